Context: an optimization exercise on an open-source flow, tuned for small area and a short achievable clock period. The choices shown serve that exercise and are no tape-out recipe.
Where RTL was checked, it was by simulation tests only, not by an equivalence proof against the original.
Order is by start time. A run may have started before the one above it ended, and the first run may already hold edits.
Not every run is shown, and edits may drop behaviour that the tests do not exercise.
For runs 6, 7, 10, 19, 20, 23 to 27, 48, 49, 52 and 55, only the layout was checked, not whether the RTL still works.
The clock input has no modelled driver; a real chip could not lean on it and would need a root buffer or a full tree.
Power figures rest on the tool's default switching activity, not on a simulated workload.

==> flow/design.v <==
module memory_unit(
    input CLK, RESET,  
    input [3:0] ADDR,  
    input [7:0] DATA_IN,  
    input READ, WRITE,  
    input [7:0] SEARCH_KEY,  
    output reg [7:0] DATA_OUT,  
    output reg [7:0] SEARCH_RESULT  
);
reg [7:0] cam_memory [7:0];  
reg [7:0] cam_data [7:0];  
reg [7:0] dasd_memory [31:0];  
always @(posedge CLK) begin
    if (!RESET && !READ && WRITE) begin
        dasd_memory[{1'b0, ADDR}] <= DATA_IN;  
        if (ADDR < 4'd8) begin
            cam_memory[ADDR[2:0]] <= DATA_IN;
            cam_data[ADDR[2:0]] <= SEARCH_KEY;
        end
    end
end
integer i;
always @(posedge CLK or posedge RESET) begin
    if (RESET) begin
        DATA_OUT <= 8'b00000000;  
        SEARCH_RESULT <= 8'b00000000;  
    end else if (READ) begin
        DATA_OUT <= dasd_memory[{1'b0, ADDR}];  
        SEARCH_RESULT <= 8'b00000000;  
        for (i = 0; i < 8; i = i + 1) begin
            if (cam_data[i] == SEARCH_KEY) begin
                SEARCH_RESULT <= cam_memory[i];  
            end
        end
    end
end
endmodule
==> flow/run.sh <==
#!/bin/bash
# synth_recipe.tcl (not shown) runs the flow's synth.tcl, then flattens the netlist and writes it again
# the make line also repeats each setting of config.mk as NAME=value (left out here)
make -C /OpenROAD-flow-scripts/flow DESIGN_CONFIG=/design/flow/config.mk WORK_HOME=/design/flow/orfs CLKGATE_MAP_FILE= SYNTH_SCRIPT=/design/flow/synth_recipe.tcl finish
==> flow/config.mk <==
export PLATFORM = sky130hd
export DESIGN_NAME = memory_unit
export DESIGN_NICKNAME = memory_unit
export VERILOG_FILES = /design/flow/design.v
export SDC_FILE = /design/flow/constraint.sdc
export NUM_CORES = 4
export LEC_CHECK = 0
export CAP_MARGIN = 20
export CORE_MARGIN = 2
export CORE_UTILIZATION = 40
export SLEW_MARGIN = 20
==> flow/constraint.sdc <==
create_clock -name core_clock -period 4.0 [get_ports {CLK}]
set_input_delay 0.8000 -clock core_clock [delete_from_list [all_inputs] [get_ports {CLK}]]
set_output_delay 0.8000 -clock core_clock [all_outputs]
set_load 0.01 [all_outputs]
==> results of run 1 <==
==> power groups by stage <==
stage / clock network, mW / logic (mW) / registers [mW]
3_3_place_gp: 0 / 0.297 / 3.22
6_report: 2.72 / 0.299 / 3.16
5_1_grt: 2.88 / 0.323 / 3.16
4_1_cts: 2.76 / 0.305 / 3.16
3_5_place_dp: 0 / 0.304 / 3.22
2_1_floorplan: 0 / 0.157 / 3.22
==> stage by stage <==
| stage | power [mW] | hold WS (ns) | utilization [%] | instance area, sq um |
|---|---|---|---|---|
| after floorplan | 3.380 | 0.5519 | - | 10900 |
| after CTS | 6.232 | 0.5262 | 47.69 | 12820 |
| final | 6.179 | 0.5241 | 47.69 | 12820 |
| after global routing | 6.367 | 0.5445 | 47.69 | 12820 |
| after detailed placement | 3.526 | 0.5023 | 44.02 | 11830 |
| after global placement | 3.517 | 0.4950 | 44.02 | 11830 |
==> cell families after synthesis <==
group           synth area share (%)
mux                            11.20
simple gates                   4.904
flops                          74.23
buf+inv                        1.676
xor+xnor                       5.145
compound gates                 2.848
==> flip-flops by register name, indices dropped and copies added (netlist names) <==
register       count
DATA_OUT           8
cam_memory        64
dasd_memory      128
SEARCH_RESULT      8
cam_data          64
==> worst max-delay path by stage <==
stage             startpoint               end  cells past startpoint
2_1_floorplan        ADDR[1]    cam_data[3][0]                      4
3_3_place_gp   SEARCH_KEY[3]  SEARCH_RESULT[7]                      7
3_5_place_dp   SEARCH_KEY[1]  SEARCH_RESULT[2]                      7
4_1_cts        SEARCH_KEY[3]  SEARCH_RESULT[2]                      7
5_1_grt        SEARCH_KEY[3]  SEARCH_RESULT[2]                      7
6_report       SEARCH_KEY[6]  SEARCH_RESULT[2]                      8
==> layer usage <==
layer / vias up / track usage, % / part of all wire [%]
met5: - / 0 / 0
met4: 0 / 4.682 / 2.9
met3: 49 / 2.455 / 5.0
met2: 183 / 27.32 / 49
met1: 2814 / 21.90 / 43
li1: 2438 / - / -
==> cell type report <==
cell class	instances	area, sq um	share of cell area [%]
Multi-Input combinational cell	262	2645	20.64
Timing Repair Buffer	76	663.1	5.174
Clock inverter	14	177.7	1.386
Clock buffer	38	809.5	6.316
Tap cell	341	426.7	3.329
Inverter	2	7.507	0.05857
Sequential cell	272	8088	63.10
==> placed cells by master, fill, tap and decap left out, types with 16 or more instances in the layout <==
cell type        instances
xnor2_1                 16
nor3_1                  20
buf_4                   37
mux4_1                  29
dfrtp_1                 16
nor2_1                  27
edfxtp_1               256
clkbuf_16               29
clkdlybuf4s50_1         38
o21ai_0                 16
xor2_1                  48
==> critical path: stages <==
cell and delay [ns]:
clkdlybuf4s50_1 0.86, buf_4 0.27, xnor2_1 0.13, nand4_1 0.12, o211ai_1 0.70, o22a_1 0.26, o21ai_0 0.18, a2bb2oi_1 0.24
==> results.yml, run 1 <==
power_and_ir_drop:
  clkPwrFrac_pct: 44.0
  p_switching_mw: 1.223
  peakVddDrop_uv: 324.9
  p_leak_nw: 4.342
  p_int_mw: 4.956
  power.share.switching_pct: 19.79
  powerDensity_nw_per_um2: 482.1
  pwr-share-seq_pct: 51.2
  pwr-share-comb_pct: 4.8
global_routing:
  first_global_vias: 5588
  grtUsageTotal_pct: 16.16
  antenna_found_initial: 0
  grt_overflow: 0
  grt_max_degree: 37
  grt_first_pass_wirelength_um: 34570
synth:
  yosys_warnings: 1
  synth_seq_cells: 272
  synth_fp_nets: 587
  netlist_area_sq_um: 10900
  synthTopCellsByCount: "edfxtp_1, xor2_1, mux4_1"
  synthFlopType: "edfxtp_1"
  synth_area_per_cell_sq_um: 19.35
  synth_edf_count: 256
  ys_seq_area_share_pct: 74.23
  synthTopCellsByArea: "edfxtp_1, mux4_1, xor2_1"
  synth_top_area_share_pct: 70.56
  ys_async_sr_fraction_pct: 5.882
  yosysTopAreaCell: "edfxtp_1"
  syn_inst: 563
  yosysMostFrequentCell: "edfxtp_1"
  yosysUniqueCellTypes: 33
sta:
  rsz0062_at_grt: "false"
  setup_violations: 0
  fin_crit_sh_pct: 78.30
  fin_skew_ns: 0.007719
  finalCriticalPeriod_ns: 3.132
  report.final.slew_viol_count: 0
  clock.fmax_mhz: 319.3
  fin_setup_tns_ns: 0
  slew_headroom_pct: 32.15
  worstMarginPinSlew_ns: 1.018
  setup_ws_ns: 0.8680
  finalHoldViolations: 0
worst_setup_path:
  rr_endpoint: "SEARCH_RESULT[2]"
  end_kind: "register"
  required_ns: 4.44
  rrSetupSlack_ns: 1.65
  r2r_start: "cam_data[5][0]"
  crit_arrival_ns: 3.57
  reg2regPathDepth: 6
  crit_type: "input port to register"
  path_max_fanout: 10
  cp-start-kind: "input port"
placed_design:
  port_buffers: 39
  dp_hpwl_um: 14320
  dp_slack_ns: 0.4058
  dp_cells: 953
  gp_congestion: 0.7561
clock_tree:
  cts_tree: "done"
  clkTransAtPathRegs_ns: 0.06
  post_cts_buffers: 0
  clock_path_buffers: 3
  clk_latency_ns: 0.53
  cts.sink_count: 272
  cts-buffers-inserted: 28
  post_cts_resized: 0
  cts.htree.levels: 1
  cts-root-buf: "clkbuf_16"
  cts.hold.buffers_added: 0
detailed_routing:
  ant_nets: 0
  via_count: 5484
  wirelength_um: 22900
  dr.pass1.iters: 5
  detail_route.wl_per_cell_um: 22.79
  route.detailed.drc: 0
  drt-vias-per-instance: 5.457
  drt_iter0_markers: 528
final_layout:
  synthToLayoutAreaGrowth_pct: 17.64
  diodes: 0
  final_cell_count_no_fill: 1005
  final_nets: 666
  final_layout_size_suffix_gt1_share_pct: 17.17
  fillers: 2236
die:
  start_util_pct: 40.54
  coreArea_sq_um: 26880
  die_area_sq_um: 28570
  dieHeight_um: 169.0
  rows: 60
  die_w_um: 169.0
  pin_count: 40
hold_path:
  min_path_cells: 1
  worstHoldStart: "DATA_OUT[5]"
  hold_end: "DATA_OUT[5]"
  hp-class: "register to register"
outcome:
  outcome: "timing/DRC/antenna clean"
run:
  max_cap_violations: 0
==> run 2, diff against run 1 <==
==> flow/design.v (replaced) <==
module memory_unit(
    input CLK, RESET,  
    input [3:0] ADDR,  
    input [7:0] DATA_IN,  
    input READ, WRITE,  
    input [7:0] SEARCH_KEY,  
    output reg [7:0] DATA_OUT,  
    output reg [7:0] SEARCH_RESULT  
);
reg [7:0] dasd_memory [0:15];  
reg [7:0] cam_key [0:7];       
wire we = !RESET && !READ && WRITE;
always @(posedge CLK) begin
    if (we) begin
        dasd_memory[ADDR] <= DATA_IN;
        if (!ADDR[3])
            cam_key[ADDR[2:0]] <= SEARCH_KEY;
    end
end
reg [7:0] search;
integer i;
always @(*) begin
    search = 8'd0;
    for (i = 0; i < 8; i = i + 1)
        if (cam_key[i] == SEARCH_KEY)
            search = dasd_memory[i];
end
always @(posedge CLK or posedge RESET) begin
    if (RESET) begin
        DATA_OUT <= 8'd0;
        SEARCH_RESULT <= 8'd0;
    end else if (READ) begin
        DATA_OUT <= dasd_memory[ADDR];
        SEARCH_RESULT <= search;
    end
end
endmodule
==> run 2 against run 1 <==
Wire length shrank 15%; cell area is 18% lower; cell count down 14%; sequential power decreased by 23%; worst hold slack got worse by 0.0050 ns; synthesized area is 18% lower; highest routed layer unchanged; global-route usage up 0.41 points; setup slack improved by 0.021 ns; critical path type unchanged; register-to-register slack better by 0.09 ns; first-iteration DRC count fell by 29%; critical path depth stayed put; sequential cell count decreased by 64.
==> results.yml, run 2 <==
sta:
  worstMarginPinSlew_ns: 1.107
  fin_crit_sh_pct: 77.76
  slew_headroom_pct: 26.23
  finalHoldViolations: 0
  rsz0062_at_grt: "false"
  fin_skew_ns: 0.01002
  setup_violations: 0
  fin_setup_tns_ns: 0
  clock.fmax_mhz: 321.5
  report.final.slew_viol_count: 0
  finalCriticalPeriod_ns: 3.111
worst_setup_path:
  rrSetupSlack_ns: 1.74
  crit_arrival_ns: 3.53
  required_ns: 4.42
  end_kind: "register"
  cp-start-kind: "input port"
  rr_endpoint: "SEARCH_RESULT[6]"
  crit_type: "input port to register"
  path_max_fanout: 11
  cp-startpoint: "SEARCH_KEY[4]"
  reg2regPathDepth: 6
  r2r_start: "cam_key[6][1]"
die:
  start_util_pct: 40.99
  rows: 54
  die_w_um: 153.8
  coreArea_sq_um: 21890
  die_area_sq_um: 23650
  dieHeight_um: 153.8
  pin_count: 40
placed_design:
  dp_hpwl_um: 13540
  port_buffers: 39
  gp_congestion: 0.7961
final_layout:
  register_area_sq_um: 6166
  largest_register: "dasd_memory"
  final_cell_mix: "edfxtp_1, xor2_1, clkdlybuf4s50_1, buf_4, mux4_1"
  diodes: 0
  fillers: 1823
  largest_reg_flops: 128
  synthToLayoutAreaGrowth_pct: 17.61
  final_nets: 597
  multi_input_area_sq_um: 2628
  final_common_cell: "edfxtp_1"
  final_layout_size_suffix_gt1_share_pct: 17.06
  post-route-util_pct: 48.21
clock_tree:
  cts-root-buf: "clkbuf_16"
  cts_tree: "done"
  post_cts_resized: 0
  cts.htree.levels: 1
  clock_path_buffers: 3
  cts.sink_count: 208
  clkTransAtPathRegs_ns: 0.06
  cts.hold.buffers_added: 0
  cts-buffers-inserted: 22
  clk_latency_ns: 0.50
  post_cts_buffers: 0
detailed_routing:
  route.detailed.drc: 0
  ant_nets: 0
  drt_iter0_markers: 375
  detail_route.wl_per_cell_um: 22.43
  dr.pass1.iters: 4
  wirelength_um: 19420
  drt-vias-per-instance: 5.529
  via_count: 4788
synth:
  synth_top_area_share_pct: 64.26
  yosys_warnings: 1
  synth_seq_cells: 208
  netlist_area_sq_um: 8972
  synthTopCellsByCount: "edfxtp_1, xor2_1, mux4_1"
  syn_inst: 499
  yosysMostFrequentCell: "edfxtp_1"
  synth_fp_nets: 523
  yosysTopAreaCell: "edfxtp_1"
  synth_edf_count: 192
  yosysUniqueCellTypes: 35
  ys_async_sr_fraction_pct: 7.692
  ys_seq_area_share_pct: 68.72
  synthTopCellsByArea: "edfxtp_1, mux4_1, xor2_1"
  synthFlopType: "edfxtp_1"
  synth_area_per_cell_sq_um: 17.98
hold_path:
  hold_end: "DATA_OUT[1]"
  worstHoldStart: "DATA_OUT[1]"
  hp-class: "register to register"
  min_path_cells: 1
power_and_ir_drop:
  powerDensity_nw_per_um2: 450.2
  peakVddDrop_uv: 305.9
  p_leak_nw: 3.635
outcome:
  outcome: "timing/DRC/antenna clean"
global_routing:
  first_global_vias: 4919
  grt_overflow: 0
  antenna_found_initial: 0
  grt_first_pass_wirelength_um: 30230
  grt_max_degree: 36
  grtUsageTotal_pct: 16.57
run:
  max_cap_violations: 0
## run 2: worst max-delay path by stage
stage	to	slack [ns]	cells after the start
3_3_place_gp	SEARCH_RESULT[0]	0.47	8
3_5_place_dp	SEARCH_RESULT[6]	0.39	8
5_1_grt	SEARCH_RESULT[6]	0.67	8
2_1_floorplan	cam_key[1][0]	1.41	5
4_1_cts	SEARCH_RESULT[6]	0.90	8
6_report	SEARCH_RESULT[6]	0.89	8
## run 2: cell families (layout without fill, tap and decap cells)
family / after synthesis / count (layout) / synth area share, %
DFF: 208 / 208 / 68.72
and+or+nand+nor: 99 / 99 / 5.955
xor gates and xnor gates: 64 / 64 / 6.247
muxes: 56 / 56 / 13.55
AOI/OAI and AO/OA: 43 / 43 / 3.458
buffers and inverters: 29 / 116 / 2.064
## run 2: layer usage
layer,wire length (um),track usage [%],up-vias
met3,1041,3.298,23
met1,8656,23.04,2478
li1,-,-,2158
met5,0,0,-
met2,9463,27.20,129
met4,263,3.844,0
## run 2: metrics by stage
step                      cells  hold slack (ns)  power (mW)  worst slack [ns]  area [sq um]
after floorplan             499           0.5520       2.623             1.407          8972
after global placement      829           0.5026       2.752            0.4703          9816
after detailed placement    829           0.5022       2.757            0.3881          9816
after CTS                   866           0.5213       4.796            0.9015         10550
after global routing        866           0.5304       4.908            0.6750         10550
final                       866           0.5191       4.751            0.8894         10550
## run 2: area by class of cell
cell class                 instances  share of cell area [%]
clock inverter                     9                   1.209
inverter                           2                 0.07114
multi-input combinational        262                   24.90
tap                              280                   3.320
sequential                       208                   58.43
timing repair buffer              77                   6.355
clock buffer                      28                   5.715
## run 2: power breakdown
part | internal [mW] | total, mW | switching [mW] | leakage (nW)
sequential | 2.40 | 2.42 | 0.0140 | 1.93
clock | 1.25 | 2.04 | 0.788 | 0.358
combinational | 0.141 | 0.292 | 0.151 | 1.34
total | 3.80 | 4.75 | 0.953 | 3.64
## run 2: worst max-delay path, cell delays in order
cell             delay [ns]
clkdlybuf4s50_1        0.85
buf_4                  0.25
xor2_1                 0.15
nor4_1                 0.09
a21oi_1                0.60
o21ai_0                0.24
nor3_1                 0.36
a2bb2oi_1              0.18
==> run 3, diff against run 2 <==
--- a/flow/config.mk
+++ b/flow/config.mk
@@ -8,4 +8,5 @@
 export CAP_MARGIN = 20
 export CORE_MARGIN = 2
 export CORE_UTILIZATION = 40
+export SETUP_SLACK_MARGIN = 2.2
 export SLEW_MARGIN = 20
==> run 3 against run 2 <==
Sequential power about the same; utilization rose by 4.6 points; first-iteration DRC count rose by 4.0%; setup slack gained 1.1 ns; highest routed layer unchanged; still clean; synthesized area stayed put; critical path depth down 3.
==> results.yml, run 3 <==
sta:
  setup_ws_ns: 2.023
  finalCriticalPeriod_ns: 1.977
  worstMarginPinSlew_ns: 0.7453
  finalHoldViolations: 0
  slew_headroom_pct: 50.16
  fin_setup_tns_ns: 0
  rsz0062_at_grt: "true"
  fin_crit_sh_pct: 49.43
  clock.fmax_mhz: 505.8
  fin_skew_ns: 0.01794
  setup_violations: 0
  report.final.slew_viol_count: 0
clock_tree:
  cts_tree: "done"
  cts-buffers-inserted: 23
  clk_latency_ns: 0.51
  clkTransAtPathRegs_ns: 0.06
  cts-root-buf: "clkbuf_16"
  cts.sink_count: 208
  cts.htree.levels: 1
  cts.hold.buffers_added: 0
  clock_path_buffers: 3
placed_design:
  dp_hpwl_um: 13670
  dp_slack_ns: 0.4163
  gp_congestion: 0.8020
  placed_area_sq_um: 9819
  port_buffers: 39
global_routing:
  grtUsageTotal_pct: 18.76
  grt_overflow: 0
  antenna_found_initial: 0
  first_global_vias: 5150
  grt_first_pass_wirelength_um: 33100
  grt_max_degree: 36
synth:
  synth_seq_cells: 208
  synthFlopType: "edfxtp_1"
  ys_seq_area_share_pct: 68.72
  synth_edf_count: 192
  ys_async_sr_fraction_pct: 7.692
  synthTopCellsByArea: "edfxtp_1, mux4_1, xor2_1"
  synth_top_area_share_pct: 64.26
  yosysMostFrequentCell: "edfxtp_1"
  synth_fp_nets: 523
  netlist_area_sq_um: 8972
  synthTopCellsByCount: "edfxtp_1, xor2_1, mux4_1"
  yosysUniqueCellTypes: 35
  yosys_warnings: 1
  syn_inst: 499
  yosysTopAreaCell: "edfxtp_1"
  synth_area_per_cell_sq_um: 17.98
die:
  start_util_pct: 40.99
  die_w_um: 153.8
  rows: 54
  dieHeight_um: 153.8
  coreArea_sq_um: 21890
  die_area_sq_um: 23650
  pin_count: 40
worst_setup_path:
  crit_chain: "buf_16 -> buf_12 -> mux4_2 -> mux4_2 -> mux2_4"
  worst_path_most_repeated_cell: "mux4_2"
  reg2regPathDepth: 3
  cp-start-kind: "input port"
  r2r_start: "dasd_memory[5][4]"
  rrSetupSlack_ns: 2.15
  path_max_fanout: 5
  cpPeakStageDelay_ns: 0.56
  crit_arrival_ns: 2.38
  end_kind: "register"
  crit_type: "input port to register"
  critPathSlowestCell: "mux4_2"
  rr_endpoint: "DATA_OUT[4]"
  required_ns: 4.40
  critPathTopFamily: "multiplexers"
  path_buf_inv: 2
final_layout:
  diodes: 0
  final_cell_mix: "edfxtp_1, xor2_1, buf_4"
  synthToLayoutAreaGrowth_pct: 28.77
  final_common_cell: "edfxtp_1"
  largest_register: "dasd_memory"
  final_nets: 633
  fin_area_sq_um: 11550
  post-route-util_pct: 52.78
  fillers: 1769
  largest_reg_flops: 128
  final_layout_size_suffix_gt1_share_pct: 41.85
detailed_routing:
  drt_iter0_markers: 390
  dr.pass1.iters: 4
  wirelength_um: 21860
  drt-vias-per-instance: 5.491
  ant_nets: 0
  via_count: 4975
  route.detailed.drc: 0
  detail_route.wl_per_cell_um: 24.13
power_and_ir_drop:
  p_leak_nw: 4.018
  powerDensity_nw_per_um2: 432.3
  total_power_mw: 4.994
  peakVddDrop_uv: 253.8
outcome:
  outcome: "timing/DRC/antenna clean"
hold_path:
  hp-class: "input port to async pin"
run:
  max_cap_violations: 0
[run 3: cell counts after synthesis]
No cell type changed its count.
[run 3: worst min-delay path: cells and delay by family]
family | cells | cell delay, ns
buf+inv | 3 | 0.48
[run 3: routing by layer]
layer  track usage (%)  vias up  part of all wire, %
met5                 0        -                    0
met4             5.068        0                  2.2
met3             2.311       32                  7.4
met2             30.73      178                   48
met1             26.79     2549                   42
li1                  -     2216                    -
[run 3: metrics by stage]
step	std cells	hold slack, ns
CTS	900	0.5245
global route	906	0.4148
detailed placement	810	0.4972
global placement	810	0.5003
floorplan	499	0.5519
finish	906	0.3929
[run 3: final cells by class]
cell class | instances | area [sq um] | area share, %
sequential | 208 | 6166 | 53.37
multi-input combinational | 263 | 3033 | 26.25
timing repair buffer | 111 | 1194 | 10.33
clock buffer | 32 | 669.4 | 5.794
tap | 280 | 350.3 | 3.032
clock inverter | 10 | 130.1 | 1.126
inverter | 2 | 11.26 | 0.09747
[run 3: power by group]
group          total (mW)  internal [mW]  switching [mW]
Sequential           2.42           2.40          0.0132
Clock                2.20           1.36           0.837
Combinational       0.381          0.187           0.194
[run 3: cells by family after synthesis]
logic type	Yosys count	share of synthesized area (%)
xor gates and xnor gates	64	6.247
buffers and inverters	29	2.064
muxes	56	13.55
and+or+nand+nor	99	5.955
AOI/OAI and AO/OA	43	3.458
DFF	208	68.72
[run 3: how the worst max path moves through the flow]
stage	start	endpoint	cells past startpoint	slack, ns
floorplan	ADDR[0]	DATA_OUT[7]	5	1.63
global placement	SEARCH_KEY[4]	SEARCH_RESULT[3]	7	0.49
detailed placement	SEARCH_KEY[2]	SEARCH_RESULT[5]	7	0.42
CTS	ADDR[0]	DATA_OUT[3]	5	2.04
global route	ADDR[0]	DATA_OUT[7]	5	2.02
finish	ADDR[0]	DATA_OUT[7]	5	2.02
[run 3: what timing repair did]
action                     CTS  global route
gates cloned                 5             0
pin swaps                   34             9
resized for setup          225             6
buffers inserted            43             6
setup endpoints to repair  224           133
==> run 4, diff against run 3 <==
--- a/flow/config.mk
+++ b/flow/config.mk
@@ -8,5 +8,5 @@
 export CAP_MARGIN = 20
 export CORE_MARGIN = 2
 export CORE_UTILIZATION = 40
-export SETUP_SLACK_MARGIN = 2.2
+export SETUP_SLACK_MARGIN = 1.5
 export SLEW_MARGIN = 20
==> run 4 against run 3 <==
Sequential cell count unchanged; via count is 1.7% lower; first-iteration DRC count up 63%; cell count decreased by 3.2%; count of clock-buffer cells in the layout shrank 1; sequential share of layout area grew 4.1 points; utilization shrank 3.8 points; largest cell class unchanged; critical endpoint is now dasd_memory[14][1]; still clean on timing, DRC and antenna; worst hold slack improved by 0.12 ns; sequential power is essentially flat.
==> results.yml, run 4 <==
sta:
  finalHoldViolations: 0
  clock.fmax_mhz: 398.7
  worstMarginPinSlew_ns: 0.7686
  report.final.slew_viol_count: 0
  fin_setup_tns_ns: 0
  finalCriticalPeriod_ns: 2.508
  setup_violations: 0
  fin_skew_ns: 0.01849
  setup_ws_ns: 1.492
  fin_crit_sh_pct: 62.70
  slew_headroom_pct: 48.60
  rsz0062_at_grt: "true"
global_routing:
  grt_overflow: 0
  grt_first_pass_wirelength_um: 31310
  first_global_vias: 4964
  grtUsageTotal_pct: 17.39
  antenna_found_initial: 0
  grt_max_degree: 36
final_layout:
  largest_register: "dasd_memory"
  largest_reg_flops: 128
  synthToLayoutAreaGrowth_pct: 19.58
  fillers: 1833
  final_layout_size_suffix_gt1_share_pct: 23.28
  diodes: 0
  final_nets: 604
  final_cell_mix: "edfxtp_1, xor2_1, buf_4"
  post-route-util_pct: 49.01
  fin_area_sq_um: 10730
  final_common_cell: "edfxtp_1"
detailed_routing:
  route.detailed.drc: 0
  ant_nets: 0
  drt-vias-per-instance: 5.576
  wirelength_um: 20480
  via_count: 4890
  drt_iter0_markers: 634
  dr.pass1.iters: 5
  detail_route.wl_per_cell_um: 23.35
worst_setup_path:
  crit_chain: "clkdlybuf4s50_1 -> nor2_1 -> nand4_1 -> nor2_2"
  rrSetupSlack_ns: 2.01
  required_ns: 4.14
  critPathTopFamily: "simple AND/OR/NAND/NOR gates"
  r2r_start: "cam_key[6][1]"
  crit_type: "input port to register"
  cp-startpoint: "READ"
  path_max_fanout: 8
  reg2regPathDepth: 7
  crit_arrival_ns: 2.65
  path_buf_inv: 1
  end_kind: "register"
  path_depth: 4
  critPathSlowestCell: "nor2_2"
  crit_end: "dasd_memory[14][1]"
  rr_endpoint: "SEARCH_RESULT[1]"
  cpPeakStageDelay_ns: 0.63
  cp-start-kind: "input port"
synth:
  synth_edf_count: 192
  synth_top_area_share_pct: 64.26
  yosys_warnings: 1
  synthTopCellsByCount: "edfxtp_1, xor2_1, mux4_1"
  ys_async_sr_fraction_pct: 7.692
  netlist_area_sq_um: 8972
  syn_inst: 499
  yosysUniqueCellTypes: 35
  synthTopCellsByArea: "edfxtp_1, mux4_1, xor2_1"
  yosysTopAreaCell: "edfxtp_1"
  synth_fp_nets: 523
  synth_seq_cells: 208
  ys_seq_area_share_pct: 68.72
  synthFlopType: "edfxtp_1"
  yosysMostFrequentCell: "edfxtp_1"
  synth_area_per_cell_sq_um: 17.98
outcome:
  outcome: "timing/DRC/antenna clean"
clock_tree:
  clock_path_buffers: 3
  cts.sink_count: 208
  cts.htree.levels: 1
  cts-buffers-inserted: 23
  cts_tree: "done"
  cts-root-buf: "clkbuf_16"
  clkTransAtPathRegs_ns: 0.06
  clk_latency_ns: 0.50
placed_design:
  dp_hpwl_um: 13770
  dp_slack_ns: 0.3722
  gp_congestion: 0.8365
  placed_area_sq_um: 9811
  port_buffers: 39
run:
  max_cap_violations: 0
hold_path:
  hp-class: "register to register"
die:
  dieHeight_um: 153.8
  die_area_sq_um: 23650
  coreArea_sq_um: 21890
  rows: 54
  start_util_pct: 40.99
  pin_count: 40
  die_w_um: 153.8
power_and_ir_drop:
  peakVddDrop_uv: 268.2
  total_power_mw: 4.796
  powerDensity_nw_per_um2: 447.0
  p_leak_nw: 3.700
run 4: cell counts after synthesis:
Identical to the previous run, type by type.
run 4: through the flow:
stage,cells,hold WS (ns)
6_report,877,0.5114
4_1_cts,871,0.5184
3_3_place_gp,827,0.4977
2_1_floorplan,499,0.5520
5_1_grt,877,0.5398
3_5_place_dp,827,0.5000
run 4: cell type report:
cell class,count,area (sq um),area share [%]
flip-flops and latches,208,6166,57.47
multi-input cells,263,2736,25.50
repair buffers,82,714.4,6.659
clock buffers,31,645.6,6.018
well taps,280,350.3,3.265
clock inverters,11,108.9,1.015
inverters,2,7.507,0.06997
run 4: power breakdown:
part,switching (mW),internal (mW),total [mW]
Combinational,0.165,0.142,0.308
Sequential,0.0137,2.40,2.42
Clock,0.810,1.26,2.07
run 4: how the worst min path moves through the flow:
stage / startpoint / end / slack, ns / depth (start not counted)
2_1_floorplan: DATA_OUT[0] / DATA_OUT[0] / 0.55 / 1
3_3_place_gp: DATA_OUT[5] / DATA_OUT[5] / 0.50 / 1
3_5_place_dp: DATA_OUT[0] / DATA_OUT[0] / 0.50 / 1
4_1_cts: DATA_OUT[5] / DATA_OUT[5] / 0.52 / 1
5_1_grt: DATA_OUT[6] / DATA_OUT[6] / 0.54 / 1
6_report: DATA_OUT[5] / DATA_OUT[5] / 0.51 / 1
run 4: worst reg2reg max path, delay by kind of cell, from the launching register on:
family / cells / cell delay [ns]
buf+inv: 1 / 0.22
compound gates: 2 / 0.27
xor+xnor: 1 / 0.20
flops: 1 / 0.38
simple gates: 3 / 0.81
run 4: logic make-up (layout without fill, tap and decap cells):
group | count (synthesis) | in the layout | synth area share [%]
simple gates | 99 | 100 | 5.955
flops | 208 | 208 | 68.72
compound gates | 43 | 43 | 3.458
mux | 56 | 56 | 13.55
buf+inv | 29 | 126 | 2.064
xor+xnor | 64 | 64 | 6.247
run 4: per-layer routing:
metal	vias up	routed length, um	GRT usage (%)
li1	2180	-	-
met1	2505	9132	25.43
met2	173	9814	27.94
met3	32	1149	2.227
met4	0	384	4.325
met5	-	0	0
run 4: timing repair:
item | 4_1_cts | 5_1_grt
gates resized for setup | 32 | 23
pin swaps | 3 | 4
hold buffers | 0 | 0
buffers inserted | 2 | 5
endpoints found under the setup margin | 122 | 42
gates cloned | 0 | 1
==> run 5, diff against run 4 <==
--- a/flow/config.mk
+++ b/flow/config.mk
@@ -8,5 +8,5 @@
 export CAP_MARGIN = 20
 export CORE_MARGIN = 2
 export CORE_UTILIZATION = 40
-export SETUP_SLACK_MARGIN = 1.5
+export SETUP_SLACK_MARGIN = 2.6
 export SLEW_MARGIN = 20
==> run 5 against run 4 <==
Wire length grew 12%; cell count grew 5.4%; largest cell class unchanged; combinational power grew 35%; critical path depth grew 1; still clean on timing, DRC and antenna; utilization grew 5.6 points; global-route usage grew 2.3 points; via count grew 5.8%; critical path type unchanged; fmax grew 27%; register-to-register slack gained 0.09 ns.
==> results.yml, run 5 <==
sta:
  worstMarginPinSlew_ns: 0.7844
  rsz0062_at_grt: "true"
  setup_violations: 0
  report.final.slew_viol_count: 0
  fin_setup_tns_ns: 0
  clock.fmax_mhz: 505.7
  finalCriticalPeriod_ns: 1.977
  fin_crit_sh_pct: 49.43
  slew_headroom_pct: 47.70
  finalHoldViolations: 0
  setup_ws_ns: 2.023
  fin_skew_ns: 0.01816
synth:
  synth_seq_cells: 208
  yosys_warnings: 1
  yosysTopAreaCell: "edfxtp_1"
  yosysUniqueCellTypes: 35
  synth_top_area_share_pct: 64.26
  synthTopCellsByCount: "edfxtp_1, xor2_1, mux4_1"
  netlist_area_sq_um: 8972
  synthTopCellsByArea: "edfxtp_1, mux4_1, xor2_1"
  ys_seq_area_share_pct: 68.72
  synthFlopType: "edfxtp_1"
  synth_area_per_cell_sq_um: 17.98
  ys_async_sr_fraction_pct: 7.692
  synth_fp_nets: 523
  synth_edf_count: 192
  yosysMostFrequentCell: "edfxtp_1"
  syn_inst: 499
detailed_routing:
  ant_nets: 0
  dr.pass1.iters: 5
  wirelength_um: 22980
  drt_iter0_markers: 401
  detail_route.wl_per_cell_um: 24.87
  drt-vias-per-instance: 5.600
  via_count: 5174
  route.detailed.drc: 0
final_layout:
  final_cell_mix: "edfxtp_1, xor2_1, buf_4"
  diodes: 0
  fillers: 1712
  final_common_cell: "edfxtp_1"
  register_area_sq_um: 6166
  synthToLayoutAreaGrowth_pct: 33.24
  final_nets: 651
  largest_reg_flops: 128
  final_layout_size_suffix_gt1_share_pct: 44.41
  largest_register: "dasd_memory"
  multi_input_area_sq_um: 3082
die:
  dieHeight_um: 153.8
  die_area_sq_um: 23650
  start_util_pct: 40.99
  pin_count: 40
  rows: 54
  coreArea_sq_um: 21890
  die_w_um: 153.8
worst_setup_path:
  required_ns: 4.39
  end_kind: "register"
  crit_arrival_ns: 2.37
  critPathSlowestCell: "mux4_2"
  crit_type: "input port to register"
  cpPeakStageDelay_ns: 0.57
  r2r_start: "cam_key[5][0]"
  rr_endpoint: "SEARCH_RESULT[2]"
  worst_path_most_repeated_cell: "mux4_2"
  reg2regPathDepth: 8
  cp-start-kind: "input port"
  cp-startpoint: "ADDR[0]"
  crit_chain: "buf_16 -> buf_8 -> mux4_2 -> mux4_2 -> mux2_4"
  rrSetupSlack_ns: 2.10
  path_max_fanout: 5
  crit_end: "DATA_OUT[3]"
power_and_ir_drop:
  powerDensity_nw_per_um2: 420.3
  clkPwrFrac_pct: 43.6
  peakVddDrop_uv: 249.4
  pwr-share-seq_pct: 48.1
  p_leak_nw: 4.201
  p_int_mw: 3.973
  power.share.switching_pct: 20.93
  p_switching_mw: 1.052
  pwr-share-comb_pct: 8.3
global_routing:
  first_global_vias: 5302
  grt_overflow: 0
  antenna_found_initial: 0
  grt_first_pass_wirelength_um: 34700
  grt_max_degree: 18
  grtUsageTotal_pct: 19.73
clock_tree:
  clk_latency_ns: 0.51
  cts_tree: "done"
  cts-buffers-inserted: 23
  clock_path_buffers: 3
  cts.htree.levels: 1
  cts.sink_count: 208
  cts-root-buf: "clkbuf_16"
  clkTransAtPathRegs_ns: 0.06
outcome:
  outcome: "timing/DRC/antenna clean"
hold_path:
  hp-class: "input port to async pin"
placed_design:
  dp_hpwl_um: 13670
  port_buffers: 39
  dp_slack_ns: 0.4163
  gp_congestion: 0.8020
run:
  max_cap_violations: 0
==> run 5: how the worst min path moves through the flow <==
stage / endpoint / slack [ns] / cells past startpoint
after detailed placement: DATA_OUT[0] / 0.50 / 1
after CTS: DATA_OUT[7] / 0.38 / 3
after floorplan: DATA_OUT[0] / 0.55 / 1
after global placement: DATA_OUT[7] / 0.50 / 1
after global routing: DATA_OUT[0] / 0.40 / 3
final: DATA_OUT[0] / 0.38 / 3
==> run 5: per-layer routing <==
metal	GRT usage [%]	routed length, um	part of all wire, %
met1	27.88	9813	43
met4	6.946	798	3.5
met2	31.43	10920	48
met5	0	0	0
met3	3.016	1450	6.3
==> run 5: area by class of cell <==
| class | count | area share (%) |
|---|---|---|
| sequential | 208 | 51.58 |
| clock buffer | 32 | 5.599 |
| clock inverter | 10 | 1.088 |
| multi-input combinational | 263 | 25.78 |
| tap | 280 | 2.930 |
| timing repair buffer | 129 | 12.94 |
| inverter | 2 | 0.09419 |
==> run 5: cell families (layout without fill, tap and decap cells) <==
kind of cell           count (synthesis)  after routing  share of synthesized area (%)
flip-flops                           208            208                          68.72
multiplexers                          56             56                          13.55
XOR/XNOR                              64             64                          6.247
AO/OA/AOI/OAI                         43             43                          3.458
AND/OR/NAND/NOR                       99            100                          5.955
buffers and inverters                 29            173                          2.064
==> run 5: critical path: cells and delay by family <==
| kind | cells | cell delay (ns) |
|---|---|---|
| buf+inv | 2 | 0.23 |
| mux | 3 | 1.33 |
==> run 5: stage by stage <==
stage                     total power, mW  std cells  utilization, %  area (sq um)  hold slack (ns)
after floorplan                     2.657        499               -          9273           0.5519
after global placement              2.776        810           44.86          9819           0.5003
after detailed placement            2.782        810           44.86          9819           0.4972
after CTS                           5.045        915           53.98         11820           0.3783
after global routing                5.184        924           54.61         11960           0.4006
final                               5.025        924           54.61         11960           0.3834
==> run 5: what timing repair did <==
action	CTS	global route
buffers inserted	55	9
hold buffers	0	0
endpoints found under the setup margin	413	224
pin swaps	42	19
cloned	8	0
gates resized for setup	269	12
==> run 5: power by group through the flow <==
stage | registers (mW) | clock network [mW] | logic, mW
floorplan | 2.47 | 0 | 0.190
global placement | 2.46 | 0 | 0.313
CTS | 2.42 | 2.23 | 0.401
detailed placement | 2.46 | 0 | 0.318
finish | 2.42 | 2.19 | 0.415
global route | 2.42 | 2.33 | 0.439
==> run 6, diff against run 5 <==
==> flow/design.v (replaced) <==
module memory_unit(
    input CLK, RESET,  
    input [3:0] ADDR,  
    input [7:0] DATA_IN,  
    input READ, WRITE,  
    input [7:0] SEARCH_KEY,  
    output reg [7:0] DATA_OUT,  
    output reg [7:0] SEARCH_RESULT  
);
wire we = !RESET && !READ && WRITE;
reg [7:0] dasd_memory [0:15];
reg [7:0] cam_key [0:7];
wire [15:0] rsel;    
wire [7:0]  match;   
wire [7:0]  ssel;    
wire [7:0]  dout_t [0:16];
wire [7:0]  sres_t [0:8];
assign dout_t[0] = READ ? 8'd0 : DATA_OUT;
assign sres_t[0] = READ ? 8'd0 : SEARCH_RESULT;
genvar g;
generate
    for (g = 0; g < 16; g = g + 1) begin : word
        always @(posedge CLK)
            if (we && ADDR == g)
                dasd_memory[g] <= DATA_IN;
        assign rsel[g] = READ && ADDR == g;
        assign dout_t[g + 1] = dout_t[g] | ({8{rsel[g]}} & dasd_memory[g]);
    end
    for (g = 0; g < 8; g = g + 1) begin : entry
        always @(posedge CLK)
            if (we && ADDR == g)
                cam_key[g] <= SEARCH_KEY;
        assign match[g] = cam_key[g] == SEARCH_KEY;
        if (g == 7) begin : top
            assign ssel[g] = READ && match[g];
        end else begin : below
            assign ssel[g] = READ && match[g] && match[7:g + 1] == 0;
        end
        assign sres_t[g + 1] = sres_t[g] | ({8{ssel[g]}} & dasd_memory[g]);
    end
endgenerate
always @(posedge CLK or posedge RESET) begin
    if (RESET) begin
        DATA_OUT <= 8'd0;
        SEARCH_RESULT <= 8'd0;
    end else begin
        DATA_OUT <= dout_t[16];
        SEARCH_RESULT <= sres_t[8];
    end
end
endmodule
--- a/flow/config.mk
+++ b/flow/config.mk
@@ -8,5 +8,5 @@
 export CAP_MARGIN = 20
 export CORE_MARGIN = 2
 export CORE_UTILIZATION = 40
-export SETUP_SLACK_MARGIN = 2.6
+export SETUP_SLACK_MARGIN = 2.2
 export SLEW_MARGIN = 20
==> run 6 against run 5 <==
Global-route usage rose by 2.2 points; cell area fell by 0.70%; utilization rose by 1.7 points; setup slack got worse by 0.13 ns; non-clock buffer count rose by 26; synthesized cell count rose by 11%; register-to-register slack got worse by 0.18 ns; critical path depth rose by 5; cell count rose by 8.7%; sequential power barely moved; synthesized area fell by 3.9%; critical path type unchanged; largest cell class unchanged.
==> results.yml, run 6 <==
outcome:
  outcome: "timing/DRC/antenna clean"
synth:
  synth_edf_count: 192
  synthTopCellsByArea: "edfxtp_1, dfrtp_1, xnor2_1"
  ys_async_sr_fraction_pct: 7.692
  netlist_area_sq_um: 8621
  yosys_warnings: 3
  synth_top_area_share_pct: 66.88
  synth_area_per_cell_sq_um: 15.56
  yosysUniqueCellTypes: 47
  ys_seq_area_share_pct: 71.52
  synthTopCellsByCount: "edfxtp_1, xnor2_1, nor2_1"
  synth_fp_nets: 578
  synthFlopType: "edfxtp_1"
  synth_seq_cells: 208
  yosysTopAreaCell: "edfxtp_1"
  yosysMostFrequentCell: "edfxtp_1"
  syn_inst: 554
sta:
  fin_setup_tns_ns: 0
  worstMarginPinSlew_ns: 0.6094
  slew_headroom_pct: 59.25
  clock.fmax_mhz: 473.5
  fin_crit_sh_pct: 52.80
  rsz0062_at_grt: "true"
  setup_violations: 0
  finalHoldViolations: 0
  report.final.slew_viol_count: 0
  fin_skew_ns: 0.02612
  finalCriticalPeriod_ns: 2.112
detailed_routing:
  drt-vias-per-instance: 5.906
  wl_met1_um: 10200
  wl_met2_um: 11930
  drt_iter0_markers: 603
  via_count: 5930
  ant_nets: 0
  top_layer_used: "met4"
  detail_route.wl_per_cell_um: 24.99
  wirelength_um: 25090
  wl_met3_um: 2004
  dr.pass1.iters: 5
  route.detailed.drc: 0
clock_tree:
  cts.sink_count: 208
  cts.hold.buffers_added: 0
  clock_path_buffers: 3
  cts-buffers-inserted: 21
  clkTransAtPathRegs_ns: 0.06
  cts.htree.levels: 1
  clk_latency_ns: 0.51
  cts-root-buf: "clkbuf_16"
  cts_tree: "done"
final_layout:
  fin_area_sq_um: 11870
  final_cell_count_no_fill: 1004
  largest_register: "dasd_memory"
  largest_reg_flops: 128
  synthToLayoutAreaGrowth_pct: 37.71
  final_cell_mix: "edfxtp_1, buf_4, xnor2_1"
  post-route-util_pct: 56.30
  final_nets: 738
  final_common_cell: "edfxtp_1"
  final_layout_size_suffix_gt1_share_pct: 41.02
  diodes: 0
power_and_ir_drop:
  peakVddDrop_uv: 258.6
  p_leak_nw: 4.021
  powerDensity_nw_per_um2: 402.1
worst_setup_path:
  reg2regPathDepth: 8
  crit_arrival_ns: 2.49
  required_ns: 4.38
  r2r_start: "cam_key[6][0]"
  crit_type: "input port to register"
  end_kind: "register"
  rrSetupSlack_ns: 1.92
  rr_endpoint: "SEARCH_RESULT[5]"
  path_max_fanout: 8
  cp-start-kind: "input port"
  cp-startpoint: "SEARCH_KEY[0]"
placed_design:
  dp_hpwl_um: 15190
  gp_congestion: 0.9140
  placed_area_sq_um: 9739
  port_buffers: 39
  dp_cells: 871
global_routing:
  grt_max_degree: 18
  grt_first_pass_wirelength_um: 36490
  grtUsageTotal_pct: 21.94
  antenna_found_initial: 0
  first_global_vias: 5873
  grt_overflow: 0
  top_usage_layer: "met2"
  grt_use_met2_pct: 34.70
  grt.met3_usage_pct: 3.494
  use_met1_pct: 30.46
die:
  rows: 53
  start_util_pct: 40.88
  dieHeight_um: 150.8
  die_w_um: 150.8
  pin_count: 40
  coreArea_sq_um: 21090
  die_area_sq_um: 22740
run:
  max_cap_violations: 0
hold_path:
  hp-class: "input port to async pin"
[run 6: what timing repair did]
item / CTS / global route
pin swaps: 58 / 31
endpoints found under the setup margin: 224 / 94
buffers inserted: 77 / 14
cloned: 3 / 1
resized for setup: 232 / 30
[run 6: stage by stage]
stage / total power, mW / hold slack, ns / worst slack (ns)
after floorplan: 2.647 / 0.4273 / 1.711
after global placement: 2.768 / 0.4535 / 0.5996
after detailed placement: 2.772 / 0.4617 / 0.5253
after CTS: 4.752 / 0.4822 / 1.904
after global routing: 4.907 / 0.4757 / 1.851
final: 4.773 / 0.4464 / 1.888
[run 6: critical path, stage by stage]
cell and delay, ns:
buf_12 0.11, buf_12 0.13, xor2_4 0.15, nor4_4 0.26, buf_4 0.18, a21oi_4 0.08, nor4b_4 0.15, buf_6 0.15
o2bb2ai_2 0.11, a2111o_1 0.35
[run 6: worst max path at each step]
stage                       endpoint  slack (ns)  cells past startpoint
floorplan           SEARCH_RESULT[4]        1.71                      9
global placement    SEARCH_RESULT[6]        0.60                      8
detailed placement  SEARCH_RESULT[5]        0.53                      8
CTS                 SEARCH_RESULT[2]        1.90                      9
global route        SEARCH_RESULT[2]        1.85                      9
finish              SEARCH_RESULT[5]        1.89                     10
[run 6: area by class of cell]
type | count | area (sq um)
Fill cell | 1586 | 9216
Sequential cell | 208 | 6166
Multi-Input combinational cell | 319 | 3075
Timing Repair Buffer | 155 | 1563
Clock buffer | 24 | 536.8
Tap cell | 275 | 344.1
Clock inverter | 14 | 148.9
Inverter | 9 | 37.54
[run 6: kinds of logic (layout without fill, tap and decap cells)]
group	after synthesis	count (layout)	synth area share (%)
DFF	208	208	71.52
buffers and inverters	29	202	2.496
and+or+nand+nor	146	148	9.071
muxes	1	1	0.1161
xor gates and xnor gates	64	64	6.763
AOI/OAI and AO/OA	106	106	10.03
[run 6: where the power goes]
| part | switching (mW) | internal, mW | total [mW] | leakage (nW) |
|---|---|---|---|---|
| sequential | 0.0208 | 2.41 | 2.43 | 1.93 |
| combinational | 0.204 | 0.183 | 0.387 | 1.76 |
| clock | 0.797 | 1.16 | 1.96 | 0.333 |
==> run 7, diff against run 6 <==
--- a/flow/config.mk
+++ b/flow/config.mk
@@ -8,5 +8,6 @@
 export CAP_MARGIN = 20
 export CORE_MARGIN = 2
 export CORE_UTILIZATION = 40
+export CTS_BUF_LIST = sky130_fd_sc_hd__clkbuf_4 sky130_fd_sc_hd__clkbuf_8
 export SETUP_SLACK_MARGIN = 2.2
 export SLEW_MARGIN = 20
==> run 7 against run 6 <==
Total power decreased by 5.0%; still clean; combinational power decreased by 5%; global-route usage about the same; register-to-register slack got worse by 0.04 ns; worst hold slack improved by 0.0085 ns; fmax decreased by 2.8%; sequential cell count unchanged; die area unchanged; highest routed layer unchanged; wire length decreased by 1.3%; count of clock-buffer cells in the layout increased by 21; critical path type unchanged.
==> results.yml, run 7 <==
synth:
  synth_fa_ha_area_share_pct: 0
  synth_seq_cells: 208
  yosysMostFrequentCell: "edfxtp_1"
  ys_async_sr_fraction_pct: 7.692
  synthFlopType: "edfxtp_1"
  ys_seq_area_share_pct: 71.52
  synth_fp_nets: 578
  synth_xor_area_share_pct: 6.763
  synth_edf_count: 192
  yosysTopAreaCell: "edfxtp_1"
  synth_top_area_share_pct: 66.88
  netlist_area_sq_um: 8621
  synth_compound_area_share_pct: 10.03
  synth_top_family_by_area: "compound AO/OA/AOI/OAI gates"
  synthTopCellsByArea: "edfxtp_1, dfrtp_1, xnor2_1"
  yosysUniqueCellTypes: 47
  yosys_warnings: 3
  synthMuxAreaShare_pct: 0.1161
  synth_area_per_cell_sq_um: 15.56
  synthTopCellsByCount: "edfxtp_1, xnor2_1, nor2_1"
  synth-simple-area-share_pct: 9.071
  syn_inst: 554
clock_tree:
  cts.htree.levels: 1
  cts-buffers-inserted: 31
  cts.hold.buffers_added: 0
  clkTransAtPathRegs_ns: 0.07
  cts_tree: "done"
  clk_latency_ns: 0.56
  clock_path_buffers: 3
  cts.sink_count: 208
  cts-root-buf: "clkbuf_8"
die:
  die_area_sq_um: 22740
  coreArea_sq_um: 21090
  die_w_um: 150.8
  start_util_pct: 40.88
  pin_count: 40
  rows: 53
  dieHeight_um: 150.8
sta:
  report.final.slew_viol_count: 0
  fin_crit_sh_pct: 54.29
  whs_ns: 0.4549
  rsz0062_at_grt: "true"
  finalCriticalPeriod_ns: 2.172
  fin_skew_ns: 0.01377
  fin_setup_tns_ns: 0
  worstMarginPinSlew_ns: 0.6319
  setup_violations: 0
  clock.fmax_mhz: 460.5
  finalHoldViolations: 0
  slew_headroom_pct: 57.74
power_and_ir_drop:
  total_power_mw: 4.533
  powerDensity_nw_per_um2: 391.4
  p_leak_nw: 3.913
  peakVddDrop_uv: 237.8
global_routing:
  grt_max_degree: 18
  antenna_found_initial: 0
  grt_overflow: 0
  grtUsageTotal_pct: 21.98
  grt_first_pass_wirelength_um: 36470
  first_global_vias: 5880
detailed_routing:
  wirelength_um: 24770
  route.detailed.drc: 0
  dr.pass1.iters: 5
  drt_iter0_markers: 616
  ant_nets: 0
  via_count: 5883
  drt-vias-per-instance: 5.831
  detail_route.wl_per_cell_um: 24.55
final_layout:
  diodes: 0
  final_layout_size_suffix_gt1_share_pct: 39.92
  largest_register: "dasd_memory"
  final_common_cell: "edfxtp_1"
  largest_reg_flops: 128
  fin_area_sq_um: 11580
  post-route-util_pct: 54.91
  final_nets: 734
  synthToLayoutAreaGrowth_pct: 34.33
  final_cell_mix: "edfxtp_1, buf_4, xnor2_1"
worst_setup_path:
  r2r_start: "cam_key[6][1]"
  crit_chain: "buf_6 -> buf_8 -> xor2_4 -> nor4_4 -> buf_4 -> a21oi_4 -> nor4b_4 -> buf_6 -> o2bb2ai_2 -> a2111o_1"
  crit_arrival_ns: 2.59
  cpPeakStageDelay_ns: 0.41
  required_ns: 4.42
  end_kind: "register"
  crit_type: "input port to register"
  cp-startpoint: "SEARCH_KEY[1]"
  reg2regPathDepth: 8
  critPathSlowestCell: "a2111o_1"
  cp-start-kind: "input port"
  rr_endpoint: "SEARCH_RESULT[7]"
  rrSetupSlack_ns: 1.88
  path_max_fanout: 8
  worst_path_most_repeated_cell: "buf_6"
hold_path:
  worstHoldStart: "SEARCH_KEY[0]"
  min_path_cells: 1
  hold_end: "cam_key[0][0]"
  hp-class: "input port to register"
run:
  max_cap_violations: 0
placed_design:
  port_buffers: 39
  gp_congestion: 0.9140
  placed_area_sq_um: 9739
  dp_hpwl_um: 15190
outcome:
  outcome: "timing/DRC/antenna clean"
run 7: cell count changes in the layout (fill, tap and decap cells not counted), sizes merged:
cell           change
buf               -15
bufinv             -2
clkbuf            +21
clkdlybuf4s15      -1
clkinv             +1
dlygate4sd2        +2
inv                -1
run 7: how the worst max path moves through the flow:
stage / to / slack, ns
floorplan: SEARCH_RESULT[4] / 1.71
global placement: SEARCH_RESULT[6] / 0.60
detailed placement: SEARCH_RESULT[5] / 0.53
CTS: SEARCH_RESULT[2] / 1.94
global route: SEARCH_RESULT[7] / 1.84
finish: SEARCH_RESULT[7] / 1.83
run 7: kinds of logic after synthesis:
family,after synthesis
simple gates,146
buf+inv,29
compound gates,106
flops,208
mux,1
xor+xnor,64
run 7: through the flow:
step	instances	worst slack [ns]
5_1_grt	1009	1.838
2_1_floorplan	554	1.711
3_3_place_gp	871	0.5996
6_report	1009	1.828
4_1_cts	998	1.944
3_5_place_dp	871	0.5253
run 7: layout make-up:
class / instances / area (sq um)
Clock inverter: 12 / 78.83
Clock buffer: 45 / 556.8
Tap cell: 275 / 344.1
Fill cell: 1666 / 9508
Inverter: 9 / 37.54
Multi-Input combinational cell: 319 / 3014
Timing Repair Buffer: 141 / 1383
Sequential cell: 208 / 6166
run 7: power breakdown:
| part | internal, mW | switching, mW | leakage, nW |
|---|---|---|---|
| Sequential | 2.41 | 0.0204 | 1.93 |
| Clock | 0.955 | 0.780 | 0.335 |
| Combinational | 0.171 | 0.197 | 1.65 |
run 7: repair_timing:
item / 4_1_cts / 5_1_grt
endpoints found under the hold margin: 0 / 0
setup endpoints to repair: 224 / 49
pin swaps: 49 / 29
gates cloned: 3 / 1
resized for setup: 201 / 41
buffers inserted: 67 / 10
run 7: per-layer routing:
metal | part of all wire (%) | global-route usage (%) | wire length, um
met3 | 7.9 | 4.157 | 1954
met1 | 42 | 30.34 | 10280
met2 | 46 | 34.64 | 11500
met4 | 4.2 | 8.785 | 1029
met5 | 0 | 0 | 0
run 7: worst max-delay path: cells and delay by family:
family	cells	cell delay, ns
and+or+nand+nor	2	0.41
AOI/OAI and AO/OA	3	0.60
buffers and inverters	4	0.58
xor gates and xnor gates	1	0.18
==> run 8, diff against run 7 <==
==> flow/design.v (replaced) <==
module memory_unit(
    input CLK, RESET,  
    input [3:0] ADDR,  
    input [7:0] DATA_IN,  
    input READ, WRITE,  
    input [7:0] SEARCH_KEY,  
    output reg [7:0] DATA_OUT,  
    output reg [7:0] SEARCH_RESULT  
);
reg [7:0] dasd_memory [0:15];  
reg [7:0] cam_key [0:7];       
wire we = !RESET && !READ && WRITE;
always @(posedge CLK) begin
    if (we) begin
        dasd_memory[ADDR] <= DATA_IN;
        if (!ADDR[3])
            cam_key[ADDR[2:0]] <= SEARCH_KEY;
    end
end
reg [7:0] search;
integer i;
always @(*) begin
    search = 8'd0;
    for (i = 0; i < 8; i = i + 1)
        if (cam_key[i] == SEARCH_KEY)
            search = dasd_memory[i];
end
always @(posedge CLK or posedge RESET) begin
    if (RESET) begin
        DATA_OUT <= 8'd0;
        SEARCH_RESULT <= 8'd0;
    end else if (READ) begin
        DATA_OUT <= dasd_memory[ADDR];
        SEARCH_RESULT <= search;
    end
end
endmodule
==> flow/flow/run.sh (new file) <==
#!/bin/bash
# Own layout flow: the standard synthesis, then the standard ORFS steps with
# extra make variables (flow/make_args.txt, one NAME=VALUE per line).
set -uo pipefail
here=$(cd "$(dirname "$0")" && pwd)
mapfile -t args < <(grep -v '^\s*#' "$here/make_args.txt" | grep -v '^\s*$')
printf '%s\n' "${args[@]}" > make_args_used.log
bash standard.sh synth > synth.log 2>&1 || exit 1
bash standard.sh "${args[@]}" finish > layout.log 2>&1
==> flow/flow/make_args.txt (new file) <==
MATCH_CELL_FOOTPRINT=0
BUFFER_PORTS_ARGS=-buffer_cell sky130_fd_sc_hd__buf_2
CTS_ARGS=-sink_clustering_enable -repair_clock_nets -dont_use_dummy_load
==> flow/standard.sh (new file) <==
#!/bin/bash
# synth_recipe.tcl (not shown) runs the flow's synth.tcl, then flattens the netlist and writes it again
# the make line also repeats each setting of config.mk as NAME=value (left out here)
make -C /OpenROAD-flow-scripts/flow DESIGN_CONFIG=/design/flow/config.mk WORK_HOME=/design/flow/orfs CLKGATE_MAP_FILE= SYNTH_SCRIPT=/design/flow/synth_recipe.tcl "${@:-finish}"
--- a/flow/config.mk
+++ b/flow/config.mk
@@ -8,6 +8,5 @@
 export CAP_MARGIN = 20
 export CORE_MARGIN = 2
 export CORE_UTILIZATION = 40
-export CTS_BUF_LIST = sky130_fd_sc_hd__clkbuf_4 sky130_fd_sc_hd__clkbuf_8
 export SETUP_SLACK_MARGIN = 2.2
 export SLEW_MARGIN = 20
removed: flow/run.sh
==> run 8 against run 7 <==
Wire length fell by 4.6%; largest power group unchanged; cell count decreased by 12%; register-to-register slack improved by 0.30 ns; cell area down 2.4%; total power down 1.0%.
==> results.yml, run 8 <==
outcome:
  outcome: "timing/DRC/antenna clean"
final_layout:
  final_layout_size_suffix_gt1_share_pct: 42.29
  diodes: 0
  final_cell_mix: "edfxtp_1, xor2_1, buf_4"
  final_nets: 629
  final_cell_count_no_fill: 883
  fin_area_sq_um: 11300
  fillers: 1736
  synthToLayoutAreaGrowth_pct: 25.92
  final_common_cell: "edfxtp_1"
  post-route-util_pct: 51.61
  largest_reg_flops: 128
  largest_register: "dasd_memory"
synth:
  synth_edf_count: 192
  yosysUniqueCellTypes: 35
  ys_async_sr_fraction_pct: 7.692
  synth_top_area_share_pct: 64.26
  syn_inst: 499
  yosysTopAreaCell: "edfxtp_1"
  ys_seq_area_share_pct: 68.72
  synth_area_per_cell_sq_um: 17.98
  yosysMostFrequentCell: "edfxtp_1"
  synthTopCellsByArea: "edfxtp_1, mux4_1, xor2_1"
  netlist_area_sq_um: 8972
  synthTopCellsByCount: "edfxtp_1, xor2_1, mux4_1"
  yosys_warnings: 1
  synth_seq_cells: 208
  synthFlopType: "edfxtp_1"
  synth_fp_nets: 523
sta:
  setup_ws_ns: 2.091
  rsz0062_at_grt: "true"
  finalHoldViolations: 0
  fin_skew_ns: 0.02042
  fin_setup_tns_ns: 0
  clock.fmax_mhz: 523.8
  whs_ns: 0.4315
  fin_crit_sh_pct: 47.73
  setup_violations: 0
  slew_headroom_pct: 73.10
  worstMarginPinSlew_ns: 0.4025
  finalCriticalPeriod_ns: 1.909
  report.final.slew_viol_count: 0
placed_design:
  dp_slack_ns: 0.9052
  dp_hpwl_um: 13510
  port_buffers: 39
  gp_congestion: 0.7862
  dp_cells: 806
  placed_area_sq_um: 9598
global_routing:
  grt_max_degree: 18
  grtUsageTotal_pct: 20.39
  first_global_vias: 5351
  grt_first_pass_wirelength_um: 35130
  grt_overflow: 0
  antenna_found_initial: 0
clock_tree:
  clkTransAtPathRegs_ns: 0.06
  cts.htree.levels: 1
  clk_latency_ns: 0.50
  cts-root-buf: "clkbuf_16"
  cts.sink_count: 208
  cts-buffers-inserted: 22
  cts_tree: "done"
  clock_path_buffers: 3
run:
  max_cap_violations: 0
die:
  start_util_pct: 40.99
  coreArea_sq_um: 21890
  dieHeight_um: 153.8
  die_area_sq_um: 23650
  die_w_um: 153.8
  pin_count: 40
  rows: 54
worst_setup_path:
  critPathSlowestCell: "dfrtp_1"
  end_kind: "output port"
  path_max_fanout: 2
  crit_type: "register to output port"
  cpPeakStageDelay_ns: 0.43
  r2r_start: "cam_key[6][4]"
  crit_chain: "buf_2"
  required_ns: 3.20
  cp-start-kind: "register"
  path_buf_inv: 1
  cp-startpoint: "SEARCH_RESULT[6]"
  crit_arrival_ns: 1.11
  critPathTopFamily: "flip-flops"
power_and_ir_drop:
  power.share.switching_pct: 20.80
  p_switching_uw: 933.1
  peakVddDrop_uv: 231.7
  clkPwrFrac_pct: 37.8
  total_power_mw: 4.487
  p_int_mw: 3.554
  pwr-share-seq_pct: 54.0
  powerDensity_nw_per_um2: 397.1
  p_leak_nw: 3.877
  pwr-share-comb_pct: 8.3
detailed_routing:
  via_count: 5172
  dr.pass1.iters: 5
  drt_iter0_markers: 556
  ant_nets: 0
  wirelength_um: 23640
  route.detailed.drc: 0
  drt-vias-per-instance: 5.857
  detail_route.wl_per_cell_um: 26.77
hold_path:
  hp-class: "input port to async pin"
[run 8: what timing repair did]
action	4_1_cts	5_1_grt
pin swaps	36	22
setup endpoints to repair	224	80
buffers inserted	46	3
hold buffers	0	0
gates resized for setup	108	31
cloned	6	0
[run 8: power by group through the flow]
stage,Combinational [mW],Sequential (mW),Clock (mW)
3_5_place_dp,0.276,2.47,0
4_1_cts,0.360,2.42,1.72
2_1_floorplan,0.189,2.47,0
3_3_place_gp,0.270,2.46,0
5_1_grt,0.395,2.42,1.80
6_report,0.370,2.42,1.69
[run 8: final timing paths]
kind | end | slack, ns | depth (start not counted)
min in group core_clock | cam_key[5][6] | 0.52 | 1
setup reg to reg | SEARCH_RESULT[7] | 2.18 | 8
hold reg to reg | DATA_OUT[5] | 0.59 | 2
setup / recovery | SEARCH_RESULT[6] | 2.09 | 1
max in group asynchronous | DATA_OUT[7] | 3.31 | 3
hold / removal | SEARCH_RESULT[4] | 0.43 | 3
[run 8: area by class of cell]
type	instances	area, sq um	share of cell area (%)
clock buffer	22	550.5	4.873
multi-input combinational	262	2997	26.52
sequential	208	6167	54.58
inverter	2	15.01	0.1329
tap	280	350.3	3.101
timing repair buffer	109	1219	10.79
[run 8: per-layer routing]
metal	part of all wire (%)	global-route usage [%]	vias up
li1	-	-	2193
met1	39	27.69	2677
met2	49	33.08	255
met3	9.2	4.228	47
met4	2.8	6.815	0
met5	0	0	-
[run 8: cell families (layout without fill, tap and decap cells)]
logic type | after synthesis | count (layout) | synth area share, %
AOI/OAI and AO/OA | 43 | 43 | 3.458
DFF | 208 | 208 | 68.72
buffers and inverters | 29 | 133 | 2.064
and+or+nand+nor | 99 | 99 | 5.955
xor gates and xnor gates | 64 | 64 | 6.247
muxes | 56 | 56 | 13.55
==> run 9, diff against run 8 <==
--- a/flow/config.mk
+++ b/flow/config.mk
@@ -8,5 +8,5 @@
 export CAP_MARGIN = 20
 export CORE_MARGIN = 2
 export CORE_UTILIZATION = 40
-export SETUP_SLACK_MARGIN = 2.2
+export SETUP_SLACK_MARGIN = 2.4
 export SLEW_MARGIN = 20
==> run 9 against run 8 <==
Still clean; fmax shrank 0.59%; critical path depth increased by 8; die area unchanged; clock skew up 0.0052 ns; synthesized cell count stayed put; count of clock-buffer cells in the layout unchanged; critical path type is now input port to register; wire length is 1.7% higher; clock power is essentially flat; total power is essentially flat; synthesized area unchanged.
==> results.yml, run 9 <==
detailed_routing:
  drt-vias-per-instance: 5.846
  ant_nets: 0
  detail_route.wl_per_cell_um: 26.97
  route.detailed.drc: 0
  dr.pass1.iters: 4
  via_count: 5209
  drt_iter0_markers: 569
  wirelength_um: 24030
clock_tree:
  cts.hold.buffers_added: 0
  cts.sink_count: 208
  cts_tree: "done"
  clk_latency_ns: 0.51
  clkTransAtPathRegs_ns: 0.06
  cts.htree.levels: 1
  cts-buffers-inserted: 22
  clock_path_buffers: 3
  cts-root-buf: "clkbuf_16"
final_layout:
  diodes: 0
  final_layout_size_suffix_gt1_share_pct: 42.55
  final_common_cell: "edfxtp_1"
  largest_reg_flops: 128
  largest_register: "dasd_memory"
  final_cell_mix: "edfxtp_1, xor2_1, mux4_2"
  synthToLayoutAreaGrowth_pct: 27.68
  final_nets: 637
power_and_ir_drop:
  p_switching_uw: 932.9
  pwr-share-seq_pct: 53.9
  clkPwrFrac_pct: 37.7
  power_leader: "sequential cells"
  pwr-share-comb_pct: 8.4
  p_leak_nw: 3.938
  power.share.switching_pct: 20.78
  p_int_mw: 3.557
  peakVddDrop_uv: 234.3
  powerSeq_mw: 2.42
  comb-power_uw: 376
  pg_clk_mw: 1.69
  powerDensity_nw_per_um2: 391.9
  total_power_mw: 4.490
worst_setup_path:
  cp-startpoint: "SEARCH_KEY[6]"
  end_kind: "register"
  crit_type: "input port to register"
  path_max_fanout: 8
  r2r_start: "cam_key[6][4]"
  reg2regPathDepth: 8
  critPathSlowestCell: "and3_4"
  worst_path_most_repeated_cell: "buf_4"
  rrSetupSlack_ns: 2.16
  crit_arrival_ns: 2.34
  cp-start-kind: "input port"
  cpPeakStageDelay_ns: 0.38
  crit_end: "SEARCH_RESULT[7]"
  crit_chain: "buf_12 -> buf_4 -> buf_4 -> xor2_2 -> nor4_2 -> and3_4 -> a22o_1 -> nor2_1 -> a2bb2oi_2"
  rr_endpoint: "SEARCH_RESULT[1]"
  required_ns: 4.42
run:
  max_cap_violations: 0
synth:
  syn_inst: 499
  yosysTopAreaCell: "edfxtp_1"
  synth_fp_nets: 523
  ys_seq_area_share_pct: 68.72
  yosys_warnings: 1
  yosysMostFrequentCell: "edfxtp_1"
  synthFlopType: "edfxtp_1"
  synth_top_area_share_pct: 64.26
  synthTopCellsByArea: "edfxtp_1, mux4_1, xor2_1"
  synthTopCellsByCount: "edfxtp_1, xor2_1, mux4_1"
  synth_edf_count: 192
  ys_async_sr_fraction_pct: 7.692
  yosysUniqueCellTypes: 35
  synth_area_per_cell_sq_um: 17.98
  synth_seq_cells: 208
  netlist_area_sq_um: 8972
global_routing:
  first_global_vias: 5440
  antenna_found_initial: 0
  grt_overflow: 0
  grtUsageTotal_pct: 20.60
  grt_first_pass_wirelength_um: 35520
  grt_max_degree: 18
sta:
  worstMarginPinSlew_ns: 0.3688
  fin_skew_ns: 0.02557
  finalHoldViolations: 0
  fin_setup_tns_ns: 0
  rsz0062_at_grt: "true"
  clock.fmax_mhz: 520.8
  setup_violations: 0
  report.final.slew_viol_count: 0
  fin_crit_sh_pct: 48.01
  finalCriticalPeriod_ns: 1.920
  slew_headroom_pct: 75.35
die:
  pin_count: 40
  start_util_pct: 40.99
  dieHeight_um: 153.8
  rows: 54
  die_w_um: 153.8
  coreArea_sq_um: 21890
  die_area_sq_um: 23650
placed_design:
  port_buffers: 39
  gp_congestion: 0.7862
  dp_hpwl_um: 13510
outcome:
  outcome: "timing/DRC/antenna clean"
hold_path:
  hp-class: "input port to async pin"
run 9: cell counts after synthesis:
Identical to the previous run, type by type.
run 9: cell type report:
class	instances	area, sq um
sequential	208	6167
multi-input combinational	262	2999
tap	280	350.3
inverter	2	15.01
clock buffer	22	550.5
timing repair buffer	117	1374
fill	1723	10440
run 9: critical path: cells and delay by family:
kind | cells | cell delay [ns]
simple gates | 3 | 0.65
compound gates | 2 | 0.31
buf+inv | 3 | 0.39
xor+xnor | 1 | 0.17
run 9: through the flow:
step	cell area (sq um)	utilization [%]	cells	setup slack (ns)	hold WS, ns
2_1_floorplan	9253	-	499	1.630	0.5519
3_3_place_gp	9595	43.83	806	0.7275	0.4957
3_5_place_dp	9598	43.84	806	0.9052	0.5115
4_1_cts	11300	51.63	887	2.055	0.4287
5_1_grt	11460	52.33	891	2.028	0.4492
6_report	11460	52.33	891	2.080	0.4409
run 9: worst min-delay path by stage:
stage | slack (ns) | depth (start not counted) | end | startpoint
floorplan | 0.55 | 1 | DATA_OUT[0] | DATA_OUT[0]
global placement | 0.50 | 1 | DATA_OUT[6] | DATA_OUT[6]
detailed placement | 0.51 | 1 | DATA_OUT[6] | DATA_OUT[6]
CTS | 0.43 | 3 | SEARCH_RESULT[4] | RESET
global route | 0.45 | 3 | SEARCH_RESULT[1] | RESET
finish | 0.44 | 3 | SEARCH_RESULT[4] | RESET
run 9: logic make-up (layout without fill, tap and decap cells):
kind of cell / Yosys count / after routing / share of synthesized area [%]
AOI/OAI and AO/OA: 43 / 43 / 3.458
xor gates and xnor gates: 64 / 64 / 6.247
buffers and inverters: 29 / 141 / 2.064
DFF: 208 / 208 / 68.72
muxes: 56 / 56 / 13.55
and+or+nand+nor: 99 / 99 / 5.955
run 9: routing by layer:
layer	vias to the layer above	GRT usage (%)	routed length, um
li1	2209	-	-
met1	2696	27.73	9404
met2	255	33.40	11840
met3	49	4.425	2015
met4	0	7.296	766
met5	-	0	0
run 9: timing repair:
action / 4_1_cts / 5_1_grt
pin swaps: 39 / 28
endpoints found under the setup margin: 224 / 207
buffers inserted: 53 / 4
cloned: 6 / 0
resized for setup: 124 / 23
hold endpoints to repair: 0 / 0
==> run 10, diff against run 9 <==
==> flow/design.v (replaced) <==
module memory_unit(
    input CLK, RESET,  
    input [3:0] ADDR,  
    input [7:0] DATA_IN,  
    input READ, WRITE,  
    input [7:0] SEARCH_KEY,  
    output reg [7:0] DATA_OUT,  
    output reg [7:0] SEARCH_RESULT  
);
wire we = !RESET && !READ && WRITE;
reg [7:0] dasd_memory [0:15];
reg [7:0] cam_key [0:7];
wire [15:0] rsel;    
wire [7:0]  match;   
wire [7:0]  ssel;    
wire [7:0]  dout_t [0:16];
wire [7:0]  sres_t [0:8];
assign dout_t[0] = READ ? 8'd0 : DATA_OUT;
assign sres_t[0] = READ ? 8'd0 : SEARCH_RESULT;
genvar g;
generate
    for (g = 0; g < 16; g = g + 1) begin : word
        always @(posedge CLK)
            if (we && ADDR == g)
                dasd_memory[g] <= DATA_IN;
        assign rsel[g] = READ && ADDR == g;
        assign dout_t[g + 1] = dout_t[g] | ({8{rsel[g]}} & dasd_memory[g]);
    end
    for (g = 0; g < 8; g = g + 1) begin : entry
        always @(posedge CLK)
            if (we && ADDR == g)
                cam_key[g] <= SEARCH_KEY;
        assign match[g] = cam_key[g] == SEARCH_KEY;
        if (g == 7) begin : top
            assign ssel[g] = READ && match[g];
        end else begin : below
            assign ssel[g] = READ && match[g] && match[7:g + 1] == 0;
        end
        assign sres_t[g + 1] = sres_t[g] | ({8{ssel[g]}} & dasd_memory[g]);
    end
endgenerate
always @(posedge CLK or posedge RESET) begin
    if (RESET) begin
        DATA_OUT <= 8'd0;
        SEARCH_RESULT <= 8'd0;
    end else begin
        DATA_OUT <= dout_t[16];
        SEARCH_RESULT <= sres_t[8];
    end
end
endmodule
--- a/flow/config.mk
+++ b/flow/config.mk
@@ -8,5 +8,5 @@
 export CAP_MARGIN = 20
 export CORE_MARGIN = 2
 export CORE_UTILIZATION = 40
-export SETUP_SLACK_MARGIN = 2.4
+export SETUP_SLACK_MARGIN = 2.2
 export SLEW_MARGIN = 20
==> run 10 against run 9 <==
Total power decreased by 1.7%; synthesized area decreased by 3.9%; largest power group unchanged; via count increased by 7.7%; sequential share of layout area increased by 2.0 points; critical path depth decreased by 1; clock skew increased by 0.0036 ns; non-clock buffer count decreased by 10.
==> results.yml, run 10 <==
clock_tree:
  cts.htree.levels: 1
  cts_tree: "done"
  cts.sink_count: 208
  clkTransAtPathRegs_ns: 0.06
  clock_path_buffers: 3
  cts-root-buf: "clkbuf_16"
  cts-buffers-inserted: 21
  clk_latency_ns: 0.50
global_routing:
  grt_first_pass_wirelength_um: 35590
  grt_max_degree: 19
  antenna_found_initial: 0
  grt_overflow: 0
  first_global_vias: 5630
  grtUsageTotal_pct: 21.45
die:
  die_w_um: 150.8
  dieHeight_um: 150.8
  pin_count: 40
  rows: 53
  die_area_sq_um: 22740
  start_util_pct: 40.88
  coreArea_sq_um: 21090
worst_setup_path:
  r2r_start: "cam_key[7][5]"
  end_kind: "register"
  cp-startpoint: "SEARCH_KEY[0]"
  crit_arrival_ns: 2.45
  critPathSlowestCell: "nor4_4"
  critPathTopFamily: "compound AO/OA/AOI/OAI gates"
  cp-start-kind: "input port"
  path_buf_inv: 2
  crit_chain: "buf_12 -> xor2_2 -> nor4_4 -> a21oi_2 -> nor4b_4 -> buf_4 -> o2bb2ai_1 -> a2111o_1"
  path_depth: 8
  cpPeakStageDelay_ns: 0.40
  crit_end: "SEARCH_RESULT[6]"
  rrSetupSlack_ns: 1.95
  reg2regPathDepth: 9
  crit_type: "input port to register"
  required_ns: 4.36
  rr_endpoint: "SEARCH_RESULT[1]"
  path_max_fanout: 16
synth:
  yosysMostFrequentCell: "edfxtp_1"
  ys_async_sr_fraction_pct: 7.692
  synth_top_area_share_pct: 66.88
  yosys_warnings: 3
  synthTopCellsByCount: "edfxtp_1, xnor2_1, nor2_1"
  syn_inst: 554
  netlist_area_sq_um: 8621
  synthTopCellsByArea: "edfxtp_1, dfrtp_1, xnor2_1"
  synthFlopType: "edfxtp_1"
  ys_seq_area_share_pct: 71.52
  synth_seq_cells: 208
  synth_area_per_cell_sq_um: 15.56
  yosysUniqueCellTypes: 47
  synth_fp_nets: 578
  synth_edf_count: 192
  yosysTopAreaCell: "edfxtp_1"
detailed_routing:
  top_layer_used: "met4"
  route.detailed.drc: 0
  wl_met2_um: 11400
  drt-vias-per-instance: 5.989
  ant_nets: 0
  wirelength_um: 24120
  drt_iter0_markers: 757
  detail_route.wl_per_cell_um: 25.75
  via_count: 5612
  dr.pass1.iters: 6
  wl_met1_um: 9500
  wl_met3_um: 2256
sta:
  fin_setup_tns_ns: 0
  report.final.slew_viol_count: 0
  slew_headroom_pct: 64.39
  finalCriticalPeriod_ns: 2.088
  rsz0062_at_grt: "true"
  worstMarginPinSlew_ns: 0.5324
  fin_crit_sh_pct: 52.19
  whs_ns: 0.4062
  setup_violations: 0
  clock.fmax_mhz: 479.0
  fin_skew_ns: 0.02921
  finalHoldViolations: 0
placed_design:
  port_buffers: 39
  placed_area_sq_um: 9380
  dp_hpwl_um: 15160
  gp_congestion: 0.9842
final_layout:
  largest_reg_flops: 128
  fin_area_sq_um: 11040
  post-route-util_pct: 52.34
  final_common_cell: "edfxtp_1"
  final_nets: 688
  register_area_sq_um: 6166
  fillers: 1708
  final_cell_mix: "edfxtp_1, buf_4, xnor2_1"
  diodes: 0
  largest_register: "dasd_memory"
  multi_input_area_sq_um: 2897
  synthToLayoutAreaGrowth_pct: 28.04
  final_layout_size_suffix_gt1_share_pct: 35.05
power_and_ir_drop:
  p_leak_nw: 3.644
  peakVddDrop_uv: 239.1
  powerDensity_nw_per_um2: 399.8
run:
  max_cap_violations: 0
hold_path:
  hp-class: "input port to async pin"
outcome:
  outcome: "timing/DRC/antenna clean"
run 10: kinds of logic after synthesis:
family | count (synthesis) | synth area share [%]
compound gates | 106 | 10.03
mux | 1 | 0.1161
flops | 208 | 71.52
xor+xnor | 64 | 6.763
simple gates | 146 | 9.071
buf+inv | 29 | 2.496
run 10: worst reg2reg max path: cells and delay by family, from the launching register on:
kind                      cells  cell delay (ns)
buffers and inverters         3             0.44
DFF                           1             0.40
and+or+nand+nor               5             1.00
xor gates and xnor gates      1             0.15
run 10: final cells by class:
type | instances | area share (%)
well taps | 275 | 3.117
repair buffers | 107 | 9.612
flip-flops and latches | 208 | 55.86
multi-input cells | 317 | 26.24
clock buffers | 21 | 4.761
inverters | 9 | 0.4081
run 10: metrics by stage:
step,instances,power [mW],worst slack [ns]
after floorplan,554,2.646,1.711
after CTS,919,4.416,1.883
after global routing,937,4.552,1.840
after detailed placement,850,2.733,0.8511
final,937,4.413,1.912
after global placement,850,2.729,0.8960
run 10: what timing repair did:
| action | in CTS | in global routing |
|---|---|---|
| hold buffers | 0 | 0 |
| buffers inserted | 48 | 18 |
| resized for setup | 95 | 28 |
| endpoints found under the hold margin | 0 | 0 |
| endpoints found under the setup margin | 224 | 50 |
| pin swaps | 43 | 22 |
run 10: routing by layer:
metal  GRT usage, %  vias up
met5              0        -
met4          8.458        0
met3          4.036       70
met2          34.07      366
met1          29.44     2779
li1               -     2397
run 10: worst min-delay path by stage:
stage | start | endpoint | depth (start not counted)
2_1_floorplan | dasd_memory[8][4] | DATA_OUT[4] | 2
3_3_place_gp | dasd_memory[8][4] | DATA_OUT[4] | 2
3_5_place_dp | dasd_memory[8][4] | DATA_OUT[4] | 2
4_1_cts | RESET | DATA_OUT[0] | 3
5_1_grt | RESET | DATA_OUT[0] | 3
6_report | RESET | DATA_OUT[0] | 3
run 10: where the power goes:
group	switching, mW	internal (mW)
clock	0.723	0.920
sequential	0.0235	2.41
combinational	0.191	0.147
total	0.937	3.48
==> run 11, diff against run 10 <==
==> flow/design.v (replaced) <==
module memory_unit(
    input CLK, RESET,  
    input [3:0] ADDR,  
    input [7:0] DATA_IN,  
    input READ, WRITE,  
    input [7:0] SEARCH_KEY,  
    output reg [7:0] DATA_OUT,  
    output reg [7:0] SEARCH_RESULT  
);
reg [7:0] dasd_memory [0:15];  
reg [7:0] cam_key [0:7];       
wire we = !RESET && !READ && WRITE;
always @(posedge CLK) begin
    if (we) begin
        dasd_memory[ADDR] <= DATA_IN;
        if (!ADDR[3])
            cam_key[ADDR[2:0]] <= SEARCH_KEY;
    end
end
reg [7:0] search;
integer i;
always @(*) begin
    search = 8'd0;
    for (i = 0; i < 8; i = i + 1)
        if (cam_key[i] == SEARCH_KEY)
            search = dasd_memory[i];
end
always @(posedge CLK or posedge RESET) begin
    if (RESET) begin
        DATA_OUT <= 8'd0;
        SEARCH_RESULT <= 8'd0;
    end else if (READ) begin
        DATA_OUT <= dasd_memory[ADDR];
        SEARCH_RESULT <= search;
    end
end
endmodule
==> flow/flow/make_args.txt (replaced) <==
MATCH_CELL_FOOTPRINT=0
BUFFER_PORTS_ARGS=-buffer_cell sky130_fd_sc_hd__buf_2
CTS_ARGS=-sink_clustering_enable -repair_clock_nets -dont_use_dummy_load -buf_list sky130_fd_sc_hd__clkbuf_16 -sink_clustering_size 30 -sink_clustering_max_diameter 100
==> run 11 against run 10 <==
Still clean on timing, DRC and antenna; count of clock-buffer cells in the layout is 11 lower; cell count fell by 7.5%; setup slack improved by 0.14 ns; sequential power hardly changed.
==> results.yml, run 11 <==
outcome:
  outcome: "timing/DRC/antenna clean"
sta:
  worstMarginPinSlew_ns: 0.4132
  fin_setup_tns_ns: 0
  slew_headroom_pct: 72.46
  fin_skew_ns: 0.03353
  setup_violations: 0
  clock.fmax_mhz: 512.4
  rsz0062_at_grt: "true"
  fin_crit_sh_pct: 48.79
  setup_ws_ns: 2.048
  finalHoldViolations: 0
  report.final.slew_viol_count: 0
  finalCriticalPeriod_ns: 1.952
worst_setup_path:
  cp-start-kind: "input port"
  rr_endpoint: "SEARCH_RESULT[7]"
  crit_arrival_ns: 2.34
  critPathTopFamily: "simple AND/OR/NAND/NOR gates"
  r2r_start: "cam_key[6][4]"
  crit_type: "input port to register"
  end_kind: "register"
  rrSetupSlack_ns: 2.06
  reg2regPathDepth: 8
  cpPeakStageDelay_ns: 0.32
  path_buf_inv: 3
  path_max_fanout: 16
  worst_path_most_repeated_cell: "buf_12"
  critPathSlowestCell: "nor4_4"
  crit_chain: "buf_12 -> xor2_2 -> nor4_4 -> nand2_2 -> buf_12 -> o211ai_1 -> buf_6 -> nor2_1 -> a2bb2oi_2"
  required_ns: 4.39
die:
  pin_count: 40
  die_w_um: 153.8
  start_util_pct: 40.99
  rows: 54
  dieHeight_um: 153.8
  coreArea_sq_um: 21890
  die_area_sq_um: 23650
global_routing:
  grt.met3_usage_pct: 3.185
  use_met1_pct: 27.19
  grt_use_met2_pct: 33.40
  grt_max_degree: 31
  grtUsageTotal_pct: 20.02
  first_global_vias: 5237
  antenna_found_initial: 0
  grt_overflow: 0
  top_usage_layer: "met2"
  grt_first_pass_wirelength_um: 34470
final_layout:
  final_common_cell: "edfxtp_1"
  diodes: 0
  final_layout_size_suffix_gt1_share_pct: 41.23
  final_nets: 613
  largest_register: "dasd_memory"
  synthToLayoutAreaGrowth_pct: 22.91
  largest_reg_flops: 128
  final_cell_mix: "edfxtp_1, xor2_1, mux4_2"
hold_path:
  hp-class: "input port to async pin"
detailed_routing:
  detail_route.wl_per_cell_um: 26.82
  ant_nets: 0
  drt-vias-per-instance: 5.840
  wl_met3_um: 1920
  wl_met1_um: 9073
  top_layer_used: "met4"
  via_count: 5063
  dr.pass1.iters: 5
  wirelength_um: 23260
  wl_met2_um: 11470
  route.detailed.drc: 0
  drt_iter0_markers: 480
clock_tree:
  cts-root-buf: "clkbuf_16"
  clock_path_buffers: 3
  cts.htree.levels: 1
  cts-buffers-inserted: 10
  clk_latency_ns: 0.48
  clkTransAtPathRegs_ns: 0.12
  cts.sink_count: 208
  cts_tree: "done"
placed_design:
  gp_congestion: 0.7862
  dp_slack_ns: 0.9052
  port_buffers: 39
  dp_hpwl_um: 13510
synth:
  syn_inst: 499
  synth_area_per_cell_sq_um: 17.98
  yosysUniqueCellTypes: 35
  ys_async_sr_fraction_pct: 7.692
  ys_seq_area_share_pct: 68.72
  synth_fp_nets: 523
  yosysTopAreaCell: "edfxtp_1"
  synthTopCellsByCount: "edfxtp_1, xor2_1, mux4_1"
  synth_seq_cells: 208
  yosys_warnings: 1
  yosysMostFrequentCell: "edfxtp_1"
  synthTopCellsByArea: "edfxtp_1, mux4_1, xor2_1"
  netlist_area_sq_um: 8972
  synthFlopType: "edfxtp_1"
  synth_top_area_share_pct: 64.26
  synth_edf_count: 192
run:
  max_cap_violations: 0
power_and_ir_drop:
  powerDensity_nw_per_um2: 350.5
  p_leak_nw: 3.711
  peakVddDrop_uv: 218.9
[run 11: cell types whose count changed in the layout (fill, tap and decap cells not counted), moves of 13 or more]
cell      change
xnor2_1      -24
nand4_1      -13
a22oi_1      -31
buf_4        -15
nand2_1      -25
a221oi_2     -13
mux4_2       +38
xor2_1       +35
[run 11: final cells by class]
class                   count  area [sq um]
multi-input cells         262          3054
fillers                  1763         10860
repair buffers            105          1191
well taps                 280         350.3
clock buffers              10         250.2
flip-flops and latches    208          6167
inverters                   2         15.01
[run 11: worst max path at each step]
stage	start	endpoint	depth (start not counted)
finish	SEARCH_KEY[4]	SEARCH_RESULT[7]	9
detailed placement	SEARCH_KEY[2]	SEARCH_RESULT[1]	7
CTS	SEARCH_KEY[6]	SEARCH_RESULT[0]	9
global route	cam_key[6][7]	SEARCH_RESULT[6]	8
floorplan	ADDR[0]	DATA_OUT[7]	5
global placement	ADDR[0]	DATA_OUT[7]	4
[run 11: metrics by stage]
step / cell area (sq um) / hold WS [ns] / util (%) / instances / power [mW]
2_1_floorplan: 9253 / 0.5519 / - / 499 / 2.655
3_5_place_dp: 9598 / 0.5115 / 43.84 / 806 / 2.742
6_report: 11030 / 0.4445 / 50.38 / 867 / 3.865
3_3_place_gp: 9595 / 0.4957 / 43.83 / 806 / 2.735
5_1_grt: 11030 / 0.4462 / 50.38 / 867 / 3.984
4_1_cts: 10860 / 0.4396 / 49.62 / 864 / 3.882
[run 11: worst register-to-register path, delay by kind of cell, from the launching register on]
family | cells | cell delay [ns]
AND/OR/NAND/NOR | 3 | 0.59
XOR/XNOR | 1 | 0.21
AO/OA/AOI/OAI | 2 | 0.23
buffers and inverters | 2 | 0.43
flip-flops | 1 | 0.43
[run 11: power by group]
part           switching (mW)  leakage (nW)  total, mW  internal (mW)
clock                   0.621         0.123       1.08          0.454
combinational           0.186          1.66      0.372          0.186
sequential             0.0173          1.93       2.42           2.40
[run 11: cells by family after synthesis]
kind of cell           share of synthesized area [%]
flip-flops                                     68.72
AO/OA/AOI/OAI                                  3.458
multiplexers                                   13.55
XOR/XNOR                                       6.247
buffers and inverters                          2.064
AND/OR/NAND/NOR                                5.955
[run 11: timing repair]
item	CTS	global route
cloned	6	1
hold buffers	0	0
pin swaps	38	11
gates resized for setup	118	25
endpoints found under the setup margin	224	73
setup buffers	42	2
==> run 12, diff against run 11 <==
==> flow/flow/make_args.txt (replaced) <==
MATCH_CELL_FOOTPRINT=0
BUFFER_PORTS_ARGS=-buffer_cell sky130_fd_sc_hd__buf_2
CTS_ARGS=-sink_clustering_enable -repair_clock_nets -dont_use_dummy_load -buf_list sky130_fd_sc_hd__clkbuf_8 -sink_clustering_size 16 -sink_clustering_max_diameter 50
==> run 12 against run 11 <==
Synthesized cell count unchanged; critical endpoint is now SEARCH_RESULT[6]; non-clock buffer count is 5 higher; highest routed layer unchanged; count of clock-buffer cells in the layout rose by 12; first-iteration DRC count fell by 1.5%; fmax rose by 0.16%; clock skew increased by 0.031 ns; critical path depth down 8; sequential power about the same; largest power group unchanged; die area is the same.
==> results.yml, run 12 <==
synth:
  synthFlopType: "edfxtp_1"
  synth_top_area_share_pct: 64.26
  yosysMostFrequentCell: "edfxtp_1"
  synth_seq_cells: 208
  yosys_warnings: 1
  syn_inst: 499
  synth_edf_count: 192
  synth_fp_nets: 523
  netlist_area_sq_um: 8972
  synthTopCellsByCount: "edfxtp_1, xor2_1, mux4_1"
  synth_area_per_cell_sq_um: 17.98
  yosysTopAreaCell: "edfxtp_1"
  ys_async_sr_fraction_pct: 7.692
  yosysUniqueCellTypes: 35
  ys_seq_area_share_pct: 68.72
  synthTopCellsByArea: "edfxtp_1, mux4_1, xor2_1"
worst_setup_path:
  critPathTopFamily: "flip-flops"
  rrSetupSlack_ns: 2.18
  cp-start-kind: "register"
  rr_endpoint: "SEARCH_RESULT[5]"
  crit_arrival_ns: 1.15
  path_max_fanout: 2
  cpPeakStageDelay_ns: 0.43
  crit_type: "register to output port"
  required_ns: 3.20
  reg2regPathDepth: 7
  path_buf_inv: 1
  end_kind: "output port"
  crit_chain: "buf_2"
  critPathSlowestCell: "dfrtp_1"
  r2r_start: "cam_key[6][7]"
global_routing:
  antenna_found_initial: 0
  grtUsageTotal_pct: 19.94
  grt_use_met2_pct: 33.04
  use_met1_pct: 27.01
  grt_overflow: 0
  top_usage_layer: "met2"
  grt_max_degree: 21
  first_global_vias: 5362
  grt.met3_usage_pct: 3.326
  grt_first_pass_wirelength_um: 34620
detailed_routing:
  dr.pass1.iters: 5
  route.detailed.drc: 0
  drt_iter0_markers: 473
  wirelength_um: 23330
  ant_nets: 0
  via_count: 5143
  detail_route.wl_per_cell_um: 26.39
  drt-vias-per-instance: 5.818
final_layout:
  fin_area_sq_um: 10960
  largest_reg_flops: 128
  final_nets: 630
  largest_register: "dasd_memory"
  synthToLayoutAreaGrowth_pct: 22.16
  final_cell_count_no_fill: 884
  diodes: 0
  final_cell_mix: "edfxtp_1, buf_4, xor2_1"
  final_layout_size_suffix_gt1_share_pct: 41.89
  fillers: 1784
  final_common_cell: "edfxtp_1"
  post-route-util_pct: 50.07
power_and_ir_drop:
  clkPwrFrac_pct: 29.5
  pwr-share-seq_pct: 61.3
  pwr-share-comb_pct: 9.2
  power.share.switching_pct: 22.17
  p_int_mw: 3.068
  p_leak_nw: 3.717
  total_power_mw: 3.942
  powerDensity_nw_per_um2: 359.6
  peakVddDrop_uv: 168.6
  p_switching_uw: 873.7
sta:
  slew_headroom_pct: 73.44
  whs_ns: 0.3860
  worstMarginPinSlew_ns: 0.3984
  fin_setup_tns_ns: 0
  fin_crit_sh_pct: 48.71
  rsz0062_at_grt: "true"
  fin_skew_ns: 0.06433
  finalCriticalPeriod_ns: 1.948
  setup_ws_ns: 2.052
  clock.fmax_mhz: 513.3
  finalHoldViolations: 0
  report.final.slew_viol_count: 0
  setup_violations: 0
clock_tree:
  cts-buffers-inserted: 22
  cts.htree.levels: 1
  cts.sink_count: 208
  clock_path_buffers: 3
  cts-root-buf: "clkbuf_8"
  clk_latency_ns: 0.56
  cts.hold.buffers_added: 0
  cts_tree: "done"
  clkTransAtPathRegs_ns: 0.08
placed_design:
  dp_slack_ns: 0.9052
  placed_area_sq_um: 9598
  port_buffers: 39
  dp_cells: 806
  gp_congestion: 0.7862
  dp_hpwl_um: 13510
die:
  pin_count: 40
  die_w_um: 153.8
  dieHeight_um: 153.8
  coreArea_sq_um: 21890
  rows: 54
  start_util_pct: 40.99
  die_area_sq_um: 23650
hold_path:
  hp-class: "input port to async pin"
outcome:
  outcome: "timing/DRC/antenna clean"
run:
  max_cap_violations: 0
-- run 12: area by class of cell --
class | instances | area [sq um] | share of cell area (%)
repair buffers | 110 | 1146 | 10.46
multi-input cells | 262 | 2979 | 27.18
well taps | 280 | 350.3 | 3.196
inverters | 2 | 15.01 | 0.1370
clock buffers | 22 | 302.8 | 2.763
flip-flops and latches | 208 | 6167 | 56.27
-- run 12: what timing repair did --
action | in CTS | in global routing
resized for setup | 100 | 22
buffers inserted | 49 | 2
endpoints found under the setup margin | 224 | 81
gates cloned | 3 | 2
pin swaps | 39 | 14
-- run 12: cell families after synthesis --
kind of cell | share of synthesized area, %
AO/OA/AOI/OAI | 3.458
buffers and inverters | 2.064
multiplexers | 13.55
flip-flops | 68.72
AND/OR/NAND/NOR | 5.955
XOR/XNOR | 6.247
-- run 12: power groups by stage --
stage                     logic [mW]  clock network, mW  registers (mW)
final                          0.361               1.16            2.42
after global routing           0.385               1.26            2.42
after CTS                      0.348               1.19            2.42
after detailed placement       0.276                  0            2.47
after global placement         0.270                  0            2.46
after floorplan                0.189                  0            2.47
-- run 12: how the worst max path moves through the flow --
| stage | startpoint | end | slack [ns] | depth (start not counted) |
|---|---|---|---|---|
| final | SEARCH_RESULT[6] | SEARCH_RESULT[6] | 2.05 | 1 |
| after global routing | SEARCH_RESULT[6] | SEARCH_RESULT[6] | 2.01 | 1 |
| after floorplan | ADDR[0] | DATA_OUT[7] | 1.63 | 5 |
| after CTS | SEARCH_RESULT[6] | SEARCH_RESULT[6] | 2.02 | 1 |
| after global placement | ADDR[0] | DATA_OUT[7] | 0.73 | 4 |
| after detailed placement | SEARCH_KEY[2] | SEARCH_RESULT[1] | 0.91 | 7 |
-- run 12: worst reg2reg max path: stages, from the launching register on --
cell	delay, ns
edfxtp_1	0.38
xor2_1	0.18
nor4_2	0.37
and2_4	0.31
buf_4	0.15
nor3_1	0.04
nor3_1	0.19
a2bb2oi_1	0.17
-- run 12: metal layers --
layer,up-vias,share of wire (%)
li1,2178,-
met1,2681,40
met2,230,49
met3,54,7.9
met4,0,3.1
met5,-,0
==> run 13, diff against run 12 <==
==> flow/flow/run.sh (replaced) <==
#!/bin/bash
# Own layout flow: the standard synthesis, then the standard ORFS steps with
# extra make variables (flow/make_args.txt, one NAME=VALUE per line; @FLOW@ is
# replaced by this folder's absolute path, for hook scripts).
set -uo pipefail
here=$(cd "$(dirname "$0")" && pwd)
mapfile -t args < <(grep -v '^\s*#' "$here/make_args.txt" | grep -v '^\s*$' | sed "s#@FLOW@#$here#g")
printf '%s\n' "${args[@]}" > make_args_used.log
bash standard.sh synth > synth.log 2>&1 || exit 1
bash standard.sh "${args[@]}" finish > layout.log 2>&1
==> flow/flow/make_args.txt (replaced) <==
MATCH_CELL_FOOTPRINT=0
BUFFER_PORTS_ARGS=-buffer_cell sky130_fd_sc_hd__buf_2
CTS_ARGS=-sink_clustering_enable -repair_clock_nets -dont_use_dummy_load -buf_list sky130_fd_sc_hd__clkbuf_8 -sink_clustering_size 16 -sink_clustering_max_diameter 50
PRE_CTS_TCL=@FLOW@/pre_cts.tcl
RECOVER_POWER=100
==> flow/flow/pre_cts.tcl (new file) <==
# Upsize the output registers and the output port buffers: the paths from the
# output registers to the ports are the slowest in the design.
foreach inst [get_cells -filter "ref_name == sky130_fd_sc_hd__dfrtp_1"] {
  replace_cell $inst sky130_fd_sc_hd__dfrtp_4
}
foreach port [get_ports {DATA_OUT* SEARCH_RESULT*}] {
  foreach pin [get_pins -of_objects [get_nets -of_objects $port] -filter "direction == output"] {
    replace_cell [get_cells -of_objects $pin] sky130_fd_sc_hd__buf_4
  }
}
==> run 13 against run 12 <==
The flow now stops in clock tree synthesis (4_1_cts); synthesized area unchanged; synthesized cell count is the same.
==> results.yml, run 13 <==
outcome:
  outcome: "aborted with a tool error"
  failed_stage: "clock tree synthesis (4_1_cts)"
  tool.error: "[ERROR STA-0100] unsupported object type Port."
synth:
  netlist_area_sq_um: 8972
  ys_seq_area_share_pct: 68.72
  yosysTopAreaCell: "edfxtp_1"
  synth_seq_cells: 208
  synth_edf_count: 192
  synthTopCellsByArea: "edfxtp_1, mux4_1, xor2_1"
  ys_async_sr_fraction_pct: 7.692
  synthFlopType: "edfxtp_1"
  yosys_warnings: 1
  yosysUniqueCellTypes: 35
  synth_top_area_share_pct: 64.26
  syn_inst: 499
  yosysMostFrequentCell: "edfxtp_1"
  synth_area_per_cell_sq_um: 17.98
  synth_fp_nets: 523
  synthTopCellsByCount: "edfxtp_1, xor2_1, mux4_1"
die:
  rows: 54
  pin_count: 40
  die_w_um: 153.8
  start_util_pct: 40.99
  dieHeight_um: 153.8
placed_design:
  port_buffers: 39
  dp_cells: 806
  placed_area_sq_um: 9598
  dp_slack_ns: 0.9052
  gp_congestion: 0.7862
  dp_hpwl_um: 13510
run 13: cell counts after synthesis:
Identical to the previous run, type by type.
run 13: cell families after synthesis:
| family | after synthesis | synth area share (%) |
|---|---|---|
| xor+xnor | 64 | 6.247 |
| mux | 56 | 13.55 |
| compound gates | 43 | 3.458 |
| flops | 208 | 68.72 |
| buf+inv | 29 | 2.064 |
| simple gates | 99 | 5.955 |
run 13: metrics by stage:
step           power [mW]  hold slack, ns
2_1_floorplan       2.655          0.5519
3_3_place_gp        2.735          0.4957
3_5_place_dp        2.742          0.5115
run 13: how the worst max path moves through the flow:
stage,startpoint,endpoint,slack (ns),depth (start not counted)
2_1_floorplan,ADDR[0],DATA_OUT[7],1.63,5
3_5_place_dp,SEARCH_KEY[2],SEARCH_RESULT[1],0.91,7
3_3_place_gp,ADDR[0],DATA_OUT[7],0.73,4
run 13: power groups by stage:
stage | combinational, mW | clock [mW] | sequential (mW)
after floorplan | 0.189 | 0 | 2.47
after global placement | 0.270 | 0 | 2.46
after detailed placement | 0.276 | 0 | 2.47
==> run 14, diff against run 13 <==
==> flow/flow/make_args.txt (replaced) <==
MATCH_CELL_FOOTPRINT=0
BUFFER_PORTS_ARGS=-buffer_cell sky130_fd_sc_hd__buf_2
CTS_ARGS=-sink_clustering_enable -repair_clock_nets -dont_use_dummy_load -buf_list sky130_fd_sc_hd__clkbuf_8 -sink_clustering_size 16 -sink_clustering_max_diameter 50
PRE_CTS_TCL=@FLOW@/pre_cts.tcl
==> run 14 against run 13 <==
The run again fails in clock tree synthesis (4_1_cts); synthesized cell count stayed put; synthesized area stayed put.
==> results.yml, run 14 <==
die:
  dieHeight_um: 153.8
  die_w_um: 153.8
  start_util_pct: 40.99
  pin_count: 40
  rows: 54
outcome:
  tool.error: "[ERROR STA-0100] unsupported object type Port."
  outcome: "aborted with a tool error"
  failed_stage: "clock tree synthesis (4_1_cts)"
placed_design:
  dp_cells: 806
  dp_hpwl_um: 13510
  dp_slack_ns: 0.9052
  gp_congestion: 0.7862
  port_buffers: 39
synth:
  synth_xor_area_share_pct: 6.247
  yosysTopAreaCell: "edfxtp_1"
  synthTopCellsByCount: "edfxtp_1, xor2_1, mux4_1"
  synth_area_per_cell_sq_um: 17.98
  ys_seq_area_share_pct: 68.72
  yosysUniqueCellTypes: 35
  synth_seq_cells: 208
  synth_compound_area_share_pct: 3.458
  synthFlopType: "edfxtp_1"
  synth-simple-area-share_pct: 5.955
  ys_async_sr_fraction_pct: 7.692
  synth_top_family_by_area: "multiplexers"
  yosysMostFrequentCell: "edfxtp_1"
  synthTopCellsByArea: "edfxtp_1, mux4_1, xor2_1"
  synth_edf_count: 192
  synth_fp_nets: 523
  syn_inst: 499
  synth_fa_ha_area_share_pct: 0
  netlist_area_sq_um: 8972
  yosys_warnings: 1
  synthMuxAreaShare_pct: 13.55
  synth_top_area_share_pct: 64.26
run 14: power by group through the flow:
stage                     Combinational [mW]  Clock, mW  Sequential, mW
after floorplan                        0.189          0            2.47
after global placement                 0.270          0            2.46
after detailed placement               0.276          0            2.47
run 14: cells by family after synthesis:
kind of cell           after synthesis
flip-flops                         208
AND/OR/NAND/NOR                     99
XOR/XNOR                            64
multiplexers                        56
AO/OA/AOI/OAI                       43
buffers and inverters               29
run 14: worst max path at each step:
| stage | startpoint | to | slack (ns) |
|---|---|---|---|
| detailed placement | SEARCH_KEY[2] | SEARCH_RESULT[1] | 0.91 |
| floorplan | ADDR[0] | DATA_OUT[7] | 1.63 |
| global placement | ADDR[0] | DATA_OUT[7] | 0.73 |
run 14: through the flow:
step	power (mW)	area, sq um	hold slack [ns]
after global placement	2.735	9595	0.4957
after detailed placement	2.742	9598	0.5115
after floorplan	2.655	9253	0.5519
==> run 15, diff against run 14 <==
==> flow/flow/pre_cts.tcl (replaced) <==
# Upsize the output registers and the output port buffers: the paths from the
# output registers to the ports are the slowest in the design.
set block [ord::get_db_block]
set master_ff [[ord::get_db] findMaster sky130_fd_sc_hd__dfrtp_4]
set master_buf [[ord::get_db] findMaster sky130_fd_sc_hd__buf_4]
foreach inst [$block getInsts] {
  if {[[$inst getMaster] getName] eq "sky130_fd_sc_hd__dfrtp_1"} {
    $inst swapMaster $master_ff
  }
}
foreach bterm [$block getBTerms] {
  if {[$bterm getIoType] ne "OUTPUT"} { continue }
  foreach iterm [[$bterm getNet] getITerms] {
    if {[$iterm isOutputSignal]} { [$iterm getInst] swapMaster $master_buf }
  }
}
==> run 15 against run 14 <==
Now clean on timing, DRC and antenna; synthesized cell count is the same; synthesized area is the same.
==> results.yml, run 15 <==
sta:
  rsz0062_at_grt: "true"
  clock.fmax_mhz: 500.1
  fin_skew_ns: 0.05750
  setup_violations: 0
  fin_crit_sh_pct: 49.99
  report.final.slew_viol_count: 0
  finalCriticalPeriod_ns: 2.000
  fin_setup_tns_ns: 0
  worstMarginPinSlew_ns: 0.3951
  slew_headroom_pct: 73.57
  finalHoldViolations: 0
hold_path:
  hp-class: "input port to async pin"
detailed_routing:
  ant_nets: 0
  drt-vias-per-instance: 5.790
  dr.pass1.iters: 5
  wirelength_um: 23490
  detail_route.wl_per_cell_um: 26.39
  route.detailed.drc: 0
  drt_iter0_markers: 435
  via_count: 5153
placed_design:
  dp_cells: 806
  gp_congestion: 0.7862
  dp_hpwl_um: 13510
  port_buffers: 39
power_and_ir_drop:
  pwr-share-comb_pct: 9.5
  pwr-share-seq_pct: 61.2
  p_int_mw: 3.092
  clkPwrFrac_pct: 29.3
  power.share.switching_pct: 22.08
  powerDensity_nw_per_um2: 353.6
  p_switching_uw: 876.2
  peakVddDrop_uv: 170.1
  p_leak_nw: 3.779
final_layout:
  diodes: 0
  final_common_cell: "edfxtp_1"
  synthToLayoutAreaGrowth_pct: 25.07
  largest_reg_flops: 128
  final_nets: 636
  final_cell_mix: "edfxtp_1, buf_4, xor2_1"
  final_cell_count_no_fill: 890
  largest_register: "dasd_memory"
  final_layout_size_suffix_gt1_share_pct: 45.90
  post-route-util_pct: 51.26
global_routing:
  first_global_vias: 5365
  grt_max_degree: 18
  grt_use_met2_pct: 33.02
  use_met1_pct: 27.28
  antenna_found_initial: 0
  top_usage_layer: "met2"
  grt.met3_usage_pct: 3.805
  grt_overflow: 0
  grt_first_pass_wirelength_um: 35020
  grtUsageTotal_pct: 20.23
clock_tree:
  cts.sink_count: 208
  clkTransAtPathRegs_ns: 0.07
  clk_latency_ns: 0.56
  cts-buffers-inserted: 22
  cts_tree: "done"
  cts.hold.buffers_added: 0
synth:
  synth_edf_count: 192
  yosysTopAreaCell: "edfxtp_1"
  yosys_warnings: 1
  yosysMostFrequentCell: "edfxtp_1"
  synth_fp_nets: 523
  syn_inst: 499
  synthFlopType: "edfxtp_1"
  synth_seq_cells: 208
  yosysUniqueCellTypes: 35
  synthTopCellsByCount: "edfxtp_1, xor2_1, mux4_1"
  ys_async_sr_fraction_pct: 7.692
  synth_top_area_share_pct: 64.26
  ys_seq_area_share_pct: 68.72
  synth_area_per_cell_sq_um: 17.98
  synthTopCellsByArea: "edfxtp_1, mux4_1, xor2_1"
  netlist_area_sq_um: 8972
outcome:
  outcome: "timing/DRC/antenna clean"
worst_setup_path:
  cp-start-kind: "register"
  required_ns: 3.20
  path_buf_inv: 1
  cpPeakStageDelay_ns: 0.51
  crit_arrival_ns: 1.20
  crit_type: "register to output port"
  crit_chain: "buf_6"
  critPathSlowestCell: "dfrtp_4"
  path_max_fanout: 2
  critPathTopFamily: "flip-flops"
  end_kind: "output port"
die:
  pin_count: 40
  start_util_pct: 40.99
  die_w_um: 153.8
  rows: 54
  coreArea_sq_um: 21890
  die_area_sq_um: 23650
  dieHeight_um: 153.8
run:
  max_cap_violations: 0
-- run 15: cell counts after synthesis --
No cell type changed its count.
-- run 15: layout make-up --
cell class | instances | area [sq um]
timing repair buffer | 116 | 1321
clock buffer | 22 | 302.8
tap | 280 | 350.3
sequential | 208 | 6226
fill | 1744 | 10670
multi-input combinational | 262 | 3007
inverter | 2 | 15.01
-- run 15: through the flow --
stage	power, mW	hold WS [ns]	setup slack [ns]	cell area [sq um]
after floorplan	2.655	0.5519	1.630	9253
after global placement	2.735	0.4957	0.7275	9595
after detailed placement	2.742	0.5115	0.9052	9598
after CTS	3.979	0.3714	1.978	10980
after global routing	4.097	0.3895	1.969	11220
final	3.968	0.3788	2.000	11220
-- run 15: what timing repair did --
| action | 4_1_cts | 5_1_grt |
|---|---|---|
| endpoints found under the setup margin | 224 | 70 |
| pin swaps | 42 | 19 |
| resized for setup | 108 | 31 |
| gates cloned | 5 | 1 |
| buffers inserted | 46 | 10 |
-- run 15: cell families (layout without fill, tap and decap cells) --
| kind of cell | after synthesis | after routing | synth area share, % |
|---|---|---|---|
| DFF | 208 | 208 | 68.72 |
| xor gates and xnor gates | 64 | 64 | 6.247 |
| muxes | 56 | 56 | 13.55 |
| and+or+nand+nor | 99 | 99 | 5.955 |
| AOI/OAI and AO/OA | 43 | 43 | 3.458 |
| buffers and inverters | 29 | 140 | 2.064 |
-- run 15: power by group through the flow --
stage	combinational, mW	clock [mW]	sequential [mW]
3_3_place_gp	0.270	0	2.46
2_1_floorplan	0.189	0	2.47
4_1_cts	0.362	1.19	2.43
6_report	0.376	1.16	2.43
3_5_place_dp	0.276	0	2.47
5_1_grt	0.400	1.27	2.43
-- run 15: routing by layer --
layer  part of all wire (%)  vias up
met5                      0        -
met4                    3.1        0
met3                    7.3       50
met2                     49      220
met1                     40     2688
li1                       -     2195
-- run 15: worst paths after layout --
path                                from  cells after the start  slack (ns)          endpoint
max in group asynchronous          RESET                      3        3.30       DATA_OUT[7]
hold reg to reg              DATA_OUT[1]                      1        0.62       DATA_OUT[1]
setup reg to reg           cam_key[6][7]                      8        2.18  SEARCH_RESULT[2]
hold / removal                     RESET                      3        0.38  SEARCH_RESULT[4]
setup / recovery             DATA_OUT[4]                      1        2.00       DATA_OUT[4]
min in group core_clock    SEARCH_KEY[6]                      1        0.49     cam_key[5][6]
==> run 16, diff against run 15 <==
==> flow/flow/make_args.txt (replaced) <==
MATCH_CELL_FOOTPRINT=0
BUFFER_PORTS_ARGS=-buffer_cell sky130_fd_sc_hd__buf_2
CTS_ARGS=-sink_clustering_enable -repair_clock_nets -dont_use_dummy_load -buf_list sky130_fd_sc_hd__clkbuf_8 -sink_clustering_size 16 -sink_clustering_max_diameter 50
PRE_CTS_TCL=@FLOW@/pre_cts.tcl
RECOVER_POWER=100
==> run 16 against run 15 <==
Still clean on timing, DRC and antenna; total power down 1.5%; critical path depth up 5; register-to-register slack worse by 0.19 ns; sequential cell count unchanged; non-clock buffer count unchanged; clock power about the same; critical endpoint is now dasd_memory[1][7]; largest cell class unchanged.
==> results.yml, run 16 <==
sta:
  report.final.slew_viol_count: 0
  clock.fmax_mhz: 347.0
  rsz0062_at_grt: "true"
  slew_headroom_pct: 17.30
  worstMarginPinSlew_ns: 1.240
  finalCriticalPeriod_ns: 2.882
  fin_skew_ns: 0.06074
  setup_ws_ns: 1.118
  fin_setup_tns_ns: 0
  finalHoldViolations: 0
  whs_ns: 0.6034
  fin_crit_sh_pct: 72.04
  setup_violations: 0
die:
  coreArea_sq_um: 21890
  pin_count: 40
  die_area_sq_um: 23650
  die_w_um: 153.8
  start_util_pct: 40.99
  rows: 54
  dieHeight_um: 153.8
synth:
  ys_seq_area_share_pct: 68.72
  yosys_warnings: 1
  synthTopCellsByArea: "edfxtp_1, mux4_1, xor2_1"
  synth_top_area_share_pct: 64.26
  synth_fp_nets: 523
  yosysMostFrequentCell: "edfxtp_1"
  netlist_area_sq_um: 8972
  ys_async_sr_fraction_pct: 7.692
  syn_inst: 499
  yosysTopAreaCell: "edfxtp_1"
  synth_seq_cells: 208
  synthFlopType: "edfxtp_1"
  yosysUniqueCellTypes: 35
  synthTopCellsByCount: "edfxtp_1, xor2_1, mux4_1"
  synth_area_per_cell_sq_um: 17.98
  synth_edf_count: 192
final_layout:
  synthToLayoutAreaGrowth_pct: 17.10
  diodes: 0
  multi_input_area_sq_um: 2781
  largest_register: "dasd_memory"
  final_nets: 636
  final_cell_count_no_fill: 890
  fillers: 1877
  final_layout_size_suffix_gt1_share_pct: 29.51
  register_area_sq_um: 6226
  largest_reg_flops: 128
  fin_area_sq_um: 10510
  final_cell_mix: "edfxtp_1, clkbuf_1, xor2_1"
  final_common_cell: "edfxtp_1"
global_routing:
  antenna_found_initial: 0
  grtUsageTotal_pct: 20.23
  grt_max_degree: 18
  grt_overflow: 0
  first_global_vias: 5365
  grt_first_pass_wirelength_um: 35020
detailed_routing:
  drt_iter0_markers: 422
  dr.pass1.iters: 5
  route.detailed.drc: 0
  wirelength_um: 23710
  via_count: 5149
  detail_route.wl_per_cell_um: 26.64
  ant_nets: 0
  drt-vias-per-instance: 5.785
placed_design:
  dp_cells: 806
  gp_congestion: 0.7862
  placed_area_sq_um: 9598
  port_buffers: 39
  dp_hpwl_um: 13510
  dp_slack_ns: 0.9052
power_and_ir_drop:
  pwr-share-seq_pct: 62.1
  clkPwrFrac_pct: 29.8
  pwr-share-comb_pct: 8.1
  power.share.switching_pct: 22.12
  p_switching_uw: 864.3
  powerDensity_nw_per_um2: 371.8
  p_leak_nw: 3.371
  p_int_mw: 3.042
  peakVddDrop_uv: 169.1
clock_tree:
  cts.hold.buffers_added: 0
  cts.sink_count: 208
  clkTransAtPathRegs_ns: 0.07
  cts_tree: "done"
  clk_latency_ns: 0.55
  cts-buffers-inserted: 22
worst_setup_path:
  required_ns: 4.16
  cp-start-kind: "input port"
  crit_type: "input port to register"
  end_kind: "register"
  path_max_fanout: 12
  crit_arrival_ns: 3.04
outcome:
  outcome: "timing/DRC/antenna clean"
hold_path:
  hp-class: "register to register"
run:
  max_cap_violations: 0
[run 16: cell counts after synthesis]
No cell type changed its count.
[run 16: what timing repair did]
action / in CTS / in global routing
pin swaps: 42 / 19
gates cloned: 5 / 1
buffers inserted: 46 / 10
endpoints found under the hold margin: 0 / 0
gates resized for setup: 108 / 31
endpoints found under the setup margin: 224 / 70
[run 16: kinds of logic after synthesis]
logic type	share of synthesized area (%)
mux	13.55
flops	68.72
buf+inv	2.064
compound gates	3.458
simple gates	5.955
xor+xnor	6.247
[run 16: final timing paths]
path                               startpoint                end  slack, ns  depth (start not counted)
worst max-delay path                     READ  dasd_memory[1][7]       1.12                          6
worst min-delay path              DATA_OUT[1]        DATA_OUT[1]       0.60                          1
worst max register to register  cam_key[6][2]   SEARCH_RESULT[1]       1.99                          7
worst min register to register    DATA_OUT[1]        DATA_OUT[1]       0.60                          1
max in group asynchronous               RESET        DATA_OUT[7]       2.23                          3
min in group asynchronous               RESET   SEARCH_RESULT[4]       0.82                          3
[run 16: through the flow]
step / util [%] / power, mW
after floorplan: - / 2.655
after global routing: 47.99 / 4.033
after global placement: 43.83 / 2.735
after CTS: 50.16 / 3.979
after detailed placement: 43.84 / 2.742
final: 47.99 / 3.907
[run 16: final cells by class]
| class | count | area share (%) |
|---|---|---|
| clock buffer | 22 | 2.882 |
| inverter | 2 | 0.1429 |
| multi-input combinational | 262 | 26.47 |
| sequential | 208 | 59.26 |
| tap | 280 | 3.335 |
| timing repair buffer | 116 | 7.908 |
[run 16: critical path: stages]
cell and delay [ns]:
clkbuf_1 0.44, clkinvlp_4 0.24, clkbuf_1 0.41, nand3_1 0.31
nor3_1 0.32, clkdlybuf4s25_1 0.53
[run 16: routing by layer]
layer,vias up,wire length [um],GRT usage [%]
met2,226,11630,33.02
met1,2687,9755,27.28
li1,2191,-,-
met3,45,1664,3.805
met5,-,0,0
met4,0,655,7.383
[run 16: power groups by stage]
stage          Clock [mW]  Sequential [mW]  Combinational, mW
2_1_floorplan           0             2.47              0.189
3_3_place_gp            0             2.46              0.270
3_5_place_dp            0             2.47              0.276
4_1_cts              1.19             2.43              0.362
5_1_grt              1.27             2.43              0.338
6_report             1.16             2.43              0.316
==> run 17, diff against run 16 <==
==> flow/flow/make_args.txt (replaced) <==
MATCH_CELL_FOOTPRINT=0
BUFFER_PORTS_ARGS=-buffer_cell sky130_fd_sc_hd__buf_2
CTS_ARGS=-sink_clustering_enable -repair_clock_nets -dont_use_dummy_load -buf_list sky130_fd_sc_hd__clkbuf_16 -sink_clustering_size 24 -sink_clustering_max_diameter 80
POST_CTS_TCL=@FLOW@/post_cts.tcl
SKIP_CTS_REPAIR_TIMING=1
==> flow/flow/post_cts.tcl (new file) <==
# Flatten the clock tree to two levels: the root buffer (the only cell the CLK
# port drives) drives the leaf buffers directly, which drive the registers. The
# branching buffers between them are removed, and the root is a clkbuf_16. All
# registers keep the same number of buffers on their clock path.
set block [ord::get_db_block]
proc out_net {inst} {
  foreach it [$inst getITerms] { if {[$it isOutputSignal]} { return [$it getNet] } }
  return ""
}
proc is_clkbuf {inst} { string match sky130_fd_sc_hd__clkbuf_* [[$inst getMaster] getName] }
set clk [$block findNet CLK]
set root ""
foreach it [$clk getITerms] { set root [$it getInst] }
set n0 [out_net $root]
set changed 1
while {$changed} {
  set changed 0
  foreach it [$n0 getITerms] {
    if {![$it isInputSignal]} { continue }
    set b [$it getInst]
    if {![is_clkbuf $b]} { continue }
    set n1 [out_net $b]
    # collapse b only if everything it drives is a clock buffer
    set all_bufs 1
    foreach l [$n1 getITerms] {
      if {[$l isInputSignal] && ![is_clkbuf [$l getInst]]} { set all_bufs 0 }
    }
    if {!$all_bufs} { continue }
    foreach l [$n1 getITerms] {
      if {[$l isInputSignal]} { $l disconnect; $l connect $n0 }
    }
    foreach bt [$b getITerms] { $bt disconnect }
    odb::dbInst_destroy $b
    odb::dbNet_destroy $n1
    set changed 1
    break
  }
}
$root swapMaster [[ord::get_db] findMaster sky130_fd_sc_hd__clkbuf_16]
puts "post_cts: root [$root getName] drives [expr {[llength [$n0 getITerms]] - 1}] clock buffers"
detailed_placement
check_placement -verbose
==> flow/flow/pre_cts.tcl (replaced) <==
# Upsize the output port buffers.
set block [ord::get_db_block]
set master_buf [[ord::get_db] findMaster sky130_fd_sc_hd__buf_4]
foreach bterm [$block getBTerms] {
  if {[$bterm getIoType] ne "OUTPUT"} { continue }
  foreach iterm [[$bterm getNet] getITerms] {
    if {[$iterm isOutputSignal]} { [$iterm getInst] swapMaster $master_buf }
  }
}
==> run 17 against run 16 <==
Still clean on timing, DRC and antenna; setup slack improved by 0.88 ns; synthesized area did not move; count of clock-buffer cells in the layout fell by 11; die area did not move; utilization rose by 2.2 points; sequential cell count did not move; cell area rose by 4.7%; total power fell by 0.19%; wire length fell by 2.1%; critical path depth rose by 3; clock power barely moved; synthesized cell count did not move; largest power group unchanged.
==> results.yml, run 17 <==
outcome:
  outcome: "timing/DRC/antenna clean"
die:
  coreArea_sq_um: 21890
  die_w_um: 153.8
  die_area_sq_um: 23650
  start_util_pct: 40.99
  dieHeight_um: 153.8
  rows: 54
  pin_count: 40
synth:
  synth-simple-area-share_pct: 5.955
  synthTopCellsByCount: "edfxtp_1, xor2_1, mux4_1"
  synth_fa_ha_area_share_pct: 0
  synthTopCellsByArea: "edfxtp_1, mux4_1, xor2_1"
  ys_async_sr_fraction_pct: 7.692
  yosysTopAreaCell: "edfxtp_1"
  synth_xor_area_share_pct: 6.247
  synth_top_area_share_pct: 64.26
  synth_top_family_by_area: "multiplexers"
  syn_inst: 499
  synth_compound_area_share_pct: 3.458
  yosysUniqueCellTypes: 35
  synth_area_per_cell_sq_um: 17.98
  synthMuxAreaShare_pct: 13.55
  synth_seq_cells: 208
  yosysMostFrequentCell: "edfxtp_1"
  ys_seq_area_share_pct: 68.72
  yosys_warnings: 1
  synth_fp_nets: 523
  synthFlopType: "edfxtp_1"
  synth_edf_count: 192
  netlist_area_sq_um: 8972
sta:
  whs_ns: 0.5097
  setup_ws_ns: 1.995
  finalCriticalPeriod_ns: 2.005
  fin_skew_ns: 0.05598
  worstMarginPinSlew_ns: 0.3786
  fin_setup_tns_ns: 0
  slew_headroom_pct: 74.76
  report.final.slew_viol_count: 0
  finalHoldViolations: 0
  rsz0062_at_grt: "true"
  fin_crit_sh_pct: 50.13
  setup_violations: 0
  clock.fmax_mhz: 498.8
global_routing:
  first_global_vias: 4933
  grt_first_pass_wirelength_um: 32480
  antenna_found_initial: 0
  grtUsageTotal_pct: 19.23
  grt_max_degree: 34
  grt_overflow: 0
detailed_routing:
  wirelength_um: 23210
  drt_iter0_markers: 532
  via_count: 5053
  detail_route.wl_per_cell_um: 26.68
  route.detailed.drc: 0
  dr.pass1.iters: 5
  drt-vias-per-instance: 5.808
  ant_nets: 0
final_layout:
  post-route-util_pct: 50.23
  largest_register: "dasd_memory"
  final_common_cell: "edfxtp_1"
  final_layout_size_suffix_gt1_share_pct: 40.17
  largest_reg_flops: 128
  final_nets: 616
  diodes: 0
  synthToLayoutAreaGrowth_pct: 22.55
  final_cell_mix: "edfxtp_1, xor2_1, mux4_2"
power_and_ir_drop:
  p_switching_uw: 837.4
  power.share.switching_pct: 21.48
  pwr-share-comb_pct: 9.1
  clkPwrFrac_pct: 29.0
  p_leak_nw: 3.720
  p_int_mw: 3.062
  peakVddDrop_uv: 233.1
  powerDensity_nw_per_um2: 354.6
  pwr-share-seq_pct: 62.0
worst_setup_path:
  path_max_fanout: 17
  required_ns: 4.33
  crit_type: "input port to register"
  cp-start-kind: "input port"
  crit_arrival_ns: 2.34
  end_kind: "register"
run:
  max_cap_violations: 0
placed_design:
  dp_slack_ns: 0.9052
  dp_hpwl_um: 13510
  port_buffers: 39
  gp_congestion: 0.7862
clock_tree:
  clkTransAtPathRegs_ns: 0.09
  clk_latency_ns: 0.41
  cts.sink_count: 208
hold_path:
  hp-class: "input port to async pin"
==> run 17: power groups by stage <==
stage | sequential (mW) | clock, mW | combinational [mW]
2_1_floorplan | 2.47 | 0 | 0.189
3_3_place_gp | 2.46 | 0 | 0.270
3_5_place_dp | 2.47 | 0 | 0.276
5_1_grt | 2.42 | 1.21 | 0.376
6_report | 2.42 | 1.13 | 0.353
==> run 17: path summary, 6_finish.rpt <==
path | from | endpoint | slack (ns) | cells after the start
max in group asynchronous | RESET | DATA_OUT[4] | 3.24 | 3
setup reg to reg | cam_key[6][0] | SEARCH_RESULT[2] | 2.13 | 8
setup / recovery | SEARCH_KEY[0] | SEARCH_RESULT[2] | 1.99 | 9
hold reg to reg | DATA_OUT[6] | DATA_OUT[6] | 0.52 | 1
hold / removal | RESET | SEARCH_RESULT[4] | 0.51 | 3
min in group core_clock | DATA_OUT[6] | DATA_OUT[6] | 0.52 | 1
==> run 17: critical path, stage by stage <==
cell and delay, ns:
buf_6 0.14, xor2_1 0.16, nor4_2 0.37, nand2_2 0.10
buf_8 0.17, o211ai_1 0.13, buf_6 0.22, nor2_1 0.06
a2bb2oi_1 0.17
==> run 17: kinds of logic after synthesis <==
logic type | count (synthesis)
AND/OR/NAND/NOR | 99
multiplexers | 56
XOR/XNOR | 64
buffers and inverters | 29
flip-flops | 208
AO/OA/AOI/OAI | 43
==> run 17: stage by stage <==
stage | cell area [sq um] | cells | power [mW]
after detailed placement | 9598 | 806 | 2.742
after global routing | 11000 | 870 | 4.010
after global placement | 9595 | 806 | 2.735
final | 11000 | 870 | 3.899
after floorplan | 9253 | 499 | 2.655
==> run 17: final cells by class <==
type,instances,area (sq um)
clock buffers,11,275.3
fillers,1765,10900
inverters,2,15.01
multi-input cells,262,2953
flip-flops and latches,208,6167
well taps,280,350.3
repair buffers,107,1235
==> run 17: layer usage <==
metal  wire, um  share of wire [%]  vias up  track usage [%]
met2      11470                 49      224            31.03
met3       1948                8.4       36            4.030
met5          0                  0        -                0
li1           -                  -     2161                -
met4        635                2.7        0            7.296
met1       9155                 39     2632            25.86
==> run 18, diff against run 17 <==
==> flow/flow/make_args.txt (replaced) <==
MATCH_CELL_FOOTPRINT=0
BUFFER_PORTS_ARGS=-buffer_cell sky130_fd_sc_hd__buf_2
CTS_ARGS=-sink_clustering_enable -repair_clock_nets -dont_use_dummy_load -buf_list sky130_fd_sc_hd__clkbuf_8 -sink_clustering_size 16 -sink_clustering_max_diameter 50
POST_CTS_TCL=@FLOW@/post_cts.tcl
SKIP_CTS_REPAIR_TIMING=1
==> run 18 against run 17 <==
Sequential cell count did not move; count of clock-buffer cells in the layout rose by 9; global-route usage rose by 0.43 points; worst hold slack barely moved; cell area rose by 2.0%; first-iteration DRC count rose by 1.9%; total power rose by 0.16%; die area did not move; register-to-register slack got worse by 0.09 ns; cell count rose by 1.5%; still clean; largest power group unchanged; sequential power barely moved.
==> results.yml, run 18 <==
detailed_routing:
  via_count: 5198
  dr.pass1.iters: 5
  detail_route.wl_per_cell_um: 27.15
  drt_iter0_markers: 542
  route.detailed.drc: 0
  drt-vias-per-instance: 5.887
  wirelength_um: 23970
  ant_nets: 0
sta:
  finalCriticalPeriod_ns: 2.012
  setup_ws_ns: 1.988
  slew_headroom_pct: 73.26
  finalHoldViolations: 0
  report.final.slew_viol_count: 0
  worstMarginPinSlew_ns: 0.3999
  whs_ns: 0.5094
  fin_skew_ns: 0.02147
  fin_setup_tns_ns: 0
  fin_crit_sh_pct: 50.30
  rsz0062_at_grt: "true"
  clock.fmax_mhz: 497.0
  setup_violations: 0
synth:
  synth_area_per_cell_sq_um: 17.98
  yosys_warnings: 1
  ys_seq_area_share_pct: 68.72
  ys_async_sr_fraction_pct: 7.692
  yosysTopAreaCell: "edfxtp_1"
  synth_fp_nets: 523
  synth_edf_count: 192
  yosysMostFrequentCell: "edfxtp_1"
  syn_inst: 499
  yosysUniqueCellTypes: 35
  synthTopCellsByArea: "edfxtp_1, mux4_1, xor2_1"
  synth_seq_cells: 208
  netlist_area_sq_um: 8972
  synthTopCellsByCount: "edfxtp_1, xor2_1, mux4_1"
  synth_top_area_share_pct: 64.26
  synthFlopType: "edfxtp_1"
die:
  rows: 54
  start_util_pct: 40.99
  coreArea_sq_um: 21890
  dieHeight_um: 153.8
  pin_count: 40
  die_area_sq_um: 23650
  die_w_um: 153.8
final_layout:
  diodes: 0
  register_area_sq_um: 6168
  final_layout_size_suffix_gt1_share_pct: 43.45
  largest_reg_flops: 128
  final_nets: 629
  final_cell_mix: "edfxtp_1, xor2_1, mux4_2"
  fillers: 1746
  final_cell_count_no_fill: 883
  synthToLayoutAreaGrowth_pct: 25.00
  final_common_cell: "edfxtp_1"
  post-route-util_pct: 51.23
  multi_input_area_sq_um: 3073
  largest_register: "dasd_memory"
  fin_area_sq_um: 11220
placed_design:
  dp_hpwl_um: 13510
  dp_cells: 806
  gp_congestion: 0.7862
  placed_area_sq_um: 9598
  port_buffers: 39
  dp_slack_ns: 0.9052
worst_setup_path:
  path_max_fanout: 8
  critPathSlowestCell: "nor4_4"
  required_ns: 4.34
  crit_arrival_ns: 2.35
  cp-start-kind: "input port"
  crit_type: "input port to register"
  end_kind: "register"
  cpPeakStageDelay_ns: 0.32
  rrSetupSlack_ns: 2.04
  crit_chain: "buf_16 -> xor2_4 -> nor4_4 -> nand2_2 -> buf_12 -> buf_6 -> and4b_1 -> nor3_2 -> a2bb2oi_1"
power_and_ir_drop:
  powerDensity_nw_per_um2: 348.2
  clkPwrFrac_pct: 28.6
  power.share.switching_pct: 21.93
  total_power_mw: 3.906
  pwr-share-seq_pct: 61.9
  pwr-share-comb_pct: 9.5
  p_leak_nw: 3.811
  p_int_mw: 3.049
  peakVddDrop_uv: 212.5
  p_switching_uw: 856.5
outcome:
  outcome: "timing/DRC/antenna clean"
global_routing:
  grt_overflow: 0
  antenna_found_initial: 0
  grt_max_degree: 34
  grtUsageTotal_pct: 19.66
  first_global_vias: 4999
  grt_first_pass_wirelength_um: 32780
clock_tree:
  clk_latency_ns: 0.42
  clkTransAtPathRegs_ns: 0.08
  cts.sink_count: 208
hold_path:
  hp-class: "input port to async pin"
run:
  max_cap_violations: 0
-- run 18: cell count changes in the layout (fill, tap and decap cells not counted), moves of 2 or more --
cell and change:
buf_16 +2, nor4_2 -3, buf_8 +2, xor2_2 +5
nor4_4 +3, clkbuf_8 +19, buf_6 -4, o21ai_1 +3
clkbuf_16 -9, xor2_1 -6, o21ai_0 -3, buf_4 +2
-- run 18: final cells by class --
| class | instances | share of cell area, % |
|---|---|---|
| clock buffers | 20 | 2.555 |
| inverters | 2 | 0.1339 |
| repair buffers | 111 | 11.79 |
| flip-flops and latches | 208 | 55.00 |
| multi-input cells | 262 | 27.40 |
| well taps | 280 | 3.124 |
-- run 18: power groups by stage --
stage | logic, mW | clock network, mW | registers [mW]
after floorplan | 0.189 | 0 | 2.47
final | 0.372 | 1.12 | 2.42
after detailed placement | 0.276 | 0 | 2.47
after global placement | 0.270 | 0 | 2.46
after global routing | 0.395 | 1.22 | 2.42
-- run 18: final timing paths --
| check | startpoint | endpoint | cells after the start |
|---|---|---|---|
| worst max-delay path | SEARCH_KEY[0] | SEARCH_RESULT[7] | 9 |
| worst min-delay path | RESET | SEARCH_RESULT[4] | 3 |
| worst max register to register | cam_key[6][0] | SEARCH_RESULT[7] | 8 |
| worst min register to register | DATA_OUT[6] | DATA_OUT[6] | 1 |
| max in group asynchronous | RESET | DATA_OUT[7] | 3 |
| min in group core_clock | DATA_OUT[6] | DATA_OUT[6] | 1 |
-- run 18: kinds of logic after synthesis --
| family | Yosys count | synth area share (%) |
|---|---|---|
| AO/OA/AOI/OAI | 43 | 3.458 |
| buffers and inverters | 29 | 2.064 |
| AND/OR/NAND/NOR | 99 | 5.955 |
| flip-flops | 208 | 68.72 |
| XOR/XNOR | 64 | 6.247 |
| multiplexers | 56 | 13.55 |
-- run 18: per-layer routing --
layer / GRT usage (%) / wire length (um) / vias up
met5: 0 / 0 / -
met4: 8.432 / 703 / 0
met3: 4.820 / 1963 / 44
met2: 31.26 / 11840 / 247
met1: 25.96 / 9462 / 2722
li1: - / - / 2185
-- run 18: worst max-delay path: cells and delay by family --
kind,cells,cell delay (ns)
buffers and inverters,3,0.41
xor gates and xnor gates,1,0.18
and+or+nand+nor,4,0.77
AOI/OAI and AO/OA,1,0.19
==> run 19, diff against run 18 <==
--- a/flow/design.v
+++ b/flow/design.v
@@ -17,21 +17,63 @@
             cam_key[ADDR[2:0]] <= SEARCH_KEY;
     end
 end
-reg [7:0] search;
-integer i;
-always @(*) begin
-    search = 8'd0;
-    for (i = 0; i < 8; i = i + 1)
-        if (cam_key[i] == SEARCH_KEY)
-            search = dasd_memory[i];
-end
+wire [7:0] lo_ne, hi_ne;  
+wire [7:0] ssel;          
+genvar g, b;
+generate
+    for (g = 0; g < 8; g = g + 1) begin : cmp
+        mu_ne4 lo (.a(cam_key[g][3:0]), .b(SEARCH_KEY[3:0]), .y(lo_ne[g]));
+        mu_ne4 hi (.a(cam_key[g][7:4]), .b(SEARCH_KEY[7:4]), .y(hi_ne[g]));
+    end
+endgenerate
+mu_prio prio (.lo_ne(lo_ne), .hi_ne(hi_ne), .rd(READ), .sel(ssel));
+wire [15:0] rsel;
+mu_dec dec (.a(ADDR), .rd(READ), .sel(rsel));
+wire [7:0] dout_d, sres_d;
+generate
+    for (b = 0; b < 8; b = b + 1) begin : bits
+        wire [15:0] col;
+        for (g = 0; g < 16; g = g + 1) begin : w
+            assign col[g] = dasd_memory[g][b];
+        end
+        mu_sel16 sd (.s(rsel), .v(col), .rd(READ), .q(DATA_OUT[b]), .y(dout_d[b]));
+        mu_sel8 ss (.s(ssel), .v(col[7:0]), .rd(READ), .q(SEARCH_RESULT[b]), .y(sres_d[b]));
+    end
+endgenerate
 always @(posedge CLK or posedge RESET) begin
     if (RESET) begin
         DATA_OUT <= 8'd0;
         SEARCH_RESULT <= 8'd0;
-    end else if (READ) begin
-        DATA_OUT <= dasd_memory[ADDR];
-        SEARCH_RESULT <= search;
+    end else begin
+        DATA_OUT <= dout_d;
+        SEARCH_RESULT <= sres_d;
     end
 end
 endmodule
+module mu_ne4(input [3:0] a, input [3:0] b, output y);
+    assign y = ~&(a ~^ b);
+endmodule
+module mu_prio(input [7:0] lo_ne, input [7:0] hi_ne, input rd, output [7:0] sel);
+    wire [7:0] m = ~(lo_ne | hi_ne);
+    assign sel[7] = rd & m[7];
+    genvar i;
+    generate
+        for (i = 0; i < 7; i = i + 1) begin : p
+            assign sel[i] = rd & m[i] & ~|m[7:i + 1];
+        end
+    endgenerate
+endmodule
+module mu_dec(input [3:0] a, input rd, output [15:0] sel);
+    genvar i;
+    generate
+        for (i = 0; i < 16; i = i + 1) begin : d
+            assign sel[i] = rd & (a == i);
+        end
+    endgenerate
+endmodule
+module mu_sel16(input [15:0] s, input [15:0] v, input rd, input q, output y);
+    assign y = |(s & v) | (~rd & q);
+endmodule
+module mu_sel8(input [7:0] s, input [7:0] v, input rd, input q, output y);
+    assign y = |(s & v) | (~rd & q);
+endmodule
==> flow/flow/make_args.txt (replaced) <==
MATCH_CELL_FOOTPRINT=0
BUFFER_PORTS_ARGS=-buffer_cell sky130_fd_sc_hd__buf_2
CTS_ARGS=-sink_clustering_enable -repair_clock_nets -dont_use_dummy_load -buf_list sky130_fd_sc_hd__clkbuf_16 -sink_clustering_size 24 -sink_clustering_max_diameter 80
POST_CTS_TCL=@FLOW@/post_cts.tcl
SKIP_CTS_REPAIR_TIMING=1
--- a/flow/config.mk
+++ b/flow/config.mk
@@ -10,3 +10,4 @@
 export CORE_UTILIZATION = 40
 export SETUP_SLACK_MARGIN = 2.2
 export SLEW_MARGIN = 20
+export SYNTH_HIERARCHICAL = 1
==> run 19 against run 18 <==
Still clean on timing, DRC and antenna; clock power fell by 4%; wire length down 12%; critical path depth unchanged; via count shrank 0.42%; first-iteration DRC count grew 25%; count of clock-buffer cells in the layout shrank 10; worst hold slack worse by 0.0047 ns; synthesized area is 6.2% lower; synthesized cell count is 2.6% higher; critical endpoint is now SEARCH_RESULT[2]; largest power group unchanged; highest routed layer unchanged.
==> results.yml, run 19 <==
sta:
  fin_skew_ns: 0.02761
  slew_headroom_pct: 50.76
  clock.fmax_mhz: 441.4
  setup_violations: 0
  whs_ns: 0.5047
  finalCriticalPeriod_ns: 2.265
  fin_setup_tns_ns: 0
  rsz0062_at_grt: "true"
  worstMarginPinSlew_ns: 0.7378
  fin_crit_sh_pct: 56.63
  report.final.slew_viol_count: 0
  setup_ws_ns: 1.735
  finalHoldViolations: 0
detailed_routing:
  route.detailed.drc: 0
  drt_iter0_markers: 675
  detail_route.wl_per_cell_um: 23.65
  drt-vias-per-instance: 5.783
  via_count: 5176
  dr.pass1.iters: 6
  wirelength_um: 21170
  ant_nets: 0
die:
  dieHeight_um: 149.1
  start_util_pct: 40.43
  rows: 53
  coreArea_sq_um: 20820
  die_area_sq_um: 22220
  die_w_um: 149.1
  pin_count: 40
synth:
  ys_async_sr_fraction_pct: 7.692
  synthFlopType: "edfxtp_1"
  synth_area_per_cell_sq_um: 16.44
  synth_top_area_share_pct: 68.48
  synthTopCellsByArea: "edfxtp_1, xnor2_1, dfrtp_1"
  syn_inst: 512
  netlist_area_sq_um: 8419
  synth_seq_cells: 208
  synthTopCellsByCount: "edfxtp_1, xnor2_1, a22oi_1"
  ys_seq_area_share_pct: 73.24
  yosys_warnings: 7
  yosysMostFrequentCell: "edfxtp_1"
  yosysUniqueCellTypes: 32
  synth_edf_count: 192
  synth_fp_nets: 536
  yosysTopAreaCell: "edfxtp_1"
power_and_ir_drop:
  peakVddDrop_uv: 209.4
  p_leak_nw: 3.481
  powerDensity_nw_per_um2: 356.9
placed_design:
  placed_area_sq_um: 9320
  dp_cells: 826
  gp_congestion: 0.9742
  port_buffers: 39
  dp_slack_ns: 0.8375
  dp_hpwl_um: 14130
final_layout:
  multi_input_area_sq_um: 2773
  synthToLayoutAreaGrowth_pct: 26.53
  fillers: 1708
  diodes: 0
  largest_register: "dasd_memory"
  fin_area_sq_um: 10650
  largest_reg_flops: 128
  final_layout_size_suffix_gt1_share_pct: 31.94
  final_common_cell: "edfxtp_1"
  final_cell_count_no_fill: 895
  final_nets: 646
  register_area_sq_um: 6166
  final_cell_mix: "edfxtp_1, xnor2_1, buf_4"
worst_setup_path:
  required_ns: 4.34
  critPathTopFamily: "simple AND/OR/NAND/NOR gates"
  end_kind: "register"
  crit_chain: "buf_16 -> xnor2_4 -> nand4_1 -> o22ai_2 -> or4_4 -> nor4_4 -> buf_6 -> a222oi_1 -> nand3_1"
  cpPeakStageDelay_ns: 0.58
  crit_type: "input port to register"
  crit_arrival_ns: 2.61
  path_buf_inv: 2
  critPathSlowestCell: "or4_4"
  path_max_fanout: 8
  cp-start-kind: "input port"
global_routing:
  grt_first_pass_wirelength_um: 30260
  grt_overflow: 0
  first_global_vias: 4903
  grt_max_degree: 25
  grtUsageTotal_pct: 18.61
  antenna_found_initial: 0
outcome:
  outcome: "timing/DRC/antenna clean"
clock_tree:
  clk_latency_ns: 0.41
  cts.sink_count: 208
  clkTransAtPathRegs_ns: 0.09
run:
  max_cap_violations: 0
hold_path:
  hp-class: "register to register"
-- run 19: metal layers --
layer	global-route usage [%]	wire (um)
met1	26.53	9084
met2	28.18	10210
met4	6.333	345
met3	4.465	1531
met5	0	0
-- run 19: modules after synthesis, one instance, submodules excluded --
module / copies in the design / cell area [sq um]
mu_dec: 1 / 117.6
mu_sel8: 8 / 50.05
mu_prio: 1 / 113.9
mu_ne4: 16 / 41.29
memory_unit: 1 / 6396
mu_sel16: 8 / 91.34
-- run 19: final timing paths --
path,cells after the start,slack (ns),startpoint,to
hold reg to reg,2,0.50,dasd_memory[15][1],DATA_OUT[1]
setup / recovery,9,1.73,SEARCH_KEY[4],SEARCH_RESULT[2]
max in group asynchronous,2,2.97,RESET,DATA_OUT[2]
setup reg to reg,8,1.78,cam_key[4][1],SEARCH_RESULT[2]
min in group asynchronous,2,0.55,RESET,SEARCH_RESULT[0]
hold / removal,2,0.50,dasd_memory[15][1],DATA_OUT[1]
-- run 19: final cells by class --
class,count,share of cell area (%)
Timing Repair Buffer,103,10.19
Inverter,9,0.3171
Sequential cell,208,57.88
Tap cell,275,3.230
Multi-Input combinational cell,290,26.03
Clock buffer,10,2.349
-- run 19: metrics by stage --
step	total power [mW]	utilization (%)
6_report	3.802	51.16
5_1_grt	3.912	51.16
3_5_place_dp	2.705	44.76
3_3_place_gp	2.698	44.76
2_1_floorplan	2.597	-
-- run 19: worst reg2reg max path: stages (launching register included) --
cell	delay, ns
edfxtp_1	0.48
xnor2_4	0.16
nand4_1	0.16
o22ai_2	0.11
or4_4	0.58
nor4_4	0.28
buf_6	0.17
a222oi_1	0.12
nand3_1	0.10
-- run 19: power breakdown --
group | internal [mW] | switching [mW]
Clock | 0.449 | 0.627
Sequential | 2.40 | 0.0140
Combinational | 0.130 | 0.181
Total | 2.98 | 0.823
-- run 19: cell families after synthesis --
| kind of cell | share of synthesized area, % |
|---|---|
| flops | 73.24 |
| compound gates | 10.36 |
| buf+inv | 0.7726 |
| simple gates | 8.976 |
| xor+xnor | 6.658 |
==> run 20, diff against run 19 <==
==> flow/design.v (replaced) <==
module memory_unit(
    input CLK, RESET,  
    input [3:0] ADDR,  
    input [7:0] DATA_IN,  
    input READ, WRITE,  
    input [7:0] SEARCH_KEY,  
    output reg [7:0] DATA_OUT,  
    output reg [7:0] SEARCH_RESULT  
);
wire we = !RESET && !READ && WRITE;
reg [7:0] dasd_memory [0:15];  
reg [7:0] cam_key [0:7];       
wire [15:0] rsel;    
wire [7:0]  dout_t [0:16];
wire [7:0]  sres_t [0:8];
assign dout_t[0] = READ ? 8'd0 : DATA_OUT;
assign sres_t[0] = 8'd0;
genvar g;
generate
    for (g = 0; g < 16; g = g + 1) begin : word
        always @(posedge CLK)
            if (we && ADDR == g)
                dasd_memory[g] <= DATA_IN;
        assign rsel[g] = READ && ADDR == g;
        assign dout_t[g + 1] = dout_t[g] | ({8{rsel[g]}} & dasd_memory[g]);
    end
    for (g = 0; g < 8; g = g + 1) begin : entry
        always @(posedge CLK)
            if (we && ADDR == g)
                cam_key[g] <= SEARCH_KEY;
        assign sres_t[g + 1] = cam_key[g] == SEARCH_KEY ? dasd_memory[g] : sres_t[g];
    end
endgenerate
always @(posedge CLK or posedge RESET) begin
    if (RESET) begin
        DATA_OUT <= 8'd0;
        SEARCH_RESULT <= 8'd0;
    end else begin
        DATA_OUT <= dout_t[16];
        if (READ)
            SEARCH_RESULT <= sres_t[8];
    end
end
endmodule
--- a/flow/config.mk
+++ b/flow/config.mk
@@ -10,4 +10,3 @@
 export CORE_UTILIZATION = 40
 export SETUP_SLACK_MARGIN = 2.2
 export SLEW_MARGIN = 20
-export SYNTH_HIERARCHICAL = 1
==> run 20 against run 19 <==
Fmax is 12% higher; count of clock-buffer cells in the layout rose by 1; setup slack better by 0.24 ns; register-to-register slack improved by 0.29 ns; combinational power rose by 4%; wire length is 15% higher; global-route usage rose by 2.9 points; worst hold slack lost 0.033 ns; sequential power is essentially flat; critical path type unchanged; largest cell class unchanged; highest routed layer unchanged.
==> results.yml, run 20 <==
sta:
  finalCriticalPeriod_ns: 2.029
  worstMarginPinSlew_ns: 0.9818
  whs_ns: 0.4720
  clock.fmax_mhz: 492.8
  slew_headroom_pct: 34.47
  fin_crit_sh_pct: 50.73
  finalHoldViolations: 0
  fin_setup_tns_ns: 0
  rsz0062_at_grt: "true"
  setup_violations: 0
  fin_skew_ns: 0.02353
  report.final.slew_viol_count: 0
placed_design:
  placed_area_sq_um: 9443
  port_buffers: 39
  gp_congestion: 0.8668
  dp_hpwl_um: 15300
final_layout:
  diodes: 0
  final_common_cell: "edfxtp_1"
  final_nets: 697
  largest_reg_flops: 128
  synthToLayoutAreaGrowth_pct: 28.30
  final_layout_size_suffix_gt1_share_pct: 38.60
  post-route-util_pct: 52.61
  final_cell_mix: "edfxtp_1, buf_4, xor2_1, a22oi_1, buf_2"
  fin_area_sq_um: 11130
  largest_register: "dasd_memory"
synth:
  synth_area_per_cell_sq_um: 15.77
  synthTopCellsByArea: "edfxtp_1, dfrtp_1, xor2_1"
  synth_edf_count: 192
  synth_top_area_share_pct: 66.46
  synth_seq_cells: 208
  ys_seq_area_share_pct: 71.08
  yosysMostFrequentCell: "edfxtp_1"
  yosysTopAreaCell: "edfxtp_1"
  syn_inst: 550
  yosysUniqueCellTypes: 47
  yosys_warnings: 3
  synthTopCellsByCount: "edfxtp_1, xor2_1, a22oi_1"
  synthFlopType: "edfxtp_1"
  ys_async_sr_fraction_pct: 7.692
  netlist_area_sq_um: 8675
  synth_fp_nets: 574
die:
  start_util_pct: 41.01
  coreArea_sq_um: 21150
  rows: 53
  die_area_sq_um: 22880
  die_w_um: 151.3
  dieHeight_um: 151.3
  pin_count: 40
power_and_ir_drop:
  powerDensity_nw_per_um2: 347.1
  peakVddDrop_uv: 198.4
  clkPwrFrac_pct: 29.1
  pwr-share-seq_pct: 62.5
  p_int_mw: 3.029
  p_leak_nw: 3.697
  pg_clk_mw: 1.12
  powerSeq_mw: 2.42
  power_leader: "sequential cells"
  power.share.switching_pct: 21.59
  pwr-share-comb_pct: 8.4
  p_switching_uw: 833.8
  comb-power_uw: 324
worst_setup_path:
  cpPeakStageDelay_ns: 0.35
  critPathSlowestCell: "o311a_2"
  required_ns: 4.27
  path_max_fanout: 17
  crit_type: "input port to register"
  crit_chain: "buf_6 -> xor2_1 -> nor4_2 -> nand2_2 -> buf_12 -> o311a_2 -> a21oi_2 -> a21oi_1"
  cp-start-kind: "input port"
  critPathTopFamily: "compound AO/OA/AOI/OAI gates"
  path_buf_inv: 2
  end_kind: "register"
  crit_arrival_ns: 2.30
clock_tree:
  clkTransAtPathRegs_ns: 0.09
  clk_latency_ns: 0.41
  cts.sink_count: 208
outcome:
  outcome: "timing/DRC/antenna clean"
global_routing:
  grt_overflow: 0
  grt_first_pass_wirelength_um: 34600
  grt_max_degree: 25
  antenna_found_initial: 0
  first_global_vias: 5450
  grtUsageTotal_pct: 21.55
detailed_routing:
  drt_iter0_markers: 648
  ant_nets: 0
  drt-vias-per-instance: 6.036
  detail_route.wl_per_cell_um: 25.79
  wirelength_um: 24390
  via_count: 5710
  dr.pass1.iters: 5
  route.detailed.drc: 0
run:
  max_cap_violations: 0
hold_path:
  hp-class: "register to register"
run 20: cell types whose count changed after synthesis, moves of 8 or more:
| cell | change |
|---|---|
| a221oi_2 | -16 |
| a22oi_1 | +12 |
| nand2_1 | +12 |
| a21oi_1 | +15 |
| nand3_1 | -24 |
| nor2_1 | +10 |
| o221ai_1 | +8 |
| xnor2_1 | -48 |
| a222oi_1 | -13 |
| nand4b_1 | +8 |
| xor2_1 | +45 |
| nor3_1 | -9 |
run 20: layer usage:
metal / vias to the layer above / track usage, % / part of all wire [%]
met5: - / 0 / 0
met4: 0 / 10.14 / 3.7
met3: 64 / 4.518 / 7.9
met2: 321 / 33.03 / 48
met1: 2892 / 29.49 / 41
li1: 2433 / - / -
run 20: final cells by class:
type | instances | area (sq um)
fillers | 1676 | 10020
flip-flops and latches | 208 | 6166
multi-input cells | 324 | 3093
repair buffers | 126 | 1244
well taps | 275 | 344.1
clock buffers | 11 | 275.3
inverters | 2 | 7.507
run 20: path summary, 6_finish.rpt:
| kind | from | end | slack, ns | depth (start not counted) |
|---|---|---|---|---|
| setup reg to reg | cam_key[1][0] | SEARCH_RESULT[7] | 2.07 | 7 |
| max in group asynchronous | RESET | SEARCH_RESULT[4] | 2.73 | 2 |
| hold / removal | dasd_memory[14][6] | DATA_OUT[6] | 0.47 | 2 |
| setup / recovery | SEARCH_KEY[5] | SEARCH_RESULT[7] | 1.97 | 8 |
| min in group asynchronous | RESET | DATA_OUT[3] | 0.64 | 2 |
| hold reg to reg | dasd_memory[14][6] | DATA_OUT[6] | 0.47 | 2 |
run 20: stage by stage:
step | power (mW) | setup WS [ns] | instances
global placement | 2.694 | 0.5380 | 859
finish | 3.863 | 1.971 | 946
global route | 3.968 | 1.961 | 946
floorplan | 2.611 | 1.709 | 550
detailed placement | 2.700 | 0.4690 | 859
run 20: logic make-up (layout without fill, tap and decap cells):
group                  after synthesis  count (layout)  share of synthesized area [%]
AO/OA/AOI/OAI                      107             107                          9.707
AND/OR/NAND/NOR                    145             145                          9.823
XOR/XNOR                            64              64                          6.721
multiplexers                         8               8                          1.039
buffers and inverters               18             139                          1.630
flip-flops                         208             208                          71.08
run 20: tightest hold or removal path: cells and delay by family (launching register included):
| kind | cells | cell delay (ns) |
|---|---|---|
| flip-flops | 1 | 0.33 |
| AND/OR/NAND/NOR | 2 | 0.11 |
==> run 21, diff against run 20 <==
==> flow/design.v (replaced) <==
module memory_unit(
    input CLK, RESET,  
    input [3:0] ADDR,  
    input [7:0] DATA_IN,  
    input READ, WRITE,  
    input [7:0] SEARCH_KEY,  
    output reg [7:0] DATA_OUT,  
    output reg [7:0] SEARCH_RESULT  
);
reg [7:0] dasd_memory [0:15];  
reg [7:0] cam_key [0:7];       
wire we = !RESET && !READ && WRITE;
always @(posedge CLK) begin
    if (we) begin
        dasd_memory[ADDR] <= DATA_IN;
        if (!ADDR[3])
            cam_key[ADDR[2:0]] <= SEARCH_KEY;
    end
end
reg [7:0] search;
integer i;
always @(*) begin
    search = 8'd0;
    for (i = 0; i < 8; i = i + 1)
        if (cam_key[i] == SEARCH_KEY)
            search = dasd_memory[i];
end
always @(posedge CLK or posedge RESET) begin
    if (RESET) begin
        DATA_OUT <= 8'd0;
        SEARCH_RESULT <= 8'd0;
    end else if (READ) begin
        DATA_OUT <= dasd_memory[ADDR];
        SEARCH_RESULT <= search;
    end
end
endmodule
==> flow/flow/run.sh (replaced) <==
#!/bin/bash
# Own layout flow: the standard synthesis, then the standard ORFS steps with
# extra make variables (flow/make_args.txt, one NAME=VALUE per line).
set -uo pipefail
here=$(cd "$(dirname "$0")" && pwd)
mapfile -t args < <(grep -v '^\s*#' "$here/make_args.txt" | grep -v '^\s*$')
printf '%s\n' "${args[@]}" > make_args_used.log
bash standard.sh synth > synth.log 2>&1 || exit 1
bash standard.sh "${args[@]}" finish > layout.log 2>&1
==> flow/flow/make_args.txt (replaced) <==
MATCH_CELL_FOOTPRINT=0
BUFFER_PORTS_ARGS=-buffer_cell sky130_fd_sc_hd__buf_2
CTS_ARGS=-sink_clustering_enable -repair_clock_nets -dont_use_dummy_load -buf_list sky130_fd_sc_hd__clkbuf_8 -sink_clustering_size 16 -sink_clustering_max_diameter 50
--- a/flow/config.mk
+++ b/flow/config.mk
@@ -7,6 +7,7 @@
 export LEC_CHECK = 0
 export CAP_MARGIN = 20
 export CORE_MARGIN = 2
-export CORE_UTILIZATION = 40
+export CORE_UTILIZATION = 70
+export PLACE_DENSITY = 0.8
 export SETUP_SLACK_MARGIN = 2.2
 export SLEW_MARGIN = 20
removed: flow/flow/post_cts.tcl
removed: flow/flow/pre_cts.tcl
==> run 21 against run 20 <==
Still clean on timing, DRC and antenna; clock skew rose by 0.021 ns; worst hold slack got worse by 0.079 ns; critical path depth did not move; setup slack got worse by 0.0082 ns; critical endpoint is now SEARCH_RESULT[5]; sequential power barely moved; largest power group unchanged; synthesized area rose by 3.4%; total power fell by 0.16%; cell area fell by 3.1%.
==> results.yml, run 21 <==
worst_setup_path:
  path_buf_inv: 2
  critPathTopFamily: "simple AND/OR/NAND/NOR gates"
  r2r_start: "cam_key[6][1]"
  cp-startpoint: "SEARCH_KEY[3]"
  crit_type: "input port to register"
  crit_arrival_ns: 2.41
  required_ns: 4.38
  critPathSlowestCell: "nor4_2"
  cpPeakStageDelay_ns: 0.34
  path_max_fanout: 16
  end_kind: "register"
  cp-start-kind: "input port"
  crit_chain: "buf_6 -> xor2_1 -> nor4_2 -> nand2_2 -> buf_12 -> mux2_2 -> o21ai_1 -> a2bb2oi_2"
synth:
  syn_inst: 499
  synthFlopType: "edfxtp_1"
  ys_seq_area_share_pct: 68.72
  ys_async_sr_fraction_pct: 7.692
  synthTopCellsByArea: "edfxtp_1, mux4_1, xor2_1"
  synth_fp_nets: 523
  synth_edf_count: 192
  yosys_warnings: 1
  synth_top_area_share_pct: 64.26
  netlist_area_sq_um: 8972
  synth_seq_cells: 208
  yosysMostFrequentCell: "edfxtp_1"
  synthTopCellsByCount: "edfxtp_1, xor2_1, mux4_1"
  yosysTopAreaCell: "edfxtp_1"
  synth_area_per_cell_sq_um: 17.98
  yosysUniqueCellTypes: 35
detailed_routing:
  wirelength_um: 23260
  ant_nets: 0
  via_count: 5456
  route.detailed.drc: 0
  dr.pass1.iters: 5
  drt_iter0_markers: 728
  detail_route.wl_per_cell_um: 30.16
  drt-vias-per-instance: 7.077
global_routing:
  first_global_vias: 5400
  grt_max_degree: 36
  antenna_found_initial: 0
  grt_overflow: 0
  grtUsageTotal_pct: 33.55
  grt_first_pass_wirelength_um: 32770
power_and_ir_drop:
  peakVddDrop_uv: 341.6
  pwr-share-comb_pct: 9.7
  p_leak_nw: 3.714
  powerDensity_nw_per_um2: 357.6
  p_int_mw: 2.979
  pwr-share-seq_pct: 62.7
  p_switching_uw: 877.9
  power.share.switching_pct: 22.76
  clkPwrFrac_pct: 27.6
final_layout:
  final_layout_size_suffix_gt1_share_pct: 41.74
  diodes: 0
  final_nets: 625
  final_cell_mix: "edfxtp_1, buf_4, xor2_1"
  final_cell_count_no_fill: 771
  largest_register: "dasd_memory"
  synthToLayoutAreaGrowth_pct: 20.19
  largest_reg_flops: 128
  post-route-util_pct: 85.80
  fin_area_sq_um: 10780
  final_common_cell: "edfxtp_1"
  fillers: 520
die:
  rows: 41
  dieHeight_um: 117.2
  coreArea_sq_um: 12570
  die_area_sq_um: 13740
  start_util_pct: 71.39
  die_w_um: 117.2
  pin_count: 40
clock_tree:
  cts.htree.levels: 1
  clkTransAtPathRegs_ns: 0.12
  cts_tree: "done"
  cts.sink_count: 208
  clock_path_buffers: 3
  clk_latency_ns: 0.52
  cts-buffers-inserted: 18
  cts-root-buf: "clkbuf_8"
sta:
  rsz0062_at_grt: "true"
  finalCriticalPeriod_ns: 2.037
  report.final.slew_viol_count: 0
  slew_headroom_pct: 69.58
  finalHoldViolations: 0
  setup_violations: 0
  clock.fmax_mhz: 490.8
  fin_setup_tns_ns: 0
  whs_ns: 0.3930
  fin_crit_sh_pct: 50.94
  fin_skew_ns: 0.04416
  worstMarginPinSlew_ns: 0.4562
placed_design:
  port_buffers: 39
  gp_congestion: 0.8770
  placed_area_sq_um: 9435
  dp_hpwl_um: 12960
  dp_cells: 693
hold_path:
  hp-class: "input port to async pin"
outcome:
  outcome: "timing/DRC/antenna clean"
run:
  max_cap_violations: 0
run 21: metal layers:
metal	GRT usage, %	up-vias	wire length (um)
met5	0	-	0
met4	12.24	0	879
met3	9.114	95	2857
met2	51.07	450	11190
met1	47.77	2735	8328
li1	-	2176	-
run 21: kinds of logic after synthesis:
kind of cell    count (synthesis)  synth area share [%]
mux                            56                 13.55
xor+xnor                       64                 6.247
buf+inv                        29                 2.064
compound gates                 43                 3.458
flops                         208                 68.72
simple gates                   99                 5.955
run 21: final timing paths:
check / depth (start not counted) / endpoint / slack (ns)
worst min-delay path: 3 / DATA_OUT[5] / 0.39
max in group asynchronous: 3 / DATA_OUT[6] / 3.35
worst max-delay path: 8 / SEARCH_RESULT[5] / 1.96
worst min register to register: 1 / DATA_OUT[0] / 0.52
min in group core_clock: 1 / DATA_OUT[0] / 0.52
worst max register to register: 7 / SEARCH_RESULT[2] / 2.00
run 21: area by class of cell:
class	instances	area [sq um]	share of cell area (%)
Multi-Input combinational cell	264	3059	28.37
Tap cell	172	215.2	1.996
Clock buffer	18	247.7	2.297
Inverter	2	15.01	0.1392
Timing Repair Buffer	107	1081	10.02
Sequential cell	208	6166	57.18
run 21: worst register-to-register path, stage by stage (launching register included):
cell and delay (ns):
edfxtp_1 0.46, xor2_4 0.19, nor4_4 0.31, buf_4 0.19, nand2_2 0.17, o21ai_0 0.33
nor3_2 0.10, a2bb2oi_1 0.14
run 21: through the flow:
| step | total power [mW] | worst slack [ns] |
|---|---|---|
| after global placement | 2.731 | 0.9692 |
| final | 3.857 | 1.963 |
| after floorplan | 2.655 | 1.630 |
| after detailed placement | 2.740 | 0.8718 |
| after global routing | 3.941 | 1.952 |
| after CTS | 3.797 | 2.041 |
run 21: power groups by stage:
| stage | sequential, mW | combinational, mW | clock, mW |
|---|---|---|---|
| after floorplan | 2.47 | 0.189 | 0 |
| after global placement | 2.46 | 0.268 | 0 |
| after detailed placement | 2.46 | 0.276 | 0 |
| after CTS | 2.41 | 0.335 | 1.05 |
| after global routing | 2.42 | 0.389 | 1.13 |
| final | 2.42 | 0.373 | 1.07 |
run 21: what timing repair did:
item | in CTS | in global routing
setup buffers | 36 | 19
cloned | 5 | 0
gates resized for setup | 93 | 34
hold buffers | 0 | 0
setup endpoints to repair | 224 | 157
pin swaps | 28 | 23
==> run 22, diff against run 21 <==
--- a/flow/config.mk
+++ b/flow/config.mk
@@ -7,7 +7,6 @@
 export LEC_CHECK = 0
 export CAP_MARGIN = 20
 export CORE_MARGIN = 2
-export CORE_UTILIZATION = 70
-export PLACE_DENSITY = 0.8
+export CORE_UTILIZATION = 60
 export SETUP_SLACK_MARGIN = 2.2
 export SLEW_MARGIN = 20
==> run 22 against run 21 <==
Worst hold slack better by 0.075 ns; count of clock-buffer cells in the layout is 3 higher; sequential cell count unchanged; via count is 4.1% lower; clock skew fell by 0.0089 ns; global-route usage is 4.7 points lower; synthesized cell count is the same; die area up 16%; fmax increased by 0.30%; largest power group unchanged.
==> results.yml, run 22 <==
outcome:
  outcome: "timing/DRC/antenna clean"
synth:
  synthTopCellsByArea: "edfxtp_1, mux4_1, xor2_1"
  synth_seq_cells: 208
  ys_seq_area_share_pct: 68.72
  synth_top_area_share_pct: 64.26
  synth_edf_count: 192
  synth_area_per_cell_sq_um: 17.98
  syn_inst: 499
  ys_async_sr_fraction_pct: 7.692
  synthTopCellsByCount: "edfxtp_1, xor2_1, mux4_1"
  yosysUniqueCellTypes: 35
  yosysMostFrequentCell: "edfxtp_1"
  synthFlopType: "edfxtp_1"
  synth_fp_nets: 523
  netlist_area_sq_um: 8972
  yosysTopAreaCell: "edfxtp_1"
  yosys_warnings: 1
global_routing:
  grt_first_pass_wirelength_um: 33400
  grt_use_met2_pct: 45.60
  first_global_vias: 5285
  antenna_found_initial: 0
  use_met1_pct: 40.65
  grt.met3_usage_pct: 5.862
  grt_max_degree: 36
  grt_overflow: 0
  top_usage_layer: "met2"
  grtUsageTotal_pct: 28.87
die:
  start_util_pct: 61.50
  rows: 44
  coreArea_sq_um: 14590
  dieHeight_um: 126.3
  die_w_um: 126.3
  pin_count: 40
  die_area_sq_um: 15950
detailed_routing:
  top_layer_used: "met4"
  drt_iter0_markers: 685
  detail_route.wl_per_cell_um: 29.17
  dr.pass1.iters: 5
  wirelength_um: 23130
  wl_met1_um: 9220
  ant_nets: 0
  route.detailed.drc: 0
  drt-vias-per-instance: 6.595
  wl_met3_um: 1928
  wl_met2_um: 11200
  via_count: 5230
final_layout:
  final_nets: 635
  fillers: 889
  final_cell_mix: "edfxtp_1, buf_4, xor2_1"
  largest_register: "dasd_memory"
  synthToLayoutAreaGrowth_pct: 21.20
  register_area_sq_um: 6166
  multi_input_area_sq_um: 3038
  diodes: 0
  final_common_cell: "edfxtp_1"
  largest_reg_flops: 128
  final_cell_count_no_fill: 793
  final_layout_size_suffix_gt1_share_pct: 44.83
sta:
  finalHoldViolations: 0
  worstMarginPinSlew_ns: 0.4727
  fin_setup_tns_ns: 0
  fin_crit_sh_pct: 50.78
  setup_violations: 0
  rsz0062_at_grt: "true"
  slew_headroom_pct: 68.49
  report.final.slew_viol_count: 0
  clock.fmax_mhz: 492.3
  fin_skew_ns: 0.03526
  finalCriticalPeriod_ns: 2.031
clock_tree:
  clkTransAtPathRegs_ns: 0.10
  cts_tree: "done"
  cts-buffers-inserted: 21
  clock_path_buffers: 3
  cts.sink_count: 208
  clk_latency_ns: 0.52
  cts.htree.levels: 1
  cts-root-buf: "clkbuf_8"
worst_setup_path:
  critPathTopFamily: "simple AND/OR/NAND/NOR gates"
  path_max_fanout: 9
  path_buf_inv: 1
  crit_arrival_ns: 2.46
  crit_type: "input port to register"
  critPathSlowestCell: "nor4_2"
  cp-start-kind: "input port"
  required_ns: 4.43
  end_kind: "register"
  crit_chain: "buf_16 -> xor2_2 -> nor4_2 -> nand2_2 -> and4b_1 -> nor3_2 -> a2bb2oi_2"
  cpPeakStageDelay_ns: 0.34
power_and_ir_drop:
  total_power_mw: 3.896
  p_leak_nw: 3.756
  powerDensity_nw_per_um2: 358.3
  peakVddDrop_uv: 308.6
run:
  max_cap_violations: 0
placed_design:
  dp_hpwl_um: 12980
  dp_cells: 707
  port_buffers: 39
  gp_congestion: 0.8819
hold_path:
  hp-class: "input port to async pin"
==> run 22: cell types whose count changed in the layout (fill, tap and decap cells not counted), moves of 5 or more <==
cell,previous run,this run
buf_4,50,56
buf_6,16,22
buf_12,13,8
o21ai_1,7,2
==> run 22: power breakdown <==
group          switching [mW]  internal, mW  leakage [nW]
clock                   0.645         0.469         0.151
sequential             0.0186          2.40          1.93
combinational           0.188         0.176          1.67
==> run 22: per-stage QoR <==
| step | setup slack (ns) | util, % | area (sq um) | hold WS [ns] |
|---|---|---|---|---|
| finish | 1.969 | 74.54 | 10870 | 0.4675 |
| detailed placement | 0.8117 | 64.88 | 9465 | 0.5032 |
| CTS | 2.069 | 71.94 | 10500 | 0.4320 |
| global placement | 0.8443 | 64.88 | 9465 | 0.5097 |
| global route | 1.923 | 74.54 | 10870 | 0.4598 |
| floorplan | 1.630 | - | 9253 | 0.5519 |
==> run 22: final timing paths <==
check | cells past startpoint | slack, ns | startpoint | to
min in group core_clock | 1 | 0.53 | SEARCH_KEY[6] | cam_key[1][6]
setup / recovery | 7 | 1.97 | SEARCH_KEY[7] | SEARCH_RESULT[4]
setup reg to reg | 6 | 2.00 | cam_key[5][7] | SEARCH_RESULT[4]
hold / removal | 3 | 0.47 | RESET | SEARCH_RESULT[0]
hold reg to reg | 1 | 0.58 | DATA_OUT[4] | DATA_OUT[4]
max in group asynchronous | 3 | 3.25 | RESET | DATA_OUT[2]
==> run 22: kinds of logic after synthesis <==
kind of cell	Yosys count	share of synthesized area, %
compound gates	43	3.458
xor+xnor	64	6.247
buf+inv	29	2.064
flops	208	68.72
simple gates	99	5.955
mux	56	13.55
==> run 22: what timing repair did <==
action                                 4_1_cts  5_1_grt
pin swaps                                   32       22
endpoints found under the hold margin        0        0
cloned                                       5        1
hold buffers                                 0        0
setup buffers                               41       18
gates resized for setup                     92       47
setup endpoints to repair                  224      117
==> run 22: cell type report <==
| type | instances | share of cell area [%] |
|---|---|---|
| Tap cell | 184 | 2.117 |
| Inverter | 2 | 0.1381 |
| Clock buffer | 21 | 2.658 |
| Multi-Input combinational cell | 262 | 27.94 |
| Sequential cell | 208 | 56.70 |
| Timing Repair Buffer | 116 | 10.45 |
==> run 23, diff against run 22 <==
==> flow/design.v (replaced) <==
module memory_unit(
    input CLK, RESET,  
    input [3:0] ADDR,  
    input [7:0] DATA_IN,  
    input READ, WRITE,  
    input [7:0] SEARCH_KEY,  
    output reg [7:0] DATA_OUT,  
    output reg [7:0] SEARCH_RESULT  
);
reg [7:0] dasd_memory [0:15];  
reg [7:0] cam_key [0:7];       
wire we = !RESET && !READ && WRITE;
always @(posedge CLK) begin
    if (we) begin
        dasd_memory[ADDR] <= DATA_IN;
        if (!ADDR[3])
            cam_key[ADDR[2:0]] <= SEARCH_KEY;
    end
end
wire nrd;
g_inv u_nrd (.a(READ), .y(nrd));
wire [7:0] nlo, nhi, m, mr;
genvar g, b;
generate
    for (g = 0; g < 8; g = g + 1) begin : cmp
        wire [7:0] eq;
        for (b = 0; b < 8; b = b + 1) begin : bit_eq
            g_xnor2 u_eq (.a(cam_key[g][b]), .b(SEARCH_KEY[b]), .y(eq[b]));
        end
        g_nand4 u_lo (.a(eq[0]), .b(eq[1]), .c(eq[2]), .d(eq[3]), .y(nlo[g]));
        g_nand4 u_hi (.a(eq[4]), .b(eq[5]), .c(eq[6]), .d(eq[7]), .y(nhi[g]));
        g_nor2 u_m (.a(nlo[g]), .b(nhi[g]), .y(m[g]));
        g_nor3 u_mr (.a(nlo[g]), .b(nhi[g]), .c(nrd), .y(mr[g]));
    end
endgenerate
wire [7:0] nh, ssel;
wire z47, n23, n13;
g_or2  u_nh6 (.a(nlo[7]), .b(nhi[7]), .y(nh[6]));
g_nor2 u_nh5 (.a(m[6]), .b(m[7]), .y(nh[5]));
g_nor3 u_nh4 (.a(m[5]), .b(m[6]), .c(m[7]), .y(nh[4]));
g_nor4 u_z47 (.a(m[4]), .b(m[5]), .c(m[6]), .d(m[7]), .y(z47));
assign nh[3] = z47;
g_or2  u_n3  (.a(nlo[3]), .b(nhi[3]), .y(n13));
g_and2 u_nh2 (.a(z47), .b(n13), .y(nh[2]));
g_nor2 u_n23 (.a(m[2]), .b(m[3]), .y(n23));
g_and2 u_nh1 (.a(z47), .b(n23), .y(nh[1]));
wire n123;
g_nor3 u_n123 (.a(m[1]), .b(m[2]), .c(m[3]), .y(n123));
g_and2 u_nh0 (.a(z47), .b(n123), .y(nh[0]));
assign nh[7] = 1'b1;
assign ssel[7] = mr[7];
generate
    for (g = 0; g < 7; g = g + 1) begin : sel
        g_and2 u_s (.a(mr[g]), .b(nh[g]), .y(ssel[g]));
    end
endgenerate
wire [15:0] rsel;
mu_dec u_dec (.a(ADDR), .rd(READ), .sel(rsel));
wire [7:0] dout_d, sres_d;
generate
    for (b = 0; b < 8; b = b + 1) begin : bits
        wire [15:0] v;
        for (g = 0; g < 16; g = g + 1) begin : w
            assign v[g] = dasd_memory[g][b];
        end
        wire s0, s1, s2;
        g_a222oi u_s0 (.a1(ssel[0]), .a2(v[0]), .b1(ssel[1]), .b2(v[1]), .c1(ssel[2]), .c2(v[2]), .y(s0));
        g_a222oi u_s1 (.a1(ssel[3]), .a2(v[3]), .b1(ssel[4]), .b2(v[4]), .c1(ssel[5]), .c2(v[5]), .y(s1));
        g_a222oi u_s2 (.a1(ssel[6]), .a2(v[6]), .b1(ssel[7]), .b2(v[7]), .c1(nrd), .c2(SEARCH_RESULT[b]), .y(s2));
        g_nand3 u_sy (.a(s0), .b(s1), .c(s2), .y(sres_d[b]));
        wire d0, d1, d2, d3, d4, d5, e0, e1;
        g_a222oi u_d0 (.a1(rsel[0]), .a2(v[0]), .b1(rsel[1]), .b2(v[1]), .c1(rsel[2]), .c2(v[2]), .y(d0));
        g_a222oi u_d1 (.a1(rsel[3]), .a2(v[3]), .b1(rsel[4]), .b2(v[4]), .c1(rsel[5]), .c2(v[5]), .y(d1));
        g_a222oi u_d2 (.a1(rsel[6]), .a2(v[6]), .b1(rsel[7]), .b2(v[7]), .c1(rsel[8]), .c2(v[8]), .y(d2));
        g_a222oi u_d3 (.a1(rsel[9]), .a2(v[9]), .b1(rsel[10]), .b2(v[10]), .c1(rsel[11]), .c2(v[11]), .y(d3));
        g_a222oi u_d4 (.a1(rsel[12]), .a2(v[12]), .b1(rsel[13]), .b2(v[13]), .c1(rsel[14]), .c2(v[14]), .y(d4));
        g_a22oi  u_d5 (.a1(rsel[15]), .a2(v[15]), .b1(nrd), .b2(DATA_OUT[b]), .y(d5));
        g_nand3 u_e0 (.a(d0), .b(d1), .c(d2), .y(e0));
        g_nand3 u_e1 (.a(d3), .b(d4), .c(d5), .y(e1));
        g_or2 u_dy (.a(e0), .b(e1), .y(dout_d[b]));
    end
endgenerate
always @(posedge CLK or posedge RESET) begin
    if (RESET) begin
        DATA_OUT <= 8'd0;
        SEARCH_RESULT <= 8'd0;
    end else begin
        DATA_OUT <= dout_d;
        SEARCH_RESULT <= sres_d;
    end
end
endmodule
module mu_dec(input [3:0] a, input rd, output [15:0] sel);
    genvar i;
    generate
        for (i = 0; i < 16; i = i + 1) begin : d
            assign sel[i] = rd & (a == i);
        end
    endgenerate
endmodule
module g_inv(input a, output y);
    assign y = ~a;
endmodule
module g_xnor2(input a, input b, output y);
    assign y = ~(a ^ b);
endmodule
module g_nand3(input a, input b, input c, output y);
    assign y = ~(a & b & c);
endmodule
module g_nand4(input a, input b, input c, input d, output y);
    assign y = ~(a & b & c & d);
endmodule
module g_nor2(input a, input b, output y);
    assign y = ~(a | b);
endmodule
module g_nor3(input a, input b, input c, output y);
    assign y = ~(a | b | c);
endmodule
module g_nor4(input a, input b, input c, input d, output y);
    assign y = ~(a | b | c | d);
endmodule
module g_or2(input a, input b, output y);
    assign y = a | b;
endmodule
module g_and2(input a, input b, output y);
    assign y = a & b;
endmodule
module g_a22oi(input a1, input a2, input b1, input b2, output y);
    assign y = ~(a1 & a2 | b1 & b2);
endmodule
module g_a222oi(input a1, input a2, input b1, input b2, input c1, input c2, output y);
    assign y = ~(a1 & a2 | b1 & b2 | c1 & c2);
endmodule
==> flow/flow/run.sh (replaced) <==
#!/bin/bash
# Own layout flow: the standard synthesis, then the standard ORFS steps with
# extra make variables (flow/make_args.txt, one NAME=VALUE per line; @FLOW@ is
# replaced by this folder's absolute path, for hook scripts).
set -uo pipefail
here=$(cd "$(dirname "$0")" && pwd)
mapfile -t args < <(grep -v '^\s*#' "$here/make_args.txt" | grep -v '^\s*$' | sed "s#@FLOW@#$here#g")
printf '%s\n' "${args[@]}" > make_args_used.log
bash standard.sh synth > synth.log 2>&1 || exit 1
bash standard.sh "${args[@]}" finish > layout.log 2>&1
==> flow/flow/make_args.txt (replaced) <==
MATCH_CELL_FOOTPRINT=0
BUFFER_PORTS_ARGS=-buffer_cell sky130_fd_sc_hd__buf_2
CTS_ARGS=-sink_clustering_enable -repair_clock_nets -dont_use_dummy_load -buf_list sky130_fd_sc_hd__clkbuf_16 -sink_clustering_size 24 -sink_clustering_max_diameter 80
POST_CTS_TCL=@FLOW@/post_cts.tcl
SKIP_CTS_REPAIR_TIMING=1
==> flow/flow/post_cts.tcl (new file) <==
# Flatten the clock tree to two levels: the root buffer (the only cell the CLK
# port drives) drives the leaf buffers directly, which drive the registers. The
# branching buffers between them are removed, and the root is a clkbuf_16. All
# registers keep the same number of buffers on their clock path.
set block [ord::get_db_block]
proc out_net {inst} {
  foreach it [$inst getITerms] { if {[$it isOutputSignal]} { return [$it getNet] } }
  return ""
}
proc is_clkbuf {inst} { string match sky130_fd_sc_hd__clkbuf_* [[$inst getMaster] getName] }
set clk [$block findNet CLK]
set root ""
foreach it [$clk getITerms] { set root [$it getInst] }
set n0 [out_net $root]
set changed 1
while {$changed} {
  set changed 0
  foreach it [$n0 getITerms] {
    if {![$it isInputSignal]} { continue }
    set b [$it getInst]
    if {![is_clkbuf $b]} { continue }
    set n1 [out_net $b]
    # collapse b only if everything it drives is a clock buffer
    set all_bufs 1
    foreach l [$n1 getITerms] {
      if {[$l isInputSignal] && ![is_clkbuf [$l getInst]]} { set all_bufs 0 }
    }
    if {!$all_bufs} { continue }
    foreach l [$n1 getITerms] {
      if {[$l isInputSignal]} { $l disconnect; $l connect $n0 }
    }
    foreach bt [$b getITerms] { $bt disconnect }
    odb::dbInst_destroy $b
    odb::dbNet_destroy $n1
    set changed 1
    break
  }
}
$root swapMaster [[ord::get_db] findMaster sky130_fd_sc_hd__clkbuf_16]
puts "post_cts: root [$root getName] drives [expr {[llength [$n0 getITerms]] - 1}] clock buffers"
detailed_placement
check_placement -verbose
==> flow/flow/pre_cts.tcl (new file) <==
# Upsize the output port buffers.
set block [ord::get_db_block]
set master_buf [[ord::get_db] findMaster sky130_fd_sc_hd__buf_4]
foreach bterm [$block getBTerms] {
  if {[$bterm getIoType] ne "OUTPUT"} { continue }
  foreach iterm [[$bterm getNet] getITerms] {
    if {[$iterm isOutputSignal]} { [$iterm getInst] swapMaster $master_buf }
  }
}
--- a/flow/config.mk
+++ b/flow/config.mk
@@ -7,6 +7,7 @@
 export LEC_CHECK = 0
 export CAP_MARGIN = 20
 export CORE_MARGIN = 2
-export CORE_UTILIZATION = 60
+export CORE_UTILIZATION = 40
 export SETUP_SLACK_MARGIN = 2.2
 export SLEW_MARGIN = 20
+export SYNTH_HIERARCHICAL = 1
==> run 23 against run 22 <==
Largest power group unchanged; still clean; critical endpoint is now SEARCH_RESULT[1]; die area rose by 38%; setup slack got worse by 0.25 ns; global-route usage fell by 10 points.
==> results.yml, run 23 <==
global_routing:
  grt_first_pass_wirelength_um: 29330
  antenna_found_initial: 0
  grt_max_degree: 25
  grt_overflow: 0
  grtUsageTotal_pct: 18.59
  first_global_vias: 4820
worst_setup_path:
  cpPeakStageDelay_ns: 0.45
  cp-startpoint: "SEARCH_KEY[6]"
  crit_arrival_ns: 2.54
  required_ns: 4.26
  r2r_start: "cam_key[7][4]"
  rrSetupSlack_ns: 1.78
  critPathTopFamily: "simple AND/OR/NAND/NOR gates"
  critPathSlowestCell: "a222oi_1"
  crit_chain: "buf_16 -> xnor2_2 -> nand4_1 -> nor2_4 -> nor4_4 -> and2_1 -> and2_4 -> a222oi_1 -> nand3_1"
  crit_type: "input port to register"
  path_max_fanout: 15
  reg2regPathDepth: 8
  rr_endpoint: "SEARCH_RESULT[1]"
  end_kind: "register"
  cp-start-kind: "input port"
  crit_end: "SEARCH_RESULT[1]"
  path_depth: 9
  path_buf_inv: 1
sta:
  fin_skew_ns: 0.01625
  slew_headroom_pct: 40.44
  fin_setup_tns_ns: 0
  clock.fmax_mhz: 438.6
  rsz0062_at_grt: "true"
  fin_crit_sh_pct: 56.99
  report.final.slew_viol_count: 0
  worstMarginPinSlew_ns: 0.8924
  setup_violations: 0
  finalCriticalPeriod_ns: 2.280
  whs_ns: 0.5214
  finalHoldViolations: 0
power_and_ir_drop:
  p_leak_nw: 3.526
  clkPwrFrac_pct: 27.7
  power.share.switching_pct: 21.21
  peakVddDrop_uv: 256.5
  pwr-share-seq_pct: 63.4
  p_int_mw: 3.008
  pwr-share-comb_pct: 8.9
  p_switching_uw: 809.5
  total_power_mw: 3.817
  powerDensity_nw_per_um2: 358.0
outcome:
  outcome: "timing/DRC/antenna clean"
final_layout:
  fillers: 1656
  final_nets: 625
  final_cell_count_no_fill: 869
  final_common_cell: "edfxtp_1"
  final_layout_size_suffix_gt1_share_pct: 36.06
  final_cell_mix: "edfxtp_1, a222oi_1, buf_4"
  fin_area_sq_um: 10660
  largest_reg_flops: 128
  diodes: 0
  synthToLayoutAreaGrowth_pct: 28.30
  largest_register: "dasd_memory"
synth:
  synthTopCellsByArea: "edfxtp_1, a222oi_1, xnor2_1"
  synthTopCellsByCount: "edfxtp_1, a222oi_1, xnor2_1"
  synth_fp_nets: 512
  ys_async_sr_fraction_pct: 7.692
  synthMuxAreaShare_pct: 0
  synth_xor_area_share_pct: 6.745
  synthFlopType: "edfxtp_1"
  synth-simple-area-share_pct: 9.681
  synth_compound_area_share_pct: 8.913
  syn_inst: 488
  synth_seq_cells: 208
  synth_edf_count: 192
  yosys_warnings: 7
  netlist_area_sq_um: 8310
  yosysTopAreaCell: "edfxtp_1"
  yosysMostFrequentCell: "edfxtp_1"
  synth_top_family_by_area: "simple AND/OR/NAND/NOR gates"
  synth_top_area_share_pct: 69.38
  ys_seq_area_share_pct: 74.19
  synth_fa_ha_area_share_pct: 0
  synth_area_per_cell_sq_um: 17.03
  yosysUniqueCellTypes: 25
clock_tree:
  clkTransAtPathRegs_ns: 0.09
  clk_latency_ns: 0.39
  cts.sink_count: 208
die:
  start_util_pct: 40.94
  coreArea_sq_um: 20300
  pin_count: 40
  die_area_sq_um: 21950
  die_w_um: 148.1
  rows: 52
  dieHeight_um: 148.1
detailed_routing:
  ant_nets: 0
  drt-vias-per-instance: 5.894
  detail_route.wl_per_cell_um: 25.25
  via_count: 5122
  drt_iter0_markers: 565
  route.detailed.drc: 0
  wirelength_um: 21940
  dr.pass1.iters: 6
hold_path:
  min_path_cells: 2
  worstHoldStart: "dasd_memory[1][6]"
  hp-class: "register to register"
  hold_end: "SEARCH_RESULT[6]"
placed_design:
  placed_area_sq_um: 9231
  gp_congestion: 0.7982
  dp_cells: 793
  port_buffers: 39
  dp_hpwl_um: 13020
run:
  max_cap_violations: 0
==> run 23: cell count changes after synthesis, moves of 10 or more <==
cell      before  now
xor2_1        48    0
nand4_1        6   16
nor3_2         0   13
mux4_1        28    0
nor3_1        24   13
o21ai_0       16    0
xnor2_1       16   64
mux4_2        12    0
a222oi_1       0   64
or2_1          0   10
nand3_1        1   26
==> run 23: power groups by stage <==
stage          clock network (mW)  registers, mW  logic, mW
5_1_grt                      1.15           2.42      0.362
2_1_floorplan                   0           2.47      0.129
3_3_place_gp                    0           2.47      0.235
3_5_place_dp                    0           2.47      0.241
6_report                     1.06           2.42      0.340
==> run 23: modules after synthesis, one instance, submodules excluded <==
| module | cell area (sq um) | cells | copies in the design | flops+latches |
|---|---|---|---|---|
| g_nor3 | 10.01 | 1 | 10 | 0 |
| g_nor4 | 12.51 | 1 | 1 | 0 |
| g_a22oi | 12.51 | 1 | 8 | 0 |
| g_and2 | 6.256 | 1 | 10 | 0 |
| g_inv | 3.754 | 1 | 1 | 0 |
| memory_unit | 6396 | 248 | 1 | 208 |
| g_or2 | 6.256 | 1 | 10 | 0 |
| mu_dec | 117.6 | 23 | 1 | 0 |
| g_nand3 | 5.005 | 1 | 24 | 0 |
| g_nor2 | 3.754 | 1 | 9 | 0 |
| g_nand4 | 6.256 | 1 | 16 | 0 |
| g_a222oi | 10.01 | 1 | 64 | 0 |
| g_xnor2 | 8.758 | 1 | 64 | 0 |
==> run 23: per-layer routing <==
layer | track usage, % | vias up | part of all wire (%)
met1 | 22.78 | 2597 | 38
met5 | 0 | - | 0
met3 | 4.969 | 38 | 7.1
li1 | - | 2268 | -
met4 | 6.095 | 0 | 2.1
met2 | 32.13 | 219 | 53
==> run 23: final cells by class <==
cell class	count	area [sq um]	share of cell area (%)
multi-input cells	273	2690	25.23
well taps	270	337.8	3.168
clock buffers	10	250.2	2.347
repair inverters	1	7.507	0.07041
inverters	2	11.26	0.1056
repair buffers	105	1199	11.24
flip-flops and latches	208	6167	57.84
==> run 23: stage by stage <==
stage	setup WS, ns	utilization [%]
after global placement	0.9182	45.48
after detailed placement	0.8288	45.48
final	1.720	52.53
after floorplan	1.826	-
after global routing	1.707	52.53
==> run 24, diff against run 23 <==
==> flow/flow/run.sh (replaced) <==
#!/bin/bash
# Own layout flow: the standard synthesis, then the standard ORFS steps with
# extra make variables (flow/make_args.txt, one NAME=VALUE per line).
set -uo pipefail
here=$(cd "$(dirname "$0")" && pwd)
mapfile -t args < <(grep -v '^\s*#' "$here/make_args.txt" | grep -v '^\s*$')
printf '%s\n' "${args[@]}" > make_args_used.log
bash standard.sh synth > synth.log 2>&1 || exit 1
bash standard.sh "${args[@]}" finish > layout.log 2>&1
==> flow/flow/make_args.txt (replaced) <==
MATCH_CELL_FOOTPRINT=0
BUFFER_PORTS_ARGS=-buffer_cell sky130_fd_sc_hd__buf_2
CTS_ARGS=-sink_clustering_enable -repair_clock_nets -dont_use_dummy_load -buf_list sky130_fd_sc_hd__clkbuf_8 -sink_clustering_size 16 -sink_clustering_max_diameter 50
removed: flow/flow/post_cts.tcl
removed: flow/flow/pre_cts.tcl
==> run 24 against run 23 <==
Synthesized cell count is the same; count of clock-buffer cells in the layout grew 11; clock skew grew 0.033 ns; still clean on timing, DRC and antenna; cell count grew 2.2%; cell area shrank 1.5%; critical path depth is the same; non-clock buffer count grew 8.
==> results.yml, run 24 <==
outcome:
  outcome: "timing/DRC/antenna clean"
sta:
  fin_crit_sh_pct: 52.89
  whs_ns: 0.4839
  fin_setup_tns_ns: 0
  setup_violations: 0
  clock.fmax_mhz: 472.7
  fin_skew_ns: 0.04933
  finalCriticalPeriod_ns: 2.116
  finalHoldViolations: 0
  report.final.slew_viol_count: 0
  worstMarginPinSlew_ns: 0.8725
  slew_headroom_pct: 41.77
  setup_ws_ns: 1.884
  rsz0062_at_grt: "true"
synth:
  synth_fp_nets: 512
  yosys_warnings: 7
  synthFlopType: "edfxtp_1"
  synthMuxAreaShare_pct: 0
  synth_top_family_by_area: "simple AND/OR/NAND/NOR gates"
  syn_inst: 488
  netlist_area_sq_um: 8310
  synthTopCellsByCount: "edfxtp_1, a222oi_1, xnor2_1"
  synth_compound_area_share_pct: 8.913
  synth_area_per_cell_sq_um: 17.03
  yosysMostFrequentCell: "edfxtp_1"
  synth_xor_area_share_pct: 6.745
  ys_async_sr_fraction_pct: 7.692
  synth_seq_cells: 208
  synth_fa_ha_area_share_pct: 0
  yosysUniqueCellTypes: 25
  ys_seq_area_share_pct: 74.19
  synthTopCellsByArea: "edfxtp_1, a222oi_1, xnor2_1"
  synth-simple-area-share_pct: 9.681
  synth_edf_count: 192
  synth_top_area_share_pct: 69.38
  yosysTopAreaCell: "edfxtp_1"
final_layout:
  largest_register: "dasd_memory"
  register_area_sq_um: 6166
  final_nets: 644
  diodes: 0
  fin_area_sq_um: 10500
  synthToLayoutAreaGrowth_pct: 26.38
  largest_reg_flops: 128
  final_layout_size_suffix_gt1_share_pct: 37.38
  fillers: 1674
  final_common_cell: "edfxtp_1"
  final_cell_mix: "edfxtp_1, buf_4, a222oi_1"
  multi_input_area_sq_um: 2671
  post-route-util_pct: 51.74
detailed_routing:
  ant_nets: 0
  route.detailed.drc: 0
  dr.pass1.iters: 7
  via_count: 5150
  detail_route.wl_per_cell_um: 23.90
  drt_iter0_markers: 615
  drt-vias-per-instance: 5.800
  wirelength_um: 21220
global_routing:
  top_usage_layer: "met2"
  grtUsageTotal_pct: 19.10
  grt_first_pass_wirelength_um: 31040
  use_met1_pct: 23.48
  grt_max_degree: 25
  grt_overflow: 0
  grt_use_met2_pct: 33.73
  antenna_found_initial: 0
  first_global_vias: 5223
  grt.met3_usage_pct: 3.313
worst_setup_path:
  cp-start-kind: "input port"
  path_max_fanout: 16
  required_ns: 4.39
  cpPeakStageDelay_ns: 0.43
  crit_arrival_ns: 2.50
  critPathSlowestCell: "a222oi_1"
  crit_chain: "buf_8 -> xnor2_2 -> nand4_1 -> nor2_4 -> nor4_4 -> and2_1 -> and2_4 -> a222oi_1 -> nand3_1"
  end_kind: "register"
  crit_type: "input port to register"
placed_design:
  dp_slack_ns: 0.8288
  dp_hpwl_um: 13020
  placed_area_sq_um: 9231
  gp_congestion: 0.7982
  port_buffers: 39
clock_tree:
  cts.sink_count: 208
  cts-buffers-inserted: 21
  clk_latency_ns: 0.53
  clock_path_buffers: 3
  cts-root-buf: "clkbuf_8"
  clkTransAtPathRegs_ns: 0.10
  cts.hold.buffers_added: 0
  cts_tree: "done"
  cts.htree.levels: 1
hold_path:
  hp-class: "input port to async pin"
die:
  coreArea_sq_um: 20300
  start_util_pct: 40.94
  die_w_um: 148.1
  pin_count: 40
  rows: 52
  die_area_sq_um: 21950
  dieHeight_um: 148.1
run:
  max_cap_violations: 0
power_and_ir_drop:
  p_leak_nw: 3.479
  peakVddDrop_uv: 259.5
  powerDensity_nw_per_um2: 367.6
run 24: cell counts after synthesis:
No cell type changed its count.
run 24: final timing paths:
kind	start	end	slack, ns	depth (start not counted)
setup reg to reg	cam_key[6][1]	SEARCH_RESULT[1]	1.90	8
setup / recovery	SEARCH_KEY[1]	SEARCH_RESULT[1]	1.88	9
max in group asynchronous	RESET	DATA_OUT[2]	2.95	2
hold / removal	RESET	SEARCH_RESULT[5]	0.48	2
min in group core_clock	dasd_memory[1][6]	SEARCH_RESULT[6]	0.48	2
hold reg to reg	dasd_memory[1][6]	SEARCH_RESULT[6]	0.48	2
run 24: Yosys stat by module, one instance, submodules excluded, a selection:
| module | flip-flops and latches | copies in the design |
|---|---|---|
| g_and2 | 0 | 10 |
| g_a222oi | 0 | 64 |
| g_nand4 | 0 | 16 |
| g_a22oi | 0 | 8 |
| g_nor2 | 0 | 9 |
| g_inv | 0 | 1 |
| g_nand3 | 0 | 24 |
| g_nor4 | 0 | 1 |
| g_nor3 | 0 | 10 |
| mu_dec | 0 | 1 |
| g_or2 | 0 | 10 |
| g_xnor2 | 0 | 64 |
run 24: critical path: cells and delay by family:
family / cells / cell delay, ns
AND/OR/NAND/NOR: 6 / 0.96
AO/OA/AOI/OAI: 1 / 0.43
XOR/XNOR: 1 / 0.16
buffers and inverters: 1 / 0.14
run 24: layout make-up:
type,instances,share of cell area [%]
Sequential cell,208,58.71
Inverter,2,0.1072
Multi-Input combinational cell,273,25.43
Tap cell,270,3.217
Timing Repair inverter,1,0.07148
Timing Repair Buffer,113,9.709
Clock buffer,21,2.752
run 24: per-stage QoR:
step                power [mW]  cells
floorplan                2.599    488
global placement         2.706    793
detailed placement       2.713    793
CTS                      3.852    861
global route             3.990    888
finish                   3.861    888
run 24: where the power goes:
part / switching (mW) / internal (mW) / total [mW]
logic: 0.181 / 0.144 / 0.325
registers: 0.0184 / 2.40 / 2.42
clock network: 0.648 / 0.468 / 1.12
total: 0.848 / 3.01 / 3.86
run 24: timing repair:
item / 4_1_cts / 5_1_grt
resized for setup: 77 / 27
pin swaps: 30 / 22
setup endpoints to repair: 224 / 44
cloned: 2 / 1
setup buffers: 45 / 26
run 24: per-layer routing:
metal  vias up  wire length (um)
met5         -                 0
met4         0               804
met3        64              1680
met2       233             10880
met1      2552              7849
li1       2301                 -
==> run 25, diff against run 24 <==
==> flow/flow/run.sh (replaced) <==
#!/bin/bash
# Own layout flow: the standard synthesis, then the standard ORFS steps with
# extra make variables (flow/make_args.txt, one NAME=VALUE per line; @FLOW@ is
# replaced by this folder's absolute path, for hook scripts).
set -uo pipefail
here=$(cd "$(dirname "$0")" && pwd)
mapfile -t args < <(grep -v '^\s*#' "$here/make_args.txt" | grep -v '^\s*$' | sed "s#@FLOW@#$here#g")
printf '%s\n' "${args[@]}" > make_args_used.log
bash standard.sh synth > synth.log 2>&1 || exit 1
bash standard.sh "${args[@]}" finish > layout.log 2>&1
==> flow/flow/make_args.txt (replaced) <==
MATCH_CELL_FOOTPRINT=0
BUFFER_PORTS_ARGS=-buffer_cell sky130_fd_sc_hd__buf_2
CTS_ARGS=-sink_clustering_enable -repair_clock_nets -dont_use_dummy_load -buf_list sky130_fd_sc_hd__clkbuf_16 -sink_clustering_size 24 -sink_clustering_max_diameter 80
POST_CTS_TCL=@FLOW@/post_cts.tcl
SKIP_CTS_REPAIR_TIMING=1
==> flow/flow/post_cts.tcl (new file) <==
# Flatten the clock tree to two levels: the root buffer (the only cell the CLK
# port drives) drives the leaf buffers directly, which drive the registers. The
# branching buffers between them are removed, and the root is a clkbuf_16. All
# registers keep the same number of buffers on their clock path.
set block [ord::get_db_block]
proc out_net {inst} {
  foreach it [$inst getITerms] { if {[$it isOutputSignal]} { return [$it getNet] } }
  return ""
}
proc is_clkbuf {inst} { string match sky130_fd_sc_hd__clkbuf_* [[$inst getMaster] getName] }
set clk [$block findNet CLK]
set root ""
foreach it [$clk getITerms] { set root [$it getInst] }
set n0 [out_net $root]
set changed 1
while {$changed} {
  set changed 0
  foreach it [$n0 getITerms] {
    if {![$it isInputSignal]} { continue }
    set b [$it getInst]
    if {![is_clkbuf $b]} { continue }
    set n1 [out_net $b]
    # collapse b only if everything it drives is a clock buffer
    set all_bufs 1
    foreach l [$n1 getITerms] {
      if {[$l isInputSignal] && ![is_clkbuf [$l getInst]]} { set all_bufs 0 }
    }
    if {!$all_bufs} { continue }
    foreach l [$n1 getITerms] {
      if {[$l isInputSignal]} { $l disconnect; $l connect $n0 }
    }
    foreach bt [$b getITerms] { $bt disconnect }
    odb::dbInst_destroy $b
    odb::dbNet_destroy $n1
    set changed 1
    break
  }
}
$root swapMaster [[ord::get_db] findMaster sky130_fd_sc_hd__clkbuf_16]
puts "post_cts: root [$root getName] drives [expr {[llength [$n0 getITerms]] - 1}] clock buffers"
detailed_placement
check_placement -verbose
==> flow/flow/pre_cts.tcl (new file) <==
# Upsize the output port buffers.
set block [ord::get_db_block]
set master_buf [[ord::get_db] findMaster sky130_fd_sc_hd__buf_4]
foreach bterm [$block getBTerms] {
  if {[$bterm getIoType] ne "OUTPUT"} { continue }
  foreach iterm [[$bterm getNet] getITerms] {
    if {[$iterm isOutputSignal]} { [$iterm getInst] swapMaster $master_buf }
  }
}
--- a/flow/config.mk
+++ b/flow/config.mk
@@ -8,6 +8,6 @@
 export CAP_MARGIN = 20
 export CORE_MARGIN = 2
 export CORE_UTILIZATION = 40
-export SETUP_SLACK_MARGIN = 2.2
+export SETUP_SLACK_MARGIN = 1.9
 export SLEW_MARGIN = 20
 export SYNTH_HIERARCHICAL = 1
==> run 25 against run 24 <==
Still clean; register-to-register slack worse by 0.07 ns; critical path depth is 1 lower; utilization is 0.81 points lower; count of clock-buffer cells in the layout is 10 lower; setup slack worse by 0.13 ns; synthesized area stayed put; sequential cell count stayed put; synthesized cell count stayed put; sequential share of layout area is 0.93 points higher; critical endpoint is now SEARCH_RESULT[2]; largest cell class unchanged; largest power group unchanged.
==> results.yml, run 25 <==
sta:
  whs_ns: 0.5073
  finalCriticalPeriod_ns: 2.243
  setup_violations: 0
  fin_crit_sh_pct: 56.08
  rsz0062_at_grt: "true"
  report.final.slew_viol_count: 0
  fin_skew_ns: 0.03039
  setup_ws_ns: 1.757
  clock.fmax_mhz: 445.8
  fin_setup_tns_ns: 0
  finalHoldViolations: 0
  worstMarginPinSlew_ns: 0.7394
  slew_headroom_pct: 50.65
outcome:
  outcome: "timing/DRC/antenna clean"
synth:
  ys_async_sr_fraction_pct: 7.692
  yosys_warnings: 7
  ys_seq_area_share_pct: 74.19
  synth_top_area_share_pct: 69.38
  synthFlopType: "edfxtp_1"
  syn_inst: 488
  synthTopCellsByCount: "edfxtp_1, a222oi_1, xnor2_1"
  yosysUniqueCellTypes: 25
  netlist_area_sq_um: 8310
  synth_fp_nets: 512
  synth_edf_count: 192
  synthTopCellsByArea: "edfxtp_1, a222oi_1, xnor2_1"
  yosysTopAreaCell: "edfxtp_1"
  synth_seq_cells: 208
  synth_area_per_cell_sq_um: 17.03
  yosysMostFrequentCell: "edfxtp_1"
die:
  start_util_pct: 40.94
  pin_count: 40
  dieHeight_um: 148.1
  rows: 52
  coreArea_sq_um: 20300
  die_area_sq_um: 21950
  die_w_um: 148.1
worst_setup_path:
  critPathSlowestCell: "a222oi_1"
  reg2regPathDepth: 7
  cp-startpoint: "SEARCH_KEY[0]"
  crit_end: "SEARCH_RESULT[2]"
  cpPeakStageDelay_ns: 0.56
  crit_chain: "buf_16 -> xnor2_4 -> nand4_1 -> nor2_2 -> nor4_4 -> and2_4 -> a222oi_1 -> nand3_1"
  crit_arrival_ns: 2.49
  cp-start-kind: "input port"
  required_ns: 4.25
  crit_type: "input port to register"
  path_depth: 8
  r2r_start: "cam_key[5][2]"
  end_kind: "register"
  path_buf_inv: 1
  rrSetupSlack_ns: 1.83
  critPathTopFamily: "simple AND/OR/NAND/NOR gates"
  rr_endpoint: "SEARCH_RESULT[2]"
  path_max_fanout: 9
placed_design:
  dp_slack_ns: 0.9921
  dp_hpwl_um: 13140
  dp_cells: 802
  gp_congestion: 0.8347
  port_buffers: 39
detailed_routing:
  drt-vias-per-instance: 5.968
  ant_nets: 0
  via_count: 5037
  wirelength_um: 20390
  dr.pass1.iters: 9
  drt_iter0_markers: 745
  route.detailed.drc: 0
  detail_route.wl_per_cell_um: 24.16
clock_tree:
  clk_latency_ns: 0.40
  clkTransAtPathRegs_ns: 0.09
  cts.sink_count: 208
power_and_ir_drop:
  peakVddDrop_uv: 233.6
  p_switching_uw: 810.6
  p_leak_nw: 3.405
  power.share.switching_pct: 21.16
  pwr-share-seq_pct: 63.2
  p_int_mw: 3.020
  powerDensity_nw_per_um2: 370.5
  clkPwrFrac_pct: 29.0
  pwr-share-comb_pct: 7.8
final_layout:
  synthToLayoutAreaGrowth_pct: 24.41
  final_common_cell: "edfxtp_1"
  largest_register: "dasd_memory"
  final_cell_count_no_fill: 844
  fillers: 1699
  final_cell_mix: "edfxtp_1, a222oi_1, xnor2_2"
  final_layout_size_suffix_gt1_share_pct: 34.84
  largest_reg_flops: 128
  final_nets: 600
  post-route-util_pct: 50.93
  diodes: 0
run:
  max_cap_violations: 0
global_routing:
  first_global_vias: 4782
  grtUsageTotal_pct: 18.41
  grt_max_degree: 25
  antenna_found_initial: 0
  grt_overflow: 0
  grt_first_pass_wirelength_um: 29560
hold_path:
  hp-class: "register to register"
  worstHoldStart: "dasd_memory[4][0]"
-- run 25: per-layer routing --
metal  GRT usage (%)  vias to the layer above  part of all wire (%)
li1                -                     2221                     -
met1           25.93                     2558                    42
met2           28.80                      235                    49
met3           3.804                       23                   7.6
met4           6.190                        0                   2.0
met5               0                        -                     0
-- run 25: kinds of logic (layout without fill, tap and decap cells) --
group                  Yosys count  after routing  share of synthesized area [%]
AO/OA/AOI/OAI                   72             72                          8.913
flip-flops                     208            208                          74.19
XOR/XNOR                        64             64                          6.745
buffers and inverters            8             94                         0.4666
AND/OR/NAND/NOR                136            136                          9.681
-- run 25: final cells by class --
type                       count  area (sq um)  share of cell area, %
timing repair buffer          81         794.5                  7.685
sequential                   208          6166                  59.64
inverter                       2         11.26                 0.1089
multi-input combinational    272          2754                  26.64
clock buffer                  11         275.3                  2.662
tap                          270         337.8                  3.268
-- run 25: stage by stage --
stage	instance area (sq um)	power, mW
2_1_floorplan	8541	2.581
3_3_place_gp	9125	2.695
3_5_place_dp	9125	2.701
5_1_grt	10340	3.959
6_report	10340	3.831
-- run 25: power by group through the flow --
stage / registers [mW] / logic, mW / clock network [mW]
2_1_floorplan: 2.47 / 0.111 / 0
3_3_place_gp: 2.47 / 0.227 / 0
3_5_place_dp: 2.47 / 0.232 / 0
5_1_grt: 2.42 / 0.318 / 1.22
6_report: 2.42 / 0.299 / 1.11
-- run 25: worst min path at each step --
stage | to | slack (ns) | cells after the start
finish | SEARCH_RESULT[0] | 0.51 | 2
global route | SEARCH_RESULT[4] | 0.55 | 2
detailed placement | SEARCH_RESULT[2] | 0.50 | 2
global placement | SEARCH_RESULT[2] | 0.49 | 2
floorplan | SEARCH_RESULT[0] | 0.47 | 2
-- run 25: Yosys stat by module, one instance, submodules excluded, a selection --
module	cells inside	flip-flops and latches	copies in the design
g_xnor2	1	0	64
g_a222oi	1	0	64
g_nand3	1	0	24
g_a22oi	1	0	8
g_and2	1	0	10
g_or2	1	0	10
g_inv	1	0	1
g_nand4	1	0	16
g_nor2	1	0	9
-- run 25: worst reg2reg max path, stage by stage (launching register included) --
cell and delay, ns:
edfxtp_1 0.44, xnor2_2 0.18, nand4_1 0.25, nor2_4 0.21, nor4_4 0.06, and2_4 0.17
a222oi_1 0.56, nand3_1 0.15
==> run 26, diff against run 25 <==
--- a/flow/design.v
+++ b/flow/design.v
@@ -33,27 +33,23 @@
         g_nor3 u_mr (.a(nlo[g]), .b(nhi[g]), .c(nrd), .y(mr[g]));
     end
 endgenerate
-wire [7:0] nh, ssel;
-wire z47, n23, n13;
-g_or2  u_nh6 (.a(nlo[7]), .b(nhi[7]), .y(nh[6]));
-g_nor2 u_nh5 (.a(m[6]), .b(m[7]), .y(nh[5]));
-g_nor3 u_nh4 (.a(m[5]), .b(m[6]), .c(m[7]), .y(nh[4]));
-g_nor4 u_z47 (.a(m[4]), .b(m[5]), .c(m[6]), .d(m[7]), .y(z47));
-assign nh[3] = z47;
-g_or2  u_n3  (.a(nlo[3]), .b(nhi[3]), .y(n13));
-g_and2 u_nh2 (.a(z47), .b(n13), .y(nh[2]));
-g_nor2 u_n23 (.a(m[2]), .b(m[3]), .y(n23));
-g_and2 u_nh1 (.a(z47), .b(n23), .y(nh[1]));
-wire n123;
+wire [7:0] ssel;
+wire nm7, nm6, nh4, z47, n13, n23, n123;
+g_or2  u_nm7  (.a(nlo[7]), .b(nhi[7]), .y(nm7));
+g_nor4 u_z47  (.a(m[4]), .b(m[5]), .c(m[6]), .d(m[7]), .y(z47));
+g_or2  u_n13  (.a(nlo[3]), .b(nhi[3]), .y(n13));
+g_nor2 u_n23  (.a(m[2]), .b(m[3]), .y(n23));
 g_nor3 u_n123 (.a(m[1]), .b(m[2]), .c(m[3]), .y(n123));
-g_and2 u_nh0 (.a(z47), .b(n123), .y(nh[0]));
-assign nh[7] = 1'b1;
 assign ssel[7] = mr[7];
-generate
-    for (g = 0; g < 7; g = g + 1) begin : sel
-        g_and2 u_s (.a(mr[g]), .b(nh[g]), .y(ssel[g]));
-    end
-endgenerate
+g_and2 u_s6 (.a(mr[6]), .b(nm7), .y(ssel[6]));
+g_and3 u_s5b (.a(mr[5]), .b(nm7), .c(nm6), .y(ssel[5]));
+g_or2  u_nm6  (.a(nlo[6]), .b(nhi[6]), .y(nm6));
+g_nor3 u_nh4 (.a(m[5]), .b(m[6]), .c(m[7]), .y(nh4));
+g_and2 u_s4  (.a(mr[4]), .b(nh4), .y(ssel[4]));
+g_and2 u_s3 (.a(mr[3]), .b(z47), .y(ssel[3]));
+g_and3 u_s2 (.a(mr[2]), .b(z47), .c(n13), .y(ssel[2]));
+g_and3 u_s1 (.a(mr[1]), .b(z47), .c(n23), .y(ssel[1]));
+g_and3 u_s0 (.a(mr[0]), .b(z47), .c(n123), .y(ssel[0]));
 wire [15:0] rsel;
 mu_dec u_dec (.a(ADDR), .rd(READ), .sel(rsel));
 wire [7:0] dout_d, sres_d;
@@ -63,11 +59,14 @@
         for (g = 0; g < 16; g = g + 1) begin : w
             assign v[g] = dasd_memory[g][b];
         end
-        wire s0, s1, s2;
-        g_a222oi u_s0 (.a1(ssel[0]), .a2(v[0]), .b1(ssel[1]), .b2(v[1]), .c1(ssel[2]), .c2(v[2]), .y(s0));
-        g_a222oi u_s1 (.a1(ssel[3]), .a2(v[3]), .b1(ssel[4]), .b2(v[4]), .c1(ssel[5]), .c2(v[5]), .y(s1));
-        g_a222oi u_s2 (.a1(ssel[6]), .a2(v[6]), .b1(ssel[7]), .b2(v[7]), .c1(nrd), .c2(SEARCH_RESULT[b]), .y(s2));
-        g_nand3 u_sy (.a(s0), .b(s1), .c(s2), .y(sres_d[b]));
+        wire s0, s1, s2, s3, sh, sx;
+        g_a22oi u_s0 (.a1(ssel[0]), .a2(v[0]), .b1(ssel[1]), .b2(v[1]), .y(s0));
+        g_a22oi u_s1 (.a1(ssel[2]), .a2(v[2]), .b1(ssel[3]), .b2(v[3]), .y(s1));
+        g_a22oi u_s2 (.a1(ssel[4]), .a2(v[4]), .b1(ssel[5]), .b2(v[5]), .y(s2));
+        g_a22oi u_s3 (.a1(ssel[6]), .a2(v[6]), .b1(ssel[7]), .b2(v[7]), .y(s3));
+        g_nand2 u_sh (.a(nrd), .b(SEARCH_RESULT[b]), .y(sh));
+        g_and2 u_sx (.a(s3), .b(sh), .y(sx));
+        g_nand4 u_sy (.a(s0), .b(s1), .c(s2), .d(sx), .y(sres_d[b]));
         wire d0, d1, d2, d3, d4, d5, e0, e1;
         g_a222oi u_d0 (.a1(rsel[0]), .a2(v[0]), .b1(rsel[1]), .b2(v[1]), .c1(rsel[2]), .c2(v[2]), .y(d0));
         g_a222oi u_d1 (.a1(rsel[3]), .a2(v[3]), .b1(rsel[4]), .b2(v[4]), .c1(rsel[5]), .c2(v[5]), .y(d1));
@@ -104,6 +103,12 @@
 module g_xnor2(input a, input b, output y);
     assign y = ~(a ^ b);
 endmodule
+module g_nand2(input a, input b, output y);
+    assign y = ~(a & b);
+endmodule
+module g_and3(input a, input b, input c, output y);
+    assign y = a & b & c;
+endmodule
 module g_nand3(input a, input b, input c, output y);
     assign y = ~(a & b & c);
 endmodule
--- a/flow/config.mk
+++ b/flow/config.mk
@@ -8,6 +8,6 @@
 export CAP_MARGIN = 20
 export CORE_MARGIN = 2
 export CORE_UTILIZATION = 40
-export SETUP_SLACK_MARGIN = 1.9
+export SETUP_SLACK_MARGIN = 2.2
 export SLEW_MARGIN = 20
 export SYNTH_HIERARCHICAL = 1
==> run 26 against run 25 <==
Total power up 1.4%; combinational power up 14%; still clean on timing, DRC and antenna; first-iteration DRC count down 33%; synthesized area up 2.8%; setup slack better by 0.21 ns; sequential share of layout area down 3.5 points; fmax up 10%; synthesized cell count up 4.3%; count of clock-buffer cells in the layout unchanged.
==> results.yml, run 26 <==
sta:
  setup_violations: 0
  whs_ns: 0.4828
  rsz0062_at_grt: "true"
  fin_skew_ns: 0.04208
  fin_setup_tns_ns: 0
  setup_ws_ns: 1.965
  finalCriticalPeriod_ns: 2.035
  worstMarginPinSlew_ns: 0.8372
  clock.fmax_mhz: 491.3
  fin_crit_sh_pct: 50.89
  slew_headroom_pct: 44.12
  finalHoldViolations: 0
  report.final.slew_viol_count: 0
detailed_routing:
  route.detailed.drc: 0
  wirelength_um: 21520
  dr.pass1.iters: 8
  ant_nets: 0
  via_count: 5229
  detail_route.wl_per_cell_um: 23.99
  drt_iter0_markers: 499
  drt-vias-per-instance: 5.829
final_layout:
  synthToLayoutAreaGrowth_pct: 28.48
  final_common_cell: "edfxtp_1"
  final_cell_mix: "edfxtp_1, xnor2_1, a222oi_1, a22oi_2, buf_4"
  final_cell_count_no_fill: 897
  final_layout_size_suffix_gt1_share_pct: 39.23
  multi_input_area_sq_um: 2902
  post-route-util_pct: 52.22
  register_area_sq_um: 6167
  largest_reg_flops: 128
  fin_area_sq_um: 10980
  diodes: 0
  final_nets: 648
  largest_register: "dasd_memory"
  fillers: 1650
power_and_ir_drop:
  total_power_mw: 3.884
  p_leak_nw: 3.527
  powerDensity_nw_per_um2: 353.8
  peakVddDrop_uv: 279.7
placed_design:
  placed_area_sq_um: 9429
  dp_slack_ns: 0.8638
  gp_congestion: 0.8084
  dp_hpwl_um: 13260
  dp_cells: 820
  port_buffers: 39
die:
  coreArea_sq_um: 21020
  dieHeight_um: 150.2
  die_w_um: 150.2
  rows: 53
  start_util_pct: 40.65
  die_area_sq_um: 22550
  pin_count: 40
run:
  max_cap_violations: 0
global_routing:
  grtUsageTotal_pct: 18.80
  grt_max_degree: 25
  first_global_vias: 4975
  grt_overflow: 0
  antenna_found_initial: 0
  grt_first_pass_wirelength_um: 30250
synth:
  ys_async_sr_fraction_pct: 7.692
  synth_edf_count: 192
  synthFlopType: "edfxtp_1"
  synthTopCellsByArea: "edfxtp_1, xnor2_1, a22oi_2"
  yosysMostFrequentCell: "edfxtp_1"
  synth_seq_cells: 208
  yosysUniqueCellTypes: 26
  synth_fp_nets: 533
  syn_inst: 509
  synth_area_per_cell_sq_um: 16.79
  ys_seq_area_share_pct: 72.16
  synth_top_area_share_pct: 67.48
  yosys_warnings: 7
  yosysTopAreaCell: "edfxtp_1"
  synthTopCellsByCount: "edfxtp_1, xnor2_1, a222oi_1, a22oi_2, nor2_1"
  netlist_area_sq_um: 8544
hold_path:
  hp-class: "register to register"
worst_setup_path:
  cpPeakStageDelay_ns: 0.40
  critPathTopFamily: "simple AND/OR/NAND/NOR gates"
  worst_path_most_repeated_cell: "nand4_1"
  critPathSlowestCell: "and3_4"
  rr_endpoint: "SEARCH_RESULT[1]"
  cp-startpoint: "SEARCH_KEY[0]"
  rrSetupSlack_ns: 2.07
  crit_arrival_ns: 2.38
  required_ns: 4.35
  reg2regPathDepth: 7
  crit_chain: "buf_8 -> xnor2_2 -> nand4_1 -> buf_6 -> nor2_4 -> nor4_4 -> and3_4 -> a22oi_2 -> nand4_1"
  path_max_fanout: 16
  path_buf_inv: 2
  cp-start-kind: "input port"
  r2r_start: "cam_key[6][4]"
  crit_type: "input port to register"
  path_depth: 9
  crit_end: "SEARCH_RESULT[1]"
  end_kind: "register"
clock_tree:
  clkTransAtPathRegs_ns: 0.09
  cts.sink_count: 208
  clk_latency_ns: 0.41
outcome:
  outcome: "timing/DRC/antenna clean"
[run 26: cell count changes in the layout (fill, tap and decap cells not counted), sizes merged, moves of 8 or more]
cell,before,now
a22oi,8,40
nand2,2,10
nand4,16,24
nand3,26,18
a222oi,64,40
buf,76,103
[run 26: per-module statistics from Yosys (local to each module, per instance), a selection]
| module | cells | times used | flops+latches | cell area, sq um |
|---|---|---|---|---|
| g_nand2 | 1 | 8 | 0 | 3.754 |
| g_and2 | 1 | 11 | 0 | 6.256 |
| g_nor3 | 1 | 10 | 0 | 10.01 |
| g_a222oi | 1 | 40 | 0 | 10.01 |
| g_inv | 1 | 1 | 0 | 3.754 |
| g_nor4 | 1 | 1 | 0 | 12.51 |
| g_and3 | 1 | 4 | 0 | 6.256 |
| g_nor2 | 1 | 8 | 0 | 3.754 |
[run 26: layer usage]
layer | vias to the layer above | part of all wire, % | routed length (um) | global-route usage, %
li1 | 2314 | - | - | -
met1 | 2638 | 39 | 8378 | 24.03
met2 | 231 | 50 | 10850 | 30.80
met3 | 46 | 7.2 | 1552 | 4.333
met4 | 0 | 3.4 | 737 | 8.302
met5 | - | 0 | 0 | 0
[run 26: worst min-delay path by stage]
| stage | cells past startpoint | end | from |
|---|---|---|---|
| after floorplan | 2 | SEARCH_RESULT[0] | dasd_memory[3][0] |
| after global placement | 2 | SEARCH_RESULT[6] | dasd_memory[3][6] |
| after detailed placement | 2 | SEARCH_RESULT[6] | dasd_memory[3][6] |
| after global routing | 2 | SEARCH_RESULT[4] | dasd_memory[3][4] |
| final | 2 | SEARCH_RESULT[4] | dasd_memory[1][4] |
[run 26: layout make-up]
class | count | area share [%]
sequential | 208 | 56.18
multi-input combinational | 293 | 26.43
timing repair buffer | 107 | 11.58
tap | 275 | 3.134
clock buffer | 11 | 2.507
inverter | 2 | 0.1026
timing repair inverter | 1 | 0.06838
[run 26: cells by family after synthesis]
logic type	Yosys count	synth area share, %
flip-flops	208	72.16
buffers and inverters	8	0.4539
AO/OA/AOI/OAI	80	10.54
AND/OR/NAND/NOR	149	10.28
XOR/XNOR	64	6.560
[run 26: report_power, final]
part           leakage (nW)  switching (mW)  total [mW]  internal (mW)
Clock                 0.136           0.630        1.12          0.490
Sequential             1.94          0.0211        2.42           2.40
Combinational          1.46           0.181       0.341          0.161
==> run 27, diff against run 26 <==
==> flow/flow/run.sh (replaced) <==
#!/bin/bash
# Own layout flow: the standard synthesis, then the standard ORFS steps with
# extra make variables (flow/make_args.txt, one NAME=VALUE per line).
set -uo pipefail
here=$(cd "$(dirname "$0")" && pwd)
mapfile -t args < <(grep -v '^\s*#' "$here/make_args.txt" | grep -v '^\s*$')
printf '%s\n' "${args[@]}" > make_args_used.log
bash standard.sh synth > synth.log 2>&1 || exit 1
bash standard.sh "${args[@]}" finish > layout.log 2>&1
==> flow/flow/make_args.txt (replaced) <==
MATCH_CELL_FOOTPRINT=0
BUFFER_PORTS_ARGS=-buffer_cell sky130_fd_sc_hd__buf_2
CTS_ARGS=-sink_clustering_enable -repair_clock_nets -dont_use_dummy_load -buf_list sky130_fd_sc_hd__clkbuf_8 -sink_clustering_size 16 -sink_clustering_max_diameter 50
removed: flow/flow/post_cts.tcl
removed: flow/flow/pre_cts.tcl
==> run 27 against run 26 <==
Register-to-register slack gained 0.03 ns; sequential power about the same; clock power about the same; synthesized area is the same; via count down 1.5%; highest routed layer unchanged.
==> results.yml, run 27 <==
final_layout:
  final_layout_size_suffix_gt1_share_pct: 37.48
  largest_register: "dasd_memory"
  post-route-util_pct: 50.61
  synthToLayoutAreaGrowth_pct: 24.51
  final_common_cell: "edfxtp_1"
  fillers: 1698
  final_nets: 645
  diodes: 0
  fin_area_sq_um: 10640
  final_cell_count_no_fill: 894
  largest_reg_flops: 128
  final_cell_mix: "edfxtp_1, xnor2_1, a222oi_1, a22oi_2, buf_4"
worst_setup_path:
  crit_arrival_ns: 2.37
  reg2regPathDepth: 7
  path_max_fanout: 16
  end_kind: "register"
  cp-start-kind: "input port"
  required_ns: 4.42
  crit_type: "input port to register"
sta:
  fin_skew_ns: 0.04706
  finalCriticalPeriod_ns: 1.950
  fin_crit_sh_pct: 48.74
  whs_ns: 0.4345
  setup_ws_ns: 2.050
  worstMarginPinSlew_ns: 0.8213
  clock.fmax_mhz: 512.9
  report.final.slew_viol_count: 0
  rsz0062_at_grt: "true"
  setup_violations: 0
  fin_setup_tns_ns: 0
  finalHoldViolations: 0
  slew_headroom_pct: 45.18
clock_tree:
  cts-buffers-inserted: 22
  cts-root-buf: "clkbuf_8"
  clk_latency_ns: 0.54
  cts.htree.levels: 1
  clkTransAtPathRegs_ns: 0.09
  clock_path_buffers: 3
  cts.sink_count: 208
  cts_tree: "done"
  cts.hold.buffers_added: 0
die:
  coreArea_sq_um: 21020
  dieHeight_um: 150.2
  die_w_um: 150.2
  start_util_pct: 40.65
  die_area_sq_um: 22550
  rows: 53
  pin_count: 40
placed_design:
  dp_cells: 820
  placed_area_sq_um: 9429
  dp_hpwl_um: 13260
  port_buffers: 39
  dp_slack_ns: 0.8638
  gp_congestion: 0.8084
global_routing:
  first_global_vias: 5276
  antenna_found_initial: 0
  grt_first_pass_wirelength_um: 31400
  grt_max_degree: 25
  grt_overflow: 0
  grtUsageTotal_pct: 18.91
synth:
  ys_async_sr_fraction_pct: 7.692
  synthFlopType: "edfxtp_1"
  ys_seq_area_share_pct: 72.16
  netlist_area_sq_um: 8544
  yosysTopAreaCell: "edfxtp_1"
  synth_fp_nets: 533
  synth_top_area_share_pct: 67.48
  synth_edf_count: 192
  synth_seq_cells: 208
  synthTopCellsByCount: "edfxtp_1, xnor2_1, a222oi_1, a22oi_2, nor2_1"
  synthTopCellsByArea: "edfxtp_1, xnor2_1, a22oi_2"
  yosys_warnings: 7
  synth_area_per_cell_sq_um: 16.79
  syn_inst: 509
  yosysMostFrequentCell: "edfxtp_1"
  yosysUniqueCellTypes: 26
power_and_ir_drop:
  power.share.switching_pct: 22.04
  p_leak_nw: 3.380
  pwr-share-seq_pct: 62.3
  clkPwrFrac_pct: 29.6
  powerDensity_nw_per_um2: 365.4
  peakVddDrop_uv: 286.9
  p_int_mw: 3.031
  p_switching_uw: 856.7
  total_power_mw: 3.887
  pwr-share-comb_pct: 8.1
detailed_routing:
  wirelength_um: 21110
  dr.pass1.iters: 9
  ant_nets: 0
  detail_route.wl_per_cell_um: 23.62
  route.detailed.drc: 0
  drt_iter0_markers: 554
  via_count: 5149
  drt-vias-per-instance: 5.760
run:
  max_cap_violations: 0
outcome:
  outcome: "timing/DRC/antenna clean"
hold_path:
  hp-class: "input port to async pin"
-- run 27: area by class of cell --
cell class	instances	area, sq um	share of cell area [%]
Sequential cell	208	6166	57.96
Multi-Input combinational cell	293	2810	26.41
Timing Repair Buffer	93	997.2	9.373
Tap cell	275	344.1	3.234
Clock buffer	22	302.8	2.846
Inverter	2	11.26	0.1058
Timing Repair inverter	1	7.507	0.07056
-- run 27: metal layers --
layer  wire length, um  global-route usage (%)  vias up
met3              1400                   3.364       52
met5                 0                       0        -
met4               708                   7.028        0
met2             10730                   32.42      225
met1              8270                   24.10     2566
li1                  -                       -     2306
-- run 27: worst paths after layout --
path,start,endpoint,slack [ns]
max in group asynchronous,RESET,SEARCH_RESULT[1],3.00
setup / recovery,SEARCH_KEY[7],SEARCH_RESULT[1],2.05
hold reg to reg,dasd_memory[3][0],SEARCH_RESULT[0],0.49
setup reg to reg,cam_key[5][7],SEARCH_RESULT[1],2.10
hold / removal,RESET,DATA_OUT[6],0.43
min in group core_clock,dasd_memory[3][0],SEARCH_RESULT[0],0.49
-- run 27: kinds of logic after synthesis --
logic type / count (synthesis) / synth area share, %
AO/OA/AOI/OAI: 80 / 10.54
buffers and inverters: 8 / 0.4539
flip-flops: 208 / 72.16
XOR/XNOR: 64 / 6.560
AND/OR/NAND/NOR: 149 / 10.28
-- run 27: what timing repair did --
action	4_1_cts	5_1_grt
buffers inserted	34	15
endpoints found under the setup margin	224	65
gates resized for setup	75	20
hold endpoints to repair	0	0
pin swaps	34	20
cloned	2	1
-- run 27: power by group through the flow --
stage,Combinational (mW),Clock (mW),Sequential (mW)
2_1_floorplan,0.127,0,2.47
3_3_place_gp,0.232,0,2.47
3_5_place_dp,0.239,0,2.47
4_1_cts,0.294,1.17,2.42
5_1_grt,0.339,1.25,2.42
6_report,0.316,1.15,2.42
-- run 27: critical path, stage by stage --
cell	delay, ns
buf_6	0.15
xnor2_1	0.14
nand4_1	0.17
nor2_2	0.09
nor4_4	0.37
and3_4	0.40
a22oi_2	0.11
nand4_1	0.13
==> run 28, diff against run 27 <==
==> flow/design.v (replaced) <==
module memory_unit(
    input CLK, RESET,  
    input [3:0] ADDR,  
    input [7:0] DATA_IN,  
    input READ, WRITE,  
    input [7:0] SEARCH_KEY,  
    output reg [7:0] DATA_OUT,  
    output reg [7:0] SEARCH_RESULT  
);
reg [7:0] dasd_memory [0:15];  
reg [7:0] cam_key [0:7];       
wire we = !RESET && !READ && WRITE;
always @(posedge CLK) begin
    if (we) begin
        dasd_memory[ADDR] <= DATA_IN;
        if (!ADDR[3])
            cam_key[ADDR[2:0]] <= SEARCH_KEY;
    end
end
reg [7:0] search;
integer i;
always @(*) begin
    search = 8'd0;
    for (i = 0; i < 8; i = i + 1)
        if (cam_key[i] == SEARCH_KEY)
            search = dasd_memory[i];
end
wire nrd;
g_inv u_nrd (.a(READ), .y(nrd));
wire [15:0] rsel;
mu_dec u_dec (.a(ADDR), .rd(READ), .sel(rsel));
wire [7:0] dout_d;
genvar g, b;
generate
    for (b = 0; b < 8; b = b + 1) begin : bits
        wire [15:0] v;
        for (g = 0; g < 16; g = g + 1) begin : w
            assign v[g] = dasd_memory[g][b];
        end
        wire d0, d1, d2, d3, d4, d5, e0, e1;
        g_a222oi u_d0 (.a1(rsel[0]), .a2(v[0]), .b1(rsel[1]), .b2(v[1]), .c1(rsel[2]), .c2(v[2]), .y(d0));
        g_a222oi u_d1 (.a1(rsel[3]), .a2(v[3]), .b1(rsel[4]), .b2(v[4]), .c1(rsel[5]), .c2(v[5]), .y(d1));
        g_a222oi u_d2 (.a1(rsel[6]), .a2(v[6]), .b1(rsel[7]), .b2(v[7]), .c1(rsel[8]), .c2(v[8]), .y(d2));
        g_a222oi u_d3 (.a1(rsel[9]), .a2(v[9]), .b1(rsel[10]), .b2(v[10]), .c1(rsel[11]), .c2(v[11]), .y(d3));
        g_a222oi u_d4 (.a1(rsel[12]), .a2(v[12]), .b1(rsel[13]), .b2(v[13]), .c1(rsel[14]), .c2(v[14]), .y(d4));
        g_a22oi  u_d5 (.a1(rsel[15]), .a2(v[15]), .b1(nrd), .b2(DATA_OUT[b]), .y(d5));
        g_nand3 u_e0 (.a(d0), .b(d1), .c(d2), .y(e0));
        g_nand3 u_e1 (.a(d3), .b(d4), .c(d5), .y(e1));
        g_or2 u_dy (.a(e0), .b(e1), .y(dout_d[b]));
    end
endgenerate
always @(posedge CLK or posedge RESET) begin
    if (RESET) begin
        DATA_OUT <= 8'd0;
        SEARCH_RESULT <= 8'd0;
    end else begin
        DATA_OUT <= dout_d;
        if (READ)
            SEARCH_RESULT <= search;
    end
end
endmodule
module mu_dec(input [3:0] a, input rd, output [15:0] sel);
    genvar i;
    generate
        for (i = 0; i < 16; i = i + 1) begin : d
            assign sel[i] = rd & (a == i);
        end
    endgenerate
endmodule
module g_inv(input a, output y);
    assign y = ~a;
endmodule
module g_nand3(input a, input b, input c, output y);
    assign y = ~(a & b & c);
endmodule
module g_or2(input a, input b, output y);
    assign y = a | b;
endmodule
module g_a22oi(input a1, input a2, input b1, input b2, output y);
    assign y = ~(a1 & a2 | b1 & b2);
endmodule
module g_a222oi(input a1, input a2, input b1, input b2, input c1, input c2, output y);
    assign y = ~(a1 & a2 | b1 & b2 | c1 & c2);
endmodule
--- a/flow/config.mk
+++ b/flow/config.mk
@@ -5,9 +5,9 @@
 export SDC_FILE = /design/flow/constraint.sdc
 export NUM_CORES = 4
 export LEC_CHECK = 0
-export CAP_MARGIN = 20
+export CAP_MARGIN = 5
 export CORE_MARGIN = 2
 export CORE_UTILIZATION = 40
 export SETUP_SLACK_MARGIN = 2.2
-export SLEW_MARGIN = 20
+export SLEW_MARGIN = 5
 export SYNTH_HIERARCHICAL = 1
==> run 28 against run 27 <==
Register-to-register slack gained 0.07 ns; worst hold slack lost 0.12 ns; largest power group unchanged; die area grew 0.75%.
==> results.yml, run 28 <==
outcome:
  outcome: "timing/DRC/antenna clean"
synth:
  synth_area_per_cell_sq_um: 16.06
  yosysMostFrequentCell: "edfxtp_1"
  yosys_warnings: 7
  synth_edf_count: 192
  syn_inst: 536
  netlist_area_sq_um: 8611
  ys_async_sr_fraction_pct: 7.692
  synthFlopType: "edfxtp_1"
  ys_seq_area_share_pct: 71.61
  synthTopCellsByCount: "edfxtp_1, xor2_1, a222oi_1"
  synth_fp_nets: 560
  yosysTopAreaCell: "edfxtp_1"
  yosysUniqueCellTypes: 44
  synth_seq_cells: 208
  synth_top_area_share_pct: 66.96
  synthTopCellsByArea: "edfxtp_1, a222oi_1, dfrtp_1"
detailed_routing:
  drt-vias-per-instance: 5.883
  detail_route.wl_per_cell_um: 23.53
  dr.pass1.iters: 6
  wirelength_um: 21670
  route.detailed.drc: 0
  wl_met1_um: 8794
  drt_iter0_markers: 637
  ant_nets: 0
  top_layer_used: "met4"
  wl_met2_um: 10570
  via_count: 5418
  wl_met3_um: 1674
worst_setup_path:
  path_buf_inv: 1
  path_max_fanout: 2
  crit_arrival_ns: 1.14
  cp-start-kind: "register"
  cpPeakStageDelay_ns: 0.42
  critPathTopFamily: "flip-flops"
  required_ns: 3.20
  end_kind: "output port"
  crit_type: "register to output port"
  crit_chain: "buf_2"
  critPathSlowestCell: "dfrtp_1"
hold_path:
  hp-class: "input port to async pin"
clock_tree:
  cts-root-buf: "clkbuf_8"
  clk_latency_ns: 0.57
  post_cts_resized: 111
  clkTransAtPathRegs_ns: 0.10
  cts-buffers-inserted: 23
  clock_path_buffers: 3
  cts_tree: "done"
  post_cts_buffers: 36
  cts.hold.buffers_added: 0
  cts.sink_count: 208
  cts.htree.levels: 1
sta:
  setup_violations: 0
  clock.fmax_mhz: 514.4
  fin_skew_ns: 0.09769
  report.final.slew_viol_count: 0
  finalCriticalPeriod_ns: 1.944
  finalHoldViolations: 0
  worstMarginPinSlew_ns: 0.8239
  fin_setup_tns_ns: 0
  rsz0062_at_grt: "true"
  setup_ws_ns: 2.056
  fin_crit_sh_pct: 48.60
  slew_headroom_pct: 45.08
global_routing:
  grtUsageTotal_pct: 19.22
  antenna_found_initial: 0
  first_global_vias: 5335
  grt_overflow: 0
  grt_first_pass_wirelength_um: 32330
  grt_max_degree: 17
die:
  coreArea_sq_um: 21090
  dieHeight_um: 150.7
  rows: 53
  start_util_pct: 40.83
  die_area_sq_um: 22720
  die_w_um: 150.7
  pin_count: 40
power_and_ir_drop:
  pwr-share-comb_pct: 8.3
  powerDensity_nw_per_um2: 370.6
  p_switching_uw: 883.7
  power.share.switching_pct: 22.44
  clkPwrFrac_pct: 30.2
  total_power_mw: 3.938
  p_leak_nw: 3.554
  p_int_mw: 3.054
  peakVddDrop_uv: 331.6
  pwr-share-seq_pct: 61.4
placed_design:
  dp_slack_ns: 0.9545
  placed_area_sq_um: 9245
  port_buffers: 39
  gp_congestion: 0.9354
  dp_hpwl_um: 14330
final_layout:
  final_nets: 672
  final_common_cell: "edfxtp_1"
  fin_area_sq_um: 10630
  post-route-util_pct: 50.39
  largest_register: "dasd_memory"
  synthToLayoutAreaGrowth_pct: 23.39
  final_layout_size_suffix_gt1_share_pct: 35.45
  largest_reg_flops: 128
  final_cell_mix: "edfxtp_1, buf_4, a222oi_1"
  fillers: 1753
  diodes: 0
run:
  max_cap_violations: 0
-- run 28: changes by cell type after synthesis, moves of 10 or more --
cell     previous run  this run
xor2_1              0        44
nor3_2             13         1
and2_1             11         1
nand4_1            24         6
nor2_1             28        39
a22oi_2            40         8
xnor2_1            64        16
a21oi_1             0        11
-- run 28: cells by family after synthesis --
kind of cell	Yosys count	synth area share, %
AOI/OAI and AO/OA	96	9.837
xor gates and xnor gates	64	6.858
buffers and inverters	19	1.584
DFF	208	71.61
muxes	8	1.046
and+or+nand+nor	141	9.067
-- run 28: final timing paths --
check | to | from | slack (ns) | cells after the start
min | DATA_OUT[7] | RESET | 0.32 | 3
max in group asynchronous | DATA_OUT[0] | RESET | 3.42 | 3
min in group core_clock | cam_key[3][7] | SEARCH_KEY[7] | 0.53 | 1
max reg2reg | SEARCH_RESULT[5] | cam_key[1][4] | 2.17 | 6
min reg2reg | DATA_OUT[1] | dasd_memory[9][1] | 0.55 | 3
max | DATA_OUT[1] | DATA_OUT[1] | 2.06 | 1
-- run 28: metal layers --
metal,global-route usage (%),up-vias
met5,0,-
met1,26.43,2728
met4,7.009,0
met2,30.77,261
met3,3.455,46
li1,-,2383
-- run 28: layout make-up --
type                            count  area, sq um  area share (%)
Sequential cell                   208         6166           58.03
Multi-Input combinational cell    309         2867           26.98
Timing Repair Buffer              103        917.1           8.632
Clock buffer                       23        316.6           2.979
Tap cell                          275        344.1           3.238
Inverter                            3        15.01          0.1413
-- run 28: per-module statistics from Yosys (local to each module, per instance) --
module,times used,cells
memory_unit,1,440
mu_dec,1,23
g_a22oi,8,1
g_a222oi,40,1
g_or2,8,1
g_nand3,16,1
g_inv,1,1
-- run 28: per-stage QoR --
| step | std cells | hold WS (ns) |
|---|---|---|
| 3_5_place_dp | 840 | 0.5549 |
| 4_1_cts | 900 | 0.3015 |
| 3_3_place_gp | 840 | 0.5526 |
| 6_report | 921 | 0.3164 |
| 2_1_floorplan | 536 | 0.5239 |
| 5_1_grt | 921 | 0.3243 |
-- run 28: power by group through the flow --
stage          clock [mW]  combinational, mW  sequential [mW]
2_1_floorplan           0              0.130             2.47
3_3_place_gp            0              0.229             2.47
3_5_place_dp            0              0.234             2.47
4_1_cts              1.20              0.295             2.42
5_1_grt              1.29              0.351             2.42
6_report             1.19              0.328             2.42
==> run 29, diff against run 28 <==
--- a/flow/config.mk
+++ b/flow/config.mk
@@ -5,9 +5,10 @@
 export SDC_FILE = /design/flow/constraint.sdc
 export NUM_CORES = 4
 export LEC_CHECK = 0
-export CAP_MARGIN = 5
+export CAP_MARGIN = 20
 export CORE_MARGIN = 2
 export CORE_UTILIZATION = 40
 export SETUP_SLACK_MARGIN = 2.2
-export SLEW_MARGIN = 5
+export SLEW_MARGIN = 20
 export SYNTH_HIERARCHICAL = 1
+export TNS_END_PERCENT = 10
==> run 29 against run 28 <==
Critical path type is now input port to register; largest power group unchanged; setup slack lost 0.047 ns; highest routed layer unchanged; combinational power shrank 7.3%; wire length grew 2.7%; sequential cell count is the same; global-route usage grew 0.60 points; via count shrank 2.0%; synthesized cell count is the same; cell count shrank 0.87%; total power shrank 3.9%.
==> results.yml, run 29 <==
final_layout:
  seq-cell-share_pct: 58.62
  clock_buffers: 19
  final_common_cell: "edfxtp_1"
  clk_share_pct: 2.486
  multi_input_gates: 310
  area_dominant_class: "flip-flops and latches"
  largest_register: "dasd_memory"
  register_area_sq_um: 6166
  n_all_buffers: 98
  num-nonclk-inverters: 3
  buffer_area_share_pct: 8.433
  post-route-util_pct: 49.88
  final_cell_mix: "edfxtp_1, buf_4, a222oi_1"
  multi_input_area_share_pct: 27.05
  multi_input_area_sq_um: 2845
  final_nets: 664
  fillers: 1764
  seq_cells: 208
  largest_reg_flops: 128
  final_layout_size_suffix_gt1_share_pct: 34.48
  synthToLayoutAreaGrowth_pct: 22.16
  diodes: 0
worst_setup_path:
  crit_chain: "buf_16 -> nand3b_1 -> nor2_2 -> a222oi_1 -> nand3_1 -> or2_1"
  critPathSlowestCell: "a222oi_1"
  r2r_start: "cam_key[1][7]"
  crit_type: "input port to register"
  crit_arrival_ns: 2.39
  cp-start-kind: "input port"
  rrSetupSlack_ns: 2.07
  path_buf_inv: 1
  end_kind: "register"
  critPathTopFamily: "simple AND/OR/NAND/NOR gates"
  cpPeakStageDelay_ns: 0.55
  path_max_fanout: 8
  rr_endpoint: "SEARCH_RESULT[6]"
  path_depth: 6
  reg2regPathDepth: 7
  required_ns: 4.40
sta:
  finalCriticalPeriod_ns: 1.991
  rsz0062_at_grt: "true"
  fin_setup_tns_ns: 0
  slew_headroom_pct: 52.95
  finalHoldViolations: 0
  setup_violations: 0
  fin_crit_sh_pct: 49.79
  clock.fmax_mhz: 502.1
  report.final.slew_viol_count: 0
  worstMarginPinSlew_ns: 0.7057
  fin_skew_ns: 0.05333
detailed_routing:
  route.detailed.drc: 0
  drt-vias-per-instance: 5.815
  drt_iter0_markers: 593
  wl_met1_um: 9184
  wl_met3_um: 1430
  ant_nets: 0
  wl_met2_um: 10980
  wirelength_um: 22270
  detail_route.wl_per_cell_um: 24.39
  via_count: 5309
  dr.pass1.iters: 7
  top_layer_used: "met4"
power_and_ir_drop:
  peakVddDrop_uv: 309.3
  p_leak_nw: 3.502
  powerDensity_nw_per_um2: 359.8
  total_power_mw: 3.785
placed_design:
  gp_congestion: 0.8611
  port_buffers: 39
  dp_hpwl_um: 14450
global_routing:
  first_global_vias: 5469
  top_usage_layer: "met2"
  grt_max_degree: 17
  antenna_found_initial: 0
  grt_first_pass_wirelength_um: 33440
  grt_overflow: 0
  grtUsageTotal_pct: 19.83
  grt.met3_usage_pct: 3.030
  grt_use_met2_pct: 33.18
  use_met1_pct: 26.64
synth:
  synth_top_area_share_pct: 66.96
  synthTopCellsByCount: "edfxtp_1, xor2_1, a222oi_1"
  yosysMostFrequentCell: "edfxtp_1"
  netlist_area_sq_um: 8611
  yosysUniqueCellTypes: 44
  syn_inst: 536
  ys_seq_area_share_pct: 71.61
  synthFlopType: "edfxtp_1"
  synthTopCellsByArea: "edfxtp_1, a222oi_1, dfrtp_1"
  synth_area_per_cell_sq_um: 16.06
  ys_async_sr_fraction_pct: 7.692
  yosys_warnings: 7
  yosysTopAreaCell: "edfxtp_1"
  synth_fp_nets: 560
  synth_seq_cells: 208
  synth_edf_count: 192
die:
  start_util_pct: 40.83
  dieHeight_um: 150.7
  pin_count: 40
  die_area_sq_um: 22720
  rows: 53
  taps: 275
  coreArea_sq_um: 21090
  die_w_um: 150.7
clock_tree:
  clock_path_buffers: 3
  clk_latency_ns: 0.52
  cts.htree.levels: 1
  clkTransAtPathRegs_ns: 0.10
  cts-buffers-inserted: 19
  cts.hold.buffers_added: 0
  cts_tree: "done"
  cts.sink_count: 208
  cts-root-buf: "clkbuf_8"
run:
  max_cap_violations: 0
hold_path:
  hp-class: "input port to async pin"
outcome:
  outcome: "timing/DRC/antenna clean"
## run 29: cell counts after synthesis
Identical to the previous run, type by type.
## run 29: report_power, final
group / internal (mW) / total, mW / switching (mW) / leakage [nW]
logic: 0.122 / 0.304 / 0.183 / 1.43
registers: 2.40 / 2.42 / 0.0189 / 1.94
clock network: 0.426 / 1.06 / 0.635 / 0.137
## run 29: how the worst max path moves through the flow
| stage | startpoint | to | slack [ns] |
|---|---|---|---|
| floorplan | ADDR[1] | cam_key[1][0] | 1.77 |
| global placement | RESET | dasd_memory[6][5] | 1.0 |
| detailed placement | ADDR[1] | dasd_memory[1][6] | 0.83 |
| CTS | SEARCH_KEY[5] | SEARCH_RESULT[7] | 1.98 |
| global route | SEARCH_KEY[2] | SEARCH_RESULT[4] | 1.98 |
| finish | ADDR[3] | DATA_OUT[7] | 2.01 |
## run 29: kinds of logic (layout without fill, tap and decap cells)
logic type | Yosys count | in the layout | synth area share, %
multiplexers | 8 | 8 | 1.046
AND/OR/NAND/NOR | 141 | 142 | 9.067
XOR/XNOR | 64 | 64 | 6.858
AO/OA/AOI/OAI | 96 | 96 | 9.837
buffers and inverters | 19 | 120 | 1.584
flip-flops | 208 | 208 | 71.61
## run 29: timing repair
| item | in CTS | in global routing |
|---|---|---|
| endpoints found under the setup margin | 212 | 160 |
| buffers inserted | 42 | 7 |
| pin swaps | 26 | 20 |
| cloned | 2 | 1 |
| gates resized for setup | 113 | 52 |
## run 29: metrics by stage
stage | worst slack (ns) | cells | hold WS, ns | area, sq um
after floorplan | 1.767 | 536 | 0.5239 | 8721
after global placement | 0.9998 | 842 | 0.5562 | 9171
after detailed placement | 0.8336 | 842 | 0.5581 | 9171
after CTS | 1.980 | 905 | 0.3434 | 10220
after global routing | 1.980 | 913 | 0.3607 | 10520
final | 2.009 | 913 | 0.3432 | 10520
## run 29: Yosys stat by module, one instance, submodules excluded
module | cell area (sq um) | flip-flops and latches | cells inside | times used
g_nand3 | 5.005 | 0 | 1 | 16
mu_dec | 117.6 | 0 | 23 | 1
memory_unit | 7859 | 208 | 440 | 1
g_a222oi | 10.01 | 0 | 1 | 40
g_inv | 3.754 | 0 | 1 | 1
g_a22oi | 12.51 | 0 | 1 | 8
g_or2 | 6.256 | 0 | 1 | 8
==> run 30, diff against run 29 <==
--- a/flow/config.mk
+++ b/flow/config.mk
@@ -11,4 +11,3 @@
 export SETUP_SLACK_MARGIN = 2.2
 export SLEW_MARGIN = 20
 export SYNTH_HIERARCHICAL = 1
-export TNS_END_PERCENT = 10
==> run 30 against run 29 <==
Still clean; critical path depth is 5 lower; setup slack gained 0.047 ns; die area unchanged; utilization is 0.50 points higher; largest cell class unchanged.
==> results.yml, run 30 <==
outcome:
  outcome: "timing/DRC/antenna clean"
detailed_routing:
  route.detailed.drc: 0
  wl_met2_um: 10570
  wl_met1_um: 8794
  detail_route.wl_per_cell_um: 23.53
  drt-vias-per-instance: 5.883
  wirelength_um: 21670
  dr.pass1.iters: 6
  via_count: 5418
  top_layer_used: "met4"
  ant_nets: 0
  drt_iter0_markers: 637
  wl_met3_um: 1674
synth:
  netlist_area_sq_um: 8611
  synthTopCellsByCount: "edfxtp_1, xor2_1, a222oi_1"
  yosys_warnings: 7
  synth_top_family_by_area: "compound AO/OA/AOI/OAI gates"
  synthMuxAreaShare_pct: 1.046
  synth_fp_nets: 560
  synthTopCellsByArea: "edfxtp_1, a222oi_1, dfrtp_1"
  synthFlopType: "edfxtp_1"
  ys_seq_area_share_pct: 71.61
  synth_area_per_cell_sq_um: 16.06
  yosysMostFrequentCell: "edfxtp_1"
  synth_top_area_share_pct: 66.96
  synth_seq_cells: 208
  yosysTopAreaCell: "edfxtp_1"
  synth-simple-area-share_pct: 9.067
  synth_compound_area_share_pct: 9.837
  yosysUniqueCellTypes: 44
  ys_async_sr_fraction_pct: 7.692
  synth_edf_count: 192
  syn_inst: 536
  synth_fa_ha_area_share_pct: 0
  synth_xor_area_share_pct: 6.858
die:
  coreArea_sq_um: 21090
  rows: 53
  start_util_pct: 40.83
  dieHeight_um: 150.7
  die_area_sq_um: 22720
  die_w_um: 150.7
  pin_count: 40
power_and_ir_drop:
  peakVddDrop_uv: 331.6
  total_power_mw: 3.938
  p_leak_nw: 3.554
  powerDensity_nw_per_um2: 370.6
worst_setup_path:
  path_buf_inv: 1
  r2r_start: "cam_key[1][4]"
  crit_chain: "buf_2"
  crit_end: "DATA_OUT[1]"
  required_ns: 3.20
  crit_type: "register to output port"
  end_kind: "output port"
  cpPeakStageDelay_ns: 0.42
  critPathSlowestCell: "dfrtp_1"
  crit_arrival_ns: 1.14
  reg2regPathDepth: 6
  cp-startpoint: "DATA_OUT[1]"
  rrSetupSlack_ns: 2.17
  path_max_fanout: 2
  cp-start-kind: "register"
  critPathTopFamily: "flip-flops"
  rr_endpoint: "SEARCH_RESULT[5]"
  path_depth: 1
final_layout:
  multi_input_area_sq_um: 2867
  final_cell_mix: "edfxtp_1, buf_4, a222oi_1"
  diodes: 0
  synthToLayoutAreaGrowth_pct: 23.39
  largest_reg_flops: 128
  final_common_cell: "edfxtp_1"
  register_area_sq_um: 6166
  fin_area_sq_um: 10630
  fillers: 1753
  final_nets: 672
  final_layout_size_suffix_gt1_share_pct: 35.45
  largest_register: "dasd_memory"
global_routing:
  antenna_found_initial: 0
  first_global_vias: 5335
  grt_overflow: 0
  grt_first_pass_wirelength_um: 32330
  grt_max_degree: 17
  grtUsageTotal_pct: 19.22
sta:
  finalHoldViolations: 0
  setup_ws_ns: 2.056
  worstMarginPinSlew_ns: 0.8239
  setup_violations: 0
  finalCriticalPeriod_ns: 1.944
  fin_crit_sh_pct: 48.60
  fin_skew_ns: 0.09769
  slew_headroom_pct: 45.08
  rsz0062_at_grt: "true"
  fin_setup_tns_ns: 0
  report.final.slew_viol_count: 0
  clock.fmax_mhz: 514.4
clock_tree:
  cts_tree: "done"
  cts.sink_count: 208
  cts-buffers-inserted: 23
  clk_latency_ns: 0.57
  cts.htree.levels: 1
  clkTransAtPathRegs_ns: 0.10
  cts.hold.buffers_added: 0
  cts-root-buf: "clkbuf_8"
  clock_path_buffers: 3
placed_design:
  placed_area_sq_um: 9245
  port_buffers: 39
  dp_hpwl_um: 14330
  gp_congestion: 0.9354
  dp_slack_ns: 0.9545
run:
  max_cap_violations: 0
hold_path:
  hp-class: "input port to async pin"
## run 30: cell counts after synthesis
No cell type changed its count.
## run 30: worst min-delay path by stage
| stage | from | to | slack, ns | depth (start not counted) |
|---|---|---|---|---|
| after floorplan | dasd_memory[13][0] | DATA_OUT[0] | 0.52 | 3 |
| after global placement | dasd_memory[13][3] | DATA_OUT[3] | 0.55 | 3 |
| after detailed placement | dasd_memory[13][3] | DATA_OUT[3] | 0.55 | 3 |
| after CTS | RESET | DATA_OUT[7] | 0.30 | 3 |
| after global routing | RESET | DATA_OUT[7] | 0.32 | 3 |
| final | RESET | DATA_OUT[7] | 0.32 | 3 |
## run 30: what timing repair did
action,in CTS,in global routing
pin swaps,35,34
cloned,1,1
setup buffers,36,20
setup endpoints to repair,186,88
resized for setup,111,38
## run 30: where the power goes
part | switching, mW | leakage [nW] | internal (mW) | total, mW
clock network | 0.681 | 0.165 | 0.510 | 1.19
logic | 0.186 | 1.45 | 0.142 | 0.328
registers | 0.0170 | 1.94 | 2.40 | 2.42
total | 0.884 | 3.55 | 3.05 | 3.94
## run 30: per-stage QoR
step / util (%) / instances / hold slack, ns
after detailed placement: 43.84 / 840 / 0.5549
after CTS: 48.65 / 900 / 0.3015
final: 50.39 / 921 / 0.3164
after global routing: 50.39 / 921 / 0.3243
after global placement: 43.84 / 840 / 0.5526
after floorplan: - / 536 / 0.5239
## run 30: per-module statistics from Yosys (local to each module, per instance)
module,cell area (sq um),copies in the design
g_or2,6.256,8
g_a22oi,12.51,8
g_a222oi,10.01,40
mu_dec,117.6,1
g_inv,3.754,1
memory_unit,7859,1
g_nand3,5.005,16
## run 30: cell type report
class	instances	share of cell area, %
Clock buffer	23	2.979
Inverter	3	0.1413
Multi-Input combinational cell	309	26.98
Sequential cell	208	58.03
Tap cell	275	3.238
Timing Repair Buffer	103	8.632
## run 30: routing by layer
layer | GRT usage, % | vias to the layer above
li1 | - | 2383
met1 | 26.43 | 2728
met5 | 0 | -
met4 | 7.009 | 0
met2 | 30.77 | 261
met3 | 3.455 | 46
## run 30: worst register-to-register path, cell delays in order (launching register included)
cell,delay (ns)
edfxtp_1,0.41
xor2_2,0.19
nor4_2,0.32
nand2_2,0.27
mux2_4,0.38
o21ai_4,0.16
a21oi_1,0.09
==> run 31, diff against run 30 <==
--- a/flow/config.mk
+++ b/flow/config.mk
@@ -8,6 +8,6 @@
 export CAP_MARGIN = 20
 export CORE_MARGIN = 2
 export CORE_UTILIZATION = 40
-export SETUP_SLACK_MARGIN = 2.2
+export SETUP_SLACK_MARGIN = 2.05
 export SLEW_MARGIN = 20
 export SYNTH_HIERARCHICAL = 1
==> run 31 against run 30 <==
Utilization is 0.48 points lower; sequential cell count stayed put; sequential share of layout area is 0.56 points higher; critical path type is now input port to register; clock power is 8% lower; cell count is 1.2% lower; critical path depth is 5 higher; synthesized cell count stayed put; critical endpoint is now DATA_OUT[1]; cell area is 0.95% lower.
==> results.yml, run 31 <==
outcome:
  outcome: "timing/DRC/antenna clean"
clock_tree:
  cts_tree: "done"
  clkTransAtPathRegs_ns: 0.11
  clock_path_buffers: 3
  cts.htree.levels: 1
  cts-buffers-inserted: 19
  cts.hold.buffers_added: 0
  cts-root-buf: "clkbuf_8"
  cts.sink_count: 208
  clk_latency_ns: 0.55
synth:
  yosys_warnings: 7
  synth_seq_cells: 208
  synthTopCellsByCount: "edfxtp_1, xor2_1, a222oi_1"
  yosysUniqueCellTypes: 44
  synthFlopType: "edfxtp_1"
  synth_fp_nets: 560
  yosysMostFrequentCell: "edfxtp_1"
  synth_area_per_cell_sq_um: 16.06
  ys_seq_area_share_pct: 71.61
  synth_top_area_share_pct: 66.96
  netlist_area_sq_um: 8611
  ys_async_sr_fraction_pct: 7.692
  yosysTopAreaCell: "edfxtp_1"
  syn_inst: 536
  synthTopCellsByArea: "edfxtp_1, a222oi_1, dfrtp_1"
  synth_edf_count: 192
die:
  pin_count: 40
  die_w_um: 150.7
  dieHeight_um: 150.7
  die_area_sq_um: 22720
  coreArea_sq_um: 21090
  rows: 53
  start_util_pct: 40.83
detailed_routing:
  ant_nets: 0
  route.detailed.drc: 0
  via_count: 5425
  drt_iter0_markers: 833
  detail_route.wl_per_cell_um: 24.56
  wirelength_um: 22350
  dr.pass1.iters: 10
  drt-vias-per-instance: 5.962
sta:
  setup_ws_ns: 2.003
  slew_headroom_pct: 50.21
  clock.fmax_mhz: 500.6
  rsz0062_at_grt: "true"
  finalHoldViolations: 0
  fin_setup_tns_ns: 0
  worstMarginPinSlew_ns: 0.7469
  finalCriticalPeriod_ns: 1.997
  whs_ns: 0.2778
  setup_violations: 0
  report.final.slew_viol_count: 0
  fin_crit_sh_pct: 49.94
  fin_skew_ns: 0.06451
global_routing:
  first_global_vias: 5298
  grt_overflow: 0
  grt_max_degree: 18
  antenna_found_initial: 0
  grtUsageTotal_pct: 19.19
  grt_first_pass_wirelength_um: 32520
power_and_ir_drop:
  pwr-share-comb_pct: 8.0
  p_int_mw: 2.950
  peakVddDrop_uv: 297.1
  comb-power_uw: 305
  clkPwrFrac_pct: 28.6
  p_switching_uw: 862.9
  total_power_mw: 3.813
  power.share.switching_pct: 22.63
  pwr-share-seq_pct: 63.4
  powerSeq_mw: 2.42
  pg_clk_mw: 1.09
  powerDensity_nw_per_um2: 362.3
  power_leader: "sequential cells"
  p_leak_nw: 3.476
worst_setup_path:
  reg2regPathDepth: 7
  cp-startpoint: "ADDR[1]"
  crit_arrival_ns: 2.42
  required_ns: 4.43
  crit_type: "input port to register"
  rr_endpoint: "SEARCH_RESULT[0]"
  path_max_fanout: 10
  r2r_start: "cam_key[5][0]"
  rrSetupSlack_ns: 2.13
  cp-start-kind: "input port"
  end_kind: "register"
  crit_end: "DATA_OUT[1]"
final_layout:
  post-route-util_pct: 49.91
  final_cell_mix: "edfxtp_1, buf_4, a222oi_1"
  final_cell_count_no_fill: 910
  final_common_cell: "edfxtp_1"
  final_layout_size_suffix_gt1_share_pct: 34.49
  synthToLayoutAreaGrowth_pct: 22.22
  fin_area_sq_um: 10520
  diodes: 0
  largest_register: "dasd_memory"
  largest_reg_flops: 128
  final_nets: 661
run:
  max_cap_violations: 0
placed_design:
  port_buffers: 39
  dp_cells: 841
  gp_congestion: 0.8620
  dp_slack_ns: 1.014
  placed_area_sq_um: 9189
  dp_hpwl_um: 14610
hold_path:
  hp-class: "input port to async pin"
==> run 31: cell counts after synthesis <==
Identical to the previous run, type by type.
==> run 31: Yosys stat by module, one instance, submodules excluded <==
module / area (sq um) / flip-flops and latches / cells inside / copies in the design
memory_unit: 7859 / 208 / 440 / 1
mu_dec: 117.6 / 0 / 23 / 1
g_a22oi: 12.51 / 0 / 1 / 8
g_a222oi: 10.01 / 0 / 1 / 40
g_or2: 6.256 / 0 / 1 / 8
g_nand3: 5.005 / 0 / 1 / 16
g_inv: 3.754 / 0 / 1 / 1
==> run 31: how the worst min path moves through the flow <==
| stage | start | endpoint | slack, ns |
|---|---|---|---|
| after CTS | RESET | DATA_OUT[6] | 0.29 |
| final | RESET | DATA_OUT[6] | 0.28 |
| after detailed placement | dasd_memory[13][0] | DATA_OUT[0] | 0.57 |
| after global routing | RESET | DATA_OUT[6] | 0.30 |
| after global placement | dasd_memory[13][3] | DATA_OUT[3] | 0.55 |
| after floorplan | dasd_memory[13][0] | DATA_OUT[0] | 0.52 |
==> run 31: routing by layer <==
metal | wire (um) | up-vias | track usage [%] | share of wire, %
met4 | 784 | 0 | 6.168 | 3.5
met1 | 8813 | 2710 | 25.82 | 39
li1 | - | 2367 | - | -
met5 | 0 | - | 0 | 0
met2 | 11120 | 291 | 32.73 | 50
met3 | 1628 | 57 | 2.152 | 7.3
==> run 31: cells by family after synthesis <==
logic type             count (synthesis)  synth area share, %
buffers and inverters                 19                1.584
XOR/XNOR                              64                6.858
AO/OA/AOI/OAI                         96                9.837
flip-flops                           208                71.61
AND/OR/NAND/NOR                      141                9.067
multiplexers                           8                1.046
==> run 31: final cells by class <==
type	instances	area, sq um
fill	1730	10560
sequential	208	6166
inverter	3	15.01
timing repair buffer	96	893.4
tap	275	344.1
multi-input combinational	309	2844
clock buffer	19	261.5
==> run 31: worst max-delay path, stage by stage <==
cell and delay, ns:
clkbuf_4 0.19, nand2b_4 0.14, nor2_4 0.08, a222oi_1 0.67, nand3_1 0.25, or2_1 0.28
==> run 31: timing repair <==
| item | in CTS | in global routing |
|---|---|---|
| cloned | 1 | 1 |
| resized for setup | 91 | 61 |
| pin swaps | 21 | 39 |
| endpoints found under the setup margin | 137 | 63 |
| setup buffers | 21 | 27 |
==> run 32, diff against run 31 <==
--- a/flow/config.mk
+++ b/flow/config.mk
@@ -8,6 +8,6 @@
 export CAP_MARGIN = 20
 export CORE_MARGIN = 2
 export CORE_UTILIZATION = 40
-export SETUP_SLACK_MARGIN = 2.05
+export SETUP_SLACK_MARGIN = 2.3
 export SLEW_MARGIN = 20
 export SYNTH_HIERARCHICAL = 1
==> run 32 against run 31 <==
Cell count grew 2.2%; fmax rose by 3.8%; sequential cell count stayed put; clock power increased by 6%; via count rose by 2.8%; combinational power rose by 11%; still clean; largest cell class unchanged; synthesized area unchanged; worst hold slack better by 0.17 ns.
==> results.yml, run 32 <==
sta:
  setup_ws_ns: 2.076
  setup_violations: 0
  worstMarginPinSlew_ns: 0.6208
  fin_crit_sh_pct: 48.10
  clock.fmax_mhz: 519.7
  finalCriticalPeriod_ns: 1.924
  finalHoldViolations: 0
  fin_setup_tns_ns: 0
  fin_skew_ns: 0.08223
  slew_headroom_pct: 58.46
  rsz0062_at_grt: "true"
  report.final.slew_viol_count: 0
final_layout:
  final_cell_mix: "edfxtp_1, buf_4, a222oi_1"
  largest_reg_flops: 128
  synthToLayoutAreaGrowth_pct: 28.00
  final_common_cell: "edfxtp_1"
  final_nets: 680
  final_cell_count_no_fill: 930
  multi_input_area_sq_um: 3070
  final_layout_size_suffix_gt1_share_pct: 41.13
  largest_register: "dasd_memory"
  register_area_sq_um: 6166
  fillers: 1744
worst_setup_path:
  crit_chain: "buf_2"
  path_buf_inv: 1
  cp-start-kind: "register"
  critPathTopFamily: "flip-flops"
  end_kind: "output port"
  path_depth: 1
  crit_type: "register to output port"
  cpPeakStageDelay_ns: 0.42
  cp-startpoint: "DATA_OUT[2]"
  rrSetupSlack_ns: 2.12
  crit_arrival_ns: 1.12
  r2r_start: "cam_key[5][7]"
  path_max_fanout: 2
  required_ns: 3.20
  rr_endpoint: "SEARCH_RESULT[4]"
  critPathSlowestCell: "dfrtp_1"
  reg2regPathDepth: 8
synth:
  synth_fp_nets: 560
  synth_edf_count: 192
  ys_seq_area_share_pct: 71.61
  synth_area_per_cell_sq_um: 16.06
  synthTopCellsByCount: "edfxtp_1, xor2_1, a222oi_1"
  synth_top_area_share_pct: 66.96
  synthFlopType: "edfxtp_1"
  synthTopCellsByArea: "edfxtp_1, a222oi_1, dfrtp_1"
  yosysUniqueCellTypes: 44
  netlist_area_sq_um: 8611
  yosysMostFrequentCell: "edfxtp_1"
  ys_async_sr_fraction_pct: 7.692
  syn_inst: 536
  synth_seq_cells: 208
  yosysTopAreaCell: "edfxtp_1"
  yosys_warnings: 7
die:
  dieHeight_um: 150.7
  coreArea_sq_um: 21090
  pin_count: 40
  die_w_um: 150.7
  rows: 53
  start_util_pct: 40.83
  die_area_sq_um: 22720
detailed_routing:
  detail_route.wl_per_cell_um: 24.39
  wirelength_um: 22680
  wl_met3_um: 1689
  drt_iter0_markers: 775
  wl_met2_um: 11150
  drt-vias-per-instance: 5.995
  ant_nets: 0
  wl_met1_um: 9139
  top_layer_used: "met4"
  route.detailed.drc: 0
  dr.pass1.iters: 9
  via_count: 5575
placed_design:
  dp_slack_ns: 0.9303
  dp_hpwl_um: 14520
  dp_cells: 838
  gp_congestion: 0.9383
  port_buffers: 39
clock_tree:
  clkTransAtPathRegs_ns: 0.10
  cts.sink_count: 208
  cts_tree: "done"
  cts-root-buf: "clkbuf_8"
  cts.htree.levels: 1
  cts-buffers-inserted: 22
  cts.hold.buffers_added: 0
  clock_path_buffers: 3
  clk_latency_ns: 0.56
power_and_ir_drop:
  powerDensity_nw_per_um2: 354.8
  p_leak_nw: 3.696
  peakVddDrop_uv: 275.8
  total_power_mw: 3.911
run:
  max_cap_violations: 0
global_routing:
  grtUsageTotal_pct: 20.05
  first_global_vias: 5540
  antenna_found_initial: 0
  grt_overflow: 0
  grt_max_degree: 17
  grt_first_pass_wirelength_um: 34020
outcome:
  outcome: "timing/DRC/antenna clean"
hold_path:
  hp-class: "input port to async pin"
==> run 32: final cells by class <==
| type | instances | share of cell area [%] |
|---|---|---|
| sequential | 208 | 55.94 |
| multi-input combinational | 310 | 27.86 |
| timing repair buffer | 111 | 10.14 |
| tap | 275 | 3.122 |
| clock buffer | 22 | 2.747 |
| inverter | 3 | 0.1703 |
| antenna | 1 | 0.02270 |
==> run 32: Yosys stat by module (local to each module, per instance) <==
module       cell area, sq um  flip-flops and latches  cells
g_a222oi                10.01                       0      1
memory_unit              7859                     208    440
g_nand3                 5.005                       0      1
g_inv                   3.754                       0      1
mu_dec                  117.6                       0     23
g_or2                   6.256                       0      1
g_a22oi                 12.51                       0      1
==> run 32: stage by stage <==
step           util (%)  cell area, sq um  hold slack, ns
6_report          52.27             11020          0.4505
5_1_grt           52.25             11020          0.4570
4_1_cts           50.07             10560          0.4249
3_5_place_dp      44.32              9345          0.5495
3_3_place_gp      44.32              9345          0.5445
2_1_floorplan         -              8932          0.5239
==> run 32: how the worst max path moves through the flow <==
stage / to / slack, ns
6_report: DATA_OUT[2] / 2.08
3_5_place_dp: SEARCH_RESULT[0] / 0.93
5_1_grt: DATA_OUT[7] / 2.05
2_1_floorplan: SEARCH_RESULT[3] / 1.77
4_1_cts: DATA_OUT[2] / 2.05
3_3_place_gp: SEARCH_RESULT[0] / 1.04
==> run 32: report_power, final <==
group / internal, mW / total, mW / switching, mW
logic: 0.145 / 0.340 / 0.195
registers: 2.40 / 2.42 / 0.0179
clock network: 0.489 / 1.15 / 0.661
==> run 32: what timing repair did <==
| item | in CTS | in global routing |
|---|---|---|
| pin swaps | 52 | 46 |
| cloned | 1 | 1 |
| resized for setup | 133 | 50 |
| buffers inserted | 51 | 16 |
| setup endpoints to repair | 168 | 128 |
==> run 32: layer usage <==
metal | vias to the layer above | GRT usage (%)
li1 | 2401 | -
met1 | 2815 | 27.32
met2 | 298 | 33.05
met3 | 61 | 3.424
met4 | 0 | 6.168
met5 | - | 0
==> run 32: cell families (layout without fill, tap and decap cells) <==
kind of cell	count (synthesis)	after routing	share of synthesized area, %
mux	8	8	1.046
other cells	0	1	0
xor+xnor	64	64	6.858
compound gates	96	96	9.837
buf+inv	19	136	1.584
flops	208	208	71.61
simple gates	141	142	9.067
==> run 33, diff against run 32 <==
==> flow/flow/run.sh (replaced) <==
#!/bin/bash
# Own layout flow: the standard synthesis, then the standard ORFS steps with
# extra make variables (flow/make_args.txt, one NAME=VALUE per line; @FLOW@ is
# replaced by this folder's absolute path, for hook scripts).
set -uo pipefail
here=$(cd "$(dirname "$0")" && pwd)
mapfile -t args < <(grep -v '^\s*#' "$here/make_args.txt" | grep -v '^\s*$' | sed "s#@FLOW@#$here#g")
printf '%s\n' "${args[@]}" > make_args_used.log
bash standard.sh synth > synth.log 2>&1 || exit 1
bash standard.sh "${args[@]}" finish > layout.log 2>&1
==> flow/flow/make_args.txt (replaced) <==
MATCH_CELL_FOOTPRINT=0
BUFFER_PORTS_ARGS=-buffer_cell sky130_fd_sc_hd__buf_2
CTS_ARGS=-sink_clustering_enable -repair_clock_nets -dont_use_dummy_load -buf_list sky130_fd_sc_hd__clkbuf_8 -sink_clustering_size 16 -sink_clustering_max_diameter 50
PRE_CTS_TCL=@FLOW@/pre_cts.tcl
==> flow/flow/post_cts.tcl (new file) <==
# Flatten the clock tree to two levels: the root buffer (the only cell the CLK
# port drives) drives the leaf buffers directly, which drive the registers. The
# branching buffers between them are removed, and the root is a clkbuf_16. All
# registers keep the same number of buffers on their clock path.
set block [ord::get_db_block]
proc out_net {inst} {
  foreach it [$inst getITerms] { if {[$it isOutputSignal]} { return [$it getNet] } }
  return ""
}
proc is_clkbuf {inst} { string match sky130_fd_sc_hd__clkbuf_* [[$inst getMaster] getName] }
set clk [$block findNet CLK]
set root ""
foreach it [$clk getITerms] { set root [$it getInst] }
set n0 [out_net $root]
set changed 1
while {$changed} {
  set changed 0
  foreach it [$n0 getITerms] {
    if {![$it isInputSignal]} { continue }
    set b [$it getInst]
    if {![is_clkbuf $b]} { continue }
    set n1 [out_net $b]
    # collapse b only if everything it drives is a clock buffer
    set all_bufs 1
    foreach l [$n1 getITerms] {
      if {[$l isInputSignal] && ![is_clkbuf [$l getInst]]} { set all_bufs 0 }
    }
    if {!$all_bufs} { continue }
    foreach l [$n1 getITerms] {
      if {[$l isInputSignal]} { $l disconnect; $l connect $n0 }
    }
    foreach bt [$b getITerms] { $bt disconnect }
    odb::dbInst_destroy $b
    odb::dbNet_destroy $n1
    set changed 1
    break
  }
}
$root swapMaster [[ord::get_db] findMaster sky130_fd_sc_hd__clkbuf_16]
puts "post_cts: root [$root getName] drives [expr {[llength [$n0 getITerms]] - 1}] clock buffers"
detailed_placement
check_placement -verbose
==> flow/flow/pre_cts.tcl (new file) <==
# Upsize the output port buffers.
set block [ord::get_db_block]
set master_buf [[ord::get_db] findMaster sky130_fd_sc_hd__buf_4]
foreach bterm [$block getBTerms] {
  if {[$bterm getIoType] ne "OUTPUT"} { continue }
  foreach iterm [[$bterm getNet] getITerms] {
    if {[$iterm isOutputSignal]} { [$iterm getInst] swapMaster $master_buf }
  }
}
--- a/flow/config.mk
+++ b/flow/config.mk
@@ -8,6 +8,6 @@
 export CAP_MARGIN = 20
 export CORE_MARGIN = 2
 export CORE_UTILIZATION = 40
-export SETUP_SLACK_MARGIN = 2.3
+export SETUP_SLACK_MARGIN = 2.2
 export SLEW_MARGIN = 20
 export SYNTH_HIERARCHICAL = 1
==> run 33 against run 32 <==
Still clean on timing, DRC and antenna; wire length decreased by 4.0%; first-iteration DRC count shrank 17%; total power up 1.0%; critical path type unchanged; critical endpoint is now DATA_OUT[7]; largest cell class unchanged.
==> results.yml, run 33 <==
clock_tree:
  cts-buffers-inserted: 23
  cts.hold.buffers_added: 0
  cts.sink_count: 208
  clkTransAtPathRegs_ns: 0.11
  cts_tree: "done"
  clk_latency_ns: 0.56
global_routing:
  first_global_vias: 5322
  grt.met3_usage_pct: 3.576
  grt_overflow: 0
  use_met1_pct: 26.56
  top_usage_layer: "met2"
  grt_max_degree: 17
  grt_use_met2_pct: 31.14
  grtUsageTotal_pct: 19.35
  grt_first_pass_wirelength_um: 32590
  antenna_found_initial: 0
synth:
  yosysTopAreaCell: "edfxtp_1"
  synthTopCellsByCount: "edfxtp_1, xor2_1, a222oi_1"
  synth_area_per_cell_sq_um: 16.06
  yosysUniqueCellTypes: 44
  netlist_area_sq_um: 8611
  synth_fp_nets: 560
  syn_inst: 536
  synthTopCellsByArea: "edfxtp_1, a222oi_1, dfrtp_1"
  ys_async_sr_fraction_pct: 7.692
  synth_top_area_share_pct: 66.96
  synth_edf_count: 192
  yosysMostFrequentCell: "edfxtp_1"
  synth_seq_cells: 208
  synthFlopType: "edfxtp_1"
  yosys_warnings: 7
  ys_seq_area_share_pct: 71.61
sta:
  fin_setup_tns_ns: 0
  fin_skew_ns: 0.09116
  slew_headroom_pct: 44.35
  setup_violations: 0
  worstMarginPinSlew_ns: 0.8316
  fin_crit_sh_pct: 48.34
  finalHoldViolations: 0
  clock.fmax_mhz: 517.2
  report.final.slew_viol_count: 0
  finalCriticalPeriod_ns: 1.934
  rsz0062_at_grt: "true"
detailed_routing:
  drt-vias-per-instance: 5.880
  detail_route.wl_per_cell_um: 23.71
  drt_iter0_markers: 644
  ant_nets: 0
  wirelength_um: 21770
  dr.pass1.iters: 7
  route.detailed.drc: 0
  via_count: 5398
final_layout:
  post-route-util_pct: 50.73
  synthToLayoutAreaGrowth_pct: 24.24
  final_nets: 669
  largest_register: "dasd_memory"
  final_layout_size_suffix_gt1_share_pct: 34.84
  diodes: 0
  largest_reg_flops: 128
  final_cell_mix: "edfxtp_1, buf_4, a222oi_1"
  final_common_cell: "edfxtp_1"
outcome:
  outcome: "timing/DRC/antenna clean"
worst_setup_path:
  critPathTopFamily: "flip-flops"
  path_buf_inv: 1
  r2r_start: "cam_key[1][4]"
  path_max_fanout: 2
  cpPeakStageDelay_ns: 0.43
  cp-startpoint: "DATA_OUT[7]"
  required_ns: 3.20
  rr_endpoint: "SEARCH_RESULT[5]"
  critPathSlowestCell: "dfrtp_1"
  reg2regPathDepth: 6
  end_kind: "output port"
  cp-start-kind: "register"
  crit_type: "register to output port"
  crit_arrival_ns: 1.13
  rrSetupSlack_ns: 2.16
  crit_chain: "buf_6"
placed_design:
  port_buffers: 39
  gp_congestion: 0.9354
  dp_hpwl_um: 14330
power_and_ir_drop:
  p_leak_nw: 3.557
  clkPwrFrac_pct: 30.2
  total_power_mw: 3.952
  pwr-share-seq_pct: 61.3
  pwr-share-comb_pct: 8.5
  p_int_mw: 3.066
  p_switching_uw: 885.2
  power.share.switching_pct: 22.40
  peakVddDrop_uv: 340.4
  powerDensity_nw_per_um2: 369.4
die:
  die_w_um: 150.7
  rows: 53
  coreArea_sq_um: 21090
  dieHeight_um: 150.7
  die_area_sq_um: 22720
  pin_count: 40
  start_util_pct: 40.83
run:
  max_cap_violations: 0
hold_path:
  hp-class: "input port to async pin"
-- run 33: cell counts after synthesis --
Identical to the previous run, type by type.
-- run 33: how the worst max path moves through the flow --
stage	to	cells past startpoint
after global placement	SEARCH_RESULT[6]	7
after CTS	dasd_memory[1][7]	4
final	DATA_OUT[7]	1
after detailed placement	SEARCH_RESULT[0]	7
after global routing	DATA_OUT[7]	6
after floorplan	SEARCH_RESULT[3]	8
-- run 33: Yosys stat by module (local to each module, per instance) --
module	cell area, sq um	times used	flops+latches
g_inv	3.754	1	0
g_a22oi	12.51	8	0
memory_unit	7859	1	208
g_a222oi	10.01	40	0
mu_dec	117.6	1	0
g_nand3	5.005	16	0
g_or2	6.256	8	0
-- run 33: repair_timing --
action	in CTS	in global routing
setup endpoints to repair	179	88
pin swaps	32	36
gates resized for setup	127	36
gates cloned	1	1
setup buffers	36	17
-- run 33: cell type report --
type                       count  area [sq um]
timing repair buffer         100         994.7
sequential                   208          6166
inverter                       3         15.01
tap                          275         344.1
multi-input combinational    309          2861
fill                        1736         10390
clock buffer                  23         316.6
-- run 33: cells by family (layout without fill, tap and decap cells) --
kind of cell	count (synthesis)	in the layout	share of synthesized area, %
flip-flops	208	208	71.61
AND/OR/NAND/NOR	141	141	9.067
AO/OA/AOI/OAI	96	96	9.837
XOR/XNOR	64	64	6.858
buffers and inverters	19	126	1.584
multiplexers	8	8	1.046
-- run 33: power groups by stage --
stage | clock [mW] | combinational, mW | sequential (mW)
after floorplan | 0 | 0.130 | 2.47
after global placement | 0 | 0.229 | 2.47
after detailed placement | 0 | 0.234 | 2.47
after CTS | 1.21 | 0.311 | 2.42
after global routing | 1.29 | 0.362 | 2.42
final | 1.19 | 0.337 | 2.42
-- run 33: per-layer routing --
layer	share of wire [%]	wire, um
met1	40	8816
met2	49	10640
met3	8.0	1733
met4	2.6	576
met5	0	0
-- run 33: metrics by stage --
| step | setup slack [ns] | std cells | hold slack (ns) | instance area (sq um) |
|---|---|---|---|---|
| finish | 2.066 | 918 | 0.3158 | 10700 |
| global route | 2.019 | 918 | 0.3129 | 10700 |
| CTS | 2.006 | 900 | 0.2958 | 10360 |
| detailed placement | 0.9545 | 840 | 0.5549 | 9245 |
| global placement | 0.9878 | 840 | 0.5526 | 9245 |
| floorplan | 1.767 | 536 | 0.5239 | 8812 |
==> run 34, diff against run 33 <==
==> flow/flow/run.sh (replaced) <==
#!/bin/bash
# Own layout flow: the standard synthesis, then the standard ORFS steps with
# extra make variables (flow/make_args.txt, one NAME=VALUE per line).
set -uo pipefail
here=$(cd "$(dirname "$0")" && pwd)
mapfile -t args < <(grep -v '^\s*#' "$here/make_args.txt" | grep -v '^\s*$')
printf '%s\n' "${args[@]}" > make_args_used.log
bash standard.sh synth > synth.log 2>&1 || exit 1
bash standard.sh "${args[@]}" finish > layout.log 2>&1
==> flow/flow/make_args.txt (replaced) <==
MATCH_CELL_FOOTPRINT=0
BUFFER_PORTS_ARGS=-buffer_cell sky130_fd_sc_hd__buf_2
CTS_ARGS=-sink_clustering_enable -repair_clock_nets -dont_use_dummy_load -buf_list sky130_fd_sc_hd__clkbuf_8 sky130_fd_sc_hd__clkbuf_16 -sink_clustering_size 20 -sink_clustering_max_diameter 60
removed: flow/flow/post_cts.tcl
removed: flow/flow/pre_cts.tcl
==> run 34 against run 33 <==
The flow now stops in clock tree synthesis (4_1_cts); synthesized area is the same; synthesized cell count is the same.
==> results.yml, run 34 <==
placed_design:
  gp_congestion: 0.9354
  port_buffers: 39
  dp_hpwl_um: 14330
synth:
  yosysMostFrequentCell: "edfxtp_1"
  synth_edf_count: 192
  synthFlopType: "edfxtp_1"
  yosys_warnings: 7
  synthTopCellsByArea: "edfxtp_1, a222oi_1, dfrtp_1"
  synth_fp_nets: 560
  syn_inst: 536
  synth_top_area_share_pct: 66.96
  synth_seq_cells: 208
  ys_seq_area_share_pct: 71.61
  ys_async_sr_fraction_pct: 7.692
  netlist_area_sq_um: 8611
  synth_area_per_cell_sq_um: 16.06
  yosysTopAreaCell: "edfxtp_1"
  yosysUniqueCellTypes: 44
  synthTopCellsByCount: "edfxtp_1, xor2_1, a222oi_1"
die:
  pin_count: 40
  die_w_um: 150.7
  rows: 53
  start_util_pct: 40.83
  dieHeight_um: 150.7
outcome:
  outcome: "aborted with a tool error"
  tool.error: "[ERROR STA-0564] clock_tree_synthesis positional arguments not supported."
  failed_stage: "clock tree synthesis (4_1_cts)"
==> run 34: cell counts after synthesis <==
Identical to the previous run, type by type.
==> run 34: power by group through the flow <==
stage               clock network (mW)  registers, mW  logic (mW)
global placement                     0           2.47       0.229
floorplan                            0           2.47       0.130
detailed placement                   0           2.47       0.234
==> run 34: logic make-up after synthesis <==
| kind of cell | share of synthesized area [%] |
|---|---|
| flops | 71.61 |
| compound gates | 9.837 |
| buf+inv | 1.584 |
| mux | 1.046 |
| xor+xnor | 6.858 |
| simple gates | 9.067 |
==> run 34: worst max-delay path by stage <==
stage                     cells after the start          endpoint          start  slack, ns
after floorplan                               8  SEARCH_RESULT[3]  SEARCH_KEY[4]       1.77
after global placement                        7  SEARCH_RESULT[6]  SEARCH_KEY[4]       0.99
after detailed placement                      7  SEARCH_RESULT[0]  SEARCH_KEY[4]       0.95
==> run 34: stage by stage <==
stage	cells	worst slack, ns	power (mW)	instance area, sq um
2_1_floorplan	536	1.767	2.600	8812
3_3_place_gp	840	0.9878	2.697	9245
3_5_place_dp	840	0.9545	2.702	9245
==> run 34: modules after synthesis (local to each module, per instance) <==
module	cells inside	flip-flops and latches
memory_unit	440	208
g_nand3	1	0
g_a222oi	1	0
g_inv	1	0
g_or2	1	0
g_a22oi	1	0
mu_dec	23	0
==> run 35, diff against run 34 <==
==> flow/flow/make_args.txt (replaced) <==
MATCH_CELL_FOOTPRINT=0
BUFFER_PORTS_ARGS=-buffer_cell sky130_fd_sc_hd__buf_2
CTS_ARGS=-sink_clustering_enable -repair_clock_nets -dont_use_dummy_load -buf_list sky130_fd_sc_hd__clkbuf_4 -sink_clustering_size 10 -sink_clustering_max_diameter 40
==> run 35 against run 34 <==
Synthesized cell count is the same; the run now finishes clean; synthesized area stayed put.
==> results.yml, run 35 <==
detailed_routing:
  wl_met1_um: 8757
  drt_iter0_markers: 663
  via_count: 5568
  detail_route.wl_per_cell_um: 23.40
  drt-vias-per-instance: 5.923
  dr.pass1.iters: 10
  wirelength_um: 21990
  wl_met3_um: 1935
  top_layer_used: "met4"
  wl_met2_um: 10360
  ant_nets: 0
  route.detailed.drc: 0
synth:
  synthTopCellsByCount: "edfxtp_1, xor2_1, a222oi_1"
  netlist_area_sq_um: 8611
  synth_seq_cells: 208
  yosysUniqueCellTypes: 44
  yosysMostFrequentCell: "edfxtp_1"
  synth_top_area_share_pct: 66.96
  synthTopCellsByArea: "edfxtp_1, a222oi_1, dfrtp_1"
  yosysTopAreaCell: "edfxtp_1"
  ys_seq_area_share_pct: 71.61
  syn_inst: 536
  ys_async_sr_fraction_pct: 7.692
  synthFlopType: "edfxtp_1"
  yosys_warnings: 7
  synth_area_per_cell_sq_um: 16.06
  synth_fp_nets: 560
  synth_edf_count: 192
clock_tree:
  clkTransAtPathRegs_ns: 0.09
  cts-root-buf: "clkbuf_4"
  clk_latency_ns: 0.64
  cts_tree: "done"
  cts.htree.levels: 2
  cts.sink_count: 208
  cts-buffers-inserted: 34
  clock_path_buffers: 3
worst_setup_path:
  crit_arrival_ns: 1.21
  path_max_fanout: 2
  end_kind: "output port"
  cpPeakStageDelay_ns: 0.41
  r2r_start: "cam_key[5][4]"
  critPathSlowestCell: "dfrtp_1"
  path_buf_inv: 1
  reg2regPathDepth: 8
  cp-start-kind: "register"
  rrSetupSlack_ns: 2.16
  crit_chain: "buf_2"
  rr_endpoint: "SEARCH_RESULT[7]"
  crit_type: "register to output port"
  required_ns: 3.20
  critPathTopFamily: "flip-flops"
final_layout:
  fillers: 1787
  largest_reg_flops: 128
  largest_register: "dasd_memory"
  final_nets: 690
  final_layout_size_suffix_gt1_share_pct: 36.30
  synthToLayoutAreaGrowth_pct: 21.48
  post-route-util_pct: 49.60
  final_cell_mix: "edfxtp_1, buf_4, xor2_1"
  final_common_cell: "edfxtp_1"
  final_cell_count_no_fill: 940
global_routing:
  grt_overflow: 0
  grtUsageTotal_pct: 19.13
  grt.met3_usage_pct: 4.515
  grt_first_pass_wirelength_um: 31900
  use_met1_pct: 25.90
  grt_max_degree: 18
  grt_use_met2_pct: 29.66
  first_global_vias: 5302
  antenna_found_initial: 1
  top_usage_layer: "met2"
sta:
  finalCriticalPeriod_ns: 2.013
  fin_setup_tns_ns: 0
  fin_crit_sh_pct: 50.32
  report.final.slew_viol_count: 0
  rsz0062_at_grt: "true"
  setup_ws_ns: 1.987
  clock.fmax_mhz: 496.8
  worstMarginPinSlew_ns: 0.8317
  fin_skew_ns: 0.1075
  slew_headroom_pct: 44.55
  setup_violations: 0
  finalHoldViolations: 0
die:
  dieHeight_um: 150.7
  start_util_pct: 40.83
  coreArea_sq_um: 21090
  pin_count: 40
  die_area_sq_um: 22720
  die_w_um: 150.7
  rows: 53
run:
  max_cap_violations: 0
hold_path:
  hp-class: "input port to async pin"
placed_design:
  dp_hpwl_um: 14330
  gp_congestion: 0.9354
  dp_slack_ns: 0.9545
  dp_cells: 840
  port_buffers: 39
power_and_ir_drop:
  p_leak_nw: 3.518
  powerDensity_nw_per_um2: 363.2
  peakVddDrop_uv: 260.0
outcome:
  outcome: "timing/DRC/antenna clean"
==> run 35: cell counts after synthesis <==
No cell type changed its count.
==> run 35: what timing repair did <==
action / in CTS / in global routing
hold buffers: 0 / 0
setup endpoints to repair: 160 / 102
resized for setup: 82 / 41
pin swaps: 18 / 22
buffers inserted: 24 / 39
gates cloned: 0 / 2
==> run 35: stage by stage <==
stage               instance area [sq um]  hold WS, ns  power (mW)
floorplan                            8812       0.5239       2.600
global placement                     9245       0.5526       2.697
detailed placement                   9245       0.5549       2.702
CTS                                  9936       0.1639       3.786
global route                        10460       0.1394       3.943
finish                              10460       0.1797       3.799
==> run 35: tightest hold or removal path, delay by kind of cell <==
kind	cells	cell delay, ns
buffers and inverters	3	0.33
==> run 35: power breakdown <==
part / internal, mW / switching (mW) / total, mW
Combinational: 0.135 / 0.184 / 0.319
Sequential: 2.40 / 0.0167 / 2.42
Clock: 0.391 / 0.671 / 1.06
Total: 2.93 / 0.872 / 3.80
==> run 35: cell families (layout without fill, tap and decap cells) <==
| family | after synthesis | after routing | share of synthesized area [%] |
|---|---|---|---|
| DFF | 208 | 208 | 71.61 |
| and+or+nand+nor | 141 | 141 | 9.067 |
| AOI/OAI and AO/OA | 96 | 96 | 9.837 |
| xor gates and xnor gates | 64 | 64 | 6.858 |
| buffers and inverters | 19 | 147 | 1.584 |
| muxes | 8 | 8 | 1.046 |
| other | 0 | 1 | 0 |
==> run 35: worst max-delay path by stage <==
stage,from,endpoint,slack [ns],cells past startpoint
floorplan,SEARCH_KEY[4],SEARCH_RESULT[3],1.77,8
global route,SEARCH_RESULT[1],SEARCH_RESULT[1],1.93,1
detailed placement,SEARCH_KEY[4],SEARCH_RESULT[0],0.95,7
global placement,SEARCH_KEY[4],SEARCH_RESULT[6],0.99,7
finish,SEARCH_RESULT[1],SEARCH_RESULT[1],1.99,1
CTS,ADDR[1],cam_key[4][2],1.95,4
==> run 35: area by class of cell <==
| type | instances | area, sq um | share of cell area [%] |
|---|---|---|---|
| inverters | 3 | 15.01 | 0.1435 |
| clock buffers | 34 | 255.2 | 2.440 |
| repair buffers | 110 | 908.4 | 8.684 |
| diodes | 1 | 2.502 | 0.02392 |
| multi-input cells | 309 | 2769 | 26.47 |
| well taps | 275 | 344.1 | 3.289 |
| flip-flops and latches | 208 | 6166 | 58.95 |
==> run 36, diff against run 35 <==
==> flow/flow/make_args.txt (replaced) <==
MATCH_CELL_FOOTPRINT=0
BUFFER_PORTS_ARGS=-buffer_cell sky130_fd_sc_hd__buf_2
CTS_ARGS=-sink_clustering_enable -repair_clock_nets -dont_use_dummy_load -buf_list sky130_fd_sc_hd__clkbuf_8 -sink_clustering_size 16 -sink_clustering_max_diameter 50
--- a/flow/config.mk
+++ b/flow/config.mk
@@ -8,6 +8,7 @@
 export CAP_MARGIN = 20
 export CORE_MARGIN = 2
 export CORE_UTILIZATION = 40
+export PLACE_DENSITY = 0.75
 export SETUP_SLACK_MARGIN = 2.2
 export SLEW_MARGIN = 20
 export SYNTH_HIERARCHICAL = 1
==> run 36 against run 35 <==
Sequential power barely moved; worst hold slack improved by 0.19 ns; synthesized area did not move; sequential share of layout area fell by 2.7 points; clock power fell by 4%; synthesized cell count did not move; sequential cell count did not move; critical path type is now input port to register; largest cell class unchanged; register-to-register slack got worse by 0.13 ns.
==> results.yml, run 36 <==
worst_setup_path:
  path_max_fanout: 8
  cp-start-kind: "input port"
  reg2regPathDepth: 8
  rrSetupSlack_ns: 2.03
  r2r_start: "cam_key[5][3]"
  required_ns: 4.42
  crit_type: "input port to register"
  crit_arrival_ns: 2.41
  end_kind: "register"
  rr_endpoint: "SEARCH_RESULT[5]"
final_layout:
  fin_area_sq_um: 10960
  largest_register: "dasd_memory"
  final_layout_size_suffix_gt1_share_pct: 39.24
  final_cell_count_no_fill: 935
  diodes: 0
  final_common_cell: "edfxtp_1"
  final_cell_mix: "edfxtp_1, buf_4, a222oi_1"
  largest_reg_flops: 128
  register_area_sq_um: 6166
  multi_input_area_sq_um: 2979
  final_nets: 686
  synthToLayoutAreaGrowth_pct: 27.30
  fillers: 1600
synth:
  synth_area_per_cell_sq_um: 16.06
  yosysTopAreaCell: "edfxtp_1"
  synth_fp_nets: 560
  ys_seq_area_share_pct: 71.61
  synthTopCellsByCount: "edfxtp_1, xor2_1, a222oi_1"
  synth_seq_cells: 208
  synth_edf_count: 192
  ys_async_sr_fraction_pct: 7.692
  synthFlopType: "edfxtp_1"
  yosysUniqueCellTypes: 44
  yosys_warnings: 7
  synthTopCellsByArea: "edfxtp_1, a222oi_1, dfrtp_1"
  yosysMostFrequentCell: "edfxtp_1"
  synth_top_area_share_pct: 66.96
  netlist_area_sq_um: 8611
  syn_inst: 536
power_and_ir_drop:
  peakVddDrop_uv: 165.9
  p_leak_nw: 3.669
  powerDensity_nw_per_um2: 346.3
clock_tree:
  post_cts_buffers: 47
  post_cts_resized: 145
  clock_path_buffers: 3
  clk_latency_ns: 0.51
  cts_tree: "done"
  cts.sink_count: 208
  cts-root-buf: "clkbuf_8"
  cts.htree.levels: 1
  cts.hold.buffers_added: 0
  cts-buffers-inserted: 17
  clkTransAtPathRegs_ns: 0.12
detailed_routing:
  drt_iter0_markers: 1053
  detail_route.wl_per_cell_um: 24.50
  drt-vias-per-instance: 6.181
  dr.pass1.iters: 10
  ant_nets: 0
  wirelength_um: 22900
  route.detailed.drc: 0
  via_count: 5779
placed_design:
  dp_slack_ns: 0.9074
  gp_congestion: 0.9044
  port_buffers: 39
  dp_hpwl_um: 13610
  dp_cells: 837
  placed_area_sq_um: 9223
die:
  die_area_sq_um: 22720
  rows: 53
  pin_count: 40
  coreArea_sq_um: 21090
  die_w_um: 150.7
  start_util_pct: 40.83
  dieHeight_um: 150.7
sta:
  fin_crit_sh_pct: 49.77
  setup_violations: 0
  whs_ns: 0.3695
  finalHoldViolations: 0
  slew_headroom_pct: 42.87
  worstMarginPinSlew_ns: 0.8569
  report.final.slew_viol_count: 0
  fin_setup_tns_ns: 0
  finalCriticalPeriod_ns: 1.991
  clock.fmax_mhz: 502.3
  setup_ws_ns: 2.009
  fin_skew_ns: 0.03494
  rsz0062_at_grt: "true"
outcome:
  outcome: "timing/DRC/antenna clean"
global_routing:
  grt_overflow: 0
  antenna_found_initial: 1
  first_global_vias: 5535
  grtUsageTotal_pct: 19.65
  grt_max_degree: 17
  grt_first_pass_wirelength_um: 33600
run:
  max_cap_violations: 0
hold_path:
  hp-class: "input port to async pin"
run 36: logic make-up after synthesis:
group                  after synthesis  synth area share, %
flip-flops                         208                71.61
XOR/XNOR                            64                6.858
buffers and inverters               19                1.584
AO/OA/AOI/OAI                       96                9.837
AND/OR/NAND/NOR                    141                9.067
multiplexers                         8                1.046
run 36: modules after synthesis, one instance, submodules excluded:
module       area (sq um)  cells
g_a22oi             12.51      1
memory_unit          7859    440
g_a222oi            10.01      1
g_inv               3.754      1
g_nand3             5.005      1
g_or2               6.256      1
mu_dec              117.6     23
run 36: how the worst max path moves through the flow:
| stage | startpoint | to | slack (ns) |
|---|---|---|---|
| after floorplan | SEARCH_KEY[4] | SEARCH_RESULT[3] | 1.77 |
| after global routing | cam_key[5][0] | SEARCH_RESULT[5] | 1.96 |
| after global placement | READ | dasd_memory[3][0] | 0.95 |
| final | SEARCH_KEY[2] | SEARCH_RESULT[7] | 2.01 |
| after CTS | ADDR[1] | dasd_memory[5][6] | 2.00 |
| after detailed placement | READ | dasd_memory[3][0] | 0.91 |
run 36: critical path, cell delays in order:
cell and delay [ns]:
buf_16 0.13, buf_6 0.12, xor2_2 0.17, nor4_4 0.36, and3_4 0.33, a22o_1 0.24
nor2_1 0.07, a21oi_1 0.19
run 36: final cells by class:
cell class | count | share of cell area (%)
Clock buffer | 17 | 2.134
Inverter | 3 | 0.1712
Multi-Input combinational cell | 310 | 27.18
Sequential cell | 208 | 56.25
Tap cell | 275 | 3.139
Timing Repair Buffer | 122 | 11.13
run 36: per-stage QoR:
stage / utilization (%) / total power, mW
2_1_floorplan: - / 2.600
3_3_place_gp: 43.73 / 2.691
3_5_place_dp: 43.73 / 2.698
4_1_cts: 49.52 / 3.741
5_1_grt: 51.98 / 3.893
6_report: 51.98 / 3.796
run 36: routing by layer:
| layer | wire length (um) | part of all wire, % | up-vias | global-route usage (%) |
|---|---|---|---|---|
| li1 | - | - | 2406 | - |
| met1 | 8568 | 37 | 2824 | 26.53 |
| met2 | 10940 | 48 | 462 | 32.07 |
| met3 | 2353 | 10 | 85 | 3.212 |
| met4 | 1034 | 4.5 | 2 | 7.570 |
| met5 | 11 | 0.048 | - | 0 |
run 36: power by group:
part	switching (mW)	internal (mW)
clock	0.633	0.383
combinational	0.204	0.160
sequential	0.0160	2.40
==> run 37, diff against run 36 <==
==> flow/design.v (replaced) <==
module memory_unit(
    input CLK, RESET,  
    input [3:0] ADDR,  
    input [7:0] DATA_IN,  
    input READ, WRITE,  
    input [7:0] SEARCH_KEY,  
    output reg [7:0] DATA_OUT,  
    output reg [7:0] SEARCH_RESULT  
);
reg [7:0] dasd_memory [0:15];  
reg [7:0] cam_key [0:7];       
genvar g, b;
wire nrd, nwr, nwen;
wire [3:0] na;
g_inv u_nrd (.a(READ), .y(nrd));
g_inv u_nwr (.a(WRITE), .y(nwr));
generate
    for (g = 0; g < 4; g = g + 1) begin : ainv
        g_inv u_na (.a(ADDR[g]), .y(na[g]));
    end
endgenerate
g_or3 u_nwen (.a(RESET), .b(READ), .c(nwr), .y(nwen));
wire [3:0] pa;
g_nor2 u_pa0 (.a(ADDR[1]), .b(ADDR[0]), .y(pa[0]));
g_nor2 u_pa1 (.a(ADDR[1]), .b(na[0]), .y(pa[1]));
g_nor2 u_pa2 (.a(na[1]), .b(ADDR[0]), .y(pa[2]));
g_nor2 u_pa3 (.a(na[1]), .b(na[0]), .y(pa[3]));
wire [3:0] wq, rq;
g_nor3 u_wq0 (.a(nwen), .b(ADDR[3]), .c(ADDR[2]), .y(wq[0]));
g_nor3 u_wq1 (.a(nwen), .b(ADDR[3]), .c(na[2]), .y(wq[1]));
g_nor3 u_wq2 (.a(nwen), .b(na[3]), .c(ADDR[2]), .y(wq[2]));
g_nor3 u_wq3 (.a(nwen), .b(na[3]), .c(na[2]), .y(wq[3]));
g_nor3 u_rq0 (.a(nrd), .b(ADDR[3]), .c(ADDR[2]), .y(rq[0]));
g_nor3 u_rq1 (.a(nrd), .b(ADDR[3]), .c(na[2]), .y(rq[1]));
g_nor3 u_rq2 (.a(nrd), .b(na[3]), .c(ADDR[2]), .y(rq[2]));
g_nor3 u_rq3 (.a(nrd), .b(na[3]), .c(na[2]), .y(rq[3]));
wire [15:0] we_d, rsel;
wire [7:0] we_k;
generate
    for (g = 0; g < 16; g = g + 1) begin : word
        g_and2 u_we (.a(pa[g % 4]), .b(wq[g / 4]), .y(we_d[g]));
        g_and2 u_rs (.a(pa[g % 4]), .b(rq[g / 4]), .y(rsel[g]));
        always @(posedge CLK)
            if (we_d[g])
                dasd_memory[g] <= DATA_IN;
    end
    for (g = 0; g < 8; g = g + 1) begin : key
        g_and2 u_we (.a(pa[g % 4]), .b(wq[g / 4]), .y(we_k[g]));
        always @(posedge CLK)
            if (we_k[g])
                cam_key[g] <= SEARCH_KEY;
    end
endgenerate
wire [7:0] nlo, nhi, nm, mr;
generate
    for (g = 0; g < 8; g = g + 1) begin : cmp
        wire [7:0] eq;
        for (b = 0; b < 8; b = b + 1) begin : bit_eq
            g_xnor2 u_eq (.a(cam_key[g][b]), .b(SEARCH_KEY[b]), .y(eq[b]));
        end
        g_nand4 u_lo (.a(eq[0]), .b(eq[1]), .c(eq[2]), .d(eq[3]), .y(nlo[g]));
        g_nand4 u_hi (.a(eq[4]), .b(eq[5]), .c(eq[6]), .d(eq[7]), .y(nhi[g]));
        g_or2 u_nm (.a(nlo[g]), .b(nhi[g]), .y(nm[g]));                
        g_nor3 u_mr (.a(nlo[g]), .b(nhi[g]), .c(nrd), .y(mr[g]));      
    end
endgenerate
wire [7:0] ssel;
wire z47, z13;
g_and4 u_z47 (.a(nm[4]), .b(nm[5]), .c(nm[6]), .d(nm[7]), .y(z47));
g_and3 u_z13 (.a(nm[1]), .b(nm[2]), .c(nm[3]), .y(z13));
assign ssel[7] = mr[7];
g_and2 u_s6 (.a(mr[6]), .b(nm[7]), .y(ssel[6]));
g_and3 u_s5 (.a(mr[5]), .b(nm[6]), .c(nm[7]), .y(ssel[5]));
g_and4 u_s4 (.a(mr[4]), .b(nm[5]), .c(nm[6]), .d(nm[7]), .y(ssel[4]));
g_and2 u_s3 (.a(mr[3]), .b(z47), .y(ssel[3]));
g_and3 u_s2 (.a(mr[2]), .b(z47), .c(nm[3]), .y(ssel[2]));
g_and4 u_s1 (.a(mr[1]), .b(z47), .c(nm[3]), .d(nm[2]), .y(ssel[1]));
g_and3 u_s0 (.a(mr[0]), .b(z47), .c(z13), .y(ssel[0]));
wire [7:0] dout_d, sres_d;
generate
    for (b = 0; b < 8; b = b + 1) begin : bits
        wire [15:0] v;
        for (g = 0; g < 16; g = g + 1) begin : w
            assign v[g] = dasd_memory[g][b];
        end
        wire [3:0] s;
        for (g = 0; g < 4; g = g + 1) begin : spair
            g_a22oi u_s (.a1(ssel[2 * g]), .a2(v[2 * g]), .b1(ssel[2 * g + 1]), .b2(v[2 * g + 1]), .y(s[g]));
        end
        wire sh, sx;
        g_nand2 u_sh (.a(nrd), .b(SEARCH_RESULT[b]), .y(sh));
        g_and2 u_sx (.a(s[3]), .b(sh), .y(sx));
        g_nand4 u_sy (.a(s[0]), .b(s[1]), .c(s[2]), .d(sx), .y(sres_d[b]));
        wire [7:0] t;
        for (g = 0; g < 8; g = g + 1) begin : dpair
            g_a22oi u_t (.a1(rsel[2 * g]), .a2(v[2 * g]), .b1(rsel[2 * g + 1]), .b2(v[2 * g + 1]), .y(t[g]));
        end
        wire e0, e1, dh;
        g_nand4 u_e0 (.a(t[0]), .b(t[1]), .c(t[2]), .d(t[3]), .y(e0));
        g_nand4 u_e1 (.a(t[4]), .b(t[5]), .c(t[6]), .d(t[7]), .y(e1));
        g_and2 u_dh (.a(nrd), .b(DATA_OUT[b]), .y(dh));
        g_or3 u_dy (.a(e0), .b(e1), .c(dh), .y(dout_d[b]));
    end
endgenerate
always @(posedge CLK or posedge RESET) begin
    if (RESET) begin
        DATA_OUT <= 8'd0;
        SEARCH_RESULT <= 8'd0;
    end else begin
        DATA_OUT <= dout_d;
        SEARCH_RESULT <= sres_d;
    end
end
endmodule
module g_inv(input a, output y);
    assign y = ~a;
endmodule
module g_xnor2(input a, input b, output y);
    assign y = ~(a ^ b);
endmodule
module g_nand2(input a, input b, output y);
    assign y = ~(a & b);
endmodule
module g_nand4(input a, input b, input c, input d, output y);
    assign y = ~(a & b & c & d);
endmodule
module g_nor2(input a, input b, output y);
    assign y = ~(a | b);
endmodule
module g_nor3(input a, input b, input c, output y);
    assign y = ~(a | b | c);
endmodule
module g_or2(input a, input b, output y);
    assign y = a | b;
endmodule
module g_or3(input a, input b, input c, output y);
    assign y = a | b | c;
endmodule
module g_and2(input a, input b, output y);
    assign y = a & b;
endmodule
module g_and3(input a, input b, input c, output y);
    assign y = a & b & c;
endmodule
module g_and4(input a, input b, input c, input d, output y);
    assign y = a & b & c & d;
endmodule
module g_a22oi(input a1, input a2, input b1, input b2, output y);
    assign y = ~(a1 & a2 | b1 & b2);
endmodule
==> flow/flow/run.sh (replaced) <==
#!/bin/bash
# Own layout flow: the standard synthesis, then the standard ORFS steps with
# extra make variables (flow/make_args.txt, one NAME=VALUE per line; @FLOW@ is
# replaced by this folder's absolute path, for hook scripts).
set -uo pipefail
here=$(cd "$(dirname "$0")" && pwd)
mapfile -t args < <(grep -v '^\s*#' "$here/make_args.txt" | grep -v '^\s*$' | sed "s#@FLOW@#$here#g")
printf '%s\n' "${args[@]}" > make_args_used.log
bash standard.sh synth > synth.log 2>&1 || exit 1
bash standard.sh "${args[@]}" finish > layout.log 2>&1
==> flow/flow/downsize.tcl (new file) <==
# Start every combinational cell at its smallest drive strength; the timing
# repair that follows sizes up what the clock period needs.
set db [ord::get_db]
set n 0
foreach inst [[ord::get_db_block] getInsts] {
  set m [[$inst getMaster] getName]
  if {![regexp {^(sky130_fd_sc_hd__([a-z0-9]+))_([0-9]+)$} $m -> base kind size]} { continue }
  if {$size == 1} { continue }
  if {[string match {*df*} $kind] || [string match {dl*} $kind] || [string match {clk*} $kind] || [string match {conb} $kind] || [string match {tap*} $kind]} { continue }
  set small [$db findMaster ${base}_1]
  if {$small eq "NULL" || $small eq ""} { continue }
  $inst swapMaster $small
  incr n
}
puts "downsize: $n cells set to drive strength 1"
==> flow/flow/make_args.txt (replaced) <==
MATCH_CELL_FOOTPRINT=0
BUFFER_PORTS_ARGS=-buffer_cell sky130_fd_sc_hd__buf_2
CTS_ARGS=-sink_clustering_enable -repair_clock_nets -dont_use_dummy_load -buf_list sky130_fd_sc_hd__clkbuf_16 -sink_clustering_size 24 -sink_clustering_max_diameter 80
PRE_FLOORPLAN_TCL=@FLOW@/downsize.tcl
POST_CTS_TCL=@FLOW@/post_cts.tcl
SKIP_CTS_REPAIR_TIMING=1
==> flow/flow/post_cts.tcl (new file) <==
# Flatten the clock tree to two levels: the root buffer (the only cell the CLK
# port drives) drives the leaf buffers directly, which drive the registers. The
# branching buffers between them are removed, and the root is a clkbuf_16. All
# registers keep the same number of buffers on their clock path.
set block [ord::get_db_block]
proc out_net {inst} {
  foreach it [$inst getITerms] { if {[$it isOutputSignal]} { return [$it getNet] } }
  return ""
}
proc is_clkbuf {inst} { string match sky130_fd_sc_hd__clkbuf_* [[$inst getMaster] getName] }
set clk [$block findNet CLK]
set root ""
foreach it [$clk getITerms] { set root [$it getInst] }
set n0 [out_net $root]
set changed 1
while {$changed} {
  set changed 0
  foreach it [$n0 getITerms] {
    if {![$it isInputSignal]} { continue }
    set b [$it getInst]
    if {![is_clkbuf $b]} { continue }
    set n1 [out_net $b]
    # collapse b only if everything it drives is a clock buffer
    set all_bufs 1
    foreach l [$n1 getITerms] {
      if {[$l isInputSignal] && ![is_clkbuf [$l getInst]]} { set all_bufs 0 }
    }
    if {!$all_bufs} { continue }
    foreach l [$n1 getITerms] {
      if {[$l isInputSignal]} { $l disconnect; $l connect $n0 }
    }
    foreach bt [$b getITerms] { $bt disconnect }
    odb::dbInst_destroy $b
    odb::dbNet_destroy $n1
    set changed 1
    break
  }
}
$root swapMaster [[ord::get_db] findMaster sky130_fd_sc_hd__clkbuf_16]
puts "post_cts: root [$root getName] drives [expr {[llength [$n0 getITerms]] - 1}] clock buffers"
detailed_placement
check_placement -verbose
==> flow/flow/pre_cts.tcl (new file) <==
# Upsize the output port buffers.
set block [ord::get_db_block]
set master_buf [[ord::get_db] findMaster sky130_fd_sc_hd__buf_4]
foreach bterm [$block getBTerms] {
  if {[$bterm getIoType] ne "OUTPUT"} { continue }
  foreach iterm [[$bterm getNet] getITerms] {
    if {[$iterm isOutputSignal]} { [$iterm getInst] swapMaster $master_buf }
  }
}
--- a/flow/config.mk
+++ b/flow/config.mk
@@ -8,7 +8,6 @@
 export CAP_MARGIN = 20
 export CORE_MARGIN = 2
 export CORE_UTILIZATION = 40
-export PLACE_DENSITY = 0.75
 export SETUP_SLACK_MARGIN = 2.2
 export SLEW_MARGIN = 20
 export SYNTH_HIERARCHICAL = 1
==> run 37 against run 36 <==
Still clean; non-clock buffer count down 63; global-route usage down 2.3 points; sequential share of layout area rose by 4.1 points; worst hold slack improved by 0.16 ns; register-to-register slack worse by 0.07 ns; clock power hardly changed; utilization down 1.8 points; count of clock-buffer cells in the layout down 7; synthesized cell count down 2.2%; first-iteration DRC count fell by 53%; critical path type unchanged; highest routed layer is now met4.
==> results.yml, run 37 <==
sta:
  finalCriticalPeriod_ns: 2.083
  slew_headroom_pct: 53.95
  setup_violations: 0
  clock.fmax_mhz: 480.1
  finalHoldViolations: 0
  fin_crit_sh_pct: 52.08
  fin_skew_ns: 0.02062
  fin_setup_tns_ns: 0
  rsz0062_at_grt: "true"
  worstMarginPinSlew_ns: 0.6900
  report.final.slew_viol_count: 0
clock_tree:
  clkTransAtPathRegs_ns: 0.09
  cts.sink_count: 208
  clk_latency_ns: 0.39
final_layout:
  final_cell_mix: "edfxtp_1, a22oi_2, and2_4"
  largest_reg_flops: 128
  final_layout_size_suffix_gt1_share_pct: 36.20
  diodes: 0
  final_nets: 620
  post-route-util_pct: 50.17
  final_common_cell: "edfxtp_1"
  fillers: 1667
  largest_register: "dasd_memory"
placed_design:
  gp_congestion: 0.8652
  dp_hpwl_um: 13130
  port_buffers: 39
die:
  die_area_sq_um: 22080
  dieHeight_um: 148.6
  rows: 52
  pin_count: 40
  coreArea_sq_um: 20360
  start_util_pct: 41.07
  die_w_um: 148.6
run:
  max_cap_violations: 0
global_routing:
  grt_first_pass_wirelength_um: 28030
  grt_overflow: 0
  first_global_vias: 4685
  antenna_found_initial: 0
  grt_max_degree: 29
  grtUsageTotal_pct: 17.33
power_and_ir_drop:
  powerDensity_nw_per_um2: 364.5
  p_leak_nw: 3.241
  peakVddDrop_uv: 347.7
synth:
  syn_inst: 524
  yosys_warnings: 11
  synth_fp_nets: 548
worst_setup_path:
  crit_type: "input port to register"
  path_max_fanout: 16
  rrSetupSlack_ns: 1.96
  required_ns: 4.25
  critPathSlowestCell: "or2_1"
  crit_chain: "buf_12 -> xnor2_1 -> nand4_1 -> or2_1 -> and3_1 -> and3_4 -> a22oi_2 -> nand4_1"
  crit_arrival_ns: 2.34
  cp-start-kind: "input port"
  end_kind: "register"
  worst_path_most_repeated_cell: "nand4_1"
  cpPeakStageDelay_ns: 0.24
detailed_routing:
  ant_nets: 0
  route.detailed.drc: 0
  drt-vias-per-instance: 5.676
  dr.pass1.iters: 5
  via_count: 4904
  drt_iter0_markers: 497
  wirelength_um: 19370
  detail_route.wl_per_cell_um: 22.41
outcome:
  outcome: "timing/DRC/antenna clean"
hold_path:
  hp-class: "register to register"
run 37: changes by cell type in the layout (fill, tap and decap cells not counted), moves of 32 or more:
cell | before | now
and2_4 | 1 | 42
a22oi_2 | 8 | 55
nand4_1 | 6 | 40
buf_4 | 65 | 15
xor2_1 | 32 | 0
a222oi_1 | 40 | 0
a22oi_1 | 0 | 41
run 37: final cells by class:
class | instances | area (sq um) | share of cell area (%)
flip-flops and latches | 208 | 6166 | 60.35
repair buffers | 59 | 531.8 | 5.205
multi-input cells | 309 | 2882 | 28.20
well taps | 270 | 337.8 | 3.306
inverters | 7 | 42.54 | 0.4164
clock buffers | 10 | 250.2 | 2.449
repair inverters | 1 | 7.507 | 0.07348
run 37: power by group:
| part | switching, mW | leakage, nW | internal, mW |
|---|---|---|---|
| clock network | 0.595 | 0.123 | 0.449 |
| registers | 0.0168 | 1.94 | 2.40 |
| logic | 0.148 | 1.18 | 0.116 |
run 37: worst max-delay path, delay by kind of cell:
kind / cells / cell delay [ns]
buffers and inverters: 1 / 0.14
xor gates and xnor gates: 1 / 0.22
and+or+nand+nor: 5 / 0.98
AOI/OAI and AO/OA: 1 / 0.20
run 37: worst paths after layout:
path / from / end / cells after the start
worst max-delay path: SEARCH_KEY[0] / SEARCH_RESULT[2] / 8
max in group asynchronous: RESET / DATA_OUT[3] / 2
worst max register to register: cam_key[3][3] / SEARCH_RESULT[2] / 7
min in group asynchronous: RESET / DATA_OUT[1] / 2
worst min register to register: dasd_memory[3][7] / SEARCH_RESULT[7] / 2
worst min-delay path: dasd_memory[3][7] / SEARCH_RESULT[7] / 2
run 37: through the flow:
stage / instance area, sq um / instances / power, mW / setup slack, ns / hold slack, ns
global route: 10220 / 864 / 3.842 / 1.848 / 0.5505
global placement: 9165 / 835 / 2.668 / 1.230 / 0.4947
floorplan: 8617 / 524 / 2.562 / 1.929 / 0.4744
finish: 10220 / 864 / 3.724 / 1.917 / 0.5276
detailed placement: 9165 / 835 / 2.674 / 1.206 / 0.5035
run 37: per-layer routing:
metal / up-vias / track usage, % / wire (um)
li1: 2223 / - / -
met1: 2498 / 23.91 / 8417
met2: 153 / 27.94 / 9510
met3: 30 / 3.988 / 1102
met4: 0 / 4.571 / 335
met5: - / 0 / 0
==> run 38, diff against run 37 <==
==> flow/flow/make_args.txt (replaced) <==
MATCH_CELL_FOOTPRINT=0
BUFFER_PORTS_ARGS=-buffer_cell sky130_fd_sc_hd__buf_2
CTS_ARGS=-sink_clustering_enable -repair_clock_nets -dont_use_dummy_load -buf_list sky130_fd_sc_hd__clkbuf_8 -sink_clustering_size 16 -sink_clustering_max_diameter 50
PRE_FLOORPLAN_TCL=@FLOW@/downsize.tcl
==> run 38 against run 37 <==
Critical endpoint unchanged; combinational power fell by 2%; critical path type unchanged; sequential cell count did not move; synthesized cell count did not move.
==> results.yml, run 38 <==
outcome:
  outcome: "timing/DRC/antenna clean"
placed_design:
  dp_hpwl_um: 13130
  gp_congestion: 0.8652
  port_buffers: 39
  dp_cells: 835
final_layout:
  largest_register: "dasd_memory"
  register_area_sq_um: 6166
  final_common_cell: "edfxtp_1"
  multi_input_area_sq_um: 2914
  largest_reg_flops: 128
  final_cell_count_no_fill: 874
  final_layout_size_suffix_gt1_share_pct: 38.25
  fillers: 1667
  diodes: 0
  final_cell_mix: "edfxtp_1, a22oi_2, and2_4"
  final_nets: 630
sta:
  fin_crit_sh_pct: 48.77
  report.final.slew_viol_count: 0
  setup_violations: 0
  fin_setup_tns_ns: 0
  worstMarginPinSlew_ns: 0.7133
  rsz0062_at_grt: "true"
  clock.fmax_mhz: 512.6
  fin_skew_ns: 0.07819
  finalCriticalPeriod_ns: 1.951
  slew_headroom_pct: 52.40
  finalHoldViolations: 0
detailed_routing:
  route.detailed.drc: 0
  wirelength_um: 19360
  dr.pass1.iters: 5
  drt_iter0_markers: 435
  ant_nets: 0
  drt-vias-per-instance: 5.593
  via_count: 4888
  detail_route.wl_per_cell_um: 22.15
worst_setup_path:
  rr_endpoint: "SEARCH_RESULT[2]"
  crit_type: "input port to register"
  crit_arrival_ns: 2.34
  required_ns: 4.39
  critPathSlowestCell: "or2_1"
  r2r_start: "cam_key[5][3]"
  end_kind: "register"
  cp-start-kind: "input port"
  worst_path_most_repeated_cell: "nand4_1"
  cpPeakStageDelay_ns: 0.29
  rrSetupSlack_ns: 2.09
  reg2regPathDepth: 7
  path_max_fanout: 16
  cp-startpoint: "SEARCH_KEY[0]"
  crit_end: "SEARCH_RESULT[2]"
  crit_chain: "buf_12 -> xnor2_2 -> nand4_1 -> or2_1 -> and4_4 -> and3_4 -> a22oi_2 -> nand4_1"
power_and_ir_drop:
  p_leak_nw: 3.267
  peakVddDrop_uv: 322.9
  powerDensity_nw_per_um2: 361.5
synth:
  synth_fp_nets: 548
  yosys_warnings: 11
  syn_inst: 524
clock_tree:
  cts.sink_count: 208
  clock_path_buffers: 3
  cts.hold.buffers_added: 0
  clk_latency_ns: 0.53
  cts-root-buf: "clkbuf_8"
  cts_tree: "done"
  clkTransAtPathRegs_ns: 0.10
  cts.htree.levels: 1
  cts-buffers-inserted: 18
die:
  die_area_sq_um: 22080
  rows: 52
  coreArea_sq_um: 20360
  pin_count: 40
  start_util_pct: 41.07
  dieHeight_um: 148.6
  die_w_um: 148.6
global_routing:
  antenna_found_initial: 0
  first_global_vias: 4904
  grt_max_degree: 17
  grtUsageTotal_pct: 17.46
  grt_overflow: 0
  grt_first_pass_wirelength_um: 29060
run:
  max_cap_violations: 0
hold_path:
  hp-class: "input port to async pin"
-- run 38: critical path: cells and delay by family --
kind	cells	cell delay (ns)
compound gates	1	0.21
simple gates	5	1.02
buf+inv	1	0.14
xor+xnor	1	0.17
-- run 38: repair_timing --
item | 4_1_cts | 5_1_grt
setup endpoints to repair | 94 | 74
cloned | 1 | 0
pin swaps | 27 | 32
gates resized for setup | 95 | 56
setup buffers | 14 | 6
-- run 38: worst min-delay path by stage --
| stage | startpoint | endpoint | depth (start not counted) |
|---|---|---|---|
| after global placement | dasd_memory[3][4] | SEARCH_RESULT[4] | 2 |
| after floorplan | dasd_memory[3][0] | SEARCH_RESULT[0] | 2 |
| after CTS | RESET | SEARCH_RESULT[4] | 2 |
| final | RESET | SEARCH_RESULT[4] | 2 |
| after global routing | RESET | DATA_OUT[1] | 2 |
| after detailed placement | dasd_memory[3][4] | SEARCH_RESULT[4] | 2 |
-- run 38: per-stage QoR --
step	instance area, sq um	utilization, %	power (mW)	setup WS, ns	hold slack (ns)
final	10210	50.15	3.692	2.049	0.3835
after global routing	10210	50.15	3.826	2.017	0.3931
after CTS	9915	48.69	3.709	2.075	0.4063
after detailed placement	9165	45.00	2.674	1.206	0.5035
after global placement	9165	45.00	2.668	1.230	0.4947
after floorplan	8617	-	2.562	1.929	0.4744
-- run 38: layout make-up --
cell class                      instances  area share (%)
Timing Repair Buffer                   61           4.925
Sequential cell                       208           60.37
Tap cell                              270           3.308
Multi-Input combinational cell        309           28.53
Clock buffer                           18           2.426
Inverter                                7          0.3675
Timing Repair inverter                  1         0.07350
-- run 38: power by group --
part	leakage, nW	total, mW	internal (mW)	switching, mW
registers	1.94	2.42	2.40	0.0173
logic	1.20	0.260	0.112	0.148
clock network	0.129	1.02	0.404	0.611
total	3.27	3.69	2.92	0.776
-- run 38: layer usage --
layer,GRT usage (%),share of wire [%],vias to the layer above
li1,-,-,2241
met1,24.19,44,2479
met2,29.10,49,138
met3,2.546,5.3,30
met4,4.762,1.8,0
met5,0,0,-
==> run 39, diff against run 38 <==
removed: flow/flow/post_cts.tcl
removed: flow/flow/pre_cts.tcl
==> run 39 against run 38 <==
Synthesized cell count did not move; sequential share of layout area did not move; count of clock-buffer cells in the layout did not move; still clean; total power did not move; largest power group unchanged; non-clock buffer count did not move.
==> results.yml, run 39 <==
outcome:
  outcome: "timing/DRC/antenna clean"
die:
  dieHeight_um: 148.6
  coreArea_sq_um: 20360
  pin_count: 40
  rows: 52
  die_area_sq_um: 22080
  start_util_pct: 41.07
  die_w_um: 148.6
detailed_routing:
  drt-vias-per-instance: 5.593
  route.detailed.drc: 0
  detail_route.wl_per_cell_um: 22.15
  ant_nets: 0
  via_count: 4888
  drt_iter0_markers: 435
  dr.pass1.iters: 5
  wirelength_um: 19360
global_routing:
  grt_max_degree: 17
  first_global_vias: 4904
  antenna_found_initial: 0
  grt_first_pass_wirelength_um: 29060
  grt_overflow: 0
  grtUsageTotal_pct: 17.46
placed_design:
  gp_congestion: 0.8652
  dp_cells: 835
  port_buffers: 39
  dp_hpwl_um: 13130
  placed_area_sq_um: 9165
clock_tree:
  cts.htree.levels: 1
  clkTransAtPathRegs_ns: 0.10
  cts-root-buf: "clkbuf_8"
  cts.sink_count: 208
  cts_tree: "done"
  clk_latency_ns: 0.53
  cts-buffers-inserted: 18
  clock_path_buffers: 3
worst_setup_path:
  crit_arrival_ns: 2.34
  path_buf_inv: 1
  crit_type: "input port to register"
  end_kind: "register"
  cpPeakStageDelay_ns: 0.29
  critPathTopFamily: "simple AND/OR/NAND/NOR gates"
  cp-start-kind: "input port"
  crit_chain: "buf_12 -> xnor2_2 -> nand4_1 -> or2_1 -> and4_4 -> and3_4 -> a22oi_2 -> nand4_1"
  required_ns: 4.39
  critPathSlowestCell: "or2_1"
  worst_path_most_repeated_cell: "nand4_1"
  path_max_fanout: 16
final_layout:
  final_nets: 630
  final_cell_mix: "edfxtp_1, a22oi_2, and2_4"
  fin_area_sq_um: 10210
  post-route-util_pct: 50.15
  largest_register: "dasd_memory"
  fillers: 1667
  diodes: 0
  largest_reg_flops: 128
  multi_input_area_sq_um: 2914
  final_layout_size_suffix_gt1_share_pct: 38.25
  final_cell_count_no_fill: 874
  register_area_sq_um: 6166
  final_common_cell: "edfxtp_1"
synth:
  synth_fp_nets: 548
  yosys_warnings: 11
  syn_inst: 524
sta:
  clock.fmax_mhz: 512.6
  fin_crit_sh_pct: 48.77
  slew_headroom_pct: 52.40
  report.final.slew_viol_count: 0
  setup_violations: 0
  rsz0062_at_grt: "true"
  fin_skew_ns: 0.07819
  finalHoldViolations: 0
  finalCriticalPeriod_ns: 1.951
  worstMarginPinSlew_ns: 0.7133
  fin_setup_tns_ns: 0
run:
  max_cap_violations: 0
power_and_ir_drop:
  powerDensity_nw_per_um2: 361.5
  total_power_mw: 3.692
  p_leak_nw: 3.267
  peakVddDrop_uv: 322.9
hold_path:
  hp-class: "input port to async pin"
-- run 39: power by group --
group / internal (mW) / total, mW / switching, mW
clock: 0.404 / 1.02 / 0.611
combinational: 0.112 / 0.260 / 0.148
sequential: 2.40 / 2.42 / 0.0173
-- run 39: area by class of cell --
| cell class | count | share of cell area [%] |
|---|---|---|
| clock buffers | 18 | 2.426 |
| flip-flops and latches | 208 | 60.37 |
| repair buffers | 61 | 4.925 |
| repair inverters | 1 | 0.07350 |
| inverters | 7 | 0.3675 |
| well taps | 270 | 3.308 |
| multi-input cells | 309 | 28.53 |
-- run 39: routing by layer --
metal | wire length [um] | GRT usage (%) | up-vias | share of wire [%]
li1 | - | - | 2241 | -
met1 | 8485 | 24.19 | 2479 | 44
met5 | 0 | 0 | - | 0
met4 | 354 | 4.762 | 0 | 1.8
met2 | 9487 | 29.10 | 138 | 49
met3 | 1030 | 2.546 | 30 | 5.3
-- run 39: final timing paths --
check	from	to	cells past startpoint	slack (ns)
worst min-delay path	RESET	SEARCH_RESULT[4]	2	0.38
worst max register to register	cam_key[5][3]	SEARCH_RESULT[2]	7	2.09
min in group core_clock	dasd_memory[3][1]	SEARCH_RESULT[1]	2	0.50
worst max-delay path	SEARCH_KEY[0]	SEARCH_RESULT[2]	8	2.05
worst min register to register	dasd_memory[3][1]	SEARCH_RESULT[1]	2	0.50
max in group asynchronous	RESET	SEARCH_RESULT[3]	2	3.13
-- run 39: repair_timing --
action | 4_1_cts | 5_1_grt
hold buffers | 0 | 0
gates cloned | 1 | 0
buffers inserted | 14 | 6
resized for setup | 95 | 56
pin swaps | 27 | 32
setup endpoints to repair | 94 | 74
-- run 39: worst reg2reg max path: stages (launching register included) --
cell      delay (ns)
edfxtp_1        0.42
xnor2_2         0.18
nand4_1         0.20
or2_1           0.29
and4_4          0.19
and3_4          0.20
a22oi_2         0.21
nand4_1         0.15
-- run 39: metrics by stage --
stage	setup slack (ns)	hold WS, ns
after global routing	2.017	0.3931
after detailed placement	1.206	0.5035
after CTS	2.075	0.4063
final	2.049	0.3835
after global placement	1.230	0.4947
after floorplan	1.929	0.4744
==> run 40, diff against run 39 <==
--- a/flow/design.v
+++ b/flow/design.v
@@ -51,7 +51,7 @@
                 cam_key[g] <= SEARCH_KEY;
     end
 endgenerate
-wire [7:0] nlo, nhi, nm, mr;
+wire [7:0] nlo, nhi, m, mr;
 generate
     for (g = 0; g < 8; g = g + 1) begin : cmp
         wire [7:0] eq;
@@ -60,22 +60,27 @@
         end
         g_nand4 u_lo (.a(eq[0]), .b(eq[1]), .c(eq[2]), .d(eq[3]), .y(nlo[g]));
         g_nand4 u_hi (.a(eq[4]), .b(eq[5]), .c(eq[6]), .d(eq[7]), .y(nhi[g]));
-        g_or2 u_nm (.a(nlo[g]), .b(nhi[g]), .y(nm[g]));                
+        g_nor2 u_m (.a(nlo[g]), .b(nhi[g]), .y(m[g]));                 
         g_nor3 u_mr (.a(nlo[g]), .b(nhi[g]), .c(nrd), .y(mr[g]));      
     end
 endgenerate
 wire [7:0] ssel;
-wire z47, z13;
-g_and4 u_z47 (.a(nm[4]), .b(nm[5]), .c(nm[6]), .d(nm[7]), .y(z47));
-g_and3 u_z13 (.a(nm[1]), .b(nm[2]), .c(nm[3]), .y(z13));
+wire nm7, nm5, nm3, q67, q45, q23, q123;
+g_or2  u_nm7  (.a(nlo[7]), .b(nhi[7]), .y(nm7));
+g_or2  u_nm5  (.a(nlo[5]), .b(nhi[5]), .y(nm5));
+g_or2  u_nm3  (.a(nlo[3]), .b(nhi[3]), .y(nm3));
+g_nor2 u_q67  (.a(m[6]), .b(m[7]), .y(q67));
+g_nor2 u_q45  (.a(m[4]), .b(m[5]), .y(q45));
+g_nor2 u_q23  (.a(m[2]), .b(m[3]), .y(q23));
+g_nor3 u_q123 (.a(m[1]), .b(m[2]), .c(m[3]), .y(q123));
 assign ssel[7] = mr[7];
-g_and2 u_s6 (.a(mr[6]), .b(nm[7]), .y(ssel[6]));
-g_and3 u_s5 (.a(mr[5]), .b(nm[6]), .c(nm[7]), .y(ssel[5]));
-g_and4 u_s4 (.a(mr[4]), .b(nm[5]), .c(nm[6]), .d(nm[7]), .y(ssel[4]));
-g_and2 u_s3 (.a(mr[3]), .b(z47), .y(ssel[3]));
-g_and3 u_s2 (.a(mr[2]), .b(z47), .c(nm[3]), .y(ssel[2]));
-g_and4 u_s1 (.a(mr[1]), .b(z47), .c(nm[3]), .d(nm[2]), .y(ssel[1]));
-g_and3 u_s0 (.a(mr[0]), .b(z47), .c(z13), .y(ssel[0]));
+g_and2 u_s6 (.a(mr[6]), .b(nm7), .y(ssel[6]));
+g_and2 u_s5 (.a(mr[5]), .b(q67), .y(ssel[5]));
+g_and3 u_s4 (.a(mr[4]), .b(nm5), .c(q67), .y(ssel[4]));
+g_and3 u_s3 (.a(mr[3]), .b(q45), .c(q67), .y(ssel[3]));
+g_and4 u_s2 (.a(mr[2]), .b(nm3), .c(q45), .d(q67), .y(ssel[2]));
+g_and4 u_s1 (.a(mr[1]), .b(q23), .c(q45), .d(q67), .y(ssel[1]));
+g_and4 u_s0 (.a(mr[0]), .b(q123), .c(q45), .d(q67), .y(ssel[0]));
 wire [7:0] dout_d, sres_d;
 generate
     for (b = 0; b < 8; b = b + 1) begin : bits
==> flow/flow/post_cts.tcl (new file) <==
# Flatten the clock tree to two levels: the root buffer (the only cell the CLK
# port drives) drives the leaf buffers directly, which drive the registers. The
# branching buffers between them are removed, and the root is a clkbuf_16. All
# registers keep the same number of buffers on their clock path.
set block [ord::get_db_block]
proc out_net {inst} {
  foreach it [$inst getITerms] { if {[$it isOutputSignal]} { return [$it getNet] } }
  return ""
}
proc is_clkbuf {inst} { string match sky130_fd_sc_hd__clkbuf_* [[$inst getMaster] getName] }
set clk [$block findNet CLK]
set root ""
foreach it [$clk getITerms] { set root [$it getInst] }
set n0 [out_net $root]
set changed 1
while {$changed} {
  set changed 0
  foreach it [$n0 getITerms] {
    if {![$it isInputSignal]} { continue }
    set b [$it getInst]
    if {![is_clkbuf $b]} { continue }
    set n1 [out_net $b]
    # collapse b only if everything it drives is a clock buffer
    set all_bufs 1
    foreach l [$n1 getITerms] {
      if {[$l isInputSignal] && ![is_clkbuf [$l getInst]]} { set all_bufs 0 }
    }
    if {!$all_bufs} { continue }
    foreach l [$n1 getITerms] {
      if {[$l isInputSignal]} { $l disconnect; $l connect $n0 }
    }
    foreach bt [$b getITerms] { $bt disconnect }
    odb::dbInst_destroy $b
    odb::dbNet_destroy $n1
    set changed 1
    break
  }
}
$root swapMaster [[ord::get_db] findMaster sky130_fd_sc_hd__clkbuf_16]
puts "post_cts: root [$root getName] drives [expr {[llength [$n0 getITerms]] - 1}] clock buffers"
detailed_placement
check_placement -verbose
==> flow/flow/pre_cts.tcl (new file) <==
# Upsize the output port buffers.
set block [ord::get_db_block]
set master_buf [[ord::get_db] findMaster sky130_fd_sc_hd__buf_4]
foreach bterm [$block getBTerms] {
  if {[$bterm getIoType] ne "OUTPUT"} { continue }
  foreach iterm [[$bterm getNet] getITerms] {
    if {[$iterm isOutputSignal]} { [$iterm getInst] swapMaster $master_buf }
  }
}
==> run 40 against run 39 <==
Still clean; register-to-register slack gained 0.06 ns; combinational power fell by 12%; sequential power is essentially flat; global-route usage increased by 0.24 points; synthesized cell count increased by 0.95%; critical endpoint is now DATA_OUT[5].
==> results.yml, run 40 <==
global_routing:
  grt_first_pass_wirelength_um: 29580
  antenna_found_initial: 0
  grtUsageTotal_pct: 17.70
  grt_max_degree: 17
  grt_overflow: 0
  first_global_vias: 4886
die:
  pin_count: 40
  die_area_sq_um: 22090
  start_util_pct: 41.09
  die_w_um: 148.6
  dieHeight_um: 148.6
  coreArea_sq_um: 20360
  rows: 52
placed_design:
  dp_hpwl_um: 13540
  port_buffers: 39
  gp_congestion: 0.9219
  placed_area_sq_um: 9067
worst_setup_path:
  end_kind: "output port"
  crit_arrival_ns: 1.11
  crit_chain: "buf_2"
  path_buf_inv: 1
  crit_type: "register to output port"
  reg2regPathDepth: 6
  required_ns: 3.20
  path_max_fanout: 2
  path_depth: 1
  cpPeakStageDelay_ns: 0.44
  critPathSlowestCell: "dfrtp_1"
  cp-start-kind: "register"
  critPathTopFamily: "flip-flops"
  rrSetupSlack_ns: 2.15
power_and_ir_drop:
  peakVddDrop_uv: 172.2
  p_leak_nw: 3.066
  powerDensity_nw_per_um2: 374.0
detailed_routing:
  dr.pass1.iters: 6
  detail_route.wl_per_cell_um: 22.49
  wirelength_um: 19550
  via_count: 4891
  ant_nets: 0
  drt-vias-per-instance: 5.628
  drt_iter0_markers: 506
  route.detailed.drc: 0
sta:
  report.final.slew_viol_count: 0
  rsz0062_at_grt: "true"
  worstMarginPinSlew_ns: 0.7576
  fin_setup_tns_ns: 0
  fin_crit_sh_pct: 47.68
  finalCriticalPeriod_ns: 1.907
  fin_skew_ns: 0.04811
  clock.fmax_mhz: 524.3
  slew_headroom_pct: 49.44
  setup_violations: 0
  finalHoldViolations: 0
final_layout:
  fillers: 1744
  final_nets: 625
  final_cell_mix: "edfxtp_1, xnor2_1, a22oi_1"
  final_layout_size_suffix_gt1_share_pct: 31.72
  fin_area_sq_um: 9846
  diodes: 0
  final_common_cell: "edfxtp_1"
  largest_register: "dasd_memory"
  largest_reg_flops: 128
clock_tree:
  clock_path_buffers: 3
  cts-root-buf: "clkbuf_8"
  cts_tree: "done"
  clkTransAtPathRegs_ns: 0.10
  cts.sink_count: 208
  cts-buffers-inserted: 18
  clk_latency_ns: 0.51
  cts.htree.levels: 1
synth:
  syn_inst: 529
  yosys_warnings: 11
  synth_fp_nets: 553
hold_path:
  hp-class: "input port to async pin"
outcome:
  outcome: "timing/DRC/antenna clean"
run:
  max_cap_violations: 0
## run 40: cell type report
| cell class | instances | area (sq um) | share of cell area (%) |
|---|---|---|---|
| Inverter | 7 | 30.03 | 0.3050 |
| Multi-Input combinational cell | 314 | 2678 | 27.20 |
| Tap cell | 270 | 337.8 | 3.431 |
| Timing Repair Buffer | 51 | 379.1 | 3.851 |
| Clock buffer | 18 | 247.7 | 2.516 |
| Sequential cell | 208 | 6166 | 62.63 |
| Timing Repair inverter | 1 | 7.507 | 0.07625 |
## run 40: stage by stage
stage	total power, mW	instances	util [%]	setup slack (ns)	hold slack (ns)
global route	3.814	869	48.35	2.045	0.4708
global placement	2.665	840	44.53	1.308	0.5268
finish	3.683	869	48.35	2.093	0.4342
floorplan	2.557	529	-	1.950	0.4748
detailed placement	2.670	840	44.53	1.300	0.5142
CTS	3.709	867	47.54	2.051	0.4494
## run 40: metal layers
| metal | track usage (%) | part of all wire [%] | vias up |
|---|---|---|---|
| li1 | - | - | 2229 |
| met1 | 25.18 | 46 | 2487 |
| met2 | 28.98 | 48 | 143 |
| met3 | 3.037 | 4.8 | 32 |
| met4 | 3.571 | 1.6 | 0 |
| met5 | 0 | 0 | - |
## run 40: final timing paths
path	from	end
worst max register to register	cam_key[5][1]	SEARCH_RESULT[4]
worst min register to register	dasd_memory[3][6]	SEARCH_RESULT[6]
worst max-delay path	DATA_OUT[5]	DATA_OUT[5]
min in group core_clock	dasd_memory[3][6]	SEARCH_RESULT[6]
max in group asynchronous	RESET	DATA_OUT[6]
worst min-delay path	RESET	DATA_OUT[7]
## run 40: power breakdown
group | switching (mW) | total [mW] | internal [mW]
sequential | 0.0214 | 2.42 | 2.40
combinational | 0.137 | 0.228 | 0.0905
clock | 0.629 | 1.03 | 0.405
total | 0.787 | 3.68 | 2.90
## run 40: repair_timing
item | 4_1_cts | 5_1_grt
cloned | 1 | 0
pin swaps | 24 | 37
setup endpoints to repair | 40 | 40
hold buffers | 0 | 0
setup buffers | 8 | 2
gates resized for setup | 90 | 34
==> run 41, diff against run 40 <==
==> flow/flow/make_args.txt (replaced) <==
MATCH_CELL_FOOTPRINT=0
BUFFER_PORTS_ARGS=-buffer_cell sky130_fd_sc_hd__buf_2
CTS_ARGS=-sink_clustering_enable -repair_clock_nets -dont_use_dummy_load -buf_list sky130_fd_sc_hd__clkbuf_8 -sink_clustering_size 16 -sink_clustering_max_diameter 50
POST_FLOORPLAN_TCL=@FLOW@/downsize.tcl
==> run 41 against run 40 <==
Still clean on timing, DRC and antenna; via count is 0.47% higher; clock skew rose by 0.0066 ns; die area is 6.6% higher; cell area increased by 0.70%; worst hold slack better by 0.0021 ns; cell count rose by 2.1%; sequential cell count unchanged; critical endpoint is now DATA_OUT[2].
==> results.yml, run 41 <==
worst_setup_path:
  reg2regPathDepth: 7
  crit_type: "register to output port"
  cpPeakStageDelay_ns: 0.41
  cp-startpoint: "DATA_OUT[2]"
  critPathTopFamily: "flip-flops"
  path_max_fanout: 2
  required_ns: 3.20
  rrSetupSlack_ns: 2.23
  crit_arrival_ns: 1.08
  crit_end: "DATA_OUT[2]"
  crit_chain: "buf_2"
  cp-start-kind: "register"
  end_kind: "output port"
  rr_endpoint: "SEARCH_RESULT[0]"
  r2r_start: "cam_key[7][5]"
  critPathSlowestCell: "dfrtp_1"
  path_buf_inv: 1
  path_depth: 1
synth:
  synth_seq_cells: 208
  yosysUniqueCellTypes: 14
  synthTopCellsByArea: "edfxtp_1, a22oi_2, xnor2_1"
  synth_fp_nets: 553
  ys_async_sr_fraction_pct: 7.692
  synthFlopType: "edfxtp_1"
  ys_seq_area_share_pct: 69.02
  syn_inst: 529
  synth_area_per_cell_sq_um: 16.89
  yosysMostFrequentCell: "edfxtp_1"
  synth_top_area_share_pct: 64.54
  netlist_area_sq_um: 8934
  synthTopCellsByCount: "edfxtp_1, a22oi_2, xnor2_1"
  yosysTopAreaCell: "edfxtp_1"
  synth_edf_count: 192
  yosys_warnings: 11
sta:
  setup_violations: 0
  rsz0062_at_grt: "true"
  report.final.slew_viol_count: 0
  fin_crit_sh_pct: 46.99
  finalCriticalPeriod_ns: 1.880
  clock.fmax_mhz: 532.0
  finalHoldViolations: 0
  worstMarginPinSlew_ns: 0.8275
  whs_ns: 0.4363
  fin_setup_tns_ns: 0
  slew_headroom_pct: 44.78
  fin_skew_ns: 0.05470
detailed_routing:
  wirelength_um: 19010
  dr.pass1.iters: 5
  route.detailed.drc: 0
  detail_route.wl_per_cell_um: 21.43
  drt_iter0_markers: 373
  ant_nets: 0
  drt-vias-per-instance: 5.540
  via_count: 4914
final_layout:
  final_layout_size_suffix_gt1_share_pct: 31.14
  largest_reg_flops: 128
  synthToLayoutAreaGrowth_pct: 10.98
  final_nets: 633
  final_cell_count_no_fill: 887
  final_common_cell: "edfxtp_1"
  fin_area_sq_um: 9915
  largest_register: "dasd_memory"
  diodes: 0
  fillers: 1919
  final_cell_mix: "edfxtp_1, xnor2_1, a22oi_1"
global_routing:
  grt_max_degree: 17
  first_global_vias: 4884
  grtUsageTotal_pct: 15.92
  grt_first_pass_wirelength_um: 28700
  antenna_found_initial: 1
  grt_overflow: 0
power_and_ir_drop:
  p_leak_nw: 3.111
  total_power_mw: 3.774
  peakVddDrop_uv: 274.5
  powerDensity_nw_per_um2: 380.7
placed_design:
  placed_area_sq_um: 8932
  gp_congestion: 0.8933
  dp_hpwl_um: 12910
  port_buffers: 39
  dp_cells: 850
die:
  start_util_pct: 40.81
  die_area_sq_um: 23550
  pin_count: 40
  die_w_um: 153.4
  coreArea_sq_um: 21890
  dieHeight_um: 153.4
  rows: 54
clock_tree:
  cts-buffers-inserted: 22
  clk_latency_ns: 0.53
  clkTransAtPathRegs_ns: 0.08
  cts-root-buf: "clkbuf_8"
  cts.sink_count: 208
  cts.htree.levels: 1
  cts.hold.buffers_added: 0
  cts_tree: "done"
  clock_path_buffers: 3
run:
  max_cap_violations: 0
outcome:
  outcome: "timing/DRC/antenna clean"
hold_path:
  hp-class: "input port to async pin"
==> run 41: cell type report <==
class                           count  area, sq um  share of cell area (%)
Clock buffer                       22        302.8                   3.054
Inverter                            7        32.53                  0.3281
Multi-Input combinational cell    314         2604                   26.26
Sequential cell                   208         6166                   62.19
Tap cell                          280        350.3                   3.534
Timing Repair Buffer               56        459.2                   4.631
==> run 41: cells by family after synthesis <==
family | count (synthesis) | share of synthesized area (%)
flip-flops | 208 | 69.02
AND/OR/NAND/NOR | 154 | 10.97
AO/OA/AOI/OAI | 96 | 13.45
XOR/XNOR | 64 | 6.275
buffers and inverters | 7 | 0.2942
==> run 41: power breakdown <==
group | total (mW) | internal, mW | switching, mW
clock network | 1.12 | 0.489 | 0.632
registers | 2.42 | 2.40 | 0.0150
logic | 0.236 | 0.0944 | 0.142
==> run 41: what timing repair did <==
action / CTS / global route
buffers inserted: 10 / 5
hold endpoints to repair: 0 / 0
resized for setup: 136 / 61
endpoints found under the setup margin: 224 / 181
pin swaps: 8 / 38
==> run 41: stage by stage <==
step	utilization [%]	setup WS [ns]
5_1_grt	45.29	2.074
4_1_cts	44.15	2.092
3_5_place_dp	40.80	0.8850
3_3_place_gp	40.80	0.9818
2_1_floorplan	-	1.883
6_report	45.29	2.120
==> run 41: worst reg2reg max path, cell delays in order (launching register included) <==
cell	delay (ns)
edfxtp_1	0.42
xnor2_2	0.14
nand4_1	0.16
or2_1	0.26
and2_4	0.19
a22oi_2	0.16
and2_4	0.16
nand4_1	0.12
==> run 41: layer usage <==
| layer | up-vias | share of wire (%) | routed length, um | global-route usage [%] |
|---|---|---|---|---|
| met2 | 175 | 48 | 9204 | 26.19 |
| li1 | 2242 | - | - | - |
| met3 | 23 | 6.8 | 1288 | 3.289 |
| met4 | 2 | 1.4 | 274 | 3.888 |
| met1 | 2472 | 43 | 8234 | 21.83 |
| met5 | - | 0.058 | 11 | 0 |
==> run 41: per-module statistics from Yosys (local to each module, per instance), a selection <==
module | flops+latches | cells inside
g_a22oi | 0 | 1
g_and2 | 0 | 1
g_and4 | 0 | 1
g_inv | 0 | 1
g_nand2 | 0 | 1
g_nand4 | 0 | 1
g_nor3 | 0 | 1
g_or2 | 0 | 1
g_or3 | 0 | 1
memory_unit | 208 | 209
==> run 42, diff against run 41 <==
removed: flow/flow/post_cts.tcl
removed: flow/flow/pre_cts.tcl
==> run 42 against run 41 <==
Largest cell class unchanged; sequential cell count unchanged; critical path type unchanged; cell area unchanged; register-to-register slack hardly changed; via count unchanged; critical endpoint unchanged; still clean on timing, DRC and antenna.
==> results.yml, run 42 <==
outcome:
  outcome: "timing/DRC/antenna clean"
detailed_routing:
  wl_met3_um: 1288
  wl_met2_um: 9204
  dr.pass1.iters: 5
  ant_nets: 0
  wirelength_um: 19010
  drt-vias-per-instance: 5.540
  top_layer_used: "met5"
  drt_iter0_markers: 373
  wl_met1_um: 8234
  detail_route.wl_per_cell_um: 21.43
  via_count: 4914
  route.detailed.drc: 0
clock_tree:
  cts.htree.levels: 1
  cts-buffers-inserted: 22
  cts.sink_count: 208
  clock_path_buffers: 3
  cts-root-buf: "clkbuf_8"
  cts.hold.buffers_added: 0
  cts_tree: "done"
  clkTransAtPathRegs_ns: 0.08
  clk_latency_ns: 0.53
synth:
  yosysMostFrequentCell: "edfxtp_1"
  synth_seq_cells: 208
  yosysUniqueCellTypes: 14
  yosysTopAreaCell: "edfxtp_1"
  synthTopCellsByArea: "edfxtp_1, a22oi_2, xnor2_1"
  netlist_area_sq_um: 8934
  synth_fp_nets: 553
  ys_async_sr_fraction_pct: 7.692
  ys_seq_area_share_pct: 69.02
  synthFlopType: "edfxtp_1"
  yosys_warnings: 11
  synthTopCellsByCount: "edfxtp_1, a22oi_2, xnor2_1"
  synth_edf_count: 192
  synth_area_per_cell_sq_um: 16.89
  synth_top_area_share_pct: 64.54
  syn_inst: 529
worst_setup_path:
  required_ns: 3.20
  path_buf_inv: 1
  end_kind: "output port"
  cp-start-kind: "register"
  critPathSlowestCell: "dfrtp_1"
  cpPeakStageDelay_ns: 0.41
  r2r_start: "cam_key[7][5]"
  path_max_fanout: 2
  cp-startpoint: "DATA_OUT[2]"
  crit_chain: "buf_2"
  crit_arrival_ns: 1.08
  crit_type: "register to output port"
  critPathTopFamily: "flip-flops"
run:
  max_cap_violations: 0
die:
  start_util_pct: 40.81
  die_area_sq_um: 23550
  dieHeight_um: 153.4
  rows: 54
  die_w_um: 153.4
  coreArea_sq_um: 21890
  pin_count: 40
power_and_ir_drop:
  p_leak_nw: 3.111
  peakVddDrop_uv: 274.5
  powerDensity_nw_per_um2: 380.7
  total_power_mw: 3.774
final_layout:
  final_cell_mix: "edfxtp_1, xnor2_1, a22oi_1"
  largest_register: "dasd_memory"
  final_common_cell: "edfxtp_1"
  fin_area_sq_um: 9915
  final_nets: 633
  final_cell_count_no_fill: 887
  fillers: 1919
  diodes: 0
  post-route-util_pct: 45.29
  largest_reg_flops: 128
  final_layout_size_suffix_gt1_share_pct: 31.14
  synthToLayoutAreaGrowth_pct: 10.98
sta:
  fin_setup_tns_ns: 0
  fin_crit_sh_pct: 46.99
  worstMarginPinSlew_ns: 0.8275
  whs_ns: 0.4363
  report.final.slew_viol_count: 0
  rsz0062_at_grt: "true"
  finalHoldViolations: 0
  finalCriticalPeriod_ns: 1.880
  fin_skew_ns: 0.05470
  clock.fmax_mhz: 532.0
  setup_ws_ns: 2.120
  slew_headroom_pct: 44.78
  setup_violations: 0
global_routing:
  antenna_found_initial: 1
  first_global_vias: 4884
  grt_first_pass_wirelength_um: 28700
  grt_overflow: 0
  grtUsageTotal_pct: 15.92
  grt_max_degree: 17
placed_design:
  dp_hpwl_um: 12910
  gp_congestion: 0.8933
  dp_cells: 850
  placed_area_sq_um: 8932
  port_buffers: 39
  dp_slack_ns: 0.8850
hold_path:
  hp-class: "input port to async pin"
-- run 42: metal layers --
metal	track usage [%]	up-vias
met1	21.83	2472
li1	-	2242
met5	0	-
met2	26.19	175
met4	3.888	2
met3	3.289	23
-- run 42: modules after synthesis (local to each module, per instance) --
module	times used	flops+latches	area (sq um)	cells inside
memory_unit	1	208	6170	209
g_and3	2	0	6.256	1
g_and4	3	0	8.758	1
g_nand4	40	0	6.256	1
g_or2	3	0	6.256	1
g_or3	9	0	6.256	1
g_xnor2	64	0	8.758	1
g_nor3	17	0	10.01	1
g_a22oi	96	0	12.51	1
g_inv	6	0	3.754	1
g_and2	58	0	6.256	1
g_nand2	8	0	3.754	1
g_nor2	14	0	3.754	1
-- run 42: kinds of logic after synthesis --
family | count (synthesis) | synth area share [%]
compound gates | 96 | 13.45
xor+xnor | 64 | 6.275
buf+inv | 7 | 0.2942
flops | 208 | 69.02
simple gates | 154 | 10.97
-- run 42: final cells by class --
class / count / area, sq um / area share (%)
Sequential cell: 208 / 6166 / 62.19
Multi-Input combinational cell: 314 / 2604 / 26.26
Timing Repair Buffer: 56 / 459.2 / 4.631
Tap cell: 280 / 350.3 / 3.534
Clock buffer: 22 / 302.8 / 3.054
Inverter: 7 / 32.53 / 0.3281
-- run 42: repair_timing --
item,4_1_cts,5_1_grt
setup buffers,10,5
pin swaps,8,38
endpoints found under the hold margin,0,0
resized for setup,136,61
setup endpoints to repair,224,181
gates cloned,0,0
-- run 42: final timing paths --
kind / to / slack, ns / cells past startpoint
worst max-delay path: DATA_OUT[2] / 2.12 / 1
worst min-delay path: DATA_OUT[6] / 0.44 / 2
max in group asynchronous: SEARCH_RESULT[0] / 3.00 / 2
worst min register to register: SEARCH_RESULT[2] / 0.52 / 2
worst max register to register: SEARCH_RESULT[0] / 2.23 / 7
min in group core_clock: SEARCH_RESULT[2] / 0.52 / 2
-- run 42: where the power goes --
group | internal (mW) | total [mW] | switching, mW
clock network | 0.489 | 1.12 | 0.632
logic | 0.0944 | 0.236 | 0.142
registers | 2.40 | 2.42 | 0.0150
-- run 42: worst register-to-register path, delay by kind of cell, from the launching register on --
kind | cells | cell delay, ns
AOI/OAI and AO/OA | 1 | 0.16
and+or+nand+nor | 5 | 0.89
xor gates and xnor gates | 1 | 0.14
DFF | 1 | 0.42
==> run 43, diff against run 42 <==
==> flow/flow/make_args.txt (replaced) <==
MATCH_CELL_FOOTPRINT=0
BUFFER_PORTS_ARGS=-buffer_cell sky130_fd_sc_hd__buf_2
CTS_ARGS=-sink_clustering_enable -repair_clock_nets -dont_use_dummy_load -buf_list sky130_fd_sc_hd__clkbuf_8 -sink_clustering_size 16 -sink_clustering_max_diameter 50
POST_FLOORPLAN_TCL=@FLOW@/downsize.tcl
PRE_GLOBAL_ROUTE_TCL=@FLOW@/recover_margin.tcl
RECOVER_POWER=100
RECOVER_SLACK_MARGIN=2.1
==> flow/flow/post_cts.tcl (new file) <==
# Flatten the clock tree to two levels: the root buffer (the only cell the CLK
# port drives) drives the leaf buffers directly, which drive the registers. The
# branching buffers between them are removed, and the root is a clkbuf_16. All
# registers keep the same number of buffers on their clock path.
set block [ord::get_db_block]
proc out_net {inst} {
  foreach it [$inst getITerms] { if {[$it isOutputSignal]} { return [$it getNet] } }
  return ""
}
proc is_clkbuf {inst} { string match sky130_fd_sc_hd__clkbuf_* [[$inst getMaster] getName] }
set clk [$block findNet CLK]
set root ""
foreach it [$clk getITerms] { set root [$it getInst] }
set n0 [out_net $root]
set changed 1
while {$changed} {
  set changed 0
  foreach it [$n0 getITerms] {
    if {![$it isInputSignal]} { continue }
    set b [$it getInst]
    if {![is_clkbuf $b]} { continue }
    set n1 [out_net $b]
    # collapse b only if everything it drives is a clock buffer
    set all_bufs 1
    foreach l [$n1 getITerms] {
      if {[$l isInputSignal] && ![is_clkbuf [$l getInst]]} { set all_bufs 0 }
    }
    if {!$all_bufs} { continue }
    foreach l [$n1 getITerms] {
      if {[$l isInputSignal]} { $l disconnect; $l connect $n0 }
    }
    foreach bt [$b getITerms] { $bt disconnect }
    odb::dbInst_destroy $b
    odb::dbNet_destroy $n1
    set changed 1
    break
  }
}
$root swapMaster [[ord::get_db] findMaster sky130_fd_sc_hd__clkbuf_16]
puts "post_cts: root [$root getName] drives [expr {[llength [$n0 getITerms]] - 1}] clock buffers"
detailed_placement
check_placement -verbose
==> flow/flow/pre_cts.tcl (new file) <==
# Upsize the output port buffers.
set block [ord::get_db_block]
set master_buf [[ord::get_db] findMaster sky130_fd_sc_hd__buf_4]
foreach bterm [$block getBTerms] {
  if {[$bterm getIoType] ne "OUTPUT"} { continue }
  foreach iterm [[$bterm getNet] getITerms] {
    if {[$iterm isOutputSignal]} { [$iterm getInst] swapMaster $master_buf }
  }
}
==> flow/flow/recover_margin.tcl (new file) <==
# Make the power/area recovery after global routing keep the same setup slack
# margin as the timing repair: it then only downsizes cells whose paths keep at
# least RECOVER_SLACK_MARGIN ns of slack.
rename repair_timing my_repair_timing_orig
proc repair_timing {args} {
  if {[lsearch $args -recover_power] >= 0} {
    lappend args -slack_margin $::env(RECOVER_SLACK_MARGIN)
  }
  my_repair_timing_orig {*}$args
}
==> run 43 against run 42 <==
Sequential cell count unchanged; count of clock-buffer cells in the layout did not move; via count fell by 0.79%; clock power hardly changed; combinational power is 8.9% lower; synthesized area unchanged.
==> results.yml, run 43 <==
die:
  die_area_sq_um: 23550
  pin_count: 40
  start_util_pct: 40.81
  die_w_um: 153.4
  coreArea_sq_um: 21890
  rows: 54
  dieHeight_um: 153.4
sta:
  whs_ns: 0.4185
  setup_violations: 0
  fin_setup_tns_ns: 0
  worstMarginPinSlew_ns: 1.061
  clock.fmax_mhz: 374.7
  rsz0062_at_grt: "true"
  report.final.slew_viol_count: 0
  fin_skew_ns: 0.05094
  finalCriticalPeriod_ns: 2.669
  slew_headroom_pct: 29.25
  fin_crit_sh_pct: 66.72
  setup_ws_ns: 1.331
  finalHoldViolations: 0
synth:
  synthTopCellsByCount: "edfxtp_1, a22oi_2, xnor2_1"
  yosysMostFrequentCell: "edfxtp_1"
  ys_async_sr_fraction_pct: 7.692
  synthMuxAreaShare_pct: 0
  synth_top_area_share_pct: 64.54
  synth_compound_area_share_pct: 13.45
  syn_inst: 529
  synth_fa_ha_area_share_pct: 0
  synth_edf_count: 192
  synthFlopType: "edfxtp_1"
  yosysTopAreaCell: "edfxtp_1"
  synthTopCellsByArea: "edfxtp_1, a22oi_2, xnor2_1"
  synth_seq_cells: 208
  yosys_warnings: 11
  synth-simple-area-share_pct: 10.97
  yosysUniqueCellTypes: 14
  netlist_area_sq_um: 8934
  synth_area_per_cell_sq_um: 16.89
  synth_xor_area_share_pct: 6.275
  ys_seq_area_share_pct: 69.02
  synth_top_family_by_area: "compound AO/OA/AOI/OAI gates"
  synth_fp_nets: 553
global_routing:
  grt_max_degree: 17
  first_global_vias: 4884
  grt_first_pass_wirelength_um: 28700
  grtUsageTotal_pct: 15.92
  grt_overflow: 0
  antenna_found_initial: 1
worst_setup_path:
  end_kind: "register"
  path_max_fanout: 16
  crit_type: "input port to register"
  rrSetupSlack_ns: 2.01
  required_ns: 4.42
  crit_arrival_ns: 3.09
  cp-start-kind: "input port"
final_layout:
  final_cell_mix: "edfxtp_1, a22oi_1, xnor2_1"
  diodes: 0
  largest_register: "dasd_memory"
  post-route-util_pct: 44.06
  final_layout_size_suffix_gt1_share_pct: 19.44
  synthToLayoutAreaGrowth_pct: 7.969
  final_nets: 633
  final_cell_count_no_fill: 887
  largest_reg_flops: 128
  final_common_cell: "edfxtp_1"
  fin_area_sq_um: 9646
clock_tree:
  clock_path_buffers: 3
  cts.sink_count: 208
  cts_tree: "done"
  cts.hold.buffers_added: 0
  cts-root-buf: "clkbuf_8"
  clkTransAtPathRegs_ns: 0.09
  cts.htree.levels: 1
  clk_latency_ns: 0.54
  cts-buffers-inserted: 22
detailed_routing:
  detail_route.wl_per_cell_um: 21.50
  drt-vias-per-instance: 5.496
  via_count: 4875
  dr.pass1.iters: 5
  wirelength_um: 19070
  drt_iter0_markers: 356
  ant_nets: 0
  route.detailed.drc: 0
placed_design:
  dp_hpwl_um: 12910
  gp_congestion: 0.8933
  dp_cells: 850
  dp_slack_ns: 0.8850
  placed_area_sq_um: 8932
  port_buffers: 39
power_and_ir_drop:
  clkPwrFrac_pct: 30.0
  pwr-share-seq_pct: 64.3
  p_leak_nw: 2.893
  total_power_mw: 3.761
  pwr-share-comb_pct: 5.7
  p_switching_uw: 793.9
  powerDensity_nw_per_um2: 390.0
  peakVddDrop_uv: 275.3
  p_int_mw: 2.967
  power.share.switching_pct: 21.11
hold_path:
  hp-class: "input port to async pin"
run:
  max_cap_violations: 0
outcome:
  outcome: "timing/DRC/antenna clean"
==> run 43: cell counts after synthesis <==
Identical to the previous run, type by type.
==> run 43: power by group through the flow <==
stage	Clock, mW	Sequential [mW]	Combinational, mW
2_1_floorplan	0	2.47	0.102
3_3_place_gp	0	2.46	0.193
3_5_place_dp	0	2.46	0.197
4_1_cts	1.16	2.42	0.227
5_1_grt	1.25	2.42	0.235
6_report	1.13	2.42	0.215
==> run 43: repair_timing <==
item | in CTS | in global routing
pin swaps | 8 | 38
resized for setup | 136 | 61
endpoints found under the setup margin | 224 | 181
setup buffers | 10 | 5
==> run 43: final timing paths <==
path / from / endpoint / cells after the start
worst max-delay path: SEARCH_KEY[5] / SEARCH_RESULT[0] / 8
worst max register to register: cam_key[7][5] / SEARCH_RESULT[0] / 7
max in group asynchronous: RESET / SEARCH_RESULT[0] / 2
worst min-delay path: RESET / DATA_OUT[6] / 2
worst min register to register: dasd_memory[3][2] / SEARCH_RESULT[2] / 2
min in group core_clock: dasd_memory[3][2] / SEARCH_RESULT[2] / 2
==> run 43: metal layers <==
layer	part of all wire [%]	routed length (um)	track usage [%]	up-vias
met3	6.4	1225	3.289	20
met4	1.3	254	3.888	2
met5	0.058	11	0	-
li1	-	-	-	2242
met2	48	9224	26.19	173
met1	44	8356	21.83	2438
==> run 43: area by class of cell <==
| type | instances | area, sq um |
|---|---|---|
| fill | 1965 | 12250 |
| sequential | 208 | 6166 |
| multi-input combinational | 314 | 2502 |
| tap | 280 | 350.3 |
| clock buffer | 22 | 302.8 |
| timing repair buffer | 56 | 294.0 |
| inverter | 7 | 30.03 |
==> run 43: critical path: stages <==
cell      delay [ns]
clkbuf_1        0.76
xnor2_1         0.19
nand4_1         0.18
buf_4           0.19
nor3_1          0.16
and3_1          0.46
a22oi_1         0.19
nand4_1         0.14
==> run 43: Yosys stat by module (local to each module, per instance), a selection <==
module / flops+latches / area, sq um / cells inside
memory_unit: 208 / 6170 / 209
g_a22oi: 0 / 12.51 / 1
g_nor3: 0 / 10.01 / 1
g_and4: 0 / 8.758 / 1
g_xnor2: 0 / 8.758 / 1
g_and2: 0 / 6.256 / 1
g_or2: 0 / 6.256 / 1
g_nand4: 0 / 6.256 / 1
g_and3: 0 / 6.256 / 1
g_nand2: 0 / 3.754 / 1
==> run 44, diff against run 43 <==
--- a/flow/flow/recover_margin.tcl
+++ b/flow/flow/recover_margin.tcl
@@ -4,7 +4,7 @@
 rename repair_timing my_repair_timing_orig
 proc repair_timing {args} {
   if {[lsearch $args -recover_power] >= 0} {
-    lappend args -slack_margin $::env(RECOVER_SLACK_MARGIN)
+    lappend args -setup_margin $::env(RECOVER_SLACK_MARGIN)
   }
   my_repair_timing_orig {*}$args
 }
==> run 44 against run 43 <==
Worst hold slack is the same; clock skew stayed put; sequential share of layout area unchanged; critical path type unchanged; cell count stayed put; count of clock-buffer cells in the layout stayed put; synthesized cell count stayed put; cell area is the same; wire length is the same; first-iteration DRC count unchanged; via count unchanged; critical path depth is the same; synthesized area is the same; largest cell class unchanged.
==> results.yml, run 44 <==
outcome:
  outcome: "timing/DRC/antenna clean"
global_routing:
  grt_first_pass_wirelength_um: 28700
  first_global_vias: 4884
  antenna_found_initial: 1
  grtUsageTotal_pct: 15.92
  grt_overflow: 0
  grt_max_degree: 17
placed_design:
  gp_congestion: 0.8933
  dp_slack_ns: 0.8850
  port_buffers: 39
  placed_area_sq_um: 8932
  dp_hpwl_um: 12910
clock_tree:
  cts-root-buf: "clkbuf_8"
  cts.htree.levels: 1
  cts.sink_count: 208
  cts.hold.buffers_added: 0
  clock_path_buffers: 3
  cts_tree: "done"
  clk_latency_ns: 0.54
  cts-buffers-inserted: 22
  clkTransAtPathRegs_ns: 0.09
final_layout:
  fin_area_sq_um: 9646
  diodes: 0
  final_nets: 633
  final_layout_size_suffix_gt1_share_pct: 19.44
  final_cell_mix: "edfxtp_1, a22oi_1, xnor2_1"
  largest_register: "dasd_memory"
  largest_reg_flops: 128
  final_common_cell: "edfxtp_1"
  synthToLayoutAreaGrowth_pct: 7.969
  fillers: 1965
synth:
  synth_fp_nets: 553
  ys_async_sr_fraction_pct: 7.692
  synth_edf_count: 192
  synth_area_per_cell_sq_um: 16.89
  synthTopCellsByArea: "edfxtp_1, a22oi_2, xnor2_1"
  yosysTopAreaCell: "edfxtp_1"
  ys_seq_area_share_pct: 69.02
  yosysMostFrequentCell: "edfxtp_1"
  yosysUniqueCellTypes: 14
  syn_inst: 529
  netlist_area_sq_um: 8934
  yosys_warnings: 11
  synthFlopType: "edfxtp_1"
  synthTopCellsByCount: "edfxtp_1, a22oi_2, xnor2_1"
  synth_seq_cells: 208
  synth_top_area_share_pct: 64.54
hold_path:
  hp-class: "input port to async pin"
detailed_routing:
  ant_nets: 0
  drt-vias-per-instance: 5.496
  detail_route.wl_per_cell_um: 21.50
  route.detailed.drc: 0
  via_count: 4875
  drt_iter0_markers: 356
  dr.pass1.iters: 5
  wirelength_um: 19070
power_and_ir_drop:
  powerDensity_nw_per_um2: 390.0
  clkPwrFrac_pct: 30.0
  p_switching_uw: 793.9
  p_leak_nw: 2.893
  pwr-share-seq_pct: 64.3
  peakVddDrop_uv: 275.3
  pwr-share-comb_pct: 5.7
  power.share.switching_pct: 21.11
  total_power_mw: 3.761
  p_int_mw: 2.967
worst_setup_path:
  path_max_fanout: 16
  path_buf_inv: 2
  crit_type: "input port to register"
  rrSetupSlack_ns: 2.01
  crit_arrival_ns: 3.09
  required_ns: 4.42
  critPathSlowestCell: "clkbuf_1"
  cp-start-kind: "input port"
  critPathTopFamily: "buffers and inverters"
  cpPeakStageDelay_ns: 0.76
  end_kind: "register"
  worst_path_most_repeated_cell: "nand4_1"
  crit_chain: "clkbuf_1 -> xnor2_1 -> nand4_1 -> buf_4 -> nor3_1 -> and3_1 -> a22oi_1 -> nand4_1"
sta:
  finalHoldViolations: 0
  setup_violations: 0
  rsz0062_at_grt: "true"
  fin_crit_sh_pct: 66.72
  fin_skew_ns: 0.05094
  clock.fmax_mhz: 374.7
  worstMarginPinSlew_ns: 1.061
  finalCriticalPeriod_ns: 2.669
  report.final.slew_viol_count: 0
  setup_ws_ns: 1.331
  slew_headroom_pct: 29.25
  fin_setup_tns_ns: 0
die:
  rows: 54
  start_util_pct: 40.81
  dieHeight_um: 153.4
  die_w_um: 153.4
  die_area_sq_um: 23550
  coreArea_sq_um: 21890
  pin_count: 40
run:
  max_cap_violations: 0
[run 44: cell counts in the layout (fill, tap and decap cells not counted)]
Identical to the previous run, type by type.
[run 44: kinds of logic (layout without fill, tap and decap cells)]
logic type | Yosys count | after routing | share of synthesized area (%)
AO/OA/AOI/OAI | 96 | 96 | 13.45
flip-flops | 208 | 208 | 69.02
buffers and inverters | 7 | 85 | 0.2942
AND/OR/NAND/NOR | 154 | 154 | 10.97
XOR/XNOR | 64 | 64 | 6.275
[run 44: layer usage]
metal / part of all wire (%) / up-vias / wire [um] / track usage (%)
met5: 0.058 / - / 11 / 0
met1: 44 / 2438 / 8356 / 21.83
met3: 6.4 / 20 / 1225 / 3.289
met2: 48 / 173 / 9224 / 26.19
li1: - / 2242 / - / -
met4: 1.3 / 2 / 254 / 3.888
[run 44: through the flow]
stage | util (%) | hold slack, ns | cells
floorplan | - | 0.4969 | 529
global placement | 40.80 | 0.5120 | 850
detailed placement | 40.80 | 0.5143 | 850
CTS | 44.15 | 0.4422 | 882
global route | 44.06 | 0.4629 | 887
finish | 44.06 | 0.4185 | 887
[run 44: area by class of cell]
class                   count  area, sq um  area share [%]
clock buffers              22        302.8           3.139
repair buffers             56        294.0           3.048
well taps                 280        350.3           3.632
flip-flops and latches    208         6166           63.93
inverters                   7        30.03          0.3113
multi-input cells         314         2502           25.94
[run 44: path summary, 6_finish.rpt]
| check | start | to | depth (start not counted) |
|---|---|---|---|
| setup / recovery | SEARCH_KEY[5] | SEARCH_RESULT[0] | 8 |
| hold / removal | RESET | DATA_OUT[6] | 2 |
| setup reg to reg | cam_key[7][5] | SEARCH_RESULT[0] | 7 |
| hold reg to reg | dasd_memory[3][2] | SEARCH_RESULT[2] | 2 |
| max in group asynchronous | RESET | SEARCH_RESULT[0] | 2 |
| min in group core_clock | dasd_memory[3][2] | SEARCH_RESULT[2] | 2 |
[run 44: power groups by stage]
stage               combinational, mW  sequential (mW)  clock, mW
floorplan                       0.102             2.47          0
global placement                0.193             2.46          0
detailed placement              0.197             2.46          0
CTS                             0.227             2.42       1.16
global route                    0.235             2.42       1.25
finish                          0.215             2.42       1.13
[run 44: timing repair]
| action | CTS | global route |
|---|---|---|
| pin swaps | 8 | 38 |
| setup endpoints to repair | 224 | 181 |
| buffers inserted | 10 | 5 |
| resized for setup | 136 | 61 |
==> run 45, diff against run 44 <==
==> flow/flow/make_args.txt (replaced) <==
MATCH_CELL_FOOTPRINT=0
BUFFER_PORTS_ARGS=-buffer_cell sky130_fd_sc_hd__buf_2
CTS_ARGS=-sink_clustering_enable -repair_clock_nets -dont_use_dummy_load -buf_list sky130_fd_sc_hd__clkbuf_8 -sink_clustering_size 16 -sink_clustering_max_diameter 50
POST_FLOORPLAN_TCL=@FLOW@/downsize.tcl
--- a/flow/config.mk
+++ b/flow/config.mk
@@ -8,6 +8,6 @@
 export CAP_MARGIN = 20
 export CORE_MARGIN = 2
 export CORE_UTILIZATION = 40
-export SETUP_SLACK_MARGIN = 2.2
+export SETUP_SLACK_MARGIN = 2.3
 export SLEW_MARGIN = 20
 export SYNTH_HIERARCHICAL = 1
==> run 45 against run 44 <==
Die area did not move; critical path depth is 7 lower; fmax grew 42%; wire length is essentially flat; synthesized cell count unchanged; largest cell class unchanged; clock power barely moved; via count is 0.41% higher; setup slack improved by 0.78 ns.
==> results.yml, run 45 <==
outcome:
  outcome: "timing/DRC/antenna clean"
clock_tree:
  post_cts_buffers: 14
  clk_latency_ns: 0.54
  cts.htree.levels: 1
  cts-root-buf: "clkbuf_8"
  cts.sink_count: 208
  clkTransAtPathRegs_ns: 0.09
  cts.hold.buffers_added: 0
  clock_path_buffers: 3
  post_cts_resized: 205
  cts-buffers-inserted: 22
  cts_tree: "done"
sta:
  rsz0062_at_grt: "true"
  fin_skew_ns: 0.05462
  fin_setup_tns_ns: 0
  setup_ws_ns: 2.115
  setup_violations: 0
  clock.fmax_mhz: 530.6
  fin_crit_sh_pct: 47.12
  report.final.slew_viol_count: 0
  worstMarginPinSlew_ns: 0.8518
  slew_headroom_pct: 43.15
  finalCriticalPeriod_ns: 1.885
  finalHoldViolations: 0
placed_design:
  dp_hpwl_um: 12910
  dp_slack_ns: 0.8850
  gp_congestion: 0.8933
  port_buffers: 39
final_layout:
  diodes: 0
  largest_reg_flops: 128
  final_cell_mix: "edfxtp_1, xnor2_1, a22oi_2"
  fillers: 1903
  synthToLayoutAreaGrowth_pct: 12.89
  final_nets: 636
  final_common_cell: "edfxtp_1"
  final_layout_size_suffix_gt1_share_pct: 34.43
  largest_register: "dasd_memory"
worst_setup_path:
  r2r_start: "cam_key[7][5]"
  required_ns: 3.20
  critPathSlowestCell: "dfrtp_1"
  crit_arrival_ns: 1.08
  rr_endpoint: "SEARCH_RESULT[0]"
  crit_chain: "buf_2"
  crit_type: "register to output port"
  end_kind: "output port"
  path_depth: 1
  cpPeakStageDelay_ns: 0.41
  critPathTopFamily: "flip-flops"
  cp-start-kind: "register"
  path_buf_inv: 1
  reg2regPathDepth: 7
  rrSetupSlack_ns: 2.22
  path_max_fanout: 2
detailed_routing:
  ant_nets: 0
  wirelength_um: 19080
  route.detailed.drc: 0
  drt_iter0_markers: 363
  detail_route.wl_per_cell_um: 21.44
  drt-vias-per-instance: 5.500
  dr.pass1.iters: 4
  via_count: 4895
synth:
  ys_seq_area_share_pct: 69.02
  synth-simple-area-share_pct: 10.97
  ys_async_sr_fraction_pct: 7.692
  syn_inst: 529
  synth_top_area_share_pct: 64.54
  synthTopCellsByArea: "edfxtp_1, a22oi_2, xnor2_1"
  synthMuxAreaShare_pct: 0
  netlist_area_sq_um: 8934
  synth_compound_area_share_pct: 13.45
  synth_fp_nets: 553
  synth_fa_ha_area_share_pct: 0
  synthFlopType: "edfxtp_1"
  synth_edf_count: 192
  yosysTopAreaCell: "edfxtp_1"
  yosys_warnings: 11
  synth_xor_area_share_pct: 6.275
  yosysUniqueCellTypes: 14
  synth_area_per_cell_sq_um: 16.89
  synthTopCellsByCount: "edfxtp_1, a22oi_2, xnor2_1"
  synth_top_family_by_area: "compound AO/OA/AOI/OAI gates"
  yosysMostFrequentCell: "edfxtp_1"
  synth_seq_cells: 208
global_routing:
  grtUsageTotal_pct: 16.16
  grt_first_pass_wirelength_um: 29220
  first_global_vias: 4985
  antenna_found_initial: 1
  grt_overflow: 0
  grt_max_degree: 17
power_and_ir_drop:
  p_leak_nw: 3.169
  peakVddDrop_uv: 278.2
  powerDensity_nw_per_um2: 376.0
die:
  dieHeight_um: 153.4
  die_w_um: 153.4
  die_area_sq_um: 23550
  pin_count: 40
  start_util_pct: 40.81
  rows: 54
  coreArea_sq_um: 21890
run:
  max_cap_violations: 0
hold_path:
  hp-class: "input port to async pin"
==> run 45: kinds of logic after synthesis <==
logic type | Yosys count
compound gates | 96
xor+xnor | 64
buf+inv | 7
flops | 208
simple gates | 154
==> run 45: area by class of cell <==
cell class	count	area, sq um	share of cell area, %
Sequential cell	208	6166	61.14
Multi-Input combinational cell	314	2730	27.07
Timing Repair Buffer	59	500.5	4.963
Tap cell	280	350.3	3.474
Clock buffer	22	302.8	3.002
Inverter	7	35.03	0.3474
==> run 45: power breakdown <==
group | leakage [nW] | internal, mW | switching, mW
combinational | 1.07 | 0.100 | 0.146
sequential | 1.94 | 2.40 | 0.0156
clock | 0.158 | 0.490 | 0.639
total | 3.17 | 2.99 | 0.801
==> run 45: through the flow <==
step	cell area [sq um]	hold WS, ns	total power, mW	std cells	utilization [%]
global route	10080	0.4712	3.937	890	46.07
global placement	8932	0.5120	2.656	850	40.80
floorplan	9060	0.4969	2.571	529	-
detailed placement	8932	0.5143	2.660	850	40.80
finish	10080	0.4423	3.792	890	46.07
CTS	9952	0.4423	3.820	886	45.46
==> run 45: worst max path at each step <==
| stage | startpoint | to | slack [ns] |
|---|---|---|---|
| after global placement | READ | dasd_memory[4][1] | 0.98 |
| after global routing | DATA_OUT[2] | DATA_OUT[2] | 2.07 |
| after detailed placement | READ | dasd_memory[6][5] | 0.88 |
| after floorplan | READ | DATA_OUT[0] | 1.88 |
| final | DATA_OUT[2] | DATA_OUT[2] | 2.12 |
| after CTS | DATA_OUT[2] | DATA_OUT[2] | 2.09 |
==> run 45: per-module statistics from Yosys (local to each module, per instance), excerpt <==
module / copies in the design / flip-flops and latches
memory_unit: 1 / 208
g_a22oi: 96 / 0
g_nor3: 17 / 0
g_and4: 3 / 0
g_or2: 3 / 0
g_nand4: 40 / 0
g_and3: 2 / 0
g_or3: 9 / 0
g_and2: 58 / 0
g_nand2: 8 / 0
g_inv: 6 / 0
g_nor2: 14 / 0
==> run 45: metal layers <==
metal | track usage, % | share of wire [%] | vias to the layer above
met4 | 3.888 | 1.3 | 2
met5 | 0 | 0.068 | -
li1 | - | - | 2248
met1 | 21.87 | 44 | 2466
met2 | 27.00 | 48 | 159
met3 | 3.261 | 6.3 | 20
==> run 46, diff against run 45 <==
--- a/flow/config.mk
+++ b/flow/config.mk
@@ -8,6 +8,6 @@
 export CAP_MARGIN = 20
 export CORE_MARGIN = 2
 export CORE_UTILIZATION = 40
-export SETUP_SLACK_MARGIN = 2.3
+export SETUP_SLACK_MARGIN = 2.1
 export SLEW_MARGIN = 20
 export SYNTH_HIERARCHICAL = 1
==> run 46 against run 45 <==
Utilization decreased by 1.6 points; cell area is 3.6% lower; global-route usage decreased by 0.41 points; first-iteration DRC count is 1.9% lower; still clean on timing, DRC and antenna; critical path type is now input port to register; non-clock buffer count down 6; critical endpoint is now DATA_OUT[0]; cell count shrank 0.67%; total power fell by 0.73%; sequential share of layout area is 2.3 points higher; count of clock-buffer cells in the layout unchanged; clock power hardly changed.
==> results.yml, run 46 <==
outcome:
  outcome: "timing/DRC/antenna clean"
clock_tree:
  cts-buffers-inserted: 22
  clk_latency_ns: 0.53
  post_cts_resized: 85
  clock_path_buffers: 3
  cts.htree.levels: 1
  post_cts_buffers: 5
  cts.hold.buffers_added: 0
  cts_tree: "done"
  cts.sink_count: 208
  cts-root-buf: "clkbuf_8"
  clkTransAtPathRegs_ns: 0.09
power_and_ir_drop:
  pwr-share-seq_pct: 64.2
  p_leak_nw: 3.048
  pg_clk_mw: 1.13
  comb-power_uw: 223
  power_leader: "sequential cells"
  powerSeq_mw: 2.42
  peakVddDrop_uv: 277.2
  powerDensity_nw_per_um2: 387.1
  p_int_mw: 2.977
  power.share.switching_pct: 20.91
  pwr-share-comb_pct: 5.9
  p_switching_uw: 787.2
  clkPwrFrac_pct: 29.9
synth:
  yosys_warnings: 11
  yosysMostFrequentCell: "edfxtp_1"
  synth_seq_cells: 208
  synthTopCellsByCount: "edfxtp_1, a22oi_2, xnor2_1"
  synth_fp_nets: 553
  synth_top_area_share_pct: 64.54
  synthTopCellsByArea: "edfxtp_1, a22oi_2, xnor2_1"
  synth_edf_count: 192
  yosysUniqueCellTypes: 14
  netlist_area_sq_um: 8934
  synth_area_per_cell_sq_um: 16.89
  synthFlopType: "edfxtp_1"
  ys_async_sr_fraction_pct: 7.692
  yosysTopAreaCell: "edfxtp_1"
  ys_seq_area_share_pct: 69.02
  syn_inst: 529
worst_setup_path:
  crit_type: "input port to register"
  r2r_start: "cam_key[7][5]"
  required_ns: 4.39
  crit_arrival_ns: 2.34
  cp-start-kind: "input port"
  end_kind: "register"
  cp-startpoint: "READ"
  path_max_fanout: 8
global_routing:
  antenna_found_initial: 1
  grt_overflow: 0
  grt_first_pass_wirelength_um: 28370
  top_usage_layer: "met2"
  first_global_vias: 4823
  grtUsageTotal_pct: 15.75
  grt.met3_usage_pct: 3.431
  grt_use_met2_pct: 25.96
  grt_max_degree: 18
  use_met1_pct: 21.43
final_layout:
  largest_register: "dasd_memory"
  final_common_cell: "edfxtp_1"
  synthToLayoutAreaGrowth_pct: 8.852
  diodes: 0
  largest_reg_flops: 128
  final_layout_size_suffix_gt1_share_pct: 27.15
  final_nets: 630
  fillers: 1934
  final_cell_mix: "edfxtp_1, a22oi_1, xnor2_1"
  fin_area_sq_um: 9724
sta:
  setup_violations: 0
  worstMarginPinSlew_ns: 0.8260
  finalHoldViolations: 0
  rsz0062_at_grt: "true"
  fin_skew_ns: 0.04831
  clock.fmax_mhz: 513.3
  fin_crit_sh_pct: 48.71
  report.final.slew_viol_count: 0
  finalCriticalPeriod_ns: 1.948
  slew_headroom_pct: 44.87
  fin_setup_tns_ns: 0
placed_design:
  dp_hpwl_um: 12910
  gp_congestion: 0.8933
  port_buffers: 39
  placed_area_sq_um: 8932
detailed_routing:
  wl_met3_um: 1330
  drt_iter0_markers: 356
  wl_met2_um: 9189
  via_count: 4824
  route.detailed.drc: 0
  detail_route.wl_per_cell_um: 21.47
  top_layer_used: "met5"
  drt-vias-per-instance: 5.457
  dr.pass1.iters: 5
  ant_nets: 0
  wl_met1_um: 8192
  wirelength_um: 18980
die:
  pin_count: 40
  coreArea_sq_um: 21890
  die_area_sq_um: 23550
  start_util_pct: 40.81
  dieHeight_um: 153.4
  rows: 54
  die_w_um: 153.4
hold_path:
  hp-class: "input port to async pin"
run:
  max_cap_violations: 0
[run 46: final timing paths]
path / end / slack, ns / depth (start not counted)
max: DATA_OUT[0] / 2.05 / 7
max reg2reg: SEARCH_RESULT[5] / 2.18 / 7
max in group asynchronous: SEARCH_RESULT[0] / 3.01 / 2
min: DATA_OUT[6] / 0.43 / 2
min in group core_clock: SEARCH_RESULT[0] / 0.53 / 2
min reg2reg: SEARCH_RESULT[0] / 0.53 / 2
[run 46: logic make-up (layout without fill, tap and decap cells)]
group / after synthesis / after routing / share of synthesized area, %
xor gates and xnor gates: 64 / 64 / 6.275
and+or+nand+nor: 154 / 154 / 10.97
AOI/OAI and AO/OA: 96 / 96 / 13.45
buffers and inverters: 7 / 82 / 0.2942
DFF: 208 / 208 / 69.02
[run 46: final cells by class]
cell class | instances | area (sq um) | area share (%)
multi-input cells | 314 | 2470 | 25.40
inverters | 7 | 32.53 | 0.3345
repair buffers | 53 | 402.9 | 4.143
well taps | 280 | 350.3 | 3.603
clock buffers | 22 | 302.8 | 3.114
flip-flops and latches | 208 | 6166 | 63.41
[run 46: worst max-delay path, stage by stage]
cell and delay, ns:
buf_2 0.12, clkinvlp_4 0.16, nor3_2 0.11, and2_2 0.26
a22oi_2 0.25, nand4_1 0.23, or3_1 0.41
[run 46: through the flow]
stage	std cells	total power, mW	hold WS [ns]	util (%)	setup slack, ns
floorplan	529	2.571	0.4969	-	1.883
global placement	850	2.656	0.5120	40.80	0.9818
detailed placement	850	2.660	0.5143	40.80	0.8850
CTS	877	3.792	0.4405	43.28	2.087
global route	884	3.914	0.4665	44.42	2.036
finish	884	3.764	0.4278	44.42	2.052
[run 46: modules after synthesis, one instance, submodules excluded, a selection]
| module | cells | flops+latches | area, sq um |
|---|---|---|---|
| memory_unit | 209 | 208 | 6170 |
| g_or2 | 1 | 0 | 6.256 |
| g_nor2 | 1 | 0 | 3.754 |
| g_nand4 | 1 | 0 | 6.256 |
| g_nor3 | 1 | 0 | 10.01 |
| g_and4 | 1 | 0 | 8.758 |
| g_and3 | 1 | 0 | 6.256 |
| g_nand2 | 1 | 0 | 3.754 |
| g_inv | 1 | 0 | 3.754 |
| g_a22oi | 1 | 0 | 12.51 |
| g_and2 | 1 | 0 | 6.256 |
==> run 47, diff against run 46 <==
==> flow/flow/make_args.txt (replaced) <==
MATCH_CELL_FOOTPRINT=0
BUFFER_PORTS_ARGS=-buffer_cell sky130_fd_sc_hd__buf_2
CTS_ARGS=-sink_clustering_enable -repair_clock_nets -dont_use_dummy_load -buf_list sky130_fd_sc_hd__clkbuf_8 -sink_clustering_size 20 -sink_clustering_max_diameter 60
POST_FLOORPLAN_TCL=@FLOW@/downsize.tcl
--- a/flow/config.mk
+++ b/flow/config.mk
@@ -8,6 +8,6 @@
 export CAP_MARGIN = 20
 export CORE_MARGIN = 2
 export CORE_UTILIZATION = 40
-export SETUP_SLACK_MARGIN = 2.1
+export SETUP_SLACK_MARGIN = 2.2
 export SLEW_MARGIN = 20
 export SYNTH_HIERARCHICAL = 1
==> run 47 against run 46 <==
Sequential power is essentially flat; clock power down 12%; die area unchanged; global-route usage is 0.19 points higher; fmax rose by 4.0%; first-iteration DRC count is 1.1% lower; synthesized cell count is the same; non-clock buffer count rose by 1; highest routed layer unchanged; setup slack gained 0.075 ns; cell area rose by 0.80%.
==> results.yml, run 47 <==
outcome:
  outcome: "timing/DRC/antenna clean"
detailed_routing:
  detail_route.wl_per_cell_um: 21.43
  ant_nets: 0
  drt-vias-per-instance: 5.520
  dr.pass1.iters: 5
  route.detailed.drc: 0
  drt_iter0_markers: 352
  wirelength_um: 18880
  via_count: 4863
synth:
  synthTopCellsByCount: "edfxtp_1, a22oi_2, xnor2_1"
  yosys_warnings: 11
  synth_edf_count: 192
  synth_seq_cells: 208
  synth_area_per_cell_sq_um: 16.89
  ys_async_sr_fraction_pct: 7.692
  synth_fp_nets: 553
  synthTopCellsByArea: "edfxtp_1, a22oi_2, xnor2_1"
  yosysUniqueCellTypes: 14
  netlist_area_sq_um: 8934
  synthFlopType: "edfxtp_1"
  syn_inst: 529
  synth_top_area_share_pct: 64.54
  yosysMostFrequentCell: "edfxtp_1"
  yosysTopAreaCell: "edfxtp_1"
  ys_seq_area_share_pct: 69.02
sta:
  report.final.slew_viol_count: 0
  fin_setup_tns_ns: 0
  setup_violations: 0
  slew_headroom_pct: 44.75
  setup_ws_ns: 2.127
  rsz0062_at_grt: "true"
  finalHoldViolations: 0
  fin_crit_sh_pct: 46.83
  finalCriticalPeriod_ns: 1.873
  worstMarginPinSlew_ns: 0.8278
  fin_skew_ns: 0.05475
  clock.fmax_mhz: 533.9
placed_design:
  port_buffers: 39
  dp_slack_ns: 0.8850
  dp_hpwl_um: 12910
  gp_congestion: 0.8933
die:
  start_util_pct: 40.81
  pin_count: 40
  die_area_sq_um: 23550
  rows: 54
  coreArea_sq_um: 21890
  dieHeight_um: 153.4
  die_w_um: 153.4
final_layout:
  final_cell_mix: "edfxtp_1, a22oi_1, xnor2_1"
  final_common_cell: "edfxtp_1"
  largest_register: "dasd_memory"
  final_nets: 626
  final_layout_size_suffix_gt1_share_pct: 30.00
  synthToLayoutAreaGrowth_pct: 9.720
  largest_reg_flops: 128
global_routing:
  grt_overflow: 0
  grtUsageTotal_pct: 15.94
  first_global_vias: 4891
  grt_first_pass_wirelength_um: 28800
  grt_max_degree: 21
  antenna_found_initial: 1
worst_setup_path:
  cp-start-kind: "register"
  crit_chain: "buf_2"
  critPathTopFamily: "flip-flops"
  crit_end: "DATA_OUT[4]"
  path_max_fanout: 2
  crit_type: "register to output port"
  rrSetupSlack_ns: 2.18
  crit_arrival_ns: 1.07
  end_kind: "output port"
  path_depth: 1
  reg2regPathDepth: 7
  cp-startpoint: "DATA_OUT[4]"
  cpPeakStageDelay_ns: 0.42
  critPathSlowestCell: "dfrtp_1"
  rr_endpoint: "SEARCH_RESULT[5]"
  r2r_start: "cam_key[7][5]"
  required_ns: 3.20
  path_buf_inv: 1
clock_tree:
  cts.htree.levels: 1
  clk_latency_ns: 0.51
  clock_path_buffers: 3
  cts.hold.buffers_added: 0
  cts_tree: "done"
  cts.sink_count: 208
  cts-buffers-inserted: 17
  clkTransAtPathRegs_ns: 0.11
  cts-root-buf: "clkbuf_8"
power_and_ir_drop:
  powerDensity_nw_per_um2: 372.5
  peakVddDrop_uv: 310.4
  p_leak_nw: 3.062
hold_path:
  hp-class: "input port to async pin"
run:
  max_cap_violations: 0
run 47: cell count changes in the layout (fill, tap and decap cells not counted), sizes merged:
| cell | before | now |
|---|---|---|
| clkbuf | 22 | 17 |
| diode | 0 | 1 |
| buf | 53 | 54 |
run 47: area by class of cell:
type,count,area (sq um)
flip-flops and latches,208,6166
fillers,1912,12090
clock buffers,17,234.0
inverters,7,32.53
well taps,280,350.3
multi-input cells,314,2584
repair buffers,54,432.9
diodes,1,2.502
run 47: worst min-delay path by stage:
stage,endpoint,startpoint,depth (start not counted)
global placement,SEARCH_RESULT[7],dasd_memory[3][7],2
global route,DATA_OUT[6],RESET,2
detailed placement,SEARCH_RESULT[7],dasd_memory[3][7],2
floorplan,SEARCH_RESULT[0],dasd_memory[3][0],2
CTS,DATA_OUT[0],RESET,2
finish,DATA_OUT[0],RESET,2
run 47: repair_timing:
action	CTS	global route
hold endpoints to repair	0	0
endpoints found under the setup margin	224	89
buffers inserted	12	1
gates resized for setup	143	42
pin swaps	15	24
run 47: through the flow:
stage	hold slack [ns]	power, mW	utilization [%]	area [sq um]	cells
global route	0.4884	3.781	44.78	9802	881
CTS	0.4643	3.667	44.08	9651	879
detailed placement	0.5143	2.660	40.80	8932	850
finish	0.4473	3.651	44.78	9802	881
floorplan	0.4969	2.571	-	9060	529
global placement	0.5120	2.656	40.80	8932	850
run 47: Yosys stat by module, one instance, submodules excluded, a selection:
module / cells / times used
g_inv: 1 / 6
g_nor2: 1 / 14
g_or3: 1 / 9
g_a22oi: 1 / 96
g_and4: 1 / 3
g_nand2: 1 / 8
memory_unit: 209 / 1
g_nand4: 1 / 40
g_nor3: 1 / 17
run 47: cell families after synthesis:
group	share of synthesized area (%)
DFF	69.02
and+or+nand+nor	10.97
AOI/OAI and AO/OA	13.45
xor gates and xnor gates	6.275
buffers and inverters	0.2942
run 47: power breakdown:
part,internal [mW],switching (mW)
sequential,2.40,0.0151
clock,0.383,0.621
combinational,0.0919,0.140
total,2.87,0.777
run 47: metal layers:
metal,global-route usage [%],up-vias,share of wire (%)
li1,-,2235,-
met1,21.93,2449,44
met2,26.68,154,49
met3,2.665,23,5.5
met4,3.364,2,1.6
met5,2.070,-,0.36
==> run 48, diff against run 47 <==
--- a/flow/design.v
+++ b/flow/design.v
@@ -10,9 +10,11 @@
 reg [7:0] dasd_memory [0:15];  
 reg [7:0] cam_key [0:7];       
 genvar g, b;
-wire nrd, nwr, nwen;
+wire nrd, nrd_m, nrd_h, nwr, nwen;
 wire [3:0] na;
 g_inv u_nrd (.a(READ), .y(nrd));
+g_inv u_nrd_m (.a(READ), .y(nrd_m));
+g_inv u_nrd_h (.a(READ), .y(nrd_h));
 g_inv u_nwr (.a(WRITE), .y(nwr));
 generate
     for (g = 0; g < 4; g = g + 1) begin : ainv
@@ -61,7 +63,7 @@
         g_nand4 u_lo (.a(eq[0]), .b(eq[1]), .c(eq[2]), .d(eq[3]), .y(nlo[g]));
         g_nand4 u_hi (.a(eq[4]), .b(eq[5]), .c(eq[6]), .d(eq[7]), .y(nhi[g]));
         g_nor2 u_m (.a(nlo[g]), .b(nhi[g]), .y(m[g]));                 
-        g_nor3 u_mr (.a(nlo[g]), .b(nhi[g]), .c(nrd), .y(mr[g]));      
+        g_nor3 u_mr (.a(nlo[g]), .b(nhi[g]), .c(nrd_m), .y(mr[g]));      
     end
 endgenerate
 wire [7:0] ssel;
@@ -93,7 +95,7 @@
             g_a22oi u_s (.a1(ssel[2 * g]), .a2(v[2 * g]), .b1(ssel[2 * g + 1]), .b2(v[2 * g + 1]), .y(s[g]));
         end
         wire sh, sx;
-        g_nand2 u_sh (.a(nrd), .b(SEARCH_RESULT[b]), .y(sh));
+        g_nand2 u_sh (.a(nrd_h), .b(SEARCH_RESULT[b]), .y(sh));
         g_and2 u_sx (.a(s[3]), .b(sh), .y(sx));
         g_nand4 u_sy (.a(s[0]), .b(s[1]), .c(s[2]), .d(sx), .y(sres_d[b]));
         wire [7:0] t;
@@ -103,7 +105,7 @@
         wire e0, e1, dh;
         g_nand4 u_e0 (.a(t[0]), .b(t[1]), .c(t[2]), .d(t[3]), .y(e0));
         g_nand4 u_e1 (.a(t[4]), .b(t[5]), .c(t[6]), .d(t[7]), .y(e1));
-        g_and2 u_dh (.a(nrd), .b(DATA_OUT[b]), .y(dh));
+        g_and2 u_dh (.a(nrd_h), .b(DATA_OUT[b]), .y(dh));
         g_or3 u_dy (.a(e0), .b(e1), .c(dh), .y(dout_d[b]));
     end
 endgenerate
==> flow/flow/make_args.txt (replaced) <==
MATCH_CELL_FOOTPRINT=0
BUFFER_PORTS_ARGS=-buffer_cell sky130_fd_sc_hd__buf_2
CTS_ARGS=-sink_clustering_enable -repair_clock_nets -dont_use_dummy_load -buf_list sky130_fd_sc_hd__clkbuf_8 -sink_clustering_size 16 -sink_clustering_max_diameter 50
POST_FLOORPLAN_TCL=@FLOW@/downsize.tcl
==> run 48 against run 47 <==
Still clean; register-to-register slack is essentially flat; global-route usage grew 1.3 points; total power grew 3.9%; sequential cell count is the same; die area is essentially flat; synthesized cell count grew 0.38%; utilization grew 1.2 points; cell area grew 2.8%; critical path depth is the same; critical path type unchanged; critical endpoint is now DATA_OUT[7]; largest power group unchanged; highest routed layer is now met4.
==> results.yml, run 48 <==
run:
  max_cap_violations: 0
detailed_routing:
  route.detailed.drc: 0
  detail_route.wl_per_cell_um: 22.98
  dr.pass1.iters: 5
  drt-vias-per-instance: 5.739
  drt_iter0_markers: 452
  ant_nets: 0
  via_count: 5102
  wirelength_um: 20430
clock_tree:
  clkTransAtPathRegs_ns: 0.10
  cts.sink_count: 208
  cts-buffers-inserted: 21
  clk_latency_ns: 0.54
  cts-root-buf: "clkbuf_8"
  cts_tree: "done"
  clock_path_buffers: 3
  cts.htree.levels: 1
outcome:
  outcome: "timing/DRC/antenna clean"
die:
  pin_count: 40
  dieHeight_um: 153.5
  start_util_pct: 40.84
  die_w_um: 153.5
  coreArea_sq_um: 21890
  rows: 54
  die_area_sq_um: 23570
worst_setup_path:
  cpPeakStageDelay_ns: 0.43
  critPathTopFamily: "flip-flops"
  reg2regPathDepth: 7
  crit_arrival_ns: 1.11
  crit_end: "DATA_OUT[7]"
  path_buf_inv: 1
  cp-start-kind: "register"
  path_max_fanout: 2
  rr_endpoint: "SEARCH_RESULT[4]"
  crit_chain: "buf_6"
  r2r_start: "cam_key[4][7]"
  crit_type: "register to output port"
  end_kind: "output port"
  required_ns: 3.20
  rrSetupSlack_ns: 2.18
  critPathSlowestCell: "dfrtp_1"
  cp-startpoint: "DATA_OUT[7]"
  path_depth: 1
global_routing:
  grtUsageTotal_pct: 17.22
  grt_first_pass_wirelength_um: 31350
  first_global_vias: 5175
  antenna_found_initial: 0
  grt_max_degree: 17
  grt_overflow: 0
final_layout:
  register_area_sq_um: 6166
  diodes: 0
  final_layout_size_suffix_gt1_share_pct: 34.65
  fillers: 1933
  final_cell_count_no_fill: 889
  largest_reg_flops: 128
  final_common_cell: "edfxtp_1"
  final_nets: 635
  multi_input_area_sq_um: 2763
  synthToLayoutAreaGrowth_pct: 12.65
  largest_register: "dasd_memory"
  final_cell_mix: "edfxtp_1, a22oi_1, xnor2_1"
placed_design:
  dp_cells: 852
  dp_hpwl_um: 13420
  port_buffers: 39
  gp_congestion: 0.8743
sta:
  clock.fmax_mhz: 522.9
  setup_violations: 0
  report.final.slew_viol_count: 0
  fin_setup_tns_ns: 0
  whs_ns: 0.3884
  worstMarginPinSlew_ns: 0.7008
  fin_skew_ns: 0.07814
  finalHoldViolations: 0
  rsz0062_at_grt: "true"
  fin_crit_sh_pct: 47.81
  finalCriticalPeriod_ns: 1.913
  slew_headroom_pct: 53.23
synth:
  yosys_warnings: 11
  synth_fp_nets: 555
  synth_area_per_cell_sq_um: 16.84
  yosysMostFrequentCell: "edfxtp_1"
  synthTopCellsByCount: "edfxtp_1, a22oi_2, xnor2_1"
  ys_seq_area_share_pct: 68.96
  ys_async_sr_fraction_pct: 7.692
  yosysTopAreaCell: "edfxtp_1"
  synthTopCellsByArea: "edfxtp_1, a22oi_2, xnor2_1"
  synth_top_area_share_pct: 64.48
  syn_inst: 531
  synthFlopType: "edfxtp_1"
  synth_seq_cells: 208
  yosysUniqueCellTypes: 14
  synth_edf_count: 192
  netlist_area_sq_um: 8941
power_and_ir_drop:
  peakVddDrop_uv: 301.3
  p_leak_nw: 3.209
  powerDensity_nw_per_um2: 376.5
hold_path:
  hp-class: "input port to async pin"
[run 48: changes by cell type in the layout (fill, tap and decap cells not counted), sizes merged]
cell	previous run	this run
clkbuf	17	21
inv	6	8
buf	54	57
diode	1	0
[run 48: power breakdown]
group	total (mW)	internal, mW	leakage [nW]	switching [mW]
Clock	1.12	0.468	0.151	0.654
Sequential	2.42	2.40	1.94	0.0167
Combinational	0.252	0.102	1.12	0.149
Total	3.79	2.97	3.21	0.820
[run 48: cell families after synthesis]
group	after synthesis	share of synthesized area, %
AO/OA/AOI/OAI	96	13.43
XOR/XNOR	64	6.269
buffers and inverters	9	0.3778
flip-flops	208	68.96
AND/OR/NAND/NOR	154	10.96
[run 48: layer usage]
layer / track usage [%] / share of wire (%) / vias to the layer above
li1: - / - / 2250
met1: 23.46 / 42 / 2630
met2: 29.21 / 50 / 189
met3: 2.480 / 6.0 / 33
met4: 4.456 / 2.2 / 0
met5: 0 / 0 / -
[run 48: modules after synthesis (local to each module, per instance), a selection]
module   cell area [sq um]  flip-flops and latches  cells  copies in the design
g_or2                6.256                       0      1                     3
g_nor2               3.754                       0      1                    14
g_or3                6.256                       0      1                     9
g_nor3               10.01                       0      1                    17
g_and2               6.256                       0      1                    58
g_and4               8.758                       0      1                     3
g_xnor2              8.758                       0      1                    64
g_and3               6.256                       0      1                     2
g_a22oi              12.51                       0      1                    96
g_nand2              3.754                       0      1                     8
[run 48: cell type report]
| type | count | area share, % |
|---|---|---|
| clock buffer | 21 | 2.870 |
| timing repair buffer | 57 | 4.634 |
| tap | 280 | 3.478 |
| sequential | 208 | 61.22 |
| inverter | 9 | 0.3727 |
| multi-input combinational | 314 | 27.43 |
[run 48: what timing repair did]
item / CTS / global route
gates cloned: 0 / 0
buffers inserted: 8 / 8
setup endpoints to repair: 224 / 222
pin swaps: 8 / 30
hold buffers: 0 / 0
gates resized for setup: 118 / 105
[run 48: per-stage QoR]
step / power (mW) / worst slack [ns] / utilization (%) / area [sq um]
after CTS: 3.789 / 2.070 / 43.83 / 9595
final: 3.792 / 2.087 / 46.01 / 10070
after global placement: 2.657 / 1.153 / 40.84 / 8940
after global routing: 3.911 / 2.041 / 46.01 / 10070
after detailed placement: 2.664 / 1.085 / 40.84 / 8940
after floorplan: 2.570 / 1.950 / - / 9105
==> run 49, diff against run 48 <==
--- a/flow/design.v
+++ b/flow/design.v
@@ -10,11 +10,9 @@
 reg [7:0] dasd_memory [0:15];  
 reg [7:0] cam_key [0:7];       
 genvar g, b;
-wire nrd, nrd_m, nrd_h, nwr, nwen;
+wire nrd, nwr, nwen;
 wire [3:0] na;
 g_inv u_nrd (.a(READ), .y(nrd));
-g_inv u_nrd_m (.a(READ), .y(nrd_m));
-g_inv u_nrd_h (.a(READ), .y(nrd_h));
 g_inv u_nwr (.a(WRITE), .y(nwr));
 generate
     for (g = 0; g < 4; g = g + 1) begin : ainv
@@ -37,7 +35,6 @@
 g_nor3 u_rq2 (.a(nrd), .b(na[3]), .c(ADDR[2]), .y(rq[2]));
 g_nor3 u_rq3 (.a(nrd), .b(na[3]), .c(na[2]), .y(rq[3]));
 wire [15:0] we_d, rsel;
-wire [7:0] we_k;
 generate
     for (g = 0; g < 16; g = g + 1) begin : word
         g_and2 u_we (.a(pa[g % 4]), .b(wq[g / 4]), .y(we_d[g]));
@@ -47,9 +44,8 @@
                 dasd_memory[g] <= DATA_IN;
     end
     for (g = 0; g < 8; g = g + 1) begin : key
-        g_and2 u_we (.a(pa[g % 4]), .b(wq[g / 4]), .y(we_k[g]));
         always @(posedge CLK)
-            if (we_k[g])
+            if (we_d[g])
                 cam_key[g] <= SEARCH_KEY;
     end
 endgenerate
@@ -63,7 +59,7 @@
         g_nand4 u_lo (.a(eq[0]), .b(eq[1]), .c(eq[2]), .d(eq[3]), .y(nlo[g]));
         g_nand4 u_hi (.a(eq[4]), .b(eq[5]), .c(eq[6]), .d(eq[7]), .y(nhi[g]));
         g_nor2 u_m (.a(nlo[g]), .b(nhi[g]), .y(m[g]));                 
-        g_nor3 u_mr (.a(nlo[g]), .b(nhi[g]), .c(nrd_m), .y(mr[g]));      
+        g_nor3 u_mr (.a(nlo[g]), .b(nhi[g]), .c(nrd), .y(mr[g]));      
     end
 endgenerate
 wire [7:0] ssel;
@@ -95,7 +91,7 @@
             g_a22oi u_s (.a1(ssel[2 * g]), .a2(v[2 * g]), .b1(ssel[2 * g + 1]), .b2(v[2 * g + 1]), .y(s[g]));
         end
         wire sh, sx;
-        g_nand2 u_sh (.a(nrd_h), .b(SEARCH_RESULT[b]), .y(sh));
+        g_nand2 u_sh (.a(nrd), .b(SEARCH_RESULT[b]), .y(sh));
         g_and2 u_sx (.a(s[3]), .b(sh), .y(sx));
         g_nand4 u_sy (.a(s[0]), .b(s[1]), .c(s[2]), .d(sx), .y(sres_d[b]));
         wire [7:0] t;
@@ -105,7 +101,7 @@
         wire e0, e1, dh;
         g_nand4 u_e0 (.a(t[0]), .b(t[1]), .c(t[2]), .d(t[3]), .y(e0));
         g_nand4 u_e1 (.a(t[4]), .b(t[5]), .c(t[6]), .d(t[7]), .y(e1));
-        g_and2 u_dh (.a(nrd_h), .b(DATA_OUT[b]), .y(dh));
+        g_and2 u_dh (.a(nrd), .b(DATA_OUT[b]), .y(dh));
         g_or3 u_dy (.a(e0), .b(e1), .c(dh), .y(dout_d[b]));
     end
 endgenerate
==> run 49 against run 48 <==
Critical path depth up 8; critical endpoint is now SEARCH_RESULT[7]; global-route usage down 0.82 points; sequential power about the same; fmax up 1.2%; worst hold slack better by 0.020 ns; die area down 0.63%; clock power about the same; largest cell class unchanged; still clean; non-clock buffer count down 3; count of clock-buffer cells in the layout up 1; wire length down 0.46%; critical path type is now input port to register; utilization down 0.69 points.
==> results.yml, run 49 <==
clock_tree:
  clock_path_buffers: 3
  cts-buffers-inserted: 22
  cts.sink_count: 208
  cts.htree.levels: 1
  clkTransAtPathRegs_ns: 0.09
  cts-root-buf: "clkbuf_8"
  cts_tree: "done"
  cts.hold.buffers_added: 0
  clk_latency_ns: 0.55
sta:
  fin_setup_tns_ns: 0
  rsz0062_at_grt: "true"
  report.final.slew_viol_count: 0
  setup_ws_ns: 2.110
  finalHoldViolations: 0
  fin_crit_sh_pct: 47.25
  whs_ns: 0.4084
  finalCriticalPeriod_ns: 1.890
  setup_violations: 0
  fin_skew_ns: 0.06366
  worstMarginPinSlew_ns: 0.8239
  slew_headroom_pct: 45.01
  clock.fmax_mhz: 529.1
synth:
  synthTopCellsByCount: "edfxtp_1, a22oi_2, xnor2_1"
  yosysUniqueCellTypes: 14
  yosysMostFrequentCell: "edfxtp_1"
  synthTopCellsByArea: "edfxtp_1, a22oi_2, xnor2_1"
  netlist_area_sq_um: 8884
  synth_edf_count: 192
  ys_seq_area_share_pct: 69.41
  syn_inst: 521
  synth_top_area_share_pct: 64.90
  synthFlopType: "edfxtp_1"
  yosysTopAreaCell: "edfxtp_1"
  synth_area_per_cell_sq_um: 17.05
  synth_fp_nets: 545
  ys_async_sr_fraction_pct: 7.692
  synth_seq_cells: 208
  yosys_warnings: 11
detailed_routing:
  drt_iter0_markers: 510
  wirelength_um: 20340
  route.detailed.drc: 0
  via_count: 5080
  dr.pass1.iters: 5
  detail_route.wl_per_cell_um: 23.01
  drt-vias-per-instance: 5.747
  ant_nets: 0
final_layout:
  final_cell_mix: "edfxtp_1, xnor2_1, a22oi_1"
  register_area_sq_um: 6166
  final_common_cell: "edfxtp_1"
  synthToLayoutAreaGrowth_pct: 11.32
  final_nets: 630
  diodes: 0
  largest_reg_flops: 128
  largest_register: "dasd_memory"
  fillers: 1882
  final_layout_size_suffix_gt1_share_pct: 31.13
  multi_input_area_sq_um: 2628
power_and_ir_drop:
  pwr-share-seq_pct: 63.7
  power.share.switching_pct: 21.28
  powerDensity_nw_per_um2: 383.1
  p_int_mw: 2.983
  p_leak_nw: 3.101
  total_power_mw: 3.789
  peakVddDrop_uv: 314.9
  clkPwrFrac_pct: 30.0
  pwr-share-comb_pct: 6.3
  p_switching_uw: 806.1
worst_setup_path:
  rr_endpoint: "SEARCH_RESULT[2]"
  crit_type: "input port to register"
  required_ns: 4.44
  reg2regPathDepth: 7
  end_kind: "register"
  cpPeakStageDelay_ns: 0.26
  critPathSlowestCell: "and2_4"
  crit_arrival_ns: 2.33
  path_buf_inv: 4
  critPathTopFamily: "buffers and inverters"
  crit_chain: "buf_6 -> clkinvlp_4 -> buf_12 -> buf_4 -> nor3_1 -> and2_4 -> a22oi_1 -> and2_1 -> nand4_1"
  path_max_fanout: 18
  cp-start-kind: "input port"
  r2r_start: "cam_key[7][3]"
  rrSetupSlack_ns: 2.22
global_routing:
  grt_max_degree: 19
  first_global_vias: 5117
  grt_first_pass_wirelength_um: 29970
  grtUsageTotal_pct: 16.40
  grt_overflow: 0
  antenna_found_initial: 1
die:
  die_w_um: 153.0
  start_util_pct: 40.71
  rows: 54
  die_area_sq_um: 23420
  coreArea_sq_um: 21820
  pin_count: 40
  dieHeight_um: 153.0
run:
  max_cap_violations: 0
placed_design:
  port_buffers: 39
  dp_hpwl_um: 13050
  gp_congestion: 0.8767
  dp_slack_ns: 1.143
hold_path:
  hp-class: "input port to async pin"
outcome:
  outcome: "timing/DRC/antenna clean"
run 49: cell types whose count changed in the layout (fill, tap and decap cells not counted), sizes merged:
cell    delta
buf        -5
clkbuf     +3
and2       -1
inv        -2
run 49: cells by family after synthesis:
logic type	Yosys count	share of synthesized area, %
flops	208	69.41
buf+inv	7	0.2958
compound gates	96	13.52
simple gates	146	10.46
xor+xnor	64	6.310
run 49: power by group through the flow:
stage	registers (mW)	clock network [mW]	logic, mW
floorplan	2.47	0	0.100
global placement	2.46	0	0.191
global route	2.42	1.26	0.259
detailed placement	2.46	0	0.197
CTS	2.41	1.17	0.216
finish	2.42	1.14	0.238
run 49: what timing repair did:
item,4_1_cts,5_1_grt
resized for setup,110,77
setup endpoints to repair,224,224
pin swaps,5,35
buffers inserted,5,8
gates cloned,2,5
run 49: final cells by class:
type                       count  area share, %
multi-input combinational    313          26.57
clock buffer                  22          3.062
sequential                   208          62.35
timing repair buffer          54          4.099
inverter                       7         0.3796
tap                          280          3.543
run 49: worst max path at each step:
| stage | depth (start not counted) | start | end | slack (ns) |
|---|---|---|---|---|
| detailed placement | 4 | READ | cam_key[2][1] | 1.14 |
| global route | 1 | DATA_OUT[3] | DATA_OUT[3] | 2.07 |
| CTS | 1 | DATA_OUT[3] | DATA_OUT[3] | 2.08 |
| finish | 9 | READ | SEARCH_RESULT[7] | 2.11 |
| global placement | 4 | READ | cam_key[2][1] | 1.21 |
| floorplan | 6 | READ | DATA_OUT[0] | 1.88 |
run 49: per-stage QoR:
| step | instance area, sq um | cells | utilization, % |
|---|---|---|---|
| 4_1_cts | 9504 | 871 | 43.55 |
| 3_3_place_gp | 8882 | 842 | 40.70 |
| 2_1_floorplan | 8994 | 521 | - |
| 5_1_grt | 9889 | 884 | 45.32 |
| 3_5_place_dp | 8882 | 842 | 40.70 |
| 6_report | 9889 | 884 | 45.32 |
run 49: per-layer routing:
metal | wire length (um) | track usage, %
met5 | 0 | 0
met2 | 9604 | 26.40
met3 | 1639 | 3.629
met4 | 399 | 3.836
met1 | 8695 | 22.91
==> run 50, diff against run 49 <==
--- a/flow/design.v
+++ b/flow/design.v
@@ -35,6 +35,7 @@
 g_nor3 u_rq2 (.a(nrd), .b(na[3]), .c(ADDR[2]), .y(rq[2]));
 g_nor3 u_rq3 (.a(nrd), .b(na[3]), .c(na[2]), .y(rq[3]));
 wire [15:0] we_d, rsel;
+wire [7:0] we_k;
 generate
     for (g = 0; g < 16; g = g + 1) begin : word
         g_and2 u_we (.a(pa[g % 4]), .b(wq[g / 4]), .y(we_d[g]));
@@ -44,8 +45,9 @@
                 dasd_memory[g] <= DATA_IN;
     end
     for (g = 0; g < 8; g = g + 1) begin : key
+        g_and2 u_we (.a(pa[g % 4]), .b(wq[g / 4]), .y(we_k[g]));
         always @(posedge CLK)
-            if (we_d[g])
+            if (we_k[g])
                 cam_key[g] <= SEARCH_KEY;
     end
 endgenerate
==> flow/flow/make_args.txt (replaced) <==
MATCH_CELL_FOOTPRINT=0
BUFFER_PORTS_ARGS=-buffer_cell sky130_fd_sc_hd__buf_2
CTS_ARGS=-sink_clustering_enable -repair_clock_nets -dont_use_dummy_load -buf_list sky130_fd_sc_hd__clkbuf_16 -sink_clustering_size 26 -sink_clustering_max_diameter 80
POST_FLOORPLAN_TCL=@FLOW@/downsize.tcl
==> run 50 against run 49 <==
Still clean on timing, DRC and antenna; sequential share of layout area shrank 3.1 points; non-clock buffer count grew 19; synthesized cell count grew 1.5%; total power grew 1.9%; die area grew 0.55%; sequential power is essentially flat; clock power is essentially flat; sequential cell count is the same; largest cell class unchanged.
==> results.yml, run 50 <==
synth:
  synth_compound_area_share_pct: 13.45
  ys_seq_area_share_pct: 69.02
  synth-simple-area-share_pct: 10.97
  synth_area_per_cell_sq_um: 16.89
  synth_fa_ha_area_share_pct: 0
  netlist_area_sq_um: 8934
  yosysMostFrequentCell: "edfxtp_1"
  synth_edf_count: 192
  synth_top_family_by_area: "compound AO/OA/AOI/OAI gates"
  synthFlopType: "edfxtp_1"
  synthTopCellsByCount: "edfxtp_1, a22oi_2, xnor2_1"
  synthTopCellsByArea: "edfxtp_1, a22oi_2, xnor2_1"
  synth_top_area_share_pct: 64.54
  synth_seq_cells: 208
  synth_xor_area_share_pct: 6.275
  yosysUniqueCellTypes: 14
  synth_fp_nets: 553
  ys_async_sr_fraction_pct: 7.692
  yosys_warnings: 11
  syn_inst: 529
  yosysTopAreaCell: "edfxtp_1"
  synthMuxAreaShare_pct: 0
worst_setup_path:
  crit_arrival_ns: 2.22
  crit_chain: "buf_12 -> xnor2_2 -> nand4_1 -> buf_4 -> nor2_4 -> nor2_4 -> and3_4 -> a22oi_2 -> nand4_1"
  path_depth: 9
  critPathSlowestCell: "and3_4"
  critPathTopFamily: "simple AND/OR/NAND/NOR gates"
  end_kind: "register"
  rr_endpoint: "SEARCH_RESULT[2]"
  cpPeakStageDelay_ns: 0.22
  cp-start-kind: "input port"
  r2r_start: "cam_key[7][7]"
  path_buf_inv: 2
  required_ns: 4.30
  rrSetupSlack_ns: 2.13
  path_max_fanout: 16
  crit_type: "input port to register"
  reg2regPathDepth: 8
hold_path:
  hp-class: "input port to async pin"
detailed_routing:
  route.detailed.drc: 0
  wl_met2_um: 9666
  wl_met3_um: 1190
  wirelength_um: 19710
  top_layer_used: "met5"
  ant_nets: 0
  detail_route.wl_per_cell_um: 22.05
  wl_met1_um: 8544
  drt_iter0_markers: 418
  via_count: 4964
  drt-vias-per-instance: 5.553
  dr.pass1.iters: 4
power_and_ir_drop:
  powerSeq_mw: 2.42
  p_leak_nw: 3.321
  pwr-share-seq_pct: 62.6
  powerDensity_nw_per_um2: 371.1
  p_int_mw: 3.059
  pg_clk_mw: 1.17
  peakVddDrop_uv: 250.0
  comb-power_uw: 273
  pwr-share-comb_pct: 7.1
  power_leader: "sequential cells"
  p_switching_uw: 801.0
  power.share.switching_pct: 20.75
  clkPwrFrac_pct: 30.4
final_layout:
  final_common_cell: "edfxtp_1"
  multi_input_area_sq_um: 2854
  largest_register: "dasd_memory"
  register_area_sq_um: 6166
  final_layout_size_suffix_gt1_share_pct: 37.95
  largest_reg_flops: 128
  post-route-util_pct: 47.52
  synthToLayoutAreaGrowth_pct: 16.44
  final_cell_mix: "edfxtp_1, a22oi_2, xnor2_1"
  final_nets: 640
  fillers: 1870
  fin_area_sq_um: 10400
  diodes: 0
die:
  rows: 54
  die_w_um: 153.4
  coreArea_sq_um: 21890
  pin_count: 40
  die_area_sq_um: 23550
  dieHeight_um: 153.4
  start_util_pct: 40.81
sta:
  finalCriticalPeriod_ns: 1.915
  report.final.slew_viol_count: 0
  rsz0062_at_grt: "true"
  clock.fmax_mhz: 522.2
  whs_ns: 0.4889
  slew_headroom_pct: 43.98
  setup_violations: 0
  finalHoldViolations: 0
  worstMarginPinSlew_ns: 0.8393
  fin_skew_ns: 0.03439
  fin_setup_tns_ns: 0
  fin_crit_sh_pct: 47.88
clock_tree:
  cts.sink_count: 208
  cts-buffers-inserted: 12
  cts.htree.levels: 1
  cts-root-buf: "clkbuf_16"
  cts.hold.buffers_added: 0
  cts_tree: "done"
  clock_path_buffers: 3
  clkTransAtPathRegs_ns: 0.10
  clk_latency_ns: 0.47
global_routing:
  first_global_vias: 5010
  use_met1_pct: 23.18
  antenna_found_initial: 1
  grt_max_degree: 27
  grt.met3_usage_pct: 3.034
  grtUsageTotal_pct: 16.51
  grt_use_met2_pct: 27.38
  grt_first_pass_wirelength_um: 29940
  top_usage_layer: "met2"
  grt_overflow: 0
run:
  max_cap_violations: 0
outcome:
  outcome: "timing/DRC/antenna clean"
placed_design:
  placed_area_sq_um: 8932
  port_buffers: 39
  gp_congestion: 0.8933
  dp_hpwl_um: 12910
run 50: cell count changes in the layout (fill, tap and decap cells not counted), moves of 4 or more:
cell / delta
clkbuf_8: -22
xnor2_2: +9
nor3_1: -5
a22oi_1: -18
a22oi_2: +18
xnor2_1: -9
and2_2: +5
buf_12: +4
buf_4: +14
buf_16: +4
clkbuf_16: +14
run 50: through the flow:
stage | total power, mW | setup slack [ns] | cells
2_1_floorplan | 2.571 | 1.883 | 529
3_3_place_gp | 2.656 | 0.9818 | 850
3_5_place_dp | 2.660 | 0.8850 | 850
4_1_cts | 3.866 | 2.145 | 885
5_1_grt | 3.987 | 2.017 | 894
6_report | 3.860 | 2.085 | 894
run 50: final cells by class:
cell class,count,area share (%)
well taps,280,3.368
flip-flops and latches,208,59.27
clock buffers,12,2.887
repair buffers,73,6.700
inverters,7,0.3368
multi-input cells,314,27.44
run 50: modules after synthesis (local to each module, per instance), a selection:
module       cell area [sq um]  flops+latches  cells  times used
g_nor3                   10.01              0      1          17
g_and2                   6.256              0      1          58
memory_unit               6170            208    209           1
g_nor2                   3.754              0      1          14
g_or3                    6.256              0      1           9
g_nand2                  3.754              0      1           8
g_and3                   6.256              0      1           2
g_or2                    6.256              0      1           3
g_a22oi                  12.51              0      1          96
run 50: cell families after synthesis:
kind of cell	Yosys count
xor+xnor	64
compound gates	96
flops	208
simple gates	154
buf+inv	7
run 50: timing repair:
action | in CTS | in global routing
pin swaps | 52 | 51
gates resized for setup | 199 | 55
setup buffers | 21 | 9
endpoints found under the setup margin | 222 | 142
endpoints found under the hold margin | 0 | 0
gates cloned | 2 | 0
run 50: how the worst max path moves through the flow:
stage / start / endpoint
floorplan: READ / DATA_OUT[0]
global placement: READ / dasd_memory[4][1]
detailed placement: READ / dasd_memory[6][5]
CTS: cam_key[7][5] / SEARCH_RESULT[2]
global route: SEARCH_KEY[3] / SEARCH_RESULT[2]
finish: SEARCH_KEY[3] / SEARCH_RESULT[2]
run 50: worst register-to-register path, delay by kind of cell, from the launching register on:
family / cells / cell delay, ns
AOI/OAI and AO/OA: 1 / 0.20
xor gates and xnor gates: 1 / 0.17
DFF: 1 / 0.42
and+or+nand+nor: 5 / 0.74
buffers and inverters: 1 / 0.19
==> run 51, diff against run 50 <==
==> flow/flow/make_args.txt (replaced) <==
MATCH_CELL_FOOTPRINT=0
BUFFER_PORTS_ARGS=-buffer_cell sky130_fd_sc_hd__buf_2
CTS_ARGS=-sink_clustering_enable -repair_clock_nets -dont_use_dummy_load -buf_list sky130_fd_sc_hd__clkbuf_8 -sink_clustering_size 16 -sink_clustering_max_diameter 50
POST_FLOORPLAN_TCL=@FLOW@/downsize.tcl
SKIP_CTS_REPAIR_TIMING=1
==> run 51 against run 50 <==
Fmax is 1.5% higher; highest routed layer unchanged; clock skew is 0.016 ns higher; wire length is 3.6% lower; worst hold slack worse by 0.063 ns; cell count is 1.2% lower; die area stayed put; global-route usage is 1.0 points lower; via count is 1.3% lower; clock power is 4% lower.
==> results.yml, run 51 <==
synth:
  ys_async_sr_fraction_pct: 7.692
  yosysMostFrequentCell: "edfxtp_1"
  yosysUniqueCellTypes: 14
  synth_edf_count: 192
  synth_seq_cells: 208
  synth_area_per_cell_sq_um: 16.89
  synth_top_area_share_pct: 64.54
  synth_fp_nets: 553
  synthTopCellsByArea: "edfxtp_1, a22oi_2, xnor2_1"
  netlist_area_sq_um: 8934
  synthFlopType: "edfxtp_1"
  yosysTopAreaCell: "edfxtp_1"
  synthTopCellsByCount: "edfxtp_1, a22oi_2, xnor2_1"
  syn_inst: 529
  yosys_warnings: 11
  ys_seq_area_share_pct: 69.02
final_layout:
  final_layout_size_suffix_gt1_share_pct: 30.51
  final_cell_mix: "edfxtp_1, xnor2_1, a22oi_1"
  largest_register: "dasd_memory"
  final_common_cell: "edfxtp_1"
  final_nets: 629
  synthToLayoutAreaGrowth_pct: 10.35
  largest_reg_flops: 128
  diodes: 0
detailed_routing:
  wl_met1_um: 8236
  via_count: 4899
  route.detailed.drc: 0
  wirelength_um: 19000
  wl_met3_um: 1286
  top_layer_used: "met5"
  detail_route.wl_per_cell_um: 21.52
  drt_iter0_markers: 395
  wl_met2_um: 9184
  dr.pass1.iters: 5
  drt-vias-per-instance: 5.548
  ant_nets: 0
sta:
  finalCriticalPeriod_ns: 1.887
  finalHoldViolations: 0
  fin_crit_sh_pct: 47.17
  fin_skew_ns: 0.05069
  rsz0062_at_grt: "true"
  report.final.slew_viol_count: 0
  setup_violations: 0
  setup_ws_ns: 2.113
  worstMarginPinSlew_ns: 0.8265
  clock.fmax_mhz: 530.0
  fin_setup_tns_ns: 0
  slew_headroom_pct: 44.84
worst_setup_path:
  crit_type: "register to output port"
  cpPeakStageDelay_ns: 0.41
  path_buf_inv: 1
  critPathTopFamily: "flip-flops"
  crit_arrival_ns: 1.09
  reg2regPathDepth: 7
  crit_chain: "buf_2"
  end_kind: "output port"
  cp-start-kind: "register"
  required_ns: 3.20
  rr_endpoint: "SEARCH_RESULT[0]"
  r2r_start: "cam_key[7][5]"
  rrSetupSlack_ns: 2.21
  path_max_fanout: 2
  critPathSlowestCell: "dfrtp_1"
placed_design:
  dp_slack_ns: 0.8850
  dp_hpwl_um: 12910
  gp_congestion: 0.8933
  port_buffers: 39
die:
  rows: 54
  die_area_sq_um: 23550
  dieHeight_um: 153.4
  die_w_um: 153.4
  pin_count: 40
  coreArea_sq_um: 21890
  start_util_pct: 40.81
clock_tree:
  clk_latency_ns: 0.53
  clock_path_buffers: 3
  cts-root-buf: "clkbuf_8"
  cts.sink_count: 208
  cts_tree: "done"
  cts.htree.levels: 1
  clkTransAtPathRegs_ns: 0.09
  cts-buffers-inserted: 22
global_routing:
  first_global_vias: 4742
  grtUsageTotal_pct: 15.49
  grt.met3_usage_pct: 3.261
  grt_use_met2_pct: 25.15
  antenna_found_initial: 1
  grt_max_degree: 18
  grt_overflow: 0
  grt_first_pass_wirelength_um: 27940
  top_usage_layer: "met2"
  use_met1_pct: 21.38
hold_path:
  hp-class: "input port to async pin"
power_and_ir_drop:
  powerDensity_nw_per_um2: 382.6
  peakVddDrop_uv: 277.2
  p_leak_nw: 3.074
run:
  max_cap_violations: 0
outcome:
  outcome: "timing/DRC/antenna clean"
[run 51: changes by cell type in the layout (fill, tap and decap cells not counted), sizes merged]
cell,previous run,this run
buf,70,52
clkbuf,15,22
[run 51: how the worst max path moves through the flow]
stage                start                end  slack (ns)  cells past startpoint
6_report       DATA_OUT[2]        DATA_OUT[2]        2.11                      1
5_1_grt        DATA_OUT[2]        DATA_OUT[2]        2.07                      1
4_1_cts               READ  dasd_memory[6][4]        1.41                      4
3_5_place_dp          READ  dasd_memory[6][5]        0.88                      4
3_3_place_gp          READ  dasd_memory[4][1]        0.98                      4
2_1_floorplan         READ        DATA_OUT[0]        1.88                      6
[run 51: where the power goes]
group,leakage [nW],switching (mW),internal [mW]
logic,0.978,0.140,0.0905
clock network,0.158,0.635,0.490
registers,1.94,0.0150,2.40
total,3.07,0.790,2.98
[run 51: cells by family (layout without fill, tap and decap cells)]
family / after synthesis / count (layout) / synth area share (%)
buffers and inverters: 7 / 81 / 0.2942
AOI/OAI and AO/OA: 96 / 96 / 13.45
DFF: 208 / 208 / 69.02
and+or+nand+nor: 154 / 154 / 10.97
xor gates and xnor gates: 64 / 64 / 6.275
[run 51: Yosys stat by module, one instance, submodules excluded, excerpt]
module	area, sq um	flip-flops and latches	times used	cells
g_nor3	10.01	0	17	1
g_a22oi	12.51	0	96	1
g_and3	6.256	0	2	1
g_or2	6.256	0	3	1
g_nand4	6.256	0	40	1
g_nand2	3.754	0	8	1
g_nor2	3.754	0	14	1
memory_unit	6170	208	1	209
g_inv	3.754	0	6	1
g_and4	8.758	0	3	1
g_xnor2	8.758	0	64	1
[run 51: layout make-up]
class                      instances  area [sq um]
sequential                       208          6166
clock buffer                      22         302.8
timing repair buffer              52         427.9
inverter                           7         32.53
multi-input combinational        314          2579
fill                            1921         12030
tap                              280         350.3
[run 51: per-stage QoR]
stage	util, %	std cells	power (mW)	area, sq um	hold WS (ns)
2_1_floorplan	-	529	2.571	9060	0.4969
3_3_place_gp	40.80	850	2.656	8932	0.5120
3_5_place_dp	40.80	850	2.660	8932	0.5143
4_1_cts	42.19	872	3.776	9235	0.4405
5_1_grt	45.03	883	3.921	9858	0.4665
6_report	45.03	883	3.771	9858	0.4255
==> run 52, diff against run 51 <==
--- a/flow/design.v
+++ b/flow/design.v
@@ -10,26 +10,24 @@
 reg [7:0] dasd_memory [0:15];  
 reg [7:0] cam_key [0:7];       
 genvar g, b;
-wire nrd, nwr, nwen;
+wire nrd;
 wire [3:0] na;
 g_inv u_nrd (.a(READ), .y(nrd));
-g_inv u_nwr (.a(WRITE), .y(nwr));
 generate
     for (g = 0; g < 4; g = g + 1) begin : ainv
         g_inv u_na (.a(ADDR[g]), .y(na[g]));
     end
 endgenerate
-g_or3 u_nwen (.a(RESET), .b(READ), .c(nwr), .y(nwen));
 wire [3:0] pa;
 g_nor2 u_pa0 (.a(ADDR[1]), .b(ADDR[0]), .y(pa[0]));
 g_nor2 u_pa1 (.a(ADDR[1]), .b(na[0]), .y(pa[1]));
 g_nor2 u_pa2 (.a(na[1]), .b(ADDR[0]), .y(pa[2]));
 g_nor2 u_pa3 (.a(na[1]), .b(na[0]), .y(pa[3]));
 wire [3:0] wq, rq;
-g_nor3 u_wq0 (.a(nwen), .b(ADDR[3]), .c(ADDR[2]), .y(wq[0]));
-g_nor3 u_wq1 (.a(nwen), .b(ADDR[3]), .c(na[2]), .y(wq[1]));
-g_nor3 u_wq2 (.a(nwen), .b(na[3]), .c(ADDR[2]), .y(wq[2]));
-g_nor3 u_wq3 (.a(nwen), .b(na[3]), .c(na[2]), .y(wq[3]));
+g_nor4 u_wq0 (.a(RESET), .b(READ), .c(ADDR[3]), .d(ADDR[2]), .y(wq[0]));
+g_nor4 u_wq1 (.a(RESET), .b(READ), .c(ADDR[3]), .d(na[2]), .y(wq[1]));
+g_nor4 u_wq2 (.a(RESET), .b(READ), .c(na[3]), .d(ADDR[2]), .y(wq[2]));
+g_nor4 u_wq3 (.a(RESET), .b(READ), .c(na[3]), .d(na[2]), .y(wq[3]));
 g_nor3 u_rq0 (.a(nrd), .b(ADDR[3]), .c(ADDR[2]), .y(rq[0]));
 g_nor3 u_rq1 (.a(nrd), .b(ADDR[3]), .c(na[2]), .y(rq[1]));
 g_nor3 u_rq2 (.a(nrd), .b(na[3]), .c(ADDR[2]), .y(rq[2]));
@@ -38,14 +36,14 @@
 wire [7:0] we_k;
 generate
     for (g = 0; g < 16; g = g + 1) begin : word
-        g_and2 u_we (.a(pa[g % 4]), .b(wq[g / 4]), .y(we_d[g]));
+        g_and3 u_we (.a(pa[g % 4]), .b(wq[g / 4]), .c(WRITE), .y(we_d[g]));
         g_and2 u_rs (.a(pa[g % 4]), .b(rq[g / 4]), .y(rsel[g]));
         always @(posedge CLK)
             if (we_d[g])
                 dasd_memory[g] <= DATA_IN;
     end
     for (g = 0; g < 8; g = g + 1) begin : key
-        g_and2 u_we (.a(pa[g % 4]), .b(wq[g / 4]), .y(we_k[g]));
+        g_and3 u_we (.a(pa[g % 4]), .b(wq[g / 4]), .c(WRITE), .y(we_k[g]));
         always @(posedge CLK)
             if (we_k[g])
                 cam_key[g] <= SEARCH_KEY;
@@ -100,11 +98,12 @@
         for (g = 0; g < 8; g = g + 1) begin : dpair
             g_a22oi u_t (.a1(rsel[2 * g]), .a2(v[2 * g]), .b1(rsel[2 * g + 1]), .b2(v[2 * g + 1]), .y(t[g]));
         end
-        wire e0, e1, dh;
+        wire e0, e1, f, ndh;
         g_nand4 u_e0 (.a(t[0]), .b(t[1]), .c(t[2]), .d(t[3]), .y(e0));
         g_nand4 u_e1 (.a(t[4]), .b(t[5]), .c(t[6]), .d(t[7]), .y(e1));
-        g_and2 u_dh (.a(nrd), .b(DATA_OUT[b]), .y(dh));
-        g_or3 u_dy (.a(e0), .b(e1), .c(dh), .y(dout_d[b]));
+        g_nor2 u_f (.a(e0), .b(e1), .y(f));                           
+        g_nand2 u_dh (.a(nrd), .b(DATA_OUT[b]), .y(ndh));             
+        g_nand2 u_dy (.a(f), .b(ndh), .y(dout_d[b]));
     end
 endgenerate
 always @(posedge CLK or posedge RESET) begin
@@ -138,8 +137,8 @@
 module g_or2(input a, input b, output y);
     assign y = a | b;
 endmodule
-module g_or3(input a, input b, input c, output y);
-    assign y = a | b | c;
+module g_nor4(input a, input b, input c, input d, output y);
+    assign y = ~(a | b | c | d);
 endmodule
 module g_and2(input a, input b, output y);
     assign y = a & b;
==> flow/flow/make_args.txt (replaced) <==
MATCH_CELL_FOOTPRINT=0
BUFFER_PORTS_ARGS=-buffer_cell sky130_fd_sc_hd__buf_2
CTS_ARGS=-sink_clustering_enable -repair_clock_nets -dont_use_dummy_load -buf_list sky130_fd_sc_hd__clkbuf_8 -sink_clustering_size 16 -sink_clustering_max_diameter 50
POST_FLOORPLAN_TCL=@FLOW@/downsize.tcl
==> run 52 against run 51 <==
Still clean on timing, DRC and antenna; utilization is 0.18 points higher; sequential share of layout area is 0.25 points lower; register-to-register slack worse by 0.07 ns; wire length is 12% higher; sequential power hardly changed; clock power hardly changed; sequential cell count stayed put; synthesized area is 0.11% lower; largest cell class unchanged.
==> results.yml, run 52 <==
outcome:
  outcome: "timing/DRC/antenna clean"
sta:
  fin_setup_tns_ns: 0
  worstMarginPinSlew_ns: 0.7147
  rsz0062_at_grt: "true"
  finalHoldViolations: 0
  fin_skew_ns: 0.08885
  report.final.slew_viol_count: 0
  fin_crit_sh_pct: 48.96
  setup_violations: 0
  slew_headroom_pct: 52.30
  finalCriticalPeriod_ns: 1.959
  clock.fmax_mhz: 510.6
  whs_ns: 0.3971
die:
  die_w_um: 153.4
  coreArea_sq_um: 21890
  die_area_sq_um: 23520
  rows: 54
  pin_count: 40
  start_util_pct: 40.76
  dieHeight_um: 153.4
detailed_routing:
  via_count: 5196
  ant_nets: 0
  route.detailed.drc: 0
  drt-vias-per-instance: 5.780
  drt_iter0_markers: 466
  dr.pass1.iters: 7
  wirelength_um: 21240
  detail_route.wl_per_cell_um: 23.63
final_layout:
  final_layout_size_suffix_gt1_share_pct: 30.15
  final_cell_mix: "edfxtp_1, a22oi_1, xnor2_1"
  largest_reg_flops: 128
  final_common_cell: "edfxtp_1"
  fillers: 1972
  largest_register: "dasd_memory"
  final_nets: 643
  synthToLayoutAreaGrowth_pct: 10.91
  final_cell_count_no_fill: 899
clock_tree:
  clkTransAtPathRegs_ns: 0.09
  cts_tree: "done"
  cts.hold.buffers_added: 0
  cts-root-buf: "clkbuf_8"
  cts-buffers-inserted: 21
  clock_path_buffers: 3
  cts.htree.levels: 1
  clk_latency_ns: 0.55
  cts.sink_count: 208
synth:
  yosysMostFrequentCell: "edfxtp_1"
  synth_top_area_share_pct: 64.61
  synth_area_per_cell_sq_um: 16.68
  yosys_warnings: 11
  ys_async_sr_fraction_pct: 7.692
  synth_seq_cells: 208
  synth_fp_nets: 559
  synthTopCellsByCount: "edfxtp_1, a22oi_2, xnor2_1"
  synthTopCellsByArea: "edfxtp_1, a22oi_2, xnor2_1"
  syn_inst: 535
  synth_edf_count: 192
  yosysUniqueCellTypes: 14
  synthFlopType: "edfxtp_1"
  ys_seq_area_share_pct: 69.10
  netlist_area_sq_um: 8924
  yosysTopAreaCell: "edfxtp_1"
worst_setup_path:
  crit_chain: "buf_2"
  end_kind: "output port"
  critPathSlowestCell: "dfrtp_1"
  rrSetupSlack_ns: 2.14
  path_buf_inv: 1
  cp-start-kind: "register"
  reg2regPathDepth: 7
  crit_type: "register to output port"
  cpPeakStageDelay_ns: 0.44
  critPathTopFamily: "flip-flops"
  crit_arrival_ns: 1.16
  path_depth: 1
  required_ns: 3.20
  r2r_start: "cam_key[6][2]"
  rr_endpoint: "SEARCH_RESULT[0]"
  path_max_fanout: 2
power_and_ir_drop:
  power.share.switching_pct: 21.94
  peakVddDrop_uv: 195.2
  p_int_mw: 2.969
  powerDensity_nw_per_um2: 384.3
  p_switching_uw: 834.5
  clkPwrFrac_pct: 29.6
  pwr-share-comb_pct: 6.7
  p_leak_nw: 3.202
  pwr-share-seq_pct: 63.7
global_routing:
  top_usage_layer: "met2"
  grt_use_met2_pct: 30.17
  grtUsageTotal_pct: 17.67
  grt.met3_usage_pct: 3.034
  grt_overflow: 0
  grt_first_pass_wirelength_um: 31690
  grt_max_degree: 25
  antenna_found_initial: 2
  first_global_vias: 5305
  use_met1_pct: 23.03
placed_design:
  port_buffers: 39
  gp_congestion: 0.9545
  dp_cells: 857
  dp_hpwl_um: 14120
hold_path:
  hp-class: "input port to async pin"
run:
  max_cap_violations: 0
run 52: changes by cell type after synthesis, sizes merged:
cell	delta
and2	-32
and3	+24
nand2	+16
or3	-9
nor2	+8
nor3	-4
nor4	+4
inv	-1
run 52: routing by layer:
layer	up-vias	share of wire, %	wire, um
li1	2294	-	-
met1	2636	41	8759
met2	216	50	10590
met3	50	6.1	1287
met4	0	2.8	599
met5	-	0	0
run 52: what timing repair did:
item                                    4_1_cts  5_1_grt
gates cloned                                  1        0
setup buffers                                10        8
endpoints found under the setup margin      193      118
resized for setup                            79       73
pin swaps                                    10       24
run 52: per-stage QoR:
step	utilization, %	cell area [sq um]	setup WS (ns)	power, mW
floorplan	-	9079	1.942	2.570
global placement	40.77	8925	1.131	2.669
detailed placement	40.77	8925	1.100	2.673
CTS	43.56	9537	2.036	3.806
global route	45.20	9894	2.016	3.921
finish	45.21	9897	2.041	3.803
run 52: cells by family (layout without fill, tap and decap cells):
| kind of cell | count (synthesis) | in the layout | synth area share [%] |
|---|---|---|---|
| AND/OR/NAND/NOR | 161 | 161 | 10.91 |
| other | 0 | 2 | 0 |
| XOR/XNOR | 64 | 64 | 6.282 |
| buffers and inverters | 6 | 88 | 0.2524 |
| AO/OA/AOI/OAI | 96 | 96 | 13.46 |
| flip-flops | 208 | 208 | 69.10 |
run 52: power by group through the flow:
stage,combinational (mW),clock (mW),sequential [mW]
floorplan,0.0997,0,2.47
global placement,0.200,0,2.47
detailed placement,0.204,0,2.47
CTS,0.232,1.15,2.42
global route,0.270,1.23,2.43
finish,0.254,1.13,2.42
run 52: worst max path at each step:
stage | from | to
2_1_floorplan | READ | DATA_OUT[0]
3_3_place_gp | READ | DATA_OUT[2]
3_5_place_dp | READ | DATA_OUT[2]
4_1_cts | DATA_OUT[2] | DATA_OUT[2]
5_1_grt | DATA_OUT[2] | DATA_OUT[2]
6_report | DATA_OUT[2] | DATA_OUT[2]
run 52: cell type report:
cell class | count | area [sq um] | share of cell area (%)
Antenna cell | 2 | 5.005 | 0.05057
Clock buffer | 21 | 289.0 | 2.920
Inverter | 6 | 26.28 | 0.2655
Multi-Input combinational cell | 321 | 2589 | 26.16
Sequential cell | 208 | 6166 | 62.30
Tap cell | 280 | 350.3 | 3.540
Timing Repair Buffer | 60 | 466.7 | 4.716
Timing Repair inverter | 1 | 5.005 | 0.05057
==> run 53, diff against run 52 <==
==> flow/design.v: back to that of run 40 <==
--- a/flow/config.mk
+++ b/flow/config.mk
@@ -7,7 +7,7 @@
 export LEC_CHECK = 0
 export CAP_MARGIN = 20
 export CORE_MARGIN = 2
-export CORE_UTILIZATION = 40
+export CORE_UTILIZATION = 50
 export SETUP_SLACK_MARGIN = 2.2
 export SLEW_MARGIN = 20
 export SYNTH_HIERARCHICAL = 1
==> run 53 against run 52 <==
Still clean; die area is 19% lower; critical path depth stayed put; non-clock buffer count is 4 lower; via count is 3.0% lower; count of clock-buffer cells in the layout stayed put; sequential share of layout area is 0.39 points lower; largest cell class unchanged; highest routed layer unchanged.
==> results.yml, run 53 <==
power_and_ir_drop:
  peakVddDrop_uv: 265.7
  pg_clk_mw: 1.12
  power_leader: "sequential cells"
  clkPwrFrac_pct: 29.5
  p_leak_nw: 3.126
  pwr-share-seq_pct: 63.9
  pwr-share-comb_pct: 6.6
  powerDensity_nw_per_um2: 380.2
  power.share.switching_pct: 21.61
  p_int_mw: 2.968
  powerSeq_mw: 2.42
  p_switching_uw: 818.2
  comb-power_uw: 249
synth:
  synthTopCellsByCount: "edfxtp_1, a22oi_2, xnor2_1"
  synth_area_per_cell_sq_um: 16.89
  synth_top_family_by_area: "compound AO/OA/AOI/OAI gates"
  synthTopCellsByArea: "edfxtp_1, a22oi_2, xnor2_1"
  synth_fa_ha_area_share_pct: 0
  synth_seq_cells: 208
  ys_async_sr_fraction_pct: 7.692
  syn_inst: 529
  yosysUniqueCellTypes: 14
  synthFlopType: "edfxtp_1"
  netlist_area_sq_um: 8934
  synth_top_area_share_pct: 64.54
  synth_fp_nets: 553
  synthMuxAreaShare_pct: 0
  synth-simple-area-share_pct: 10.97
  synth_xor_area_share_pct: 6.275
  synth_edf_count: 192
  yosysTopAreaCell: "edfxtp_1"
  synth_compound_area_share_pct: 13.45
  yosys_warnings: 11
  ys_seq_area_share_pct: 69.02
  yosysMostFrequentCell: "edfxtp_1"
die:
  die_area_sq_um: 18950
  rows: 48
  start_util_pct: 51.47
  dieHeight_um: 137.7
  coreArea_sq_um: 17360
  taps: 225
  die_w_um: 137.7
  pin_count: 40
detailed_routing:
  wirelength_um: 20520
  route.detailed.drc: 0
  wl_met2_um: 9799
  wl_met1_um: 8629
  drt_iter0_markers: 557
  ant_nets: 0
  detail_route.wl_per_cell_um: 24.69
  via_count: 5042
  dr.pass1.iters: 5
  drt-vias-per-instance: 6.067
  wl_met3_um: 1220
  top_layer_used: "met4"
worst_setup_path:
  cpPeakStageDelay_ns: 0.42
  rrSetupSlack_ns: 2.20
  cp-start-kind: "register"
  path_max_fanout: 2
  path_buf_inv: 1
  crit_arrival_ns: 1.08
  crit_type: "register to output port"
  critPathSlowestCell: "dfrtp_1"
  critPathTopFamily: "flip-flops"
  crit_chain: "buf_2"
  required_ns: 3.20
  end_kind: "output port"
sta:
  fin_crit_sh_pct: 47.12
  slew_headroom_pct: 50.12
  report.final.slew_viol_count: 0
  finalHoldViolations: 0
  clock.fmax_mhz: 530.6
  fin_skew_ns: 0.04643
  setup_violations: 0
  finalCriticalPeriod_ns: 1.885
  rsz0062_at_grt: "true"
  worstMarginPinSlew_ns: 0.7474
  fin_setup_tns_ns: 0
final_layout:
  clock_buffers: 21
  seq_cells: 208
  multi_input_gates: 314
  final_common_cell: "edfxtp_1"
  synthToLayoutAreaGrowth_pct: 11.48
  largest_register: "dasd_memory"
  largest_reg_flops: 128
  multi_input_area_sq_um: 2746
  clk_share_pct: 2.902
  seq-cell-share_pct: 61.91
  area_dominant_class: "flip-flops and latches"
  num-nonclk-inverters: 7
  final_layout_size_suffix_gt1_share_pct: 35.81
  fin_area_sq_um: 9960
  final_cell_mix: "edfxtp_1, a22oi_2, xnor2_1"
  fillers: 1349
  final_nets: 632
  buffer_area_share_pct: 4.435
  n_all_buffers: 56
  diodes: 0
  multi_input_area_share_pct: 27.58
  register_area_sq_um: 6166
global_routing:
  grt_overflow: 0
  grt.met3_usage_pct: 3.458
  grtUsageTotal_pct: 22.45
  use_met1_pct: 30.75
  first_global_vias: 5138
  top_usage_layer: "met2"
  grt_first_pass_wirelength_um: 30630
  antenna_found_initial: 1
  grt_use_met2_pct: 36.10
  grt_max_degree: 17
clock_tree:
  cts.sink_count: 208
  cts.hold.buffers_added: 0
  cts_tree: "done"
  cts-buffers-inserted: 21
  clk_latency_ns: 0.53
  cts.htree.levels: 1
  clkTransAtPathRegs_ns: 0.09
  cts-root-buf: "clkbuf_8"
  clock_path_buffers: 3
outcome:
  outcome: "timing/DRC/antenna clean"
placed_design:
  placed_area_sq_um: 8901
  gp_congestion: 0.9050
  dp_hpwl_um: 13440
  port_buffers: 39
hold_path:
  hp-class: "input port to async pin"
run:
  max_cap_violations: 0
[run 53: cell types whose count changed in the layout (fill, tap and decap cells not counted), sizes merged]
cell and change:
nor2 -8, inv +1, and3 -24, diode -2, nor4 -4, nand2 -16
buf -4, and2 +32, or3 +9, clkinvlp -1, nor3 +4
[run 53: cell families after synthesis]
| logic type | after synthesis |
|---|---|
| AO/OA/AOI/OAI | 96 |
| XOR/XNOR | 64 |
| flip-flops | 208 |
| buffers and inverters | 7 |
| AND/OR/NAND/NOR | 154 |
[run 53: modules after synthesis (local to each module, per instance)]
| module | times used | cells inside | flops+latches |
|---|---|---|---|
| g_nor3 | 17 | 1 | 0 |
| g_and3 | 2 | 1 | 0 |
| g_nor2 | 14 | 1 | 0 |
| g_nand2 | 8 | 1 | 0 |
| g_or3 | 9 | 1 | 0 |
| g_and4 | 3 | 1 | 0 |
| g_or2 | 3 | 1 | 0 |
| g_xnor2 | 64 | 1 | 0 |
| g_and2 | 58 | 1 | 0 |
| memory_unit | 1 | 209 | 208 |
| g_nand4 | 40 | 1 | 0 |
| g_inv | 6 | 1 | 0 |
| g_a22oi | 96 | 1 | 0 |
[run 53: final timing paths]
kind / start / endpoint / cells past startpoint
setup / recovery: DATA_OUT[6] / DATA_OUT[6] / 1
hold reg to reg: dasd_memory[3][7] / SEARCH_RESULT[7] / 2
hold / removal: RESET / SEARCH_RESULT[3] / 2
setup reg to reg: cam_key[7][5] / SEARCH_RESULT[1] / 7
max in group asynchronous: RESET / DATA_OUT[1] / 2
min in group core_clock: dasd_memory[3][7] / SEARCH_RESULT[7] / 2
[run 53: metrics by stage]
stage | setup WS (ns) | power [mW] | hold slack [ns] | std cells | util (%)
after floorplan | 1.883 | 2.571 | 0.4969 | 529 | -
after global placement | 1.268 | 2.667 | 0.4978 | 800 | 51.28
after detailed placement | 1.237 | 2.671 | 0.4999 | 800 | 51.28
after CTS | 2.092 | 3.790 | 0.3926 | 826 | 55.86
after global routing | 2.083 | 3.912 | 0.4171 | 831 | 57.38
final | 2.115 | 3.787 | 0.3999 | 831 | 57.38
[run 53: repair_timing]
| action | in CTS | in global routing |
|---|---|---|
| gates resized for setup | 163 | 66 |
| cloned | 0 | 1 |
| endpoints found under the setup margin | 224 | 109 |
| pin swaps | 28 | 34 |
| setup buffers | 5 | 4 |
==> run 54, diff against run 53 <==
--- a/flow/config.mk
+++ b/flow/config.mk
@@ -7,7 +7,8 @@
 export LEC_CHECK = 0
 export CAP_MARGIN = 20
 export CORE_MARGIN = 2
-export CORE_UTILIZATION = 50
+export CORE_UTILIZATION = 40
+export GPL_TIMING_DRIVEN = 0
 export SETUP_SLACK_MARGIN = 2.2
 export SLEW_MARGIN = 20
 export SYNTH_HIERARCHICAL = 1
==> run 54 against run 53 <==
Clock power shrank 9%; fmax up 1.6%; still clean on timing, DRC and antenna; largest power group unchanged; total power down 2.7%; largest cell class unchanged; via count decreased by 2.2%.
==> results.yml, run 54 <==
synth:
  synthFlopType: "edfxtp_1"
  netlist_area_sq_um: 8934
  synth_seq_cells: 208
  synth_fp_nets: 553
  synth_edf_count: 192
  yosysUniqueCellTypes: 14
  ys_async_sr_fraction_pct: 7.692
  synthTopCellsByCount: "edfxtp_1, a22oi_2, xnor2_1"
  syn_inst: 529
  ys_seq_area_share_pct: 69.02
  yosysTopAreaCell: "edfxtp_1"
  synth_area_per_cell_sq_um: 16.89
  yosysMostFrequentCell: "edfxtp_1"
  synthTopCellsByArea: "edfxtp_1, a22oi_2, xnor2_1"
  yosys_warnings: 11
  synth_top_area_share_pct: 64.54
worst_setup_path:
  cp-start-kind: "input port"
  required_ns: 4.37
  crit_arrival_ns: 2.23
  rr_endpoint: "SEARCH_RESULT[5]"
  path_max_fanout: 16
  rrSetupSlack_ns: 2.19
  end_kind: "register"
  reg2regPathDepth: 7
  r2r_start: "cam_key[7][4]"
  crit_type: "input port to register"
final_layout:
  final_layout_size_suffix_gt1_share_pct: 30.53
  fin_area_sq_um: 9941
  num-nonclk-inverters: 8
  largest_reg_flops: 128
  final_common_cell: "edfxtp_1"
  clock_buffers: 18
  final_cell_mix: "edfxtp_1, a22oi_1, xnor2_1"
  largest_register: "dasd_memory"
  multi_input_area_sq_um: 2611
  buffer_area_share_pct: 5.236
  fillers: 1922
  multi_input_area_share_pct: 26.27
  seq-cell-share_pct: 62.03
  clk_share_pct: 2.492
  n_all_buffers: 58
  diodes: 0
  register_area_sq_um: 6166
  seq_cells: 208
  synthToLayoutAreaGrowth_pct: 11.27
  multi_input_gates: 314
  final_nets: 632
  post-route-util_pct: 45.41
  area_dominant_class: "flip-flops and latches"
die:
  pin_count: 40
  dieHeight_um: 153.4
  taps: 280
  coreArea_sq_um: 21890
  start_util_pct: 40.81
  rows: 54
  die_w_um: 153.4
  die_area_sq_um: 23550
global_routing:
  grtUsageTotal_pct: 15.84
  grt_max_degree: 17
  grt_first_pass_wirelength_um: 29210
  first_global_vias: 5032
  grt_overflow: 0
  antenna_found_initial: 0
sta:
  fin_setup_tns_ns: 0
  fin_crit_sh_pct: 46.40
  slew_headroom_pct: 41.10
  setup_violations: 0
  fin_skew_ns: 0.03116
  whs_ns: 0.4888
  clock.fmax_mhz: 538.8
  worstMarginPinSlew_ns: 0.8826
  finalCriticalPeriod_ns: 1.856
  report.final.slew_viol_count: 0
  rsz0062_at_grt: "true"
  finalHoldViolations: 0
clock_tree:
  cts_tree: "done"
  clock_path_buffers: 3
  cts-buffers-inserted: 18
  cts.hold.buffers_added: 0
  clk_latency_ns: 0.50
  cts.htree.levels: 1
  cts.sink_count: 208
  cts-root-buf: "clkbuf_8"
  clkTransAtPathRegs_ns: 0.09
detailed_routing:
  detail_route.wl_per_cell_um: 21.45
  dr.pass1.iters: 5
  drt_iter0_markers: 399
  wirelength_um: 19010
  ant_nets: 0
  via_count: 4931
  drt-vias-per-instance: 5.565
  route.detailed.drc: 0
power_and_ir_drop:
  peakVddDrop_uv: 284.1
  p_leak_nw: 3.131
  powerDensity_nw_per_um2: 370.6
  total_power_mw: 3.684
placed_design:
  port_buffers: 39
  dp_hpwl_um: 12530
  placed_area_sq_um: 8917
  gp_congestion: 0.8257
outcome:
  outcome: "timing/DRC/antenna clean"
hold_path:
  hp-class: "input port to async pin"
run:
  max_cap_violations: 0
-- run 54: what timing repair did --
| action | in CTS | in global routing |
|---|---|---|
| setup buffers | 13 | 6 |
| endpoints found under the setup margin | 224 | 125 |
| gates cloned | 1 | 0 |
| pin swaps | 17 | 19 |
| resized for setup | 150 | 50 |
-- run 54: routing by layer --
metal	routed length, um	part of all wire (%)	GRT usage, %
met3	1079	5.7	2.920
met2	9532	50	27.06
met5	0	0	0
met4	209	1.1	3.189
met1	8183	43	21.38
-- run 54: worst max-delay path: stages --
cell	delay [ns]
buf_8	0.14
xnor2_2	0.17
nand4_1	0.16
or2_1	0.28
and2_4	0.19
a22oi_2	0.20
and2_1	0.17
nand4_1	0.11
-- run 54: Yosys stat by module (local to each module, per instance), a selection --
| module | flops+latches | area [sq um] |
|---|---|---|
| g_or3 | 0 | 6.256 |
| g_and4 | 0 | 8.758 |
| g_and3 | 0 | 6.256 |
| g_nand2 | 0 | 3.754 |
| g_xnor2 | 0 | 8.758 |
| g_or2 | 0 | 6.256 |
-- run 54: power breakdown --
part           switching [mW]  internal (mW)  total (mW)
Sequential             0.0138           2.40        2.41
Combinational           0.148          0.101       0.249
Clock                   0.618          0.404        1.02
-- run 54: per-stage QoR --
step / setup slack [ns] / instances
6_report: 2.144 / 886
5_1_grt: 2.025 / 886
4_1_cts: 2.118 / 880
3_5_place_dp: 0.9523 / 848
3_3_place_gp: 0.9830 / 848
2_1_floorplan: 1.883 / 529
-- run 54: cell families after synthesis --
family | after synthesis | synth area share, %
flops | 208 | 69.02
simple gates | 154 | 10.97
compound gates | 96 | 13.45
xor+xnor | 64 | 6.275
buf+inv | 7 | 0.2942
-- run 54: worst max path at each step --
stage | from | to | slack, ns | cells past startpoint
final | SEARCH_KEY[4] | SEARCH_RESULT[5] | 2.14 | 8
after global routing | cam_key[7][1] | SEARCH_RESULT[4] | 2.03 | 7
after CTS | SEARCH_RESULT[4] | SEARCH_RESULT[4] | 2.12 | 1
after detailed placement | READ | dasd_memory[6][7] | 0.95 | 4
after global placement | READ | DATA_OUT[0] | 0.98 | 7
after floorplan | READ | DATA_OUT[0] | 1.88 | 6
==> run 55, diff against run 54 <==
==> flow/design.v: back to that of run 52 <==
==> flow/flow/fosize.tcl (new file) <==
# Size every combinational cell by its fanout before placement: drive
# strength 1 for up to 2 loads, 2 for 3 to 5 loads, 4 for 6 or more (or the
# largest of those the cell comes in). The timing repair that follows sizes
# the critical paths further.
set db [ord::get_db]
set n 0
foreach inst [[ord::get_db_block] getInsts] {
  set m [[$inst getMaster] getName]
  if {![regexp {^(sky130_fd_sc_hd__([a-z0-9]+))_([0-9]+)$} $m -> base kind size]} { continue }
  if {[string match {*df*} $kind] || [string match {dl*} $kind] || [string match {clk*} $kind] || [string match {conb} $kind] || [string match {tap*} $kind]} { continue }
  set fo 0
  foreach it [$inst getITerms] {
    if {![$it isOutputSignal]} { continue }
    set net [$it getNet]
    if {$net eq "NULL" || $net eq ""} { continue }
    foreach l [$net getITerms] { if {[$l isInputSignal]} { incr fo } }
    incr fo [llength [$net getBTerms]]
  }
  if {$fo <= 2} { set want {1} } elseif {$fo <= 5} { set want {2 1} } else { set want {4 2 1} }
  foreach w $want {
    set mm [$db findMaster ${base}_$w]
    if {$mm ne "NULL" && $mm ne ""} {
      if {$w != $size} { $inst swapMaster $mm; incr n }
      break
    }
  }
}
puts "fosize: $n cells resized by fanout"
==> flow/flow/make_args.txt (replaced) <==
MATCH_CELL_FOOTPRINT=0
BUFFER_PORTS_ARGS=-buffer_cell sky130_fd_sc_hd__buf_2
CTS_ARGS=-sink_clustering_enable -repair_clock_nets -dont_use_dummy_load -buf_list sky130_fd_sc_hd__clkbuf_8 -sink_clustering_size 16 -sink_clustering_max_diameter 50
POST_FLOORPLAN_TCL=@FLOW@/fosize.tcl
--- a/flow/config.mk
+++ b/flow/config.mk
@@ -8,7 +8,6 @@
 export CAP_MARGIN = 20
 export CORE_MARGIN = 2
 export CORE_UTILIZATION = 40
-export GPL_TIMING_DRIVEN = 0
 export SETUP_SLACK_MARGIN = 2.2
 export SLEW_MARGIN = 20
 export SYNTH_HIERARCHICAL = 1
==> run 55 against run 54 <==
Sequential share of layout area decreased by 1.3 points; largest cell class unchanged; sequential power hardly changed; cell area grew 2.1%; register-to-register slack better by 0.08 ns; first-iteration DRC count grew 6.8%; combinational power is about 10% higher; clock power increased by 6%; via count up 3.7%; total power is 2.4% higher.
==> results.yml, run 55 <==
outcome:
  outcome: "timing/DRC/antenna clean"
placed_design:
  gp_congestion: 0.8758
  dp_slack_ns: 1.134
  placed_area_sq_um: 9239
  dp_cells: 854
  port_buffers: 39
  dp_hpwl_um: 13780
worst_setup_path:
  critPathSlowestCell: "dfrtp_1"
  rr_endpoint: "SEARCH_RESULT[1]"
  crit_type: "register to output port"
  path_max_fanout: 2
  reg2regPathDepth: 6
  crit_arrival_ns: 1.08
  path_buf_inv: 1
  r2r_start: "cam_key[5][7]"
  cpPeakStageDelay_ns: 0.39
  end_kind: "output port"
  cp-start-kind: "register"
  rrSetupSlack_ns: 2.27
  critPathTopFamily: "flip-flops"
  crit_chain: "buf_2"
  required_ns: 3.20
global_routing:
  grt_overflow: 0
  first_global_vias: 5199
  antenna_found_initial: 0
  grtUsageTotal_pct: 17.31
  grt_first_pass_wirelength_um: 31350
  grt_max_degree: 25
run:
  max_cap_violations: 0
clock_tree:
  cts-buffers-inserted: 20
  cts.sink_count: 208
  cts.htree.levels: 1
  clk_latency_ns: 0.54
  clkTransAtPathRegs_ns: 0.10
  cts-root-buf: "clkbuf_8"
  cts.hold.buffers_added: 0
  clock_path_buffers: 3
  cts_tree: "done"
die:
  die_area_sq_um: 23520
  start_util_pct: 40.76
  dieHeight_um: 153.4
  pin_count: 40
  coreArea_sq_um: 21890
  die_w_um: 153.4
  rows: 54
synth:
  synthTopCellsByCount: "edfxtp_1, a22oi_2, xnor2_1"
  synth_top_area_share_pct: 64.61
  synthTopCellsByArea: "edfxtp_1, a22oi_2, xnor2_1"
  yosysUniqueCellTypes: 14
  synthFlopType: "edfxtp_1"
  ys_seq_area_share_pct: 69.10
  ys_async_sr_fraction_pct: 7.692
  yosys_warnings: 11
  synth_area_per_cell_sq_um: 16.68
  netlist_area_sq_um: 8924
  synth_seq_cells: 208
  synth_edf_count: 192
  syn_inst: 535
  yosysMostFrequentCell: "edfxtp_1"
  synth_fp_nets: 559
  yosysTopAreaCell: "edfxtp_1"
detailed_routing:
  drt_iter0_markers: 426
  detail_route.wl_per_cell_um: 23.26
  via_count: 5113
  drt-vias-per-instance: 5.687
  wirelength_um: 20920
  dr.pass1.iters: 5
  ant_nets: 0
  route.detailed.drc: 0
final_layout:
  largest_register: "dasd_memory"
  final_common_cell: "edfxtp_1"
  final_nets: 645
  largest_reg_flops: 128
  final_cell_count_no_fill: 899
  final_layout_size_suffix_gt1_share_pct: 31.99
  fin_area_sq_um: 10150
  diodes: 0
  fillers: 1923
  synthToLayoutAreaGrowth_pct: 13.76
  post-route-util_pct: 46.37
  final_cell_mix: "edfxtp_1, a22oi_1, xnor2_1"
sta:
  setup_ws_ns: 2.118
  fin_skew_ns: 0.08929
  fin_crit_sh_pct: 47.04
  setup_violations: 0
  finalHoldViolations: 0
  finalCriticalPeriod_ns: 1.882
  fin_setup_tns_ns: 0
  clock.fmax_mhz: 531.4
  report.final.slew_viol_count: 0
  whs_ns: 0.2832
  rsz0062_at_grt: "true"
  worstMarginPinSlew_ns: 0.5854
  slew_headroom_pct: 60.76
power_and_ir_drop:
  peakVddDrop_uv: 280.7
  total_power_mw: 3.774
  p_leak_nw: 3.235
  powerDensity_nw_per_um2: 371.8
hold_path:
  hp-class: "input port to async pin"
[run 55: cell count changes in the layout (fill, tap and decap cells not counted), moves of 10 or more]
cell	change
and2_4	-15
xnor2_1	-13
a22oi_1	+11
and3_4	+25
a22oi_2	-11
buf_4	+10
nand2_1	+16
and2_2	-12
[run 55: modules after synthesis (local to each module, per instance), excerpt]
module       area, sq um  flops+latches
g_nor3             10.01              0
g_and2             6.256              0
g_nand2            3.754              0
g_a22oi            12.51              0
g_inv              3.754              0
g_xnor2            8.758              0
g_and4             8.758              0
g_or2              6.256              0
memory_unit         6170            208
[run 55: per-layer routing]
| metal | vias up | wire length (um) | global-route usage (%) |
|---|---|---|---|
| met3 | 50 | 1113 | 2.637 |
| li1 | 2296 | - | - |
| met5 | - | 0 | 0 |
| met2 | 179 | 10180 | 28.61 |
| met1 | 2588 | 9003 | 23.58 |
| met4 | 0 | 619 | 5.767 |
[run 55: cell type report]
type	count	area, sq um	area share [%]
flip-flops and latches	208	6166	60.74
multi-input cells	321	2826	27.84
repair buffers	63	496.7	4.893
well taps	280	350.3	3.451
clock buffers	20	275.3	2.712
inverters	6	31.28	0.3081
repair inverters	1	5.005	0.04930
[run 55: cell families (layout without fill, tap and decap cells)]
group	count (synthesis)	in the layout	synth area share, %
xor+xnor	64	64	6.282
compound gates	96	96	13.46
buf+inv	6	90	0.2524
flops	208	208	69.10
simple gates	161	161	10.91
[run 55: where the power goes]
part / switching [mW] / internal, mW
clock network: 0.636 / 0.447
logic: 0.165 / 0.110
registers: 0.0157 / 2.40
[run 55: how the worst max path moves through the flow]
stage	from	to	slack (ns)	cells after the start
after floorplan	READ	DATA_OUT[0]	1.94	7
after global placement	READ	DATA_OUT[1]	1.15	8
after detailed placement	READ	DATA_OUT[0]	1.13	8
after CTS	DATA_OUT[1]	DATA_OUT[1]	2.10	1
after global routing	DATA_OUT[0]	DATA_OUT[0]	2.07	1
final	SEARCH_RESULT[7]	SEARCH_RESULT[7]	2.12	1
[run 55: timing repair]
action,4_1_cts,5_1_grt
gates resized for setup,48,42
hold endpoints to repair,0,0
endpoints found under the setup margin,38,37
gates cloned,1,0
buffers inserted,16,8
pin swaps,6,18
==> run 56, diff against run 55 <==
==> flow/design.v: back to that of run 40 <==
==> run 56 against run 55 <==
Cell count is 1.0% lower; via count grew 0.16%; wire length grew 1.3%; synthesized cell count fell by 1.1%; synthesized area increased by 0.11%; die area increased by 0.11%; largest power group unchanged.
==> results.yml, run 56 <==
clock_tree:
  clk_latency_ns: 0.54
  cts.sink_count: 208
  cts_tree: "done"
  cts.htree.levels: 1
  cts-buffers-inserted: 22
  clock_path_buffers: 3
  cts.hold.buffers_added: 0
  cts-root-buf: "clkbuf_8"
  clkTransAtPathRegs_ns: 0.10
hold_path:
  hp-class: "input port to async pin"
placed_design:
  port_buffers: 39
  dp_hpwl_um: 14140
  gp_congestion: 0.9073
worst_setup_path:
  required_ns: 3.20
  critPathSlowestCell: "dfrtp_1"
  crit_type: "register to output port"
  critPathTopFamily: "flip-flops"
  path_buf_inv: 1
  crit_chain: "buf_6"
  cp-start-kind: "register"
  path_max_fanout: 2
  end_kind: "output port"
  crit_arrival_ns: 1.12
  cpPeakStageDelay_ns: 0.44
power_and_ir_drop:
  p_int_mw: 2.994
  pg_clk_mw: 1.15
  power_leader: "sequential cells"
  peakVddDrop_uv: 263.3
  total_power_mw: 3.829
  p_leak_nw: 3.220
  pwr-share-comb_pct: 6.8
  power.share.switching_pct: 21.80
  p_switching_uw: 834.6
  clkPwrFrac_pct: 30.0
  powerDensity_nw_per_um2: 375.9
  powerSeq_mw: 2.42
  comb-power_uw: 261
  pwr-share-seq_pct: 63.2
global_routing:
  grt_max_degree: 17
  first_global_vias: 5241
  grt_first_pass_wirelength_um: 32150
  antenna_found_initial: 0
  grt_overflow: 0
  grtUsageTotal_pct: 17.99
sta:
  whs_ns: 0.2095
  clock.fmax_mhz: 520.6
  rsz0062_at_grt: "true"
  report.final.slew_viol_count: 0
  fin_setup_tns_ns: 0
  finalHoldViolations: 0
  setup_violations: 0
  fin_skew_ns: 0.07510
  slew_headroom_pct: 61.88
  finalCriticalPeriod_ns: 1.921
  worstMarginPinSlew_ns: 0.5686
  fin_crit_sh_pct: 48.02
synth:
  synth_top_area_share_pct: 64.54
  yosysMostFrequentCell: "edfxtp_1"
  yosys_warnings: 11
  synthTopCellsByCount: "edfxtp_1, a22oi_2, xnor2_1"
  synth_seq_cells: 208
  syn_inst: 529
  ys_async_sr_fraction_pct: 7.692
  synthTopCellsByArea: "edfxtp_1, a22oi_2, xnor2_1"
  netlist_area_sq_um: 8934
  ys_seq_area_share_pct: 69.02
  synth_fp_nets: 553
  synthFlopType: "edfxtp_1"
  synth_edf_count: 192
  yosysUniqueCellTypes: 14
  yosysTopAreaCell: "edfxtp_1"
  synth_area_per_cell_sq_um: 16.89
detailed_routing:
  route.detailed.drc: 0
  dr.pass1.iters: 5
  detail_route.wl_per_cell_um: 23.81
  drt-vias-per-instance: 5.754
  drt_iter0_markers: 563
  wirelength_um: 21190
  via_count: 5121
  ant_nets: 0
die:
  dieHeight_um: 153.4
  pin_count: 40
  rows: 54
  coreArea_sq_um: 21890
  die_w_um: 153.4
  start_util_pct: 40.81
  die_area_sq_um: 23550
final_layout:
  diodes: 0
  final_cell_mix: "edfxtp_1, xnor2_1, a22oi_1"
  final_layout_size_suffix_gt1_share_pct: 35.90
  final_nets: 636
  final_common_cell: "edfxtp_1"
  synthToLayoutAreaGrowth_pct: 14.03
  largest_reg_flops: 128
  largest_register: "dasd_memory"
run:
  max_cap_violations: 0
outcome:
  outcome: "timing/DRC/antenna clean"
-- run 56: logic make-up (layout without fill, tap and decap cells) --
logic type                after synthesis  count (layout)  synth area share (%)
and+or+nand+nor                       154             154                 10.97
xor gates and xnor gates               64              64                 6.275
buffers and inverters                   7              88                0.2942
AOI/OAI and AO/OA                      96              96                 13.45
DFF                                   208             208                 69.02
-- run 56: per-module statistics from Yosys, one instance, submodules excluded --
module	flip-flops and latches	copies in the design
g_xnor2	0	64
g_and4	0	3
memory_unit	208	1
g_inv	0	6
g_and2	0	58
g_a22oi	0	96
g_and3	0	2
g_or3	0	9
g_or2	0	3
g_nand2	0	8
g_nor3	0	17
g_nor2	0	14
g_nand4	0	40
-- run 56: path summary, 6_finish.rpt --
| check | to | startpoint | slack (ns) | depth (start not counted) |
|---|---|---|---|---|
| setup reg to reg | SEARCH_RESULT[6] | cam_key[7][3] | 2.12 | 7 |
| hold reg to reg | SEARCH_RESULT[2] | dasd_memory[3][2] | 0.49 | 2 |
| hold / removal | DATA_OUT[2] | RESET | 0.21 | 2 |
| max in group asynchronous | SEARCH_RESULT[0] | RESET | 3.53 | 2 |
| setup / recovery | DATA_OUT[6] | DATA_OUT[6] | 2.08 | 1 |
| min in group core_clock | SEARCH_RESULT[2] | dasd_memory[3][2] | 0.49 | 2 |
-- run 56: cell type report --
type	instances	area [sq um]
Multi-Input combinational cell	314	2833
Clock buffer	22	302.8
Timing Repair inverter	1	5.005
Sequential cell	208	6166
Tap cell	280	350.3
Fill cell	1953	11700
Timing Repair Buffer	58	495.5
Inverter	7	35.03
-- run 56: metal layers --
metal,up-vias,GRT usage [%],share of wire [%]
met5,-,0,0
met4,0,5.548,2.9
met3,50,3.657,7.2
met2,210,29.72,48
met1,2609,24.11,42
li1,2252,-,-
-- run 56: stage by stage --
step	std cells	utilization [%]	instance area (sq um)	worst slack [ns]
after floorplan	529	-	9060	1.883
after global placement	848	41.96	9185	1.159
after detailed placement	848	41.96	9185	1.114
after CTS	886	45.16	9886	2.063
after global routing	890	46.54	10190	2.036
final	890	46.54	10190	2.079
-- run 56: timing repair --
action / in CTS / in global routing
endpoints found under the setup margin: 197 / 34
pin swaps: 19 / 21
gates cloned: 1 / 0
buffers inserted: 15 / 4
resized for setup: 62 / 52

[re-timing with driven ports]
The results above use ideal ports. As a check the final layouts listed here were re-extracted and re-timed, cells and wires unchanged. Step 1 assumes that a clkbuf_16 drives the clock port and a buf_2 every other input. Step 2 adds t to the input delays and takes it off the output delays; t is the mean of the earliest and latest rising clock arrival at the registers after step 1. Input paths then give back, and output paths get back, about the clock's delay inside the block. a / b / c = no drivers / after step 1 / after step 2; a / b = the first two.
run	t, ns	setup slack, ns	worst setup path at the end
run 1	0.575	0.868 / 0.876 / 0.301	input to register
run 2	0.546	0.889 / 0.911 / 0.365	input to register
run 3	0.550	2.023 / 1.805 / 1.255	input to register
run 4	0.539	1.492 / 1.515 / 0.976	input to register
run 5	0.548	2.023 / 1.800 / 1.252	input to register
run 6	0.540	1.888 / 1.887 / 1.347	input to register
run 7	0.589	1.828 / 1.835 / 1.246	input to register
run 8	0.536	2.091 / 1.885 / 1.349	input to register
run 9	0.540	2.080 / 1.861 / 1.321	input to register
run 10	0.524	1.912 / 1.899 / 1.375	input to register
run 11	0.507	2.048 / 1.859 / 1.352	input to register
run 12	0.568	2.052 / 1.937 / 1.369	input to register
run 15	0.570	2.000 / 1.925 / 1.355	input to register
run 16	0.569	1.118 / 1.056 / 0.487	input to register
run 17	0.430	1.995 / 1.798 / 1.368	input to register
run 18	0.460	1.988 / 1.805 / 1.346	input to register
run 19	0.438	1.735 / 1.688 / 1.250	input to register
run 20	0.438	1.971 / 1.965 / 1.527	input to register
run 21	0.532	1.963 / 1.877 / 1.345	input to register
run 22	0.545	1.969 / 1.871 / 1.326	input to register
run 23	0.426	1.720 / 1.656 / 1.229	input to register
run 24	0.542	1.884 / 1.877 / 1.335	input to register
run 25	0.425	1.757 / 1.673 / 1.248	input to register
run 26	0.436	1.965 / 1.933 / 1.497	input to register
run 27	0.548	2.050 / 2.036 / 1.502	input to register
run 28	0.557	2.056 / 2.016 / 1.468	input to register
run 29	0.533	2.009 / 1.964 / 1.430	input to register
run 30	0.557	2.056 / 2.016 / 1.468	input to register
run 31	0.557	2.003 / 1.979 / 1.421	input to register
run 32	0.557	2.076 / 2.025 / 1.467	input to register
run 33	0.556	2.066 / 2.026 / 1.475	input to register
run 35	0.626	1.987 / 1.919 / 1.293	input to register
run 36	0.534	2.009 / 1.948 / 1.414	input to register
run 37	0.424	1.917 / 1.837 / 1.412	input to register
run 38	0.528	2.049 / 2.037 / 1.508	input to register
run 39	0.528	2.049 / 2.037 / 1.508	input to register
run 40	0.528	2.093 / 2.054 / 1.574	input to register
run 41	0.546	2.120 / 2.081 / 1.614	input to register
run 42	0.546	2.120 / 2.081 / 1.614	input to register
run 43	0.550	1.331 / 1.338 / 0.788	input to register
run 44	0.550	1.331 / 1.338 / 0.788	input to register
run 45	0.547	2.115 / 2.076 / 1.610	input to register
run 46	0.548	2.052 / 2.072 / 1.524	input to register
run 47	0.527	2.127 / 2.083 / 1.612	input to register
run 48	0.540	2.087 / 2.046 / 1.594	input to register
run 49	0.548	2.110 / 2.075 / 1.557	input to register
run 50	0.497	2.085 / 2.041 / 1.544	input to register
run 51	0.547	2.113 / 2.073 / 1.598	input to register
run 52	0.549	2.041 / 2.000 / 1.548	input to register
run 53	0.550	2.115 / 2.073 / 1.601	input to register
run 54	0.521	2.144 / 2.113 / 1.617	input to register
run 55	0.540	2.118 / 2.078 / 1.644	input to register
run 56	0.540	2.079 / 2.039 / 1.546	input to register
After both steps every run listed still meets setup and hold. For run 5, which loses most, drivers alone change the setup slack by -0.223 ns; drivers and shift together by -0.771 ns.
